Context: an optimization exercise on an open-source flow, tuned for small area, a short achievable clock period and few clock cycles per item. The choices shown serve that exercise and are no tape-out recipe.
At most, simulation tests tie the RTL to the original design; equivalence was not proved.
Order is by start time. A run may have started before the one above it ended, and the first run may already hold edits.
The series may have gaps, and a smaller design here may also do less where the tests do not look.
Only the layout flow was run in runs 2, 3, 19, 26 to 28 and 30; the RTL was not checked for function there.
Power and IR drop assume default switching activity.

==> flow/design.v <==
module carry_save_adder_384 (
    input  [383:0] A_sum,
    input  [383:0] A_carry,
    input  [383:0] B,
    output [383:0] C_sum,
    output [383:0] C_carry
);
    assign C_sum   = A_sum ^ A_carry ^ B;   
    assign C_carry = (A_sum & A_carry) | (A_sum & B) | (A_carry & B);  
endmodule
`timescale 1ns / 1ps
module montgomery(
  input           clk,
  input           resetn,
  input           start,
  input  [380:0] in_a,
  input  [380:0] in_b,
  input  [380:0] in_m,
  input          out_read,
  output [380:0] result,
  output reg         done
    );
    localparam S0 = 3'b000;
    localparam S1 = 3'b001;
    localparam S2 = 3'b010;
    localparam S3 = 3'b011;
    localparam S4 = 3'b100;
    localparam S5 = 3'b101;
    localparam S6 = 3'b110;
    reg [2:0] state, next_state;
    reg [8:0] count;  
    reg done_next;
    reg start_buf, start_buf2;
    always @(posedge clk or negedge resetn) begin
        if (!resetn) begin
            start_buf <= 1'b0;
            start_buf2 <= 1'b0;
        end else begin
            start_buf <= start;
            start_buf2 <= start_buf;
        end
    end
    wire [383:0] C1_sum, C1_carry;
    wire [383:0] C2_sum, C2_carry;
    wire [383:0] C_sum_next, C_carry_next;
    reg [383:0] C_sum, C_carry;
    reg [383:0] C;
    reg [380:0] B_reg, A_reg, M_reg;
    reg [383:0] B2_reg, M2_reg, B3_reg, M3_reg;
    reg [384:0] M_neg_reg;
    wire [384:0] sub_out;
    reg [383:0] B_c, M_c;
    reg increment, reset_count;
    reg increment_next, reset_count_next;
    reg subtract;
    reg subtract_next;
    reg select_in;
    reg select_in_next;
    reg [1:0] select_C;  
    reg [1:0] select_C_next;
    always @(posedge clk or negedge resetn) begin
        if (!resetn) begin
            state <= S0;
        end else begin
            state <= next_state;
        end
    end
    always @(posedge clk or negedge resetn) begin
        if (!resetn) begin
            increment <= 1'b1;
            reset_count <= 1'b0;
            subtract <= 1'b0;
            select_in <= 1'b1;
            select_C <= 2'b00;
            done <= 1'b0;
        end else begin
            increment <= increment_next;
            reset_count <= reset_count_next;
            subtract <= subtract_next;
            select_in <= select_in_next;
            select_C <= select_C_next;
            done <= done_next;
        end
    end
    always @(*) begin
        case (state)
            S0: begin
                if (start_buf2) begin
                    next_state = S1;
                end else begin
                    next_state = S0;
                end
            end
            S1: begin
                if (count == 9'd189) begin
                    next_state = S2;
                end else begin
                    next_state = S1;
                end
            end
            S2: begin
                next_state = S3;
            end
            S3: begin
                next_state = S4;
            end
            S4: begin
                if (sub_out[384] == 1'b0) begin
                    next_state = S4;
                end else begin
                    next_state = S5;
                end
            end
            S5: begin
                if (out_read) begin
                    next_state = S0;
                end else begin
                    next_state = S5;
                end
            end
            default: begin
                next_state = S0;
            end
        endcase
    end
    always @(*) begin
        case (next_state)
            S0: begin
                select_in_next = 1'b1;
                done_next = 1'b0;
                increment_next = 1'b0;
                reset_count_next = 1'b1;
                subtract_next = 1'b0;
                select_C_next = 2'b00;
            end
            S1: begin
                select_in_next = 1'b0;
                done_next = 1'b0;
                increment_next = 1'b1;
                reset_count_next = 1'b0;
                subtract_next = 1'b0;
                select_C_next = 2'b10;
            end
            S2: begin
                select_in_next = 1'b0;
                done_next = 1'b0;
                increment_next = 1'b0;
                reset_count_next = 1'b0;
                subtract_next = 1'b1;
                select_C_next = 2'b01;
            end
            S3: begin
                select_in_next = 1'b0;
                done_next = 1'b0;
                increment_next = 1'b0;
                reset_count_next = 1'b0;
                subtract_next = 1'b1;
                select_C_next = 2'b11;
            end
            S4: begin
                select_in_next = 1'b0;
                done_next = 1'b0;
                increment_next = 1'b0;
                reset_count_next = 1'b0;
                subtract_next = 1'b0;
                select_C_next = 2'b01;
            end
            S5: begin
                select_in_next = 1'b0;
                done_next = 1'b1;
                increment_next = 1'b0;
                reset_count_next = 1'b0;
                subtract_next = 1'b0;
                select_C_next = 2'b00;
            end
            default: begin
                select_in_next = 1'b0;
                done_next = 1'b0;
                increment_next = 1'b0;
                reset_count_next = 1'b0;
                subtract_next = 1'b0;
                select_C_next = 2'b00;
            end
        endcase
    end
    always @(*) begin
        case (A_reg[1:0])
            2'b00: B_c = 384'b0;
            2'b01: B_c = {3'b0, B_reg};
            2'b10: B_c = B2_reg;
            2'b11: B_c = B3_reg;
            default: B_c = 384'b0;
        endcase
    end
    carry_save_adder_384 csa1 (
        .A_sum   (C_sum   ),
        .A_carry (C_carry << 1 ),
        .B       (B_c  ),
        .C_sum   (C1_sum   ),
        .C_carry (C1_carry )
    );
    wire [1:0] r, u;
    assign u = (C1_sum[1:0] + {C1_carry[0], 1'b0}) & 2'b11;  
    always @(*) begin
        if (u == 2'b00 || (state == S2 && u[0] == 1'b0) ) begin
            M_c = 384'b0;
        end else if (state == S2 && u[0] == 1'b1) begin
            M_c = {3'b0, M_reg};
        end else if ({u, M_reg[1:0]} == 4'b0101 || {u, M_reg[1:0]} == 4'b1111) begin
            M_c = M3_reg;
        end else if (u == 2'b10) begin
            M_c = M2_reg;
        end else if ({u, M_reg[1:0]} == 4'b1101 || {u, M_reg[1:0]} == 4'b0111) begin
            M_c = {3'b0, M_reg};
        end else begin
            M_c = 384'b0;
        end
    end
    carry_save_adder_384 csa2 (
        .A_sum   (C1_sum   ),
        .A_carry (C1_carry << 1),
        .B       (M_c  ),
        .C_sum   (C2_sum   ),
        .C_carry (C2_carry )
    );
    wire [3:0] k = C2_sum[1:0] + {C2_carry[1:0], 1'b0};
    wire [383:0] Correction_sum_in, Correction_carry_in, Correction_term;
    assign Correction_sum_in   = (state == S2) ? (C2_sum >> 1) : (C2_sum >> 2);
    assign Correction_carry_in = (state == S2) ? ({C2_carry[383:1], 1'b0}) : ({1'b0, C2_carry[383:2], 1'b0});
    assign Correction_term     = (state == S2) ? ({383'b0, C2_carry[0]}) : ({383'b0, (k[3] | k[2])} );
    carry_save_adder_384 csa_correction (
        .A_sum   (Correction_sum_in   ),
        .A_carry (Correction_carry_in),
        .B       (Correction_term  ),
        .C_sum   (C_sum_next   ),
        .C_carry (C_carry_next )
    );
    assign sub_out = C + M_neg_reg;
    always @(posedge clk or negedge resetn) begin
        if (!resetn) begin
            B_reg <= 381'b0;
            M_reg <= 381'b0;
            M2_reg <= 384'b0;
            M3_reg <= 384'b0;
            M_neg_reg <= 384'b0;
        end else begin
            if ((state == S0) & (!start_buf2)) begin
                B_reg <= in_b;
                M_reg <= in_m;
                M2_reg <= {2'b0, in_m, 1'b0};
                M3_reg <= {3'b0, in_m} + {2'b0, in_m, 1'b0};
                M_neg_reg <= -{3'b0, in_m};
            end else begin
                B_reg <= B_reg;
                M_reg <= M_reg;
                M2_reg <= M2_reg;
                M3_reg <= M3_reg;
                M_neg_reg <= M_neg_reg;
            end
        end
    end
    always @(posedge clk or negedge resetn) begin
        if (!resetn) begin
            A_reg <= 381'b0;
        end else begin
            if ((state == S0)) begin
                if (!start_buf2) begin
                    A_reg <= in_a;
                end else begin
                    A_reg <= A_reg;
                end
            end else begin
                A_reg <= A_reg >> 2;
            end
        end
    end
    always @(posedge clk or negedge resetn) begin
        if (!resetn) begin 
            C_sum <= 384'b0;
            C_carry <= 384'b0;
            B2_reg <= 384'b0;
            B3_reg <= 384'b0;
        end else if (state == S0) begin
            B2_reg <= {2'b0, B_reg, 1'b0};
            B3_reg <= {3'b0, B_reg} + {2'b0, B_reg, 1'b0};
            C_sum <= 384'b0;
            C_carry <= 384'b0;
        end else begin 
            B2_reg <= B2_reg;
            B3_reg <= B3_reg;
            C_sum <= C_sum_next;
            C_carry <= C_carry_next;
        end
    end
    always @(posedge clk or negedge resetn) begin
        if (!resetn) begin
            C <= 384'b0;
        end else begin
            case (state)
                S0: begin
                    C <= 384'b0;
                end
                S1: begin
                    C <= C_sum + {C_carry, 1'b0};
                end
                S2: begin
                    C <= C_sum + {C_carry, 1'b0};
                end
                S3: begin
                    C <= C_sum + {C_carry, 1'b0};
                end
                S4: begin
                    C <= sub_out[384] ? C : sub_out[383:0];
                end
                S5: begin
                    C <= C;
                end
                default: begin
                    C <= 384'b0;
                end
            endcase
        end
    end
    always @(posedge clk or negedge resetn) begin
        if (!resetn) begin
            count <= 9'd0;
        end else begin
            if (reset_count) begin
                count <= 9'd0;
            end else if (increment) begin
                count <= count + 9'd1;
            end else begin
                count <= count;
            end
        end
    end
    assign result = C[380:0];
endmodule
==> flow/run.sh <==
#!/bin/bash
# synth_recipe.tcl (not shown) runs the flow's synth.tcl, then flattens the netlist and writes it again
# the make line also repeats each setting of config.mk as NAME=value (left out here)
make -C /OpenROAD-flow-scripts/flow DESIGN_CONFIG=/design/flow/config.mk WORK_HOME=/design/flow/orfs CLKGATE_MAP_FILE= SYNTH_SCRIPT=/design/flow/synth_recipe.tcl finish
==> flow/config.mk <==
export PLATFORM = sky130hd
export DESIGN_NAME = montgomery
export DESIGN_NICKNAME = montgomery
export VERILOG_FILES = /design/flow/design.v
export SDC_FILE = /design/flow/constraint.sdc
export NUM_CORES = 8
export LEC_CHECK = 0
export CAP_MARGIN = 40
export CORE_MARGIN = 2
export CORE_UTILIZATION = 30
export SLEW_MARGIN = 40
==> flow/constraint.sdc <==
create_clock -name core_clock -period 10.0 [get_ports {clk}]
set_input_delay 2.0000 -clock core_clock [delete_from_list [all_inputs] [get_ports {clk}]]
set_output_delay 2.0000 -clock core_clock [all_outputs]
set_load 0.01 [all_outputs]
==> impl_metrics.json, run 1 <==
{
  "status": "complete, no violations",
  "synth_compound_area_frac": 0.2239,
  "seq_area_frac_synth": 0.2997,
  "hold_viol": 0,
  "dr.pass1.iters": 7,
  "start_kind": "register",
  "critPathRequiredTime_ps": 10970,
  "synth_top_family_by_area": "compound AO/OA/AOI/OAI gates",
  "grt_start_max_net_pins": 263,
  "startpoint": "C_sum[30]",
  "pin_count": 1529,
  "relSlewSlack": 0.2486,
  "clock_path_buffers": 5,
  "yosysUniqueCellTypes": 115,
  "slowest_stage": "nand2_1",
  "synth-simple-area-share": 0.1824,
  "r2r_setup_slack_ps": 1600,
  "muxShareOfSynthArea": 0.04972,
  "worst_r2r_path_depth": 20,
  "worst_skew_pair.late_latency_ps": 1240,
  "core_mm2": 1.065,
  "pwr-share-clk": 0.112,
  "hpwlAfterDp_um": 1564000,
  "p_int_mw": 76.11,
  "die_w_um": 1038,
  "seqPwrFrac": 0.182,
  "grt_pass1_wl_um": 2483000,
  "drcViolationCount": 0,
  "path_class": "register to register",
  "die_area_mm2": 1.077,
  "syn_inst": 39681,
  "cp_top_family": "compound AO/OA/AOI/OAI gates",
  "gp_congestion": 1.075,
  "clock_sinks": 3839,
  "powerDensity_mw_per_mm2": 465.6,
  "antenna_found_initial": 458,
  "cts_setup_buffers": 0,
  "overflow": 0,
  "slew_viol_final": 0,
  "cp.depth": 20,
  "cts_resized": 0,
  "grt_pass1_vias": 293987,
  "synth_area_per_cell_um2": 8.077,
  "ant_nets": 0,
  "nets": 44004,
  "synth_fa_ha_area_frac": 0.1377,
  "min_period_over_period": 0.8405,
  "switchingPower_mw": 95.98,
  "path_cells": "ha_1 -> nand2_1 -> o21ai_0 -> a311oi_1 -> a211oi_2 -> buf_4 -> a211oi_1 -> o21ai_2 -> a41oi_1 -> o21a_1 -> o31a_1 -> o41ai_2 -> buf_4 -> a31o_2 -> a31o_2 -> a31oi_1 -> o21ai_0 -> a21oi_1 -> xor2_2 -> o221ai_1",
  "numPortBuffers": 1528,
  "clock_tree.root_cell": "clkbuf_16",
  "fillers": 112867,
  "fmax_ghz": 0.1190,
  "vias_per_cell": 5.773,
  "p_comb_frac": 0.706,
  "ir_drop_uv": 510.9,
  "rsz0062_at_grt": "no",
  "synth_edf_count": 0,
  "hold_buffers": 0,
  "placementRows": 379,
  "h-tree-depth": 5,
  "register_area_mm2": 0.09608,
  "worst_pin_slew_ps": 1099,
  "clkSlewWorstSetupHoldPaths_ps": 60,
  "ys_ff_latch": 3839,
  "worstReg2RegEnd": "C[383]",
  "total_power_mw": 172.1,
  "drive_above_1_share": 0.06283,
  "tns_ps": 0,
  "setup_viol": 0,
  "drt_wl_total_um": 1845000,
  "endpoint_kind": "register",
  "fin_skew_ps": 130.8,
  "cp.arrival_ps": 9370,
  "fp.dieH_um": 1038,
  "area_growth_pct": 15.31,
  "start_util": 0.3009,
  "worst-path-buf-inv": 2,
  "synth_warnings": 1,
  "cts_buffers": 480,
  "grt_use_total": 0.3288,
  "min_path_type": "register to register",
  "cpPeakStageDelay_ps": 750,
  "drt_iter0_drc": 42052,
  "r2r-start": "C_sum[30]",
  "syn-num-nets": 43894,
  "synth_xor_xnor_area_share": 0.05146,
  "wl_per_cell_um": 33.81,
  "p_sw_frac": 0.5577,
  "period_needed_ps": 8405,
  "synth_ff_type": "dfrtp_1",
  "syn_area_mm2": 0.3205,
  "p_leak_nw": 159.6,
  "cap_viol_max_count": 0,
  "synthArstFlopShare": 1.000,
  "multi_input_area_mm2": 0.2104,
  "vias": 314956,
  "crit_end": "C[383]",
  "path_max_fanout": 5,
  "cts_tree": "done"
}
## power groups by stage
stage	clock (mW)	combinational [mW]	sequential, mW
finish	19.3	121	31.3
CTS	19.5	116	31.0
floorplan	0	70.0	26.8
detailed placement	0	115	31.1
global route	20.1	130	31.8
global placement	0	114	31.1
## per-layer routing
| layer | part of all wire | vias to the layer above | global-route usage |
|---|---|---|---|
| li1 | - | 139249 | - |
| met1 | 0.45 | 157069 | 0.4757 |
| met2 | 0.35 | 15944 | 0.4033 |
| met3 | 0.14 | 2490 | 0.1465 |
| met4 | 0.057 | 204 | 0.1567 |
| met5 | 0.00069 | - | 0.001974 |
## cells by family after synthesis
family                     Yosys count
and+or+nand+nor                  13238
AOI/OAI and AO/OA                11813
buffers and inverters             4299
DFF                               3839
adders and majority gates         3066
xor gates and xnor gates          1883
muxes                             1543
## layout make-up
class	instances	area share
clock inverters	246	0.009357
repair buffers	2124	0.05711
clock buffers	648	0.03665
inverters	1803	0.01831
flip-flops and latches	3839	0.2600
diodes	254	0.001720
multi-input cells	31543	0.5692
well taps	14097	0.04772
## worst reg2reg max path, delay by kind of cell, from the launching register on
family	cells	cell delay (ps)
fa+ha+maj	1	400
xor+xnor	1	690
flops	1	400
compound gates	15	5520
buf+inv	2	440
simple gates	1	750
## cells in the mapped netlist, drive strengths merged (245+ instances only)
master | instances | area (um^2)
nor3 | 491 | 2504
a21o | 1081 | 8117
fa | 768 | 15370
inv | 1803 | 6768
nand2 | 7119 | 26730
o21a | 245 | 1839
o21bai | 630 | 4737
nor2 | 2421 | 9100
a221oi | 298 | 2610
clkbuf | 1934 | 7264
buf | 562 | 3628
nand3 | 413 | 2105
xnor2 | 1341 | 11750
mux2i | 1150 | 11510
o21ai | 4372 | 21910
xor2 | 542 | 4747
and2 | 846 | 5293
mux2 | 393 | 4425
a22o | 757 | 6630
dfrtp | 3838 | 96040
a21oi | 3224 | 16140
ha | 2298 | 28750
nand4 | 1023 | 6412
## how the worst min path moves through the flow
| stage | start | end | slack [ps] | cells after the start |
|---|---|---|---|---|
| final | start_buf | start_buf2 | 370 | 0 |
| after floorplan | start_buf | start_buf2 | 330 | 0 |
| after detailed placement | start_buf | start_buf2 | 350 | 0 |
| after global placement | start_buf | start_buf2 | 340 | 0 |
| after CTS | start_buf | start_buf2 | 380 | 0 |
| after global routing | start_buf | start_buf2 | 390 | 0 |
## placed cells by master, fill, tap and decap left out, drive strengths merged, types with 1150 or more instances in the layout
cell type      synthesis  final
a21oi               3224   3224
clkdlybuf4s50          0   1527
dfrtp               3838   3838
ha                  2298   2298
inv                 1803   1827
mux2i               1150   1150
nand2               7119   7119
nor2                2421   2421
o21ai               4372   4372
xnor2               1341   1341
## through the flow
stage               hold WS [ps]  cells    util  setup WS, ps  cell area, um^2
floorplan                  331.2  39681       -          3813           320500
global placement           339.0  53376  0.3271         380.6           348300
detailed placement         348.9  53391  0.3297         657.1           351100
CTS                        379.8  54285  0.3456          1827           368100
global route               393.6  54423  0.3467          1592           369300
finish                     369.2  54554  0.3470          1595           369600
Testbench counts, summed over its fixed seeds: cycles 37,858, items 192.
==> run 2: changes to the inputs <==
==> flow/design.v (replaced) <==
`timescale 1ns / 1ps
module montgomery(
  input           clk,
  input           resetn,
  input           start,
  input  [380:0]  in_a,
  input  [380:0]  in_b,
  input  [380:0]  in_m,
  input           out_read,
  output [380:0]  result,
  output reg      done
);
  localparam W = 386;    
  reg  [383:0] S;        
  reg  [381:0] C;        
  reg          corr;     
  reg        m_it;       
  reg        m_rs;       
  reg        first;      
  reg        safe;       
  reg  [7:0] cnt;        
  reg        d_one, d_two, d_neg;        
  reg        q_one, q_two, q_neg;        
  reg        k_one, y_neg;               
  reg        n_hi, n_lo, cur_hi;         
  wire [W-1:0] Bx = {{(W-381){1'b0}}, in_b};
  wire [W-1:0] Mx = {{(W-381){1'b0}}, in_m};
  wire [W-1:0] S_ext = {{2{S[383]}}, S};
  wire [W-1:0] C_ext = {{(W-382){1'b0}}, C};
  wire [W-1:0] S_in = ({W{m_it}} & S_ext) | ({W{m_rs}} & {S_ext[W-3:0], 2'b00});
  wire [W-1:0] C_in = ({W{m_it}} & C_ext) | ({W{m_rs}} & {C_ext[W-3:0], 2'b00});
  wire [W-1:0] Zoc = (({W{d_one}} & Bx) | ({W{d_two}} & {Bx[W-2:0], 1'b0})) ^ {W{d_neg}};
  wire [W-1:0] X;
  assign X[0]       = corr & m_it;
  assign X[1]       = Zoc[0];
  assign X[2]       = Zoc[1] | (corr & m_rs);
  assign X[W-1:3]   = Zoc[W-2:2];
  wire [W-1:0] Ysel = ({W{q_one}} & Mx) | ({W{q_two}} & {Mx[W-2:0], 1'b0})
                    | ({W{k_one}} & {Mx[W-3:0], 2'b00});
  wire [W-1:0] Y;
  assign Y[0]     = q_one;
  assign Y[1]     = Ysel[1] ^ q_neg;
  assign Y[2]     = (Ysel[2] & ~k_one) ^ q_neg | k_one;
  assign Y[W-1:3] = Ysel[W-1:3] ^ {(W-3){y_neg}};
  wire [W-1:0] sum1 = S_in ^ C_in ^ X;
  wire [W-1:0] cy1  = {(S_in[W-2:0] & C_in[W-2:0]) | (S_in[W-2:0] & X[W-2:0]) | (C_in[W-2:0] & X[W-2:0]), d_neg};
  wire [W-1:0] P    = sum1 ^ cy1 ^ Y;
  wire [W-1:0] Q    = {(sum1[W-2:0] & cy1[W-2:0]) | (sum1[W-2:0] & Y[W-2:0]) | (cy1[W-2:0] & Y[W-2:0]), d_neg};
  wire [1:0]   u      = P[W-1:W-2] + Q[W-1:W-2];
  wire [383:0] S_next = {u[1], u[0], P[W-3:2]};
  wire [381:0] C_next = Q[W-3:2];
  wire         corr_next = P[1] | P[0];
  wire         cz     = ~|C_next;
  wire         sgn    = u[1];
  function [2:0] booth(input hi, input lo, input pr);
    begin
      booth[0] = lo ^ pr;                            
      booth[1] = (hi & ~lo & ~pr) | (~hi & lo & pr);  
      booth[2] = hi & ~(lo & pr);                     
    end
  endfunction
  wire [2:0] nd = m_it ? booth(n_hi, n_lo, cur_hi) : booth(in_a[1], in_a[0], 1'b0);
  wire [511:0] ax = {131'b0, in_a};
  wire a_hi = ax[{cnt, 1'b1}];
  wire a_lo = ax[{cnt, 1'b0}];
  wire       zoc0 = (nd[0] & in_b[0]) ^ nd[2];
  wire [1:0] t0 = {1'b0, P[2]} + {1'b0, Q[2]} + {1'b0, corr_next} + {nd[2], 1'b0}
                + {P[3] ^ Q[3] ^ zoc0, 1'b0};
  wire [1:0] qq = in_m[1] ? t0 : (2'd0 - t0);
  wire signed [15:0] vhat = $signed(S[383:370]) + $signed({1'b0, C[381:370]});
  wire signed [15:0] mt   = $signed({5'b0, in_m[380:370]});
  wire conf   = in_m[380];
  wire est_hi = conf & (vhat >= mt - 16'sd1);    
  wire est_lo = conf & (vhat <= -16'sd2);        
  wire last = (cnt == 8'd192);
  wire go   = ~m_it & ~m_rs & start;
  wire to_it = go | (m_it & ~last);
  always @(posedge clk) begin
    S    <= S_next;
    C    <= C_next;
    corr <= corr_next;
    n_hi   <= m_it ? a_hi : in_a[3];
    n_lo   <= m_it ? a_lo : in_a[2];
    cur_hi <= m_it ? n_hi : in_a[1];
  end
  always @(posedge clk or negedge resetn) begin
    if (!resetn) begin
      m_it <= 1'b0; m_rs <= 1'b0; first <= 1'b0; safe <= 1'b0; done <= 1'b0;
      cnt <= 8'd0;
      d_one <= 1'b0; d_two <= 1'b0; d_neg <= 1'b0;
      q_one <= 1'b0; q_two <= 1'b0; q_neg <= 1'b0;
      k_one <= 1'b0; y_neg <= 1'b0;
    end else begin
      d_one <= to_it & nd[0];
      d_two <= to_it & nd[1];
      d_neg <= to_it & nd[2];
      q_one <= to_it & qq[0];
      q_two <= to_it & (qq == 2'd2);
      q_neg <= to_it & (qq == 2'd3);
      cnt   <= go ? 8'd2 : cnt + 8'd1;
      k_one <= 1'b0;
      y_neg <= to_it & (qq == 2'd3);
      if (go) begin
        m_it <= 1'b1;
      end else if (m_it) begin
        if (last) begin
          m_it  <= 1'b0;
          m_rs  <= 1'b1;
          first <= 1'b1;
        end
      end else if (m_rs & ~done) begin
        if (first) begin
          first <= 1'b0;
          safe  <= conf;
          k_one <= est_hi | est_lo;
          y_neg <= est_hi;
        end else if (cz) begin
          if (sgn) begin
            k_one <= 1'b1;
            safe  <= 1'b1;
          end else if (safe) begin
            done  <= 1'b1;
          end else begin
            k_one <= 1'b1;
            y_neg <= 1'b1;
            safe  <= 1'b1;
          end
        end
      end else if (done & out_read) begin
        done <= 1'b0;
        m_rs <= 1'b0;
      end
    end
  end
  assign result = S[380:0];
endmodule
==> run 2 against run 1 <==
Against the previous run:
- still clean on timing, DRC and antenna
- wire length shrank 83%
- global-route usage is 4.5 points lower
- worst setup slack better by 1900 ps
- first-iteration DRC count down 81%
- critical path depth decreased by 4
- design area decreased by 78%
- via count decreased by 82%
- register-to-register slack gained 1900 ps
- maximum frequency is 29% higher
- non-clock buffer count fell by 505
- clock skew decreased by 31 ps
- clock power fell by 79%
==> impl_metrics.json, run 2 <==
{
  "endpoint_kind": "register",
  "top_register": "S",
  "overflow": 0,
  "antenna_found_initial": 139,
  "h-tree-depth": 3,
  "numPortBuffers": 1528,
  "pwr-share-clk": 0.099,
  "critPathRequiredTime_ps": 10620,
  "fin_skew_ps": 99.33,
  "hold_viol": 0,
  "cp.depth": 16,
  "synth_warnings": 1,
  "switchingPower_mw": 20.25,
  "worst-path-buf-inv": 5,
  "whs_ps": 498.2,
  "fp.dieH_um": 465.4,
  "most-common-layout-cells": "1527 x clkdlybuf4s50_1, 1154 x a22oi_1, 790 x xnor2_1",
  "drt_iter0_drc": 7790,
  "placementRows": 169,
  "clock_sinks": 791,
  "syn_inst": 6230,
  "p_comb_frac": 0.710,
  "period_needed_ps": 6502,
  "hpwlAfterDp_um": 261800,
  "min_path_type": "register to register",
  "place_area_mm2": 0.07894,
  "ir_drop_uv": 280.6,
  "rsz0062_at_grt": "no",
  "drt_wl_total_um": 318800,
  "fmax_ghz": 0.1538,
  "cp.arrival_ps": 7130,
  "clock_path_buffers": 3,
  "largest_reg_flops": 384,
  "grt_start_max_net_pins": 154,
  "drcViolationCount": 0,
  "p_leak_nw": 32.55,
  "slew_viol_final": 0,
  "synth.cells.most_frequent": "1154 x a22oi_1, 790 x xnor2_1, 787 x inv_1",
  "synth_edf_count": 0,
  "stdcell_area_mm2": 0.08281,
  "path_max_fanout": 74,
  "worst_pin_slew_ps": 881.8,
  "synthTopCellsByArea": "dfxtp_1 24%, fa_1 24%, a22oi_1 14%",
  "start_util": 0.3014,
  "synth_area_per_cell_um2": 10.25,
  "clkSlewWorstSetupHoldPaths_ps": 60,
  "tns_ps": 0,
  "pin_count": 1529,
  "ys_ff_latch": 791,
  "grt_use_total": 0.2840,
  "clock_tree.root_cell": "clkbuf_16",
  "cts_resized": 0,
  "cp_top_family": "simple AND/OR/NAND/NOR gates",
  "p_int_mw": 19.84,
  "synth.most_common_cell": "a22oi_1",
  "seqPwrFrac": 0.191,
  "path_class": "register to register",
  "drive_above_1_share": 0.05075,
  "gp_congestion": 0.9799,
  "whs_path_depth": 2,
  "dr.pass1.iters": 15,
  "wl_per_cell_um": 31.68,
  "grt_pass1_vias": 57343,
  "die_w_um": 465.4,
  "syn_area_mm2": 0.06386,
  "grt_pass1_wl_um": 441600,
  "synthArstFlopShare": 0.02655,
  "relSlewSlack": 0.4072,
  "synth_ff_type": "dfxtp_1",
  "yosys.area.top_type": "dfxtp_1",
  "status": "complete, no violations",
  "cts_tree": "done",
  "vias_per_cell": 5.619,
  "synth_top_area_frac": 0.2414,
  "cap_viol_max_count": 0,
  "r2r-start": "d_neg",
  "nets": 9002,
  "startpoint": "d_neg",
  "p_sw_frac": 0.5052,
  "path_cells": "buf_4 -> inv_8 -> buf_12 -> buf_4 -> xnor2_1 -> fa_1 -> inv_1 -> fa_1 -> nor4_1 -> nand4_1 -> nor4_1 -> nand2_1 -> nor2_1 -> o21a_1 -> o21ai_0 -> a211oi_1",
  "worst_skew_pair.late_latency_ps": 760,
  "start_kind": "register",
  "ant_nets": 0,
  "cts_setup_buffers": 0,
  "hold_buffers": 0,
  "vias": 56542,
  "total_power_mw": 40.09,
  "cpPeakStageDelay_ps": 690,
  "die_area_mm2": 0.2166,
  "core_mm2": 0.2119,
  "r2r_setup_slack_ps": 3500,
  "min_period_over_period": 0.6502,
  "area_growth_pct": 29.67,
  "mostFrequentLayoutCell": "clkdlybuf4s50_1",
  "setup_viol": 0,
  "seq_area_frac_synth": 0.2496,
  "slowest_stage": "nor4_1",
  "cts_buffers": 100,
  "worst_r2r_path_depth": 16,
  "hp-start": "n_hi",
  "syn-num-nets": 8180,
  "powerDensity_mw_per_mm2": 484.2,
  "yosysUniqueCellTypes": 70
}
run 2: changes by cell type after synthesis, moves of 1016 or more:
cell | previous run | this run
o21ai_0 | 4322 | 22
mux2i_1 | 1150 | 57
inv_1 | 1803 | 787
nor2_1 | 2418 | 45
a21o_1 | 1080 | 6
nand2_1 | 7117 | 48
a22oi_1 | 70 | 1154
dfrtp_1 | 3838 | 21
a21oi_1 | 3222 | 44
ha_1 | 2298 | 33
clkbuf_1 | 1930 | 417
run 2: path summary, 6_finish.rpt:
| path | to |
|---|---|
| setup reg to reg | k_one |
| setup / recovery | k_one |
| hold reg to reg | cur_hi |
| hold / removal | cur_hi |
| min in group asynchronous | d_two |
| max in group asynchronous | m_rs |
run 2: kinds of logic after synthesis:
kind of cell             share of synthesized area
AND/OR/NAND/NOR                            0.02631
adder cells (fa/ha/maj)                     0.2479
buffers and inverters                       0.1236
XOR/XNOR                                    0.1099
AO/OA/AOI/OAI                               0.2160
flip-flops                                  0.2496
multiplexers                               0.02675
run 2: worst reg2reg max path: cells and delay by family, from the launching register on:
family          cells  cell delay (ps)
fa+ha+maj           2              950
compound gates      3              570
buf+inv             5             1910
xor+xnor            1              220
simple gates        5             2360
flops               1              400
run 2: stage by stage:
stage | instances | setup WS, ps | utilization
floorplan | 6230 | 4871 | -
global placement | 9768 | 1656 | 0.3718
detailed placement | 9770 | 2788 | 0.3726
CTS | 9953 | 3198 | 0.3895
global route | 10051 | 2968 | 0.3907
finish | 10062 | 3498 | 0.3908
run 2: final cells by class:
type	instances	area [um^2]
Antenna cell	108	270.3
Clock buffer	136	2869
Clock inverter	47	719.4
Fill cell	20953	129100
Inverter	791	2977
Multi-Input combinational cell	3749	40200
Sequential cell	791	15980
Tap cell	2821	3530
Timing Repair Buffer	1619	16260
run 2: power groups by stage:
stage	combinational [mW]	clock [mW]	sequential, mW
after global placement	27.2	0	7.68
after detailed placement	28.3	0	7.65
after CTS	28.6	4.05	7.61
final	28.5	3.98	7.66
after global routing	32.1	4.16	7.80
after floorplan	19.3	0	6.50
run 2: per-layer routing:
metal	track usage	vias to the layer above	share of wire
li1	-	23738	-
met1	0.3325	28787	0.37
met2	0.4499	3325	0.46
met3	0.07307	672	0.091
met4	0.2073	20	0.081
met5	0	-	0.00039
==> run 3: changes to the inputs <==
--- a/flow/design.v
+++ b/flow/design.v
@@ -50,8 +50,8 @@
   wire [383:0] S_next = {u[1], u[0], P[W-3:2]};
   wire [381:0] C_next = Q[W-3:2];
   wire         corr_next = P[1] | P[0];
-  wire         cz     = ~|C_next;
-  wire         sgn    = u[1];
+  wire         cz     = ~|C;
+  wire         sgn    = S[383];
   function [2:0] booth(input hi, input lo, input pr);
     begin
       booth[0] = lo ^ pr;                            
@@ -67,11 +67,11 @@
   wire [1:0] t0 = {1'b0, P[2]} + {1'b0, Q[2]} + {1'b0, corr_next} + {nd[2], 1'b0}
                 + {P[3] ^ Q[3] ^ zoc0, 1'b0};
   wire [1:0] qq = in_m[1] ? t0 : (2'd0 - t0);
-  wire signed [15:0] vhat = $signed(S[383:370]) + $signed({1'b0, C[381:370]});
-  wire signed [15:0] mt   = $signed({5'b0, in_m[380:370]});
+  wire [14:0] vh   = {1'b0, ~S[383], S[382:370]} + {3'b000, C[381:370]};
+  wire [14:0] mt   = {4'b0, in_m[380:370]};
   wire conf   = in_m[380];
-  wire est_hi = conf & (vhat >= mt - 16'sd1);    
-  wire est_lo = conf & (vhat <= -16'sd2);        
+  wire est_hi = conf & (vh >= mt + 15'd8191);    
+  wire est_lo = conf & (vh <= 15'd8190);         
   wire last = (cnt == 8'd192);
   wire go   = ~m_it & ~m_rs & start;
   wire to_it = go | (m_it & ~last);
@@ -114,7 +114,7 @@
           safe  <= conf;
           k_one <= est_hi | est_lo;
           y_neg <= est_hi;
-        end else if (cz) begin
+        end else if (cz & ~k_one) begin
           if (sgn) begin
             k_one <= 1'b1;
             safe  <= 1'b1;
==> run 3 against run 2 <==
Against the previous run:
- still clean
- clock power fell by 3%
- clock skew fell by 25 ps
- worst hold slack improved by 47 ps
- sequential share of layout area rose by 0.056 points
- total power fell by 8.8%
- core utilization fell by 0.11 points
- critical path type is now primary input to register
==> impl_metrics.json, run 3 <==
{
  "placementRows": 169,
  "cp.arrival_ps": 6020,
  "cts_setup_buffers": 0,
  "seq_area_frac_synth": 0.2495,
  "preCtsSetupSlack_ps": 3940,
  "worst_skew_pair.late_latency_ps": 770,
  "synth_area_per_cell_um2": 10.27,
  "most-common-layout-cells": "1524 x clkdlybuf4s50_1, 1163 x a22oi_1, 795 x inv_1",
  "vias": 56684,
  "cp.depth": 15,
  "grt_pass1_wl_um": 453300,
  "gp_congestion": 1.033,
  "critPathRequiredTime_ps": 10640,
  "mostFrequentLayoutCell": "clkdlybuf4s50_1",
  "die_w_um": 465.4,
  "worst-path-buf-inv": 2,
  "overflow": 0,
  "area_growth_pct": 29.27,
  "dr.pass1.iters": 14,
  "synth_warnings": 1,
  "path_class": "primary input to register",
  "worst_pin_slew_ps": 891.1,
  "top_register": "S",
  "slowest_stage": "a2111oi_0",
  "fmax_ghz": 0.1860,
  "p_leak_nw": 31.94,
  "fp.dieH_um": 465.4,
  "period_needed_ps": 5375,
  "hpwlAfterDp_um": 269000,
  "h-tree-depth": 3,
  "syn-num-nets": 8172,
  "synthArstFlopShare": 0.02655,
  "start_kind": "primary input",
  "rsz0062_at_grt": "no",
  "nets": 8984,
  "min_path_type": "register to register",
  "clock_path_buffers": 3,
  "final.setup.worst_slack_ps": 4625,
  "synth_edf_count": 0,
  "pin_count": 1529,
  "fin_skew_ps": 74.07,
  "drt_iter0_drc": 7879,
  "antenna_found_initial": 136,
  "whs_path_depth": 2,
  "drive_above_1_share": 0.04904,
  "setup_viol": 0,
  "clkSlewWorstSetupHoldPaths_ps": 50,
  "synth.most_common_cell": "a22oi_1",
  "crit_end": "y_neg",
  "clock_tree.root_cell": "clkbuf_16",
  "largest_reg_flops": 384,
  "die_area_mm2": 0.2166,
  "core_mm2": 0.2119,
  "hp-start": "done",
  "syn_area_mm2": 0.06388,
  "synthTopCellsByArea": "dfxtp_1 24%, fa_1 24%, a22oi_1 14%",
  "cts_tree": "done",
  "r2r-start": "m_rs",
  "wl_per_cell_um": 32.84,
  "cap_viol_max_count": 0,
  "path_cells": "clkdlybuf4s50_1 -> inv_1 -> ha_1 -> nand2_1 -> nor3_1 -> nand2b_1 -> nor4_1 -> xnor2_1 -> ha_1 -> a21oi_1 -> o21ai_0 -> a21o_1 -> a2111oi_0 -> o21ai_0 -> a221o_1",
  "yosysUniqueCellTypes": 69,
  "yosys.area.top_type": "dfxtp_1",
  "synth_ff_type": "dfxtp_1",
  "startpoint": "in_m[370]",
  "start_util": 0.3015,
  "cts_resized": 0,
  "vias_per_cell": 5.648,
  "synth.cells.most_frequent": "1163 x a22oi_1, 795 x inv_1, 790 x xnor2_1",
  "synth_top_area_frac": 0.2413,
  "tns_ps": 0,
  "grt_start_max_net_pins": 192,
  "cpPeakStageDelay_ps": 750,
  "ys_ff_latch": 791,
  "worstReg2RegEnd": "y_neg",
  "status": "complete, no violations",
  "numPortBuffers": 1528,
  "clock_sinks": 791,
  "endpoint_kind": "register",
  "path_max_fanout": 5,
  "cp_top_family": "compound AO/OA/AOI/OAI gates",
  "min_period_over_period": 0.5375,
  "grt_use_total": 0.2931,
  "hold_viol": 0,
  "worst_r2r_path_depth": 12,
  "drt_wl_total_um": 329600,
  "powerDensity_mw_per_mm2": 442.7,
  "syn_inst": 6223,
  "ant_nets": 0,
  "grt_pass1_vias": 57382,
  "hold_buffers": 0,
  "slew_viol_final": 0,
  "relSlewSlack": 0.4005,
  "r2r_setup_slack_ps": 5240,
  "drcViolationCount": 0,
  "ir_drop_uv": 325.9,
  "cts_buffers": 102
}
run 3: changes by cell type in the layout (fill, tap and decap cells not counted), moves of 11 or more:
cell / previous run / this run
mux2i_1: 57 / 46
buf_6: 0 / 21
mux2_2: 10 / 28
nor4_1: 84 / 98
buf_4: 67 / 38
run 3: cells by family (layout without fill, tap and decap cells):
group	Yosys count	after routing	synth area share
xor gates and xnor gates	799	799	0.1095
adders and majority gates	802	802	0.2476
AOI/OAI and AO/OA	1721	1721	0.2165
muxes	117	117	0.02748
and+or+nand+nor	295	295	0.02531
DFF	791	791	0.2495
other	0	99	0
buffers and inverters	1698	2591	0.1241
run 3: cell type report:
type / count / area, um^2
diodes: 99 / 247.7
clock buffers: 150 / 2994
clock inverters: 35 / 442.9
fillers: 20868 / 129300
inverters: 797 / 2999
multi-input cells: 3734 / 40100
flip-flops and latches: 791 / 15980
well taps: 2821 / 3530
repair buffers: 1609 / 16290
run 3: worst min path at each step:
stage / endpoint
after detailed placement: done
after floorplan: done
final: done
after global routing: done
after CTS: done
after global placement: done
run 3: where the power goes:
group	total (mW)	leakage (nW)	switching, mW	internal (mW)
Combinational	24.3	23.5	13.9	10.5
Clock	3.86	1.69	1.63	2.23
Sequential	8.35	6.74	2.66	5.69
Total	36.6	31.9	18.2	18.4
run 3: stage by stage:
stage	util	instances	cell area (um^2)	hold slack, ps	power, mW
after detailed placement	0.3718	9749	78790	537.7	32.64
final	0.3898	10036	82580	545.6	36.56
after global routing	0.3896	10025	82550	605.1	40.34
after floorplan	-	6223	63880	438.2	24.09
after global placement	0.3704	9739	78480	523.5	31.23
after CTS	0.3881	9934	82220	551.5	36.76
run 3: tightest hold or removal path, stage by stage (launching register included):
cell and delay (ps):
dfrtp_1 390, nand2_1 70, nand2_1 50
run 3: metal layers:
| layer | vias to the layer above | share of wire | global-route usage |
|---|---|---|---|
| met3 | 613 | 0.098 | 0.07643 |
| met1 | 29007 | 0.39 | 0.3655 |
| li1 | 23703 | - | - |
| met5 | - | 0.00069 | 0 |
| met2 | 3325 | 0.45 | 0.4490 |
| met4 | 36 | 0.065 | 0.1870 |
==> run 4: changes to the inputs <==
--- a/flow/design.v
+++ b/flow/design.v
@@ -12,7 +12,7 @@
 );
   localparam W = 386;    
   reg  [383:0] S;        
-  reg  [381:0] C;        
+  reg  [383:0] C;        
   reg          corr;     
   reg        m_it;       
   reg        m_rs;       
@@ -25,10 +25,11 @@
   reg        n_hi, n_lo, cur_hi;         
   wire [W-1:0] Bx = {{(W-381){1'b0}}, in_b};
   wire [W-1:0] Mx = {{(W-381){1'b0}}, in_m};
-  wire [W-1:0] S_ext = {{2{S[383]}}, S};
-  wire [W-1:0] C_ext = {{(W-382){1'b0}}, C};
-  wire [W-1:0] S_in = ({W{m_it}} & S_ext) | ({W{m_rs}} & {S_ext[W-3:0], 2'b00});
-  wire [W-1:0] C_in = ({W{m_it}} & C_ext) | ({W{m_rs}} & {C_ext[W-3:0], 2'b00});
+  wire [1:0]   u     = S[383:382] + C[383:382];
+  wire [W-1:0] S_ext = {{(W-383){u[1]}}, u[0], S[381:0]};
+  wire [W-1:0] C_ext = {{(W-382){1'b0}}, C[381:0]};
+  wire [W-1:0] S_in = m_it ? S_ext : m_rs ? {S_ext[W-3:0], 2'b00} : {W{1'b0}};
+  wire [W-1:0] C_in = m_it ? C_ext : m_rs ? {C_ext[W-3:0], 2'b00} : {W{1'b0}};
   wire [W-1:0] Zoc = (({W{d_one}} & Bx) | ({W{d_two}} & {Bx[W-2:0], 1'b0})) ^ {W{d_neg}};
   wire [W-1:0] X;
   assign X[0]       = corr & m_it;
@@ -46,12 +47,11 @@
   wire [W-1:0] cy1  = {(S_in[W-2:0] & C_in[W-2:0]) | (S_in[W-2:0] & X[W-2:0]) | (C_in[W-2:0] & X[W-2:0]), d_neg};
   wire [W-1:0] P    = sum1 ^ cy1 ^ Y;
   wire [W-1:0] Q    = {(sum1[W-2:0] & cy1[W-2:0]) | (sum1[W-2:0] & Y[W-2:0]) | (cy1[W-2:0] & Y[W-2:0]), d_neg};
-  wire [1:0]   u      = P[W-1:W-2] + Q[W-1:W-2];
-  wire [383:0] S_next = {u[1], u[0], P[W-3:2]};
-  wire [381:0] C_next = Q[W-3:2];
+  wire [383:0] S_next = P[W-1:2];
+  wire [383:0] C_next = Q[W-1:2];
   wire         corr_next = P[1] | P[0];
-  wire         cz     = ~|C;
-  wire         sgn    = S[383];
+  wire         cz     = ~|C[381:0];
+  wire         sgn    = u[1];
   function [2:0] booth(input hi, input lo, input pr);
     begin
       booth[0] = lo ^ pr;                            
@@ -67,11 +67,10 @@
   wire [1:0] t0 = {1'b0, P[2]} + {1'b0, Q[2]} + {1'b0, corr_next} + {nd[2], 1'b0}
                 + {P[3] ^ Q[3] ^ zoc0, 1'b0};
   wire [1:0] qq = in_m[1] ? t0 : (2'd0 - t0);
-  wire [14:0] vh   = {1'b0, ~S[383], S[382:370]} + {3'b000, C[381:370]};
-  wire [14:0] mt   = {4'b0, in_m[380:370]};
+  wire [8:0] vh   = {1'b0, ~S_ext[383], S_ext[382:376]} + {3'd0, C[381:376]} + 9'd1;
   wire conf   = in_m[380];
-  wire est_hi = conf & (vh >= mt + 15'd8191);    
-  wire est_lo = conf & (vh <= 15'd8190);         
+  wire est_hi = conf & (vh >= {4'd4, in_m[380:376]});    
+  wire est_lo = conf & (vh <= 9'd127);                     
   wire last = (cnt == 8'd192);
   wire go   = ~m_it & ~m_rs & start;
   wire to_it = go | (m_it & ~last);
==> flow/flow/run.sh (new file) <==
#!/bin/bash
set -euo pipefail
export BUFFER_PORTS_ARGS="-buffer_cell sky130_fd_sc_hd__buf_1"
export SETUP_SLACK_MARGIN=6.5
bash standard.sh finish > standard_flow.log 2>&1
==> flow/standard.sh (new file) <==
#!/bin/bash
# synth_recipe.tcl (not shown) runs the flow's synth.tcl, then flattens the netlist and writes it again
# the make line also repeats each setting of config.mk as NAME=value (left out here)
make -C /OpenROAD-flow-scripts/flow DESIGN_CONFIG=/design/flow/config.mk WORK_HOME=/design/flow/orfs CLKGATE_MAP_FILE= SYNTH_SCRIPT=/design/flow/synth_recipe.tcl "${@:-finish}"
removed: flow/run.sh
==> run 4 against run 3 <==
Against the previous run:
- still clean on timing, DRC and antenna
- global-route usage up 3.9 points
- die area decreased by 3.5%
- worst hold slack lost 4.6 ps
- final cell count decreased by 8.9%
- via count shrank 1.6%
- critical path depth is 1 higher
- design area is 13% lower
- maximum frequency grew 20%
- total power up 1.6%
- synthesized cell count is 13% lower
- critical path type unchanged
==> impl_metrics.json, run 4 <==
{
  "status": "complete, no violations",
  "syn_area_mm2": 0.06160,
  "most-common-layout-cells": "1367 x buf_1, 777 x xnor2_1, 770 x fa_1",
  "placementRows": 166,
  "hold_viol": 0,
  "area_growth_pct": 16.07,
  "synth_top_family_by_area": "adder cells",
  "overflow": 0,
  "yosys.area.top_type": "dfxtp_1",
  "cts_buffers": 98,
  "endpoint_kind": "register",
  "min_path_type": "register to register",
  "synthArstFlopShare": 0.02648,
  "synth_warnings": 1,
  "start_kind": "primary input",
  "grt_start_max_net_pins": 174,
  "path_max_fanout": 3,
  "fillers": 20909,
  "cap_viol_max_count": 0,
  "drt_iter0_drc": 9144,
  "ir_drop_uv": 343.4,
  "synth.most_common_cell": "xnor2_1",
  "whs_ps": 541.0,
  "grt_use_total": 0.3316,
  "wl_per_cell_um": 39.62,
  "period_needed_ps": 4462,
  "slew_viol_final": 0,
  "nets": 8193,
  "synth_edf_count": 0,
  "die_area_mm2": 0.2090,
  "synth.cells.most_frequent": "777 x xnor2_1, 772 x dfxtp_1, 770 x fa_1",
  "die_w_um": 457.1,
  "dr.pass1.iters": 15,
  "antenna_found_initial": 192,
  "clkSlewWorstSetupHoldPaths_ps": 60,
  "syn-num-nets": 7362,
  "pin_count": 1529,
  "grt_pass1_vias": 54952,
  "drt_wl_total_um": 362400,
  "core_mm2": 0.2044,
  "syn_inst": 5429,
  "fp.dieH_um": 457.1,
  "drcViolationCount": 0,
  "drive_above_1_share": 0.09005,
  "worst_skew_pair.late_latency_ps": 780,
  "start_util": 0.3014,
  "synth_xor_xnor_area_share": 0.1115,
  "fmax_ghz": 0.2241,
  "ant_nets": 0,
  "clock_sinks": 793,
  "clock_path_buffers": 3,
  "setup_viol": 0,
  "h-tree-depth": 3,
  "vias_per_cell": 6.100,
  "yosysUniqueCellTypes": 72,
  "mostFrequentLayoutCell": "buf_1",
  "grt_pass1_wl_um": 478400,
  "synth_area_per_cell_um2": 11.35,
  "relSlewSlack": 0.3730,
  "slowest_stage": "fa_1",
  "synthTopCellsByArea": "dfxtp_1 25%, fa_1 25%, xnor2_1 11%",
  "cpPeakStageDelay_ps": 510,
  "tns_ps": 0,
  "gp_congestion": 1.030,
  "synth_compound_area_frac": 0.2375,
  "synth_fa_ha_area_frac": 0.2535,
  "powerDensity_mw_per_mm2": 519.8,
  "vias": 55800,
  "seq_area_frac_synth": 0.2594,
  "path_cells": "buf_8 -> a22oi_2 -> xnor2_1 -> nand2_1 -> fa_1 -> inv_1 -> fa_1 -> inv_2 -> fa_1 -> nand2b_1 -> xnor2_1 -> xnor2_1 -> xor2_1 -> nor3b_2 -> inv_1 -> o211ai_1",
  "synth_top_area_frac": 0.2509,
  "cp.arrival_ps": 5100,
  "clock_tree.root_cell": "clkbuf_16",
  "path_class": "primary input to register",
  "critPathRequiredTime_ps": 10640,
  "worst_pin_slew_ps": 931.9,
  "min_period_over_period": 0.4462,
  "rsz0062_at_grt": "yes",
  "synth_ff_type": "dfxtp_1",
  "p_leak_nw": 25.00,
  "ys_ff_latch": 793,
  "numPortBuffers": 1528,
  "hpwlAfterDp_um": 294000,
  "cts_tree": "done",
  "muxShareOfSynthArea": 0.02858,
  "synth-simple-area-share": 0.02698,
  "fin_skew_ps": 44.53
}
==> run 4: changes by cell type after synthesis, moves of 13 or more <==
cell | previous run | this run
xnor2_1 | 790 | 777
a22oi_1 | 1163 | 399
buf_1 | 63 | 35
mux2i_1 | 46 | 72
inv_1 | 795 | 28
a22o_1 | 3 | 754
nor2_1 | 46 | 33
ha_1 | 32 | 16
clkbuf_1 | 427 | 449
==> run 4: logic make-up after synthesis <==
group	after synthesis
compound gates	1701
fa+ha+maj	786
xor+xnor	784
flops	793
buf+inv	932
simple gates	303
mux	130
==> run 4: cell type report <==
| cell class | count | area [um^2] | area share |
|---|---|---|---|
| Timing Repair Buffer | 1633 | 7644 | 0.1069 |
| Sequential cell | 793 | 16080 | 0.2249 |
| Antenna cell | 118 | 295.3 | 0.004130 |
| Clock inverter | 39 | 467.9 | 0.006545 |
| Clock buffer | 142 | 2838 | 0.03969 |
| Multi-Input combinational cell | 3704 | 40700 | 0.5692 |
| Inverter | 30 | 112.6 | 0.001575 |
| Tap cell | 2688 | 3363 | 0.04704 |
==> run 4: worst paths after layout <==
kind	start	end	slack (ps)	cells after the start
max reg2reg	d_neg	y_neg	5860	15
min	first	first	540	2
min in group asynchronous	resetn	y_neg	1180	1
max in group asynchronous	resetn	d_neg	8330	2
max	in_b[0]	y_neg	5540	16
min reg2reg	first	first	540	2
==> run 4: through the flow <==
step           total power [mW]  setup slack [ps]  utilization  cell area [um^2]  cells
6_report                  37.16              5538       0.3498             71490   9147
5_1_grt                   40.21              5394       0.3495             71430   9120
4_1_cts                   36.76              5648       0.3466             70830   9016
3_5_place_dp              32.15              4628       0.3264             66700   8822
3_3_place_gp              31.00              4509       0.3253             66490   8815
2_1_floorplan             24.67              5190            -             61600   5429
==> run 4: report_power, final <==
group / switching [mW] / internal (mW)
Clock: 1.63 / 2.14
Combinational: 14.2 / 10.9
Sequential: 2.60 / 5.68
==> run 4: routing by layer <==
layer | routed length (um) | GRT usage | vias up
met5 | 302 | 0 | -
met4 | 34840 | 0.2817 | 46
met3 | 38720 | 0.09435 | 902
met1 | 124200 | 0.3765 | 28653
met2 | 164400 | 0.5145 | 4087
li1 | - | - | 22112
==> run 4: repair_timing <==
item | in CTS | in global routing
setup buffers | 8 | 5
hold buffers | 0 | 0
pin swaps | 1 | 7
cloned | 5 | 3
endpoints found under the setup margin | 792 | 402
resized for setup | 287 | 23
==> run 4: worst max-delay path, delay by kind of cell <==
kind	cells	cell delay (ps)
AO/OA/AOI/OAI	2	250
adder cells (fa/ha/maj)	3	1510
AND/OR/NAND/NOR	3	260
buffers and inverters	4	300
XOR/XNOR	4	770
Testbench counts for the RTL of run 4, summed over its fixed seeds: cycles 38,216, items 192.
==> run 5: changes to the inputs <==
--- a/flow/design.v
+++ b/flow/design.v
@@ -23,8 +23,11 @@
   reg        q_one, q_two, q_neg;        
   reg        k_one, y_neg;               
   reg        n_hi, n_lo, cur_hi;         
-  wire [W-1:0] Bx = {{(W-381){1'b0}}, in_b};
-  wire [W-1:0] Mx = {{(W-381){1'b0}}, in_m};
+  reg  [2:0]   b_lo;
+  reg  [3:0]   m_lo;
+  reg  [4:0]   m_hi;
+  wire [W-1:0] Bx = {{(W-381){1'b0}}, in_b[380:3], b_lo};
+  wire [W-1:0] Mx = {{(W-381){1'b0}}, in_m[380:4], m_lo};
   wire [1:0]   u     = S[383:382] + C[383:382];
   wire [W-1:0] S_ext = {{(W-383){u[1]}}, u[0], S[381:0]};
   wire [W-1:0] C_ext = {{(W-382){1'b0}}, C[381:0]};
@@ -52,6 +55,8 @@
   wire         corr_next = P[1] | P[0];
   wire         cz     = ~|C[381:0];
   wire         sgn    = u[1];
+  wire last = (cnt == 8'd192);
+  wire go   = ~m_it & ~m_rs & start;
   function [2:0] booth(input hi, input lo, input pr);
     begin
       booth[0] = lo ^ pr;                            
@@ -61,18 +66,27 @@
   endfunction
   wire [2:0] nd = m_it ? booth(n_hi, n_lo, cur_hi) : booth(in_a[1], in_a[0], 1'b0);
   wire [511:0] ax = {131'b0, in_a};
-  wire a_hi = ax[{cnt, 1'b1}];
-  wire a_lo = ax[{cnt, 1'b0}];
-  wire       zoc0 = (nd[0] & in_b[0]) ^ nd[2];
-  wire [1:0] t0 = {1'b0, P[2]} + {1'b0, Q[2]} + {1'b0, corr_next} + {nd[2], 1'b0}
-                + {P[3] ^ Q[3] ^ zoc0, 1'b0};
-  wire [1:0] qq = in_m[1] ? t0 : (2'd0 - t0);
+  wire [7:0]   cnt_next = go ? 8'd2 : cnt + 8'd1;
+  reg  [11:0]  g_hi, g_lo;
+  integer gi;
+  always @(posedge clk) begin
+    for (gi = 0; gi < 12; gi = gi + 1) begin
+      g_hi[gi] <= ax[{gi[3:0], cnt_next[3:0], 1'b1}];
+      g_lo[gi] <= ax[{gi[3:0], cnt_next[3:0], 1'b0}];
+    end
+  end
+  wire a_hi = g_hi[cnt[7:4]];
+  wire a_lo = g_lo[cnt[7:4]];
+  wire [1:0] t0;
+  assign t0[0] = P[2] ^ Q[2] ^ corr_next;
+  assign t0[1] = ((P[2] & Q[2]) | (P[2] & corr_next) | (Q[2] & corr_next))
+               ^ P[3] ^ Q[3] ^ (nd[0] & b_lo[0]);
+  wire [1:0] qq = m_it ? {t0[1] ^ (t0[0] & ~m_lo[1]), t0[0]}
+                       : {in_a[0] & in_b[0], 1'b0};
   wire [8:0] vh   = {1'b0, ~S_ext[383], S_ext[382:376]} + {3'd0, C[381:376]} + 9'd1;
-  wire conf   = in_m[380];
-  wire est_hi = conf & (vh >= {4'd4, in_m[380:376]});    
+  wire conf   = m_hi[4];
+  wire est_hi = conf & (vh >= {4'd4, m_hi});             
   wire est_lo = conf & (vh <= 9'd127);                     
-  wire last = (cnt == 8'd192);
-  wire go   = ~m_it & ~m_rs & start;
   wire to_it = go | (m_it & ~last);
   always @(posedge clk) begin
     S    <= S_next;
@@ -81,6 +95,11 @@
     n_hi   <= m_it ? a_hi : in_a[3];
     n_lo   <= m_it ? a_lo : in_a[2];
     cur_hi <= m_it ? n_hi : in_a[1];
+    if (~m_it & ~m_rs) begin
+      b_lo <= in_b[2:0];
+      m_lo <= in_m[3:0];
+      m_hi <= in_m[380:376];
+    end
   end
   always @(posedge clk or negedge resetn) begin
     if (!resetn) begin
@@ -96,7 +115,7 @@
       q_one <= to_it & qq[0];
       q_two <= to_it & (qq == 2'd2);
       q_neg <= to_it & (qq == 2'd3);
-      cnt   <= go ? 8'd2 : cnt + 8'd1;
+      cnt   <= cnt_next;
       k_one <= 1'b0;
       y_neg <= to_it & (qq == 2'd3);
       if (go) begin
==> run 5 against run 4 <==
Against the previous run:
- global-route usage shrank 1.2 points
- clock power grew 2%
- sequential share of layout area grew 0.97 points
- register-to-register slack gained 700 ps
- via count grew 2.0%
- critical path depth shrank 15
- worst setup slack gained 960 ps
==> impl_metrics.json, run 5 <==
{
  "area_growth_pct": 15.91,
  "seqPwrFrac": 0.226,
  "nets": 8395,
  "post-place-cells": 9014,
  "place_area_mm2": 0.06710,
  "stdcell_area_mm2": 0.07215,
  "p_int_mw": 16.99,
  "cp_top_family": "flip-flops",
  "register_area_mm2": 0.01692,
  "min_period_over_period": 0.3505,
  "clock_sinks": 829,
  "drt_wl_total_um": 353000,
  "path_class": "register to output port",
  "clock_tree.root_cell": "clkbuf_16",
  "synth.most_common_cell": "dfxtp_1",
  "yosysUniqueCellTypes": 59,
  "worst_pin_slew_ps": 945.3,
  "endpoint_kind": "output port",
  "wl_per_cell_um": 37.68,
  "grt_pass1_vias": 55378,
  "yosys.area.top_type": "dfxtp_1",
  "worst_skew_pair.late_latency_ps": 760,
  "min_path_type": "register to register",
  "cp.arrival_ps": 1510,
  "synth.cells.most_frequent": "796 x dfxtp_1, 773 x xnor2_1, 769 x fa_1",
  "p_leak_nw": 26.35,
  "grt_use_total": 0.3197,
  "clkSlewWorstSetupHoldPaths_ps": 60,
  "synth_top_area_frac": 0.2560,
  "utilization": 0.3491,
  "cp.depth": 1,
  "total_power_mw": 33.60,
  "placementRows": 167,
  "gp_congestion": 1.037,
  "hpwlAfterDp_um": 281300,
  "drive_above_1_share": 0.08016,
  "ant_nets": 0,
  "drt_iter0_drc": 8691,
  "ys_ff_latch": 829,
  "grt_pass1_wl_um": 469300,
  "synthArstFlopShare": 0.02533,
  "multi_input_area_mm2": 0.04043,
  "critPathRequiredTime_ps": 8000,
  "cts_buffers": 102,
  "synthTopCellsByArea": "dfxtp_1 26%, fa_1 25%, xnor2_1 11%",
  "relSlewSlack": 0.3640,
  "whs_path_depth": 1,
  "slew_viol_final": 0,
  "start_kind": "register",
  "start_util": 0.3012,
  "syn_inst": 5656,
  "hold_viol": 0,
  "p_comb_frac": 0.660,
  "syn_area_mm2": 0.06224,
  "cts_tree": "done",
  "fillers": 21156,
  "antenna_found_initial": 190,
  "syn-num-nets": 7589,
  "most-common-layout-cells": "1340 x buf_1, 773 x xnor2_1, 769 x fa_1",
  "worst-path-buf-inv": 1,
  "clock_path_buffers": 3,
  "p_sw_frac": 0.4943,
  "slowest_stage": "dfxtp_1",
  "rsz0062_at_grt": "yes",
  "synth_ff_type": "dfxtp_1",
  "cap_viol_max_count": 0,
  "core_mm2": 0.2067,
  "vias_per_cell": 6.073,
  "path_max_fanout": 3,
  "seq_area_frac_synth": 0.2702,
  "synth_area_per_cell_um2": 11.01,
  "vias": 56891,
  "synth_edf_count": 12,
  "worst_r2r_path_depth": 5,
  "cpPeakStageDelay_ps": 450,
  "mostFrequentLayoutCell": "buf_1",
  "fmax_ghz": 0.2853,
  "pwr-share-clk": 0.114,
  "status": "complete, no violations",
  "tns_ps": 0,
  "drcViolationCount": 0,
  "synth_warnings": 1,
  "period_needed_ps": 3505,
  "powerDensity_mw_per_mm2": 465.6,
  "switchingPower_mw": 16.60,
  "die_area_mm2": 0.2111,
  "hold_buffers": 0,
  "numPortBuffers": 1528,
  "path_cells": "clkbuf_4",
  "ir_drop_uv": 201.7,
  "fin_skew_ps": 47.83,
  "h-tree-depth": 3,
  "dr.pass1.iters": 15,
  "pin_count": 1529,
  "overflow": 0,
  "finalNonFillerCells": 9368,
  "fp.dieH_um": 459.5,
  "grt_start_max_net_pins": 182,
  "die_w_um": 459.5,
  "setup_viol": 0
}
-- run 5: cell types whose count changed after synthesis, sizes merged, moves of 27 or more --
cell | before | now
nand2 | 51 | 217
mux2i | 72 | 3
o221ai | 1 | 68
o21ai | 31 | 80
and3 | 3 | 49
buf | 452 | 497
nand3 | 19 | 52
a221oi | 29 | 0
a21oi | 33 | 61
mux4 | 34 | 7
-- run 5: logic make-up (layout without fill, tap and decap cells) --
logic type | after synthesis | after routing | synth area share
AOI/OAI and AO/OA | 1802 | 1802 | 0.2437
buffers and inverters | 955 | 1843 | 0.08244
DFF | 829 | 829 | 0.2702
adders and majority gates | 786 | 786 | 0.2507
xor gates and xnor gates | 783 | 783 | 0.1104
and+or+nand+nor | 491 | 496 | 0.03946
muxes | 10 | 10 | 0.003015
other | 0 | 115 | 0
-- run 5: through the flow --
step                      hold slack (ps)  setup slack (ps)
after floorplan                     437.9              6549
after global placement              449.0              4559
after detailed placement            462.9              4545
after CTS                           471.1              6485
after global routing                505.0              6442
final                               468.3              6495
-- run 5: final cells by class --
type                            count  area share
Antenna cell                      115    0.003989
Clock buffer                      163     0.04202
Clock inverter                     28    0.004943
Inverter                           28    0.002150
Multi-Input combinational cell   3877      0.5604
Sequential cell                   829      0.2346
Tap cell                         2704     0.04689
Timing Repair Buffer             1624      0.1051
-- run 5: per-layer routing --
layer / wire, um / GRT usage
met2: 158700 / 0.4954
met5: 474 / 0
met1: 122800 / 0.3669
met4: 31570 / 0.2471
met3: 39460 / 0.1002
-- run 5: worst reg2reg max path: cells and delay by family (launching register included) --
kind | cells | cell delay, ps
buf+inv | 2 | 1150
xor+xnor | 1 | 550
flops | 1 | 810
fa+ha+maj | 1 | 510
compound gates | 1 | 310
-- run 5: power groups by stage --
stage / clock network [mW] / logic (mW) / registers [mW]
6_report: 3.83 / 22.2 / 7.59
5_1_grt: 4.00 / 24.6 / 7.66
4_1_cts: 3.88 / 22.0 / 7.55
3_5_place_dp: 0 / 21.1 / 7.70
3_3_place_gp: 0 / 20.2 / 7.70
2_1_floorplan: 0 / 16.1 / 6.36
-- run 5: path summary, 6_finish.rpt --
check / from / end / slack, ps
max in group asynchronous: resetn / q_two / 8130
min in group asynchronous: resetn / cnt[2] / 1320
setup reg to reg: q_one / S[181] / 6560
setup / recovery: S[160] / result[160] / 6490
hold / removal: first / k_one / 470
hold reg to reg: first / k_one / 470
-- run 5: repair_timing --
action / 4_1_cts / 5_1_grt
endpoints found under the setup margin: 913 / 95
gates resized for setup: 292 / 19
buffers inserted: 22 / 10
cloned: 12 / 1
pin swaps: 2 / 0
Testbench counts for the RTL of run 5, summed over its fixed seeds: cycles 38,216, items 192.
==> run 6: changes to the inputs <==
--- a/flow/design.v
+++ b/flow/design.v
@@ -67,12 +67,13 @@
   wire [2:0] nd = m_it ? booth(n_hi, n_lo, cur_hi) : booth(in_a[1], in_a[0], 1'b0);
   wire [511:0] ax = {131'b0, in_a};
   wire [7:0]   cnt_next = go ? 8'd2 : cnt + 8'd1;
+  wire [3:0]   o_next   = m_it ? cnt[3:0] + 4'd1 : 4'd2;
   reg  [11:0]  g_hi, g_lo;
   integer gi;
   always @(posedge clk) begin
     for (gi = 0; gi < 12; gi = gi + 1) begin
-      g_hi[gi] <= ax[{gi[3:0], cnt_next[3:0], 1'b1}];
-      g_lo[gi] <= ax[{gi[3:0], cnt_next[3:0], 1'b0}];
+      g_hi[gi] <= ax[{gi[3:0], o_next, 1'b1}];
+      g_lo[gi] <= ax[{gi[3:0], o_next, 1'b0}];
     end
   end
   wire a_hi = g_hi[cnt[7:4]];
==> flow/flow/run.sh (replaced) <==
#!/bin/bash
set -euo pipefail
export BUFFER_PORTS_ARGS="-buffer_cell sky130_fd_sc_hd__buf_1"
export SETUP_SLACK_MARGIN=7.0
bash standard.sh finish > standard_flow.log 2>&1
==> run 6 against run 5 <==
Against the previous run:
- total power rose by 25%
- clock power up 4%
- combinational power is 32% higher
- maximum frequency rose by 4.3%
- clock skew up 19 ps
- sequential share of layout area down 1.6 points
- largest cell class unchanged
- largest power group unchanged
- highest routed layer unchanged
==> impl_metrics.json, run 6 <==
{
  "min_period_over_period": 0.3359,
  "grt_start_max_net_pins": 184,
  "grt_pass1_vias": 58834,
  "cap_viol_max_count": 0,
  "drt_iter0_drc": 9628,
  "synth_area_per_cell_um2": 11.02,
  "slowest_stage": "dfxtp_4",
  "antenna_found_initial": 168,
  "wl_per_cell_um": 37.75,
  "cts_tree": "done",
  "fp.dieH_um": 461.1,
  "relSlewSlack": 0.3543,
  "dr.pass1.iters": 15,
  "synth.most_common_cell": "dfxtp_1",
  "die_w_um": 461.1,
  "synth_ff_type": "dfxtp_1",
  "vias": 59841,
  "finalNonFillerCells": 9950,
  "endpoint_kind": "output port",
  "h-tree-depth": 3,
  "syn_area_mm2": 0.06269,
  "powerDensity_mw_per_mm2": 512.7,
  "grt_use_total": 0.3336,
  "most-common-layout-cells": "1116 x buf_1, 750 x a22o_1, 746 x xnor2_1",
  "ir_drop_uv": 269.4,
  "syn_inst": 5690,
  "cpPeakStageDelay_ps": 410,
  "worst_skew_pair.late_latency_ps": 800,
  "met1_usage": 0.3736,
  "period_needed_ps": 3359,
  "overflow": 0,
  "synth_top_area_frac": 0.2542,
  "cp.arrival_ps": 1360,
  "post-place-cells": 9153,
  "path_max_fanout": 2,
  "top_usage_layer": "met2",
  "critPathRequiredTime_ps": 8000,
  "yosysUniqueCellTypes": 62,
  "grt_pass1_wl_um": 491000,
  "path_cells": "buf_6",
  "synthArstFlopShare": 0.02533,
  "numPortBuffers": 1528,
  "core_mm2": 0.2075,
  "synth.cells.most_frequent": "796 x dfxtp_1, 773 x xnor2_1, 769 x fa_1",
  "synth_edf_count": 12,
  "synthTopCellsByArea": "dfxtp_1 25%, fa_1 25%, xnor2_1 11%",
  "ys_ff_latch": 829,
  "die_area_mm2": 0.2126,
  "path_class": "register to output port",
  "clock_tree.root_cell": "clkbuf_16",
  "fin_skew_ps": 67.32,
  "hold_viol": 0,
  "status": "complete, no violations",
  "final.setup.worst_slack_ps": 6641,
  "fmax_ghz": 0.2977,
  "seq_area_frac_synth": 0.2683,
  "drive_above_1_share": 0.2541,
  "start_kind": "register",
  "start_util": 0.3021,
  "tns_ps": 0,
  "synth_warnings": 1,
  "ant_nets": 0,
  "p_leak_nw": 29.81,
  "hpwlAfterDp_um": 282600,
  "clkSlewWorstSetupHoldPaths_ps": 60,
  "yosys.area.top_type": "dfxtp_1",
  "setup_viol": 0,
  "min_path_type": "register to register",
  "cp_top_family": "flip-flops",
  "drcViolationCount": 0,
  "syn-num-nets": 7623,
  "register_area_mm2": 0.01784,
  "met2_usage": 0.5067,
  "vias_per_cell": 6.014,
  "cts_buffers": 104,
  "slew_viol_final": 0,
  "gp_congestion": 1.029,
  "stdcell_area_mm2": 0.08161,
  "clock_path_buffers": 3,
  "area_growth_pct": 30.19,
  "rsz0062_at_grt": "yes",
  "fillers": 20377,
  "placementRows": 167,
  "clock_sinks": 829,
  "multi_input_area_mm2": 0.04204,
  "place_area_mm2": 0.06830,
  "worst-path-buf-inv": 1,
  "drt_wl_total_um": 375600,
  "nets": 8878,
  "grtUsageMet3": 0.1120,
  "mostFrequentLayoutCell": "buf_1",
  "pin_count": 1529,
  "worst_pin_slew_ps": 967.2,
  "preCtsSetupSlack_ps": 5470
}
[run 6: cell count changes after synthesis, moves of 21 or more]
cell      before  now
clkbuf_1     430  350
mux2i_1        3   42
and2_1         7   50
and3_1        49    4
a211oi_1       3   51
a21oi_1       61   34
o22ai_1       23    2
nand2_1      217  266
a31oi_1        2   34
buf_2         70  146
a311oi_1      26   61
o21ai_0       73   19
o221ai_1      68    0
[run 6: final timing paths]
| check | endpoint | startpoint | slack [ps] | depth (start not counted) |
|---|---|---|---|---|
| worst max-delay path | result[254] | S[254] | 6640 | 1 |
| worst min-delay path | cur_hi | n_hi | 490 | 2 |
| worst max register to register | y_neg | C[248] | 6900 | 8 |
| worst min register to register | cur_hi | n_hi | 490 | 2 |
| max in group asynchronous | cnt[0] | resetn | 8360 | 1 |
| min in group asynchronous | q_neg | resetn | 1210 | 1 |
[run 6: cell families (layout without fill, tap and decap cells)]
group                    after synthesis  count (layout)  share of synthesized area
AO/OA/AOI/OAI                       1742            1742                     0.2372
buffers and inverters                943            2282                    0.08245
flip-flops                           829             829                     0.2683
adder cells (fa/ha/maj)              786             786                     0.2490
XOR/XNOR                             784             784                     0.1099
AND/OR/NAND/NOR                      554             557                    0.04307
multiplexers                          52              52                    0.01012
other                                  0             130                          0
[run 6: what timing repair did]
item / 4_1_cts / 5_1_grt
buffers inserted: 422 / 19
endpoints found under the setup margin: 1146 / 861
resized for setup: 1784 / 118
endpoints found under the hold margin: 0 / 0
pin swaps: 18 / 34
hold buffers: 0 / 0
gates cloned: 18 / 14
[run 6: area by class of cell]
type                       instances  share of cell area
antenna                          130            0.003986
clock buffer                     154             0.03753
clock inverter                    39            0.005105
inverter                          22            0.001104
multi-input combinational       3921              0.5151
sequential                       829              0.2186
tap                             2788             0.04274
timing repair buffer            2067              0.1759
[run 6: stage by stage]
stage | total power, mW | hold WS, ps | util
2_1_floorplan | 25.22 | 444.9 | -
3_3_place_gp | 31.53 | 465.7 | 0.3283
3_5_place_dp | 32.66 | 476.0 | 0.3292
4_1_cts | 40.88 | 487.8 | 0.3869
5_1_grt | 44.91 | 533.9 | 0.3928
6_report | 41.84 | 489.6 | 0.3933
[run 6: routing by layer]
metal	share of wire	vias up	wire length (um)
met5	0.0014	-	533
met4	0.11	78	39570
met3	0.12	1085	46720
met2	0.44	4552	163900
met1	0.33	30370	124900
li1	-	23756	-
[run 6: report_power, final]
group          switching (mW)  total, mW  internal [mW]
Clock                    1.73       3.97           2.23
Sequential               2.39       8.59           6.20
Combinational            15.9       29.3           13.4
Testbench counts for the RTL of run 6, summed over its fixed seeds: cycles 38,216, items 192.
==> run 7: changes to the inputs <==
--- a/flow/config.mk
+++ b/flow/config.mk
@@ -7,5 +7,5 @@
 export LEC_CHECK = 0
 export CAP_MARGIN = 40
 export CORE_MARGIN = 2
-export CORE_UTILIZATION = 30
+export CORE_UTILIZATION = 50
 export SLEW_MARGIN = 40
==> run 7 against run 6 <==
Against the previous run:
- the run now fails in I/O pin placement
- synthesized cell count stayed put
- synthesized area is the same
==> impl_metrics.json, run 7 <==
{
  "status": "did not finish",
  "haltStage": "I/O pin placement",
  "firstError": "[ERROR PPL-0024] Number of IO pins (1529) exceeds maximum number of available positions (1292). Increase the die perimeter from 1432.34um to 2079.44um.",
  "synthArstFlopShare": 0.02533,
  "syn-num-nets": 7623,
  "synth_warnings": 1,
  "synth.most_common_cell": "dfxtp_1",
  "placementRows": 129,
  "synthTopCellsByArea": "dfxtp_1 25%, fa_1 25%, xnor2_1 11%",
  "synth_ff_type": "dfxtp_1",
  "start_util": 0.5051,
  "synth.cells.most_frequent": "796 x dfxtp_1, 773 x xnor2_1, 769 x fa_1",
  "synth_area_per_cell_um2": 11.02,
  "seq_area_frac_synth": 0.2683,
  "yosysUniqueCellTypes": 62,
  "yosys.area.top_type": "dfxtp_1",
  "synth_edf_count": 12,
  "syn_area_mm2": 0.06269,
  "ys_ff_latch": 829,
  "synth_top_area_frac": 0.2542,
  "die_w_um": 358.1,
  "fp.dieH_um": 358.1,
  "syn_inst": 5690
}
## run 7: cells by family after synthesis
group,count (synthesis),share of synthesized area
compound gates,1742,0.2372
xor+xnor,784,0.1099
fa+ha+maj,786,0.2490
buf+inv,943,0.08245
flops,829,0.2683
mux,52,0.01012
simple gates,554,0.04307
==> run 8: changes to the inputs <==
--- a/flow/config.mk
+++ b/flow/config.mk
@@ -7,5 +7,7 @@
 export LEC_CHECK = 0
 export CAP_MARGIN = 40
 export CORE_MARGIN = 2
-export CORE_UTILIZATION = 50
+export CORE_UTILIZATION = 30
+export CTS_CLUSTER_DIAMETER = 60
+export CTS_CLUSTER_SIZE = 30
 export SLEW_MARGIN = 40
==> run 8 against run 7 <==
Against the previous run:
- the run now finishes clean
- synthesized cell count is the same
- synthesized area is the same
==> impl_metrics.json, run 8 <==
{
  "grt_pass1_vias": 58777,
  "start_util": 0.3021,
  "slew_viol_final": 0,
  "die_area_mm2": 0.2126,
  "core_mm2": 0.2075,
  "path_class": "register to output port",
  "register_area_mm2": 0.01783,
  "p_leak_nw": 29.88,
  "clock_sinks": 829,
  "hold_viol": 0,
  "yosys.area.top_type": "dfxtp_1",
  "slowest_stage": "dfxtp_4",
  "drive_above_1_share": 0.2556,
  "path_max_fanout": 3,
  "wl_per_cell_um": 37.76,
  "ys_ff_latch": 829,
  "ant_nets": 0,
  "fin_skew_ps": 67.64,
  "vias": 60029,
  "nets": 8879,
  "synth_ff_type": "dfxtp_1",
  "cts_buffers": 101,
  "overflow": 0,
  "min_path_type": "register to register",
  "multi_input_area_mm2": 0.04199,
  "pin_count": 1529,
  "drt_wl_total_um": 376400,
  "h-tree-depth": 3,
  "synth_edf_count": 12,
  "yosysUniqueCellTypes": 62,
  "fp.dieH_um": 461.1,
  "status": "complete, no violations",
  "synth.cells.most_frequent": "796 x dfxtp_1, 773 x xnor2_1, 769 x fa_1",
  "synth_top_area_frac": 0.2542,
  "min_period_over_period": 0.3364,
  "fillers": 20335,
  "fmax_ghz": 0.2973,
  "grt_start_max_net_pins": 184,
  "synthArstFlopShare": 0.02533,
  "setup_viol": 0,
  "vias_per_cell": 6.022,
  "ir_drop_uv": 256.1,
  "syn_area_mm2": 0.06269,
  "synth_area_per_cell_um2": 11.02,
  "numPortBuffers": 1528,
  "worst_skew_pair.late_latency_ps": 800,
  "most-common-layout-cells": "1120 x buf_1, 750 x a22o_1, 747 x xnor2_1",
  "hpwlAfterDp_um": 282600,
  "grt_pass1_wl_um": 494700,
  "powerDensity_mw_per_mm2": 512.2,
  "placementRows": 167,
  "start_kind": "register",
  "die_w_um": 461.1,
  "critPathRequiredTime_ps": 8000,
  "worst-path-buf-inv": 1,
  "clock_tree.root_cell": "clkbuf_16",
  "cp_top_family": "flip-flops",
  "worst_pin_slew_ps": 940.2,
  "drcViolationCount": 0,
  "gp_congestion": 1.029,
  "area_growth_pct": 30.54,
  "cts_tree": "done",
  "clock_path_buffers": 3,
  "total_power_mw": 41.91,
  "grt_use_total": 0.3367,
  "antenna_found_initial": 169,
  "synth_warnings": 1,
  "mostFrequentLayoutCell": "buf_1",
  "cap_viol_max_count": 0,
  "path_cells": "buf_6",
  "syn_inst": 5690,
  "drt_iter0_drc": 9786,
  "cp.arrival_ps": 1360,
  "clkSlewWorstSetupHoldPaths_ps": 70,
  "cpPeakStageDelay_ps": 430,
  "tns_ps": 0,
  "period_needed_ps": 3364,
  "syn-num-nets": 7623,
  "rsz0062_at_grt": "yes",
  "relSlewSlack": 0.3732,
  "dr.pass1.iters": 14,
  "synth.most_common_cell": "dfxtp_1",
  "synthTopCellsByArea": "dfxtp_1 25%, fa_1 25%, xnor2_1 11%",
  "endpoint_kind": "output port",
  "seq_area_frac_synth": 0.2683
}
[run 8: cell counts after synthesis]
Identical to the previous run, type by type.
[run 8: cells by family after synthesis]
family                   synth area share
adder cells (fa/ha/maj)            0.2490
XOR/XNOR                           0.1099
AND/OR/NAND/NOR                   0.04307
flip-flops                         0.2683
buffers and inverters             0.08245
multiplexers                      0.01012
AO/OA/AOI/OAI                      0.2372
[run 8: worst paths after layout]
check | cells past startpoint | startpoint | slack (ps) | endpoint
worst max register to register | 9 | C[256] | 6900 | y_neg
min in group asynchronous | 1 | resetn | 1220 | q_two
worst max-delay path | 1 | S[253] | 6640 | result[253]
worst min-delay path | 2 | n_hi | 480 | cur_hi
max in group asynchronous | 1 | resetn | 8310 | y_neg
worst min register to register | 2 | n_hi | 480 | cur_hi
[run 8: worst register-to-register path, cell delays in order (launching register included)]
cell and delay [ps]:
dfxtp_1 440, nor4_4 440, buf_4 230, nand4_1 330, nor4_4 650, nand3_2 140, buf_6 170, nor3_4 330
a22oi_2 90, a21oi_1 140
[run 8: where the power goes]
group / switching [mW] / internal (mW) / total [mW]
logic: 15.9 / 13.4 / 29.3
registers: 2.40 / 6.20 / 8.60
clock network: 1.86 / 2.18 / 4.03
total: 20.2 / 21.8 / 41.9
[run 8: per-layer routing]
metal,GRT usage,part of all wire,wire (um)
met5,0,0.0011,396
met4,0.3020,0.11,40490
met3,0.1237,0.13,47740
met2,0.5034,0.43,163000
met1,0.3740,0.33,124700
[run 8: through the flow]
step	hold slack, ps	util	setup slack [ps]	area [um^2]	std cells
2_1_floorplan	444.9	-	6626	63330	5690
3_5_place_dp	476.0	0.3292	5470	68300	9153
6_report	482.0	0.3944	6636	81830	9968
3_3_place_gp	465.7	0.3283	5187	68110	9148
5_1_grt	526.2	0.3938	6610	81700	9916
4_1_cts	487.6	0.3884	6602	80580	9792
[run 8: layout make-up]
type	instances	share of cell area
well taps	2788	0.04263
clock inverters	74	0.01012
flip-flops and latches	829	0.2179
inverters	22	0.001193
multi-input cells	3922	0.5132
diodes	146	0.004465
repair buffers	2070	0.1774
clock buffers	117	0.03312
[run 8: what timing repair did]
action                                  in CTS  in global routing
endpoints found under the setup margin    1147                788
pin swaps                                   31                 23
setup buffers                              423                 15
gates cloned                                25                 13
hold buffers                                 0                  0
hold endpoints to repair                     0                  0
resized for setup                         1800                100
==> run 9: changes to the inputs <==
==> flow/flow/run.sh (replaced) <==
#!/bin/bash
set -euo pipefail
export BUFFER_PORTS_ARGS="-buffer_cell sky130_fd_sc_hd__buf_1"
export SETUP_SLACK_MARGIN=6.5
bash standard.sh finish > standard_flow.log 2>&1
==> flow/config.mk (replaced) <==
export PLATFORM = sky130hd
export DESIGN_NAME = montgomery
export DESIGN_NICKNAME = montgomery
export VERILOG_FILES = /design/flow/design.v
export SDC_FILE = /design/flow/constraint.sdc
export NUM_CORES = 8
export LEC_CHECK = 0
export CAP_MARGIN = 20
export CORE_MARGIN = 2
export CORE_UTILIZATION = 30
export SLEW_MARGIN = 20
==> run 9 against run 8 <==
Against the previous run:
- critical path depth rose by 4
- clock-buffer cell count grew 27
- worst hold slack improved by 30 ps
- sequential cell count unchanged
- synthesized area stayed put
- final cell count decreased by 4.9%
- critical path type is now register to register
- largest power group unchanged
==> impl_metrics.json, run 9 <==
{
  "status": "complete, no violations",
  "h-tree-depth": 3,
  "clock_tree.root_cell": "clkbuf_16",
  "clock_sinks": 829,
  "mostFrequentLayoutCell": "buf_1",
  "start_util": 0.3021,
  "dr.pass1.iters": 15,
  "syn-num-nets": 7623,
  "tns_ps": 0,
  "grt_pass1_wl_um": 464500,
  "drcViolationCount": 0,
  "synth.cells.most_frequent": "796 x dfxtp_1, 773 x xnor2_1, 769 x fa_1",
  "seq_area_frac_synth": 0.2683,
  "top_usage_layer": "met2",
  "r2r_setup_slack_ps": 6510,
  "fmax_ghz": 0.2867,
  "yosysUniqueCellTypes": 62,
  "utilization": 0.3504,
  "synthTopCellsByArea": "dfxtp_1 25%, fa_1 25%, xnor2_1 11%",
  "total_power_mw": 37.38,
  "critPathRequiredTime_ps": 10610,
  "core_mm2": 0.2075,
  "met1_usage": 0.3654,
  "register_area_mm2": 0.01693,
  "nets": 8429,
  "path_max_fanout": 167,
  "min_period_over_period": 0.3488,
  "place_area_mm2": 0.06750,
  "cts_buffers": 103,
  "placementRows": 167,
  "most-common-layout-cells": "1353 x buf_1, 772 x xnor2_1, 769 x fa_1",
  "met2_usage": 0.4781,
  "ys_ff_latch": 829,
  "fillers": 21138,
  "r2r-start": "d_one",
  "clock_path_buffers": 3,
  "hp-start": "n_hi",
  "gp_congestion": 1.060,
  "p_leak_nw": 25.64,
  "worst_skew_pair.late_latency_ps": 800,
  "fp.dieH_um": 461.1,
  "synth_top_area_frac": 0.2542,
  "wl_per_cell_um": 36.72,
  "hold_viol": 0,
  "drt_wl_total_um": 348000,
  "period_needed_ps": 3488,
  "setup_viol": 0,
  "hpwlAfterDp_um": 279100,
  "die_w_um": 461.1,
  "grt_start_max_net_pins": 168,
  "antenna_found_initial": 188,
  "cp.arrival_ps": 4100,
  "multi_input_area_mm2": 0.04091,
  "drt_iter0_drc": 8134,
  "path_class": "register to register",
  "relSlewSlack": 0.1916,
  "ant_nets": 0,
  "grtUsageMet3": 0.1032,
  "grt_use_total": 0.3149,
  "slew_viol_final": 0,
  "cts_tree": "done",
  "synthArstFlopShare": 0.02533,
  "syn_area_mm2": 0.06269,
  "syn_inst": 5690,
  "stdcell_area_mm2": 0.07271,
  "worst_pin_slew_ps": 1201,
  "overflow": 0,
  "synth_edf_count": 12,
  "startpoint": "d_one",
  "drive_above_1_share": 0.08370,
  "cap_viol_max_count": 0,
  "vias": 56547,
  "min_path_type": "register to register",
  "powerDensity_mw_per_mm2": 514.1,
  "area_growth_pct": 15.99,
  "synth.most_common_cell": "dfxtp_1",
  "synth_area_per_cell_um2": 11.02,
  "die_area_mm2": 0.2126,
  "clkSlewWorstSetupHoldPaths_ps": 60,
  "synth_warnings": 1,
  "start_kind": "register",
  "numPortBuffers": 1528,
  "endpoint_kind": "register",
  "rsz0062_at_grt": "no",
  "synth_ff_type": "dfxtp_1",
  "fin_skew_ps": 73.58,
  "yosys.area.top_type": "dfxtp_1",
  "ir_drop_uv": 417.7,
  "grt_pass1_vias": 56323,
  "vias_per_cell": 5.968,
  "pin_count": 1529
}
[run 9: final timing paths]
check | end | cells past startpoint
setup / recovery | S[155] | 5
hold / removal | cur_hi | 2
setup reg to reg | S[155] | 5
hold reg to reg | cur_hi | 2
max in group asynchronous | k_one | 1
min in group asynchronous | d_one | 1
[run 9: cells by family after synthesis]
family,count (synthesis),share of synthesized area
compound gates,1742,0.2372
xor+xnor,784,0.1099
fa+ha+maj,786,0.2490
buf+inv,943,0.08245
flops,829,0.2683
mux,52,0.01012
simple gates,554,0.04307
[run 9: worst max-delay path, stage by stage, from the launching register on]
cell     delay [ps]
dfrtp_4         720
buf_12          520
a22oi_1         400
xnor2_1         270
fa_1            640
fa_1            410
[run 9: metal layers]
metal  up-vias  wire (um)
met4        76      31420
met2      3878     153400
li1      22769          -
met5         -        507
met1     28918     123600
met3       906      39110
[run 9: repair_timing]
action / CTS / global route
setup endpoints to repair: 906 / 125
pin swaps: 0 / 1
resized for setup: 322 / 33
buffers inserted: 23 / 6
hold buffers: 0 / 0
gates cloned: 4 / 1
[run 9: cell type report]
cell class | count | share of cell area
repair buffers | 1621 | 0.1019
well taps | 2788 | 0.04798
inverters | 22 | 0.001136
flip-flops and latches | 829 | 0.2329
clock inverters | 48 | 0.008329
multi-input cells | 3919 | 0.5626
diodes | 104 | 0.003579
clock buffers | 144 | 0.04157
[run 9: power by group]
group | leakage [nW] | switching [mW] | internal (mW)
Sequential | 7.06 | 2.51 | 5.87
Clock | 1.79 | 1.70 | 2.35
Combinational | 16.8 | 14.4 | 10.5
[run 9: stage by stage]
| step | setup slack [ps] | hold slack (ps) | instances |
|---|---|---|---|
| floorplan | 6565 | 444.9 | 5690 |
| global placement | 5396 | 471.5 | 9145 |
| detailed placement | 5271 | 499.5 | 9145 |
| CTS | 6470 | 511.1 | 9364 |
| global route | 6490 | 537.4 | 9452 |
| finish | 6512 | 511.5 | 9475 |
==> run 10: changes to the inputs <==
--- a/flow/config.mk
+++ b/flow/config.mk
@@ -5,7 +5,7 @@
 export SDC_FILE = /design/flow/constraint.sdc
 export NUM_CORES = 8
 export LEC_CHECK = 0
-export CAP_MARGIN = 20
+export CAP_MARGIN = 40
 export CORE_MARGIN = 2
 export CORE_UTILIZATION = 30
-export SLEW_MARGIN = 20
+export SLEW_MARGIN = 40
==> run 10 against run 9 <==
Against the previous run:
- still clean on timing, DRC and antenna
- synthesized cell count is the same
- maximum frequency shrank 1.4%
- clock skew shrank 29 ps
- clock power shrank 1%
- non-clock buffer count up 6
- via count decreased by 0.45%
- worst hold slack worse by 2.0 ps
- largest cell class unchanged
==> impl_metrics.json, run 10 <==
{
  "clock_sinks": 829,
  "fillers": 21187,
  "whs_path_depth": 2,
  "synth.most_common_cell": "dfxtp_1",
  "worst_skew_pair.late_latency_ps": 790,
  "top_usage_layer": "met2",
  "pwr-share-clk": 0.107,
  "yosysUniqueCellTypes": 62,
  "yosys.area.top_type": "dfxtp_1",
  "cpPeakStageDelay_ps": 860,
  "syn_inst": 5690,
  "h-tree-depth": 3,
  "setup_viol": 0,
  "grt_use_total": 0.3115,
  "clkSlewWorstSetupHoldPaths_ps": 60,
  "p_int_mw": 18.86,
  "worst_r2r_path_depth": 7,
  "seqPwrFrac": 0.224,
  "vias": 56293,
  "met1_usage": 0.3622,
  "most-common-layout-cells": "1337 x buf_1, 771 x xnor2_1, 769 x fa_1",
  "synth_area_per_cell_um2": 11.02,
  "synthArstFlopShare": 0.02533,
  "dr.pass1.iters": 12,
  "fin_skew_ps": 44.33,
  "synth_warnings": 1,
  "synthTopCellsByArea": "dfxtp_1 25%, fa_1 25%, xnor2_1 11%",
  "antenna_found_initial": 192,
  "cpMostUsedCell": "nand4_1",
  "slowest_stage": "nor4_1",
  "cts_tree": "done",
  "period_needed_ps": 3537,
  "p_sw_frac": 0.4964,
  "p_comb_frac": 0.670,
  "critPathRequiredTime_ps": 10660,
  "slew_viol_final": 0,
  "clock_tree.root_cell": "clkbuf_16",
  "min_path_type": "register to register",
  "vias_per_cell": 5.941,
  "ir_drop_uv": 274.3,
  "synth_top_area_frac": 0.2542,
  "area_growth_pct": 16.32,
  "met2_usage": 0.4700,
  "status": "complete, no violations",
  "die_w_um": 461.1,
  "numPortBuffers": 1528,
  "grt_start_max_net_pins": 168,
  "hpwlAfterDp_um": 280700,
  "synth_ff_type": "dfxtp_1",
  "gp_congestion": 1.060,
  "worstReg2RegEnd": "k_one",
  "placementRows": 167,
  "core_mm2": 0.2075,
  "ant_nets": 0,
  "drt_wl_total_um": 345600,
  "tns_ps": 0,
  "nets": 8434,
  "drcViolationCount": 0,
  "syn-num-nets": 7623,
  "hold_viol": 0,
  "cts_buffers": 102,
  "r2r_setup_slack_ps": 6460,
  "rsz0062_at_grt": "yes",
  "grt_pass1_wl_um": 459700,
  "path_cells": "nor4_1 -> nand4_1 -> nor4_2 -> nand4_1 -> nor3_2 -> a21oi_1 -> a211oi_2",
  "path_max_fanout": 3,
  "ys_ff_latch": 829,
  "worst_hold_path.endpoint": "cur_hi",
  "pin_count": 1529,
  "die_area_mm2": 0.2126,
  "endpoint_kind": "register",
  "hold_buffers": 0,
  "worst-path-buf-inv": 0,
  "powerDensity_mw_per_mm2": 513.5,
  "r2r-start": "C[68]",
  "drive_above_1_share": 0.08503,
  "cp.arrival_ps": 4200,
  "fmax_ghz": 0.2827,
  "synth.cells.most_frequent": "796 x dfxtp_1, 773 x xnor2_1, 769 x fa_1",
  "syn_area_mm2": 0.06269,
  "overflow": 0,
  "mostFrequentLayoutCell": "buf_1",
  "start_kind": "register",
  "cap_viol_max_count": 0,
  "whs_ps": 509.5,
  "grtUsageMet3": 0.1041,
  "switchingPower_mw": 18.59,
  "path_class": "register to register",
  "worst_pin_slew_ps": 1012,
  "start_util": 0.3021,
  "seq_area_frac_synth": 0.2683,
  "fp.dieH_um": 461.1,
  "drt_iter0_drc": 7999,
  "synth_edf_count": 12,
  "wl_per_cell_um": 36.47,
  "relSlewSlack": 0.3191,
  "min_period_over_period": 0.3537,
  "cp_top_family": "simple AND/OR/NAND/NOR gates",
  "p_leak_nw": 25.73,
  "clock_path_buffers": 3,
  "grt_pass1_vias": 55655,
  "hp-start": "n_hi"
}
run 10: worst min-delay path, delay by kind of cell (launching register included):
family           cells  cell delay, ps
DFF                  1             320
and+or+nand+nor      2             140
run 10: final cells by class:
cell class,count,area (um^2),area share
diodes,101,252.7,0.003466
clock inverters,38,510.5,0.007001
flip-flops and latches,829,16930,0.2322
multi-input cells,3919,40930,0.5614
inverters,22,86.33,0.001184
well taps,2788,3488,0.04784
repair buffers,1627,7680,0.1053
clock buffers,151,3033,0.04159
run 10: kinds of logic (layout without fill, tap and decap cells):
kind of cell    after synthesis  count (layout)  share of synthesized area
mux                          52              52                    0.01012
flops                       829             829                     0.2683
compound gates             1742            1742                     0.2372
simple gates                554             555                    0.04307
buf+inv                     943            1838                    0.08245
fa+ha+maj                   786             786                     0.2490
other cells                   0             101                          0
xor+xnor                    784             784                     0.1099
run 10: through the flow:
stage                 util  std cells  power [mW]  instance area [um^2]  worst slack (ps)
floorplan                -       5690       24.98                 62690              6565
global placement    0.3253       9145       31.29                 67500              5396
detailed placement  0.3272       9155       32.42                 67880              5224
CTS                 0.3484       9362       37.16                 72280              6455
global route        0.3512       9453       40.65                 72860              6482
finish              0.3514       9475       37.44                 72920              6463
run 10: worst max path at each step:
stage | startpoint | to | slack (ps) | cells after the start
2_1_floorplan | m_it | y_neg | 6560 | 15
3_3_place_gp | m_it | S[333] | 5400 | 7
3_5_place_dp | m_it | S[184] | 5220 | 7
4_1_cts | done | done | 6450 | 1
5_1_grt | done | done | 6480 | 1
6_report | C[68] | k_one | 6460 | 7
run 10: per-layer routing:
layer | part of all wire | vias to the layer above | routed length, um
met5 | 0.0015 | - | 529
met4 | 0.090 | 76 | 31060
met3 | 0.11 | 874 | 37800
met2 | 0.44 | 3812 | 152600
met1 | 0.36 | 28740 | 123600
li1 | - | 22791 | -
run 10: power by group through the flow:
stage | logic (mW) | registers, mW | clock network [mW]
global route | 28.0 | 8.46 | 4.16
CTS | 24.8 | 8.31 | 4.04
detailed placement | 24.0 | 8.40 | 0
global placement | 22.8 | 8.46 | 0
finish | 25.1 | 8.37 | 3.99
floorplan | 18.1 | 6.84 | 0
run 10: timing repair:
| action | CTS | global route |
|---|---|---|
| setup buffers | 15 | 5 |
| resized for setup | 313 | 38 |
| cloned | 3 | 3 |
| pin swaps | 0 | 3 |
| setup endpoints to repair | 840 | 201 |
==> run 11: changes to the inputs <==
--- a/flow/design.v
+++ b/flow/design.v
@@ -67,13 +67,12 @@
   wire [2:0] nd = m_it ? booth(n_hi, n_lo, cur_hi) : booth(in_a[1], in_a[0], 1'b0);
   wire [511:0] ax = {131'b0, in_a};
   wire [7:0]   cnt_next = go ? 8'd2 : cnt + 8'd1;
-  wire [3:0]   o_next   = m_it ? cnt[3:0] + 4'd1 : 4'd2;
   reg  [11:0]  g_hi, g_lo;
   integer gi;
   always @(posedge clk) begin
     for (gi = 0; gi < 12; gi = gi + 1) begin
-      g_hi[gi] <= ax[{gi[3:0], o_next, 1'b1}];
-      g_lo[gi] <= ax[{gi[3:0], o_next, 1'b0}];
+      g_hi[gi] <= ax[{gi[3:0], cnt_next[3:0], 1'b1}];
+      g_lo[gi] <= ax[{gi[3:0], cnt_next[3:0], 1'b0}];
     end
   end
   wire a_hi = g_hi[cnt[7:4]];
--- a/flow/config.mk
+++ b/flow/config.mk
@@ -5,7 +5,9 @@
 export SDC_FILE = /design/flow/constraint.sdc
 export NUM_CORES = 8
 export LEC_CHECK = 0
-export CAP_MARGIN = 40
+export CAP_MARGIN = 20
 export CORE_MARGIN = 2
 export CORE_UTILIZATION = 30
-export SLEW_MARGIN = 40
+export CTS_CLUSTER_DIAMETER = 90
+export CTS_CLUSTER_SIZE = 25
+export SLEW_MARGIN = 20
==> run 11 against run 10 <==
Against the previous run:
- largest power group unchanged
- via count rose by 0.44%
- synthesized area fell by 0.71%
- non-clock buffer count rose by 2
==> impl_metrics.json, run 11 <==
{
  "status": "complete, no violations",
  "yosys.area.top_type": "dfxtp_1",
  "tns_ps": 0,
  "syn_area_mm2": 0.06224,
  "die_area_mm2": 0.2111,
  "clock_path_buffers": 3,
  "relSlewSlack": 0.1271,
  "utilization": 0.3413,
  "fillers": 21330,
  "seq_area_frac_synth": 0.2702,
  "slew_viol_final": 0,
  "path_class": "register to output port",
  "muxShareOfSynthArea": 0.003015,
  "register_area_mm2": 0.01691,
  "grt_start_max_net_pins": 210,
  "start_util": 0.3012,
  "grt_pass1_wl_um": 467700,
  "drcViolationCount": 0,
  "path_cells": "buf_1",
  "overflow": 0,
  "synthTopCellsByArea": "dfxtp_1 26%, fa_1 25%, xnor2_1 11%",
  "core_mm2": 0.2067,
  "synth.cells.most_frequent": "796 x dfxtp_1, 773 x xnor2_1, 769 x fa_1",
  "cap_viol_max_count": 0,
  "placementRows": 167,
  "synth_warnings": 1,
  "vias": 56538,
  "most-common-layout-cells": "1373 x buf_1, 773 x xnor2_1, 769 x fa_1",
  "die_w_um": 459.5,
  "setup_viol": 0,
  "powerDensity_mw_per_mm2": 459.1,
  "synth.most_common_cell": "dfxtp_1",
  "nets": 8351,
  "synth_edf_count": 12,
  "slowest_stage": "dfxtp_1",
  "synth_xor_xnor_area_share": 0.1104,
  "cp.arrival_ps": 1490,
  "endpoint_kind": "output port",
  "synth_area_per_cell_um2": 11.01,
  "ant_nets": 0,
  "cpPeakStageDelay_ps": 570,
  "critPathRequiredTime_ps": 8000,
  "syn-num-nets": 7589,
  "grt_pass1_vias": 55023,
  "min_path_type": "register to register",
  "ir_drop_uv": 238.0,
  "fp.dieH_um": 459.5,
  "min_period_over_period": 0.3493,
  "drive_above_1_share": 0.06523,
  "h-tree-depth": 2,
  "period_needed_ps": 3493,
  "start_kind": "register",
  "pin_count": 1529,
  "worst_skew_pair.late_latency_ps": 750,
  "cts_buffers": 53,
  "multi_input_area_mm2": 0.04042,
  "hpwlAfterDp_um": 280800,
  "fin_skew_ps": 36.73,
  "mostFrequentLayoutCell": "buf_1",
  "synth_fa_ha_area_frac": 0.2507,
  "synth_ff_type": "dfxtp_1",
  "worst_pin_slew_ps": 1297,
  "p_leak_nw": 25.52,
  "gp_congestion": 1.037,
  "synthArstFlopShare": 0.02533,
  "cts_tree": "done",
  "numPortBuffers": 1528,
  "path_max_fanout": 3,
  "ys_ff_latch": 829,
  "drt_iter0_drc": 9324,
  "synth-simple-area-share": 0.03946,
  "synth_top_family_by_area": "adder cells",
  "yosysUniqueCellTypes": 59,
  "clock_tree.root_cell": "clkbuf_16",
  "fmax_ghz": 0.2863,
  "cp_top_family": "flip-flops",
  "rsz0062_at_grt": "no",
  "drt_wl_total_um": 352300,
  "clock_sinks": 829,
  "synth_compound_area_frac": 0.2437,
  "vias_per_cell": 6.098,
  "grt_use_total": 0.3178,
  "syn_inst": 5656,
  "dr.pass1.iters": 15,
  "clkSlewWorstSetupHoldPaths_ps": 100,
  "area_growth_pct": 13.32,
  "hold_viol": 0,
  "wl_per_cell_um": 38.00,
  "hold_buffers": 0,
  "synth_top_area_frac": 0.2560,
  "worst-path-buf-inv": 1,
  "antenna_found_initial": 192
}
[run 11: cell count changes in the layout (fill, tap and decap cells not counted), moves of 46 or more]
cell	previous run	this run
o221ai_1	0	68
nand2_1	265	217
and3_1	3	49
a211oi_1	50	3
o21ai_0	19	69
clkbuf_16	110	58
[run 11: cell families (layout without fill, tap and decap cells)]
group / after synthesis / in the layout
AOI/OAI and AO/OA: 1802 / 1802
buffers and inverters: 955 / 1748
DFF: 829 / 829
adders and majority gates: 786 / 786
xor gates and xnor gates: 783 / 783
and+or+nand+nor: 491 / 496
muxes: 10 / 10
other: 0 / 114
[run 11: area by class of cell]
class / count / share of cell area
tap: 2704 / 0.04797
timing repair buffer: 1629 / 0.1059
antenna: 114 / 0.004044
multi-input combinational: 3877 / 0.5730
sequential: 829 / 0.2397
clock inverter: 37 / 0.008018
clock buffer: 54 / 0.01916
inverter: 28 / 0.002200
[run 11: worst paths after layout]
path	startpoint	to	slack (ps)	cells past startpoint
worst max-delay path	S[360]	result[360]	6510	1
min in group asynchronous	resetn	y_neg	1300	1
max in group asynchronous	resetn	q_two	8170	1
worst max register to register	m_it	S[238]	6560	6
worst min register to register	first	k_one	470	1
worst min-delay path	first	k_one	470	1
[run 11: per-layer routing]
metal | GRT usage | routed length [um] | share of wire | up-vias
met2 | 0.4933 | 158100 | 0.45 | 3985
met3 | 0.09686 | 38500 | 0.11 | 855
met5 | 0 | 483 | 0.0014 | -
li1 | - | - | - | 22630
met4 | 0.2389 | 31440 | 0.089 | 76
met1 | 0.3685 | 123800 | 0.35 | 28992
[run 11: report_power, final]
group	switching, mW	leakage [nW]	internal [mW]
sequential	2.07	7.02	5.50
combinational	12.9	17.6	9.23
clock	1.54	0.926	1.16
total	16.5	25.5	15.9
[run 11: timing repair]
action | in CTS | in global routing
setup buffers | 23 | 19
endpoints found under the setup margin | 948 | 179
cloned | 10 | 4
resized for setup | 248 | 27
pin swaps | 2 | 1
[run 11: per-stage QoR]
step | hold WS (ps) | area, um^2 | setup WS (ps) | power [mW] | instances
4_1_cts | 474.8 | 69880 | 6437 | 32.14 | 9135
3_5_place_dp | 461.9 | 66970 | 4504 | 28.69 | 9011
2_1_floorplan | 437.9 | 62250 | 6549 | 22.50 | 5656
3_3_place_gp | 449.0 | 66950 | 4559 | 27.94 | 9011
5_1_grt | 503.1 | 70430 | 6501 | 35.06 | 9230
6_report | 472.4 | 70530 | 6507 | 32.38 | 9272
Testbench counts for the RTL of run 11, summed over its fixed seeds: cycles 38,216, items 192.
==> run 12: changes to the inputs <==
--- a/flow/config.mk
+++ b/flow/config.mk
@@ -10,4 +10,5 @@
 export CORE_UTILIZATION = 30
 export CTS_CLUSTER_DIAMETER = 90
 export CTS_CLUSTER_SIZE = 25
+export PLACE_DENSITY = 0.75
 export SLEW_MARGIN = 20
==> run 12 against run 11 <==
Against the previous run:
- wire length up 4.6%
- register-to-register slack about the same
- first-iteration DRC count up 3.0%
- core utilization up 0.27 points
- clock-buffer cell count up 8
- combinational power up 4%
- non-clock buffer count up 13
- clock skew up 45 ps
- global-route usage up 1.2 points
- largest cell class unchanged
- highest routed layer unchanged
==> impl_metrics.json, run 12 <==
{
  "synth_edf_count": 12,
  "die_w_um": 459.5,
  "clock_path_buffers": 3,
  "drt_wl_total_um": 368500,
  "wl_per_cell_um": 39.54,
  "drcViolationCount": 0,
  "h-tree-depth": 2,
  "area_growth_pct": 14.20,
  "synth_area_per_cell_um2": 11.01,
  "wl_met3_um": 46860,
  "start_util": 0.3012,
  "r2r-start": "d_neg",
  "slowest_stage": "a311oi_2",
  "dr.pass1.iters": 14,
  "gp_congestion": 1.036,
  "switchingPower_mw": 17.07,
  "yosys.area.top_type": "dfxtp_1",
  "status": "complete, no violations",
  "grt_start_max_net_pins": 194,
  "path_cells": "buf_2 -> nor3b_4 -> buf_12 -> nand2b_4 -> buf_4 -> buf_12 -> inv_8 -> nand2_1 -> nand3_1 -> a311oi_2 -> a21oi_1",
  "clock_sinks": 829,
  "drive_above_1_share": 0.07703,
  "syn_area_mm2": 0.06224,
  "clkSlewWorstSetupHoldPaths_ps": 100,
  "dr_wl_met2_um": 159800,
  "endpoint_kind": "register",
  "grt_use_total": 0.3299,
  "worst_skew_pair.late_latency_ps": 780,
  "cts_tree": "done",
  "antenna_found_initial": 194,
  "place_area_mm2": 0.06698,
  "synth_top_area_frac": 0.2560,
  "p_sw_frac": 0.5134,
  "grt_pass1_vias": 55666,
  "synth_top_family_by_area": "adder cells",
  "powerDensity_mw_per_mm2": 467.8,
  "multi_input_area_mm2": 0.04047,
  "synth.cells.most_frequent": "796 x dfxtp_1, 773 x xnor2_1, 769 x fa_1",
  "path_max_fanout": 52,
  "synthArstFlopShare": 0.02533,
  "utilization": 0.3440,
  "slew_viol_final": 0,
  "hold_buffers": 0,
  "worst_r2r_path_depth": 6,
  "nets": 8367,
  "relSlewSlack": 0.2573,
  "whs_path_depth": 1,
  "ir_drop_uv": 238.1,
  "syn-num-nets": 7589,
  "cp.arrival_ps": 4110,
  "ys_ff_latch": 829,
  "synth_ff_type": "dfxtp_1",
  "seq_area_frac_synth": 0.2702,
  "worst_pin_slew_ps": 1104,
  "seqPwrFrac": 0.230,
  "r2r_setup_slack_ps": 6570,
  "synth_compound_area_frac": 0.2437,
  "fp.dieH_um": 459.5,
  "wl_met1_um": 123700,
  "rsz0062_at_grt": "yes",
  "syn_inst": 5656,
  "muxShareOfSynthArea": 0.003015,
  "ant_nets": 0,
  "path_class": "primary input to register",
  "mostFrequentLayoutCell": "buf_1",
  "drt_iter0_drc": 9606,
  "worst_hold_path.endpoint": "k_one",
  "synth_warnings": 1,
  "numPortBuffers": 1528,
  "worstReg2RegEnd": "S[142]",
  "core_mm2": 0.2067,
  "hpwlAfterDp_um": 293600,
  "p_leak_nw": 25.79,
  "placementRows": 167,
  "min_period_over_period": 0.3526,
  "period_needed_ps": 3526,
  "synth_fa_ha_area_frac": 0.2507,
  "vias": 57821,
  "vias_per_cell": 6.205,
  "overflow": 0,
  "tns_ps": 0,
  "most-common-layout-cells": "1341 x buf_1, 773 x xnor2_1, 769 x fa_1",
  "pin_count": 1529,
  "fillers": 21025,
  "grt_pass1_wl_um": 482000,
  "cts_buffers": 54,
  "p_comb_frac": 0.690,
  "pwr-share-clk": 0.080,
  "setup_viol": 0,
  "start_kind": "primary input",
  "startpoint": "start",
  "hold_viol": 0,
  "synthTopCellsByArea": "dfxtp_1 26%, fa_1 25%, xnor2_1 11%",
  "critPathRequiredTime_ps": 10580,
  "stdcell_area_mm2": 0.07108,
  "synth.most_common_cell": "dfxtp_1",
  "cap_viol_max_count": 0,
  "fmax_ghz": 0.2836,
  "yosysUniqueCellTypes": 59,
  "die_area_mm2": 0.2111,
  "p_int_mw": 16.18,
  "cpMostUsedCell": "buf_12",
  "register_area_mm2": 0.01694,
  "fin_skew_ps": 81.28,
  "clock_tree.root_cell": "clkbuf_16",
  "cpPeakStageDelay_ps": 500,
  "hp-start": "first",
  "highest_layer": "met5",
  "synth-simple-area-share": 0.03946,
  "min_path_type": "register to register",
  "synth_xor_xnor_area_share": 0.1104
}
==> run 12: power groups by stage <==
stage / sequential [mW] / clock [mW] / combinational (mW)
6_report: 7.64 / 2.67 / 22.9
5_1_grt: 7.69 / 2.80 / 25.3
4_1_cts: 7.58 / 2.70 / 22.4
3_5_place_dp: 7.72 / 0 / 21.3
3_3_place_gp: 7.69 / 0 / 20.3
2_1_floorplan: 6.36 / 0 / 16.1
==> run 12: stage by stage <==
stage | instances | hold slack, ps | setup slack [ps] | power, mW
4_1_cts | 9152 | 480.1 | 6333 | 32.68
3_3_place_gp | 9018 | 444.0 | 4428 | 28.01
2_1_floorplan | 5656 | 437.9 | 6549 | 22.50
3_5_place_dp | 9018 | 465.6 | 4370 | 29.06
6_report | 9319 | 482.1 | 6474 | 33.25
5_1_grt | 9267 | 505.4 | 6367 | 35.82
==> run 12: worst max-delay path by stage <==
stage / end / slack [ps] / cells past startpoint
final: g_hi[4] / 6470 / 11
after global routing: y_neg / 6370 / 12
after CTS: y_neg / 6330 / 11
after detailed placement: g_hi[2] / 4370 / 11
after global placement: g_hi[2] / 4430 / 11
after floorplan: y_neg / 6550 / 15
==> run 12: logic make-up (layout without fill, tap and decap cells) <==
kind of cell / after synthesis / in the layout
simple gates: 491 / 495
other cells: 0 / 137
fa+ha+maj: 786 / 786
buf+inv: 955 / 1773
flops: 829 / 829
xor+xnor: 783 / 783
compound gates: 1802 / 1802
mux: 10 / 10
==> run 12: worst max-delay path: cells and delay by family <==
| kind | cells | cell delay [ps] |
|---|---|---|
| simple gates | 4 | 710 |
| buf+inv | 5 | 760 |
| compound gates | 2 | 570 |
==> run 12: cell type report <==
class / instances / share of cell area
antenna: 137 / 0.004823
clock buffer: 62 / 0.01957
clock inverter: 38 / 0.007551
inverter: 28 / 0.002411
multi-input combinational: 3876 / 0.5693
sequential: 829 / 0.2383
tap: 2704 / 0.04760
timing repair buffer: 1642 / 0.1100
timing repair inverter: 3 / 0.0004753
==> run 12: per-layer routing <==
layer / vias up / track usage
met2: 4613 / 0.4961
met4: 76 / 0.2804
met5: - / 0
met3: 998 / 0.1197
met1: 29458 / 0.3713
li1: 22676 / -
==> run 12: what timing repair did <==
item | CTS | global route
setup buffers | 21 | 23
gates resized for setup | 358 | 32
pin swaps | 2 | 7
setup endpoints to repair | 1015 | 180
cloned | 13 | 7
==> run 13: changes to the inputs <==
--- a/flow/config.mk
+++ b/flow/config.mk
@@ -8,7 +8,7 @@
 export CAP_MARGIN = 20
 export CORE_MARGIN = 2
 export CORE_UTILIZATION = 30
-export CTS_CLUSTER_DIAMETER = 90
-export CTS_CLUSTER_SIZE = 25
-export PLACE_DENSITY = 0.75
+export CTS_CLUSTER_DIAMETER = 100
+export CTS_CLUSTER_SIZE = 20
+export PLACE_DENSITY = 0.4
 export SLEW_MARGIN = 20
==> run 13 against run 12 <==
Against the previous run:
- non-clock buffer count fell by 21
- clock skew shrank 18 ps
- global-route usage decreased by 0.25 points
- combinational power is 4% lower
- maximum frequency grew 0.38%
- clock power grew 7%
- worst hold slack better by 6.0 ps
- critical endpoint is now g_lo[3]
- highest routed layer unchanged
==> impl_metrics.json, run 13 <==
{
  "status": "complete, no violations",
  "drt_wl_total_um": 359900,
  "powerDensity_mw_per_mm2": 460.4,
  "drt_iter0_drc": 7317,
  "most-common-layout-cells": "1360 x buf_1, 773 x xnor2_1, 768 x fa_1",
  "post-place-cells": 9017,
  "p_sw_frac": 0.5071,
  "min_path_type": "register to register",
  "whs_path_depth": 1,
  "synth_warnings": 1,
  "placementRows": 167,
  "worstReg2RegEnd": "S[134]",
  "seqPwrFrac": 0.236,
  "core_mm2": 0.2067,
  "p_int_mw": 16.04,
  "preCtsSetupSlack_ps": 4071,
  "numPortBuffers": 1528,
  "switchingPower_mw": 16.50,
  "cts_tree": "done",
  "clkSlewWorstSetupHoldPaths_ps": 80,
  "antenna_found_initial": 204,
  "area_growth_pct": 13.51,
  "mostFrequentLayoutCell": "buf_1",
  "finalNonFillerCells": 9270,
  "nets": 8351,
  "synth_area_per_cell_um2": 11.01,
  "r2r-start": "q_one",
  "synthTopCellsByArea": "dfxtp_1 26%, fa_1 25%, xnor2_1 11%",
  "overflow": 0,
  "p_comb_frac": 0.676,
  "place_area_mm2": 0.06697,
  "syn_inst": 5656,
  "r2r_setup_slack_ps": 6550,
  "worst_r2r_path_depth": 5,
  "synth_edf_count": 12,
  "stdcell_area_mm2": 0.07065,
  "cts_buffers": 60,
  "hpwlAfterDp_um": 286600,
  "pin_count": 1529,
  "multi_input_area_mm2": 0.04042,
  "hp-start": "first",
  "fillers": 21569,
  "worst_skew_pair.late_latency_ps": 780,
  "clock_path_buffers": 3,
  "grt_pass1_vias": 55509,
  "final.setup.worst_slack_ps": 6488,
  "syn-num-nets": 7589,
  "p_leak_nw": 25.57,
  "grt_use_total": 0.3274,
  "endpoint_kind": "register",
  "total_power_mw": 32.53,
  "vias_per_cell": 5.956,
  "cp.arrival_ps": 4110,
  "pwr-share-clk": 0.087,
  "ir_drop_uv": 216.4,
  "synth_ff_type": "dfxtp_1",
  "worst_hold_path.endpoint": "k_one",
  "synth_top_area_frac": 0.2560,
  "ant_nets": 0,
  "hold_buffers": 0,
  "fmax_ghz": 0.2847,
  "slew_viol_final": 0,
  "syn_area_mm2": 0.06224,
  "wl_per_cell_um": 38.82,
  "yosys.area.top_type": "dfxtp_1",
  "drive_above_1_share": 0.07048,
  "synthArstFlopShare": 0.02533,
  "fp.dieH_um": 459.5,
  "worst_pin_slew_ps": 1102,
  "die_w_um": 459.5,
  "path_class": "primary input to register",
  "grt_pass1_wl_um": 481400,
  "gp_congestion": 0.9745,
  "yosysUniqueCellTypes": 59,
  "setup_viol": 0,
  "clock_sinks": 829,
  "ys_ff_latch": 829,
  "cap_viol_max_count": 0,
  "drcViolationCount": 0,
  "dr.pass1.iters": 17,
  "seq_area_frac_synth": 0.2702,
  "tns_ps": 0,
  "start_util": 0.3012,
  "register_area_mm2": 0.01695,
  "rsz0062_at_grt": "yes",
  "critPathRequiredTime_ps": 10600,
  "hold_viol": 0,
  "fin_skew_ps": 62.79,
  "path_max_fanout": 60,
  "die_area_mm2": 0.2111,
  "synth.cells.most_frequent": "796 x dfxtp_1, 773 x xnor2_1, 769 x fa_1",
  "period_needed_ps": 3512,
  "grt_start_max_net_pins": 199,
  "start_kind": "primary input",
  "clock_tree.root_cell": "clkbuf_16",
  "vias": 55212,
  "min_period_over_period": 0.3512,
  "h-tree-depth": 2,
  "relSlewSlack": 0.2650,
  "synth.most_common_cell": "dfxtp_1"
}
## run 13: cell type report
type,count,share of cell area
Antenna cell,110,0.003896
Timing Repair Buffer,1621,0.1060
Multi-Input combinational cell,3877,0.5720
Clock inverter,31,0.005738
Inverter,28,0.001895
Timing Repair inverter,1,0.0001240
Sequential cell,829,0.2399
Clock buffer,69,0.02260
Tap cell,2704,0.04788
## run 13: per-layer routing
metal | vias up | global-route usage | share of wire
met1 | 28975 | 0.3969 | 0.38
met2 | 2882 | 0.5364 | 0.47
met5 | - | 0 | 0.0011
met3 | 667 | 0.06880 | 0.077
met4 | 62 | 0.1902 | 0.064
li1 | 22626 | - | -
## run 13: cells by family after synthesis
logic type,count (synthesis),share of synthesized area
AOI/OAI and AO/OA,1802,0.2437
buffers and inverters,955,0.08244
DFF,829,0.2702
adders and majority gates,786,0.2507
xor gates and xnor gates,783,0.1104
and+or+nand+nor,491,0.03946
muxes,10,0.003015
## run 13: power groups by stage
stage	clock network [mW]	logic, mW	registers, mW
2_1_floorplan	0	16.1	6.36
3_3_place_gp	0	20.8	7.81
3_5_place_dp	0	21.0	7.81
4_1_cts	2.92	22.0	7.66
5_1_grt	3.01	24.8	7.78
6_report	2.85	22.0	7.68
## run 13: how the worst max path moves through the flow
| stage | startpoint | endpoint | slack [ps] | cells past startpoint |
|---|---|---|---|---|
| 2_1_floorplan | m_rs | y_neg | 6550 | 15 |
| 3_3_place_gp | start | g_lo[1] | 4120 | 9 |
| 3_5_place_dp | start | g_lo[3] | 4070 | 9 |
| 4_1_cts | S[29] | result[29] | 6500 | 1 |
| 5_1_grt | d_two | y_neg | 6410 | 11 |
| 6_report | start | g_lo[3] | 6490 | 10 |
## run 13: through the flow
stage	hold WS, ps	util
2_1_floorplan	437.9	-
3_3_place_gp	452.2	0.3241
3_5_place_dp	467.7	0.3241
4_1_cts	482.9	0.3396
5_1_grt	518.1	0.3416
6_report	488.1	0.3419
## run 13: timing repair
action / CTS / global route
buffers inserted: 26 / 6
resized for setup: 335 / 29
cloned: 10 / 1
setup endpoints to repair: 992 / 71
pin swaps: 1 / 4
## run 13: critical path, cell delays in order
cell	delay (ps)
buf_2	240
nor3b_4	270
buf_12	160
or2_4	160
inv_8	130
clkbuf_16	270
o221ai_1	210
a21oi_1	90
a311oi_1	420
a21oi_1	70
==> run 14: changes to the inputs <==
--- a/flow/config.mk
+++ b/flow/config.mk
@@ -10,5 +10,4 @@
 export CORE_UTILIZATION = 30
 export CTS_CLUSTER_DIAMETER = 100
 export CTS_CLUSTER_SIZE = 20
-export PLACE_DENSITY = 0.4
 export SLEW_MARGIN = 20
==> run 14 against run 13 <==
Against the previous run:
- core utilization shrank 0.21 points
- synthesized area unchanged
- global-route usage down 0.95 points
- still clean
- critical endpoint is now result[71]
- final cell count fell by 0.13%
- sequential cell count unchanged
- synthesized cell count unchanged
- clock-buffer cell count fell by 11
==> impl_metrics.json, run 14 <==
{
  "rsz0062_at_grt": "no",
  "endpoint_kind": "output port",
  "worst_skew_pair.late_latency_ps": 740,
  "syn_inst": 5656,
  "final.setup.worst_slack_ps": 6501,
  "cp.depth": 1,
  "vias": 56351,
  "ys_ff_latch": 829,
  "ir_drop_uv": 248.4,
  "startpoint": "S[71]",
  "antenna_found_initial": 197,
  "h-tree-depth": 2,
  "r2r-start": "m_it",
  "total_power_mw": 32.13,
  "path_class": "register to output port",
  "mostFrequentLayoutCell": "buf_1",
  "synth.cells.most_frequent": "796 x dfxtp_1, 773 x xnor2_1, 769 x fa_1",
  "fmax_ghz": 0.2858,
  "relSlewSlack": 0.2641,
  "tns_ps": 0,
  "synth_edf_count": 12,
  "fp.dieH_um": 459.5,
  "core_mm2": 0.2067,
  "worst_pin_slew_ps": 1104,
  "clock_sinks": 829,
  "syn-num-nets": 7589,
  "drcViolationCount": 0,
  "start_util": 0.3012,
  "start_kind": "register",
  "whs_ps": 471.0,
  "cap_viol_max_count": 0,
  "nets": 8347,
  "synthArstFlopShare": 0.02533,
  "grt_pass1_wl_um": 467300,
  "yosysUniqueCellTypes": 59,
  "cts_buffers": 53,
  "grt_use_total": 0.3179,
  "dr.pass1.iters": 15,
  "hold_viol": 0,
  "place_area_mm2": 0.06697,
  "worst_r2r_path_depth": 6,
  "synth_area_per_cell_um2": 11.01,
  "clkSlewWorstSetupHoldPaths_ps": 100,
  "synthTopCellsByArea": "dfxtp_1 26%, fa_1 25%, xnor2_1 11%",
  "most-common-layout-cells": "1379 x buf_1, 771 x xnor2_1, 769 x fa_1",
  "powerDensity_mw_per_mm2": 457.6,
  "slew_viol_final": 0,
  "seq_area_frac_synth": 0.2702,
  "synth.most_common_cell": "dfxtp_1",
  "min_path_type": "register to register",
  "path_max_fanout": 3,
  "crit_end": "result[71]",
  "whs_path_depth": 1,
  "vias_per_cell": 6.087,
  "synth_top_area_frac": 0.2560,
  "cp.arrival_ps": 1500,
  "hold_buffers": 0,
  "worst-path-buf-inv": 1,
  "yosys.area.top_type": "dfxtp_1",
  "ant_nets": 0,
  "status": "complete, no violations",
  "p_leak_nw": 25.34,
  "clock_tree.root_cell": "clkbuf_16",
  "fin_skew_ps": 55.01,
  "die_area_mm2": 0.2111,
  "worstReg2RegEnd": "S[130]",
  "grt_start_max_net_pins": 210,
  "setup_viol": 0,
  "preCtsSetupSlack_ps": 4504,
  "clock_path_buffers": 3,
  "r2r_setup_slack_ps": 6590,
  "numPortBuffers": 1528,
  "period_needed_ps": 3499,
  "drt_wl_total_um": 352200,
  "min_period_over_period": 0.3499,
  "area_growth_pct": 12.80,
  "drive_above_1_share": 0.06138,
  "cts_tree": "done",
  "die_w_um": 459.5,
  "slowest_stage": "dfxtp_1",
  "hpwlAfterDp_um": 280800,
  "cp_top_family": "flip-flops",
  "path_cells": "buf_1",
  "overflow": 0,
  "grt_pass1_vias": 55027,
  "cpPeakStageDelay_ps": 410,
  "gp_congestion": 1.037,
  "synth_warnings": 1,
  "syn_area_mm2": 0.06224,
  "critPathRequiredTime_ps": 8000,
  "synth_ff_type": "dfxtp_1",
  "stdcell_area_mm2": 0.07021,
  "drt_iter0_drc": 8644,
  "placementRows": 167,
  "wl_per_cell_um": 38.04,
  "pin_count": 1529
}
[run 14: kinds of logic (layout without fill, tap and decap cells)]
logic type               Yosys count  after routing  share of synthesized area
buffers and inverters            955           1729                    0.08244
adder cells (fa/ha/maj)          786            786                     0.2507
multiplexers                      10             10                   0.003015
flip-flops                       829            829                     0.2702
AO/OA/AOI/OAI                   1802           1802                     0.2437
AND/OR/NAND/NOR                  491            496                    0.03946
other                              0            119                          0
XOR/XNOR                         783            783                     0.1104
[run 14: area by class of cell]
| class | instances | area, um^2 |
|---|---|---|
| fill | 21350 | 136400 |
| multi-input combinational | 3877 | 40430 |
| sequential | 829 | 16910 |
| timing repair buffer | 1625 | 7403 |
| tap | 2704 | 3383 |
| clock buffer | 58 | 1366 |
| antenna | 119 | 297.8 |
| clock inverter | 18 | 264.0 |
| inverter | 28 | 158.9 |
[run 14: metal layers]
metal  wire [um]  vias up  GRT usage
met4       33490       74     0.2673
met2      156300     3919     0.4832
met1      123600    28876     0.3640
met3       38270      891     0.1006
met5         483        -          0
li1            -    22591          -
[run 14: power breakdown]
part	switching [mW]	internal, mW
clock network	1.40	1.06
logic	12.9	9.22
registers	2.08	5.50
[run 14: worst reg2reg max path, cell delays in order (launching register included)]
cell and delay [ps]:
dfrtp_4 600, nor2b_4 290, buf_16 380, buf_16 730
a22o_1 430, fa_1 470, fa_1 440
[run 14: how the worst min path moves through the flow]
stage | start | to | slack, ps
floorplan | first | k_one | 440
global placement | first | k_one | 450
detailed placement | first | k_one | 460
CTS | first | k_one | 470
global route | first | k_one | 500
finish | first | k_one | 470
[run 14: timing repair]
item                                    in CTS  in global routing
gates resized for setup                    243                 22
endpoints found under the setup margin     945                158
pin swaps                                    2                  1
buffers inserted                            22                 16
gates cloned                                10                  4
[run 14: per-stage QoR]
stage                     std cells    util
final                          9258  0.3398
after CTS                      9119  0.3366
after global routing           9221  0.3393
after detailed placement       9011  0.3241
after global placement         9011  0.3240
after floorplan                5656       -
==> run 15: changes to the inputs <==
==> flow/flow/run.sh (replaced) <==
#!/bin/bash
set -euo pipefail
export BUFFER_PORTS_ARGS="-buffer_cell sky130_fd_sc_hd__buf_1"
export SETUP_SLACK_MARGIN=6.65
bash standard.sh finish > standard_flow.log 2>&1
==> run 15 against run 14 <==
Against the previous run:
- largest power group unchanged
- first-iteration DRC count fell by 0.45%
- final cell count increased by 0.56%
- total power rose by 3.9%
- critical path depth increased by 3
- clock power about the same
- still clean on timing, DRC and antenna
- critical path type is now primary input to register
==> impl_metrics.json, run 15 <==
{
  "grt_pass1_vias": 55271,
  "most-common-layout-cells": "1221 x buf_1, 769 x xnor2_1, 769 x fa_1",
  "whs_path_depth": 1,
  "slew_viol_final": 0,
  "ys_ff_latch": 829,
  "hp-start": "first",
  "synthArstFlopShare": 0.02533,
  "synth_fa_ha_area_frac": 0.2507,
  "dr.pass1.iters": 15,
  "clkSlewWorstSetupHoldPaths_ps": 90,
  "nets": 8400,
  "hold_viol": 0,
  "fin_skew_ps": 43.79,
  "cp.arrival_ps": 4140,
  "slowest_stage": "a222oi_1",
  "cpPeakStageDelay_ps": 1170,
  "synth_compound_area_frac": 0.2437,
  "synth_top_family_by_area": "adder cells",
  "cts_buffers": 54,
  "hpwlAfterDp_um": 287000,
  "hold_buffers": 0,
  "overflow": 0,
  "grt_use_total": 0.3286,
  "place_area_mm2": 0.06701,
  "status": "complete, no violations",
  "synth_edf_count": 12,
  "vias_per_cell": 6.110,
  "ant_nets": 0,
  "placementRows": 167,
  "pin_count": 1529,
  "fmax_ghz": 0.2894,
  "worst_r2r_path_depth": 7,
  "cts_tree": "done",
  "start_util": 0.3012,
  "finalNonFillerCells": 9310,
  "synth-simple-area-share": 0.03946,
  "drcViolationCount": 0,
  "synth_xor_xnor_area_share": 0.1104,
  "tns_ps": 0,
  "seq_area_frac_synth": 0.2702,
  "p_leak_nw": 26.38,
  "powerDensity_mw_per_mm2": 461.7,
  "r2r-start": "cnt[0]",
  "synth_area_per_cell_um2": 11.01,
  "wl_per_cell_um": 39.14,
  "min_period_over_period": 0.3455,
  "fp.dieH_um": 459.5,
  "die_w_um": 459.5,
  "critPathRequiredTime_ps": 10690,
  "endpoint_kind": "register",
  "numPortBuffers": 1528,
  "grt_pass1_wl_um": 478400,
  "h-tree-depth": 2,
  "mostFrequentLayoutCell": "buf_1",
  "synthTopCellsByArea": "dfxtp_1 26%, fa_1 25%, xnor2_1 11%",
  "synth_top_area_frac": 0.2560,
  "syn-num-nets": 7589,
  "stdcell_area_mm2": 0.07228,
  "syn_area_mm2": 0.06224,
  "min_path_type": "register to register",
  "relSlewSlack": 0.07675,
  "path_class": "primary input to register",
  "die_area_mm2": 0.2111,
  "post-place-cells": 9017,
  "path_max_fanout": 3,
  "area_growth_pct": 16.12,
  "cp_top_family": "compound AO/OA/AOI/OAI gates",
  "worst_pin_slew_ps": 1385,
  "grt_start_max_net_pins": 181,
  "antenna_found_initial": 193,
  "worst-path-buf-inv": 1,
  "worst_skew_pair.late_latency_ps": 740,
  "clock_tree.root_cell": "clkbuf_16",
  "core_mm2": 0.2067,
  "synth.most_common_cell": "dfxtp_1",
  "drive_above_1_share": 0.1347,
  "drt_iter0_drc": 8605,
  "worstReg2RegEnd": "g_lo[11]",
  "yosys.area.top_type": "dfxtp_1",
  "clock_sinks": 829,
  "syn_inst": 5656,
  "worst_hold_path.endpoint": "k_one",
  "setup_viol": 0,
  "drt_wl_total_um": 364400,
  "utilization": 0.3498,
  "fillers": 21121,
  "clock_path_buffers": 3,
  "synth_warnings": 1,
  "path_cells": "buf_1 -> a222oi_1 -> xnor2_1 -> fa_1",
  "r2r_setup_slack_ps": 6680,
  "gp_congestion": 1.040,
  "vias": 56884,
  "start_kind": "primary input",
  "yosysUniqueCellTypes": 59,
  "synth_ff_type": "dfxtp_1",
  "synth.cells.most_frequent": "796 x dfxtp_1, 773 x xnor2_1, 769 x fa_1",
  "muxShareOfSynthArea": 0.003015,
  "whs_ps": 466.9,
  "cap_viol_max_count": 0,
  "ir_drop_uv": 276.1,
  "rsz0062_at_grt": "yes",
  "period_needed_ps": 3455
}
[run 15: layout make-up]
type | count | area [um^2] | area share
clock inverter | 15 | 212.7 | 0.002943
sequential | 829 | 17370 | 0.2403
inverter | 28 | 156.4 | 0.002164
tap | 2704 | 3383 | 0.04681
timing repair inverter | 4 | 40.04 | 0.0005539
antenna | 118 | 295.3 | 0.004085
timing repair buffer | 1673 | 8874 | 0.1228
multi-input combinational | 3877 | 40540 | 0.5609
clock buffer | 62 | 1411 | 0.01953
[run 15: cells by family after synthesis]
| family | count (synthesis) |
|---|---|
| buffers and inverters | 955 |
| and+or+nand+nor | 491 |
| xor gates and xnor gates | 783 |
| adders and majority gates | 786 |
| muxes | 10 |
| DFF | 829 |
| AOI/OAI and AO/OA | 1802 |
[run 15: worst max path at each step]
| stage | startpoint | depth (start not counted) | to |
|---|---|---|---|
| 6_report | in_m[19] | 4 | S[17] |
| 5_1_grt | start | 12 | g_lo[11] |
| 4_1_cts | S[243] | 1 | result[243] |
| 3_5_place_dp | start | 9 | g_hi[2] |
| 3_3_place_gp | start | 9 | g_hi[2] |
| 2_1_floorplan | in_b[277] | 4 | S[277] |
[run 15: per-layer routing]
layer | track usage | routed length [um]
met5 | 0.005741 | 632
met4 | 0.2506 | 33520
met3 | 0.1034 | 40480
met2 | 0.5125 | 163800
met1 | 0.3750 | 125900
[run 15: power breakdown]
group          total, mW  internal (mW)  switching, mW
combinational       23.1           9.85           13.3
sequential          7.78           5.68           2.10
clock               2.45           1.04           1.41
total               33.4           16.6           16.8
[run 15: repair_timing]
item / 4_1_cts / 5_1_grt
pin swaps: 2 / 4
cloned: 17 / 5
endpoints found under the setup margin: 1135 / 232
gates resized for setup: 969 / 71
setup buffers: 59 / 17
endpoints found under the hold margin: 0 / 0
[run 15: stage by stage]
stage / power (mW) / setup WS (ps)
floorplan: 22.51 / 6626
global placement: 28.05 / 3942
detailed placement: 28.86 / 3948
CTS: 32.95 / 6618
global route: 35.95 / 6545
finish: 33.37 / 6545
==> run 16: changes to the inputs <==
==> flow/flow/run.sh (replaced) <==
#!/bin/bash
set -euo pipefail
export BUFFER_PORTS_ARGS="-buffer_cell sky130_fd_sc_hd__buf_1"
export SETUP_SLACK_MARGIN=6.5
bash standard.sh finish > standard_flow.log 2>&1
--- a/flow/config.mk
+++ b/flow/config.mk
@@ -6,6 +6,7 @@
 export NUM_CORES = 8
 export LEC_CHECK = 0
 export CAP_MARGIN = 20
+export CORE_ASPECT_RATIO = 0.5
 export CORE_MARGIN = 2
 export CORE_UTILIZATION = 30
 export CTS_CLUSTER_DIAMETER = 100
==> run 16 against run 15 <==
Against the previous run:
- total power decreased by 0.77%
- combinational power about the same
- die area increased by 0.11%
- sequential share of layout area about the same
- sequential power increased by 1%
- design area decreased by 2.4%
- worst setup slack got worse by 170 ps
- synthesized area unchanged
- clock skew increased by 36 ps
- critical path type unchanged
- highest routed layer unchanged
==> impl_metrics.json, run 16 <==
{
  "drcViolationCount": 0,
  "highest_layer": "met5",
  "yosys.area.top_type": "dfxtp_1",
  "rsz0062_at_grt": "yes",
  "r2r_setup_slack_ps": 6530,
  "grt_pass1_vias": 54615,
  "nets": 8363,
  "worst_r2r_path_depth": 4,
  "vias": 57711,
  "r2r-start": "k_one",
  "path_max_fanout": 12,
  "synth_warnings": 1,
  "synth.cells.most_frequent": "796 x dfxtp_1, 773 x xnor2_1, 769 x fa_1",
  "syn-num-nets": 7589,
  "fin_skew_ps": 79.51,
  "hp-start": "first",
  "worst_pin_slew_ps": 1182,
  "fmax_ghz": 0.2759,
  "drt_iter0_drc": 10124,
  "wl_met3_um": 57320,
  "synthArstFlopShare": 0.02533,
  "grt_pass1_wl_um": 496000,
  "synth_ff_type": "dfxtp_1",
  "area_growth_pct": 13.38,
  "clkSlewWorstSetupHoldPaths_ps": 100,
  "period_needed_ps": 3625,
  "fillers": 21360,
  "slowest_stage": "a311oi_1",
  "register_area_mm2": 0.01693,
  "ir_drop_uv": 192.3,
  "synth_edf_count": 12,
  "fp.dieH_um": 326.1,
  "syn_area_mm2": 0.06224,
  "ant_nets": 0,
  "syn_inst": 5656,
  "h-tree-depth": 2,
  "cp.arrival_ps": 4150,
  "cts_tree": "done",
  "most-common-layout-cells": "1372 x buf_1, 769 x xnor2_1, 769 x fa_1",
  "total_power_mw": 33.11,
  "cap_viol_max_count": 0,
  "antenna_found_initial": 252,
  "gp_congestion": 1.135,
  "die_w_um": 648.2,
  "wl_met1_um": 150100,
  "hold_viol": 0,
  "drt_wl_total_um": 377900,
  "whs_path_depth": 1,
  "hpwlAfterDp_um": 304000,
  "yosysUniqueCellTypes": 59,
  "placementRows": 118,
  "wl_per_cell_um": 40.50,
  "critPathRequiredTime_ps": 10530,
  "die_area_mm2": 0.2114,
  "worstReg2RegEnd": "S[311]",
  "clock_sinks": 829,
  "vias_per_cell": 6.184,
  "hold_buffers": 0,
  "synth_top_area_frac": 0.2560,
  "stdcell_area_mm2": 0.07058,
  "synth_area_per_cell_um2": 11.01,
  "numPortBuffers": 1528,
  "powerDensity_mw_per_mm2": 469.2,
  "core_mm2": 0.2066,
  "seq_area_frac_synth": 0.2702,
  "cts_buffers": 51,
  "place_area_mm2": 0.06709,
  "synth.most_common_cell": "dfxtp_1",
  "path_class": "primary input to register",
  "ys_ff_latch": 829,
  "tns_ps": 0,
  "dr.pass1.iters": 17,
  "min_path_type": "register to register",
  "worst_skew_pair.late_latency_ps": 720,
  "drive_above_1_share": 0.06889,
  "dr_wl_met2_um": 151200,
  "grt_start_max_net_pins": 175,
  "whs_ps": 458.3,
  "overflow": 0,
  "p_leak_nw": 25.49,
  "slew_viol_final": 0,
  "synthTopCellsByArea": "dfxtp_1 26%, fa_1 25%, xnor2_1 11%",
  "min_period_over_period": 0.3625,
  "status": "complete, no violations",
  "worst_hold_path.endpoint": "k_one",
  "pin_count": 1529,
  "endpoint_kind": "register",
  "clock_tree.root_cell": "clkbuf_16",
  "path_cells": "buf_2 -> nor3b_2 -> buf_6 -> or2_4 -> buf_4 -> nand3_1 -> a311oi_1 -> a21oi_1",
  "grt_use_total": 0.3426,
  "start_kind": "primary input",
  "multi_input_area_mm2": 0.04046,
  "setup_viol": 0,
  "start_util": 0.3014,
  "mostFrequentLayoutCell": "buf_1",
  "relSlewSlack": 0.2118,
  "cpPeakStageDelay_ps": 850,
  "clock_path_buffers": 3
}
run 16: worst max-delay path by stage:
stage	start	to	slack, ps	depth (start not counted)
3_5_place_dp	start	g_lo[2]	4410	12
3_3_place_gp	start	g_lo[2]	4400	12
4_1_cts	S[98]	result[98]	6500	1
6_report	start	g_lo[9]	6380	8
2_1_floorplan	m_rs	y_neg	6550	15
5_1_grt	k_one	S[311]	6460	4
run 16: critical path: cells and delay by family:
| family | cells | cell delay, ps |
|---|---|---|
| and+or+nand+nor | 3 | 560 |
| buffers and inverters | 3 | 650 |
| AOI/OAI and AO/OA | 2 | 920 |
run 16: final cells by class:
class,instances,share of cell area
Timing Repair inverter,2,0.0002482
Clock buffer,59,0.01909
Multi-Input combinational cell,3877,0.5733
Inverter,28,0.001950
Sequential cell,829,0.2399
Timing Repair Buffer,1641,0.1099
Clock inverter,9,0.002127
Antenna cell,127,0.004503
Tap cell,2760,0.04893
run 16: what timing repair did:
action | CTS | global route
setup buffers | 27 | 8
cloned | 15 | 4
endpoints found under the setup margin | 982 | 375
gates resized for setup | 298 | 66
pin swaps | 1 | 2
run 16: layer usage:
layer  global-route usage  up-vias
li1                     -    22649
met4               0.1566      100
met5             0.007986        -
met3               0.1710      824
met1               0.4533    30073
met2               0.4601     4065
run 16: cells by family (layout without fill, tap and decap cells):
group / after synthesis / count (layout) / synth area share
simple gates: 491 / 496 / 0.03946
other cells: 0 / 127 / 0
xor+xnor: 783 / 783 / 0.1104
fa+ha+maj: 786 / 786 / 0.2507
buf+inv: 955 / 1739 / 0.08244
flops: 829 / 829 / 0.2702
mux: 10 / 10 / 0.003015
compound gates: 1802 / 1802 / 0.2437
run 16: power breakdown:
group / total [mW] / switching [mW] / leakage (nW) / internal [mW]
registers: 7.88 / 2.37 / 7.02 / 5.51
logic: 22.8 / 13.4 / 17.7 / 9.40
clock network: 2.44 / 1.45 / 0.727 / 0.984
run 16: stage by stage:
step / utilization / worst slack (ps) / instances
global placement: 0.3248 / 4405 / 9080
global route: 0.3413 / 6457 / 9298
CTS: 0.3382 / 6500 / 9191
floorplan: - / 6549 / 5656
finish: 0.3417 / 6375 / 9332
detailed placement: 0.3248 / 4407 / 9081
==> run 17: changes to the inputs <==
==> flow/flow/run.sh (replaced) <==
#!/bin/bash
set -euo pipefail
export BUFFER_PORTS_ARGS="-buffer_cell sky130_fd_sc_hd__buf_1"
export POST_GLOBAL_PLACE_TCL="$PWD/flow/move_port_buffers.tcl"
export SETUP_SLACK_MARGIN=6.5
bash standard.sh finish > standard_flow.log 2>&1
==> flow/flow/move_port_buffers.tcl (new file) <==
# After global placement: put each output port buffer on top of the cell
# that drives it, and each input port buffer at the centre of the cells it
# drives, so that the buffer (not a flip-flop, nor the port) drives the long
# wire between the port and the logic.  Detailed placement legalizes them.
set block [ord::get_db_block]
set n_out 0
set n_in 0
foreach bt [$block getBTerms] {
  set net [$bt getNet]
  if {$net == "NULL"} continue
  set io [$bt getIoType]
  foreach it [$net getITerms] {
    set buf [$it getInst]
    if {![string match "*buf*" [[$buf getMaster] getName]]} continue
    # the buffer's other net
    set onet "NULL"
    foreach bit [$buf getITerms] {
      set n2 [$bit getNet]
      if {$n2 != "NULL" && $n2 != $net && [$n2 getSigType] == "SIGNAL"} { set onet $n2 }
    }
    if {$onet == "NULL"} continue
    set sx 0
    set sy 0
    set cnt 0
    foreach oit [$onet getITerms] {
      set c [$oit getInst]
      if {$c == $buf} continue
      if {$io == "OUTPUT" && ![$oit isOutputSignal]} continue
      if {$io == "INPUT" && ![$oit isInputSignal]} continue
      set loc [$c getLocation]
      set sx [expr {$sx + [lindex $loc 0]}]
      set sy [expr {$sy + [lindex $loc 1]}]
      incr cnt
    }
    if {$cnt == 0} continue
    $buf setLocation [expr {$sx / $cnt}] [expr {$sy / $cnt}]
    if {$io == "OUTPUT"} { incr n_out } else { incr n_in }
  }
}
puts "move_port_buffers: moved $n_out output and $n_in input buffers"
--- a/flow/config.mk
+++ b/flow/config.mk
@@ -6,7 +6,6 @@
 export NUM_CORES = 8
 export LEC_CHECK = 0
 export CAP_MARGIN = 20
-export CORE_ASPECT_RATIO = 0.5
 export CORE_MARGIN = 2
 export CORE_UTILIZATION = 30
 export CTS_CLUSTER_DIAMETER = 100
==> run 17 against run 16 <==
Against the previous run:
- largest cell class unchanged
- sequential share of layout area down 0.060 points
- via count is 2.0% lower
- sequential power down 8.1%
==> impl_metrics.json, run 17 <==
{
  "h-tree-depth": 2,
  "min_path_type": "register to register",
  "hpwlAfterDp_um": 291800,
  "ant_nets": 0,
  "fillers": 21235,
  "dr.pass1.iters": 14,
  "p_int_mw": 15.91,
  "fp.dieH_um": 459.5,
  "wl_per_cell_um": 38.97,
  "powerDensity_mw_per_mm2": 459.7,
  "vias": 56562,
  "cpMostUsedCell": "o21ai_0",
  "die_w_um": 459.5,
  "pin_count": 1529,
  "critPathRequiredTime_ps": 10550,
  "seq_area_frac_synth": 0.2702,
  "slew_viol_final": 0,
  "overflow": 0,
  "syn-num-nets": 7589,
  "ys_ff_latch": 829,
  "start_kind": "primary input",
  "cts_tree": "done",
  "path_max_fanout": 94,
  "fin_skew_ps": 92.04,
  "clock_path_buffers": 3,
  "synthArstFlopShare": 0.02533,
  "cp.arrival_ps": 4150,
  "start_util": 0.3012,
  "core_mm2": 0.2067,
  "seqPwrFrac": 0.223,
  "path_class": "primary input to register",
  "hold_viol": 0,
  "synth_edf_count": 12,
  "cap_viol_max_count": 0,
  "syn_area_mm2": 0.06224,
  "cpPeakStageDelay_ps": 580,
  "grt_start_max_net_pins": 210,
  "ir_drop_uv": 239.9,
  "rsz0062_at_grt": "yes",
  "synth.most_common_cell": "dfxtp_1",
  "worst_skew_pair.late_latency_ps": 770,
  "drt_iter0_drc": 9316,
  "path_cells": "buf_1 -> nor3b_4 -> buf_6 -> nand2b_4 -> clkinv_16 -> o221ai_1 -> o21ai_0 -> o21ai_0 -> a21oi_1",
  "cts_buffers": 53,
  "grt_pass1_vias": 55305,
  "synth.cells.most_frequent": "796 x dfxtp_1, 773 x xnor2_1, 769 x fa_1",
  "clkSlewWorstSetupHoldPaths_ps": 90,
  "synth_ff_type": "dfxtp_1",
  "mostFrequentLayoutCell": "buf_1",
  "dr_wl_met2_um": 161300,
  "drt_wl_total_um": 363900,
  "antenna_found_initial": 278,
  "yosysUniqueCellTypes": 59,
  "wl_met1_um": 118600,
  "yosys.area.top_type": "dfxtp_1",
  "min_period_over_period": 0.3600,
  "synthTopCellsByArea": "dfxtp_1 26%, fa_1 25%, xnor2_1 11%",
  "worst_pin_slew_ps": 1217,
  "p_sw_frac": 0.5091,
  "grt_use_total": 0.3295,
  "stdcell_area_mm2": 0.07051,
  "synth_area_per_cell_um2": 11.01,
  "synth_warnings": 1,
  "placementRows": 167,
  "relSlewSlack": 0.1812,
  "tns_ps": 0,
  "area_growth_pct": 13.28,
  "drive_above_1_share": 0.06870,
  "wl_met3_um": 45190,
  "clock_tree.root_cell": "clkbuf_16",
  "syn_inst": 5656,
  "drcViolationCount": 0,
  "place_area_mm2": 0.06697,
  "period_needed_ps": 3600,
  "setup_viol": 0,
  "highest_layer": "met5",
  "endpoint_kind": "register",
  "die_area_mm2": 0.2111,
  "slowest_stage": "o21ai_0",
  "switchingPower_mw": 16.50,
  "p_leak_nw": 25.57,
  "pwr-share-clk": 0.075,
  "p_comb_frac": 0.702,
  "most-common-layout-cells": "1307 x buf_1, 785 x dfxtp_1, 773 x xnor2_1",
  "vias_per_cell": 6.056,
  "status": "complete, no violations",
  "synth_top_area_frac": 0.2560,
  "numPortBuffers": 1528,
  "grt_pass1_wl_um": 482300,
  "clock_sinks": 829,
  "nets": 8348,
  "fmax_ghz": 0.2778
}
run 17: changes by cell type in the layout (fill, tap and decap cells not counted), sizes merged:
cell    delta
diode     +75
clkbuf    -27
buf       +10
clkinv     +3
bufinv     +2
inv        +1
run 17: per-layer routing:
metal,global-route usage,up-vias
li1,-,22763
met1,0.3501,28547
met2,0.4986,4084
met3,0.1313,1040
met4,0.3079,128
met5,0,-
run 17: final cells by class:
cell class | count | area [um^2] | area share
diodes | 202 | 505.5 | 0.007169
clock buffers | 57 | 1341 | 0.01902
clock inverters | 17 | 255.2 | 0.003620
inverters | 28 | 168.9 | 0.002395
multi-input cells | 3877 | 40410 | 0.5731
flip-flops and latches | 829 | 16870 | 0.2393
well taps | 2704 | 3383 | 0.04798
repair buffers | 1626 | 7574 | 0.1074
run 17: logic make-up (layout without fill, tap and decap cells):
group / after synthesis / in the layout / synth area share
AOI/OAI and AO/OA: 1802 / 1802 / 0.2437
buffers and inverters: 955 / 1728 / 0.08244
DFF: 829 / 829 / 0.2702
adders and majority gates: 786 / 786 / 0.2507
xor gates and xnor gates: 783 / 783 / 0.1104
and+or+nand+nor: 491 / 496 / 0.03946
muxes: 10 / 10 / 0.003015
other: 0 / 202 / 0
run 17: critical path: cells and delay by family:
family | cells | cell delay (ps)
AO/OA/AOI/OAI | 4 | 1020
buffers and inverters | 3 | 530
AND/OR/NAND/NOR | 2 | 500
run 17: what timing repair did:
| item | in CTS | in global routing |
|---|---|---|
| setup buffers | 24 | 13 |
| pin swaps | 2 | 1 |
| hold buffers | 0 | 0 |
| gates resized for setup | 305 | 23 |
| setup endpoints to repair | 1001 | 197 |
| cloned | 12 | 4 |
run 17: per-stage QoR:
| stage | hold WS [ps] | utilization | worst slack (ps) | total power, mW | std cells |
|---|---|---|---|---|---|
| 2_1_floorplan | 437.9 | - | 6549 | 22.50 | 5656 |
| 3_3_place_gp | 449.0 | 0.3240 | 4559 | 27.94 | 9011 |
| 3_5_place_dp | 461.9 | 0.3241 | 4529 | 28.87 | 9011 |
| 4_1_cts | 474.6 | 0.3372 | 6500 | 32.17 | 9121 |
| 5_1_grt | 502.6 | 0.3404 | 6407 | 35.05 | 9270 |
| 6_report | 472.1 | 0.3412 | 6400 | 32.42 | 9340 |
run 17: power by group through the flow:
stage               sequential (mW)  combinational [mW]  clock [mW]
floorplan                      6.36                16.1           0
global placement               7.70                20.2           0
detailed placement             7.41                21.5           0
CTS                            7.21                22.5        2.47
global route                   7.36                25.1        2.56
finish                         7.24                22.7        2.43
run 17: path summary, 6_finish.rpt:
kind	startpoint	to	slack, ps	cells past startpoint
max reg2reg	q_one	S[181]	6630	5
min	first	k_one	470	1
max	start	g_lo[7]	6400	9
min reg2reg	first	k_one	470	1
max in group asynchronous	resetn	d_one	8090	1
min in group asynchronous	resetn	q_neg	1310	1
==> run 18: changes to the inputs <==
--- a/flow/design.v
+++ b/flow/design.v
@@ -67,12 +67,13 @@
   wire [2:0] nd = m_it ? booth(n_hi, n_lo, cur_hi) : booth(in_a[1], in_a[0], 1'b0);
   wire [511:0] ax = {131'b0, in_a};
   wire [7:0]   cnt_next = go ? 8'd2 : cnt + 8'd1;
+  wire [3:0]   o_next   = m_it ? cnt[3:0] + 4'd1 : 4'd2;
   reg  [11:0]  g_hi, g_lo;
   integer gi;
   always @(posedge clk) begin
     for (gi = 0; gi < 12; gi = gi + 1) begin
-      g_hi[gi] <= ax[{gi[3:0], cnt_next[3:0], 1'b1}];
-      g_lo[gi] <= ax[{gi[3:0], cnt_next[3:0], 1'b0}];
+      g_hi[gi] <= ax[{gi[3:0], o_next, 1'b1}];
+      g_lo[gi] <= ax[{gi[3:0], o_next, 1'b0}];
     end
   end
   wire a_hi = g_hi[cnt[7:4]];
==> flow/flow/run.sh (replaced) <==
#!/bin/bash
set -euo pipefail
export BUFFER_PORTS_ARGS="-buffer_cell sky130_fd_sc_hd__buf_1"
export SETUP_SLACK_MARGIN=6.5
bash standard.sh finish > standard_flow.log 2>&1
removed: flow/flow/move_port_buffers.tcl
==> run 18 against run 17 <==
Against the previous run:
- sequential power rose by 15%
- critical endpoint is now k_one
- still clean
- combinational power rose by 9.3%
- global-route usage fell by 1.8 points
- maximum frequency rose by 0.54%
- worst setup slack improved by 19 ps
- critical path depth fell by 2
- largest cell class unchanged
- die area rose by 0.71%
- worst hold slack improved by 40 ps
- critical path type is now register to register
- synthesized area rose by 0.71%
- clock power fell by 2%
- first-iteration DRC count fell by 12%
==> impl_metrics.json, run 18 <==
{
  "synthArstFlopShare": 0.02533,
  "vias_per_cell": 6.019,
  "cap_viol_max_count": 0,
  "synth_area_per_cell_um2": 11.02,
  "mostFrequentLayoutCell": "buf_1",
  "core_mm2": 0.2075,
  "vias": 56312,
  "grt_pass1_vias": 55474,
  "relSlewSlack": 0.1421,
  "p_leak_nw": 24.43,
  "synth_top_area_frac": 0.2542,
  "grt_pass1_wl_um": 460400,
  "numPortBuffers": 1528,
  "tns_ps": 0,
  "fmax_ghz": 0.2792,
  "die_area_mm2": 0.2126,
  "hold_viol": 0,
  "fillers": 21328,
  "critPathRequiredTime_ps": 10620,
  "cts_tree": "done",
  "synth_warnings": 1,
  "drcViolationCount": 0,
  "clkSlewWorstSetupHoldPaths_ps": 90,
  "hold_buffers": 0,
  "cts_buffers": 52,
  "cp.arrival_ps": 4200,
  "ant_nets": 0,
  "start_util": 0.3021,
  "path_class": "register to register",
  "seq_area_frac_synth": 0.2683,
  "ir_drop_uv": 411.0,
  "min_path_type": "register to register",
  "pin_count": 1529,
  "hpwlAfterDp_um": 279100,
  "powerDensity_mw_per_mm2": 504.9,
  "rsz0062_at_grt": "no",
  "post-place-cells": 9145,
  "syn_area_mm2": 0.06269,
  "endpoint_kind": "register",
  "drive_above_1_share": 0.05697,
  "syn-num-nets": 7623,
  "worst_pin_slew_ps": 1287,
  "drt_wl_total_um": 346100,
  "dr.pass1.iters": 15,
  "placementRows": 167,
  "grt_use_total": 0.3118,
  "area_growth_pct": 12.36,
  "gp_congestion": 1.060,
  "status": "complete, no violations",
  "period_needed_ps": 3581,
  "die_w_um": 461.1,
  "min_period_over_period": 0.3581,
  "synthTopCellsByArea": "dfxtp_1 25%, fa_1 25%, xnor2_1 11%",
  "finalNonFillerCells": 9356,
  "most-common-layout-cells": "1404 x buf_1, 772 x xnor2_1, 770 x dfxtp_1",
  "fin_skew_ps": 55.38,
  "yosysUniqueCellTypes": 62,
  "slew_viol_final": 0,
  "synth.cells.most_frequent": "796 x dfxtp_1, 773 x xnor2_1, 769 x fa_1",
  "setup_viol": 0,
  "synth_ff_type": "dfxtp_1",
  "synth_edf_count": 12,
  "drt_iter0_drc": 8163,
  "start_kind": "register",
  "syn_inst": 5690,
  "clock_tree.root_cell": "clkbuf_16",
  "utilization": 0.3395,
  "total_power_mw": 35.56,
  "clock_path_buffers": 3,
  "ys_ff_latch": 829,
  "h-tree-depth": 2,
  "path_max_fanout": 3,
  "synth.most_common_cell": "dfxtp_1",
  "overflow": 0,
  "wl_per_cell_um": 37.00,
  "worst_skew_pair.late_latency_ps": 730,
  "antenna_found_initial": 184,
  "nets": 8375,
  "yosys.area.top_type": "dfxtp_1",
  "fp.dieH_um": 461.1,
  "grt_start_max_net_pins": 205,
  "clock_sinks": 829
}
[run 18: per-stage QoR]
step           setup WS, ps  hold WS (ps)  cell area (um^2)
6_report               6419         512.5             70430
5_1_grt                6484         540.2             70360
4_1_cts                6473         513.8             69910
3_5_place_dp           5271         499.5             67500
3_3_place_gp           5396         471.5             67500
2_1_floorplan          6565         444.9             62690
[run 18: critical path: stages, from the launching register on]
cell and delay (ps):
dfxtp_1 410, nor4_1 900, nand4_1 660, nor4_4 620
nand4_1 280, nor3_2 310, a21oi_1 90, a211oi_2 190
[run 18: final cells by class]
cell class                      instances  area (um^2)  share of cell area
Timing Repair Buffer                 1618         7252              0.1030
Antenna cell                          109        272.8            0.003873
Clock buffer                           59         1359             0.01929
Tap cell                             2788         3488             0.04953
Multi-Input combinational cell       3919        40910              0.5808
Sequential cell                       829        16900              0.2399
Inverter                               22        82.58            0.001172
Clock inverter                         12        171.4            0.002434
[run 18: layer usage]
layer  GRT usage  part of all wire  vias up  wire length (um)
li1            -                 -    22612                 -
met1      0.3659              0.36    28921            124100
met2      0.4770              0.44     3839            152900
met3     0.09727              0.11      856             38210
met4      0.2335             0.088       84             30340
met5           0            0.0016        -               556
[run 18: path summary, 6_finish.rpt]
check	startpoint	end	slack, ps	depth (start not counted)
setup / recovery	C[248]	k_one	6420	7
hold / removal	n_hi	cur_hi	510	2
setup reg to reg	C[248]	k_one	6420	7
hold reg to reg	n_hi	cur_hi	510	2
max in group asynchronous	resetn	d_neg	8210	1
min in group asynchronous	resetn	d_one	1270	1
[run 18: kinds of logic after synthesis]
logic type / Yosys count / share of synthesized area
compound gates: 1742 / 0.2372
simple gates: 554 / 0.04307
fa+ha+maj: 786 / 0.2490
buf+inv: 943 / 0.08245
flops: 829 / 0.2683
mux: 52 / 0.01012
xor+xnor: 784 / 0.1099
[run 18: repair_timing]
| action | CTS | global route |
|---|---|---|
| hold endpoints to repair | 0 | 0 |
| setup buffers | 19 | 7 |
| gates cloned | 3 | 2 |
| endpoints found under the setup margin | 839 | 172 |
| gates resized for setup | 221 | 28 |
| pin swaps | 0 | 2 |
[run 18: report_power, final]
part	switching, mW	internal [mW]	leakage, nW
logic	14.4	10.5	16.6
clock network	1.37	1.02	0.751
registers	2.49	5.85	7.06
total	18.2	17.3	24.4
Testbench counts for the RTL of run 18, summed over its fixed seeds: cycles 38,216, items 192.
==> run 19: changes to the inputs <==
--- a/flow/design.v
+++ b/flow/design.v
@@ -16,12 +16,16 @@
   reg          corr;     
   reg        m_it;       
   reg        m_rs;       
+  reg        c_it;       
+  reg        c_rs;       
   reg        first;      
   reg        safe;       
   reg  [7:0] cnt;        
   reg        d_one, d_two, d_neg;        
+  reg        d_negn;                     
   reg        q_one, q_two, q_neg;        
   reg        k_one, y_neg;               
+  reg        y_negn;                     
   reg        n_hi, n_lo, cur_hi;         
   reg  [2:0]   b_lo;
   reg  [3:0]   m_lo;
@@ -32,8 +36,10 @@
   wire [W-1:0] S_ext = {{(W-383){u[1]}}, u[0], S[381:0]};
   wire [W-1:0] C_ext = {{(W-382){1'b0}}, C[381:0]};
   wire [W-1:0] S_in = m_it ? S_ext : m_rs ? {S_ext[W-3:0], 2'b00} : {W{1'b0}};
-  wire [W-1:0] C_in = m_it ? C_ext : m_rs ? {C_ext[W-3:0], 2'b00} : {W{1'b0}};
-  wire [W-1:0] Zoc = (({W{d_one}} & Bx) | ({W{d_two}} & {Bx[W-2:0], 1'b0})) ^ {W{d_neg}};
+  wire [W-1:0] C_in = c_it ? C_ext : c_rs ? {C_ext[W-3:0], 2'b00} : {W{1'b0}};
+  localparam H = 193;
+  wire [W-1:0] Zoc = (({W{d_one}} & Bx) | ({W{d_two}} & {Bx[W-2:0], 1'b0}))
+                   ^ {{(W-H){~d_negn}}, {H{d_neg}}};
   wire [W-1:0] X;
   assign X[0]       = corr & m_it;
   assign X[1]       = Zoc[0];
@@ -45,7 +51,7 @@
   assign Y[0]     = q_one;
   assign Y[1]     = Ysel[1] ^ q_neg;
   assign Y[2]     = (Ysel[2] & ~k_one) ^ q_neg | k_one;
-  assign Y[W-1:3] = Ysel[W-1:3] ^ {(W-3){y_neg}};
+  assign Y[W-1:3] = Ysel[W-1:3] ^ {{(W-H){~y_negn}}, {(H-3){y_neg}}};
   wire [W-1:0] sum1 = S_in ^ C_in ^ X;
   wire [W-1:0] cy1  = {(S_in[W-2:0] & C_in[W-2:0]) | (S_in[W-2:0] & X[W-2:0]) | (C_in[W-2:0] & X[W-2:0]), d_neg};
   wire [W-1:0] P    = sum1 ^ cy1 ^ Y;
@@ -102,53 +108,44 @@
       m_hi <= in_m[380:376];
     end
   end
+  wire rs_act  = m_rs & ~done;                          
+  wire fin     = rs_act & ~first & cz & ~k_one;         
+  wire fin_ok  = fin & ~sgn & safe;                     
+  wire fin_add = fin & sgn;                             
+  wire fin_sub = fin & ~sgn & ~safe;                    
+  wire m_it_nx  = to_it;
+  wire m_rs_nx  = (m_it & last) | (m_rs & ~(done & out_read));
+  wire done_nx  = done ? ~out_read : fin_ok;
+  wire k_one_nx = rs_act & (first ? (est_hi | est_lo) : (fin_add | fin_sub));
+  wire y_neg_nx = rs_act ? (first ? est_hi : fin_sub) : (to_it & (qq == 2'd3));
   always @(posedge clk or negedge resetn) begin
     if (!resetn) begin
       m_it <= 1'b0; m_rs <= 1'b0; first <= 1'b0; safe <= 1'b0; done <= 1'b0;
+      c_it <= 1'b0; c_rs <= 1'b0;
       cnt <= 8'd0;
-      d_one <= 1'b0; d_two <= 1'b0; d_neg <= 1'b0;
+      d_one <= 1'b0; d_two <= 1'b0; d_neg <= 1'b0; d_negn <= 1'b1;
       q_one <= 1'b0; q_two <= 1'b0; q_neg <= 1'b0;
-      k_one <= 1'b0; y_neg <= 1'b0;
+      k_one <= 1'b0; y_neg <= 1'b0; y_negn <= 1'b1;
     end else begin
-      d_one <= to_it & nd[0];
-      d_two <= to_it & nd[1];
-      d_neg <= to_it & nd[2];
-      q_one <= to_it & qq[0];
-      q_two <= to_it & (qq == 2'd2);
-      q_neg <= to_it & (qq == 2'd3);
-      cnt   <= cnt_next;
-      k_one <= 1'b0;
-      y_neg <= to_it & (qq == 2'd3);
-      if (go) begin
-        m_it <= 1'b1;
-      end else if (m_it) begin
-        if (last) begin
-          m_it  <= 1'b0;
-          m_rs  <= 1'b1;
-          first <= 1'b1;
-        end
-      end else if (m_rs & ~done) begin
-        if (first) begin
-          first <= 1'b0;
-          safe  <= conf;
-          k_one <= est_hi | est_lo;
-          y_neg <= est_hi;
-        end else if (cz & ~k_one) begin
-          if (sgn) begin
-            k_one <= 1'b1;
-            safe  <= 1'b1;
-          end else if (safe) begin
-            done  <= 1'b1;
-          end else begin
-            k_one <= 1'b1;
-            y_neg <= 1'b1;
-            safe  <= 1'b1;
-          end
-        end
-      end else if (done & out_read) begin
-        done <= 1'b0;
-        m_rs <= 1'b0;
-      end
+      m_it   <= m_it_nx;
+      m_rs   <= m_rs_nx;
+      c_it   <= m_it & ~last;
+      c_rs   <= m_rs_nx & ~done_nx;
+      done   <= done_nx;
+      first  <= m_it & last;
+      if (rs_act & (first | fin_add | fin_sub))
+        safe <= first ? conf : 1'b1;
+      cnt    <= cnt_next;
+      d_one  <= to_it & nd[0];
+      d_two  <= to_it & nd[1];
+      d_neg  <= to_it & nd[2];
+      d_negn <= ~(to_it & nd[2]);
+      q_one  <= to_it & qq[0];
+      q_two  <= to_it & (qq == 2'd2);
+      q_neg  <= to_it & (qq == 2'd3);
+      k_one  <= k_one_nx;
+      y_neg  <= y_neg_nx;
+      y_negn <= ~y_neg_nx;
     end
   end
   assign result = S[380:0];
==> run 19 against run 18 <==
Against the previous run:
- first-iteration DRC count grew 12%
- critical path type is now register to output port
- final cell count grew 1.0%
- synthesized area grew 0.41%
- wire length grew 4.4%
- synthesized cell count grew 0.67%
- clock power grew about 10%
- total power shrank 3.5%
- die area grew 0.40%
- design area grew 1.5%
- clock skew shrank 2.4 ps
==> impl_metrics.json, run 19 <==
{
  "critPathRequiredTime_ps": 8000,
  "finalNonFillerCells": 9453,
  "path_max_fanout": 3,
  "nets": 8417,
  "worst_pin_slew_ps": 1258,
  "synthTopCellsByArea": "dfxtp_1 25%, fa_1 24%, a22o_1 11%",
  "placementRows": 168,
  "clock_path_buffers": 3,
  "area_growth_pct": 13.54,
  "overflow": 0,
  "p_leak_nw": 25.10,
  "setup_viol": 0,
  "grtUsageMet3": 0.1146,
  "drt_wl_total_um": 361400,
  "synth_area_per_cell_um2": 10.99,
  "ys_ff_latch": 833,
  "vias_per_cell": 6.066,
  "mostFrequentLayoutCell": "buf_1",
  "most-common-layout-cells": "1306 x buf_1, 769 x fa_1, 760 x dfxtp_1",
  "met2_usage": 0.4838,
  "worst-path-buf-inv": 1,
  "syn_area_mm2": 0.06294,
  "start_kind": "register",
  "hold_viol": 0,
  "start_util": 0.3009,
  "fin_skew_ps": 52.98,
  "final.setup.worst_slack_ps": 6495,
  "seq_area_frac_synth": 0.2689,
  "synthArstFlopShare": 0.03001,
  "met1_usage": 0.3659,
  "yosysUniqueCellTypes": 66,
  "core_mm2": 0.2092,
  "cpPeakStageDelay_ps": 460,
  "clock_sinks": 833,
  "clock_tree.root_cell": "clkbuf_16",
  "gp_congestion": 1.028,
  "powerDensity_mw_per_mm2": 480.2,
  "grt_pass1_wl_um": 476200,
  "worst_skew_pair.late_latency_ps": 770,
  "drcViolationCount": 0,
  "drt_iter0_drc": 9140,
  "h-tree-depth": 2,
  "fmax_ghz": 0.2853,
  "utilization": 0.3417,
  "dr.pass1.iters": 14,
  "pin_count": 1529,
  "cp_top_family": "flip-flops",
  "path_cells": "buf_2",
  "relSlewSlack": 0.1617,
  "die_w_um": 462.0,
  "hpwlAfterDp_um": 281800,
  "syn_inst": 5728,
  "ir_drop_uv": 290.7,
  "numPortBuffers": 1528,
  "synth_top_area_frac": 0.2532,
  "cts_buffers": 57,
  "wl_per_cell_um": 38.23,
  "clkSlewWorstSetupHoldPaths_ps": 90,
  "endpoint_kind": "output port",
  "path_class": "register to output port",
  "tns_ps": 0,
  "syn-num-nets": 7661,
  "vias": 57346,
  "antenna_found_initial": 192,
  "grt_start_max_net_pins": 216,
  "cts_tree": "done",
  "total_power_mw": 34.31,
  "rsz0062_at_grt": "no",
  "cap_viol_max_count": 0,
  "drive_above_1_share": 0.07737,
  "status": "complete, no violations",
  "preCtsSetupSlack_ps": 5492,
  "die_area_mm2": 0.2135,
  "yosys.area.top_type": "dfxtp_1",
  "period_needed_ps": 3505,
  "slew_viol_final": 0,
  "top_usage_layer": "met2",
  "slowest_stage": "dfxtp_1",
  "synth_edf_count": 12,
  "min_period_over_period": 0.3505,
  "cp.arrival_ps": 1500,
  "grt_pass1_vias": 56131,
  "synth.cells.most_frequent": "796 x dfxtp_1, 769 x fa_1, 756 x a22o_1",
  "grt_use_total": 0.3215,
  "min_path_type": "register to register",
  "synth.most_common_cell": "dfxtp_1",
  "synth_warnings": 1,
  "fp.dieH_um": 462.0,
  "ant_nets": 0,
  "synth_ff_type": "dfxtp_1",
  "post-place-cells": 9195
}
[run 19: cell count changes after synthesis, moves of 36 or more]
cell | before | now
a31oi_1 | 34 | 70
buf_2 | 146 | 46
clkbuf_1 | 350 | 459
nor2b_1 | 10 | 54
xnor2_1 | 773 | 579
xor2_1 | 9 | 202
[run 19: where the power goes]
| part | switching, mW | internal (mW) | total [mW] |
|---|---|---|---|
| clock | 1.52 | 1.10 | 2.62 |
| combinational | 13.6 | 9.78 | 23.3 |
| sequential | 2.59 | 5.76 | 8.36 |
| total | 17.7 | 16.6 | 34.3 |
[run 19: cell families (layout without fill, tap and decap cells)]
logic type,after synthesis,in the layout,synth area share
AOI/OAI and AO/OA,1778,1778,0.2406
buffers and inverters,957,1743,0.08095
DFF,833,833,0.2689
adders and majority gates,786,786,0.2480
xor gates and xnor gates,785,785,0.1099
and+or+nand+nor,558,558,0.04514
muxes,31,31,0.006520
other,0,134,0
[run 19: final cells by class]
class / count / area [um^2]
well taps: 2805 / 3510
diodes: 134 / 335.3
clock inverters: 26 / 317.8
multi-input cells: 3938 / 41080
repair buffers: 1624 / 7620
clock buffers: 63 / 1459
flip-flops and latches: 833 / 17020
inverters: 30 / 120.1
fillers: 21474 / 137700
[run 19: per-stage QoR]
step / hold WS [ps] / cell area (um^2)
after floorplan: 456.6 / 62940
final: 514.3 / 71460
after detailed placement: 503.4 / 67940
after CTS: 517.5 / 70730
after global placement: 477.5 / 67910
after global routing: 548.1 / 71370
[run 19: path summary, 6_finish.rpt]
path                             start  cells past startpoint  slack, ps    endpoint
worst max-delay path             S[69]                      1       6500  result[69]
worst min-delay path              n_hi                      2        510      cur_hi
worst max register to register    m_it                      8       6500      S[308]
worst min register to register    n_hi                      2        510      cur_hi
max in group asynchronous       resetn                      1       7980      cnt[0]
min in group asynchronous       resetn                      1       1340       d_neg
[run 19: timing repair]
item,CTS,global route
setup endpoints to repair,851,336
setup buffers,9,14
resized for setup,356,26
hold buffers,0,0
pin swaps,1,4
gates cloned,7,3
[run 19: layer usage]
| metal | share of wire | wire (um) | vias up |
|---|---|---|---|
| met3 | 0.12 | 43040 | 905 |
| met5 | 0.0014 | 494 | - |
| met2 | 0.44 | 159400 | 4146 |
| met1 | 0.35 | 125000 | 29395 |
| li1 | - | - | 22824 |
| met4 | 0.093 | 33500 | 76 |
==> run 20: changes to the inputs <==
==> flow/design.v: back to that of run 6 <==
==> flow/flow/run.sh (replaced) <==
#!/bin/bash
set -euo pipefail
export BUFFER_PORTS_ARGS="-buffer_cell sky130_fd_sc_hd__buf_1"
export CTS_ARGS="-sink_clustering_enable -repair_clock_nets -sink_clustering_size 20 -sink_clustering_max_diameter 100 -buf_list sky130_fd_sc_hd__buf_12"
export SETUP_SLACK_MARGIN=6.6
bash standard.sh finish > standard_flow.log 2>&1
==> run 20 against run 19 <==
Against the previous run:
- final cell count fell by 0.91%
- combinational power rose by 9.4%
- synthesized cell count fell by 0.66%
- clock skew rose by 10 ps
- non-clock buffer count did not move
- highest routed layer unchanged
- sequential power rose by 0.7%
- worst hold slack got worse by 24 ps
- design area fell by 0.79%
- global-route usage fell by 0.22 points
==> impl_metrics.json, run 20 <==
{
  "period_needed_ps": 3397,
  "setup_viol": 0,
  "drive_above_1_share": 0.08036,
  "clock_sinks": 829,
  "path_max_fanout": 2,
  "drt_iter0_drc": 8790,
  "p_leak_nw": 24.79,
  "fp.dieH_um": 461.1,
  "antenna_found_initial": 187,
  "synth_area_per_cell_um2": 11.02,
  "relSlewSlack": 0.1965,
  "synth_edf_count": 12,
  "powerDensity_mw_per_mm2": 511.0,
  "fin_skew_ps": 62.97,
  "worst_skew_pair.late_latency_ps": 690,
  "hold_viol": 0,
  "worst_pin_slew_ps": 1205,
  "place_area_mm2": 0.06755,
  "synth.cells.most_frequent": "796 x dfxtp_1, 773 x xnor2_1, 769 x fa_1",
  "grt_start_max_net_pins": 173,
  "slew_viol_final": 0,
  "fmax_ghz": 0.2944,
  "vias": 56756,
  "hpwlAfterDp_um": 283200,
  "syn_inst": 5690,
  "grt_use_total": 0.3193,
  "cts_buffers": 54,
  "nets": 8383,
  "die_area_mm2": 0.2126,
  "clock_path_buffers": 3,
  "numPortBuffers": 1528,
  "seq_area_frac_synth": 0.2683,
  "synth_ff_type": "dfxtp_1",
  "cts_tree": "done",
  "placementRows": 167,
  "gp_congestion": 1.071,
  "post-place-cells": 9145,
  "r2r_setup_slack_ps": 6600,
  "grt_pass1_vias": 55261,
  "overflow": 0,
  "preCtsSetupSlack_ps": 5474,
  "synth.most_common_cell": "dfxtp_1",
  "most-common-layout-cells": "1313 x buf_1, 772 x xnor2_1, 769 x fa_1",
  "ys_ff_latch": 829,
  "ir_drop_uv": 356.4,
  "critPathRequiredTime_ps": 10510,
  "vias_per_cell": 6.059,
  "start_kind": "primary input",
  "dr.pass1.iters": 14,
  "area_growth_pct": 13.09,
  "final.setup.worst_slack_ps": 6603,
  "synth_warnings": 1,
  "endpoint_kind": "register",
  "status": "complete, no violations",
  "cp.arrival_ps": 3900,
  "clkSlewWorstSetupHoldPaths_ps": 90,
  "min_period_over_period": 0.3397,
  "h-tree-depth": 2,
  "yosysUniqueCellTypes": 62,
  "finalNonFillerCells": 9367,
  "drcViolationCount": 0,
  "path_class": "primary input to register",
  "core_mm2": 0.2075,
  "yosys.area.top_type": "dfxtp_1",
  "clock_tree.root_cell": "buf_12",
  "whs_ps": 489.9,
  "hold_buffers": 0,
  "die_w_um": 461.1,
  "stdcell_area_mm2": 0.07089,
  "pin_count": 1529,
  "mostFrequentLayoutCell": "buf_1",
  "grt_pass1_wl_um": 469500,
  "synth_top_area_frac": 0.2542,
  "synthArstFlopShare": 0.02533,
  "syn-num-nets": 7623,
  "drt_wl_total_um": 357300,
  "rsz0062_at_grt": "yes",
  "ant_nets": 0,
  "utilization": 0.3417,
  "syn_area_mm2": 0.06269,
  "total_power_mw": 36.23,
  "synthTopCellsByArea": "dfxtp_1 25%, fa_1 25%, xnor2_1 11%",
  "min_path_type": "register to register",
  "wl_per_cell_um": 38.14,
  "cap_viol_max_count": 0,
  "start_util": 0.3021,
  "tns_ps": 0
}
[run 20: changes by cell type in the layout (fill, tap and decap cells not counted), moves of 35 or more]
cell / previous run / this run
a31oi_1: 69 / 34
buf_12: 18 / 73
clkbuf_16: 61 / 3
nor2b_1: 50 / 9
xnor2_1: 577 / 772
xor2_1: 202 / 8
[run 20: layout make-up]
| cell class | instances | area [um^2] |
|---|---|---|
| diodes | 108 | 270.3 |
| clock buffers | 54 | 1081 |
| clock inverters | 23 | 259.0 |
| fillers | 21354 | 136600 |
| inverters | 22 | 83.83 |
| multi-input cells | 3919 | 40980 |
| flip-flops and latches | 829 | 16980 |
| well taps | 2788 | 3488 |
| repair buffers | 1624 | 7744 |
[run 20: final timing paths]
path	endpoint	depth (start not counted)	start
worst max-delay path	S[245]	5	in_b[245]
worst min-delay path	cur_hi	2	n_hi
worst max register to register	k_one	7	C[209]
worst min register to register	cur_hi	2	n_hi
max in group asynchronous	cnt[0]	1	resetn
min in group asynchronous	k_one	1	resetn
[run 20: cells by family after synthesis]
kind of cell,share of synthesized area
compound gates,0.2372
xor+xnor,0.1099
fa+ha+maj,0.2490
buf+inv,0.08245
flops,0.2683
mux,0.01012
simple gates,0.04307
[run 20: report_power, final]
part | total (mW) | internal [mW] | switching (mW)
clock network | 2.36 | 0.917 | 1.44
registers | 8.42 | 5.89 | 2.53
logic | 25.5 | 10.8 | 14.7
[run 20: worst max-delay path: stages]
cell,delay [ps]
buf_1,470
a22oi_1,180
xnor2_1,190
fa_1,650
fa_1,420
[run 20: layer usage]
metal  global-route usage  wire (um)  up-vias
met5                    0        428        -
met3               0.1022      42260      861
met4               0.2381      30480       66
met1               0.3796     128100    29152
met2               0.4813     156000     4027
li1                     -          -    22650
[run 20: repair_timing]
action | in CTS | in global routing
setup buffers | 17 | 9
pin swaps | 2 | 10
endpoints found under the setup margin | 1020 | 253
gates resized for setup | 417 | 38
gates cloned | 7 | 4
endpoints found under the hold margin | 0 | 0
Testbench counts for the RTL of run 20, summed over its fixed seeds: cycles 38,216, items 192.
==> run 21: changes to the inputs <==
==> flow/flow/run.sh (replaced) <==
#!/bin/bash
set -euo pipefail
export BUFFER_PORTS_ARGS="-buffer_cell sky130_fd_sc_hd__buf_1"
export SETUP_SLACK_MARGIN=6.6
bash standard.sh finish > standard_flow.log 2>&1
==> run 21 against run 20 <==
Against the previous run:
- core utilization up 0.41 points
- clock-buffer cell count up 6
- worst setup slack worse by 13 ps
- critical path type is now register to register
- clock power up 5%
- total power up 0.79%
- largest power group unchanged
- first-iteration DRC count up 0.14%
- clock skew down 4.4 ps
- still clean
- combinational power about the same
==> impl_metrics.json, run 21 <==
{
  "grt_pass1_vias": 55405,
  "synth.most_common_cell": "dfxtp_1",
  "endpoint_kind": "register",
  "syn_area_mm2": 0.06269,
  "die_area_mm2": 0.2126,
  "path_max_fanout": 3,
  "placementRows": 167,
  "synth_top_area_frac": 0.2542,
  "whs_path_depth": 2,
  "clock_tree.root_cell": "clkbuf_16",
  "area_growth_pct": 14.45,
  "worst_r2r_path_depth": 7,
  "status": "complete, no violations",
  "path_cells": "nor4_1 -> nand4_1 -> nor4_2 -> nand4_1 -> nor3_2 -> a21oi_1 -> a211oi_2",
  "setup_viol": 0,
  "start_kind": "register",
  "nets": 8397,
  "synth_area_per_cell_um2": 11.02,
  "path_class": "register to register",
  "core_mm2": 0.2075,
  "ys_ff_latch": 829,
  "period_needed_ps": 3410,
  "cts_buffers": 54,
  "die_w_um": 461.1,
  "fmax_ghz": 0.2932,
  "drive_above_1_share": 0.1025,
  "register_area_mm2": 0.01711,
  "r2r-start": "C[209]",
  "fp.dieH_um": 461.1,
  "gp_congestion": 1.071,
  "overflow": 0,
  "min_path_type": "register to register",
  "worst_hold_path.endpoint": "cur_hi",
  "cap_viol_max_count": 0,
  "cpMostUsedCell": "nand4_1",
  "grt_pass1_wl_um": 473100,
  "most-common-layout-cells": "1252 x buf_1, 771 x xnor2_1, 769 x fa_1",
  "grt_start_max_net_pins": 173,
  "slowest_stage": "nor4_1",
  "drcViolationCount": 0,
  "ant_nets": 0,
  "syn-num-nets": 7623,
  "h-tree-depth": 2,
  "dr.pass1.iters": 15,
  "slew_viol_final": 0,
  "clock_sinks": 829,
  "hpwlAfterDp_um": 283200,
  "hold_buffers": 0,
  "cpPeakStageDelay_ps": 990,
  "min_period_over_period": 0.3410,
  "wl_per_cell_um": 38.26,
  "ir_drop_uv": 358.8,
  "cp.arrival_ps": 4060,
  "clock_path_buffers": 3,
  "p_leak_nw": 25.28,
  "fillers": 21254,
  "synth_edf_count": 12,
  "fin_skew_ps": 58.54,
  "hold_viol": 0,
  "post-place-cells": 9145,
  "worst_skew_pair.late_latency_ps": 740,
  "worst_pin_slew_ps": 1160,
  "relSlewSlack": 0.2195,
  "rsz0062_at_grt": "yes",
  "numPortBuffers": 1528,
  "drt_iter0_drc": 8802,
  "synth_warnings": 1,
  "vias": 56771,
  "pin_count": 1529,
  "synth_ff_type": "dfxtp_1",
  "seq_area_frac_synth": 0.2683,
  "cp_top_family": "simple AND/OR/NAND/NOR gates",
  "drt_wl_total_um": 359000,
  "worst-path-buf-inv": 0,
  "grt_use_total": 0.3219,
  "powerDensity_mw_per_mm2": 508.9,
  "synthArstFlopShare": 0.02533,
  "antenna_found_initial": 193,
  "synthTopCellsByArea": "dfxtp_1 25%, fa_1 25%, xnor2_1 11%",
  "tns_ps": 0,
  "r2r_setup_slack_ps": 6590,
  "finalNonFillerCells": 9381,
  "mostFrequentLayoutCell": "buf_1",
  "worstReg2RegEnd": "k_one",
  "cts_tree": "done",
  "synth.cells.most_frequent": "796 x dfxtp_1, 773 x xnor2_1, 769 x fa_1",
  "start_util": 0.3021,
  "critPathRequiredTime_ps": 10650,
  "syn_inst": 5690,
  "vias_per_cell": 6.052,
  "multi_input_area_mm2": 0.04096,
  "clkSlewWorstSetupHoldPaths_ps": 90,
  "yosysUniqueCellTypes": 62,
  "yosys.area.top_type": "dfxtp_1",
  "hp-start": "n_hi"
}
[run 21: cell types whose count changed in the layout (fill, tap and decap cells not counted), sizes merged]
| cell | delta |
|---|---|
| bufbuf | +3 |
| inv | -5 |
| buf | -45 |
| clkbuf | +62 |
| clkinv | -1 |
[run 21: cells by family (layout without fill, tap and decap cells)]
group	after synthesis	in the layout	share of synthesized area
adder cells (fa/ha/maj)	786	786	0.2490
other	0	108	0
AND/OR/NAND/NOR	554	555	0.04307
multiplexers	52	52	0.01012
AO/OA/AOI/OAI	1742	1742	0.2372
flip-flops	829	829	0.2683
buffers and inverters	943	1737	0.08245
XOR/XNOR	784	784	0.1099
[run 21: cell type report]
type | instances | area share
well taps | 2788 | 0.04862
clock inverters | 17 | 0.003261
diodes | 108 | 0.003767
repair buffers | 1638 | 0.1144
inverters | 22 | 0.001168
clock buffers | 60 | 0.01943
flip-flops and latches | 829 | 0.2385
multi-input cells | 3919 | 0.5709
[run 21: how the worst max path moves through the flow]
stage	from	end	slack, ps	cells after the start
finish	C[209]	k_one	6590	7
global route	done	done	6540	1
CTS	done	done	6500	1
detailed placement	cnt[0]	g_lo[7]	5470	9
global placement	cnt[0]	g_lo[7]	5520	9
floorplan	in_b[101]	S[100]	6610	4
[run 21: what timing repair did]
item	4_1_cts	5_1_grt
resized for setup	636	42
gates cloned	10	3
setup endpoints to repair	1094	190
pin swaps	2	5
setup buffers	27	11
[run 21: through the flow]
stage / util / hold slack, ps / worst slack, ps / instance area (um^2) / power [mW]
4_1_cts: 0.3428 / 493.6 / 6503 / 71130 / 36.12
2_1_floorplan: - / 444.9 / 6614 / 62690 / 24.98
5_1_grt: 0.3454 / 515.8 / 6538 / 71670 / 39.50
3_3_place_gp: 0.3255 / 479.3 / 5522 / 67550 / 31.34
3_5_place_dp: 0.3256 / 497.5 / 5474 / 67550 / 32.41
6_report: 0.3458 / 489.3 / 6590 / 71750 / 36.51
[run 21: power by group]
part	leakage, nW	total [mW]	internal [mW]	switching, mW
registers	7.07	8.47	5.93	2.54
clock network	0.800	2.48	1.06	1.42
logic	17.4	25.6	10.9	14.7
[run 21: worst reg2reg max path: cells and delay by family, from the launching register on]
family,cells,cell delay [ps]
and+or+nand+nor,5,2640
AOI/OAI and AO/OA,2,350
DFF,1,350
[run 21: routing by layer]
layer | wire, um | up-vias | track usage
met2 | 156100 | 4054 | 0.4870
met3 | 43380 | 909 | 0.1085
met5 | 448 | - | 0
met1 | 128100 | 29090 | 0.3803
li1 | - | 22650 | -
met4 | 30960 | 68 | 0.2332
==> run 22: changes to the inputs <==
==> flow/flow/run.sh (replaced) <==
#!/bin/bash
set -euo pipefail
export BUFFER_PORTS_ARGS="-buffer_cell sky130_fd_sc_hd__buf_1"
export SETUP_SLACK_MARGIN=6.7
bash standard.sh finish > standard_flow.log 2>&1
==> run 22 against run 21 <==
Against the previous run:
- critical path type unchanged
- design area grew 3.6%
- highest routed layer unchanged
- worst setup slack gained 61 ps
- total power is 2.6% higher
- synthesized cell count unchanged
==> impl_metrics.json, run 22 <==
{
  "fp.dieH_um": 461.1,
  "synth.cells.most_frequent": "796 x dfxtp_1, 773 x xnor2_1, 769 x fa_1",
  "yosysUniqueCellTypes": 62,
  "numPortBuffers": 1528,
  "fmax_ghz": 0.2986,
  "cts_buffers": 53,
  "start_util": 0.3021,
  "hold_viol": 0,
  "grt_use_total": 0.3195,
  "ir_drop_uv": 257.7,
  "worst_pin_slew_ps": 1326,
  "relSlewSlack": 0.1161,
  "final.setup.worst_slack_ps": 6651,
  "synthArstFlopShare": 0.02533,
  "hpwlAfterDp_um": 280900,
  "antenna_found_initial": 157,
  "wl_per_cell_um": 37.46,
  "placementRows": 167,
  "critPathRequiredTime_ps": 10590,
  "period_needed_ps": 3349,
  "endpoint_kind": "register",
  "cts_tree": "done",
  "yosys.area.top_type": "dfxtp_1",
  "synth_ff_type": "dfxtp_1",
  "synth_top_area_frac": 0.2542,
  "dr_wl_met2_um": 155300,
  "p_leak_nw": 26.31,
  "syn_area_mm2": 0.06269,
  "drive_above_1_share": 0.1766,
  "grt_pass1_wl_um": 470500,
  "min_period_over_period": 0.3349,
  "cp.arrival_ps": 3940,
  "clkSlewWorstSetupHoldPaths_ps": 90,
  "synth.most_common_cell": "dfxtp_1",
  "ys_ff_latch": 829,
  "worst_skew_pair.late_latency_ps": 720,
  "r2r-start": "q_one",
  "rsz0062_at_grt": "yes",
  "min_path_type": "register to register",
  "pin_count": 1529,
  "h-tree-depth": 2,
  "syn-num-nets": 7623,
  "syn_inst": 5690,
  "drcViolationCount": 0,
  "setup_viol": 0,
  "clock_tree.root_cell": "clkbuf_16",
  "die_w_um": 461.1,
  "drt_wl_total_um": 354300,
  "wl_met1_um": 121300,
  "seq_area_frac_synth": 0.2683,
  "core_mm2": 0.2075,
  "synth_area_per_cell_um2": 11.02,
  "synthTopCellsByArea": "dfxtp_1 25%, fa_1 25%, xnor2_1 11%",
  "gp_congestion": 1.091,
  "most-common-layout-cells": "1146 x buf_1, 770 x xnor2_1, 768 x fa_1",
  "synth_edf_count": 12,
  "worstReg2RegEnd": "S[137]",
  "nets": 8476,
  "synth_warnings": 1,
  "powerDensity_mw_per_mm2": 503.8,
  "clock_sinks": 829,
  "tns_ps": 0,
  "area_growth_pct": 18.61,
  "dr.pass1.iters": 14,
  "worst_r2r_path_depth": 5,
  "hp-start": "n_hi",
  "status": "complete, no violations",
  "wl_met3_um": 43050,
  "drt_iter0_drc": 8555,
  "path_class": "register to register",
  "vias_per_cell": 6.021,
  "grt_pass1_vias": 55920,
  "r2r_setup_slack_ps": 6650,
  "fin_skew_ps": 48.20,
  "cap_viol_max_count": 0,
  "mostFrequentLayoutCell": "buf_1",
  "worst_hold_path.endpoint": "cur_hi",
  "die_area_mm2": 0.2126,
  "path_max_fanout": 95,
  "clock_path_buffers": 3,
  "vias": 56961,
  "grt_start_max_net_pins": 192,
  "start_kind": "register",
  "overflow": 0,
  "whs_path_depth": 2,
  "highest_layer": "met5",
  "ant_nets": 0,
  "slew_viol_final": 0,
  "preCtsSetupSlack_ps": 5256
}
[run 22: kinds of logic after synthesis]
| logic type | count (synthesis) | share of synthesized area |
|---|---|---|
| DFF | 829 | 0.2683 |
| buffers and inverters | 943 | 0.08245 |
| xor gates and xnor gates | 784 | 0.1099 |
| adders and majority gates | 786 | 0.2490 |
| muxes | 52 | 0.01012 |
| and+or+nand+nor | 554 | 0.04307 |
| AOI/OAI and AO/OA | 1742 | 0.2372 |
[run 22: critical path, cell delays in order (launching register included)]
cell and delay (ps):
dfrtp_4 620, buf_8 480, buf_8 520, a222oi_1 240, xnor2_1 570, fa_1 510
[run 22: worst max path at each step]
| stage | start | endpoint |
|---|---|---|
| floorplan | in_b[112] | S[111] |
| global placement | m_it | S[157] |
| detailed placement | m_it | S[159] |
| CTS | d_one | y_neg |
| global route | d_one | y_neg |
| finish | q_one | S[137] |
[run 22: per-layer routing]
layer  track usage  vias up
met4        0.2604       54
met3        0.1132      862
li1              -    22841
met2        0.4848     4058
met1        0.3618    29146
met5             0        -
[run 22: timing repair]
action                                  4_1_cts  5_1_grt
gates cloned                                 11        1
pin swaps                                     5        5
endpoints found under the setup margin     1148      440
gates resized for setup                    1392       63
setup buffers                               113        6
hold buffers                                  0        0
[run 22: where the power goes]
group	total [mW]	internal, mW	switching, mW	leakage (nW)
Combinational	26.4	11.6	14.8	18.4
Clock	2.43	1.05	1.38	0.783
Sequential	8.65	6.16	2.49	7.11
Total	37.5	18.8	18.7	26.3
[run 22: final cells by class]
type / instances / area [um^2]
antenna: 110 / 275.3
clock buffer: 59 / 1401
clock inverter: 15 / 192.7
fill: 21046 / 133100
inverter: 22 / 83.83
multi-input combinational: 3918 / 41330
sequential: 829 / 17740
tap: 2788 / 3488
timing repair buffer: 1719 / 9844
[run 22: through the flow]
step                cells  area, um^2  hold WS (ps)  utilization  total power [mW]
global route         9433       74290         539.0       0.3580             40.57
floorplan            5690       63050         444.9            -             25.06
finish               9460       74360         491.3       0.3584             37.46
detailed placement   9145       67920         472.2       0.3273             32.42
global placement     9145       67910         472.3       0.3273             31.46
CTS                  9343       73780         487.5       0.3556             37.07
==> run 23: changes to the inputs <==
==> flow/flow/run.sh (replaced) <==
#!/bin/bash
set -euo pipefail
export BUFFER_PORTS_ARGS="-buffer_cell sky130_fd_sc_hd__buf_1"
export SETUP_SLACK_MARGIN=6.5
bash standard.sh finish > standard_flow.log 2>&1
--- a/flow/config.mk
+++ b/flow/config.mk
@@ -7,7 +7,7 @@
 export LEC_CHECK = 0
 export CAP_MARGIN = 20
 export CORE_MARGIN = 2
-export CORE_UTILIZATION = 30
+export CORE_UTILIZATION = 35
 export CTS_CLUSTER_DIAMETER = 100
 export CTS_CLUSTER_SIZE = 20
 export SLEW_MARGIN = 20
==> run 23 against run 22 <==
Against the previous run:
- worst hold slack got worse by 5.5 ps
- register-to-register slack got worse by 110 ps
- clock-buffer cell count decreased by 1
- wire length decreased by 2.5%
- design area decreased by 6.1%
- sequential share of layout area increased by 0.31 points
- non-clock buffer count decreased by 95
- via count decreased by 1.1%
- critical endpoint is now result[117]
==> impl_metrics.json, run 23 <==
{
  "vias": 56354,
  "worst_pin_slew_ps": 1198,
  "ir_drop_uv": 234.5,
  "pwr-share-clk": 0.068,
  "pin_count": 1529,
  "synth_edf_count": 12,
  "fmax_ghz": 0.2862,
  "synth_top_family_by_area": "adder cells",
  "nets": 8383,
  "gp_congestion": 1.081,
  "yosys.area.top_type": "dfxtp_1",
  "r2r_setup_slack_ps": 6540,
  "place_area_mm2": 0.06695,
  "drt_wl_total_um": 345400,
  "cp.arrival_ps": 1490,
  "dr.pass1.iters": 15,
  "synth-simple-area-share": 0.04307,
  "min_period_over_period": 0.3494,
  "synthTopCellsByArea": "dfxtp_1 25%, fa_1 25%, xnor2_1 11%",
  "synth_fa_ha_area_frac": 0.2490,
  "vias_per_cell": 6.297,
  "rsz0062_at_grt": "no",
  "clock_path_buffers": 3,
  "yosysUniqueCellTypes": 62,
  "tns_ps": 0,
  "p_sw_frac": 0.5144,
  "grt_use_total": 0.3637,
  "clock_sinks": 829,
  "seqPwrFrac": 0.234,
  "hold_buffers": 0,
  "area_growth_pct": 11.40,
  "relSlewSlack": 0.2016,
  "synth_ff_type": "dfxtp_1",
  "synth_area_per_cell_um2": 11.02,
  "final.setup.worst_slack_ps": 6506,
  "slowest_stage": "dfxtp_1",
  "die_area_mm2": 0.1825,
  "stdcell_area_mm2": 0.06984,
  "drive_above_1_share": 0.05659,
  "cp_top_family": "flip-flops",
  "p_comb_frac": 0.698,
  "syn-num-nets": 7623,
  "path_max_fanout": 3,
  "seq_area_frac_synth": 0.2683,
  "path_cells": "buf_1",
  "h-tree-depth": 2,
  "fp.dieH_um": 427.2,
  "placementRows": 155,
  "cts_buffers": 52,
  "setup_viol": 0,
  "whs_ps": 485.8,
  "clkSlewWorstSetupHoldPaths_ps": 110,
  "drt_iter0_drc": 9049,
  "switchingPower_mw": 18.29,
  "ant_nets": 0,
  "drcViolationCount": 0,
  "preCtsSetupSlack_ps": 5094,
  "powerDensity_mw_per_mm2": 509.1,
  "grt_start_max_net_pins": 204,
  "overflow": 0,
  "most-common-layout-cells": "1396 x buf_1, 784 x dfxtp_1, 773 x xnor2_1",
  "cpPeakStageDelay_ps": 400,
  "numPortBuffers": 1528,
  "core_mm2": 0.1782,
  "min_path_type": "register to register",
  "mostFrequentLayoutCell": "buf_1",
  "synth_compound_area_frac": 0.2372,
  "hold_viol": 0,
  "synth.most_common_cell": "dfxtp_1",
  "slew_viol_final": 0,
  "synth.cells.most_frequent": "796 x dfxtp_1, 773 x xnor2_1, 769 x fa_1",
  "grt_pass1_vias": 54566,
  "grt_pass1_wl_um": 460300,
  "p_leak_nw": 24.45,
  "ys_ff_latch": 829,
  "cap_viol_max_count": 0,
  "critPathRequiredTime_ps": 8000,
  "die_w_um": 427.2,
  "status": "complete, no violations",
  "wl_per_cell_um": 38.59,
  "worst-path-buf-inv": 1,
  "start_kind": "register",
  "antenna_found_initial": 186,
  "finalNonFillerCells": 8949,
  "hpwlAfterDp_um": 277600,
  "period_needed_ps": 3494,
  "synth_top_area_frac": 0.2542,
  "post-place-cells": 8713,
  "cts_tree": "done",
  "start_util": 0.3517,
  "clock_tree.root_cell": "clkbuf_16",
  "worst_skew_pair.late_latency_ps": 710,
  "synth_xor_xnor_area_share": 0.1099,
  "syn_inst": 5690,
  "muxShareOfSynthArea": 0.01012,
  "path_class": "register to output port",
  "endpoint_kind": "output port",
  "p_int_mw": 17.27,
  "fin_skew_ps": 72.29,
  "syn_area_mm2": 0.06269,
  "synthArstFlopShare": 0.02533,
  "synth_warnings": 1
}
## run 23: kinds of logic after synthesis
| family | after synthesis |
|---|---|
| AO/OA/AOI/OAI | 1742 |
| multiplexers | 52 |
| XOR/XNOR | 784 |
| adder cells (fa/ha/maj) | 786 |
| AND/OR/NAND/NOR | 554 |
| flip-flops | 829 |
| buffers and inverters | 943 |
## run 23: path summary, 6_finish.rpt
path / cells after the start / endpoint / from
worst min register to register: 2 / cur_hi / n_hi
worst max-delay path: 1 / result[117] / S[117]
min in group asynchronous: 1 / y_neg / resetn
worst min-delay path: 2 / cur_hi / n_hi
worst max register to register: 7 / done / C[347]
max in group asynchronous: 1 / cnt[0] / resetn
## run 23: layout make-up
class | instances | area, um^2
Antenna cell | 126 | 315.3
Clock buffer | 58 | 1345
Clock inverter | 14 | 202.7
Fill cell | 17978 | 108400
Inverter | 22 | 86.33
Multi-Input combinational cell | 3921 | 40880
Sequential cell | 829 | 16880
Tap cell | 2355 | 2947
Timing Repair Buffer | 1624 | 7178
## run 23: stage by stage
| step | total power [mW] | util |
|---|---|---|
| after floorplan | 24.98 | - |
| after global routing | 38.68 | 0.3913 |
| after CTS | 35.37 | 0.3892 |
| after detailed placement | 32.23 | 0.3756 |
| after global placement | 31.27 | 0.3756 |
| final | 35.56 | 0.3918 |
## run 23: power by group through the flow
| stage | combinational (mW) | sequential (mW) | clock, mW |
|---|---|---|---|
| detailed placement | 23.8 | 8.44 | 0 |
| global route | 27.7 | 8.40 | 2.54 |
| floorplan | 18.1 | 6.84 | 0 |
| CTS | 24.7 | 8.26 | 2.44 |
| finish | 24.8 | 8.34 | 2.42 |
| global placement | 22.8 | 8.45 | 0 |
## run 23: repair_timing
item | 4_1_cts | 5_1_grt
gates cloned | 5 | 0
buffers inserted | 24 | 9
setup endpoints to repair | 905 | 179
gates resized for setup | 258 | 32
pin swaps | 1 | 1
## run 23: routing by layer
metal | GRT usage | part of all wire
met4 | 0.2897 | 0.091
met1 | 0.4024 | 0.33
met3 | 0.1568 | 0.13
met2 | 0.5456 | 0.44
met5 | 0 | 0.0014
==> run 24: changes to the inputs <==
==> flow/flow/run.sh (replaced) <==
#!/bin/bash
set -euo pipefail
export BUFFER_PORTS_ARGS="-buffer_cell sky130_fd_sc_hd__buf_1"
export SETUP_SLACK_MARGIN=6.3
bash standard.sh finish > standard_flow.log 2>&1
--- a/flow/config.mk
+++ b/flow/config.mk
@@ -7,7 +7,7 @@
 export LEC_CHECK = 0
 export CAP_MARGIN = 20
 export CORE_MARGIN = 2
-export CORE_UTILIZATION = 35
+export CORE_UTILIZATION = 30
 export CTS_CLUSTER_DIAMETER = 100
 export CTS_CLUSTER_SIZE = 20
 export SLEW_MARGIN = 20
==> run 24 against run 23 <==
Against the previous run:
- still clean on timing, DRC and antenna
- critical path depth rose by 6
- non-clock buffer count fell by 15
- total power fell by 0.73%
- design area rose by 0.19%
- clock-buffer cell count rose by 1
- first-iteration DRC count fell by 14%
- global-route usage fell by 5.3 points
- register-to-register slack got worse by 250 ps
==> impl_metrics.json, run 24 <==
{
  "utilization": 0.3372,
  "syn-num-nets": 7623,
  "grt_pass1_vias": 55337,
  "worst_r2r_path_depth": 7,
  "yosysUniqueCellTypes": 62,
  "syn_inst": 5690,
  "endpoint_kind": "register",
  "start_util": 0.3021,
  "h-tree-depth": 2,
  "cpPeakStageDelay_ps": 900,
  "drt_iter0_drc": 7786,
  "gp_congestion": 1.060,
  "worst_pin_slew_ps": 1315,
  "die_w_um": 461.1,
  "min_path_type": "register to register",
  "hold_viol": 0,
  "placementRows": 167,
  "setup_viol": 0,
  "slowest_stage": "nor4_1",
  "period_needed_ps": 3711,
  "final.setup.worst_slack_ps": 6289,
  "numPortBuffers": 1528,
  "r2r_setup_slack_ps": 6290,
  "grt_use_total": 0.3105,
  "ant_nets": 0,
  "area_growth_pct": 11.62,
  "drive_above_1_share": 0.03442,
  "drt_wl_total_um": 344500,
  "worstReg2RegEnd": "done",
  "synth_ff_type": "dfxtp_1",
  "start_kind": "register",
  "synth_area_per_cell_um2": 11.02,
  "mostFrequentLayoutCell": "buf_1",
  "wl_per_cell_um": 36.85,
  "vias_per_cell": 5.971,
  "min_period_over_period": 0.3711,
  "cts_tree": "done",
  "r2r-start": "C[248]",
  "synth.cells.most_frequent": "796 x dfxtp_1, 773 x xnor2_1, 769 x fa_1",
  "fillers": 21389,
  "ir_drop_uv": 414.1,
  "powerDensity_mw_per_mm2": 504.5,
  "cp.arrival_ps": 4310,
  "clock_tree.root_cell": "clkbuf_16",
  "p_leak_nw": 24.00,
  "path_max_fanout": 3,
  "nets": 8366,
  "critPathRequiredTime_ps": 10590,
  "fin_skew_ps": 47.42,
  "startpoint": "C[248]",
  "synthArstFlopShare": 0.02533,
  "syn_area_mm2": 0.06269,
  "status": "complete, no violations",
  "clkSlewWorstSetupHoldPaths_ps": 90,
  "path_cells": "nor4_1 -> nand4_1 -> nor4_2 -> nand4_1 -> nor2_1 -> o21ai_0 -> a22o_1",
  "relSlewSlack": 0.1231,
  "grtUsageMet3": 0.09919,
  "drcViolationCount": 0,
  "overflow": 0,
  "met1_usage": 0.3627,
  "worst_skew_pair.late_latency_ps": 720,
  "synth_edf_count": 12,
  "preCtsSetupSlack_ps": 5271,
  "synth.most_common_cell": "dfxtp_1",
  "cap_viol_max_count": 0,
  "clock_path_buffers": 3,
  "tns_ps": 0,
  "yosys.area.top_type": "dfxtp_1",
  "met2_usage": 0.4729,
  "top_usage_layer": "met2",
  "synth_warnings": 1,
  "slew_viol_final": 0,
  "core_mm2": 0.2075,
  "fmax_ghz": 0.2695,
  "ys_ff_latch": 829,
  "vias": 55819,
  "pin_count": 1529,
  "crit_end": "done",
  "rsz0062_at_grt": "no",
  "finalNonFillerCells": 9349,
  "most-common-layout-cells": "1511 x buf_1, 793 x dfxtp_1, 773 x xnor2_1",
  "grt_start_max_net_pins": 205,
  "die_area_mm2": 0.2126,
  "synthTopCellsByArea": "dfxtp_1 25%, fa_1 25%, xnor2_1 11%",
  "path_class": "register to register",
  "cts_buffers": 52,
  "fp.dieH_um": 461.1,
  "dr.pass1.iters": 14,
  "cpMostUsedCell": "nand4_1",
  "post-place-cells": 9145,
  "synth_top_area_frac": 0.2542,
  "clock_sinks": 829,
  "antenna_found_initial": 187,
  "seq_area_frac_synth": 0.2683,
  "hpwlAfterDp_um": 279100,
  "grt_pass1_wl_um": 459000
}
==> run 24: report_power, final <==
| group | total [mW] | leakage [nW] | switching (mW) | internal, mW |
|---|---|---|---|---|
| logic | 24.6 | 16.2 | 14.3 | 10.3 |
| registers | 8.35 | 7.06 | 2.52 | 5.83 |
| clock network | 2.39 | 0.751 | 1.37 | 1.02 |
| total | 35.3 | 24.0 | 18.2 | 17.1 |
==> run 24: cell families after synthesis <==
| logic type | Yosys count | share of synthesized area |
|---|---|---|
| AOI/OAI and AO/OA | 1742 | 0.2372 |
| xor gates and xnor gates | 784 | 0.1099 |
| adders and majority gates | 786 | 0.2490 |
| buffers and inverters | 943 | 0.08245 |
| DFF | 829 | 0.2683 |
| muxes | 52 | 0.01012 |
| and+or+nand+nor | 554 | 0.04307 |
==> run 24: layer usage <==
metal | vias up | wire length, um | share of wire
met1 | 28681 | 124300 | 0.36
li1 | 22578 | - | -
met2 | 3620 | 151600 | 0.44
met4 | 90 | 30990 | 0.090
met5 | - | 595 | 0.0017
met3 | 850 | 37020 | 0.11
==> run 24: worst min path at each step <==
stage / end / start / depth (start not counted)
global route: cur_hi / n_hi / 2
detailed placement: cur_hi / n_hi / 2
global placement: cur_hi / n_hi / 2
CTS: cur_hi / n_hi / 2
floorplan: cur_hi / n_hi / 2
finish: cur_hi / n_hi / 2
==> run 24: layout make-up <==
class	instances	area (um^2)	share of cell area
multi-input combinational	3919	40860	0.5839
tap	2788	3488	0.04985
clock buffer	59	1359	0.01942
clock inverter	12	171.4	0.002450
timing repair buffer	1609	6875	0.09826
inverter	22	82.58	0.001180
sequential	829	16860	0.2410
antenna	111	277.8	0.003970
==> run 24: repair_timing <==
action	4_1_cts	5_1_grt
resized for setup	64	14
setup endpoints to repair	698	376
gates cloned	4	0
hold buffers	0	0
buffers inserted	10	8
==> run 24: critical path: cells and delay by family (launching register included) <==
kind / cells / cell delay (ps)
DFF: 1 / 410
and+or+nand+nor: 5 / 2830
AOI/OAI and AO/OA: 2 / 330
==> run 24: through the flow <==
step / power, mW / area, um^2 / hold slack (ps)
final: 35.30 / 69970 / 513.7
after global placement: 31.29 / 67500 / 471.5
after CTS: 35.20 / 69530 / 513.8
after global routing: 38.49 / 69900 / 540.2
after detailed placement: 32.31 / 67500 / 499.5
after floorplan: 24.98 / 62690 / 444.9
==> run 25: changes to the inputs <==
==> flow/flow/run.sh (replaced) <==
#!/bin/bash
set -euo pipefail
export BUFFER_PORTS_ARGS="-buffer_cell sky130_fd_sc_hd__buf_1"
export SETUP_SLACK_MARGIN=6.4
bash standard.sh finish > standard_flow.log 2>&1
==> run 25 against run 24 <==
Against the previous run:
- worst hold slack improved by 1.9 ps
- combinational power barely moved
- critical endpoint is now result[103]
- wire length rose by 0.14%
==> impl_metrics.json, run 25 <==
{
  "final.setup.worst_slack_ps": 6372,
  "clkSlewWorstSetupHoldPaths_ps": 90,
  "whs_path_depth": 2,
  "die_area_mm2": 0.2126,
  "core_mm2": 0.2075,
  "critPathRequiredTime_ps": 8000,
  "synthTopCellsByArea": "dfxtp_1 25%, fa_1 25%, xnor2_1 11%",
  "ys_ff_latch": 829,
  "cp.arrival_ps": 1630,
  "cpPeakStageDelay_ps": 500,
  "cp_top_family": "buffers and inverters",
  "path_class": "register to output port",
  "p_leak_nw": 24.16,
  "mostFrequentLayoutCell": "buf_1",
  "worst_r2r_path_depth": 6,
  "cts_buffers": 52,
  "wl_per_cell_um": 36.90,
  "preCtsSetupSlack_ps": 5271,
  "clock_tree.root_cell": "clkbuf_16",
  "synth_top_area_frac": 0.2542,
  "fin_skew_ps": 53.73,
  "grt_pass1_vias": 55473,
  "nets": 8368,
  "ant_nets": 0,
  "hold_buffers": 0,
  "dr.pass1.iters": 17,
  "path_max_fanout": 3,
  "slew_viol_final": 0,
  "synth_warnings": 1,
  "grt_pass1_wl_um": 460100,
  "synth.cells.most_frequent": "796 x dfxtp_1, 773 x xnor2_1, 769 x fa_1",
  "area_growth_pct": 11.88,
  "cts_tree": "done",
  "rsz0062_at_grt": "no",
  "yosysUniqueCellTypes": 62,
  "yosys.area.top_type": "dfxtp_1",
  "syn_inst": 5690,
  "overflow": 0,
  "synth_edf_count": 12,
  "clock_path_buffers": 3,
  "synth.most_common_cell": "dfxtp_1",
  "numPortBuffers": 1528,
  "hold_viol": 0,
  "hp-start": "n_hi",
  "min_path_type": "register to register",
  "synth_area_per_cell_um2": 11.02,
  "setup_viol": 0,
  "most-common-layout-cells": "1473 x buf_1, 784 x dfxtp_1, 772 x xnor2_1",
  "min_period_over_period": 0.3628,
  "h-tree-depth": 2,
  "drt_wl_total_um": 345000,
  "syn-num-nets": 7623,
  "antenna_found_initial": 191,
  "worst_skew_pair.late_latency_ps": 730,
  "powerDensity_mw_per_mm2": 504.4,
  "placementRows": 167,
  "grt_start_max_net_pins": 205,
  "slowest_stage": "buf_1",
  "fp.dieH_um": 461.1,
  "worst-path-buf-inv": 1,
  "synthArstFlopShare": 0.02533,
  "die_w_um": 461.1,
  "fmax_ghz": 0.2756,
  "hpwlAfterDp_um": 279100,
  "worstReg2RegEnd": "S[155]",
  "vias_per_cell": 5.973,
  "drt_iter0_drc": 7627,
  "period_needed_ps": 3628,
  "syn_area_mm2": 0.06269,
  "vias": 55842,
  "drcViolationCount": 0,
  "ir_drop_uv": 434.2,
  "r2r-start": "m_it",
  "pin_count": 1529,
  "start_kind": "register",
  "cap_viol_max_count": 0,
  "drive_above_1_share": 0.04231,
  "worst_hold_path.endpoint": "cur_hi",
  "start_util": 0.3021,
  "status": "complete, no violations",
  "clock_sinks": 829,
  "worst_pin_slew_ps": 1227,
  "relSlewSlack": 0.1742,
  "synth_ff_type": "dfxtp_1",
  "gp_congestion": 1.060,
  "grt_use_total": 0.3116,
  "seq_area_frac_synth": 0.2683,
  "path_cells": "buf_1",
  "r2r_setup_slack_ps": 6420,
  "endpoint_kind": "output port",
  "tns_ps": 0
}
-- run 25: power breakdown --
group          internal [mW]  leakage, nW  total, mW  switching, mW
registers               5.84         7.06       8.35           2.51
clock network           1.02        0.751       2.38           1.37
logic                   10.3         16.4       24.6           14.3
-- run 25: kinds of logic (layout without fill, tap and decap cells) --
logic type | count (synthesis) | count (layout) | share of synthesized area
AO/OA/AOI/OAI | 1742 | 1742 | 0.2372
XOR/XNOR | 784 | 784 | 0.1099
adder cells (fa/ha/maj) | 786 | 786 | 0.2490
buffers and inverters | 943 | 1704 | 0.08245
flip-flops | 829 | 829 | 0.2683
multiplexers | 52 | 52 | 0.01012
other | 0 | 109 | 0
AND/OR/NAND/NOR | 554 | 555 | 0.04307
-- run 25: metal layers --
metal | global-route usage | vias to the layer above | share of wire
met3 | 0.1035 | 842 | 0.11
met2 | 0.4740 | 3627 | 0.44
met4 | 0.2403 | 88 | 0.089
met5 | 0 | - | 0.0017
met1 | 0.3614 | 28690 | 0.36
li1 | - | 22595 | -
-- run 25: cell type report --
cell class              count  area (um^2)
clock inverters            12        171.4
multi-input cells        3919        40880
fillers                 21366       137400
well taps                2788         3488
repair buffers           1611         7000
diodes                    109        272.8
flip-flops and latches    829        16880
inverters                  22        82.58
clock buffers              59         1359
-- run 25: through the flow --
stage / power [mW] / util / area (um^2) / instances / hold slack [ps]
after global routing: 38.59 / 0.3378 / 70080 / 9329 / 540.2
after CTS: 35.29 / 0.3360 / 69710 / 9237 / 513.8
after detailed placement: 32.31 / 0.3253 / 67500 / 9145 / 499.5
final: 35.38 / 0.3380 / 70130 / 9349 / 515.6
after global placement: 31.29 / 0.3253 / 67500 / 9145 / 471.5
after floorplan: 24.98 / - / 62690 / 5690 / 444.9
-- run 25: worst max path at each step --
| stage | start | end | slack (ps) | cells past startpoint |
|---|---|---|---|---|
| after floorplan | m_it | y_neg | 6560 | 15 |
| after global placement | m_it | S[333] | 5400 | 7 |
| after detailed placement | m_it | S[184] | 5270 | 7 |
| after CTS | S[176] | result[176] | 6400 | 1 |
| after global routing | cnt[0] | g_lo[3] | 6400 | 8 |
| final | S[103] | result[103] | 6370 | 1 |
-- run 25: repair_timing --
| item | in CTS | in global routing |
|---|---|---|
| gates cloned | 4 | 1 |
| gates resized for setup | 104 | 40 |
| buffers inserted | 17 | 2 |
| endpoints found under the setup margin | 742 | 96 |
==> run 26: changes to the inputs <==
--- a/flow/design.v
+++ b/flow/design.v
@@ -67,17 +67,17 @@
   wire [2:0] nd = m_it ? booth(n_hi, n_lo, cur_hi) : booth(in_a[1], in_a[0], 1'b0);
   wire [511:0] ax = {131'b0, in_a};
   wire [7:0]   cnt_next = go ? 8'd2 : cnt + 8'd1;
-  wire [3:0]   o_next   = m_it ? cnt[3:0] + 4'd1 : 4'd2;
-  reg  [11:0]  g_hi, g_lo;
+  wire [4:0]   o_next   = m_it ? cnt[4:0] + 5'd1 : 5'd2;
+  reg  [5:0]   g_hi, g_lo;
   integer gi;
   always @(posedge clk) begin
-    for (gi = 0; gi < 12; gi = gi + 1) begin
-      g_hi[gi] <= ax[{gi[3:0], o_next, 1'b1}];
-      g_lo[gi] <= ax[{gi[3:0], o_next, 1'b0}];
+    for (gi = 0; gi < 6; gi = gi + 1) begin
+      g_hi[gi] <= ax[{gi[2:0], o_next, 1'b1}];
+      g_lo[gi] <= ax[{gi[2:0], o_next, 1'b0}];
     end
   end
-  wire a_hi = g_hi[cnt[7:4]];
-  wire a_lo = g_lo[cnt[7:4]];
+  wire a_hi = g_hi[cnt[7:5]];
+  wire a_lo = g_lo[cnt[7:5]];
   wire [1:0] t0;
   assign t0[0] = P[2] ^ Q[2] ^ corr_next;
   assign t0[1] = ((P[2] & Q[2]) | (P[2] & corr_next) | (Q[2] & corr_next))
==> flow/flow/run.sh (replaced) <==
#!/bin/bash
set -euo pipefail
export BUFFER_PORTS_ARGS="-buffer_cell sky130_fd_sc_hd__buf_1"
export SETUP_SLACK_MARGIN=6.5
bash standard.sh finish > standard_flow.log 2>&1
==> run 26 against run 25 <==
Against the previous run:
- still clean
- sequential power is 8.1% lower
- sequential share of layout area fell by 0.42 points
- combinational power down 29%
- worst setup slack improved by 120 ps
- final cell count fell by 0.88%
- critical endpoint is now y_neg
- largest power group unchanged
==> impl_metrics.json, run 26 <==
{
  "status": "complete, no violations",
  "fillers": 21241,
  "tns_ps": 0,
  "grtUsageMet3": 0.09439,
  "overflow": 0,
  "ir_drop_uv": 176.8,
  "gp_congestion": 1.040,
  "path_class": "register to register",
  "cp.arrival_ps": 4150,
  "post-place-cells": 9023,
  "dr.pass1.iters": 17,
  "met2_usage": 0.5008,
  "synth_top_area_frac": 0.2520,
  "antenna_found_initial": 214,
  "ys_ff_latch": 817,
  "syn_inst": 5643,
  "hold_viol": 0,
  "vias_per_cell": 6.092,
  "grt_use_total": 0.3255,
  "start_util": 0.3014,
  "clkSlewWorstSetupHoldPaths_ps": 90,
  "path_max_fanout": 35,
  "vias": 56454,
  "synth_edf_count": 12,
  "nets": 8348,
  "cpPeakStageDelay_ps": 540,
  "top_usage_layer": "met2",
  "start_kind": "register",
  "synth.most_common_cell": "dfxtp_1",
  "cap_viol_max_count": 0,
  "cpMostUsedCell": "xnor2_1",
  "cp_top_family": "adder cells",
  "cts_buffers": 53,
  "area_growth_pct": 13.06,
  "syn_area_mm2": 0.06229,
  "fp.dieH_um": 459.7,
  "synth.cells.most_frequent": "784 x dfxtp_1, 773 x xnor2_1, 769 x fa_1",
  "clock_path_buffers": 3,
  "slowest_stage": "dfrtp_4",
  "synth_ff_type": "dfxtp_1",
  "grt_start_max_net_pins": 213,
  "rsz0062_at_grt": "yes",
  "grt_pass1_wl_um": 473200,
  "min_path_type": "register to register",
  "whs_ps": 462.4,
  "stdcell_area_mm2": 0.07043,
  "synthTopCellsByArea": "dfxtp_1 25%, fa_1 25%, xnor2_1 11%",
  "synth_warnings": 1,
  "synth_area_per_cell_um2": 11.04,
  "yosysUniqueCellTypes": 61,
  "worst-path-buf-inv": 2,
  "finalNonFillerCells": 9267,
  "relSlewSlack": 0.1644,
  "die_area_mm2": 0.2113,
  "hpwlAfterDp_um": 292700,
  "hold_buffers": 0,
  "min_period_over_period": 0.3510,
  "core_mm2": 0.2067,
  "cts_tree": "done",
  "place_area_mm2": 0.06729,
  "die_w_um": 459.7,
  "worst_pin_slew_ps": 1253,
  "worst_skew_pair.late_latency_ps": 750,
  "drive_above_1_share": 0.06496,
  "wl_per_cell_um": 39.15,
  "fin_skew_ps": 55.78,
  "h-tree-depth": 2,
  "endpoint_kind": "register",
  "met1_usage": 0.3834,
  "syn-num-nets": 7576,
  "critPathRequiredTime_ps": 10640,
  "most-common-layout-cells": "1376 x buf_1, 771 x xnor2_1, 769 x fa_1",
  "fmax_ghz": 0.2849,
  "period_needed_ps": 3510,
  "seq_area_frac_synth": 0.2662,
  "pin_count": 1529,
  "p_leak_nw": 25.83,
  "powerDensity_mw_per_mm2": 391.9,
  "ant_nets": 0,
  "numPortBuffers": 1528,
  "grt_pass1_vias": 54203,
  "setup_viol": 0,
  "drt_wl_total_um": 362800,
  "drt_iter0_drc": 8158,
  "clock_sinks": 817,
  "yosys.area.top_type": "dfxtp_1",
  "drcViolationCount": 0,
  "slew_viol_final": 0,
  "clock_tree.root_cell": "clkbuf_16",
  "placementRows": 167,
  "mostFrequentLayoutCell": "buf_1",
  "path_cells": "nor2b_4 -> buf_12 -> a22oi_2 -> fa_1 -> inv_1 -> fa_1 -> xor2_1 -> xnor2_1 -> xnor2_1 -> xnor2_1 -> and2_1 -> o31a_1",
  "synthArstFlopShare": 0.02570
}
## run 26: final cells by class
class / count / area, um^2 / share of cell area
inverters: 23 / 86.33 / 0.001226
flip-flops and latches: 817 / 16650 / 0.2364
clock buffers: 60 / 1394 / 0.01979
clock inverters: 15 / 200.2 / 0.002843
repair buffers: 1643 / 7541 / 0.1071
multi-input cells: 3877 / 40850 / 0.5801
diodes: 128 / 320.3 / 0.004548
well taps: 2704 / 3383 / 0.04804
## run 26: timing repair
action / in CTS / in global routing
pin swaps: 3 / 1
setup buffers: 14 / 17
cloned: 3 / 7
gates resized for setup: 245 / 23
setup endpoints to repair: 852 / 437
## run 26: worst paths after layout
path	from	endpoint	slack [ps]	depth (start not counted)
max reg2reg	m_it	y_neg	6490	12
max in group asynchronous	resetn	m_it	8220	1
min	n_hi	cur_hi	460	2
min reg2reg	n_hi	cur_hi	460	2
max	m_it	y_neg	6490	12
min in group asynchronous	resetn	q_one	1280	1
## run 26: stage by stage
step / setup WS, ps / utilization / power (mW)
global route: 6365 / 0.3403 / 29.52
global placement: 4921 / 0.3256 / 23.79
detailed placement: 4984 / 0.3256 / 24.45
floorplan: 6501 / - / 18.47
CTS: 6212 / 0.3370 / 27.29
finish: 6490 / 0.3408 / 27.60
## run 26: routing by layer
layer / share of wire / vias to the layer above
met5: 0.0014 / -
met4: 0.091 / 72
met3: 0.11 / 862
met2: 0.44 / 4082
met1: 0.36 / 28900
li1: - / 22538
## run 26: worst reg2reg max path: cells and delay by family, from the launching register on
| family | cells | cell delay, ps |
|---|---|---|
| adder cells (fa/ha/maj) | 2 | 1030 |
| XOR/XNOR | 4 | 680 |
| flip-flops | 1 | 540 |
| AO/OA/AOI/OAI | 2 | 430 |
| AND/OR/NAND/NOR | 2 | 420 |
| buffers and inverters | 2 | 310 |
## run 26: logic make-up after synthesis
| group | synth area share |
|---|---|
| compound gates | 0.2390 |
| xor+xnor | 0.1107 |
| fa+ha+maj | 0.2506 |
| buf+inv | 0.08095 |
| flops | 0.2662 |
| mux | 0.01103 |
| simple gates | 0.04158 |
## run 26: power by group
group	leakage, nW	switching [mW]	internal (mW)
sequential	6.87	2.36	5.31
combinational	18.2	10.5	7.02
clock	0.783	1.40	1.03
total	25.8	14.2	13.4
==> run 27: changes to the inputs <==
--- a/flow/design.v
+++ b/flow/design.v
@@ -25,7 +25,6 @@
   reg        n_hi, n_lo, cur_hi;         
   reg  [2:0]   b_lo;
   reg  [3:0]   m_lo;
-  reg  [4:0]   m_hi;
   wire [W-1:0] Bx = {{(W-381){1'b0}}, in_b[380:3], b_lo};
   wire [W-1:0] Mx = {{(W-381){1'b0}}, in_m[380:4], m_lo};
   wire [1:0]   u     = S[383:382] + C[383:382];
@@ -85,8 +84,8 @@
   wire [1:0] qq = m_it ? {t0[1] ^ (t0[0] & ~m_lo[1]), t0[0]}
                        : {in_a[0] & in_b[0], 1'b0};
   wire [8:0] vh   = {1'b0, ~S_ext[383], S_ext[382:376]} + {3'd0, C[381:376]} + 9'd1;
-  wire conf   = m_hi[4];
-  wire est_hi = conf & (vh >= {4'd4, m_hi});             
+  wire conf   = in_m[380];
+  wire est_hi = conf & (vh >= {4'd4, in_m[380:376]});    
   wire est_lo = conf & (vh <= 9'd127);                     
   wire to_it = go | (m_it & ~last);
   always @(posedge clk) begin
@@ -99,7 +98,6 @@
     if (~m_it & ~m_rs) begin
       b_lo <= in_b[2:0];
       m_lo <= in_m[3:0];
-      m_hi <= in_m[380:376];
     end
   end
   always @(posedge clk or negedge resetn) begin
==> run 27 against run 26 <==
Against the previous run:
- clock power grew 7%
- clock-buffer cell count grew 3
- first-iteration DRC count grew 5.6%
- sequential share of layout area shrank 0.15 points
==> impl_metrics.json, run 27 <==
{
  "p_leak_nw": 24.42,
  "drive_above_1_share": 0.06155,
  "status": "complete, no violations",
  "worst_skew_pair.late_latency_ps": 720,
  "clkSlewWorstSetupHoldPaths_ps": 80,
  "min_path_type": "register to register",
  "cp_top_family": "adder cells",
  "cts_tree": "done",
  "grt_pass1_wl_um": 471400,
  "ant_nets": 0,
  "syn_inst": 5620,
  "synth_area_per_cell_um2": 11.05,
  "syn-num-nets": 7553,
  "wl_met1_um": 114200,
  "nets": 8307,
  "wl_per_cell_um": 38.20,
  "start_util": 0.3008,
  "slowest_stage": "dfrtp_4",
  "vias": 56210,
  "synth.most_common_cell": "dfxtp_1",
  "hold_buffers": 0,
  "synth.cells.most_frequent": "784 x dfxtp_1, 773 x xnor2_1, 769 x fa_1",
  "overflow": 0,
  "die_w_um": 459.0,
  "drt_wl_total_um": 352400,
  "antenna_found_initial": 223,
  "period_needed_ps": 3607,
  "wl_met3_um": 36030,
  "worst_pin_slew_ps": 1192,
  "hold_viol": 0,
  "area_growth_pct": 13.08,
  "worst-path-buf-inv": 2,
  "synthTopCellsByArea": "dfxtp_1 25%, fa_1 25%, xnor2_1 11%",
  "ir_drop_uv": 257.6,
  "path_cells": "buf_8 -> buf_16 -> a22oi_1 -> xnor2_1 -> fa_1 -> fa_1",
  "grt_start_max_net_pins": 188,
  "placementRows": 167,
  "cp.arrival_ps": 4200,
  "highest_layer": "met5",
  "synth_edf_count": 7,
  "hpwlAfterDp_um": 277100,
  "slew_viol_final": 0,
  "pin_count": 1529,
  "min_period_over_period": 0.3607,
  "stdcell_area_mm2": 0.07022,
  "grt_pass1_vias": 55511,
  "gp_congestion": 1.130,
  "synth_warnings": 1,
  "tns_ps": 0,
  "die_area_mm2": 0.2106,
  "drt_iter0_drc": 8617,
  "clock_sinks": 812,
  "path_max_fanout": 144,
  "start_kind": "register",
  "dr_wl_met2_um": 161500,
  "setup_viol": 0,
  "dr.pass1.iters": 22,
  "fmax_ghz": 0.2773,
  "cpPeakStageDelay_ps": 690,
  "synth_ff_type": "dfxtp_1",
  "preCtsSetupSlack_ps": 5156,
  "numPortBuffers": 1528,
  "mostFrequentLayoutCell": "buf_1",
  "synth_top_area_frac": 0.2528,
  "yosysUniqueCellTypes": 63,
  "fp.dieH_um": 459.0,
  "yosys.area.top_type": "dfxtp_1",
  "vias_per_cell": 6.093,
  "seq_area_frac_synth": 0.2646,
  "place_area_mm2": 0.06696,
  "clock_tree.root_cell": "clkbuf_16",
  "clock_path_buffers": 3,
  "ys_ff_latch": 812,
  "rsz0062_at_grt": "yes",
  "cts_buffers": 56,
  "endpoint_kind": "register",
  "final.setup.worst_slack_ps": 6393,
  "cpMostUsedCell": "fa_1",
  "syn_area_mm2": 0.06210,
  "drcViolationCount": 0,
  "critPathRequiredTime_ps": 10590,
  "grt_use_total": 0.3213,
  "core_mm2": 0.2064,
  "relSlewSlack": 0.2056,
  "whs_ps": 506.9,
  "path_class": "register to register",
  "h-tree-depth": 2,
  "powerDensity_mw_per_mm2": 478.0,
  "fin_skew_ps": 26.07,
  "cap_viol_max_count": 0,
  "most-common-layout-cells": "1383 x buf_1, 773 x xnor2_1, 769 x fa_1",
  "synthArstFlopShare": 0.02586
}
run 27: changes by cell type after synthesis, sizes merged, moves of 8 or more:
cell / previous run / this run
a31oi: 19 / 60
o22ai: 6 / 16
nand2: 234 / 192
nand3: 38 / 4
buf: 461 / 481
and2: 54 / 77
nor2: 23 / 32
mux2i: 36 / 19
a211oi: 52 / 88
a311oi: 61 / 24
clkbuf: 465 / 440
a21o: 2 / 10
run 27: metal layers:
| metal | GRT usage | vias up |
|---|---|---|
| met1 | 0.3361 | 28597 |
| li1 | - | 22426 |
| met3 | 0.1042 | 1071 |
| met5 | 0.0006889 | - |
| met4 | 0.3192 | 132 |
| met2 | 0.5020 | 3984 |
run 27: final timing paths:
| check | start | to | slack, ps | cells after the start |
|---|---|---|---|---|
| worst min register to register | n_hi | cur_hi | 510 | 2 |
| worst min-delay path | n_hi | cur_hi | 510 | 2 |
| min in group asynchronous | resetn | q_one | 1340 | 1 |
| max in group asynchronous | resetn | d_neg | 8110 | 1 |
| worst max-delay path | d_one | S[128] | 6390 | 6 |
| worst max register to register | d_one | S[128] | 6390 | 6 |
run 27: layout make-up:
class | instances | area (um^2)
diodes | 121 | 302.8
clock buffers | 63 | 1469
clock inverters | 22 | 341.6
fillers | 21380 | 136200
inverters | 22 | 86.33
multi-input cells | 3866 | 40760
flip-flops and latches | 812 | 16500
well taps | 2704 | 3383
repair buffers | 1616 | 7380
run 27: metrics by stage:
stage | power [mW] | util | std cells
global placement | 29.36 | 0.3244 | 8989
finish | 33.57 | 0.3402 | 9226
CTS | 33.51 | 0.3377 | 9096
detailed placement | 30.24 | 0.3244 | 8989
floorplan | 23.50 | - | 5620
global route | 36.40 | 0.3397 | 9190
run 27: kinds of logic (layout without fill, tap and decap cells):
logic type                 after synthesis  count (layout)  synth area share
buffers and inverters                  943            1723           0.08124
DFF                                    812             812            0.2646
adders and majority gates              786             786            0.2513
muxes                                   38              38          0.009410
AOI/OAI and AO/OA                     1784            1784            0.2437
other                                    0             121                 0
and+or+nand+nor                        473             474           0.03865
xor gates and xnor gates               784             784            0.1110
run 27: power by group:
group,internal [mW],leakage [nW],total (mW),switching (mW)
Clock,1.17,0.880,2.61,1.44
Sequential,5.62,6.92,7.92,2.30
Combinational,9.80,16.6,23.0,13.2
Total,16.6,24.4,33.6,17.0
run 27: worst register-to-register path: cells and delay by family, from the launching register on:
family	cells	cell delay, ps
flip-flops	1	690
AO/OA/AOI/OAI	1	840
adder cells (fa/ha/maj)	2	1000
XOR/XNOR	1	240
buffers and inverters	2	720
run 27: timing repair:
| action | 4_1_cts | 5_1_grt |
|---|---|---|
| pin swaps | 1 | 2 |
| cloned | 9 | 2 |
| setup endpoints to repair | 854 | 201 |
| hold endpoints to repair | 0 | 0 |
| gates resized for setup | 229 | 28 |
| buffers inserted | 13 | 7 |
==> run 28: changes to the inputs <==
--- a/flow/config.mk
+++ b/flow/config.mk
@@ -5,9 +5,9 @@
 export SDC_FILE = /design/flow/constraint.sdc
 export NUM_CORES = 8
 export LEC_CHECK = 0
-export CAP_MARGIN = 20
+export CAP_MARGIN = 10
 export CORE_MARGIN = 2
 export CORE_UTILIZATION = 30
 export CTS_CLUSTER_DIAMETER = 100
 export CTS_CLUSTER_SIZE = 20
-export SLEW_MARGIN = 20
+export SLEW_MARGIN = 10
==> run 28 against run 27 <==
Against the previous run:
- final cell count did not move
- synthesized area did not move
- global-route usage did not move
- sequential power barely moved
- die area did not move
- synthesized cell count did not move
- clock power barely moved
- design area did not move
- core utilization did not move
- register-to-register slack barely moved
- sequential cell count did not move
- critical path type unchanged
- critical endpoint unchanged
- largest cell class unchanged
==> impl_metrics.json, run 28 <==
{
  "worst-path-buf-inv": 2,
  "path_cells": "buf_8 -> buf_16 -> a22oi_1 -> xnor2_1 -> fa_1 -> fa_1",
  "whs_path_depth": 2,
  "min_period_over_period": 0.3607,
  "pin_count": 1529,
  "cp_top_family": "adder cells",
  "relSlewSlack": 0.2056,
  "clock_tree.root_cell": "clkbuf_16",
  "dr.pass1.iters": 22,
  "cts_tree": "done",
  "vias_per_cell": 6.093,
  "cpMostUsedCell": "fa_1",
  "synthTopCellsByArea": "dfxtp_1 25%, fa_1 25%, xnor2_1 11%",
  "fmax_ghz": 0.2773,
  "powerDensity_mw_per_mm2": 478.0,
  "min_path_type": "register to register",
  "vias": 56210,
  "synth_top_area_frac": 0.2528,
  "synth.cells.most_frequent": "784 x dfxtp_1, 773 x xnor2_1, 769 x fa_1",
  "period_needed_ps": 3607,
  "area_growth_pct": 13.08,
  "drt_wl_total_um": 352400,
  "synthArstFlopShare": 0.02586,
  "hold_buffers": 0,
  "yosysUniqueCellTypes": 63,
  "clock_path_buffers": 3,
  "tns_ps": 0,
  "placementRows": 167,
  "critPathRequiredTime_ps": 10590,
  "most-common-layout-cells": "1383 x buf_1, 773 x xnor2_1, 769 x fa_1",
  "antenna_found_initial": 223,
  "status": "complete, no violations",
  "syn_area_mm2": 0.06210,
  "fp.dieH_um": 459.0,
  "grt_pass1_vias": 55511,
  "worst_skew_pair.late_latency_ps": 720,
  "ir_drop_uv": 257.6,
  "grt_pass1_wl_um": 471400,
  "gp_congestion": 1.130,
  "cp.depth": 6,
  "syn-num-nets": 7553,
  "overflow": 0,
  "ant_nets": 0,
  "setup_viol": 0,
  "drt_iter0_drc": 8617,
  "path_class": "register to register",
  "drive_above_1_share": 0.06155,
  "slowest_stage": "dfrtp_4",
  "path_max_fanout": 144,
  "nets": 8307,
  "whs_ps": 506.9,
  "wl_per_cell_um": 38.20,
  "r2r_setup_slack_ps": 6390,
  "cp.arrival_ps": 4200,
  "worst_pin_slew_ps": 1192,
  "start_util": 0.3008,
  "total_power_mw": 33.57,
  "grt_start_max_net_pins": 188,
  "die_w_um": 459.0,
  "seq_area_frac_synth": 0.2646,
  "hold_viol": 0,
  "synth_edf_count": 7,
  "synth_ff_type": "dfxtp_1",
  "cpPeakStageDelay_ps": 690,
  "yosys.area.top_type": "dfxtp_1",
  "endpoint_kind": "register",
  "grt_use_total": 0.3213,
  "numPortBuffers": 1528,
  "fin_skew_ps": 26.07,
  "clkSlewWorstSetupHoldPaths_ps": 80,
  "synth.most_common_cell": "dfxtp_1",
  "mostFrequentLayoutCell": "buf_1",
  "core_mm2": 0.2064,
  "syn_inst": 5620,
  "clock_sinks": 812,
  "h-tree-depth": 2,
  "hpwlAfterDp_um": 277100,
  "worst_r2r_path_depth": 6,
  "start_kind": "register",
  "rsz0062_at_grt": "yes",
  "drcViolationCount": 0,
  "ys_ff_latch": 812,
  "p_leak_nw": 24.42,
  "die_area_mm2": 0.2106,
  "slew_viol_final": 0,
  "synth_area_per_cell_um2": 11.05,
  "synth_warnings": 1,
  "cts_buffers": 56,
  "cap_viol_max_count": 0
}
## run 28: cell counts in the layout (fill, tap and decap cells not counted)
Identical to the previous run, type by type.
## run 28: kinds of logic (layout without fill, tap and decap cells)
| kind of cell | Yosys count | in the layout | synth area share |
|---|---|---|---|
| buf+inv | 943 | 1723 | 0.08124 |
| simple gates | 473 | 474 | 0.03865 |
| mux | 38 | 38 | 0.009410 |
| compound gates | 1784 | 1784 | 0.2437 |
| fa+ha+maj | 786 | 786 | 0.2513 |
| flops | 812 | 812 | 0.2646 |
| xor+xnor | 784 | 784 | 0.1110 |
| other cells | 0 | 121 | 0 |
## run 28: power breakdown
part	internal [mW]	leakage [nW]	total [mW]	switching (mW)
Clock	1.17	0.880	2.61	1.44
Combinational	9.80	16.6	23.0	13.2
Sequential	5.62	6.92	7.92	2.30
Total	16.6	24.4	33.6	17.0
## run 28: layout make-up
class | instances | area (um^2)
clock buffer | 63 | 1469
timing repair buffer | 1616 | 7380
tap | 2704 | 3383
clock inverter | 22 | 341.6
multi-input combinational | 3866 | 40760
sequential | 812 | 16500
antenna | 121 | 302.8
inverter | 22 | 86.33
fill | 21380 | 136200
## run 28: layer usage
layer / part of all wire / global-route usage / wire [um] / vias to the layer above
met3: 0.10 / 0.1042 / 36030 / 1071
li1: - / - / - / 22426
met2: 0.46 / 0.5020 / 161500 / 3984
met4: 0.11 / 0.3192 / 39910 / 132
met5: 0.0024 / 0.0006889 / 856 / -
met1: 0.32 / 0.3361 / 114200 / 28597
## run 28: worst paths after layout
path	to	startpoint
worst min register to register	cur_hi	n_hi
worst max-delay path	S[128]	d_one
max in group asynchronous	d_neg	resetn
worst min-delay path	cur_hi	n_hi
worst max register to register	S[128]	d_one
min in group asynchronous	q_one	resetn
## run 28: worst reg2reg max path, stage by stage, from the launching register on
cell     delay (ps)
dfrtp_4         690
buf_8           370
buf_16          350
a22oi_1         840
xnor2_1         240
fa_1            590
fa_1            410
## run 28: what timing repair did
action / 4_1_cts / 5_1_grt
setup buffers: 13 / 7
resized for setup: 229 / 28
cloned: 9 / 2
setup endpoints to repair: 854 / 201
pin swaps: 1 / 2
## run 28: per-stage QoR
step / util / cell area, um^2 / std cells / setup slack (ps)
finish: 0.3402 / 70220 / 9226 / 6393
global route: 0.3397 / 70130 / 9190 / 6363
CTS: 0.3377 / 69710 / 9096 / 6499
detailed placement: 0.3244 / 66960 / 8989 / 5156
global placement: 0.3244 / 66960 / 8989 / 5205
floorplan: - / 62100 / 5620 / 6535
==> run 29: changes to the inputs <==
--- a/flow/design.v
+++ b/flow/design.v
@@ -25,6 +25,7 @@
   reg        n_hi, n_lo, cur_hi;         
   reg  [2:0]   b_lo;
   reg  [3:0]   m_lo;
+  reg  [4:0]   m_hi;
   wire [W-1:0] Bx = {{(W-381){1'b0}}, in_b[380:3], b_lo};
   wire [W-1:0] Mx = {{(W-381){1'b0}}, in_m[380:4], m_lo};
   wire [1:0]   u     = S[383:382] + C[383:382];
@@ -66,17 +67,16 @@
   wire [2:0] nd = m_it ? booth(n_hi, n_lo, cur_hi) : booth(in_a[1], in_a[0], 1'b0);
   wire [511:0] ax = {131'b0, in_a};
   wire [7:0]   cnt_next = go ? 8'd2 : cnt + 8'd1;
-  wire [4:0]   o_next   = m_it ? cnt[4:0] + 5'd1 : 5'd2;
-  reg  [5:0]   g_hi, g_lo;
+  reg  [11:0]  g_hi, g_lo;
   integer gi;
   always @(posedge clk) begin
-    for (gi = 0; gi < 6; gi = gi + 1) begin
-      g_hi[gi] <= ax[{gi[2:0], o_next, 1'b1}];
-      g_lo[gi] <= ax[{gi[2:0], o_next, 1'b0}];
+    for (gi = 0; gi < 12; gi = gi + 1) begin
+      g_hi[gi] <= ax[{gi[3:0], cnt_next[3:0], 1'b1}];
+      g_lo[gi] <= ax[{gi[3:0], cnt_next[3:0], 1'b0}];
     end
   end
-  wire a_hi = g_hi[cnt[7:5]];
-  wire a_lo = g_lo[cnt[7:5]];
+  wire a_hi = g_hi[cnt[7:4]];
+  wire a_lo = g_lo[cnt[7:4]];
   wire [1:0] t0;
   assign t0[0] = P[2] ^ Q[2] ^ corr_next;
   assign t0[1] = ((P[2] & Q[2]) | (P[2] & corr_next) | (Q[2] & corr_next))
@@ -84,8 +84,8 @@
   wire [1:0] qq = m_it ? {t0[1] ^ (t0[0] & ~m_lo[1]), t0[0]}
                        : {in_a[0] & in_b[0], 1'b0};
   wire [8:0] vh   = {1'b0, ~S_ext[383], S_ext[382:376]} + {3'd0, C[381:376]} + 9'd1;
-  wire conf   = in_m[380];
-  wire est_hi = conf & (vh >= {4'd4, in_m[380:376]});    
+  wire conf   = m_hi[4];
+  wire est_hi = conf & (vh >= {4'd4, m_hi});             
   wire est_lo = conf & (vh <= 9'd127);                     
   wire to_it = go | (m_it & ~last);
   always @(posedge clk) begin
@@ -98,6 +98,7 @@
     if (~m_it & ~m_rs) begin
       b_lo <= in_b[2:0];
       m_lo <= in_m[3:0];
+      m_hi <= in_m[380:376];
     end
   end
   always @(posedge clk or negedge resetn) begin
==> flow/flow/run.sh (replaced) <==
#!/bin/bash
# Standard ORFS layout (standard.sh), with these changes:
#  - the port buffers are buf_1 cells instead of buffer_ports' default pick;
set -euo pipefail
export BUFFER_PORTS_ARGS="-buffer_cell sky130_fd_sc_hd__buf_1"
export SETUP_SLACK_MARGIN=6.5
bash standard.sh cts > standard_flow.log 2>&1
export SETUP_SLACK_MARGIN=6.72
bash standard.sh finish > standard_flow_finish.log 2>&1
--- a/flow/config.mk
+++ b/flow/config.mk
@@ -5,9 +5,9 @@
 export SDC_FILE = /design/flow/constraint.sdc
 export NUM_CORES = 8
 export LEC_CHECK = 0
-export CAP_MARGIN = 10
+export CAP_MARGIN = 20
 export CORE_MARGIN = 2
 export CORE_UTILIZATION = 30
 export CTS_CLUSTER_DIAMETER = 100
 export CTS_CLUSTER_SIZE = 20
-export SLEW_MARGIN = 10
+export SLEW_MARGIN = 20
==> run 29 against run 28 <==
Against the previous run:
- synthesized cell count grew 0.64%
- first-iteration DRC count is 2.6% higher
- critical endpoint is now result[302]
- maximum frequency increased by 8.0%
- via count increased by 1.7%
- clock skew rose by 34 ps
- register-to-register slack improved by 400 ps
- critical path type is now register to output port
- synthesized area increased by 0.24%
- still clean
==> impl_metrics.json, run 29 <==
{
  "path_class": "register to output port",
  "synth.most_common_cell": "dfxtp_1",
  "vias": 57158,
  "seqPwrFrac": 0.233,
  "pin_count": 1529,
  "clock_sinks": 829,
  "placementRows": 167,
  "synthArstFlopShare": 0.02533,
  "synth_area_per_cell_um2": 11.01,
  "mostFrequentLayoutCell": "buf_1",
  "hold_viol": 0,
  "fillers": 20955,
  "fp.dieH_um": 459.5,
  "worstReg2RegEnd": "S[180]",
  "synth_warnings": 1,
  "slew_viol_final": 0,
  "drt_iter0_drc": 8837,
  "min_path_type": "register to register",
  "die_area_mm2": 0.2111,
  "utilization": 0.3614,
  "whs_path_depth": 1,
  "critPathRequiredTime_ps": 8000,
  "vias_per_cell": 6.089,
  "worst_pin_slew_ps": 1111,
  "status": "complete, no violations",
  "worst_skew_pair.late_latency_ps": 750,
  "start_kind": "register",
  "path_cells": "buf_6",
  "clock_tree.root_cell": "clkbuf_16",
  "min_period_over_period": 0.3339,
  "register_area_mm2": 0.01790,
  "gp_congestion": 1.037,
  "cts_buffers": 53,
  "grt_pass1_wl_um": 467300,
  "clkSlewWorstSetupHoldPaths_ps": 90,
  "numPortBuffers": 1528,
  "p_leak_nw": 27.45,
  "p_comb_frac": 0.695,
  "multi_input_area_mm2": 0.04056,
  "cts_tree": "done",
  "overflow": 0,
  "path_max_fanout": 3,
  "powerDensity_mw_per_mm2": 458.6,
  "synth.cells.most_frequent": "796 x dfxtp_1, 773 x xnor2_1, 769 x fa_1",
  "drive_above_1_share": 0.1714,
  "antenna_found_initial": 196,
  "yosys.area.top_type": "dfxtp_1",
  "syn_area_mm2": 0.06224,
  "rsz0062_at_grt": "yes",
  "total_power_mw": 34.25,
  "drt_wl_total_um": 357200,
  "setup_viol": 0,
  "yosysUniqueCellTypes": 59,
  "p_int_mw": 17.49,
  "synth_ff_type": "dfxtp_1",
  "post-place-cells": 9011,
  "fmax_ghz": 0.2995,
  "relSlewSlack": 0.2528,
  "most-common-layout-cells": "1144 x buf_1, 768 x fa_1, 766 x xnor2_1",
  "ys_ff_latch": 829,
  "fin_skew_ps": 59.72,
  "hold_buffers": 0,
  "worst-path-buf-inv": 1,
  "switchingPower_mw": 16.76,
  "seq_area_frac_synth": 0.2702,
  "stdcell_area_mm2": 0.07469,
  "ant_nets": 0,
  "place_area_mm2": 0.06697,
  "ir_drop_uv": 250.4,
  "grt_pass1_vias": 55027,
  "cp.arrival_ps": 1340,
  "clock_path_buffers": 3,
  "synthTopCellsByArea": "dfxtp_1 26%, fa_1 25%, xnor2_1 11%",
  "syn-num-nets": 7589,
  "worst_r2r_path_depth": 4,
  "worst_hold_path.endpoint": "k_one",
  "cap_viol_max_count": 0,
  "r2r_setup_slack_ps": 6790,
  "hpwlAfterDp_um": 280800,
  "drcViolationCount": 0,
  "endpoint_kind": "output port",
  "cpPeakStageDelay_ps": 450,
  "grt_start_max_net_pins": 210,
  "period_needed_ps": 3339,
  "area_growth_pct": 19.99,
  "syn_inst": 5656,
  "cp_top_family": "flip-flops",
  "synth_edf_count": 12,
  "tns_ps": 0,
  "dr.pass1.iters": 17,
  "grt_use_total": 0.3179,
  "core_mm2": 0.2067,
  "synth_top_area_frac": 0.2560,
  "slowest_stage": "dfxtp_4",
  "nets": 8475,
  "pwr-share-clk": 0.072,
  "start_util": 0.3012,
  "h-tree-depth": 2,
  "finalNonFillerCells": 9387,
  "p_sw_frac": 0.4894,
  "r2r-start": "y_neg",
  "die_w_um": 459.5,
  "wl_per_cell_um": 38.05,
  "hp-start": "first"
}
-- run 29: routing by layer --
layer,GRT usage,up-vias,part of all wire
met5,0,-,0.0017
li1,-,22878,-
met1,0.3640,29295,0.34
met3,0.1006,927,0.11
met4,0.2673,78,0.097
met2,0.4832,3980,0.44
-- run 29: layout make-up --
class / count / area share
timing repair buffer: 1749 / 0.1432
clock inverter: 18 / 0.003535
inverter: 28 / 0.002379
timing repair inverter: 3 / 0.0005193
tap: 2704 / 0.04530
sequential: 829 / 0.2396
multi-input combinational: 3878 / 0.5431
antenna: 120 / 0.004021
clock buffer: 58 / 0.01829
-- run 29: timing repair --
item | 4_1_cts | 5_1_grt
buffers inserted | 22 | 134
setup endpoints to repair | 945 | 1073
gates cloned | 10 | 14
gates resized for setup | 243 | 1772
pin swaps | 2 | 15
-- run 29: worst max path at each step --
stage / startpoint / endpoint / cells after the start
after detailed placement: start / g_lo[9] / 10
after floorplan: m_rs / y_neg / 15
after global placement: start / g_lo[9] / 10
final: S[302] / result[302] / 1
after global routing: S[302] / result[302] / 1
after CTS: S[7] / result[7] / 1
-- run 29: worst reg2reg max path: cells and delay by family (launching register included) --
family | cells | cell delay (ps)
buffers and inverters | 2 | 1190
adders and majority gates | 1 | 610
xor gates and xnor gates | 1 | 620
DFF | 1 | 780
-- run 29: logic make-up (layout without fill, tap and decap cells) --
family | count (synthesis) | in the layout | share of synthesized area
AOI/OAI and AO/OA | 1802 | 1802 | 0.2437
xor gates and xnor gates | 783 | 783 | 0.1104
adders and majority gates | 786 | 786 | 0.2507
buffers and inverters | 955 | 1856 | 0.08244
DFF | 829 | 829 | 0.2702
muxes | 10 | 10 | 0.003015
other | 0 | 120 | 0
and+or+nand+nor | 491 | 497 | 0.03946
-- run 29: metrics by stage --
stage,hold WS (ps),setup slack [ps]
after floorplan,437.9,6549
after global placement,449.0,4559
after detailed placement,461.9,4504
after CTS,473.5,6501
after global routing,502.2,6644
final,471.1,6661
-- run 29: power by group through the flow --
stage	logic (mW)	registers [mW]	clock network [mW]
after floorplan	16.1	6.36	0
after global placement	20.2	7.70	0
after detailed placement	21.0	7.72	0
after CTS	21.9	7.56	2.49
after global routing	26.3	8.07	2.59
final	23.8	7.99	2.46
Testbench counts for the RTL of run 29, summed over its fixed seeds: cycles 38,216, items 192.
==> run 30: changes to the inputs <==
--- a/flow/design.v
+++ b/flow/design.v
@@ -25,7 +25,6 @@
   reg        n_hi, n_lo, cur_hi;         
   reg  [2:0]   b_lo;
   reg  [3:0]   m_lo;
-  reg  [4:0]   m_hi;
   wire [W-1:0] Bx = {{(W-381){1'b0}}, in_b[380:3], b_lo};
   wire [W-1:0] Mx = {{(W-381){1'b0}}, in_m[380:4], m_lo};
   wire [1:0]   u     = S[383:382] + C[383:382];
@@ -67,16 +66,17 @@
   wire [2:0] nd = m_it ? booth(n_hi, n_lo, cur_hi) : booth(in_a[1], in_a[0], 1'b0);
   wire [511:0] ax = {131'b0, in_a};
   wire [7:0]   cnt_next = go ? 8'd2 : cnt + 8'd1;
-  reg  [11:0]  g_hi, g_lo;
+  wire [4:0]   o_next   = m_it ? cnt[4:0] + 5'd1 : 5'd2;
+  reg  [5:0]   g_hi, g_lo;
   integer gi;
   always @(posedge clk) begin
-    for (gi = 0; gi < 12; gi = gi + 1) begin
-      g_hi[gi] <= ax[{gi[3:0], cnt_next[3:0], 1'b1}];
-      g_lo[gi] <= ax[{gi[3:0], cnt_next[3:0], 1'b0}];
+    for (gi = 0; gi < 6; gi = gi + 1) begin
+      g_hi[gi] <= ax[{gi[2:0], o_next, 1'b1}];
+      g_lo[gi] <= ax[{gi[2:0], o_next, 1'b0}];
     end
   end
-  wire a_hi = g_hi[cnt[7:4]];
-  wire a_lo = g_lo[cnt[7:4]];
+  wire a_hi = g_hi[cnt[7:5]];
+  wire a_lo = g_lo[cnt[7:5]];
   wire [1:0] t0;
   assign t0[0] = P[2] ^ Q[2] ^ corr_next;
   assign t0[1] = ((P[2] & Q[2]) | (P[2] & corr_next) | (Q[2] & corr_next))
@@ -84,8 +84,8 @@
   wire [1:0] qq = m_it ? {t0[1] ^ (t0[0] & ~m_lo[1]), t0[0]}
                        : {in_a[0] & in_b[0], 1'b0};
   wire [8:0] vh   = {1'b0, ~S_ext[383], S_ext[382:376]} + {3'd0, C[381:376]} + 9'd1;
-  wire conf   = m_hi[4];
-  wire est_hi = conf & (vh >= {4'd4, m_hi});             
+  wire conf   = in_m[380];
+  wire est_hi = conf & (vh >= {4'd4, in_m[380:376]});    
   wire est_lo = conf & (vh <= 9'd127);                     
   wire to_it = go | (m_it & ~last);
   always @(posedge clk) begin
@@ -98,7 +98,6 @@
     if (~m_it & ~m_rs) begin
       b_lo <= in_b[2:0];
       m_lo <= in_m[3:0];
-      m_hi <= in_m[380:376];
     end
   end
   always @(posedge clk or negedge resetn) begin
--- a/flow/flow/run.sh
+++ b/flow/flow/run.sh
@@ -5,5 +5,5 @@
 export BUFFER_PORTS_ARGS="-buffer_cell sky130_fd_sc_hd__buf_1"
 export SETUP_SLACK_MARGIN=6.5
 bash standard.sh cts > standard_flow.log 2>&1
-export SETUP_SLACK_MARGIN=6.72
+export SETUP_SLACK_MARGIN=6.62
 bash standard.sh finish > standard_flow_finish.log 2>&1
==> run 30 against run 29 <==
Against the previous run:
- sequential power hardly changed
- still clean
- worst setup slack worse by 31 ps
- sequential cell count is 17 lower
- die area is 0.23% lower
- critical path type unchanged
- highest routed layer unchanged
- critical path depth is the same
- final cell count fell by 1.4%
==> impl_metrics.json, run 30 <==
{
  "placementRows": 167,
  "yosysUniqueCellTypes": 63,
  "synth.most_common_cell": "dfxtp_1",
  "drive_above_1_share": 0.1131,
  "path_cells": "buf_2",
  "grt_pass1_vias": 55511,
  "grt_use_total": 0.3213,
  "synth_edf_count": 7,
  "vias_per_cell": 6.120,
  "utilization": 0.3461,
  "preCtsSetupSlack_ps": 5156,
  "critPathRequiredTime_ps": 8000,
  "drcViolationCount": 0,
  "slowest_stage": "dfxtp_1",
  "synthArstFlopShare": 0.02586,
  "synth_warnings": 1,
  "cpPeakStageDelay_ps": 400,
  "syn_area_mm2": 0.06210,
  "numPortBuffers": 1528,
  "powerDensity_mw_per_mm2": 479.1,
  "synth.cells.most_frequent": "784 x dfxtp_1, 773 x xnor2_1, 769 x fa_1",
  "pin_count": 1529,
  "min_path_type": "register to register",
  "hold_viol": 0,
  "mostFrequentLayoutCell": "buf_1",
  "syn_inst": 5620,
  "min_period_over_period": 0.3370,
  "finalNonFillerCells": 9257,
  "worst-path-buf-inv": 1,
  "slew_viol_final": 0,
  "post-place-cells": 8989,
  "vias": 56649,
  "h-tree-depth": 2,
  "synthTopCellsByArea": "dfxtp_1 25%, fa_1 25%, xnor2_1 11%",
  "core_mm2": 0.2064,
  "start_kind": "register",
  "worst_skew_pair.late_latency_ps": 730,
  "stdcell_area_mm2": 0.07144,
  "synth_ff_type": "dfxtp_1",
  "cp.arrival_ps": 1370,
  "synth_top_area_frac": 0.2528,
  "final.setup.worst_slack_ps": 6630,
  "die_w_um": 459.0,
  "cts_buffers": 56,
  "drt_iter0_drc": 8745,
  "overflow": 0,
  "antenna_found_initial": 224,
  "path_max_fanout": 3,
  "clock_path_buffers": 3,
  "dr.pass1.iters": 11,
  "fmax_ghz": 0.2967,
  "path_class": "register to output port",
  "whs_ps": 503.1,
  "rsz0062_at_grt": "no",
  "clock_sinks": 812,
  "place_area_mm2": 0.06696,
  "worst_pin_slew_ps": 1238,
  "fp.dieH_um": 459.0,
  "ant_nets": 0,
  "hold_buffers": 0,
  "fin_skew_ps": 34.44,
  "endpoint_kind": "output port",
  "nets": 8335,
  "grt_pass1_wl_um": 471400,
  "gp_congestion": 1.130,
  "hpwlAfterDp_um": 277100,
  "status": "complete, no violations",
  "most-common-layout-cells": "1247 x buf_1, 771 x xnor2_1, 768 x fa_1",
  "ys_ff_latch": 812,
  "grt_start_max_net_pins": 188,
  "tns_ps": 0,
  "yosys.area.top_type": "dfxtp_1",
  "clock_tree.root_cell": "clkbuf_16",
  "syn-num-nets": 7553,
  "drt_wl_total_um": 357100,
  "cp_top_family": "flip-flops",
  "start_util": 0.3008,
  "setup_viol": 0,
  "total_power_mw": 34.23,
  "ir_drop_uv": 273.4,
  "wl_per_cell_um": 38.58,
  "period_needed_ps": 3370,
  "die_area_mm2": 0.2106,
  "seq_area_frac_synth": 0.2646,
  "area_growth_pct": 15.05,
  "synth_area_per_cell_um2": 11.05,
  "clkSlewWorstSetupHoldPaths_ps": 90,
  "cap_viol_max_count": 0,
  "relSlewSlack": 0.1750,
  "p_leak_nw": 25.17,
  "cts_tree": "done"
}
-- run 30: changes by cell type after synthesis, sizes merged, moves of 12 or more --
cell | previous run | this run
a31oi | 2 | 60
and3 | 49 | 4
mux2i | 3 | 19
nand2 | 217 | 192
a211oi | 3 | 88
dfxtp | 796 | 784
o21ai | 80 | 14
and2 | 7 | 77
o221ai | 68 | 1
nor2 | 17 | 32
nand3 | 52 | 4
a21oi | 61 | 27
buf | 497 | 481
-- run 30: routing by layer --
layer  part of all wire  track usage  vias to the layer above
li1                   -            -                    22483
met4               0.12       0.3192                      138
met1               0.32       0.3361                    28802
met2               0.45       0.5020                     4093
met3               0.11       0.1042                     1133
met5             0.0024    0.0006889                        -
-- run 30: cell type report --
cell class | instances | area, um^2
Timing Repair Buffer | 1644 | 8282
Antenna cell | 124 | 310.3
Multi-Input combinational cell | 3866 | 40810
Sequential cell | 812 | 16750
Tap cell | 2704 | 3383
Inverter | 22 | 88.84
Fill cell | 21235 | 135000
Clock inverter | 22 | 341.6
Clock buffer | 63 | 1469
-- run 30: repair_timing --
item                                    4_1_cts  5_1_grt
endpoints found under the setup margin      854      775
buffers inserted                             13       28
pin swaps                                     1       11
gates cloned                                  9        9
resized for setup                           229      566
-- run 30: worst reg2reg max path, cell delays in order, from the launching register on --
cell and delay, ps:
dfrtp_4 550, buf_4 180, buf_12 170, a22oi_1 1170
xnor2_1 180, fa_1 570, fa_1 400
-- run 30: worst paths after layout --
| kind | slack [ps] | startpoint | cells after the start | to |
|---|---|---|---|---|
| setup / recovery | 6630 | S[364] | 1 | result[364] |
| min in group asynchronous | 1320 | resetn | 1 | q_one |
| setup reg to reg | 6670 | d_two | 6 | S[125] |
| hold / removal | 500 | n_hi | 2 | cur_hi |
| hold reg to reg | 500 | n_hi | 2 | cur_hi |
| max in group asynchronous | 8130 | resetn | 1 | d_neg |
-- run 30: cell families after synthesis --
group                    synth area share
adder cells (fa/ha/maj)            0.2513
buffers and inverters             0.08124
AND/OR/NAND/NOR                   0.03865
flip-flops                         0.2646
XOR/XNOR                           0.1110
AO/OA/AOI/OAI                      0.2437
multiplexers                     0.009410
-- run 30: power breakdown --
group	switching (mW)	internal [mW]	total, mW
logic	13.4	10.2	23.6
clock network	1.45	1.17	2.62
registers	2.28	5.72	8.00
==> run 31: changes to the inputs <==
--- a/flow/design.v
+++ b/flow/design.v
@@ -25,6 +25,7 @@
   reg        n_hi, n_lo, cur_hi;         
   reg  [2:0]   b_lo;
   reg  [3:0]   m_lo;
+  reg  [4:0]   m_hi;
   wire [W-1:0] Bx = {{(W-381){1'b0}}, in_b[380:3], b_lo};
   wire [W-1:0] Mx = {{(W-381){1'b0}}, in_m[380:4], m_lo};
   wire [1:0]   u     = S[383:382] + C[383:382];
@@ -66,17 +67,16 @@
   wire [2:0] nd = m_it ? booth(n_hi, n_lo, cur_hi) : booth(in_a[1], in_a[0], 1'b0);
   wire [511:0] ax = {131'b0, in_a};
   wire [7:0]   cnt_next = go ? 8'd2 : cnt + 8'd1;
-  wire [4:0]   o_next   = m_it ? cnt[4:0] + 5'd1 : 5'd2;
-  reg  [5:0]   g_hi, g_lo;
+  reg  [11:0]  g_hi, g_lo;
   integer gi;
   always @(posedge clk) begin
-    for (gi = 0; gi < 6; gi = gi + 1) begin
-      g_hi[gi] <= ax[{gi[2:0], o_next, 1'b1}];
-      g_lo[gi] <= ax[{gi[2:0], o_next, 1'b0}];
+    for (gi = 0; gi < 12; gi = gi + 1) begin
+      g_hi[gi] <= ax[{gi[3:0], cnt_next[3:0], 1'b1}];
+      g_lo[gi] <= ax[{gi[3:0], cnt_next[3:0], 1'b0}];
     end
   end
-  wire a_hi = g_hi[cnt[7:5]];
-  wire a_lo = g_lo[cnt[7:5]];
+  wire a_hi = g_hi[cnt[7:4]];
+  wire a_lo = g_lo[cnt[7:4]];
   wire [1:0] t0;
   assign t0[0] = P[2] ^ Q[2] ^ corr_next;
   assign t0[1] = ((P[2] & Q[2]) | (P[2] & corr_next) | (Q[2] & corr_next))
@@ -84,8 +84,8 @@
   wire [1:0] qq = m_it ? {t0[1] ^ (t0[0] & ~m_lo[1]), t0[0]}
                        : {in_a[0] & in_b[0], 1'b0};
   wire [8:0] vh   = {1'b0, ~S_ext[383], S_ext[382:376]} + {3'd0, C[381:376]} + 9'd1;
-  wire conf   = in_m[380];
-  wire est_hi = conf & (vh >= {4'd4, in_m[380:376]});    
+  wire conf   = m_hi[4];
+  wire est_hi = conf & (vh >= {4'd4, m_hi});             
   wire est_lo = conf & (vh <= 9'd127);                     
   wire to_it = go | (m_it & ~last);
   always @(posedge clk) begin
@@ -98,6 +98,7 @@
     if (~m_it & ~m_rs) begin
       b_lo <= in_b[2:0];
       m_lo <= in_m[3:0];
+      m_hi <= in_m[380:376];
     end
   end
   always @(posedge clk or negedge resetn) begin
==> run 31 against run 30 <==
Against the previous run:
- largest cell class unchanged
- synthesized area rose by 0.24%
- highest routed layer unchanged
- synthesized cell count increased by 0.64%
- total power is 4.6% lower
==> impl_metrics.json, run 31 <==
{
  "min_period_over_period": 0.3393,
  "worst_pin_slew_ps": 1080,
  "cap_viol_max_count": 0,
  "preCtsSetupSlack_ps": 4504,
  "die_w_um": 459.5,
  "total_power_mw": 32.64,
  "most-common-layout-cells": "1255 x buf_1, 771 x xnor2_1, 769 x fa_1",
  "wl_met1_um": 123500,
  "yosysUniqueCellTypes": 59,
  "cp_top_family": "flip-flops",
  "critPathRequiredTime_ps": 8000,
  "r2r-start": "d_neg",
  "slowest_stage": "dfxtp_1",
  "overflow": 0,
  "synth.cells.most_frequent": "796 x dfxtp_1, 773 x xnor2_1, 769 x fa_1",
  "synth_warnings": 1,
  "hold_viol": 0,
  "path_max_fanout": 3,
  "fin_skew_ps": 58.52,
  "rsz0062_at_grt": "yes",
  "pwr-share-clk": 0.075,
  "synth_compound_area_frac": 0.2437,
  "clock_path_buffers": 3,
  "core_mm2": 0.2067,
  "antenna_found_initial": 195,
  "wl_per_cell_um": 38.16,
  "powerDensity_mw_per_mm2": 458.5,
  "synth_ff_type": "dfxtp_1",
  "placementRows": 167,
  "p_comb_frac": 0.689,
  "die_area_mm2": 0.2111,
  "min_path_type": "register to register",
  "muxShareOfSynthArea": 0.003015,
  "final.setup.worst_slack_ps": 6607,
  "drt_iter0_drc": 8800,
  "wl_met3_um": 38440,
  "p_leak_nw": 25.92,
  "start_util": 0.3012,
  "start_kind": "register",
  "setup_viol": 0,
  "grt_pass1_vias": 55027,
  "ir_drop_uv": 250.6,
  "pin_count": 1529,
  "tns_ps": 0,
  "synth_edf_count": 12,
  "whs_ps": 471.2,
  "path_class": "register to output port",
  "path_cells": "buf_1",
  "hp-start": "first",
  "clock_sinks": 829,
  "drt_wl_total_um": 353600,
  "slew_viol_final": 0,
  "synth_xor_xnor_area_share": 0.1104,
  "worst_skew_pair.late_latency_ps": 750,
  "period_needed_ps": 3393,
  "p_int_mw": 16.18,
  "cp.arrival_ps": 1390,
  "grt_pass1_wl_um": 467300,
  "synth-simple-area-share": 0.03946,
  "hpwlAfterDp_um": 280800,
  "fmax_ghz": 0.2947,
  "grt_start_max_net_pins": 210,
  "mostFrequentLayoutCell": "buf_1",
  "worst-path-buf-inv": 1,
  "p_sw_frac": 0.5042,
  "endpoint_kind": "output port",
  "switchingPower_mw": 16.46,
  "dr_wl_met2_um": 157900,
  "status": "complete, no violations",
  "fp.dieH_um": 459.5,
  "relSlewSlack": 0.2735,
  "syn_area_mm2": 0.06224,
  "clkSlewWorstSetupHoldPaths_ps": 90,
  "syn_inst": 5656,
  "vias": 56542,
  "hold_buffers": 0,
  "numPortBuffers": 1528,
  "highest_layer": "met5",
  "drive_above_1_share": 0.1100,
  "synth_area_per_cell_um2": 11.01,
  "startpoint": "S[79]",
  "seqPwrFrac": 0.236,
  "yosys.area.top_type": "dfxtp_1",
  "cts_buffers": 53,
  "ys_ff_latch": 829,
  "drcViolationCount": 0,
  "clock_tree.root_cell": "clkbuf_16",
  "cpPeakStageDelay_ps": 380,
  "cts_tree": "done",
  "synthArstFlopShare": 0.02533,
  "synth_top_family_by_area": "adder cells",
  "grt_use_total": 0.3179,
  "synth_top_area_frac": 0.2560,
  "nets": 8360,
  "dr.pass1.iters": 14,
  "synth.most_common_cell": "dfxtp_1",
  "ant_nets": 0,
  "seq_area_frac_synth": 0.2702,
  "synthTopCellsByArea": "dfxtp_1 26%, fa_1 25%, xnor2_1 11%",
  "h-tree-depth": 2,
  "area_growth_pct": 14.37,
  "synth_fa_ha_area_frac": 0.2507,
  "syn-num-nets": 7589,
  "vias_per_cell": 6.102,
  "gp_congestion": 1.037
}
-- run 31: metal layers --
| metal | global-route usage | up-vias |
|---|---|---|
| met1 | 0.3640 | 29045 |
| met3 | 0.1006 | 906 |
| met5 | 0 | - |
| met4 | 0.2673 | 84 |
| met2 | 0.4832 | 3885 |
| li1 | - | 22622 |
-- run 31: repair_timing --
| item | 4_1_cts | 5_1_grt |
|---|---|---|
| endpoints found under the setup margin | 945 | 769 |
| gates cloned | 10 | 7 |
| buffers inserted | 22 | 26 |
| resized for setup | 243 | 572 |
| pin swaps | 2 | 3 |
-- run 31: cells by family (layout without fill, tap and decap cells) --
kind of cell,count (synthesis),in the layout
DFF,829,829
adders and majority gates,786,786
and+or+nand+nor,491,496
other,0,114
buffers and inverters,955,1742
AOI/OAI and AO/OA,1802,1802
xor gates and xnor gates,783,783
muxes,10,10
-- run 31: area by class of cell --
class,count,area (um^2)
fillers,21306,135500
well taps,2704,3383
diodes,114,285.3
inverters,28,177.7
clock inverters,18,264.0
repair buffers,1637,8066
multi-input cells,3877,40450
flip-flops and latches,829,17190
repair inverters,1,11.26
clock buffers,58,1366
-- run 31: power groups by stage --
stage / logic, mW / registers (mW) / clock network [mW]
floorplan: 16.1 / 6.36 / 0
global placement: 20.2 / 7.70 / 0
detailed placement: 21.0 / 7.72 / 0
CTS: 21.9 / 7.56 / 2.49
global route: 25.0 / 7.77 / 2.58
finish: 22.5 / 7.71 / 2.46
-- run 31: path summary, 6_finish.rpt --
path	to	slack, ps	cells after the start
max	result[79]	6610	1
min	k_one	470	1
max reg2reg	S[145]	6710	5
min reg2reg	k_one	470	1
max in group asynchronous	q_two	8140	1
min in group asynchronous	y_neg	1330	1
-- run 31: stage by stage --
step,std cells,instance area (um^2),utilization
after global placement,9011,66950,0.3240
after CTS,9119,69570,0.3366
after detailed placement,9011,66970,0.3241
final,9266,71190,0.3445
after floorplan,5656,62250,-
after global routing,9234,71110,0.3441
Testbench counts for the RTL of run 31, summed over its fixed seeds: cycles 38,216, items 192.
==> run 32: changes to the inputs <==
--- a/flow/design.v
+++ b/flow/design.v
@@ -67,12 +67,13 @@
   wire [2:0] nd = m_it ? booth(n_hi, n_lo, cur_hi) : booth(in_a[1], in_a[0], 1'b0);
   wire [511:0] ax = {131'b0, in_a};
   wire [7:0]   cnt_next = go ? 8'd2 : cnt + 8'd1;
+  wire [3:0]   o_next   = m_it ? cnt[3:0] + 4'd1 : 4'd2;
   reg  [11:0]  g_hi, g_lo;
   integer gi;
   always @(posedge clk) begin
     for (gi = 0; gi < 12; gi = gi + 1) begin
-      g_hi[gi] <= ax[{gi[3:0], cnt_next[3:0], 1'b1}];
-      g_lo[gi] <= ax[{gi[3:0], cnt_next[3:0], 1'b0}];
+      g_hi[gi] <= ax[{gi[3:0], o_next, 1'b1}];
+      g_lo[gi] <= ax[{gi[3:0], o_next, 1'b0}];
     end
   end
   wire a_hi = g_hi[cnt[7:4]];
==> run 32 against run 31 <==
Against the previous run:
- highest routed layer unchanged
- non-clock buffer count grew 4
- die area rose by 0.71%
- worst hold slack improved by 41 ps
- total power rose by 11%
- clock-buffer cell count is 1 higher
- critical endpoint is now S[165]
==> impl_metrics.json, run 32 <==
{
  "rsz0062_at_grt": "yes",
  "die_area_mm2": 0.2126,
  "gp_congestion": 1.060,
  "fmax_ghz": 0.2918,
  "fillers": 21253,
  "worst_pin_slew_ps": 1253,
  "die_w_um": 461.1,
  "syn-num-nets": 7623,
  "placementRows": 167,
  "synthArstFlopShare": 0.02533,
  "drcViolationCount": 0,
  "numPortBuffers": 1528,
  "yosys.area.top_type": "dfxtp_1",
  "most-common-layout-cells": "1244 x buf_1, 772 x xnor2_1, 768 x fa_1",
  "synth_warnings": 1,
  "slew_viol_final": 0,
  "period_needed_ps": 3427,
  "vias_per_cell": 5.986,
  "start_kind": "register",
  "grt_pass1_vias": 55474,
  "grt_start_max_net_pins": 205,
  "drt_iter0_drc": 7734,
  "clock_tree.root_cell": "clkbuf_16",
  "critPathRequiredTime_ps": 10590,
  "synth.cells.most_frequent": "796 x dfxtp_1, 773 x xnor2_1, 769 x fa_1",
  "cts_buffers": 52,
  "worst_skew_pair.late_latency_ps": 730,
  "ir_drop_uv": 409.0,
  "core_mm2": 0.2075,
  "seq_area_frac_synth": 0.2683,
  "synth_area_per_cell_um2": 11.02,
  "hold_viol": 0,
  "synth_ff_type": "dfxtp_1",
  "synthTopCellsByArea": "dfxtp_1 25%, fa_1 25%, xnor2_1 11%",
  "wl_per_cell_um": 37.09,
  "synth.most_common_cell": "dfxtp_1",
  "hpwlAfterDp_um": 279100,
  "fp.dieH_um": 461.1,
  "grt_pass1_wl_um": 460400,
  "path_class": "register to register",
  "pin_count": 1529,
  "hold_buffers": 0,
  "clock_path_buffers": 3,
  "drt_wl_total_um": 347900,
  "total_power_mw": 36.21,
  "tns_ps": 0,
  "powerDensity_mw_per_mm2": 505.8,
  "vias": 56154,
  "grt_use_total": 0.3118,
  "mostFrequentLayoutCell": "buf_1",
  "setup_viol": 0,
  "yosysUniqueCellTypes": 62,
  "syn_inst": 5690,
  "area_growth_pct": 14.19,
  "cp.arrival_ps": 4010,
  "min_path_type": "register to register",
  "path_max_fanout": 204,
  "status": "complete, no violations",
  "synth_top_area_frac": 0.2542,
  "h-tree-depth": 2,
  "start_util": 0.3021,
  "clkSlewWorstSetupHoldPaths_ps": 100,
  "utilization": 0.3450,
  "relSlewSlack": 0.1570,
  "overflow": 0,
  "min_period_over_period": 0.3427,
  "antenna_found_initial": 187,
  "endpoint_kind": "register",
  "fin_skew_ps": 52.38,
  "synth_edf_count": 12,
  "nets": 8398,
  "cts_tree": "done",
  "drive_above_1_share": 0.1078,
  "ys_ff_latch": 829,
  "dr.pass1.iters": 15,
  "ant_nets": 0,
  "p_leak_nw": 25.19,
  "cap_viol_max_count": 0,
  "syn_area_mm2": 0.06269,
  "clock_sinks": 829
}
-- run 32: cell count changes in the layout (fill, tap and decap cells not counted), moves of 38 or more --
cell | before | now
and3_1 | 49 | 3
a211oi_1 | 3 | 49
clkbuf_2 | 103 | 141
mux2i_1 | 3 | 42
o221ai_1 | 68 | 0
dfxtp_1 | 591 | 629
and2_1 | 7 | 50
nand2_1 | 217 | 265
o21ai_0 | 69 | 19
-- run 32: path summary, 6_finish.rpt --
check / startpoint / endpoint / slack [ps] / cells after the start
max in group asynchronous: resetn / d_neg / 8200 / 1
min: n_hi / cur_hi / 510 / 2
max reg2reg: m_it / S[165] / 6570 / 6
min reg2reg: n_hi / cur_hi / 510 / 2
min in group asynchronous: resetn / q_two / 1270 / 1
max: m_it / S[165] / 6570 / 6
-- run 32: cells by family (layout without fill, tap and decap cells) --
logic type	after synthesis	in the layout	share of synthesized area
mux	52	52	0.01012
buf+inv	943	1734	0.08245
flops	829	829	0.2683
xor+xnor	784	784	0.1099
simple gates	554	555	0.04307
compound gates	1742	1742	0.2372
other cells	0	111	0
fa+ha+maj	786	786	0.2490
-- run 32: per-stage QoR --
step                worst slack (ps)  instances  cell area, um^2  hold WS [ps]
finish                          6573       9381            71580         512.5
global route                    6509       9349            71500         540.2
CTS                             6473       9238            69910         513.8
detailed placement              5271       9145            67500         499.5
global placement                5396       9145            67500         471.5
floorplan                       6565       5690            62690         444.9
-- run 32: metal layers --
layer | wire, um | part of all wire | up-vias | GRT usage
li1 | - | - | 22643 | -
met1 | 124700 | 0.36 | 28844 | 0.3659
met2 | 154300 | 0.44 | 3735 | 0.4770
met3 | 37930 | 0.11 | 844 | 0.09727
met4 | 30170 | 0.087 | 88 | 0.2335
met5 | 841 | 0.0024 | - | 0
-- run 32: where the power goes --
part	switching, mW	internal (mW)
logic	14.5	10.9
registers	2.48	5.94
clock network	1.37	1.02
-- run 32: final cells by class --
class | instances | area, um^2 | area share
multi-input cells | 3919 | 40960 | 0.5723
flip-flops and latches | 829 | 17120 | 0.2392
repair buffers | 1641 | 8117 | 0.1134
well taps | 2788 | 3488 | 0.04873
clock buffers | 59 | 1359 | 0.01898
diodes | 111 | 277.8 | 0.003881
clock inverters | 12 | 171.4 | 0.002395
inverters | 22 | 82.58 | 0.001154
-- run 32: what timing repair did --
action                                  4_1_cts  5_1_grt
buffers inserted                             19       26
pin swaps                                     0       15
endpoints found under the setup margin      839      744
gates cloned                                  3        6
resized for setup                           221      580
-- run 32: worst max-delay path, stage by stage, from the launching register on --
cell     delay [ps]
dfrtp_4         570
nor2b_4         240
buf_12          340
buf_16          440
a22o_1          280
fa_1            460
fa_1            450
Testbench counts for the RTL of run 32, summed over its fixed seeds: cycles 38,216, items 192.
==> run 33: changes to the inputs <==
--- a/flow/design.v
+++ b/flow/design.v
@@ -67,13 +67,12 @@
   wire [2:0] nd = m_it ? booth(n_hi, n_lo, cur_hi) : booth(in_a[1], in_a[0], 1'b0);
   wire [511:0] ax = {131'b0, in_a};
   wire [7:0]   cnt_next = go ? 8'd2 : cnt + 8'd1;
-  wire [3:0]   o_next   = m_it ? cnt[3:0] + 4'd1 : 4'd2;
   reg  [11:0]  g_hi, g_lo;
   integer gi;
   always @(posedge clk) begin
     for (gi = 0; gi < 12; gi = gi + 1) begin
-      g_hi[gi] <= ax[{gi[3:0], o_next, 1'b1}];
-      g_lo[gi] <= ax[{gi[3:0], o_next, 1'b0}];
+      g_hi[gi] <= ax[{gi[3:0], cnt_next[3:0], 1'b1}];
+      g_lo[gi] <= ax[{gi[3:0], cnt_next[3:0], 1'b0}];
     end
   end
   wire a_hi = g_hi[cnt[7:4]];
==> flow/flow/run.sh (replaced) <==
#!/bin/bash
# Standard ORFS layout (standard.sh), with these changes:
#  - the port buffers are buf_1 cells instead of buffer_ports' default pick;
set -euo pipefail
export BUFFER_PORTS_ARGS="-buffer_cell sky130_fd_sc_hd__buf_1"
export SETUP_SLACK_MARGIN=6.3
bash standard.sh cts > standard_flow.log 2>&1
export SETUP_SLACK_MARGIN=6.62
bash standard.sh finish > standard_flow_finish.log 2>&1
==> run 33 against run 32 <==
Against the previous run:
- clock power grew 6%
- non-clock buffer count grew 1
- worst setup slack gained 39 ps
- sequential power shrank 7.3%
- largest power group unchanged
- highest routed layer unchanged
==> impl_metrics.json, run 33 <==
{
  "slowest_stage": "a22oi_1",
  "antenna_found_initial": 202,
  "worstReg2RegEnd": "S[358]",
  "fp.dieH_um": 459.5,
  "synth-simple-area-share": 0.03946,
  "relSlewSlack": 0.2396,
  "final.setup.worst_slack_ps": 6612,
  "fin_skew_ps": 66.68,
  "mostFrequentLayoutCell": "buf_1",
  "grt_start_max_net_pins": 184,
  "ys_ff_latch": 829,
  "hold_viol": 0,
  "startpoint": "in_b[78]",
  "preCtsSetupSlack_ps": 4243,
  "min_path_type": "register to register",
  "synth_warnings": 1,
  "synthTopCellsByArea": "dfxtp_1 26%, fa_1 25%, xnor2_1 11%",
  "die_w_um": 459.5,
  "yosysUniqueCellTypes": 59,
  "clock_tree.root_cell": "clkbuf_16",
  "endpoint_kind": "register",
  "grt_pass1_vias": 55210,
  "die_area_mm2": 0.2111,
  "drive_above_1_share": 0.1210,
  "finalNonFillerCells": 9279,
  "h-tree-depth": 2,
  "clock_path_buffers": 3,
  "drcViolationCount": 0,
  "rsz0062_at_grt": "yes",
  "grt_use_total": 0.3188,
  "r2r-start": "d_one",
  "synth.most_common_cell": "dfxtp_1",
  "cpMostUsedCell": "fa_1",
  "dr.pass1.iters": 14,
  "pin_count": 1529,
  "start_util": 0.3012,
  "hpwlAfterDp_um": 282100,
  "status": "complete, no violations",
  "overflow": 0,
  "worst_hold_path.endpoint": "k_one",
  "worst_skew_pair.late_latency_ps": 770,
  "yosys.area.top_type": "dfxtp_1",
  "cp.arrival_ps": 4030,
  "tns_ps": 0,
  "placementRows": 167,
  "wl_per_cell_um": 38.73,
  "syn-num-nets": 7589,
  "ant_nets": 0,
  "seq_area_frac_synth": 0.2702,
  "wl_met1_um": 123300,
  "synth_compound_area_frac": 0.2437,
  "syn_inst": 5656,
  "synth_area_per_cell_um2": 11.01,
  "hold_buffers": 0,
  "syn_area_mm2": 0.06224,
  "gp_congestion": 1.088,
  "area_growth_pct": 15.34,
  "slew_viol_final": 0,
  "core_mm2": 0.2067,
  "numPortBuffers": 1528,
  "cts_buffers": 54,
  "start_kind": "primary input",
  "vias_per_cell": 6.145,
  "most-common-layout-cells": "1250 x buf_1, 768 x xnor2_1, 767 x fa_1",
  "p_leak_nw": 26.14,
  "setup_viol": 0,
  "worst_r2r_path_depth": 6,
  "wl_met3_um": 42420,
  "synth.cells.most_frequent": "796 x dfxtp_1, 773 x xnor2_1, 769 x fa_1",
  "synth_top_area_frac": 0.2560,
  "path_class": "primary input to register",
  "path_max_fanout": 2,
  "nets": 8366,
  "synth_ff_type": "dfxtp_1",
  "cap_viol_max_count": 0,
  "synth_fa_ha_area_frac": 0.2507,
  "total_power_mw": 33.27,
  "min_period_over_period": 0.3388,
  "whs_path_depth": 1,
  "dr_wl_met2_um": 158500,
  "synthArstFlopShare": 0.02533,
  "r2r_setup_slack_ps": 6710,
  "critPathRequiredTime_ps": 10650,
  "powerDensity_mw_per_mm2": 463.4,
  "drt_wl_total_um": 359400,
  "synth_edf_count": 12,
  "ir_drop_uv": 221.6,
  "worst_pin_slew_ps": 1141,
  "hp-start": "first",
  "clock_sinks": 829,
  "period_needed_ps": 3388,
  "muxShareOfSynthArea": 0.003015,
  "drt_iter0_drc": 9000,
  "cpPeakStageDelay_ps": 700,
  "fmax_ghz": 0.2951,
  "cts_tree": "done",
  "synth_top_family_by_area": "adder cells",
  "vias": 57015,
  "highest_layer": "met5",
  "grt_pass1_wl_um": 467500,
  "post-place-cells": 9014,
  "clkSlewWorstSetupHoldPaths_ps": 90,
  "path_cells": "buf_1 -> a22oi_1 -> xnor2_1 -> fa_1 -> fa_1",
  "synth_xor_xnor_area_share": 0.1104
}
[run 33: changes by cell type after synthesis, moves of 48 or more]
cell and change:
nand2_1 -49, o221ai_1 +68, a211oi_1 -48, buf_2 -76
o21ai_0 +54, clkbuf_1 +80
[run 33: metal layers]
metal / global-route usage / up-vias
li1: - / 22642
met1: 0.3648 / 29080
met2: 0.4853 / 4203
met3: 0.1066 / 998
met4: 0.2577 / 92
met5: 0 / -
[run 33: logic make-up (layout without fill, tap and decap cells)]
family | count (synthesis) | in the layout
XOR/XNOR | 783 | 783
buffers and inverters | 955 | 1749
flip-flops | 829 | 829
AND/OR/NAND/NOR | 491 | 496
multiplexers | 10 | 10
AO/OA/AOI/OAI | 1802 | 1802
other | 0 | 120
adder cells (fa/ha/maj) | 786 | 786
[run 33: cell type report]
class | count | area (um^2)
Timing Repair inverter | 1 | 8.758
Multi-Input combinational cell | 3877 | 40570
Antenna cell | 120 | 300.3
Tap cell | 2704 | 3383
Sequential cell | 829 | 17280
Inverter | 28 | 156.4
Timing Repair Buffer | 1642 | 8389
Clock buffer | 58 | 1376
Fill cell | 21292 | 134900
Clock inverter | 20 | 320.3
[run 33: worst max-delay path: cells and delay by family]
| family | cells | cell delay (ps) |
|---|---|---|
| AOI/OAI and AO/OA | 1 | 700 |
| adders and majority gates | 2 | 990 |
| buffers and inverters | 1 | 150 |
| xor gates and xnor gates | 1 | 190 |
[run 33: power by group]
group          total (mW)  internal, mW  switching (mW)
clock network        2.54          1.10            1.43
registers            7.80          5.65            2.15
logic                22.9          9.74            13.2
[run 33: how the worst max path moves through the flow]
stage	endpoint	slack, ps	depth (start not counted)
after floorplan	y_neg	6480	15
after global placement	g_lo[7]	4240	11
after detailed placement	g_lo[7]	4240	11
after CTS	result[231]	6310	1
after global routing	g_hi[11]	6580	11
final	S[77]	6610	5
[run 33: stage by stage]
| stage | hold slack (ps) | utilization | cell area, um^2 |
|---|---|---|---|
| 2_1_floorplan | 437.9 | - | 62240 |
| 3_3_place_gp | 445.3 | 0.3241 | 66970 |
| 5_1_grt | 494.8 | 0.3470 | 71720 |
| 4_1_cts | 462.4 | 0.3353 | 69290 |
| 3_5_place_dp | 449.2 | 0.3241 | 66970 |
| 6_report | 461.5 | 0.3474 | 71790 |
[run 33: repair_timing]
item | CTS | global route
setup endpoints to repair | 637 | 1029
gates resized for setup | 67 | 1067
pin swaps | 0 | 20
buffers inserted | 12 | 32
cloned | 12 | 11
Testbench counts for the RTL of run 33, summed over its fixed seeds: cycles 38,216, items 192.
==> run 34: changes to the inputs <==
==> flow/flow/run.sh (replaced) <==
#!/bin/bash
# Standard ORFS layout (standard.sh), with these changes:
#  - the port buffers are buf_1 cells instead of buffer_ports' default pick;
set -euo pipefail
export BUFFER_PORTS_ARGS="-buffer_cell sky130_fd_sc_hd__buf_1"
export SETUP_SLACK_MARGIN=6.5
bash standard.sh cts > standard_flow.log 2>&1
export SETUP_SLACK_MARGIN=6.58
bash standard.sh finish > standard_flow_finish.log 2>&1
==> run 34 against run 33 <==
Against the previous run:
- sequential cell count unchanged
- register-to-register slack got worse by 100 ps
- worst hold slack improved by 9.0 ps
- total power decreased by 2.7%
- wire length decreased by 2.0%
- largest power group unchanged
- global-route usage decreased by 0.091 points
- critical path depth decreased by 4
- clock power decreased by 3%
- worst setup slack got worse by 33 ps
- synthesized cell count unchanged
- clock skew decreased by 5.0 ps
- via count decreased by 1.5%
==> impl_metrics.json, run 34 <==
{
  "status": "complete, no violations",
  "nets": 8350,
  "stdcell_area_mm2": 0.07064,
  "synth_top_area_frac": 0.2560,
  "endpoint_kind": "output port",
  "critPathRequiredTime_ps": 8000,
  "drive_above_1_share": 0.08512,
  "drcViolationCount": 0,
  "multi_input_area_mm2": 0.04044,
  "min_path_type": "register to register",
  "setup_viol": 0,
  "relSlewSlack": 0.2224,
  "synth.most_common_cell": "dfxtp_1",
  "grt_pass1_vias": 55027,
  "synth.cells.most_frequent": "796 x dfxtp_1, 773 x xnor2_1, 769 x fa_1",
  "synth_edf_count": 12,
  "post-place-cells": 9011,
  "antenna_found_initial": 196,
  "synth_warnings": 1,
  "whs_ps": 470.5,
  "syn_area_mm2": 0.06224,
  "rsz0062_at_grt": "yes",
  "register_area_mm2": 0.01701,
  "path_class": "register to output port",
  "placementRows": 167,
  "preCtsSetupSlack_ps": 4504,
  "worst_pin_slew_ps": 1156,
  "grt_start_max_net_pins": 210,
  "worst-path-buf-inv": 1,
  "core_mm2": 0.2067,
  "gp_congestion": 1.037,
  "synthTopCellsByArea": "dfxtp_1 26%, fa_1 25%, xnor2_1 11%",
  "syn_inst": 5656,
  "die_area_mm2": 0.2111,
  "synth_ff_type": "dfxtp_1",
  "h-tree-depth": 2,
  "p_leak_nw": 25.68,
  "drt_iter0_drc": 8325,
  "fillers": 21355,
  "fp.dieH_um": 459.5,
  "path_max_fanout": 3,
  "cap_viol_max_count": 0,
  "most-common-layout-cells": "1295 x buf_1, 771 x xnor2_1, 769 x fa_1",
  "pwr-share-clk": 0.076,
  "clock_tree.root_cell": "clkbuf_16",
  "vias": 56180,
  "fmax_ghz": 0.2923,
  "final.setup.worst_slack_ps": 6578,
  "die_w_um": 459.5,
  "switchingPower_mw": 16.39,
  "ant_nets": 0,
  "p_sw_frac": 0.5063,
  "path_cells": "buf_1",
  "numPortBuffers": 1528,
  "slew_viol_final": 0,
  "start_kind": "register",
  "seq_area_frac_synth": 0.2702,
  "finalNonFillerCells": 9252,
  "overflow": 0,
  "cts_tree": "done",
  "ir_drop_uv": 249.1,
  "worst_r2r_path_depth": 6,
  "utilization": 0.3418,
  "wl_per_cell_um": 38.09,
  "ys_ff_latch": 829,
  "cp.arrival_ps": 1420,
  "total_power_mw": 32.36,
  "worst_skew_pair.late_latency_ps": 750,
  "syn-num-nets": 7589,
  "whs_path_depth": 1,
  "p_comb_frac": 0.688,
  "vias_per_cell": 6.072,
  "synth_area_per_cell_um2": 11.01,
  "cp_top_family": "flip-flops",
  "powerDensity_mw_per_mm2": 458.1,
  "fin_skew_ps": 61.72,
  "seqPwrFrac": 0.235,
  "start_util": 0.3012,
  "synthArstFlopShare": 0.02533,
  "pin_count": 1529,
  "tns_ps": 0,
  "hold_viol": 0,
  "cpPeakStageDelay_ps": 490,
  "place_area_mm2": 0.06697,
  "mostFrequentLayoutCell": "buf_1",
  "slowest_stage": "dfxtp_1",
  "yosysUniqueCellTypes": 59,
  "cp.depth": 1,
  "drt_wl_total_um": 352400,
  "clkSlewWorstSetupHoldPaths_ps": 90,
  "clock_sinks": 829,
  "grt_use_total": 0.3179,
  "area_growth_pct": 13.48,
  "dr.pass1.iters": 15,
  "period_needed_ps": 3422,
  "p_int_mw": 15.98,
  "clock_path_buffers": 3,
  "min_period_over_period": 0.3422,
  "cts_buffers": 53,
  "yosys.area.top_type": "dfxtp_1",
  "hpwlAfterDp_um": 280800,
  "grt_pass1_wl_um": 467300
}
-- run 34: cell count changes in the layout (fill, tap and decap cells not counted), sizes merged --
| cell | before | now |
|---|---|---|
| inv | 35 | 36 |
| bufbuf | 5 | 3 |
| clkinv | 9 | 4 |
| diode | 120 | 110 |
| clkbuf | 227 | 188 |
| clkinvlp | 2 | 3 |
| buf | 1468 | 1495 |
-- run 34: area by class of cell --
class                           count  area share
Clock inverter                     18    0.003737
Clock buffer                       58     0.01934
Tap cell                         2704     0.04790
Antenna cell                      110    0.003897
Multi-Input combinational cell   3877      0.5725
Inverter                           28    0.002250
Sequential cell                   829      0.2408
Timing Repair Buffer             1628      0.1096
-- run 34: routing by layer --
metal | vias up | wire length [um] | global-route usage
li1 | 22590 | - | -
met1 | 28817 | 123700 | 0.3640
met2 | 3801 | 156500 | 0.4832
met3 | 886 | 38000 | 0.1006
met4 | 86 | 33480 | 0.2673
met5 | - | 655 | 0
-- run 34: logic make-up (layout without fill, tap and decap cells) --
family,after synthesis,after routing,synth area share
AOI/OAI and AO/OA,1802,1802,0.2437
xor gates and xnor gates,783,783,0.1104
adders and majority gates,786,786,0.2507
buffers and inverters,955,1732,0.08244
DFF,829,829,0.2702
muxes,10,10,0.003015
other,0,110,0
and+or+nand+nor,491,496,0.03946
-- run 34: what timing repair did --
item / 4_1_cts / 5_1_grt
endpoints found under the setup margin: 945 / 563
hold buffers: 0 / 0
gates cloned: 10 / 5
gates resized for setup: 243 / 277
setup buffers: 22 / 18
pin swaps: 2 / 2
-- run 34: power by group through the flow --
stage               sequential [mW]  clock [mW]  combinational, mW
floorplan                      6.36           0               16.1
global placement               7.70           0               20.2
finish                         7.62        2.46               22.3
global route                   7.69        2.58               24.8
detailed placement             7.72           0               21.0
CTS                            7.56        2.49               21.9
-- run 34: final timing paths --
check | slack, ps | endpoint | startpoint
max reg2reg | 6610 | S[130] | m_it
max | 6580 | result[34] | S[34]
min in group asynchronous | 1340 | cnt[0] | resetn
min | 470 | k_one | first
min reg2reg | 470 | k_one | first
max in group asynchronous | 8130 | q_two | resetn
==> run 35: changes to the inputs <==
==> flow/flow/run.sh (replaced) <==
#!/bin/bash
set -euo pipefail
export BUFFER_PORTS_ARGS="-buffer_cell sky130_fd_sc_hd__buf_1"
export CTS_ARGS="-sink_clustering_enable -repair_clock_nets -sink_clustering_size 20 -sink_clustering_max_diameter 100 -buf_list sky130_fd_sc_hd__buf_12"
export SETUP_SLACK_MARGIN=6.5
bash standard.sh cts > standard_flow.log 2>&1
export SETUP_SLACK_MARGIN=6.7
bash standard.sh finish > standard_flow_finish.log 2>&1
==> run 35 against run 34 <==
Against the previous run:
- core utilization grew 0.61 points
- global-route usage is essentially flat
- synthesized cell count is the same
- maximum frequency grew 3.6%
- sequential power grew 2%
- clock skew grew 3.5 ps
- clock power shrank 3%
- sequential share of layout area grew 0.11 points
- register-to-register slack gained 150 ps
- wire length grew 1.1%
- first-iteration DRC count grew 4.6%
==> impl_metrics.json, run 35 <==
{
  "yosys.area.top_type": "dfxtp_1",
  "synth_edf_count": 12,
  "h-tree-depth": 2,
  "tns_ps": 0,
  "drt_wl_total_um": 356100,
  "slew_viol_final": 0,
  "ir_drop_uv": 239.1,
  "clock_path_buffers": 3,
  "cpPeakStageDelay_ps": 470,
  "wl_per_cell_um": 38.30,
  "fp.dieH_um": 459.5,
  "synth_top_area_frac": 0.2560,
  "p_leak_nw": 26.24,
  "min_path_type": "register to register",
  "overflow": 0,
  "ys_ff_latch": 829,
  "clock_sinks": 829,
  "gp_congestion": 1.037,
  "synth_ff_type": "dfxtp_1",
  "worst-path-buf-inv": 1,
  "post-place-cells": 9011,
  "hold_buffers": 0,
  "antenna_found_initial": 198,
  "powerDensity_mw_per_mm2": 459.7,
  "synth.cells.most_frequent": "796 x dfxtp_1, 773 x xnor2_1, 769 x fa_1",
  "worst_pin_slew_ps": 1117,
  "path_class": "register to output port",
  "numPortBuffers": 1528,
  "grt_pass1_wl_um": 467100,
  "path_cells": "buf_6",
  "relSlewSlack": 0.2551,
  "stdcell_area_mm2": 0.07190,
  "drive_above_1_share": 0.1384,
  "slowest_stage": "dfxtp_4",
  "finalNonFillerCells": 9298,
  "most-common-layout-cells": "1201 x buf_1, 769 x fa_1, 768 x xnor2_1",
  "hold_viol": 0,
  "cp_top_family": "flip-flops",
  "place_area_mm2": 0.06697,
  "synthArstFlopShare": 0.02533,
  "cp.arrival_ps": 1300,
  "area_growth_pct": 15.52,
  "status": "complete, no violations",
  "grt_use_total": 0.3177,
  "drt_iter0_drc": 8704,
  "endpoint_kind": "output port",
  "cts_buffers": 53,
  "cts_tree": "done",
  "synth.most_common_cell": "dfxtp_1",
  "core_mm2": 0.2067,
  "ant_nets": 0,
  "hpwlAfterDp_um": 280800,
  "cap_viol_max_count": 0,
  "start_kind": "register",
  "syn_inst": 5656,
  "clkSlewWorstSetupHoldPaths_ps": 100,
  "synthTopCellsByArea": "dfxtp_1 26%, fa_1 25%, xnor2_1 11%",
  "vias_per_cell": 6.115,
  "critPathRequiredTime_ps": 8000,
  "rsz0062_at_grt": "yes",
  "period_needed_ps": 3302,
  "yosysUniqueCellTypes": 59,
  "total_power_mw": 33.05,
  "vias": 56858,
  "whs_ps": 472.7,
  "setup_viol": 0,
  "fin_skew_ps": 65.26,
  "worst_skew_pair.late_latency_ps": 700,
  "dr.pass1.iters": 15,
  "die_area_mm2": 0.2111,
  "placementRows": 167,
  "die_w_um": 459.5,
  "syn-num-nets": 7589,
  "syn_area_mm2": 0.06224,
  "grt_pass1_vias": 54893,
  "pin_count": 1529,
  "min_period_over_period": 0.3302,
  "mostFrequentLayoutCell": "buf_1",
  "seq_area_frac_synth": 0.2702,
  "clock_tree.root_cell": "buf_12",
  "nets": 8385,
  "fmax_ghz": 0.3029,
  "grt_start_max_net_pins": 210,
  "synth_warnings": 1,
  "path_max_fanout": 3,
  "drcViolationCount": 0,
  "synth_area_per_cell_um2": 11.01,
  "start_util": 0.3012
}
==> run 35: cell counts after synthesis <==
No cell type changed its count.
==> run 35: power by group <==
group / total, mW / switching, mW / internal, mW / leakage, nW
clock network: 2.38 / 1.43 / 0.953 / 0.656
logic: 22.9 / 13.1 / 9.80 / 18.5
registers: 7.78 / 2.09 / 5.69 / 7.04
==> run 35: area by class of cell <==
| type | count | area [um^2] |
|---|---|---|
| inverters | 28 | 177.7 |
| clock inverters | 23 | 321.6 |
| repair inverters | 1 | 11.26 |
| fillers | 21221 | 134700 |
| clock buffers | 53 | 1061 |
| repair buffers | 1661 | 8722 |
| flip-flops and latches | 829 | 17400 |
| well taps | 2704 | 3383 |
| multi-input cells | 3878 | 40530 |
| diodes | 121 | 302.8 |
==> run 35: cell families after synthesis <==
group	share of synthesized area
simple gates	0.03946
compound gates	0.2437
xor+xnor	0.1104
fa+ha+maj	0.2507
flops	0.2702
mux	0.003015
buf+inv	0.08244
==> run 35: per-stage QoR <==
step           worst slack, ps  utilization
2_1_floorplan             6549            -
3_3_place_gp              4559       0.3240
3_5_place_dp              4504       0.3241
4_1_cts                   6500       0.3349
5_1_grt                   6564       0.3474
6_report                  6698       0.3479
==> run 35: what timing repair did <==
action | CTS | global route
buffers inserted | 21 | 43
cloned | 10 | 16
endpoints found under the setup margin | 889 | 1006
gates resized for setup | 175 | 1051
pin swaps | 2 | 11
==> run 35: path summary, 6_finish.rpt <==
check	startpoint	endpoint	slack, ps	cells past startpoint
hold / removal	first	k_one	470	1
setup / recovery	S[252]	result[252]	6700	1
min in group asynchronous	resetn	q_neg	1380	1
setup reg to reg	C[348]	y_neg	6760	8
hold reg to reg	first	k_one	470	1
max in group asynchronous	resetn	q_two	8100	1
==> run 35: routing by layer <==
layer | vias up | global-route usage | wire length [um]
met1 | 29127 | 0.3645 | 122300
li1 | 22681 | - | -
met2 | 4070 | 0.4892 | 159900
met3 | 904 | 0.1014 | 41010
met5 | - | 0 | 604
met4 | 76 | 0.2497 | 32360

## static timing again, ports no longer ideal
The flow's constraints put no driver on any port. The routed layouts listed below were extracted and timed again, unchanged, in two steps.
Step 1, drivers: a clkbuf_16 drives clk and a buf_2 each remaining input, both assumed.
Step 2 adds t to the input delays and takes it off the output delays; t is the mean of the earliest and latest rising clock arrival at the registers after step 1. Input paths then give back, and output paths get back, about the clock's delay inside the block.
Three values: ideal ports, drivers, drivers and shift; two values: the first two.
run | t, ns | setup slack, ns | clock arrival spread, ns | slew at the worst register clock pin (ns) | pins driven straight from the clock port
run 1 | 1.316 | 1.595 / 1.595 / 0.353 | 0.143 / 0.143 | 0.08 / 0.08 | 1
run 2 | 0.811 | 3.498 / 3.498 / 2.994 | 0.108 / 0.108 | 0.07 / 0.07 | 1
run 3 | 0.822 | 4.625 / 4.690 / 3.868 | 0.074 / 0.074 | 0.07 / 0.07 | 1
run 4 | 0.853 | 5.538 / 5.577 / 4.724 | 0.049 / 0.048 | 0.08 / 0.08 | 1
run 5 | 0.829 | 6.495 / 6.400 / 5.695 | 0.070 / 0.070 | 0.07 / 0.07 | 1
run 6 | 0.861 | 6.641 / 6.544 / 6.061 | 0.069 / 0.069 | 0.07 / 0.07 | 1
run 8 | 0.859 | 6.636 / 6.539 / 6.100 | 0.068 / 0.068 | 0.08 / 0.08 | 1
run 9 | 0.858 | 6.512 / 6.432 / 5.832 | 0.078 / 0.078 | 0.07 / 0.07 | 1
run 10 | 0.855 | 6.463 / 6.420 / 5.919 | 0.048 / 0.049 | 0.07 / 0.07 | 1
run 11 | 0.818 | 6.507 / 6.413 / 5.736 | 0.049 / 0.049 | 0.12 / 0.12 | 1
run 12 | 0.843 | 6.474 / 6.395 / 5.709 | 0.087 / 0.087 | 0.12 / 0.12 | 1
run 13 | 0.811 | 6.488 / 6.470 / 5.717 | 0.066 / 0.066 | 0.10 / 0.10 | 1
run 14 | 0.812 | 6.501 / 6.406 / 5.683 | 0.058 / 0.058 | 0.10 / 0.10 | 1
run 15 | 0.817 | 6.545 / 6.552 / 5.735 | 0.049 / 0.049 | 0.10 / 0.10 | 1
run 16 | 0.773 | 6.375 / 6.406 / 5.661 | 0.099 / 0.098 | 0.11 / 0.11 | 1
run 17 | 0.817 | 6.400 / 6.299 / 5.482 | 0.096 / 0.096 | 0.10 / 0.10 | 1
run 18 | 0.801 | 6.419 / 6.406 / 5.957 | 0.057 / 0.057 | 0.10 / 0.10 | 1
run 19 | 0.839 | 6.495 / 6.402 / 5.922 | 0.056 / 0.056 | 0.10 / 0.10 | 1
run 20 | 0.758 | 6.603 / 6.524 / 5.796 | 0.072 / 0.072 | 0.11 / 0.11 | 1
run 21 | 0.819 | 6.590 / 6.511 / 5.746 | 0.072 / 0.072 | 0.10 / 0.10 | 1
run 22 | 0.794 | 6.651 / 6.612 / 5.947 | 0.053 / 0.053 | 0.10 / 0.10 | 1
run 23 | 0.770 | 6.506 / 6.414 / 5.970 | 0.081 / 0.081 | 0.11 / 0.11 | 1
run 24 | 0.800 | 6.289 / 6.192 / 5.898 | 0.053 / 0.053 | 0.10 / 0.10 | 1
run 25 | 0.799 | 6.372 / 6.276 / 5.884 | 0.059 / 0.059 | 0.10 / 0.10 | 1
run 26 | 0.820 | 6.490 / 6.397 / 5.848 | 0.068 / 0.068 | 0.10 / 0.10 | 1
run 27 | 0.803 | 6.393 / 6.393 / 5.886 | 0.032 / 0.032 | 0.10 / 0.10 | 1
run 28 | 0.803 | 6.393 / 6.393 / 5.886 | 0.032 / 0.032 | 0.10 / 0.10 | 1
run 29 | 0.813 | 6.661 / 6.564 / 5.859 | 0.063 / 0.064 | 0.10 / 0.10 | 1
run 30 | 0.808 | 6.630 / 6.535 / 5.905 | 0.042 / 0.041 | 0.10 / 0.10 | 1
run 31 | 0.811 | 6.607 / 6.507 / 5.696 | 0.063 / 0.063 | 0.10 / 0.10 | 1
run 32 | 0.802 | 6.573 / 6.479 / 5.956 | 0.053 / 0.053 | 0.10 / 0.10 | 1
run 33 | 0.832 | 6.612 / 6.533 / 5.774 | 0.066 / 0.067 | 0.10 / 0.10 | 1
run 34 | 0.810 | 6.578 / 6.476 / 5.665 | 0.065 / 0.065 | 0.10 / 0.10 | 1
run 35 | 0.758 | 6.698 / 6.598 / 5.840 | 0.069 / 0.069 | 0.10 / 0.10 | 1
After both steps every run listed still meets setup and hold. For run 1, which loses most, drivers alone change the setup slack by 0.000 ns; drivers and shift together by -1.242 ns.
